This design comes from an exercise in tuning for small area, a short achievable clock period and few clock cycles on the open sky130 flow, not from production work.
RTL that was checked went through simulation tests only; none was proved equivalent to the original.
Runs are listed by start time; runs that overlapped did not see each other's results, and the first one shown may already differ from the original design.
The series may have gaps, and a smaller design here may also do less where the tests do not look.
Function not checked in runs 2 to 12, 16 to 23, 29, 31, 34 to 37, 39, 41, 43 to 47, 49 and 51: the RTL went through the layout flow alone.

--- flow/config.mk ---
export PLATFORM = sky130hd
export DESIGN_NAME = sha256_v2
export DESIGN_NICKNAME = sha256_v2
export VERILOG_FILES = /design/flow/design.v
export SDC_FILE = /design/flow/constraint.sdc
export NUM_CORES = 8
export LEC_CHECK = 0
export CAP_MARGIN = 20
export CORE_MARGIN = 2
export CORE_UTILIZATION = 40
export SLEW_MARGIN = 20
--- flow/constraint.sdc ---
create_clock -name core_clock -period 20.0 [get_ports {i_clk}]
set_input_delay 4.0000 -clock core_clock [delete_from_list [all_inputs] [get_ports {i_clk}]]
set_output_delay 4.0000 -clock core_clock [all_outputs]
set_load 0.01 [all_outputs]
--- flow/design.v ---
module sha256_counter_data_v2 (
    input wire        i_clk,
    input wire        i_rst,
    input wire        clr_data,
    input wire        cnt_data_en,
    output reg [4:0]  counter_data
);
    always @(posedge i_clk or negedge i_rst) begin
        if (!i_rst) begin
            counter_data <= 0;
        end else begin
            if (clr_data) counter_data <= 0;
            else if (cnt_data_en) counter_data <= counter_data + 5'd1;
            else counter_data <= counter_data;
        end
    end
endmodule
module sha256_counter_i_v2 (
    input wire        i_clk,
    input wire        i_rst,
    input wire        clr_i,
    input wire        cnt_i_en,
    output reg [7:0]  i
);
    always @(posedge i_clk or negedge i_rst) begin
        if (!i_rst) begin
            i <= 0;
        end else begin
            if (clr_i) i <= 0;
            else if (cnt_i_en) i <= i + 8'd1;
            else i <= i;
        end
    end
endmodule
module sha256_counter_j_v2 (
    input wire        i_clk,
    input wire        i_rst,
    input wire        clr_j,
    input wire        cnt_j_en,
    output reg [6:0]  j
);
    always @(posedge i_clk or negedge i_rst) begin
        if (!i_rst) begin
            j <= 0;
        end else begin
            if (clr_j) j <= 0;
            else if (cnt_j_en) j <= j + 7'd1;
            else j <= j;
        end
    end
endmodule
module sha256_functions_v2 (
    input  wire [6:0]  j,
    output wire [31:0] k_j
);
    assign k_j   = func_k(j);
    function [31:0] func_k;
        input [6:0] j;
        begin
            case (j)
                7'd0 :  func_k = 32'h428a2f98;
                7'd1 :  func_k = 32'h71374491;
                7'd2 :  func_k = 32'hb5c0fbcf;
                7'd3 :  func_k = 32'he9b5dba5;
                7'd4 :  func_k = 32'h3956c25b;
                7'd5 :  func_k = 32'h59f111f1;
                7'd6 :  func_k = 32'h923f82a4;
                7'd7 :  func_k = 32'hab1c5ed5;
                7'd8 :  func_k = 32'hd807aa98;
                7'd9 :  func_k = 32'h12835b01;
                7'd10:  func_k = 32'h243185be;
                7'd11:  func_k = 32'h550c7dc3;
                7'd12:  func_k = 32'h72be5d74;
                7'd13:  func_k = 32'h80deb1fe;
                7'd14:  func_k = 32'h9bdc06a7;
                7'd15:  func_k = 32'hc19bf174;
                7'd16:  func_k = 32'he49b69c1;
                7'd17:  func_k = 32'hefbe4786;
                7'd18:  func_k = 32'h0fc19dc6;
                7'd19:  func_k = 32'h240ca1cc;
                7'd20:  func_k = 32'h2de92c6f;
                7'd21:  func_k = 32'h4a7484aa;
                7'd22:  func_k = 32'h5cb0a9dc;
                7'd23:  func_k = 32'h76f988da;
                7'd24:  func_k = 32'h983e5152;
                7'd25:  func_k = 32'ha831c66d;
                7'd26:  func_k = 32'hb00327c8;
                7'd27:  func_k = 32'hbf597fc7;
                7'd28:  func_k = 32'hc6e00bf3;
                7'd29:  func_k = 32'hd5a79147;
                7'd30:  func_k = 32'h06ca6351;
                7'd31:  func_k = 32'h14292967;
                7'd32:  func_k = 32'h27b70a85;
                7'd33:  func_k = 32'h2e1b2138;
                7'd34:  func_k = 32'h4d2c6dfc;
                7'd35:  func_k = 32'h53380d13;
                7'd36:  func_k = 32'h650a7354;
                7'd37:  func_k = 32'h766a0abb;
                7'd38:  func_k = 32'h81c2c92e;
                7'd39:  func_k = 32'h92722c85;
                7'd40:  func_k = 32'ha2bfe8a1;
                7'd41:  func_k = 32'ha81a664b;
                7'd42:  func_k = 32'hc24b8b70;
                7'd43:  func_k = 32'hc76c51a3;
                7'd44:  func_k = 32'hd192e819;
                7'd45:  func_k = 32'hd6990624;
                7'd46:  func_k = 32'hf40e3585;
                7'd47:  func_k = 32'h106aa070;
                7'd48:  func_k = 32'h19a4c116;
                7'd49:  func_k = 32'h1e376c08;
                7'd50:  func_k = 32'h2748774c;
                7'd51:  func_k = 32'h34b0bcb5;
                7'd52:  func_k = 32'h391c0cb3;
                7'd53:  func_k = 32'h4ed8aa4a;
                7'd54:  func_k = 32'h5b9cca4f;
                7'd55:  func_k = 32'h682e6ff3;
                7'd56:  func_k = 32'h748f82ee;
                7'd57:  func_k = 32'h78a5636f;
                7'd58:  func_k = 32'h84c87814;
                7'd59:  func_k = 32'h8cc70208;
                7'd60:  func_k = 32'h90befffa;
                7'd61:  func_k = 32'ha4506ceb;
                7'd62:  func_k = 32'hbef9a3f7;
                default:func_k = 32'hc67178f2;
            endcase
        end
    endfunction
endmodule
module sha256_padding_v2_top (
    input  wire [511:0] i_data,
    input  wire         output_block_pad2,
    input  wire [7:0]   i_N,
    input  wire [8:0]   i_bit_miss,
    output reg  [511:0] o_data_padding
);
    wire [9:0] valid_bits = 10'd512 - i_bit_miss;
    wire [63:0] length_data = ((i_N - 1) * 64'd512 + valid_bits);
    always @(*) begin
        o_data_padding = i_data & ({512{1'b1}} << i_bit_miss);
        if (valid_bits < 10'd448) begin
            o_data_padding[63:0] = length_data;
            o_data_padding[512'd511 - valid_bits] = 1'b1;
        end else if (valid_bits < 10'd512) begin
            o_data_padding[512'd511 - valid_bits] = 1'b1;
            if (output_block_pad2) begin
                o_data_padding = {448'd0, length_data};
            end
        end else begin
            if (output_block_pad2) begin
                o_data_padding = {1'b1, 447'd0, length_data};
            end
        end
    end
endmodule
module sha256_scheduler_v2 (
    input wire clk,
    input wire rst,
    input wire [511:0] i_block,
    input wire i_enable,
    output reg [31:0] W_out
);
    parameter  IDLE = 2'd0,
               LOAD = 2'd1,
               GEN  = 2'd2; 
    reg[1:0] state;
    reg [31:0] w_mem [0:15];
    wire [31:0] w_new;
    reg [5:0] j;
    assign w_new = sigma1(w_mem[14]) + w_mem[9] + sigma0(w_mem[1]) + w_mem[0];
    function [31:0] sigma0(input [31:0] x);
        sigma0 = {x[6:0], x[31:7]} ^ {x[17:0], x[31:18]} ^ (x >> 3);
    endfunction
    function [31:0] sigma1(input [31:0] x);
        sigma1 = {x[16:0], x[31:17]} ^ {x[18:0], x[31:19]} ^ (x >> 10);
    endfunction
    always @(posedge clk or negedge rst) begin
        if (!rst) begin
            state <= IDLE;
            j <= 0;
            W_out <= 0;
            w_mem[1] <= 0;
            w_mem[2] <= 0;
            w_mem[3] <= 0;
            w_mem[4] <= 0;
            w_mem[5] <= 0;
            w_mem[6] <= 0;
            w_mem[7] <= 0;
            w_mem[8] <= 0;
            w_mem[9] <= 0;
            w_mem[10] <= 0;
            w_mem[11] <= 0;
            w_mem[12] <= 0;
            w_mem[13] <= 0;
            w_mem[14] <= 0;
            w_mem[15] <= 0;
        end else begin
            case (state)
                IDLE: begin
                    j <= 0;
                    W_out <= 0;
                    if (i_enable) begin
                        state <= LOAD;
                        w_mem[j] <= i_block[512'd511 - j*512'd32 -: 512'd32];
                        W_out <= i_block[512'd511 - j*512'd32 -: 512'd32];
                        j <= j + 1;
                    end
                end
                LOAD: begin
                    w_mem[j] <= i_block[512'd511 - j*512'd32 -: 512'd32];
                    W_out <= i_block[512'd511 - j*512'd32 -: 512'd32];
                    if (j == 6'd15) begin
                        state <= GEN;
                    end
                    j <= j + 1;
                end
                GEN: begin
                    W_out <= w_new;
                    w_mem[0] <= w_mem[1];
                    w_mem[1] <= w_mem[2];
                    w_mem[2] <= w_mem[3];
                    w_mem[3] <= w_mem[4];
                    w_mem[4] <= w_mem[5];
                    w_mem[5] <= w_mem[6];
                    w_mem[6] <= w_mem[7];
                    w_mem[7] <= w_mem[8];
                    w_mem[8] <= w_mem[9];
                    w_mem[9] <= w_mem[10];
                    w_mem[10] <= w_mem[11];
                    w_mem[11] <= w_mem[12];
                    w_mem[12] <= w_mem[13];
                    w_mem[13] <= w_mem[14];
                    w_mem[14] <= w_mem[15];
                    w_mem[15] <= w_new;
                    if (j == 6'd63) begin
                        state <= IDLE;
                    end else begin
                        j <= j + 1;
                    end
                end
                default: state <= IDLE;
            endcase
        end
    end
endmodule
module sha256_v2(
    input wire i_clk,
    input wire i_rst,
    input wire i_write,
    input wire [7:0] i_N,  
    input wire [8:0] i_bit_miss,  
    input wire i_read, 
    input wire [31:0] i_data,
    output reg [31:0] o_data,
    output reg o_done
);
    parameter IDLE = 3'd0,
            GETDATA = 3'd1,
            PADDING = 3'd2, 
            INITIAL = 3'd3,
            COMPRESS = 3'd4,
            FINISH = 3'd5,  
            READ = 3'd6;
    reg i_write_reg;
    reg [31:0] i_data_reg;
    reg [8:0] i_bit_miss_reg;
    reg i_read_reg;
    reg [2:0] state, next_state;
    reg [31:0] data_use_reg [0:15];
    reg [31:0] a,b,c,d,e,f,g,h;
    reg [31:0] H [0:7];
    reg pad;
    reg output_pad2;
    reg cnt_j_en;
    reg cnt_i_en;
    reg clr_j;
    reg clr_i;
    reg clr_data;
    reg calc_w;
    reg [3:0] cnt_read;
    reg [511:0] data_use;
    wire [511:0] padded_block;
    wire [31:0] k_j;
    wire [31:0] w_out;
    wire [7:0] counter_i;
    wire [6:0] counter_j;
    wire [4:0] counter_data;
    wire output_block_pad2 = output_pad2;
    wire w_enable = calc_w;
    sha256_counter_j_v2 u_counter_j_v2(
        .i_clk(i_clk),
        .i_rst(i_rst),
        .clr_j(clr_j),
        .cnt_j_en(cnt_j_en),
        .j(counter_j)
    );
    sha256_counter_i_v2 u_counter_i_v2(
        .i_clk(i_clk),
        .i_rst(i_rst),
        .clr_i(clr_i),
        .cnt_i_en(cnt_i_en),
        .i(counter_i)
    );
    sha256_counter_data_v2 u_counter_data_v2(
        .i_clk(i_clk),
        .i_rst(i_rst),
        .clr_data(clr_data),
        .cnt_data_en(i_write_reg),  
        .counter_data(counter_data)
    );
    sha256_padding_v2_top u_padding_v2_top(
        .i_data(data_use),
        .i_N(i_N),
        .output_block_pad2(output_block_pad2),
        .i_bit_miss(i_bit_miss_reg),
        .o_data_padding(padded_block)
    );
    sha256_scheduler_v2 u_scheduler_v2(
        .clk(i_clk),
        .rst(i_rst),
        .i_block(data_use),
        .i_enable(w_enable),
        .W_out(w_out)
    );
    sha256_functions_v2 u_functions_v2 (    
        .j(counter_j),
        .k_j(k_j)
    );
    always @(*) begin
        clr_i    = 0;
        clr_j    = 0;
        clr_data = 0;
        cnt_i_en = 0;
        cnt_j_en = 0;
        next_state = state;
        case (next_state) 
            IDLE: begin
                clr_j = 1;
                clr_i = 1;
                if (i_write_reg) begin             
                    next_state = GETDATA;
                end
            end
            GETDATA: begin
                if (counter_data == 5'd16 ) begin
                    clr_data = 1;
                    if (counter_i == i_N-1) begin
                        next_state = PADDING;
                    end else next_state = INITIAL;
                end 
            end
            PADDING: begin
                next_state = INITIAL;
            end
            INITIAL: begin
                next_state = COMPRESS;
            end
            COMPRESS: begin
                cnt_j_en = 1;
                if (counter_j == 7'd64) begin
                    clr_j = 1;
                    cnt_j_en = 0;
                    cnt_i_en = 1;
                    next_state = FINISH; 
                end
            end
            FINISH: begin
                if (i_write_reg) begin           
                    next_state = GETDATA;
                end else begin
                    if (!pad && counter_i >= i_N) begin
                        next_state = READ;
                    end else if(pad) next_state = PADDING;
                end
            end
            READ: begin
                if (cnt_read == 4'd7) begin
                    next_state = IDLE;
                end
            end
            default: next_state = state;
        endcase
    end
    always@(posedge i_clk or negedge i_rst) begin
        if(!i_rst) begin
            i_write_reg <= 1'b0;
            i_data_reg  <= 32'b0;
            i_bit_miss_reg <= 9'd0;
            i_read_reg <= 1'b0;
            state <= IDLE;
            o_done <= 0;
            o_data <= 0;
            cnt_read <= 0; 
            pad <= 0;
            output_pad2 <= 0;
            calc_w <= 0;
            data_use_reg [0]  <=  32'b0;
            data_use_reg [1]  <=  32'b0;
            data_use_reg [2]  <=  32'b0;
            data_use_reg [3]  <=  32'b0;
            data_use_reg [4]  <=  32'b0;
            data_use_reg [5]  <=  32'b0;
            data_use_reg [6]  <=  32'b0;
            data_use_reg [7]  <=  32'b0;
            data_use_reg [8]  <=  32'b0;
            data_use_reg [9]  <=  32'b0;
            data_use_reg [10] <=  32'b0;
            data_use_reg [11] <=  32'b0;
            data_use_reg [12] <=  32'b0;
            data_use_reg [13] <=  32'b0;
            data_use_reg [14] <=  32'b0;
            data_use_reg [15] <=  32'b0;
            H[0] <= 32'h6a09e667;
            H[1] <= 32'hbb67ae85;
            H[2] <= 32'h3c6ef372;
            H[3] <= 32'ha54ff53a;
            H[4] <= 32'h510e527f;
            H[5] <= 32'h9b05688c;
            H[6] <= 32'h1f83d9ab;
            H[7] <= 32'h5be0cd19;
        end else begin
            i_write_reg <= i_write;
            i_data_reg  <= i_data;
            i_bit_miss_reg <= i_bit_miss;
            i_read_reg <= i_read;
            state <= next_state;
            case(state)
                IDLE: begin
                    o_done <= 1;
                    cnt_read <= 0;
                    output_pad2 <= 0;
                    H[0] <= 32'h6a09e667;
                    H[1] <= 32'hbb67ae85;
                    H[2] <= 32'h3c6ef372;
                    H[3] <= 32'ha54ff53a;
                    H[4] <= 32'h510e527f;
                    H[5] <= 32'h9b05688c;
                    H[6] <= 32'h1f83d9ab;
                    H[7] <= 32'h5be0cd19;
                    a <= H[0]; b <= H[1];
                    c <= H[2]; d <= H[3];
                    e <= H[4]; f <= H[5];
                    g <= H[6]; h <= H[7];
                    if (i_write_reg) begin
                        data_use[512'd511 - counter_data*512'd32 -: 512'd32] <= i_data_reg;
                    end
                end
                GETDATA: begin
                    o_done <= 0;
                    if (i_write_reg) begin
                        data_use[512'd511 - counter_data*512'd32 -: 512'd32] <= i_data_reg;
                    end 
                    if (counter_data == 5'd16) begin
                        if (counter_i == i_N - 1) begin
                            pad <= (i_bit_miss_reg <= 9'd64);
                        end else begin
                            calc_w <= 1;
                        end
                    end
                end
                PADDING: begin
                    data_use <= padded_block;
                    calc_w <= 1;
                    if (pad && output_pad2) begin
                        pad <= 0;
                    end
                end
                INITIAL: begin
                    a <= H[0]; b <= H[1];
                    c <= H[2]; d <= H[3];
                    e <= H[4]; f <= H[5];
                    g <= H[6]; h <= H[7];
                    o_done <= 0;
                end
                COMPRESS: begin 
                    calc_w <= 0;
                    if (counter_j < 7'd64) begin
                        a <= t1 + t2;
                        b <= a;
                        c <= b;
                        d <= c;
                        e <= d + t1;
                        f <= e;
                        g <= f;
                        h <= g;
                    end
                    else begin
                        if (counter_i == i_N-1 && i_bit_miss_reg <= 9'd64) begin
                            o_done <= 0;
                        end else o_done <= 1;
                        H[0] <= a + H[0];
                        H[1] <= b + H[1];
                        H[2] <= c + H[2];
                        H[3] <= d + H[3];
                        H[4] <= e + H[4];
                        H[5] <= f + H[5];
                        H[6] <= g + H[6];
                        H[7] <= h + H[7];
                        data_use_reg [0]  <=  32'b0;
                        data_use_reg [1]  <=  32'b0;
                        data_use_reg [2]  <=  32'b0;
                        data_use_reg [3]  <=  32'b0;
                        data_use_reg [4]  <=  32'b0;
                        data_use_reg [5]  <=  32'b0;
                        data_use_reg [6]  <=  32'b0;
                        data_use_reg [7]  <=  32'b0;
                        data_use_reg [8]  <=  32'b0;
                        data_use_reg [9]  <=  32'b0;
                        data_use_reg [10] <=  32'b0;
                        data_use_reg [11] <=  32'b0;
                        data_use_reg [12] <=  32'b0;
                        data_use_reg [13] <=  32'b0;
                        data_use_reg [14] <=  32'b0;
                        data_use_reg [15] <=  32'b0;
                    end 
                end
                FINISH: begin
                    if (i_write_reg ) begin
                        data_use[512'd511 - counter_data*512'd32 -: 512'd32] <= i_data_reg;
                    end else begin
                        if (pad) begin
                            output_pad2 <= 1;
                        end
                    end
                end
                READ: begin
                    if (i_read_reg) begin
                        if (cnt_read < 4'd8) begin
                            cnt_read <= cnt_read + 1;
                        end
                    end
                    case(cnt_read)
                        4'd0: o_data <= H[0];
                        4'd1: o_data <= H[1];
                        4'd2: o_data <= H[2];
                        4'd3: o_data <= H[3];
                        4'd4: o_data <= H[4];
                        4'd5: o_data <= H[5];
                        4'd6: o_data <= H[6];
                        4'd7: o_data <= H[7];
                        default: o_data <= 0;
                    endcase
                end
                default: state <= IDLE;
            endcase
        end
    end
    function [31:0] func_ch;
        input [31:0] x, y, z;
        begin
            func_ch = (x & y) ^ (~x & z);
    end
    endfunction
    function [31:0] func_maj;
        input [31:0] x, y, z;
        begin
            func_maj = (x & y) ^ (x & z) ^ (y & z);
        end
    endfunction
    function [31:0] func_sigma0;
        input [31:0] x;
        begin
            func_sigma0 = {x[1:0], x[31:2]} ^ {x[12:0], x[31:13]} ^ {x[21:0], x[31:22]};
        end
    endfunction
    function [31:0] func_sigma1;
        input [31:0] x;
        begin
            func_sigma1 = {x[5:0], x[31:6]} ^ {x[10:0], x[31:11]} ^ {x[24:0], x[31:25]};
        end
    endfunction
    wire [31:0] ch   = func_ch(e, f, g);
    wire [31:0] maj  = func_maj(a, b, c);
    wire [31:0] sig0 = func_sigma0(a);
    wire [31:0] sig1 = func_sigma1(e);
    wire [31:0] t1 = h + sig1 + ch + k_j + w_out;
    wire [31:0] t2 = sig0 + maj;
endmodule
--- flow/run.sh ---
#!/bin/bash
# synth_recipe.tcl (not shown) runs the flow's synth.tcl, then flattens the netlist and writes it again
# the make line also repeats each setting of config.mk as NAME=value (left out here)
make -C /OpenROAD-flow-scripts/flow DESIGN_CONFIG=/design/flow/config.mk WORK_HOME=/design/flow/orfs CLKGATE_MAP_FILE= SYNTH_SCRIPT=/design/flow/synth_recipe.tcl finish
==> summary.txt, run 1 <==
Run status
  – Status: finished clean

Worst setup path
  – Reg2reg path depth: 36
  – Worst setup SP type: flop
  – Setup crit start: u_counter_j_v2.j[1]$_DFFE_PN0P_
  – Slowest CP cell: fa_1
  – Critical path fanouts, max: 21
  – WP data arrival: 11210 ps
  – Endpoint type of the worst setup path: flop
  – CP peak stage delay: 610 ps
  – Cell mode on critical path: o21ai_0
  – Worst setup path class: flop to flop
  – Reg-to-reg startpoint: u_counter_j_v2.j[1]$_DFFE_PN0P_
  – Critical path data required time: 20640 ps

Global routing
  – Total track usage: 0.337
  – Initial antenna violation count: 32
  – First-pass GRT wire length: 748000 µm
  – GRT overflow: 0
  – Largest net degree at the start of global routing: 233
  – Vias in the first global route: 103000

Clock network
  – TritonCTS clock tree: built
  – Num CTS Buffers: 205
  – Setup bufs post-CTS: 0
  – Clk sinks: 1682
  – CTS root buf: clkbuf_16
  – Hold_buf cts: 0
  – Worst-path clk slew: 60 ps
  – Worst-Skew Late Latency: 970 ps
  – CTS resizes: 0
  – H-tree levels: 4
  – Clk buf depth: 4

Floorplan
  – Core Area: 293000 µm²
  – Die height: 546 µm
  – Die W: 546 µm
  – IO Count: 86
  – Row Count: 199
  – Full die area: 298000 µm²
  – Initial core utilization: 0.401

Min path
  – Hold path cells: 2
  – Min-delay src: u_scheduler_v2.w_mem[15][21]$_DFFE_PN0P_
  – Hold crit path type: flop to flop

Logic synthesis
  – Async SR Flop Fraction: 0.524
  – Synth Warn #: 10
  – Register area share after synthesis: 0.393
  – Synthesis-stage register bit count: 1682
  – Syn Nets: 14100
  – Synth top area cells: edfxtp_1, dfrtp_1, a21oi_1, nand2_1, ha_1
  – Count of different cell masters after synthesis: 98
  – Area leader, netlist: edfxtp_1
  – Synth top area share: 0.204
  – Post-synth EDFFs: 800
  – Syn avg cell area: 8.76 µm²
  – Mapped Cells: 13400
  – Synth Flop Type: edfxtp_1
  – Post-Syn Area: 118000 µm²

STA
  – TNS Setup: 0 ps
  – Max Slew Vio Count: 0
  – Period utilisation layout: 0.528
  – Worst-margin pin slew: 1360 ps
  – RSZ-0062 raised after global routing: no
  – Clock Skews: 127 ps
  – Minimum clock period: 10570 ps
  – Setup-failing EPs final: 0
  – Achievable frequency: 94.6 MHz
  – Final hold vios: 0
  – Worst relative slew slack: 0.0946

Detailed routing
  – Vias per cell: 6.59
  – Residual DRC count: 0
  – First-pass DRT Iterations: 12
  – Iteration-0 DRC Markers: 17700
  – Antenna viol nets, final: 0
  – Drt wl/cell: 30.9 µm
  – Drt total wl: 522000 µm
  – Vias: 111000

Cells and area
  – Area of all placed cells without fillers: 128000 µm²
  – Most common cell after layout, fill and taps aside: nand2_1
  – Nets: 13500
  – Fraction of layout cells with a size suffix above 1: 0.0816
  – Final Core Density: 0.438
  – Most frequent cells in the layout: nand2_1, a21oi_1, nor2_1, o21ai_0, edfxtp_1
  – Syn-to-layout area delta: 9.08%

Flow run
  – Max Cap Violations: 0

Placement
  – Port bufs: 85
  – Placed instance area: 121000 µm²
  – Gpl congestion: 1.01
  – Dpl hpwl: 343000 µm
## through the flow
step | worst slack, ps | hold slack, ps | cells
final | 9430 | 476 | 16900
after global routing | 8830 | 500 | 16900
after CTS | 9620 | 476 | 16900
after detailed placement | 9620 | 460 | 16500
after global placement | 9560 | 464 | 16500
after floorplan | 2370 | 439 | 13400
## final cells by class
class | instances | area [µm²]
clock buffer | 278 | 5760
clock inverter | 98 | 1010
multi-input combinational | 10200 | 65800
sequential | 1682 | 46300
tap | 3919 | 4900
fill | 28900 | 165000
timing repair buffer | 327 | 2880
antenna | 23 | 57.6
inverter | 424 | 1590
## per-layer routing
layer	track usage	vias to the layer above	wire length, µm
met4	0.190	18	36600
met2	0.495	7788	221000
met5	0.00657	-	177
li1	-	47600	-
met1	0.439	54100	198000
met3	0.103	1970	66300
## worst max-delay path: cells and delay by family (launching register included)
| family | cells | cell delay, ps |
|---|---|---|
| AND/OR/NAND/NOR | 5 | 1170 |
| XOR/XNOR | 2 | 390 |
| AO/OA/AOI/OAI | 14 | 3700 |
| adder cells (fa/ha/maj) | 8 | 3740 |
| flip-flops | 1 | 360 |
| buffers and inverters | 7 | 930 |
## final timing paths
check	end	slack [ps]
min in group asynchronous	u_scheduler_v2.w_mem[15][11]$_DFFE_PN0P_	3340
hold reg to reg	u_scheduler_v2.w_mem[15][21]$_DFFE_PN0P_	480
setup reg to reg	a[28]$_DFFE_PP_	9430
max in group asynchronous	u_scheduler_v2.w_mem[4][17]$_DFFE_PN0P_	14370
hold / removal	u_scheduler_v2.w_mem[15][21]$_DFFE_PN0P_	480
setup / recovery	a[28]$_DFFE_PP_	9430
## synth_stat cells (250+ instances only)
master	number
o21ai_0	880
a21o_1	250
edfxtp_1	800
ha_1	463
nand3_1	268
clkbuf_1	966
a221oi_1	264
inv_1	421
a21oi_1	1701
dfrtp_1	746
a31oi_1	445
nand2_1	1814
xnor2_1	371
nor2_1	1217
## kinds of logic (layout without fill, tap and decap cells)
family,count (synthesis),in the layout,share of synthesized area
xor+xnor,610,610,0.0454
simple gates,4044,4044,0.147
compound gates,4557,4557,0.237
buf+inv,1583,1127,0.0518
other cells,0,23,0
fa+ha+maj,662,662,0.0829
flops,1682,1682,0.393
mux,286,286,0.0422
Testbench counts, summed over its fixed seeds: cycles 16,472.
Power of run 1 is not shown: default switching activity piles up to over one toggle a cycle in this logic, so the estimate is an artifact.
## Run 2: large edit since run 1, in outline
flow/design.v: 577 -> 311 lines; modules unchanged: 3
  sha256_functions_v2: edited, 77 -> 77 lines, not shown
  sha256_padding_v2_top: edited, 26 -> 34 lines, not shown
  sha256_scheduler_v2: edited, 90 -> 11 lines
  sha256_v2: edited, 333 -> 138 lines, shown in part
==> module sha256_scheduler_v2 as of run 2 <==
module sha256_scheduler_v2 (
    input  wire [31:0] w0,
    input  wire [31:0] w1,
    input  wire [31:0] w9,
    input  wire [31:0] w14,
    output wire [31:0] w_new
);
    wire [31:0] sg0 = {w1[6:0], w1[31:7]} ^ {w1[17:0], w1[31:18]} ^ (w1 >> 3);
    wire [31:0] sg1 = {w14[16:0], w14[31:17]} ^ {w14[18:0], w14[31:19]} ^ (w14 >> 10);
    assign w_new = sg1 + w9 + sg0 + w0;
endmodule
==> module sha256_v2 as of run 2, first 48 of 138 lines <==
module sha256_v2(
    input wire i_clk,
    input wire i_rst,
    input wire i_write,
    input wire [7:0] i_N,
    input wire [8:0] i_bit_miss,
    input wire i_read,
    input wire [31:0] i_data,
    output reg [31:0] o_data,
    output reg o_done
);
    localparam [255:0] IV = {32'h6a09e667, 32'hbb67ae85, 32'h3c6ef372, 32'ha54ff53a,
                             32'h510e527f, 32'h9b05688c, 32'h1f83d9ab, 32'h5be0cd19};
    reg        wr_r;         
    reg        rd_r, rd_d2;  
    reg [7:0]  n_r;          
    reg [8:0]  bm_r;         
    reg [6:0]  t;            
    reg        padblk;       
    reg [7:0]  blk;          
    reg        ro_d, ro_en;  
    reg [2:0]  rc;           
    wire first    = (blk == 8'd0) & ~padblk;
    wire last     = (blk == n_r - 8'd1) & ~padblk;
    wire need_pad = (bm_r <= 9'd64);
    wire t_lo     = ~t[6] & ~t[5] & ~t[4];           
    wire rnd_en   = t_lo ? (wr_r | padblk) : ~t[6];   
    wire t64      = t[6];
    wire fin      = t64 & (padblk | (last & ~need_pad));
    wire ring_add = t64 | (t[5] & t[4] & t[3] & t[2] & (t[1] | t[0]));  
    wire iv_ld    = (t == 7'd0) & first & ~wr_r;
    wire rot      = ro_en & rd_d2 & (rc != 3'd7);
    always @(posedge i_clk or negedge i_rst) begin
        if (!i_rst) begin
            wr_r   <= 1'b0;
            t      <= 7'd0;
            padblk <= 1'b0;
            blk    <= 8'd0;
            ro_d   <= 1'b0;
            ro_en  <= 1'b0;
            rc     <= 3'd0;
            o_done <= 1'b0;
        end else begin
            wr_r  <= i_write;
            ro_d  <= fin;
            ro_en <= ro_d | (ro_en & (t == 7'd0));
            o_done <= (t == 7'd63) & ~(last & need_pad);
            if (rot) rc <= rc + 3'd1;
==> run 2 against run 1 <==
  * Still clean
  * Utilization grew 0.96 points
  * Non-clock buffer count shrank 165
  * Global-route usage shrank 8.1 points
  * Critical path type unchanged
  * Critical endpoint is now a[30]$_SDFFE_PP1P_
==> summary.txt, run 2 <==
Placement
  – Placed instance area: 61500 µm² (-49%)
  – Dpl hpwl: 142000 µm (-59%)
  – Gpl congestion: 0.969 (-4.4%)
  – Post-place setup slack: 9610 ps (-14.2 ps)
  – Port bufs: 85 (unchanged)

Worst setup path
  – Endpoint type of the worst setup path: flop
  – Crit-path leading delay family: adder cells
  – WP data arrival: 11270 ps (+60 ps)
  – Worst setup SP type: flop
  – CP peak stage delay: 630 ps (+20 ps)
  – R2R Setup Slk: 9380 ps (-50 ps)
  – Worst setup path class: flop to flop
  – Cell mode on critical path: fa_1
  – Reg-to-reg startpoint: t[0]$_DFFE_PN0P_
  – Worst path bufs/invs: 5 (-2)
  – FF-to-FF End: a[30]$_SDFFE_PP1P_
  – Critical path data required time: 20650 ps (about the same)
  – Slowest CP cell: ha_1
  – Reg2reg path depth: 34 (-5.6%)
  – Critical path fanouts, max: 23 (+9.5%)

Global routing
  – Initial antenna violation count: 4 (-88%)
  – Vias in the first global route: 41800 (-59%)
  – GRT overflow: 0 (unchanged)
  – Total track usage: 0.256 (-0.0807)
  – Largest net degree at the start of global routing: 215 (-7.7%)
  – First-pass GRT wire length: 287000 µm (-62%)

Clock network
  – CTS root buf: clkbuf_16
  – Hold_buf cts: 0 (unchanged)
  – Worst-Skew Late Latency: 780 ps (-190 ps)
  – Clk sinks: 1066 (-37%)
  – Setup bufs post-CTS: 0 (unchanged)
  – Worst-path clk slew: 70 ps (about the same)
  – CTS resizes: 0 (unchanged)
  – Num CTS Buffers: 115 (-44%)
  – H-tree levels: 3 (-1)
  – TritonCTS clock tree: built
  – Clk buf depth: 3 (-1)

Logic synthesis
  – Synth top area cells: edfxtp_1, dfxtp_1, nand2_1, fa_1, ha_1
  – Post-synth EDFFs: 736 (-8.0%)
  – Register area share after synthesis: 0.490 (+0.0967)
  – Count of different cell masters after synthesis: 91 (-7.1%)
  – Top post-synthesis cells by count: nand2_1, edfxtp_1, inv_1
  – Synthesis-stage register bit count: 1066 (-37%)
  – Async SR Flop Fraction: 0.0216 (-0.503)
  – Synth Warn #: 4 (-6)
  – Syn Nets: 6237 (-56%)
  – Mapped Cells: 5773 (-57%)
  – Area leader, netlist: edfxtp_1
  – Synth top area share: 0.376 (+0.171)
  – Post-Syn Area: 58800 µm² (-50%)
  – Synth Flop Type: edfxtp_1
  – Syn avg cell area: 10.2 µm² (+16%)
  – Count leader, synth: nand2_1

STA
  – Worst-margin pin slew: 1390 ps (+33.3 ps)
  – Final hold vios: 0 (unchanged)
  – Minimum clock period: 10620 ps (+54.7 ps)
  – TNS Setup: 0 ps (unchanged)
  – Setup-failing EPs final: 0 (unchanged)
  – RSZ-0062 raised after global routing: no
  – Clock Skews: 71.9 ps (-55.3 ps)
  – Max Slew Vio Count: 0 (unchanged)
  – Worst relative slew slack: 0.0723 (-0.0222)
  – Worst setup margin: 9380 ps (-54.7 ps)
  – Achievable frequency: 94.1 MHz (-0.51%)
  – Period utilisation layout: 0.531 (+0.00273)

Min path
  – Hold crit path type: flop to flop
  – Hold Path Sink: rd_d2$_DFF_P_
  – Hold path cells: 0 (-2)
  – Min-delay src: rd_r$_DFF_P_

Flow run
  – Max Cap Violations: 0 (unchanged)

Cells and area
  – Most frequent cells in the layout: nand2_1, edfxtp_1, inv_1, a21oi_1, dfxtp_1
  – Fraction of layout cells with a size suffix above 1: 0.0571 (-0.0245)
  – Syn-to-layout area delta: 10.9%
  – Largest register FFs: 512
  – Area of all placed cells without fillers: 65200 µm² (-49%)
  – Most common cell after layout, fill and taps aside: nand2_1
  – Most flops, register: W
  – Nets: 6182 (-54%)

Floorplan
  – Row Count: 140 (-30%)
  – Initial core utilization: 0.403 (+0.00207)
  – Full die area: 150000 µm² (-50%)
  – Core Area: 146000 µm² (-50%)
  – IO Count: 86 (unchanged)
  – Die W: 388 µm (-29%)
  – Die height: 388 µm (-29%)

Detailed routing
  – Vias per cell: 5.79 (-12%)
  – Vias: 44800 (-60%)
  – First-pass DRT Iterations: 8 (-4)
  – Antenna viol nets, final: 0 (unchanged)
  – Iteration-0 DRC Markers: 4975 (-72%)
  – Drt total wl: 197000 µm (-62%)
  – Residual DRC count: 0 (unchanged)
  – Drt wl/cell: 25.5 µm (-17%)

Run status
  – Status: finished clean
## run 2: cell count changes after synthesis, moves of 407 or more
cell      change
a21oi_1    -1371
a31oi_1     -407
clkbuf_1    -676
dfrtp_1     -723
nand2_1     -693
nor2_1      -988
o21ai_0     -603
## run 2: layer usage
metal,track usage,vias to the layer above,routed length (µm)
met5,0,-,13
met4,0.0731,2,5860
met3,0.0435,295,15200
met2,0.389,1958,87600
met1,0.375,22400,88800
li1,-,20200,-
## run 2: how the worst max path moves through the flow
stage | slack (ps) | cells after the start | startpoint | endpoint
after floorplan | 4160 | 9 | t[5]$_DFFE_PN0P_ | W[0][0]$_DFFE_PN_
after global placement | 9860 | 33 | n_r[0]$_DFF_P_ | a[30]$_SDFFE_PP1P_
after detailed placement | 9610 | 33 | n_r[0]$_DFF_P_ | a[30]$_SDFFE_PP1P_
after CTS | 9530 | 33 | n_r[0]$_DFF_P_ | a[30]$_SDFFE_PP1P_
after global routing | 8930 | 35 | t[0]$_DFFE_PN0P_ | a[30]$_SDFFE_PP1P_
final | 9380 | 34 | t[0]$_DFFE_PN0P_ | a[30]$_SDFFE_PP1P_
## run 2: kinds of logic (layout without fill, tap and decap cells)
group           count (synthesis)  in the layout  share of synthesized area
other cells                     0              1                          0
flops                        1066           1066                      0.490
xor+xnor                      445            445                     0.0667
compound gates               1347           1347                      0.149
mux                            56             56                     0.0111
buf+inv                       674            720                     0.0433
simple gates                 1772           1772                      0.128
fa+ha+maj                     413            413                      0.112
## run 2: cell type report
cell class	count	area [µm²]
Fill cell	13700	80700
Sequential cell	1066	28800
Multi-Input combinational cell	4033	27500
Clock buffer	146	3050
Tap cell	1917	2400
Timing Repair Buffer	162	1480
Inverter	340	1290
Clock inverter	72	663
Antenna cell	1	2.50
## run 2: metrics by stage
step                std cells  hold slack (ps)  utilization
finish                   7737              338        0.447
global route             7736              355        0.447
CTS                      7732              337        0.447
detailed placement       7514              315        0.421
global placement         7514              317        0.421
floorplan                5773              310            -
Power of run 2 is left out for the same reason.
==> inputs of run 3 (changes only) <==
--- a/flow/design.v
+++ b/flow/design.v
@@ -194,7 +194,8 @@
     reg        ro_d, ro_en;  
     reg [2:0]  rc;           
     wire first    = (blk == 8'd0) & ~padblk;
-    wire last     = (blk == n_r - 8'd1) & ~padblk;
+    reg        last_r;       
+    wire last     = last_r & ~padblk;
     wire need_pad = (bm_r <= 9'd64);
     wire t_lo     = ~t[6] & ~t[5] & ~t[4];           
     wire rnd_en   = t_lo ? (wr_r | padblk) : ~t[6];   
@@ -203,6 +204,7 @@
     wire ring_add = t64 | (t[5] & t[4] & t[3] & t[2] & (t[1] | t[0]));  
     wire iv_ld    = (t == 7'd0) & first & ~wr_r;
     wire rot      = ro_en & rd_d2 & (rc != 3'd7);
+    wire [7:0] blk_nx = ~t64 ? blk : (fin ? 8'd0 : (last ? blk : blk + 8'd1));
     always @(posedge i_clk or negedge i_rst) begin
         if (!i_rst) begin
             wr_r   <= 1'b0;
@@ -213,8 +215,10 @@
             ro_en  <= 1'b0;
             rc     <= 3'd0;
             o_done <= 1'b0;
+            last_r <= 1'b0;
         end else begin
             wr_r  <= i_write;
+            last_r <= (i_N == blk_nx + 8'd1);
             ro_d  <= fin;
             ro_en <= ro_d | (ro_en & (t == 7'd0));
             o_done <= (t == 7'd63) & ~(last & need_pad);
--- a/flow/config.mk
+++ b/flow/config.mk
@@ -5,6 +5,7 @@
 export SDC_FILE = /design/flow/constraint.sdc
 export NUM_CORES = 8
 export LEC_CHECK = 0
+export ABC_CLOCK_PERIOD_IN_PS = 4000
 export CAP_MARGIN = 20
 export CORE_MARGIN = 2
 export CORE_UTILIZATION = 40
==> run 3 against run 2 <==
  * Wire length decreased by 2.6%
  * First-iteration DRC count fell by 4.1%
  * Area after synthesis rose by 0.89%
  * Utilization about the same
  * Critical path depth fell by 1
  * Sequential share of layout area down 0.40 points
  * Clock skew grew 0.71 ps
  * Register-to-register slack gained 550 ps
  * Via count decreased by 1.8%
  * Worst hold slack got worse by 6.9 ps
==> summary.txt, run 3 <==
Run status
  – Status: finished clean

Logic synthesis
  – Post-synthesis mux area share: 0.0136 (+0.00250)
  – Syn avg cell area: 10.2 µm² (-0.35%)
  – Post-Synth XOR/XNOR Area: 0.0686 (+0.00188)
  – Synth Flop Type: edfxtp_1
  – Synth Warn #: 4 (unchanged)
  – Post-synth EDFFs: 736 (unchanged)
  – Area leader, netlist: edfxtp_1
  – Main combinational cell family by area after synthesis: compound AO/OA/AOI/OAI gates
  – Count of different cell masters after synthesis: 100 (+9.9%)
  – Synthesis-stage register bit count: 1067 (+0.094%)
  – Post-Synth Simple-Gate Area: 0.127 (-0.000705)
  – Register area share after synthesis: 0.486 (-0.00390)
  – Mapped Cells: 5845 (+1.2%)
  – Post-Syn Area: 59400 µm² (+0.89%)
  – Adder-Cell Fraction of Synth Area: 0.111 (-0.000775)
  – Compound-Gate Fraction of Synth Area: 0.147 (-0.00220)
  – Top post-synthesis cells by count: nand2_1, edfxtp_1, inv_1
  – Count leader, synth: nand2_1
  – Synth top area share: 0.372 (-0.00331)
  – Async SR Flop Fraction: 0.0225 (+0.000917)
  – Syn Nets: 6310 (+1.2%)
  – Synth top area cells: edfxtp_1, dfxtp_1, nand2_1, fa_1, ha_1

Floorplan
  – Full die area: 151000 µm² (+0.88%)
  – Core Area: 147000 µm² (+1.1%)
  – Die height: 389 µm (+0.44%)
  – Die W: 389 µm (+0.44%)
  – Initial core utilization: 0.402 (-0.000750)
  – IO Count: 86 (unchanged)
  – Row Count: 141 (+0.71%)

Detailed routing
  – Drt total wl: 192000 µm (-2.6%)
  – First-pass DRT Iterations: 6 (-2)
  – Vias: 44000 (-1.8%)
  – Iteration-0 DRC Markers: 4773 (-4.1%)
  – Drt wl/cell: 24.6 µm (-3.5%)
  – Antenna viol nets, final: 0 (unchanged)
  – Residual DRC count: 0 (unchanged)
  – Vias per cell: 5.64 (-2.7%)

Cells and area
  – Register area: 28900 µm² (about the same)
  – Most flops, register: W
  – Syn-to-layout area delta: 11.0%
  – Most common cell after layout, fill and taps aside: nand2_1
  – Area of the multi-input gates: 27800 µm² (+1.1%)
  – Most frequent cells in the layout: nand2_1, edfxtp_1, inv_1, a21oi_1, dfxtp_1
  – Fraction of layout cells with a size suffix above 1: 0.0619 (+0.00481)
  – Nets: 6247 (+1.1%)
  – Fill count: 14000 (+1.6%)
  – Non-Filler Instances: 7814 (+1.0%)
  – N_diodes: 0 (-1)
  – Largest register FFs: 512 (unchanged)

Worst setup path
  – Crit-path leading delay family: adder cells
  – CP peak stage delay: 870 ps (+240 ps)
  – Worst path bufs/invs: 4 (-1)
  – Critical path fanouts, max: 25 (+8.7%)
  – Cell mode on critical path: fa_1
  – Critical path data required time: 20610 ps (-40 ps)
  – Worst setup path class: flop to flop
  – Endpoint type of the worst setup path: flop
  – Worst setup SP type: flop
  – Slowest CP cell: ha_1
  – WP data arrival: 10680 ps (-590 ps)
  – R2R Setup Slk: 9930 ps (+550 ps)

STA
  – Setup-failing EPs final: 0 (unchanged)
  – Max Slew Vio Count: 0 (unchanged)
  – RSZ-0062 raised after global routing: no
  – Worst-margin pin slew: 1140 ps (-254 ps)
  – Final hold vios: 0 (unchanged)
  – Period utilisation layout: 0.503 (-0.0277)
  – Minimum clock period: 10070 ps (-554 ps)
  – Worst relative slew slack: 0.233 (+0.161)
  – Achievable frequency: 99.3 MHz (+5.5%)
  – Clock Skews: 72.6 ps (+0.708 ps)
  – TNS Setup: 0 ps (unchanged)
  – WHS: 331 ps (-6.95 ps)

Clock network
  – Worst-Skew Late Latency: 770 ps (about the same)
  – Hold_buf cts: 0 (unchanged)
  – Clk sinks: 1067 (+0.094%)
  – Num CTS Buffers: 116 (+0.87%)
  – CTS root buf: clkbuf_16
  – TritonCTS clock tree: built
  – Clk buf depth: 3 (unchanged)
  – CTS resizes: 0 (unchanged)
  – H-tree levels: 3 (unchanged)
  – Worst-path clk slew: 60 ps (about the same)
  – Setup bufs post-CTS: 0 (unchanged)

Placement
  – Dpl cells: 7594 (+1.1%)
  – Port bufs: 85 (unchanged)
  – Gpl congestion: 0.953 (-1.7%)
  – Dpl hpwl: 138000 µm (-2.8%)

Flow run
  – Max Cap Violations: 0 (unchanged)

Global routing
  – Total track usage: 0.250 (-0.00652)
  – Initial antenna violation count: 1 (-3)
  – Vias in the first global route: 42200 (+0.88%)
  – Largest net degree at the start of global routing: 168 (-22%)
  – GRT overflow: 0 (unchanged)
  – First-pass GRT wire length: 283000 µm (-1.6%)

Min path
  – Hold crit path type: flop to flop
run 3: final timing paths:
path,startpoint,cells past startpoint,end
worst min-delay path,rd_r$_DFF_P_,0,rd_d2$_DFF_P_
worst min register to register,rd_r$_DFF_P_,0,rd_d2$_DFF_P_
max in group asynchronous,i_rst,2,t[6]$_DFF_PN0_
worst max register to register,t[0]$_DFFE_PN0P_,33,a[31]$_SDFFE_PP0P_
min in group asynchronous,i_rst,2,wr_r$_DFF_PN0_
worst max-delay path,t[0]$_DFFE_PN0P_,33,a[31]$_SDFFE_PP0P_
run 3: cells by family after synthesis:
family	Yosys count
compound gates	1342
xor+xnor	462
fa+ha+maj	414
buf+inv	727
flops	1067
mux	67
simple gates	1766
run 3: routing by layer:
| metal | global-route usage | vias up | part of all wire |
|---|---|---|---|
| li1 | - | 20300 | - |
| met1 | 0.346 | 21600 | 0.43 |
| met2 | 0.395 | 1743 | 0.45 |
| met3 | 0.0333 | 347 | 0.066 |
| met4 | 0.102 | 0 | 0.045 |
| met5 | 0 | - | 0 |
run 3: metrics by stage:
| step | setup WS [ps] | cell area (µm²) | util |
|---|---|---|---|
| global placement | 10290 | 61900 | 0.420 |
| global route | 9280 | 65900 | 0.447 |
| detailed placement | 10150 | 61900 | 0.420 |
| finish | 9930 | 65900 | 0.447 |
| floorplan | 4430 | 59400 | - |
| CTS | 9990 | 65900 | 0.447 |
run 3: area by class of cell:
type                       instances  area share
clock buffer                     147      0.0481
clock inverter                    73      0.0116
tap                             1930      0.0366
multi-input combinational       4051       0.422
inverter                         393      0.0226
timing repair buffer             153      0.0211
sequential                      1067       0.438
Power of run 3 is left out for the same reason.
## Run 4: large edit since run 3, in outline
flow/design.v: 315 -> 331 lines; modules unchanged: 4
  sha256_padding_v2_top: edited, 34 -> 18 lines
  sha256_scheduler_v2: edited, 11 -> 15 lines, not shown
  sha256_v2: edited, 142 -> 170 lines, shown in part
==> module sha256_padding_v2_top as of run 4 <==
module sha256_padding_v2_top (
    input  wire [31:0] i_word,
    input  wire [4:0]  i_bit_miss,    
    input  wire [16:0] i_len,
    input  wire        i_full,
    input  wire        i_bnd,
    input  wire        i_p31,
    input  wire        i_len_here,
    output wire [31:0] o_word
);
    wire [31:0] mask_b = {32{1'b1}} << i_bit_miss;
    wire [31:0] pad_b  = (mask_b >> 1) & ~mask_b;         
    wire [31:0] keep   = {32{i_full}} | ({32{i_bnd}} & mask_b);
    assign o_word = (i_word & keep)
                  | ({32{i_bnd}} & pad_b)
                  | {i_p31, 31'd0}
                  | ({32{i_len_here}} & {15'd0, i_len});
endmodule
==> module sha256_v2, changes in run 4, first 33 of 150 lines <==
@@ -15,13 +15,18 @@
     reg        rd_r, rd_d2;  
     reg [7:0]  n_r;          
     reg [8:0]  bm_r;         
+    reg [16:0] len_r;        
     reg [6:0]  t;            
     reg        padblk;       
     reg [7:0]  blk;          
+    reg        last_r;       
     reg        ro_d, ro_en;  
     reg [2:0]  rc;           
+    reg        c_full;       
+    reg        c_bnd;        
+    reg        c_p31;        
+    reg        c_len;        
     wire first    = (blk == 8'd0) & ~padblk;
-    reg        last_r;       
     wire last     = last_r & ~padblk;
     wire need_pad = (bm_r <= 9'd64);
     wire t_lo     = ~t[6] & ~t[5] & ~t[4];           
@@ -31,38 +36,48 @@
     wire ring_add = t64 | (t[5] & t[4] & t[3] & t[2] & (t[1] | t[0]));  
     wire iv_ld    = (t == 7'd0) & first & ~wr_r;
     wire rot      = ro_en & rd_d2 & (rc != 3'd7);
-    wire [7:0] blk_nx = ~t64 ? blk : (fin ? 8'd0 : (last ? blk : blk + 8'd1));
+    wire [6:0] t_nx      = rnd_en ? t + 7'd1 : (t64 ? 7'd0 : t);
+    wire       padblk_nx = t64 ? (~fin & (last | padblk)) : padblk;
+    wire [7:0] blk_nx    = ~t64 ? blk : (fin ? 8'd0 : (last ? blk : blk + 8'd1));
+    wire       last_nx   = (i_N == blk_nx + 8'd1);
+    wire [3:0] k_nx   = t_nx[3:0];
+    wire       lo_nx  = ~t_nx[6] & ~t_nx[5] & ~t_nx[4];
+    wire       actl_nx = lo_nx & last_nx & ~padblk_nx;
+    wire       actp_nx = lo_nx & padblk_nx;
--- a/flow/config.mk
+++ b/flow/config.mk
@@ -5,7 +5,6 @@
 export SDC_FILE = /design/flow/constraint.sdc
 export NUM_CORES = 8
 export LEC_CHECK = 0
-export ABC_CLOCK_PERIOD_IN_PS = 4000
 export CAP_MARGIN = 20
 export CORE_MARGIN = 2
 export CORE_UTILIZATION = 40
==> run 4 against run 3 <==
  * Still clean on timing, DRC and antenna
  * First-iteration DRC count is 5.3% lower
  * Via count down 1.6%
  * Worst setup slack better by 1000 ps
  * Maximum frequency grew 11%
  * Clock skew increased by 13 ps
  * Sequential share of layout area grew 0.81 points
  * Count of clock-buffer cells in the layout rose by 3
  * Critical endpoint is now a[30]$_SDFFE_PP1P_
==> summary.txt, run 4 <==
Worst setup path
  – CP peak stage delay: 920 ps (+50 ps)
  – Critical path data required time: 20640 ps (+30 ps)
  – Worst setup path class: flop to flop
  – Reg-to-reg startpoint: t[1]$_DFF_PN0_
  – R2R Setup Slk: 10950 ps (+1020 ps)
  – Cell mode on critical path: fa_1
  – FF-to-FF End: a[30]$_SDFFE_PP1P_
  – Reg2reg path depth: 24 (-27%)
  – WP data arrival: 9690 ps (-990 ps)
  – Worst setup SP type: flop
  – Cell chain of the critical path: buf_4 -> inv_1 -> ha_1 -> and2_1 -> a21oi_1 -> a211oi_1 -> a21oi_1 -> o21ai_0 -> fa_1 -> inv_1 -> fa_1 -> inv_1 -> fa_1 -> fa_1 -> ha_1 -> a211oi_1 -> nor2_1 -> a211oi_1 -> a21oi_1 -> o41ai_1 -> o21ai_0 -> a31oi_1 -> mux2i_1 -> a221o_1
  – Endpoint type of the worst setup path: flop
  – Crit-path leading delay family: compound AO/OA/AOI/OAI gates
  – Critical path fanouts, max: 27 (+8.0%)
  – Worst path bufs/invs: 4 (unchanged)
  – Slowest CP cell: o21ai_0

Cells and area
  – Syn-to-layout area delta: 11.4%
  – Area of all placed cells without fillers: 65700 µm² (-0.33%)
  – Most flops, register: W
  – Register area: 29300 µm² (+1.5%)
  – Fill count: 13800 (-1.2%)
  – Fraction of layout cells with a size suffix above 1: 0.0607 (-0.00118)
  – Area of the multi-input gates: 27400 µm² (-1.3%)
  – Largest register FFs: 512 (unchanged)
  – Nets: 6076 (-2.7%)
  – Most frequent cells in the layout: nand2_1, edfxtp_1, a21oi_1, dfxtp_1, xnor2_1
  – Final Core Density: 0.450 (+0.00277)
  – Most common cell after layout, fill and taps aside: nand2_1

Clock network
  – CTS resizes: 0 (unchanged)
  – Worst-path clk slew: 70 ps (about the same)
  – Clk buf depth: 3 (unchanged)
  – Setup bufs post-CTS: 0 (unchanged)
  – H-tree levels: 3 (unchanged)
  – Hold_buf cts: 0 (unchanged)
  – Worst-Skew Late Latency: 790 ps (+20 ps)
  – CTS root buf: clkbuf_16
  – Clk sinks: 1088 (+2.0%)
  – TritonCTS clock tree: built
  – Num CTS Buffers: 117 (+0.86%)

STA
  – Clock Skews: 85.3 ps (+12.6 ps)
  – Final hold vios: 0 (unchanged)
  – Achievable frequency: 111 MHz (+11%)
  – Setup-failing EPs final: 0 (unchanged)
  – Max Slew Vio Count: 0 (unchanged)
  – Worst-margin pin slew: 1260 ps (+125 ps)
  – Minimum clock period: 9050 ps (-1020 ps)
  – Period utilisation layout: 0.452 (-0.0511)
  – RSZ-0062 raised after global routing: no
  – Worst relative slew slack: 0.158 (-0.0751)
  – TNS Setup: 0 ps (unchanged)

Logic synthesis
  – Count leader, synth: nand2_1
  – Synth Warn #: 4 (unchanged)
  – Area leader, netlist: edfxtp_1
  – Syn avg cell area: 10.5 µm² (+3.2%)
  – Synthesis-stage register bit count: 1088 (+2.0%)
  – Async SR Flop Fraction: 0.0257 (+0.00324)
  – Register area share after synthesis: 0.497 (+0.0106)
  – Post-synth EDFFs: 736 (unchanged)
  – Post-Syn Area: 59000 µm² (-0.63%)
  – Synth Flop Type: edfxtp_1
  – Synth top area share: 0.375 (+0.00235)
  – Count of different cell masters after synthesis: 86 (-14%)
  – Top post-synthesis cells by count: nand2_1, edfxtp_1, a21oi_1
  – Synth top area cells: edfxtp_1, dfxtp_1, fa_1, nand2_1, xnor2_1
  – Syn Nets: 6124 (-2.9%)
  – Mapped Cells: 5630 (-3.7%)

Floorplan
  – IO Count: 86 (unchanged)
  – Core Area: 146000 µm² (-0.95%)
  – Initial core utilization: 0.404 (+0.00129)
  – Die height: 388 µm (-0.31%)
  – Die W: 388 µm (-0.31%)
  – Full die area: 151000 µm² (-0.62%)
  – Row Count: 140 (-0.71%)

Detailed routing
  – Antenna viol nets, final: 0 (unchanged)
  – Met2 WL: 87500 µm (+0.22%)
  – Drt total wl: 192000 µm (-0.31%)
  – Top sig layer: met5
  – Vias: 43300 (-1.6%)
  – Iteration-0 DRC Markers: 4520 (-5.3%)
  – Drt wl/cell: 25.2 µm (+2.4%)
  – Residual DRC count: 0 (unchanged)
  – First-pass DRT Iterations: 6 (unchanged)
  – WL met3: 14100 µm (+11%)
  – Vias per cell: 5.70 (+1.1%)
  – WL met1: 79900 µm (-4.5%)

Min path
  – Min-delay src: rd_r$_DFF_P_
  – Hold Path Sink: rd_d2$_DFF_P_
  – Hold crit path type: flop to flop
  – Hold path cells: 0 (unchanged)

Global routing
  – Initial antenna violation count: 4 (+3)
  – Largest net degree at the start of global routing: 204 (+21%)
  – GRT overflow: 0 (unchanged)
  – Vias in the first global route: 42000 (-0.63%)
  – Total track usage: 0.252 (+0.00186)
  – First-pass GRT wire length: 283000 µm (about the same)

Placement
  – Gpl congestion: 0.971 (+1.9%)
  – Placed instance area: 61600 µm² (-0.48%)
  – Dpl hpwl: 139000 µm (+1.0%)
  – Port bufs: 85 (unchanged)

Flow run
  – Max Cap Violations: 0 (unchanged)

Run status
  – Status: finished clean
## run 4: how the worst max path moves through the flow
stage / from / endpoint / slack (ps) / cells past startpoint
global placement: t[2]$_DFF_PN0_ / a[30]$_SDFFE_PP1P_ / 11500 / 22
CTS: t[2]$_DFF_PN0_ / a[30]$_SDFFE_PP1P_ / 11270 / 22
detailed placement: t[2]$_DFF_PN0_ / a[30]$_SDFFE_PP1P_ / 11340 / 22
finish: t[1]$_DFF_PN0_ / a[30]$_SDFFE_PP1P_ / 10950 / 24
floorplan: t[4]$_DFF_PN0_ / W[0][0]$_DFFE_PN_ / 4380 / 8
global route: t[2]$_DFF_PN0_ / a[30]$_SDFFE_PP1P_ / 10820 / 23
## run 4: area by class of cell
class	instances	share of cell area
inverter	284	0.0165
tap	1917	0.0365
clock buffer	150	0.0478
antenna	3	0.000114
timing repair buffer	158	0.0219
sequential	1088	0.446
multi-input combinational	3933	0.418
clock inverter	72	0.0132
## run 4: logic make-up after synthesis
logic type               share of synthesized area
buffers and inverters                       0.0389
AND/OR/NAND/NOR                              0.129
flip-flops                                   0.497
AO/OA/AOI/OAI                                0.131
XOR/XNOR                                    0.0629
adder cells (fa/ha/maj)                      0.130
multiplexers                                0.0118
## run 4: metrics by stage
| stage | hold WS [ps] | setup slack [ps] | cells |
|---|---|---|---|
| 2_1_floorplan | 310 | 4380 | 5630 |
| 3_3_place_gp | 318 | 11500 | 7379 |
| 3_5_place_dp | 318 | 11340 | 7379 |
| 4_1_cts | 339 | 11270 | 7601 |
| 5_1_grt | 348 | 10820 | 7602 |
| 6_report | 336 | 10950 | 7605 |
## run 4: routing by layer
metal  vias up  track usage
li1      19700            -
met1     21500        0.338
met2      1786        0.394
met3       379       0.0449
met4         6        0.120
met5         -            0
Power of run 4 is left out for the same reason.
==> inputs of run 5 (changes only) <==
==> flow/flow/run.sh (new file) <==
#!/bin/bash
# Layout flow: the standard synthesis, then the standard layout with
# the timing repair told to keep a setup margin, so that it closes the design
# at a shorter period than the 20 ns constraint. Each step's full output goes
# to a log file of its own here.
set -euo pipefail
MARGIN=14.8
bash standard.sh synth > synth.log 2>&1
bash standard.sh SETUP_SLACK_MARGIN=$MARGIN finish > layout.log 2>&1
==> flow/standard.sh (new file) <==
#!/bin/bash
# synth_recipe.tcl (not shown) runs the flow's synth.tcl, then flattens the netlist and writes it again
# the make line also repeats each setting of config.mk as NAME=value (left out here)
make -C /OpenROAD-flow-scripts/flow DESIGN_CONFIG=/design/flow/config.mk WORK_HOME=/design/flow/orfs CLKGATE_MAP_FILE= SYNTH_SCRIPT=/design/flow/synth_recipe.tcl "${@:-finish}"
removed: flow/run.sh
==> run 5 against run 4 <==
  * Highest routed layer unchanged
  * Still clean
  * Final cell count rose by 1.9%
  * Worst setup slack improved by 2500 ps
  * Wire length is 2.0% higher
  * Sequential cell count stayed put
  * Synthesized cell count is the same
  * Critical path depth stayed put
  * Largest cell class is now multi-input gates
  * First-iteration DRC count shrank 5.9%
  * Global-route usage grew 0.22 points
  * Critical path type unchanged
  * Count of clock-buffer cells in the layout rose by 9
  * Non-clock buffer count is 154 higher
  * Worst hold slack worse by 6.4 ps
==> summary.txt, run 5 <==
Logic synthesis
  – Syn avg cell area: 10.5 µm² (unchanged)
  – Top post-synthesis cells by count: nand2_1, edfxtp_1, a21oi_1
  – Synthesis-stage register bit count: 1088 (unchanged)
  – Syn Nets: 6124 (unchanged)
  – Post-synth EDFFs: 736 (unchanged)
  – Synth Flop Type: edfxtp_1
  – Area leader, netlist: edfxtp_1
  – Synth top area cells: edfxtp_1, dfxtp_1, fa_1, nand2_1, xnor2_1
  – Mapped Cells: 5630 (unchanged)
  – Register area share after synthesis: 0.497 (unchanged)
  – Synth top area share: 0.375 (unchanged)
  – Synth Warn #: 4 (unchanged)
  – Post-Syn Area: 59000 µm² (unchanged)
  – Count leader, synth: nand2_1
  – Count of different cell masters after synthesis: 86 (unchanged)
  – Async SR Flop Fraction: 0.0257 (unchanged)

Clock network
  – Worst-Skew Late Latency: 790 ps (about the same)
  – Num CTS Buffers: 117 (unchanged)
  – Hold_buf cts: 0 (unchanged)
  – TritonCTS clock tree: built
  – Clk buf depth: 3 (unchanged)
  – H-tree levels: 3 (unchanged)
  – Clk sinks: 1088 (unchanged)
  – Worst-path clk slew: 60 ps (about the same)
  – CTS root buf: clkbuf_16

STA
  – Clock Skews: 81.8 ps (-3.51 ps)
  – Worst-margin pin slew: 1380 ps (+119 ps)
  – Worst setup margin: 13440 ps (+2490 ps)
  – RSZ-0062 raised after global routing: yes
  – Achievable frequency: 153 MHz (+38%)
  – Final hold vios: 0 (unchanged)
  – Worst relative slew slack: 0.0790 (-0.0793)
  – Max Slew Vio Count: 0 (unchanged)
  – Period utilisation layout: 0.328 (-0.125)
  – Minimum clock period: 6560 ps (-2490 ps)
  – Setup-failing EPs final: 0 (unchanged)
  – TNS Setup: 0 ps (unchanged)
  – WHS: 330 ps (-6.42 ps)

Global routing
  – GRT overflow: 0 (unchanged)
  – First-pass GRT wire length: 287000 µm (+1.4%)
  – Vias in the first global route: 43000 (+2.4%)
  – Total track usage: 0.254 (+0.00215)
  – Largest net degree at the start of global routing: 165 (-19%)
  – Initial antenna violation count: 5 (+1)

Detailed routing
  – Iteration-0 DRC Markers: 4253 (-5.9%)
  – Drt total wl: 196000 µm (+2.0%)
  – Vias per cell: 5.73 (+0.58%)
  – Drt wl/cell: 25.2 µm (about the same)
  – Antenna viol nets, final: 0 (unchanged)
  – First-pass DRT Iterations: 6 (unchanged)
  – Residual DRC count: 0 (unchanged)
  – Vias: 44400 (+2.5%)

Cells and area
  – Non-Filler Instances: 7753 (+1.9%)
  – Most flops, register: W
  – Final Core Density: 0.475 (+0.0251)
  – Most frequent cells in the layout: nand2_1, edfxtp_1, dfxtp_1, xnor2_1, a21oi_1
  – Fraction of layout cells with a size suffix above 1: 0.149 (+0.0884)
  – Largest register FFs: 512 (unchanged)
  – Syn-to-layout area delta: 17.6%
  – Nets: 6230 (+2.5%)
  – Most common cell after layout, fill and taps aside: nand2_1
  – Fill count: 13500 (-2.4%)
  – Area of all placed cells without fillers: 69300 µm² (+5.6%)

Floorplan
  – Die W: 388 µm (unchanged)
  – Row Count: 140 (unchanged)
  – Die height: 388 µm (unchanged)
  – IO Count: 86 (unchanged)
  – Core Area: 146000 µm² (unchanged)
  – Initial core utilization: 0.404 (unchanged)
  – Full die area: 151000 µm² (unchanged)

Flow run
  – Max Cap Violations: 0 (unchanged)

Placement
  – Post-place setup slack: 12070 ps (+731 ps)
  – Dpl hpwl: 136000 µm (-2.0%)
  – Gpl congestion: 0.949 (-2.3%)
  – Dpl cells: 7367 (-0.16%)
  – Port bufs: 85 (unchanged)
  – Placed instance area: 61900 µm² (+0.49%)

Worst setup path
  – Worst setup SP type: flop
  – Critical path data required time: 20650 ps (about the same)
  – WP data arrival: 7210 ps (-2480 ps)
  – Worst setup path class: flop to flop
  – Critical path fanouts, max: 6 (-78%)
  – Endpoint type of the worst setup path: flop

Run status
  – Status: finished clean

Min path
  – Hold crit path type: flop to flop
run 5: cell counts after synthesis:
No cell type changed its count.
run 5: routing by layer:
layer | GRT usage | up-vias | wire length (µm)
li1 | - | 20000 | -
met1 | 0.344 | 22300 | 81700
met2 | 0.403 | 1751 | 90600
met3 | 0.0367 | 396 | 13400
met4 | 0.115 | 2 | 9710
met5 | 0 | - | 17
run 5: repair_timing:
item,in CTS,in global routing
cloned,4,2
setup endpoints to repair,226,113
gates resized for setup,394,221
pin swaps,75,127
buffers inserted,92,69
run 5: critical path, cell delays in order, from the launching register on:
cell        delay, ps
dfrtp_4           500
clkinvlp_4        200
ha_4              290
buf_8             140
buf_4             140
nand2b_4          170
nand3_4           100
o21ai_1            70
mux4_2            540
fa_2              590
fa_2              480
fa_1              500
inv_1              50
fa_1              480
ha_4              190
a211oi_2          230
nor2_2             80
buf_4             140
nor3_2            220
a21oi_4            80
o41ai_4           420
o21ai_2           140
a31oi_2           250
mux2i_1           100
a221o_1           290
run 5: area by class of cell:
cell class                      count  area (µm²)  area share
Multi-Input combinational cell   3933       29500       0.426
Sequential cell                  1088       29300       0.423
Clock buffer                      159        3320      0.0478
Timing Repair Buffer              312        2950      0.0425
Tap cell                         1917        2400      0.0346
Inverter                          284        1110      0.0161
Clock inverter                     58         713      0.0103
Antenna cell                        2        5.00   0.0000722
run 5: cells by family (layout without fill, tap and decap cells):
family                     after synthesis  after routing  share of synthesized area
AOI/OAI and AO/OA                     1203           1203                      0.131
muxes                                   58             58                     0.0118
buffers and inverters                  609            813                     0.0389
and+or+nand+nor                       1780           1780                      0.129
adders and majority gates              470            470                      0.130
other                                    0              2                          0
DFF                                   1088           1088                      0.497
xor gates and xnor gates               422            422                     0.0629
run 5: path summary, 6_finish.rpt:
check                               startpoint  slack, ps  depth (start not counted)                 end
min in group asynchronous                i_rst       3250                          1     c_bnd$_DFF_PN0_
worst min register to register    rd_r$_DFF_P_        330                          0       rd_d2$_DFF_P_
worst min-delay path              rd_r$_DFF_P_        330                          0       rd_d2$_DFF_P_
worst max register to register  t[1]$_DFF_PN0_      13440                         24  a[30]$_SDFFE_PP1P_
max in group asynchronous                i_rst      16150                          1    blk[0]$_DFF_PN0_
worst max-delay path            t[1]$_DFF_PN0_      13440                         24  a[30]$_SDFFE_PP1P_
Power of run 5 is left out for the same reason.
==> inputs of run 6 (changes only) <==
--- a/flow/design.v
+++ b/flow/design.v
@@ -167,13 +167,13 @@
     input wire [8:0] i_bit_miss,
     input wire i_read,
     input wire [31:0] i_data,
-    output reg [31:0] o_data,
+    output reg [31:0] o_data,    
     output reg o_done
 );
     localparam [255:0] IV = {32'h6a09e667, 32'hbb67ae85, 32'h3c6ef372, 32'ha54ff53a,
                              32'h510e527f, 32'h9b05688c, 32'h1f83d9ab, 32'h5be0cd19};
     reg        wr_r;         
-    reg        rd_r, rd_d2;  
+    reg        rd_r;         
     reg [7:0]  n_r;          
     reg [8:0]  bm_r;         
     reg [16:0] len_r;        
@@ -181,7 +181,7 @@
     reg        padblk;       
     reg [7:0]  blk;          
     reg        last_r;       
-    reg        ro_d, ro_en;  
+    reg        ro_en;        
     reg [2:0]  rc;           
     reg        c_full;       
     reg        c_bnd;        
@@ -196,7 +196,7 @@
     wire fin      = t64 & (padblk | (last & ~need_pad));
     wire ring_add = t64 | (t[5] & t[4] & t[3] & t[2] & (t[1] | t[0]));  
     wire iv_ld    = (t == 7'd0) & first & ~wr_r;
-    wire rot      = ro_en & rd_d2 & (rc != 3'd7);
+    wire rot      = ro_en & rd_r & (rc != 3'd7);
     wire [6:0] t_nx      = rnd_en ? t + 7'd1 : (t64 ? 7'd0 : t);
     wire       padblk_nx = t64 ? (~fin & (last | padblk)) : padblk;
     wire [7:0] blk_nx    = ~t64 ? blk : (fin ? 8'd0 : (last ? blk : blk + 8'd1));
@@ -215,7 +215,6 @@
             padblk <= 1'b0;
             blk    <= 8'd0;
             last_r <= 1'b0;
-            ro_d   <= 1'b0;
             ro_en  <= 1'b0;
             rc     <= 3'd0;
             o_done <= 1'b0;
@@ -229,8 +228,7 @@
             padblk <= padblk_nx;
             blk    <= blk_nx;
             last_r <= last_nx;
-            ro_d   <= fin;
-            ro_en  <= ro_d | (ro_en & (t == 7'd0));
+            ro_en  <= fin | (ro_en & (t == 7'd0));
             o_done <= (t == 7'd63) & ~(last & need_pad);
             if (fin) rc <= 3'd0;
             else if (rot) rc <= rc + 3'd1;
@@ -243,7 +241,6 @@
     end
     always @(posedge i_clk) begin
         rd_r  <= i_read;
-        rd_d2 <= rd_r;
         n_r   <= i_N;
         bm_r  <= i_bit_miss;
         len_r <= {n_r, 9'd0} - {8'd0, bm_r};
@@ -274,28 +271,28 @@
         end
         W[15] <= w15_sched ? w_new : i_data;
     end
-    reg [31:0] a, b, c, d, e, f, g, h;
-    reg [31:0] HA1, HA2, HA3, HE0, HE1, HE2, HE3;
-    wire [31:0] k_t;
-    sha256_functions_v2 u_k (.j(t[5:0]), .k_j(k_t));
+    reg [31:0] a, b, c, d, e, f, g, hk;
+    reg [31:0] HA0, HA1, HA2, HA3, HE0, HE1, HE2, HE3;
+    wire [31:0] kc_nx;
+    sha256_functions_v2 u_k (.j(t_nx[5:0]), .k_j(kc_nx));
     wire [31:0] s0  = {a[1:0], a[31:2]} ^ {a[12:0], a[31:13]} ^ {a[21:0], a[31:22]};
     wire [31:0] s1  = {e[5:0], e[31:6]} ^ {e[10:0], e[31:11]} ^ {e[24:0], e[31:25]};
     wire [31:0] ch  = (e & f) ^ (~e & g);
     wire [31:0] maj = (a & b) | (a & c) | (b & c);
-    wire [31:0] x1s = h ^ ch ^ wt;
-    wire [31:0] x1c = {(h[30:0] & ch[30:0]) | (h[30:0] & wt[30:0]) | (ch[30:0] & wt[30:0]), 1'b0};
-    wire [31:0] x2s = x1s ^ x1c ^ k_t;
-    wire [31:0] x2c = {(x1s[30:0] & x1c[30:0]) | (x1s[30:0] & k_t[30:0]) | (x1c[30:0] & k_t[30:0]), 1'b0};
-    wire [31:0] x3s = x2s ^ x2c ^ s1;
-    wire [31:0] x3c = {(x2s[30:0] & x2c[30:0]) | (x2s[30:0] & s1[30:0]) | (x2c[30:0] & s1[30:0]), 1'b0};
-    wire [31:0] xes = x3s ^ x3c ^ d;
-    wire [31:0] xec = {(x3s[30:0] & x3c[30:0]) | (x3s[30:0] & d[30:0]) | (x3c[30:0] & d[30:0]), 1'b0};
-    wire [31:0] x4s = x3s ^ x3c ^ s0;
-    wire [31:0] x4c = {(x3s[30:0] & x3c[30:0]) | (x3s[30:0] & s0[30:0]) | (x3c[30:0] & s0[30:0]), 1'b0};
-    wire [31:0] x5s = x4s ^ x4c ^ maj;
-    wire [31:0] x5c = {(x4s[30:0] & x4c[30:0]) | (x4s[30:0] & maj[30:0]) | (x4c[30:0] & maj[30:0]), 1'b0};
-    wire [31:0] a_new = x5s + x5c;
-    wire [31:0] e_new = xes + xec;
+    wire [31:0] p_s = hk ^ wt ^ ch;
+    wire [31:0] p_c = {(hk[30:0] & wt[30:0]) | (hk[30:0] & ch[30:0]) | (wt[30:0] & ch[30:0]), 1'b0};
+    wire [31:0] m_s = s1 ^ s0 ^ maj;
+    wire [31:0] m_c = {(s1[30:0] & s0[30:0]) | (s1[30:0] & maj[30:0]) | (s0[30:0] & maj[30:0]), 1'b0};
+    wire [31:0] ea_s = p_s ^ p_c ^ d;
+    wire [31:0] ea_c = {(p_s[30:0] & p_c[30:0]) | (p_s[30:0] & d[30:0]) | (p_c[30:0] & d[30:0]), 1'b0};
+    wire [31:0] eb_s = ea_s ^ ea_c ^ s1;
+    wire [31:0] eb_c = {(ea_s[30:0] & ea_c[30:0]) | (ea_s[30:0] & s1[30:0]) | (ea_c[30:0] & s1[30:0]), 1'b0};
+    wire [31:0] aa_s = p_s ^ p_c ^ m_s;
+    wire [31:0] aa_c = {(p_s[30:0] & p_c[30:0]) | (p_s[30:0] & m_s[30:0]) | (p_c[30:0] & m_s[30:0]), 1'b0};
+    wire [31:0] ab_s = aa_s ^ aa_c ^ m_c;
+    wire [31:0] ab_c = {(aa_s[30:0] & aa_c[30:0]) | (aa_s[30:0] & m_c[30:0]) | (aa_c[30:0] & m_c[30:0]), 1'b0};
+    wire [31:0] a_new = ab_s + ab_c;
+    wire [31:0] e_new = eb_s + eb_c;
     reg [31:0] iva, ive;
     always @(*) begin
         case (t[1:0])
@@ -307,25 +304,27 @@
     end
     wire [31:0] add_a = (first ? iva : HA3) + a;
     wire [31:0] add_e = (first ? ive : HE3) + e;
+    wire [31:0] hk_nx = (t64 ? HE2 : g) + kc_nx;
     always @(posedge i_clk) begin
         if (iv_ld) begin
             a <= IV[255:224]; b <= IV[223:192]; c <= IV[191:160]; d <= IV[159:128];
-            e <= IV[127:96];  f <= IV[95:64];   g <= IV[63:32];   h <= IV[31:0];
+            e <= IV[127:96];  f <= IV[95:64];   g <= IV[63:32];   hk <= IV[31:0] + 32'h428a2f98;
         end else if (t64) begin
-            a <= add_a; b <= o_data; c <= HA1; d <= HA2;
-            e <= add_e; f <= HE0; g <= HE1; h <= HE2;
+            a <= add_a; b <= HA0; c <= HA1; d <= HA2;
+            e <= add_e; f <= HE0; g <= HE1; hk <= hk_nx;
         end else if (rnd_en) begin
             a <= a_new; b <= a; c <= b; d <= c;
-            e <= e_new; f <= e; g <= f; h <= g;
+            e <= e_new; f <= e; g <= f; hk <= hk_nx;
         end
     end
     always @(posedge i_clk) begin
         if (ring_add) begin
-            o_data <= add_a; HA1 <= o_data; HA2 <= HA1; HA3 <= HA2;
+            HA0 <= add_a; HA1 <= HA0; HA2 <= HA1; HA3 <= HA2;
             HE0 <= add_e; HE1 <= HE0; HE2 <= HE1; HE3 <= HE2;
         end else if (rot) begin
-            o_data <= HA1; HA1 <= HA2; HA2 <= HA3; HA3 <= HE0;
+            HA0 <= HA1; HA1 <= HA2; HA2 <= HA3; HA3 <= HE0;
             HE0 <= HE1; HE1 <= HE2; HE2 <= HE3;
         end
     end
+    always @(posedge i_clk) o_data <= HA0;
 endmodule
==> run 6 against run 5 <==
  * Worst hold slack better by 47 ps
  * Worst setup slack better by 700 ps
  * Maximum frequency is 12% higher
  * Via count is 4.9% higher
  * First-iteration DRC count is 13% higher
  * Clock skew is 11 ps lower
  * Non-clock buffer count is 77 higher
  * Utilization is 0.71 points higher
  * Synthesized cell count is 4.8% higher
  * Sequential cell count is 30 higher
==> summary.txt, run 6 <==
Global routing
  – Initial antenna violation count: 9 (+4)
  – GRT overflow: 0 (unchanged)
  – Vias in the first global route: 44700 (+3.9%)
  – First-pass GRT wire length: 301000 µm (+5.1%)
  – Largest net degree at the start of global routing: 199 (+21%)
  – Total track usage: 0.258 (+0.00428)

Detailed routing
  – Vias per cell: 5.68 (-0.96%)
  – Residual DRC count: 0 (unchanged)
  – Antenna viol nets, final: 0 (unchanged)
  – First-pass DRT Iterations: 6 (unchanged)
  – Drt total wl: 210000 µm (+7.3%)
  – Iteration-0 DRC Markers: 4801 (+13%)
  – Drt wl/cell: 25.6 µm (+1.4%)
  – Vias: 46600 (+4.9%)

Logic synthesis
  – Syn Nets: 6437 (+5.1%)
  – Count leader, synth: nand2_1
  – Post-synth EDFFs: 736 (unchanged)
  – Area leader, netlist: edfxtp_1
  – Synth Warn #: 4 (unchanged)
  – Synthesis-stage register bit count: 1118 (+2.8%)
  – Synth top area cells: edfxtp_1, dfxtp_1, fa_1, nand2_1, ha_1
  – Register area share after synthesis: 0.487 (-0.0100)
  – Async SR Flop Fraction: 0.0242 (-0.00159)
  – Mapped Cells: 5901 (+4.8%)
  – Post-Syn Area: 61400 µm² (+4.1%)
  – Top post-synthesis cells by count: nand2_1, edfxtp_1, dfxtp_1
  – Syn avg cell area: 10.4 µm² (-0.64%)
  – Count of different cell masters after synthesis: 102 (+19%)
  – Synth top area share: 0.360 (-0.0149)
  – Synth Flop Type: edfxtp_1

STA
  – Clock Skews: 70.7 ps (-11.0 ps)
  – Max Slew Vio Count: 0 (unchanged)
  – Setup-failing EPs final: 0 (unchanged)
  – RSZ-0062 raised after global routing: yes
  – Period utilisation layout: 0.293 (-0.0351)
  – Worst relative slew slack: 0.224 (+0.145)
  – Minimum clock period: 5850 ps (-702 ps)
  – Worst-margin pin slew: 1160 ps (-221 ps)
  – Final hold vios: 0 (unchanged)
  – Achievable frequency: 171 MHz (+12%)
  – TNS Setup: 0 ps (unchanged)
  – WHS: 377 ps (+47.2 ps)
  – Worst setup margin: 14150 ps (+702 ps)

Min path
  – Hold crit path type: flop to flop

Floorplan
  – IO Count: 86 (unchanged)
  – Full die area: 157000 µm² (+4.1%)
  – Die height: 396 µm (+2.0%)
  – Initial core utilization: 0.403 (about the same)
  – Row Count: 143 (+2.1%)
  – Die W: 396 µm (+2.0%)
  – Core Area: 152000 µm² (+4.2%)

Clock network
  – Hold_buf cts: 0 (unchanged)
  – Worst-path clk slew: 70 ps (about the same)
  – TritonCTS clock tree: built
  – CTS root buf: clkbuf_16
  – Clk buf depth: 3 (unchanged)
  – H-tree levels: 3 (unchanged)
  – Num CTS Buffers: 117 (unchanged)
  – Worst-Skew Late Latency: 790 ps (about the same)
  – Clk sinks: 1118 (+2.8%)

Placement
  – Dpl cells: 7740 (+5.1%)
  – Gpl congestion: 0.980 (+3.3%)
  – Placed instance area: 64100 µm² (+3.5%)
  – Port bufs: 85 (unchanged)
  – Dpl hpwl: 145000 µm (+6.5%)
  – Post-place setup slack: 11650 ps (-424 ps)

Worst setup path
  – Critical path fanouts, max: 4 (-2)
  – WP data arrival: 6550 ps (-660 ps)
  – Worst setup SP type: flop
  – Cell chain of the critical path: nor2b_4 -> nand2_4 -> nor2_4 -> o21ai_2 -> nand3_4 -> fa_2 -> inv_2 -> fa_1 -> fa_1 -> inv_1 -> ha_2 -> inv_2 -> fa_2 -> nor2b_4 -> o31a_1 -> o21ai_4 -> nand4_1 -> a221oi_2 -> buf_4 -> o21bai_4 -> o311ai_4 -> a21oi_2 -> mux2_4 -> a221oi_2
  – Endpoint type of the worst setup path: flop
  – Crit-path leading delay family: adder cells
  – Worst setup path class: flop to flop
  – Slowest CP cell: fa_2
  – Worst path bufs/invs: 4 (-1)
  – CP peak stage delay: 640 ps (+50 ps)
  – Critical path data required time: 20700 ps (+50 ps)

Cells and area
  – Final Core Density: 0.482 (+0.00712)
  – Most frequent cells in the layout: nand2_1, edfxtp_1, dfxtp_1, inv_1, a21oi_1
  – Syn-to-layout area delta: 19.4%
  – Fraction of layout cells with a size suffix above 1: 0.169 (+0.0196)
  – Non-Filler Instances: 8208 (+5.9%)
  – Most flops, register: W
  – Area of all placed cells without fillers: 73400 µm² (+5.8%)
  – Most common cell after layout, fill and taps aside: nand2_1
  – Fill count: 13800 (+2.6%)
  – Register area: 29900 µm² (+2.1%)
  – Largest register FFs: 512 (unchanged)
  – Nets: 6607 (+6.1%)
  – Area of the multi-input gates: 31600 µm² (+7.0%)

Flow run
  – Max Cap Violations: 0 (unchanged)

Run status
  – Status: finished clean
[run 6: cell count changes after synthesis, sizes merged, moves of 16 or more]
| cell | previous run | this run |
|---|---|---|
| nor3 | 51 | 81 |
| maj3 | 29 | 1 |
| buf | 32 | 48 |
| mux2 | 42 | 66 |
| dfxtp | 324 | 355 |
| inv | 281 | 332 |
| a22oi | 207 | 90 |
| a221oi | 24 | 118 |
| o21ai | 251 | 310 |
| nand2 | 1113 | 1179 |
| ha | 194 | 234 |
| a21o | 68 | 125 |
| nand3 | 175 | 60 |
| xor2 | 126 | 154 |
[run 6: area by class of cell]
cell class,instances,share of cell area
antenna,4,0.000136
clock buffer,150,0.0435
clock inverter,72,0.0123
inverter,333,0.0186
multi-input combinational,4110,0.431
sequential,1118,0.408
tap,2030,0.0346
timing repair buffer,389,0.0519
timing repair inverter,2,0.000273
[run 6: worst paths after layout]
path / slack (ps) / startpoint / depth (start not counted) / endpoint
worst max-delay path: 14150 / c_bnd$_DFF_PN0_ / 24 / e[31]$_SDFFE_PP0P_
worst min-delay path: 380 / W[13][14]$_DFFE_PN_ / 0 / W[12][14]$_DFFE_PN_
worst max register to register: 14150 / c_bnd$_DFF_PN0_ / 24 / e[31]$_SDFFE_PP0P_
worst min register to register: 380 / W[13][14]$_DFFE_PN_ / 0 / W[12][14]$_DFFE_PN_
max in group asynchronous: 16020 / i_rst / 2 / c_full$_DFF_PN1_
min in group asynchronous: 3630 / i_rst / 2 / blk[1]$_DFF_PN0_
[run 6: metal layers]
metal  wire, µm  global-route usage
met3      15300              0.0425
met1      87900               0.351
met4       8630              0.0976
met2      98000               0.413
met5        100                   0
[run 6: repair_timing]
item,in CTS,in global routing
setup buffers,126,100
pin swaps,125,178
gates resized for setup,560,298
gates cloned,8,8
setup endpoints to repair,472,166
[run 6: cell families (layout without fill, tap and decap cells)]
family | after synthesis | after routing | synth area share
buf+inv | 673 | 946 | 0.0418
xor+xnor | 447 | 447 | 0.0637
other cells | 0 | 4 | 0
compound gates | 1333 | 1333 | 0.143
simple gates | 1759 | 1759 | 0.120
fa+ha+maj | 484 | 484 | 0.129
flops | 1118 | 1118 | 0.487
mux | 87 | 87 | 0.0155
Power of run 6 is left out for the same reason.
==> inputs of run 7 (changes only) <==
--- a/flow/config.mk
+++ b/flow/config.mk
@@ -7,5 +7,5 @@
 export LEC_CHECK = 0
 export CAP_MARGIN = 20
 export CORE_MARGIN = 2
-export CORE_UTILIZATION = 40
+export CORE_UTILIZATION = 60
 export SLEW_MARGIN = 20
==> run 7 against run 6 <==
  * Synthesized cell count unchanged
  * Non-clock buffer count down 45
  * Area after synthesis unchanged
  * Final cell count down 8.7%
  * Wire length down 4.6%
  * Count of clock-buffer cells in the layout up 9
  * Largest cell class unchanged
  * Sequential cell count unchanged
  * Worst setup slack worse by 130 ps
  * Design area down 3.2%
  * Die area down 33%
  * First-iteration DRC count up 16%
  * Critical path depth down 2
==> summary.txt, run 7 <==
Global routing
  – Largest net degree at the start of global routing: 217 (+9.0%)
  – GRT overflow: 0 (unchanged)
  – Initial antenna violation count: 10 (+1)
  – First-pass GRT wire length: 289000 µm (-4.0%)
  – Total track usage: 0.375 (+0.117)

STA
  – Setup-failing EPs final: 0 (unchanged)
  – WHS: 404 ps (+27.0 ps)
  – Achievable frequency: 167 MHz (-2.2%)
  – TNS Setup: 0 ps (unchanged)
  – Minimum clock period: 5990 ps (+132 ps)
  – Period utilisation layout: 0.299 (+0.00659)
  – Max Slew Vio Count: 0 (unchanged)
  – RSZ-0062 raised after global routing: yes
  – Final hold vios: 0 (unchanged)
  – Worst relative slew slack: 0.260 (+0.0363)
  – Worst-margin pin slew: 1110 ps (-50.1 ps)

Cells and area
  – Area of the multi-input gates: 31000 µm² (-1.7%)
  – Most common cell after layout, fill and taps aside: nand2_1
  – Largest register FFs: 512 (unchanged)
  – Fill count: 7576 (-45%)
  – Fraction of layout cells with a size suffix above 1: 0.150 (-0.0189)
  – Non-Filler Instances: 7491 (-8.7%)
  – Syn-to-layout area delta: 15.6%

Logic synthesis
  – Register area share after synthesis: 0.487 (unchanged)
  – Area leader, netlist: edfxtp_1
  – Post-Synth XOR/XNOR Area: 0.0637 (unchanged)
  – Compound-Gate Fraction of Synth Area: 0.143 (unchanged)
  – Count leader, synth: nand2_1
  – Synth top area cells: edfxtp_1, dfxtp_1, fa_1, nand2_1, ha_1
  – Synth Warn #: 4 (unchanged)
  – Count of different cell masters after synthesis: 102 (unchanged)
  – Synth top area share: 0.360 (unchanged)
  – Synth Flop Type: edfxtp_1
  – Post-synth EDFFs: 736 (unchanged)
  – Post-synthesis mux area share: 0.0155 (unchanged)
  – Main combinational cell family by area after synthesis: compound AO/OA/AOI/OAI gates
  – Async SR Flop Fraction: 0.0242 (unchanged)
  – Synthesis-stage register bit count: 1118 (unchanged)
  – Adder-Cell Fraction of Synth Area: 0.129 (unchanged)

Clock network
  – TritonCTS clock tree: built
  – CTS root buf: clkbuf_16
  – Clk sinks: 1118 (unchanged)
  – Worst-path clk slew: 60 ps (about the same)
  – Worst-Skew Late Latency: 760 ps (-30 ps)
  – Hold_buf cts: 0 (unchanged)
  – H-tree levels: 3 (unchanged)

Floorplan
  – Core Area: 102000 µm² (-33%)
  – Die height: 324 µm (-18%)
  – Full die area: 105000 µm² (-33%)

Worst setup path
  – WP data arrival: 6620 ps (+70 ps)
  – FF-to-FF End: e[31]$_SDFFE_PP0P_
  – Critical path data required time: 20630 ps (-70 ps)
  – Endpoint type of the worst setup path: flop
  – Reg2reg path depth: 22 (-8.3%)
  – Worst setup path class: flop to flop
  – Worst setup SP type: flop
  – Critical path fanouts, max: 5 (+1)
  – Reg-to-reg startpoint: c_bnd$_DFF_PN0_

Detailed routing
  – Vias per cell: 6.31 (+11%)
  – Drt total wl: 200000 µm (-4.6%)
  – Vias: 47300 (+1.4%)
  – Antenna viol nets, final: 0 (unchanged)
  – Iteration-0 DRC Markers: 5566 (+16%)

Placement
  – Gpl congestion: 0.996 (+1.6%)
  – Port bufs: 85 (unchanged)
  – Dpl cells: 7069 (-8.7%)
  – Dpl hpwl: 137000 µm (-6.0%)

Min path
  – Hold Path Sink: o_data[0]$_DFF_P_
  – Hold path cells: 0 (unchanged)

Flow run
  – Max Cap Violations: 0 (unchanged)

Run status
  – Status: finished clean
-- run 7: cell counts after synthesis --
Identical to the previous run, type by type.
-- run 7: critical path, stage by stage (launching register included) --
cell	delay [ps]
dfrtp_4	480
nor2b_4	170
nand2b_4	120
buf_4	130
nor2_1	40
o22ai_1	180
nand2_2	220
fa_2	660
inv_2	70
fa_2	530
fa_1	410
inv_1	70
ha_2	290
o211ai_1	330
a2111oi_4	150
o21ai_4	130
nand4_1	270
a221oi_2	390
o21bai_2	160
o311ai_4	390
a21oi_2	120
mux2_4	320
a221oi_2	220
-- run 7: through the flow --
stage | worst slack [ps] | area, µm²
2_1_floorplan | 14640 | 61500
3_3_place_gp | 12210 | 63200
3_5_place_dp | 12050 | 63200
4_1_cts | 14090 | 69500
5_1_grt | 13940 | 71000
6_report | 14010 | 71000
-- run 7: layout make-up --
class                           instances  share of cell area
Clock buffer                          159              0.0440
Tap cell                             1368              0.0241
Timing Repair Buffer                  344              0.0454
Sequential cell                      1118               0.421
Inverter                              333              0.0188
Antenna cell                            3            0.000106
Multi-Input combinational cell       4112               0.437
Clock inverter                         54             0.00876
-- run 7: cell families after synthesis --
kind of cell    count (synthesis)
simple gates                 1759
compound gates               1333
flops                        1118
buf+inv                       673
fa+ha+maj                     484
xor+xnor                      447
mux                            87
-- run 7: timing repair --
item | 4_1_cts | 5_1_grt
cloned | 10 | 2
endpoints found under the setup margin | 309 | 80
pin swaps | 126 | 178
resized for setup | 492 | 222
buffers inserted | 118 | 75
-- run 7: worst max-delay path by stage --
stage	from	to	cells past startpoint
2_1_floorplan	bm_r[1]$_DFF_P_	e[31]$_SDFFE_PP0P_	25
3_3_place_gp	t[6]$_DFF_PN0_	hk[31]$_SDFFE_PP1P_	24
3_5_place_dp	t[6]$_DFF_PN0_	hk[31]$_SDFFE_PP1P_	26
4_1_cts	bm_r[0]$_DFF_P_	e[31]$_SDFFE_PP0P_	23
5_1_grt	bm_r[0]$_DFF_P_	e[31]$_SDFFE_PP0P_	23
6_report	c_bnd$_DFF_PN0_	e[31]$_SDFFE_PP0P_	22
-- run 7: per-layer routing --
layer / part of all wire / track usage / routed length [µm] / up-vias
met5: 0.00047 / 0 / 95 / -
met4: 0.056 / 0.183 / 11200 / 14
met3: 0.10 / 0.0753 / 20200 / 530
met2: 0.45 / 0.579 / 90800 / 2561
met1: 0.39 / 0.510 / 78000 / 23200
li1: - / - / - / 21000
Power of run 7 is left out for the same reason.
==> run 8: too many edits to list; what changed since run 7 <==
flow/design.v: 330 -> 335 lines; modules unchanged: 5
  sha256_padding_v2_top: edited, 18 -> 22 lines
  sha256_v2: edited, 169 -> 170 lines, shown in part
==> module sha256_padding_v2_top as of run 8 <==
module sha256_padding_v2_top (
    input  wire [3:0]  i_k,
    input  wire        i_last,       
    input  wire        i_padblk,     
    input  wire [8:0]  i_bit_miss,
    input  wire [16:0] i_len,        
    output wire [31:0] o_keep,
    output wire [31:0] o_set
);
    wire [3:0] q  = i_bit_miss[8:5];
    wire [4:0] s  = i_bit_miss[4:0];
    wire [3:0] kb = ~q;                           
    wire full = ~i_padblk & (~i_last | (i_k < kb));
    wire bnd  = i_last & (i_k == kb);
    wire p31  = (i_last & (i_k == kb + 4'd1) & (q != 4'd0) & (s == 5'd0)) |
                (i_padblk & (i_k == 4'd0) & (i_bit_miss == 9'd0));
    wire lenw = (i_k == 4'd15) & (i_padblk | (i_last & (i_bit_miss > 9'd64)));
    wire [31:0] mask_b = {32{1'b1}} << s;
    wire [31:0] pad_b  = (mask_b >> 1) & ~mask_b;    
    assign o_keep = {32{full}} | ({32{bnd}} & mask_b);
    assign o_set  = ({32{bnd}} & pad_b) | {p31, 31'd0} | ({32{lenw}} & {15'd0, i_len});
endmodule
==> module sha256_v2, changes in run 8, first 30 of 168 lines <==
@@ -6,7 +6,7 @@
     input wire [8:0] i_bit_miss,
     input wire i_read,
     input wire [31:0] i_data,
-    output reg [31:0] o_data,    
+    output reg [31:0] o_data,
     output reg o_done
 );
     localparam [255:0] IV = {32'h6a09e667, 32'hbb67ae85, 32'h3c6ef372, 32'ha54ff53a,
@@ -22,10 +22,8 @@
     reg        last_r;       
     reg        ro_en;        
     reg [2:0]  rc;           
-    reg        c_full;       
-    reg        c_bnd;        
-    reg        c_p31;        
-    reg        c_len;        
+    reg [31:0] keep_r;       
+    reg [31:0] set_r;        
     wire first    = (blk == 8'd0) & ~padblk;
     wire last     = last_r & ~padblk;
     wire need_pad = (bm_r <= 9'd64);
@@ -35,68 +33,53 @@
     wire fin      = t64 & (padblk | (last & ~need_pad));
     wire ring_add = t64 | (t[5] & t[4] & t[3] & t[2] & (t[1] | t[0]));  
     wire iv_ld    = (t == 7'd0) & first & ~wr_r;
-    wire rot      = ro_en & rd_r & (rc != 3'd7);
     wire [6:0] t_nx      = rnd_en ? t + 7'd1 : (t64 ? 7'd0 : t);
     wire       padblk_nx = t64 ? (~fin & (last | padblk)) : padblk;
     wire [7:0] blk_nx    = ~t64 ? blk : (fin ? 8'd0 : (last ? blk : blk + 8'd1));
--- a/flow/config.mk
+++ b/flow/config.mk
@@ -7,5 +7,5 @@
 export LEC_CHECK = 0
 export CAP_MARGIN = 20
 export CORE_MARGIN = 2
-export CORE_UTILIZATION = 60
+export CORE_UTILIZATION = 40
 export SLEW_MARGIN = 20
==> run 8 against run 7 <==
  * Area after synthesis is 2.4% higher
  * Highest routed layer unchanged
  * Sequential share of layout area is 2.9 points higher
  * Register-to-register slack better by 540 ps
  * Critical path type unchanged
  * Design area is 5.1% higher
  * Worst hold slack worse by 29 ps
  * Final cell count is 4.1% higher
  * Synthesized cell count is 8.8% lower
  * Utilization is 22 points lower
  * Global-route usage is 12 points lower
==> summary.txt, run 8 <==
Placement
  – Gpl congestion: 0.963 (-3.3%)
  – Dpl hpwl: 143000 µm (+4.3%)
  – Port bufs: 85 (unchanged)
  – Dpl cells: 7297 (+3.2%)
  – Placed instance area: 65900 µm² (+4.2%)

Floorplan
  – Die W: 400 µm
  – Core Area: 156000 µm² (+54%)
  – IO Count: 86
  – Initial core utilization: 0.403
  – Row Count: 145
  – Full die area: 160000 µm² (+53%)
  – Die height: 400 µm (+24%)

Clock network
  – Hold_buf cts: 0 (unchanged)
  – CTS root buf: clkbuf_16
  – Worst-Skew Late Latency: 790 ps (+30 ps)
  – Num CTS Buffers: 133
  – TritonCTS clock tree: built
  – Clk buf depth: 3
  – Clk sinks: 1178 (+5.4%)
  – Worst-path clk slew: 70 ps (about the same)
  – H-tree levels: 4 (+1)

Min path
  – Hold crit path type: flop to flop
  – Min-delay src: bm_r[0]$_DFF_P_

Logic synthesis
  – Async SR Flop Fraction: 0.0161 (-0.00802)
  – Post-synth EDFFs: 992 (+35%)
  – Mapped Cells: 5381
  – Synth top area cells: edfxtp_1, fa_1, dfxtp_1, ha_1, xnor2_1
  – Synth top area share: 0.474 (+0.114)
  – Synth Flop Type: edfxtp_1
  – Top post-synthesis cells by count: edfxtp_1, nand2_1, nor2_1
  – Count of different cell masters after synthesis: 92 (-9.8%)
  – Syn Nets: 5910
  – Register area share after synthesis: 0.534 (+0.0479)
  – Synth Warn #: 4 (unchanged)
  – Synthesis-stage register bit count: 1178 (+5.4%)
  – Count leader, synth: edfxtp_1
  – Syn avg cell area: 11.7 µm²
  – Post-Syn Area: 62900 µm²
  – Area leader, netlist: edfxtp_1

Worst setup path
  – Worst path bufs/invs: 2 (-1)
  – Setup crit start: e[26]$_DFFE_PP_
  – Critical path data required time: 20520 ps (-110 ps)
  – CP peak stage delay: 560 ps (-100 ps)
  – Worst setup path class: flop to flop
  – Reg-to-reg startpoint: e[26]$_DFFE_PP_
  – Critical path fanouts, max: 3 (-2)
  – Cell chain of the critical path: xnor2_2 -> xnor2_2 -> inv_2 -> fa_1 -> inv_1 -> fa_2 -> fa_1 -> ha_2 -> fa_2 -> a211oi_4 -> o211ai_1 -> a31oi_2 -> a21oi_4 -> a221o_1 -> a41oi_2 -> mux2i_1 -> o2111ai_1 -> o21a_1
  – Crit-path leading delay family: adder cells
  – Worst setup SP type: flop
  – Endpoint type of the worst setup path: flop
  – WP data arrival: 5960 ps (-660 ps)
  – Slowest CP cell: fa_1

Detailed routing
  – Antenna viol nets, final: 0 (unchanged)
  – Drt wl/cell: 26.7 µm
  – Vias per cell: 5.81 (-8.0%)
  – First-pass DRT Iterations: 7
  – Drt total wl: 208000 µm (+4.0%)
  – Iteration-0 DRC Markers: 5745 (+3.2%)
  – Vias: 45300 (-4.2%)
  – Residual DRC count: 0

Global routing
  – Largest net degree at the start of global routing: 209 (-3.7%)
  – First-pass GRT wire length: 297000 µm (+2.6%)
  – Total track usage: 0.251 (-0.124)
  – Vias in the first global route: 43400
  – GRT overflow: 0 (unchanged)
  – Initial antenna violation count: 7 (-3)

Run status
  – Status: finished clean

STA
  – Achievable frequency: 184 MHz (+9.9%)
  – TNS Setup: 0 ps (unchanged)
  – Setup-failing EPs final: 0 (unchanged)
  – Period utilisation layout: 0.272 (-0.0270)
  – Max Slew Vio Count: 0 (unchanged)
  – Minimum clock period: 5440 ps (-541 ps)
  – Worst relative slew slack: 0.184 (-0.0762)
  – Worst-margin pin slew: 1220 ps (+111 ps)
  – RSZ-0062 raised after global routing: yes
  – Final hold vios: 0 (unchanged)
  – Clock Skews: 44.3 ps

Cells and area
  – Most flops, register: W
  – Most common cell after layout, fill and taps aside: edfxtp_1
  – Nets: 6160
  – Area of all placed cells without fillers: 74600 µm² (+5.1%)
  – Most frequent cells in the layout: edfxtp_1, nand2_1, nor2_1, a21oi_1, inv_1
  – Syn-to-layout area delta: 18.7%
  – Non-Filler Instances: 7799 (+4.1%)
  – Fraction of layout cells with a size suffix above 1: 0.169 (+0.0195)
  – Largest register FFs: 512 (unchanged)
  – Fill count: 13900 (+83%)

Flow run
  – Max Cap Violations: 0 (unchanged)
run 8: worst reg2reg max path: cells and delay by family, from the launching register on:
kind | cells | cell delay [ps]
mux | 1 | 210
compound gates | 8 | 1830
xor+xnor | 2 | 550
buf+inv | 2 | 150
flops | 1 | 530
fa+ha+maj | 5 | 1940
run 8: stage by stage:
stage | hold slack (ps) | setup slack (ps) | util
6_report | 375 | 14560 | 0.478
5_1_grt | 379 | 14380 | 0.478
4_1_cts | 374 | 14620 | 0.465
3_5_place_dp | 363 | 12590 | 0.422
3_3_place_gp | 365 | 12260 | 0.422
2_1_floorplan | 351 | 12510 | -
run 8: layer usage:
layer | share of wire | vias to the layer above | GRT usage | wire (µm)
met1 | 0.41 | 22700 | 0.344 | 84900
li1 | - | 19900 | - | -
met2 | 0.46 | 2225 | 0.393 | 95600
met5 | 0.000062 | - | 0 | 13
met3 | 0.082 | 478 | 0.0386 | 17100
met4 | 0.052 | 2 | 0.116 | 10800
run 8: layout make-up:
cell class                      instances  area (µm²)  area share
Timing Repair Buffer                  400        3770      0.0505
Inverter                              347        1400      0.0187
Antenna cell                            7        17.5    0.000235
Clock buffer                          178        3550      0.0475
Sequential cell                      1178       33600       0.451
Timing Repair inverter                  5        47.5    0.000637
Clock inverter                         60         709     0.00950
Multi-Input combinational cell       3566       28900       0.388
Tap cell                             2058        2570      0.0345
run 8: kinds of logic (layout without fill, tap and decap cells):
family          Yosys count  count (layout)  synth area share
compound gates         1326            1326             0.135
mux                     111             111            0.0189
fa+ha+maj               477             477             0.125
flops                  1178            1178             0.534
xor+xnor                452             452            0.0630
simple gates           1193            1200            0.0847
other cells               0               7                 0
buf+inv                 644             990            0.0391
run 8: final timing paths:
path / endpoint / slack (ps) / depth (start not counted)
worst max-delay path: a[30]$_DFFE_PP_ / 14560 / 18
worst min-delay path: len_r[0]$_DFF_P_ / 370 / 0
worst max register to register: a[30]$_DFFE_PP_ / 14560 / 18
worst min register to register: len_r[0]$_DFF_P_ / 370 / 0
max in group asynchronous: t[1]$_DFF_PN0_ / 16380 / 1
min in group asynchronous: blk[3]$_DFF_PN0_ / 3180 / 1
run 8: timing repair:
action / CTS / global route
cloned: 12 / 10
endpoints found under the setup margin: 325 / 155
pin swaps: 108 / 99
setup buffers: 142 / 92
gates resized for setup: 473 / 213
Power of run 8 is left out for the same reason.
==> inputs of run 9 (changes only) <==
--- a/flow/config.mk
+++ b/flow/config.mk
@@ -5,6 +5,7 @@
 export SDC_FILE = /design/flow/constraint.sdc
 export NUM_CORES = 8
 export LEC_CHECK = 0
+export ABC_CLOCK_PERIOD_IN_PS = 4000
 export CAP_MARGIN = 20
 export CORE_MARGIN = 2
 export CORE_UTILIZATION = 40
==> run 9 against run 8 <==
  * Clock skew did not move
  * Wire length stayed put
  * Worst setup slack did not move
  * Design area unchanged
  * First-iteration DRC count did not move
  * Critical endpoint unchanged
  * Largest cell class unchanged
  * Highest routed layer unchanged
==> summary.txt, run 9 <==
Floorplan
  – Die W: 400 µm (unchanged)
  – Full die area: 160000 µm² (unchanged)
  – Die height: 400 µm (unchanged)
  – Initial core utilization: 0.403 (unchanged)
  – IO Count: 86 (unchanged)
  – Core Area: 156000 µm² (unchanged)
  – Row Count: 145 (unchanged)

Logic synthesis
  – Area leader, netlist: edfxtp_1
  – Syn Nets: 5910 (unchanged)
  – Synth top area share: 0.474 (unchanged)
  – Synth Warn #: 4 (unchanged)
  – Async SR Flop Fraction: 0.0161 (unchanged)
  – Count of different cell masters after synthesis: 92 (unchanged)
  – Top post-synthesis cells by count: edfxtp_1, nand2_1, nor2_1
  – Mapped Cells: 5381 (unchanged)
  – Post-Syn Area: 62900 µm² (unchanged)
  – Synthesis-stage register bit count: 1178 (unchanged)
  – Synth top area cells: edfxtp_1, fa_1, dfxtp_1, ha_1, xnor2_1
  – Post-synth EDFFs: 992 (unchanged)
  – Register area share after synthesis: 0.534 (unchanged)
  – Count leader, synth: edfxtp_1
  – Syn avg cell area: 11.7 µm² (unchanged)
  – Synth Flop Type: edfxtp_1

Clock network
  – CTS root buf: clkbuf_16
  – TritonCTS clock tree: built
  – Clk buf depth: 3 (unchanged)
  – Worst-Skew Late Latency: 790 ps (about the same)
  – Worst-path clk slew: 70 ps (about the same)
  – H-tree levels: 4 (unchanged)
  – Num CTS Buffers: 133 (unchanged)
  – Clk sinks: 1178 (unchanged)

STA
  – Achievable frequency: 184 MHz (unchanged)
  – Final hold vios: 0 (unchanged)
  – Period utilisation layout: 0.272 (unchanged)
  – Worst-margin pin slew: 1220 ps (unchanged)
  – Clock Skews: 44.3 ps (unchanged)
  – Setup-failing EPs final: 0 (unchanged)
  – Worst relative slew slack: 0.184 (unchanged)
  – RSZ-0062 raised after global routing: yes
  – TNS Setup: 0 ps (unchanged)
  – Max Slew Vio Count: 0 (unchanged)
  – Minimum clock period: 5440 ps (unchanged)

Global routing
  – Vias in the first global route: 43400 (unchanged)
  – GRT overflow: 0 (unchanged)
  – Initial antenna violation count: 7 (unchanged)
  – Total track usage: 0.251 (unchanged)
  – First-pass GRT wire length: 297000 µm (unchanged)
  – Largest net degree at the start of global routing: 209 (unchanged)

Worst setup path
  – Reg-to-reg startpoint: e[26]$_DFFE_PP_
  – Setup crit start: e[26]$_DFFE_PP_
  – Endpoint type of the worst setup path: flop
  – Crit-path leading delay family: adder cells
  – Worst setup path class: flop to flop
  – Critical path data required time: 20520 ps (about the same)
  – Critical path fanouts, max: 3 (unchanged)
  – Slowest CP cell: fa_1
  – Cell chain of the critical path: xnor2_2 -> xnor2_2 -> inv_2 -> fa_1 -> inv_1 -> fa_2 -> fa_1 -> ha_2 -> fa_2 -> a211oi_4 -> o211ai_1 -> a31oi_2 -> a21oi_4 -> a221o_1 -> a41oi_2 -> mux2i_1 -> o2111ai_1 -> o21a_1
  – CP peak stage delay: 560 ps (about the same)
  – WP data arrival: 5960 ps (about the same)
  – Worst setup SP type: flop
  – Worst path bufs/invs: 2 (unchanged)

Cells and area
  – Fill count: 13900 (unchanged)
  – Syn-to-layout area delta: 18.7% (unchanged)
  – Most frequent cells in the layout: edfxtp_1, nand2_1, nor2_1, a21oi_1, inv_1
  – Final Core Density: 0.478 (unchanged)
  – Most common cell after layout, fill and taps aside: edfxtp_1
  – Fraction of layout cells with a size suffix above 1: 0.169 (unchanged)
  – Most flops, register: W
  – Largest register FFs: 512 (unchanged)
  – Nets: 6160 (unchanged)

Placement
  – Dpl hpwl: 143000 µm (unchanged)
  – Port bufs: 85 (unchanged)
  – Gpl congestion: 0.963 (unchanged)

Detailed routing
  – Drt wl/cell: 26.7 µm (unchanged)
  – Drt total wl: 208000 µm (unchanged)
  – Vias per cell: 5.81 (unchanged)
  – Residual DRC count: 0 (unchanged)
  – Vias: 45300 (unchanged)
  – First-pass DRT Iterations: 7 (unchanged)
  – Iteration-0 DRC Markers: 5745 (unchanged)
  – Antenna viol nets, final: 0 (unchanged)

Run status
  – Status: finished clean

Flow run
  – Max Cap Violations: 0 (unchanged)

Min path
  – Min-delay src: bm_r[0]$_DFF_P_
  – Hold crit path type: flop to flop
==> run 9: cell counts after synthesis <==
Identical to the previous run, type by type.
==> run 9: path summary, 6_finish.rpt <==
check,cells after the start,end,slack [ps]
worst max-delay path,18,a[30]$_DFFE_PP_,14560
worst min-delay path,0,len_r[0]$_DFF_P_,370
worst max register to register,18,a[30]$_DFFE_PP_,14560
worst min register to register,0,len_r[0]$_DFF_P_,370
max in group asynchronous,1,t[1]$_DFF_PN0_,16380
min in group asynchronous,1,blk[3]$_DFF_PN0_,3180
==> run 9: final cells by class <==
class | instances | area [µm²] | share of cell area
repair buffers | 400 | 3770 | 0.0505
flip-flops and latches | 1178 | 33600 | 0.451
clock buffers | 178 | 3550 | 0.0475
clock inverters | 60 | 709 | 0.00950
multi-input cells | 3566 | 28900 | 0.388
well taps | 2058 | 2570 | 0.0345
repair inverters | 5 | 47.5 | 0.000637
diodes | 7 | 17.5 | 0.000235
inverters | 347 | 1400 | 0.0187
==> run 9: per-stage QoR <==
| stage | std cells | area (µm²) | worst slack [ps] | hold slack [ps] |
|---|---|---|---|---|
| finish | 7799 | 74600 | 14560 | 375 |
| global route | 7792 | 74600 | 14380 | 379 |
| CTS | 7689 | 72700 | 14620 | 374 |
| detailed placement | 7297 | 65900 | 12590 | 363 |
| global placement | 7296 | 65900 | 12260 | 365 |
| floorplan | 5381 | 63100 | 12510 | 351 |
==> run 9: logic make-up (layout without fill, tap and decap cells) <==
| family | Yosys count | in the layout | synth area share |
|---|---|---|---|
| other cells | 0 | 7 | 0 |
| fa+ha+maj | 477 | 477 | 0.125 |
| compound gates | 1326 | 1326 | 0.135 |
| flops | 1178 | 1178 | 0.534 |
| mux | 111 | 111 | 0.0189 |
| xor+xnor | 452 | 452 | 0.0630 |
| simple gates | 1193 | 1200 | 0.0847 |
| buf+inv | 644 | 990 | 0.0391 |
==> run 9: timing repair <==
action                                  CTS  global route
buffers inserted                        142            92
hold buffers                              0             0
pin swaps                               108            99
hold endpoints to repair                  0             0
endpoints found under the setup margin  325           155
cloned                                   12            10
gates resized for setup                 473           213
==> run 9: metal layers <==
| metal | share of wire | wire, µm | track usage |
|---|---|---|---|
| met1 | 0.41 | 84900 | 0.344 |
| met2 | 0.46 | 95600 | 0.393 |
| met3 | 0.082 | 17100 | 0.0386 |
| met4 | 0.052 | 10800 | 0.116 |
| met5 | 0.000062 | 13 | 0 |
Power of run 9 is left out for the same reason.
==> inputs of run 10 (changes only) <==
--- a/flow/design.v
+++ b/flow/design.v
@@ -292,26 +292,16 @@
     wire [31:0] add_a = (first ? iva : HA3) + a;
     wire [31:0] add_e = (first ? ive : HE3) + e;
     wire [31:0] hk_nx = (t64 ? HE2 : g) + kc_nx;
-    reg [31:0] a_o, b_o, c_o, d_o, e_o, f_o, g_o, hk_o;
-    always @(*) begin
+    always @(posedge i_clk) begin
         if (iv_ld) begin
-            a_o = IV[255:224]; b_o = IV[223:192]; c_o = IV[191:160]; d_o = IV[159:128];
-            e_o = IV[127:96];  f_o = IV[95:64];   g_o = IV[63:32];   hk_o = IV[31:0] + 32'h428a2f98;
+            a <= IV[255:224]; b <= IV[223:192]; c <= IV[191:160]; d <= IV[159:128];
+            e <= IV[127:96];  f <= IV[95:64];   g <= IV[63:32];   hk <= IV[31:0] + 32'h428a2f98;
         end else if (t64) begin
-            a_o = add_a; b_o = HA0; c_o = HA1; d_o = HA2;
-            e_o = add_e; f_o = HE0; g_o = HE1; hk_o = hk_nx;
-        end else begin
-            a_o = a; b_o = b; c_o = c; d_o = d;
-            e_o = e; f_o = f; g_o = g; hk_o = hk;
-        end
-    end
-    always @(posedge i_clk) begin
-        if (rnd_en) begin
+            a <= add_a; b <= HA0; c <= HA1; d <= HA2;
+            e <= add_e; f <= HE0; g <= HE1; hk <= hk_nx;
+        end else if (rnd_en) begin
             a <= a_new; b <= a; c <= b; d <= c;
             e <= e_new; f <= e; g <= f; hk <= hk_nx;
-        end else begin
-            a <= a_o; b <= b_o; c <= c_o; d <= d_o;
-            e <= e_o; f <= f_o; g <= g_o; hk <= hk_o;
         end
     end
     always @(posedge i_clk) begin
--- a/flow/config.mk
+++ b/flow/config.mk
@@ -5,7 +5,6 @@
 export SDC_FILE = /design/flow/constraint.sdc
 export NUM_CORES = 8
 export LEC_CHECK = 0
-export ABC_CLOCK_PERIOD_IN_PS = 4000
 export CAP_MARGIN = 20
 export CORE_MARGIN = 2
 export CORE_UTILIZATION = 40
==> run 10 against run 9 <==
  * Worst setup slack better by 5.8 ps
  * Global-route usage is 2.3 points higher
  * Register-to-register slack hardly changed
  * Area after synthesis is 0.14% lower
  * Largest cell class is now multi-input gates
  * Still clean on timing, DRC and antenna
  * Final cell count is 4.8% higher
  * Critical path depth is 7 higher
  * Via count is 5.7% higher
  * First-iteration DRC count is 2.5% lower
  * Clock skew is 17 ps higher
  * Maximum frequency is 0.11% higher
  * Design area is 0.73% lower
==> summary.txt, run 10 <==
Detailed routing
  – First-pass DRT Iterations: 10 (+3)
  – Drt total wl: 225000 µm (+8.0%)
  – Iteration-0 DRC Markers: 5604 (-2.5%)
  – Antenna viol nets, final: 0 (unchanged)
  – Drt wl/cell: 27.5 µm (+3.0%)
  – Vias: 47900 (+5.7%)
  – Residual DRC count: 0 (unchanged)
  – Vias per cell: 5.86 (+0.81%)

Floorplan
  – Initial core utilization: 0.402 (about the same)
  – Core Area: 156000 µm² (-0.12%)
  – Full die area: 160000 µm² (-0.14%)
  – Die height: 400 µm (about the same)
  – Row Count: 145 (unchanged)
  – IO Count: 86 (unchanged)
  – Die W: 400 µm (about the same)

STA
  – Minimum clock period: 5440 ps (-5.80 ps)
  – Max Slew Vio Count: 0 (unchanged)
  – Achievable frequency: 184 MHz (+0.11%)
  – Clock Skews: 61.4 ps (+17.2 ps)
  – Worst-margin pin slew: 1300 ps (+75.0 ps)
  – Final hold vios: 0 (unchanged)
  – RSZ-0062 raised after global routing: yes
  – Period utilisation layout: 0.272 (-0.000290)
  – Worst relative slew slack: 0.136 (-0.0480)
  – TNS Setup: 0 ps (unchanged)
  – Setup-failing EPs final: 0 (unchanged)

Min path
  – Hold path cells: 0 (unchanged)
  – Hold Path Sink: len_r[0]$_DFF_P_
  – Min-delay src: bm_r[0]$_DFF_P_
  – Hold crit path type: flop to flop

Global routing
  – Largest net degree at the start of global routing: 188 (-10%)
  – GRT overflow: 0 (unchanged)
  – Vias in the first global route: 45800 (+5.6%)
  – First-pass GRT wire length: 321000 µm (+8.3%)
  – Initial antenna violation count: 14 (+7)
  – Total track usage: 0.274 (+0.0229)

Logic synthesis
  – Count leader, synth: edfxtp_1
  – Synthesis-stage register bit count: 1178 (unchanged)
  – Post-synth EDFFs: 736 (-26%)
  – Top post-synthesis cells by count: edfxtp_1, nand2_1, a21oi_1
  – Syn Nets: 6424 (+8.7%)
  – Synth top area cells: edfxtp_1, dfxtp_1, fa_1, ha_1, nand2_1
  – Synth Warn #: 4 (unchanged)
  – Post-Syn Area: 62800 µm² (-0.14%)
  – Synth top area share: 0.352 (-0.122)
  – Count of different cell masters after synthesis: 98 (+6.5%)
  – Async SR Flop Fraction: 0.0161 (unchanged)
  – Syn avg cell area: 10.7 µm² (-8.7%)
  – Synth Flop Type: edfxtp_1
  – Area leader, netlist: edfxtp_1
  – Mapped Cells: 5885 (+9.4%)
  – Register area share after synthesis: 0.494 (-0.0401)

Clock network
  – Worst-Skew Late Latency: 800 ps (about the same)
  – Setup bufs post-CTS: 119 (-16%)
  – Clk sinks: 1178 (unchanged)
  – Hold_buf cts: 0 (unchanged)
  – Num CTS Buffers: 131 (-1.5%)
  – CTS resizes: 529 (+12%)
  – Clk buf depth: 3 (unchanged)
  – H-tree levels: 4 (unchanged)
  – Worst-path clk slew: 60 ps (about the same)
  – TritonCTS clock tree: built
  – CTS root buf: clkbuf_16

Worst setup path
  – FF-to-FF End: hk[30]$_SDFFE_PP0P_
  – Worst setup path class: flop to flop
  – Worst setup SP type: flop
  – R2R Setup Slk: 14560 ps (about the same)
  – Worst path bufs/invs: 4 (+2)
  – Crit-path leading delay family: compound AO/OA/AOI/OAI gates
  – Critical path fanouts, max: 8 (+5)
  – Critical path data required time: 20610 ps (+90 ps)
  – Slowest CP cell: or4_4
  – WP data arrival: 6050 ps (+90 ps)
  – Endpoint type of the worst setup path: flop
  – Reg2reg path depth: 25 (+7)
  – Reg-to-reg startpoint: t[5]$_DFF_PN0_
  – CP peak stage delay: 590 ps (+30 ps)

Placement
  – Port bufs: 85 (unchanged)
  – Gpl congestion: 0.992 (+3.0%)
  – Dpl hpwl: 156000 µm (+9.6%)

Run status
  – Status: finished clean

Cells and area
  – Syn-to-layout area delta: 18.0%
  – Largest register FFs: 512 (unchanged)
  – Most flops, register: W
  – Most frequent cells in the layout: edfxtp_1, nand2_1, a21oi_1, dfxtp_1, nor2_1
  – Most common cell after layout, fill and taps aside: edfxtp_1
  – Fraction of layout cells with a size suffix above 1: 0.158 (-0.0109)
  – Nets: 6549 (+6.3%)

Flow run
  – Max Cap Violations: 0 (unchanged)
-- run 10: cell types whose count changed after synthesis, moves of 12 or more --
cell,change
a21oi_1,+49
nand2_1,+274
nand2b_1,+12
o211ai_1,+34
o21ai_0,+54
o21a_1,+12
dfxtp_1,+256
clkbuf_1,+59
nand3_1,+79
a211oi_1,+18
nor3_1,-15
nor2_1,-70
edfxtp_1,-256
-- run 10: how the worst max path moves through the flow --
| stage | start | depth (start not counted) | endpoint | slack [ps] |
|---|---|---|---|---|
| after floorplan | t[4]$_DFF_PN0_ | 7 | W[15][15]$_DFF_P_ | 9500 |
| after global placement | t[4]$_DFF_PN0_ | 22 | hk[30]$_SDFFE_PP0P_ | 12850 |
| after detailed placement | padblk$_DFF_PN0_ | 22 | hk[30]$_SDFFE_PP0P_ | 12870 |
| after CTS | o_done$_DFF_PN0_ | 1 | o_done | 14660 |
| after global routing | t[5]$_DFF_PN0_ | 24 | hk[30]$_SDFFE_PP0P_ | 14360 |
| final | t[5]$_DFF_PN0_ | 25 | hk[30]$_SDFFE_PP0P_ | 14560 |
-- run 10: routing by layer --
| layer | global-route usage | vias up | wire length [µm] |
|---|---|---|---|
| li1 | - | 21100 | - |
| met1 | 0.361 | 23700 | 89300 |
| met2 | 0.416 | 2453 | 99400 |
| met3 | 0.0637 | 591 | 21400 |
| met4 | 0.151 | 16 | 14700 |
| met5 | 0 | - | 198 |
-- run 10: cells by family after synthesis --
logic type,share of synthesized area
AOI/OAI and AO/OA,0.154
xor gates and xnor gates,0.0626
adders and majority gates,0.127
buffers and inverters,0.0414
DFF,0.494
muxes,0.0175
and+or+nand+nor,0.103
-- run 10: per-stage QoR --
stage	utilization	cell area (µm²)	cells	hold slack, ps	setup WS (ps)
floorplan	-	63300	5885	360	9500
global placement	0.422	65900	7754	376	12850
detailed placement	0.422	65900	7754	377	12870
CTS	0.466	72800	8125	386	14660
global route	0.475	74100	8173	400	14360
finish	0.475	74100	8177	387	14560
-- run 10: final cells by class --
type | instances | area (µm²)
Tap cell | 2058 | 2570
Multi-Input combinational cell | 4025 | 31300
Sequential cell | 1178 | 31200
Inverter | 337 | 1340
Antenna cell | 4 | 10.0
Timing Repair Buffer | 335 | 3250
Timing Repair inverter | 2 | 17.5
Fill cell | 14200 | 81900
Clock inverter | 66 | 818
Clock buffer | 172 | 3580
Power of run 10 is left out for the same reason.
==> inputs of run 11 (changes only) <==
--- a/flow/design.v
+++ b/flow/design.v
@@ -187,6 +187,7 @@
     reg        last_r;       
     reg        ro_en;        
     reg [2:0]  rc;           
+    reg [5:0]  kj;           
     reg [31:0] keep_r;       
     reg [31:0] set_r;        
     wire first    = (blk == 8'd0) & ~padblk;
@@ -238,6 +239,7 @@
         last_r <= last_nx;
         keep_r <= keep_nx;
         set_r  <= set_nx;
+        kj     <= t_nx[6] ? 6'd0 : t_nx[5:0] + 6'd1;
         if (fin) rc <= 3'd0;
         else if (ro_en & rd_r & (rc != 3'd7)) rc <= rc + 3'd1;
     end
@@ -261,7 +263,7 @@
     reg [31:0] a, b, c, d, e, f, g, hk;
     reg [31:0] HA0, HA1, HA2, HA3, HE0, HE1, HE2, HE3;
     wire [31:0] kc_nx;
-    sha256_functions_v2 u_k (.j(t_nx[5:0]), .k_j(kc_nx));
+    sha256_functions_v2 u_k (.j(kj), .k_j(kc_nx));
     wire [31:0] s0  = {a[1:0], a[31:2]} ^ {a[12:0], a[31:13]} ^ {a[21:0], a[31:22]};
     wire [31:0] s1  = {e[5:0], e[31:6]} ^ {e[10:0], e[31:11]} ^ {e[24:0], e[31:25]};
     wire [31:0] ch  = (e & f) ^ (~e & g);
==> run 11 against run 10 <==
  * Design area down 1.5%
  * Utilization decreased by 0.82 points
  * Clock skew is 1.5 ps higher
  * Via count decreased by 3.9%
  * Non-clock buffer count down 100
  * Maximum frequency is 1.7% higher
  * Worst hold slack worse by 26 ps
  * Synthesized cell count shrank 3.6%
  * Worst setup slack better by 91 ps
  * Global-route usage fell by 2.1 points
  * First-iteration DRC count decreased by 8.2%
  * Highest routed layer unchanged
==> summary.txt, run 11 <==
Clock network
  – Worst-path clk slew: 60 ps (about the same)
  – Worst-Skew Late Latency: 820 ps (+20 ps)
  – CTS root buf: clkbuf_16
  – Clk buf depth: 3 (unchanged)
  – H-tree levels: 4 (unchanged)
  – Hold_buf cts: 0 (unchanged)
  – Num CTS Buffers: 135 (+3.1%)
  – TritonCTS clock tree: built
  – Clk sinks: 1210 (+2.7%)

Flow run
  – Max Cap Violations: 0 (unchanged)

STA
  – Setup-failing EPs final: 0 (unchanged)
  – TNS Setup: 0 ps (unchanged)
  – Clock Skews: 62.9 ps (+1.47 ps)
  – Final hold vios: 0 (unchanged)
  – Worst relative slew slack: 0.114 (-0.0221)
  – Minimum clock period: 5350 ps (-91.0 ps)
  – Period utilisation layout: 0.267 (-0.00455)
  – Worst-margin pin slew: 1330 ps (+33.1 ps)
  – RSZ-0062 raised after global routing: yes
  – WHS: 361 ps (-25.7 ps)
  – Achievable frequency: 187 MHz (+1.7%)
  – Max Slew Vio Count: 0 (unchanged)

Detailed routing
  – Drt wl/cell: 26.5 µm (-3.7%)
  – Drt total wl: 209000 µm (-7.2%)
  – Vias: 46000 (-3.9%)
  – Vias per cell: 5.84 (-0.33%)
  – Residual DRC count: 0 (unchanged)
  – Antenna viol nets, final: 0 (unchanged)
  – First-pass DRT Iterations: 9 (-1)
  – Iteration-0 DRC Markers: 5146 (-8.2%)

Cells and area
  – Syn-to-layout area delta: 15.9%
  – Most frequent cells in the layout: edfxtp_1, nand2_1, dfxtp_1, a21oi_1, inv_1
  – Largest register FFs: 512 (unchanged)
  – Most common cell after layout, fill and taps aside: edfxtp_1
  – Nets: 6242 (-4.7%)
  – Fraction of layout cells with a size suffix above 1: 0.137 (-0.0211)
  – Final Core Density: 0.467 (-0.00822)
  – Most flops, register: W

Placement
  – Port bufs: 85 (unchanged)
  – Dpl hpwl: 146000 µm (-6.4%)
  – Gpl congestion: 0.963 (-2.9%)

Worst setup path
  – Cell mode on critical path: buf_6
  – Reg-to-reg startpoint: t[1]$_DFF_PN0_
  – Endpoint type of the worst setup path: flop
  – Critical path fanouts, max: 4 (-4)
  – CP peak stage delay: 320 ps (-270 ps)
  – Reg2reg path depth: 11 (-56%)
  – Cell chain of the critical path: buf_8 -> xnor2_4 -> nor2b_4 -> nand2_1 -> o21ai_1 -> nand4_1 -> buf_6 -> buf_6 -> nor4_4 -> buf_4 -> nand3b_1 -> buf_4 -> buf_6 -> a21o_1 -> nand2_1
  – R2R Setup Slk: 14880 ps (+320 ps)
  – Worst path bufs/invs: 6 (+2)
  – Crit-path leading delay family: buffers and inverters
  – Worst setup path class: input pin to flop
  – Slowest CP cell: nor4_4
  – Worst setup SP type: input pin
  – WP data arrival: 6080 ps (+30 ps)
  – FF-to-FF End: kc_nx[27]$_DFF_P_
  – Critical path data required time: 20730 ps (+120 ps)

Logic synthesis
  – Syn Nets: 6202 (-3.5%)
  – Count leader, synth: edfxtp_1
  – Post-Syn Area: 63000 µm² (+0.33%)
  – Synthesis-stage register bit count: 1210 (+2.7%)
  – Area leader, netlist: edfxtp_1
  – Syn avg cell area: 11.1 µm² (+4.1%)
  – Register area share after synthesis: 0.503 (+0.00853)
  – Synth Flop Type: edfxtp_1
  – Synth top area share: 0.351 (-0.00117)
  – Post-synth EDFFs: 736 (unchanged)
  – Mapped Cells: 5674 (-3.6%)
  – Synth Warn #: 4 (unchanged)
  – Count of different cell masters after synthesis: 94 (-4.1%)
  – Async SR Flop Fraction: 0.0157 (-0.000427)
  – Synth top area cells: edfxtp_1, dfxtp_1, fa_1, ha_1, xnor2_1
  – Top post-synthesis cells by count: edfxtp_1, nand2_1, dfxtp_1

Floorplan
  – Initial core utilization: 0.403 (about the same)
  – IO Count: 86 (unchanged)
  – Core Area: 156000 µm² (+0.23%)
  – Die W: 401 µm (+0.16%)
  – Die height: 401 µm (+0.16%)
  – Row Count: 145 (unchanged)
  – Full die area: 161000 µm² (+0.33%)

Global routing
  – GRT overflow: 0 (unchanged)
  – Vias in the first global route: 44500 (-2.9%)
  – Initial antenna violation count: 13 (-1)
  – First-pass GRT wire length: 301000 µm (-6.4%)
  – Largest net degree at the start of global routing: 192 (+2.1%)
  – Total track usage: 0.253 (-0.0213)

Min path
  – Hold crit path type: flop to flop
  – Hold path cells: 0 (unchanged)
  – Hold Path Sink: len_r[0]$_DFF_P_
  – Min-delay src: bm_r[0]$_DFF_P_

Run status
  – Status: finished clean
[run 11: how the worst max path moves through the flow]
stage                     cells after the start                  to          start
after detailed placement                      9    set_r[5]$_DFF_P_  i_bit_miss[5]
after global routing                         15   keep_r[8]$_DFF_P_         i_N[1]
final                                        15   keep_r[8]$_DFF_P_         i_N[2]
after global placement                        9    set_r[1]$_DFF_P_  i_bit_miss[5]
after floorplan                               9   set_r[11]$_DFF_P_  i_bit_miss[2]
after CTS                                    12  keep_r[12]$_DFF_P_  i_bit_miss[5]
[run 11: repair_timing]
item,CTS,global route
buffers inserted,51,33
cloned,8,2
endpoints found under the setup margin,261,179
gates resized for setup,465,165
pin swaps,63,59
[run 11: final cells by class]
type | instances | area (µm²)
flip-flops and latches | 1210 | 31900
clock inverters | 82 | 1020
diodes | 3 | 7.51
multi-input cells | 3800 | 30200
inverters | 332 | 1270
fillers | 14200 | 83400
clock buffers | 163 | 3610
repair buffers | 235 | 2480
well taps | 2058 | 2570
[run 11: metal layers]
metal	vias up	wire length, µm	global-route usage
met5	-	27	0
met4	4	11200	0.121
met3	450	16800	0.0510
met2	2108	95500	0.399
met1	22900	85400	0.332
li1	20600	-	-
[run 11: kinds of logic after synthesis]
| kind of cell | synth area share |
|---|---|
| flip-flops | 0.503 |
| AND/OR/NAND/NOR | 0.0909 |
| adder cells (fa/ha/maj) | 0.124 |
| buffers and inverters | 0.0407 |
| multiplexers | 0.0198 |
| XOR/XNOR | 0.0624 |
| AO/OA/AOI/OAI | 0.159 |
[run 11: through the flow]
step | setup WS [ps] | area [µm²] | instances
detailed placement | 12530 | 65800 | 7540
CTS | 14650 | 71900 | 7844
floorplan | 14290 | 63200 | 5674
finish | 14650 | 73000 | 7883
global route | 14570 | 73000 | 7880
global placement | 12590 | 65800 | 7540
Power of run 11 is left out for the same reason.
==> inputs of run 12 (changes only) <==
--- a/flow/design.v
+++ b/flow/design.v
@@ -294,17 +294,18 @@
     wire [31:0] add_a = (first ? iva : HA3) + a;
     wire [31:0] add_e = (first ? ive : HE3) + e;
     wire [31:0] hk_nx = (t64 ? HE2 : g) + kc_nx;
+    wire s_rnd = rnd_en, s_ld = t64, s_iv = iv_ld;
+    wire s_hold = ~(s_rnd | s_ld | s_iv);
+    wire [31:0] m_rnd = {32{s_rnd}}, m_ld = {32{s_ld}}, m_iv = {32{s_iv}}, m_hold = {32{s_hold}};
     always @(posedge i_clk) begin
-        if (iv_ld) begin
-            a <= IV[255:224]; b <= IV[223:192]; c <= IV[191:160]; d <= IV[159:128];
-            e <= IV[127:96];  f <= IV[95:64];   g <= IV[63:32];   hk <= IV[31:0] + 32'h428a2f98;
-        end else if (t64) begin
-            a <= add_a; b <= HA0; c <= HA1; d <= HA2;
-            e <= add_e; f <= HE0; g <= HE1; hk <= hk_nx;
-        end else if (rnd_en) begin
-            a <= a_new; b <= a; c <= b; d <= c;
-            e <= e_new; f <= e; g <= f; hk <= hk_nx;
-        end
+        a  <= (m_rnd & a_new) | (m_ld & add_a) | (m_iv & IV[255:224]) | (m_hold & a);
+        b  <= (m_rnd & a)     | (m_ld & HA0)   | (m_iv & IV[223:192]) | (m_hold & b);
+        c  <= (m_rnd & b)     | (m_ld & HA1)   | (m_iv & IV[191:160]) | (m_hold & c);
+        d  <= (m_rnd & c)     | (m_ld & HA2)   | (m_iv & IV[159:128]) | (m_hold & d);
+        e  <= (m_rnd & e_new) | (m_ld & add_e) | (m_iv & IV[127:96])  | (m_hold & e);
+        f  <= (m_rnd & e)     | (m_ld & HE0)   | (m_iv & IV[95:64])   | (m_hold & f);
+        g  <= (m_rnd & f)     | (m_ld & HE1)   | (m_iv & IV[63:32])   | (m_hold & g);
+        hk <= ((m_rnd | m_ld) & hk_nx) | (m_iv & (IV[31:0] + 32'h428a2f98)) | (m_hold & hk);
     end
     always @(posedge i_clk) begin
         if (ring_add) begin
==> run 12 against run 11 <==
  * Still clean on timing, DRC and antenna
  * Sequential share of layout area up 0.60 points
  * Area after synthesis decreased by 0.65%
  * Global-route usage rose by 0.42 points
  * Count of clock-buffer cells in the layout rose by 32
  * Utilization down 0.59 points
  * Largest cell class unchanged
==> summary.txt, run 12 <==
Run status
  – Status: finished clean

Logic synthesis
  – Mapped Cells: 5571 (-1.8%)
  – Synth Flop Type: edfxtp_1
  – Syn avg cell area: 11.2 µm² (+1.2%)
  – Post-synth EDFFs: 736 (unchanged)
  – Synth top area share: 0.353 (+0.00229)
  – Async SR Flop Fraction: 0.0157 (unchanged)
  – Post-Syn Area: 62600 µm² (-0.65%)
  – Synth top area cells: edfxtp_1, dfxtp_1, fa_1, xnor2_1, ha_1
  – Register area share after synthesis: 0.506 (+0.00329)
  – Synthesis-stage register bit count: 1210 (unchanged)

Cells and area
  – Fraction of layout cells with a size suffix above 1: 0.118 (-0.0199)
  – Nets: 6106 (-2.2%)
  – Fill count: 14100 (-0.69%)
  – Most frequent cells in the layout: edfxtp_1, nand2_1, dfxtp_1, inv_1, xnor2_1
  – Syn-to-layout area delta: 14.7%
  – Area of all placed cells without fillers: 71800 µm² (-1.6%)

STA
  – Worst-margin pin slew: 1240 ps (-91.4 ps)
  – Final hold vios: 0 (unchanged)
  – RSZ-0062 raised after global routing: yes
  – WHS: 384 ps (+22.6 ps)
  – Clock Skews: 39.3 ps (-23.5 ps)
  – TNS Setup: 0 ps (unchanged)
  – Period utilisation layout: 0.271 (+0.00316)
  – Achievable frequency: 185 MHz (-1.2%)
  – Max Slew Vio Count: 0 (unchanged)
  – Worst relative slew slack: 0.175 (+0.0609)

Global routing
  – Vias in the first global route: 44200 (-0.52%)
  – GRT overflow: 0 (unchanged)
  – Initial antenna violation count: 8 (-5)
  – GR peak layer: met2
  – Total track usage: 0.257 (+0.00416)
  – Met1 Usage GRT: 0.339 (+0.00634)
  – GR Layer Usage met2: 0.397 (-0.00260)

Placement
  – Placed instance area: 65500 µm² (-0.50%)
  – Port bufs: 85 (unchanged)
  – Post-place setup slack: 13230 ps (+701 ps)

Min path
  – Hold path cells: 0 (unchanged)
  – Hold Path Sink: len_r[0]$_DFF_P_
  – Min-delay src: bm_r[0]$_DFF_P_

Worst setup path
  – Reg2reg path depth: 16 (+5)
  – Cell mode on critical path: buf_12
  – Reg-to-reg startpoint: a[8]$_DFF_P_
  – Crit-path leading delay family: simple AND/OR/NAND/NOR gates
  – WP data arrival: 6120 ps (+40 ps)
  – Worst setup path class: input pin to flop
  – Endpoint type of the worst setup path: flop
  – Slowest CP cell: a2111oi_4
  – R2R Setup Slk: 14880 ps (about the same)
  – Worst setup SP type: input pin
  – Critical path fanouts, max: 6 (+2)
  – Cell chain of the critical path: buf_6 -> or3_4 -> a21o_1 -> a2111oi_4 -> nand4_4 -> buf_12 -> buf_12 -> buf_4 -> nand2b_4 -> nor4b_2

Detailed routing
  – Iteration-0 DRC Markers: 5931 (+15%)
  – Antenna viol nets, final: 0 (unchanged)
  – First-pass DRT Iterations: 9 (unchanged)
  – Drt wl/cell: 26.8 µm (+0.93%)
  – Drt total wl: 208000 µm (-0.41%)
  – Residual DRC count: 0 (unchanged)

Clock network
  – Worst-path clk slew: 70 ps (about the same)
  – Worst-Skew Late Latency: 800 ps (-20 ps)
  – TritonCTS clock tree: built
  – H-tree levels: 4 (unchanged)
  – Num CTS Buffers: 139 (+3.0%)
  – Clk sinks: 1210 (unchanged)
  – Clk buf depth: 3 (unchanged)
  – CTS root buf: clkbuf_16

Floorplan
  – Initial core utilization: 0.402 (-0.00122)
  – Die height: 400 µm (-0.32%)
  – Core Area: 156000 µm² (-0.35%)
  – Row Count: 145 (unchanged)
  – IO Count: 86 (unchanged)
## run 12: changes by cell type after synthesis, sizes merged, moves of 17 or more
cell	change
xnor2	+65
a22oi	-56
nand2b	+23
fa	-36
a221o	+18
a21oi	-90
nand2	-126
a222oi	+82
inv	+59
a211oi	-17
mux2	-29
a21o	+19
xor2	-18
## run 12: area by class of cell
type / instances / area, µm² / share of cell area
multi-input combinational: 3665 / 29400 / 0.409
inverter: 390 / 1480 / 0.0207
tap: 2058 / 2570 / 0.0359
clock inverter: 62 / 761 / 0.0106
sequential: 1210 / 31800 / 0.442
antenna: 2 / 5.00 / 0.0000697
timing repair buffer: 196 / 1970 / 0.0275
clock buffer: 195 / 3860 / 0.0538
## run 12: metrics by stage
step,utilization,cells
after floorplan,-,5571
after global placement,0.420,7465
after detailed placement,0.420,7466
after CTS,0.456,7761
after global routing,0.461,7777
final,0.461,7778
## run 12: kinds of logic (layout without fill, tap and decap cells)
| group | count (synthesis) | in the layout | share of synthesized area |
|---|---|---|---|
| AO/OA/AOI/OAI | 1441 | 1442 | 0.163 |
| XOR/XNOR | 496 | 496 | 0.0694 |
| adder cells (fa/ha/maj) | 455 | 455 | 0.116 |
| buffers and inverters | 704 | 843 | 0.0427 |
| flip-flops | 1210 | 1210 | 0.506 |
| multiplexers | 100 | 100 | 0.0173 |
| other | 0 | 2 | 0 |
| AND/OR/NAND/NOR | 1165 | 1172 | 0.0853 |
## run 12: how the worst max path moves through the flow
| stage | startpoint | endpoint | cells after the start |
|---|---|---|---|
| 2_1_floorplan | i_N[7] | keep_r[6]$_DFF_P_ | 8 |
| 3_3_place_gp | i_N[7] | keep_r[10]$_DFF_P_ | 7 |
| 3_5_place_dp | i_N[7] | keep_r[4]$_DFF_P_ | 7 |
| 4_1_cts | i_N[7] | set_r[10]$_DFF_P_ | 10 |
| 5_1_grt | i_N[7] | set_r[13]$_DFF_P_ | 11 |
| 6_report | i_N[7] | set_r[17]$_DFF_P_ | 10 |
## run 12: routing by layer
metal / share of wire / up-vias
met5: 0.00021 / -
met4: 0.067 / 6
met3: 0.083 / 523
met2: 0.45 / 2240
met1: 0.40 / 22800
li1: - / 20300
## run 12: what timing repair did
item	CTS	global route
cloned	10	2
pin swaps	33	37
resized for setup	300	178
endpoints found under the setup margin	240	260
setup buffers	28	13
Power of run 12 is left out for the same reason.
==> inputs of run 13 (changes only) <==
--- a/flow/design.v
+++ b/flow/design.v
@@ -132,6 +132,9 @@
     input  wire        i_padblk,     
     input  wire [8:0]  i_bit_miss,
     input  wire [16:0] i_len,        
+    input  wire        i_first,      
+    input  wire [7:0]  i_N_in,
+    input  wire [8:0]  i_bm_in,
     output wire [31:0] o_keep,
     output wire [31:0] o_set
 );
@@ -145,8 +148,13 @@
     wire lenw = (i_k == 4'd15) & (i_padblk | (i_last & (i_bit_miss > 9'd64)));
     wire [31:0] mask_b = {32{1'b1}} << s;
     wire [31:0] pad_b  = (mask_b >> 1) & ~mask_b;    
-    assign o_keep = {32{full}} | ({32{bnd}} & mask_b);
-    assign o_set  = ({32{bnd}} & pad_b) | {p31, 31'd0} | ({32{lenw}} & {15'd0, i_len});
+    wire        cut0    = (i_N_in == 8'd1) & (i_bm_in[8:5] == 4'd15);
+    wire [31:0] mask_0  = {32{1'b1}} << i_bm_in[4:0];
+    wire [31:0] pad_0   = (mask_0 >> 1) & ~mask_0;
+    assign o_keep = i_first ? (mask_0 | {32{~cut0}})
+                            : ({32{full}} | ({32{bnd}} & mask_b));
+    assign o_set  = i_first ? (pad_0 & {32{cut0}})
+                            : (({32{bnd}} & pad_b) | {p31, 31'd0} | ({32{lenw}} & {15'd0, i_len}));
 endmodule
 module sha256_scheduler_v2 (
     input  wire [31:0] w0,
@@ -202,15 +210,18 @@
     wire [6:0] t_nx      = rnd_en ? t + 7'd1 : (t64 ? 7'd0 : t);
     wire       padblk_nx = t64 ? (~fin & (last | padblk)) : padblk;
     wire [7:0] blk_nx    = ~t64 ? blk : (fin ? 8'd0 : (last ? blk : blk + 8'd1));
-    wire       last_nx   = (i_N == blk_nx + 8'd1);
+    wire       last_nx   = (n_r == blk_nx + 8'd1);
     wire       lo_nx     = ~t_nx[6] & ~t_nx[5] & ~t_nx[4];
     wire [31:0] keep_nx, set_nx;
     sha256_padding_v2_top u_pad (
         .i_k(t_nx[3:0]),
         .i_last(lo_nx & last_nx & ~padblk_nx),
         .i_padblk(lo_nx & padblk_nx),
-        .i_bit_miss(i_bit_miss),
+        .i_bit_miss(bm_r),
         .i_len(len_r),
+        .i_first((t_nx == 7'd0) & (blk_nx == 8'd0) & ~padblk_nx),
+        .i_N_in(i_N),
+        .i_bm_in(i_bit_miss),
         .o_keep(keep_nx),
         .o_set(set_nx)
     );
==> run 13 against run 12 <==
  * Via count increased by 6.2%
  * Wire length increased by 9.0%
  * Count of clock-buffer cells in the layout decreased by 21
  * Die area increased by 3.2%
  * Non-clock buffer count decreased by 16
  * Maximum frequency increased by 1.4%
  * Utilization decreased by 0.59 points
  * Critical path depth decreased by 9
  * Largest cell class unchanged
==> summary.txt, run 13 <==
Run status
  – Status: finished clean

STA
  – RSZ-0062 raised after global routing: yes
  – Clock Skews: 35.9 ps (-3.43 ps)
  – Worst-margin pin slew: 1190 ps (-51.8 ps)
  – Period utilisation layout: 0.267 (-0.00378)
  – Worst relative slew slack: 0.201 (+0.0262)
  – Setup-failing EPs final: 0
  – Final hold vios: 0 (unchanged)
  – Minimum clock period: 5340 ps
  – WHS: 406 ps (+22.5 ps)
  – Max Slew Vio Count: 0 (unchanged)
  – TNS Setup: 0 ps (unchanged)
  – Achievable frequency: 187 MHz (+1.4%)

Logic synthesis
  – Syn avg cell area: 10.5 µm² (-6.4%)
  – Top post-synthesis cells by count: edfxtp_1, nand2_1, dfxtp_1
  – Syn Nets: 6659
  – Async SR Flop Fraction: 0.0157 (unchanged)
  – Compound-Gate Fraction of Synth Area: 0.160 (-0.00260)
  – Synthesis-stage register bit count: 1210 (unchanged)
  – Post-synth EDFFs: 736 (unchanged)
  – Mapped Cells: 6147 (+10%)
  – Post-Synth Simple-Gate Area: 0.113 (+0.0274)
  – Count of different cell masters after synthesis: 106
  – Count leader, synth: edfxtp_1
  – Post-synthesis mux area share: 0.0153 (-0.00193)
  – Adder-Cell Fraction of Synth Area: 0.114 (-0.00208)
  – Main combinational cell family by area after synthesis: compound AO/OA/AOI/OAI gates
  – Post-Syn Area: 64600 µm² (+3.2%)
  – Area leader, netlist: edfxtp_1
  – Synth Warn #: 4
  – Synth top area share: 0.342 (-0.0110)
  – Synth top area cells: edfxtp_1, dfxtp_1, fa_1, ha_1, xnor2_1
  – Synth Flop Type: edfxtp_1
  – Post-Synth XOR/XNOR Area: 0.0650 (-0.00440)
  – Register area share after synthesis: 0.490 (-0.0158)

Worst setup path
  – Worst setup path class: flop to output port
  – Endpoint type of the worst setup path: output port
  – WP data arrival: 1340 ps (-4780 ps)
  – Cell chain of the critical path: buf_6
  – Critical path fanouts, max: 1 (-5)
  – Worst setup SP type: flop
  – Worst path bufs/invs: 1
  – Crit-path leading delay family: flip-flops
  – Slowest CP cell: dfxtp_4
  – CP peak stage delay: 410 ps
  – Critical path data required time: 16000 ps

Placement
  – Gpl congestion: 0.985
  – Port bufs: 85 (unchanged)
  – Dpl hpwl: 164000 µm

Cells and area
  – Nets: 6612 (+8.3%)
  – Syn-to-layout area delta: 13.1%
  – Most frequent cells in the layout: edfxtp_1, nand2_1, o21ai_0, dfxtp_1, a21oi_1
  – Most flops, register: W
  – Most common cell after layout, fill and taps aside: edfxtp_1
  – Largest register FFs: 512
  – Fill count: 14900 (+5.5%)
  – Fraction of layout cells with a size suffix above 1: 0.0995 (-0.0180)

Floorplan
  – Initial core utilization: 0.402 (+0.000752)
  – Core Area: 161000 µm² (+3.0%)
  – Die W: 406 µm
  – Die height: 406 µm (+1.6%)
  – IO Count: 86 (unchanged)
  – Row Count: 147 (+1.4%)
  – Full die area: 165000 µm²

Clock network
  – Clk buf depth: 3 (unchanged)
  – Num CTS Buffers: 136 (-2.2%)
  – Clk sinks: 1210 (unchanged)
  – Worst-path clk slew: 60 ps (about the same)
  – Worst-Skew Late Latency: 810 ps (about the same)
  – Hold_buf cts: 0
  – CTS root buf: clkbuf_16
  – H-tree levels: 4 (unchanged)
  – TritonCTS clock tree: built

Flow run
  – Max Cap Violations: 0

Detailed routing
  – Drt wl/cell: 27.1 µm (+1.2%)
  – Residual DRC count: 0 (unchanged)
  – Antenna viol nets, final: 0 (unchanged)
  – First-pass DRT Iterations: 6 (-3)
  – Iteration-0 DRC Markers: 6197 (+4.5%)
  – Drt total wl: 227000 µm (+9.0%)
  – Vias per cell: 5.82
  – Vias: 48800

Global routing
  – Initial antenna violation count: 8 (unchanged)
  – Total track usage: 0.272 (+0.0149)
  – First-pass GRT wire length: 325000 µm
  – Largest net degree at the start of global routing: 203
  – GRT overflow: 0 (unchanged)
  – Vias in the first global route: 46400 (+4.9%)

Min path
  – Hold crit path type: flop to flop
run 13: cell types whose count changed after synthesis, sizes merged, moves of 21 or more:
cell and change:
clkbuf +32, inv -50, and3 +63, a21oi +139, a222oi -86, nand3 +107
o211ai +24, o21ai +152, nor2 +59, a31oi +27, nand2b -21, nand2 +192
a221oi -109
run 13: cell type report:
class / count / area (µm²) / share of cell area
antenna: 3 / 7.51 / 0.000103
clock buffer: 174 / 3700 / 0.0506
clock inverter: 74 / 896 / 0.0123
inverter: 337 / 1280 / 0.0176
multi-input combinational: 4235 / 31000 / 0.424
sequential: 1210 / 31800 / 0.435
tap: 2160 / 2700 / 0.0370
timing repair buffer: 180 / 1680 / 0.0230
run 13: timing repair:
action / CTS / global route
pin swaps: 7 / 20
resized for setup: 276 / 110
endpoints found under the setup margin: 212 / 101
cloned: 3 / 0
setup buffers: 5 / 11
run 13: final timing paths:
| kind | from | end | slack (ps) | cells past startpoint |
|---|---|---|---|---|
| max | o_data[3]$_DFF_P_ | o_data[3] | 14660 | 1 |
| min | W[10][17]$_DFFE_PN_ | W[9][17]$_DFFE_PN_ | 410 | 0 |
| max reg2reg | keep_r[1]$_DFF_P_ | e[31]$_DFF_P_ | 14790 | 19 |
| min reg2reg | W[10][17]$_DFFE_PN_ | W[9][17]$_DFFE_PN_ | 410 | 0 |
| max in group asynchronous | i_rst | t[6]$_DFF_PN0_ | 15610 | 1 |
| min in group asynchronous | i_rst | padblk$_DFF_PN0_ | 3710 | 1 |
run 13: cells by family after synthesis:
family                   count (synthesis)
flip-flops                            1210
XOR/XNOR                               477
AND/OR/NAND/NOR                       1589
buffers and inverters                  702
adder cells (fa/ha/maj)                463
AO/OA/AOI/OAI                         1612
multiplexers                            94
run 13: stage by stage:
step                      instances  setup slack, ps  area (µm²)   util
after detailed placement       8103            13190       67500  0.420
after floorplan                6147            14650       64700      -
final                          8373            14660       73000  0.455
after global placement         8099            13280       67500  0.420
after CTS                      8359            14620       72500  0.452
after global routing           8370            14610       73000  0.455
run 13: routing by layer:
metal	GRT usage	wire length, µm
met1	0.360	93200
met2	0.432	104000
met3	0.0432	17400
met4	0.134	12300
met5	0	26
Testbench counts for the RTL of run 13, summed over its fixed seeds: cycles 12,948.
Power of run 13 is left out for the same reason.
==> inputs of run 14 (changes only) <==
--- a/flow/config.mk
+++ b/flow/config.mk
@@ -8,4 +8,5 @@
 export CAP_MARGIN = 20
 export CORE_MARGIN = 2
 export CORE_UTILIZATION = 40
+export CTS_BUF_LIST = sky130_fd_sc_hd__clkbuf_8
 export SLEW_MARGIN = 20
==> run 14 against run 13 <==
  * Still clean
  * Utilization shrank 0.23 points
  * Sequential cell count is the same
  * Die area is the same
  * Worst hold slack lost 8.0 ps
  * Register-to-register slack lost 80 ps
  * Sequential share of layout area grew 0.21 points
  * First-iteration DRC count shrank 1.8%
  * Non-clock buffer count shrank 2
  * Synthesized cell count is the same
  * Wire length grew 0.35%
  * Critical endpoint is now o_data[5]
  * Largest cell class unchanged
  * Highest routed layer unchanged
==> summary.txt, run 14 <==
Logic synthesis
  – Post-Syn Area: 64600 µm² (unchanged)
  – Mapped Cells: 6147 (unchanged)
  – Synth top area cells: edfxtp_1, dfxtp_1, fa_1, ha_1, xnor2_1
  – Post-synth EDFFs: 736 (unchanged)
  – Syn Nets: 6659 (unchanged)
  – Area leader, netlist: edfxtp_1
  – Async SR Flop Fraction: 0.0157 (unchanged)
  – Synthesis-stage register bit count: 1210 (unchanged)
  – Synth Warn #: 4 (unchanged)
  – Register area share after synthesis: 0.490 (unchanged)
  – Syn avg cell area: 10.5 µm² (unchanged)
  – Count leader, synth: edfxtp_1
  – Synth Flop Type: edfxtp_1
  – Count of different cell masters after synthesis: 106 (unchanged)
  – Synth top area share: 0.342 (unchanged)
  – Top post-synthesis cells by count: edfxtp_1, nand2_1, dfxtp_1

STA
  – Achievable frequency: 182 MHz (-2.9%)
  – Worst-margin pin slew: 1210 ps (+27.4 ps)
  – WHS: 398 ps (-7.98 ps)
  – Final hold vios: 0 (unchanged)
  – Worst relative slew slack: 0.187 (-0.0137)
  – RSZ-0062 raised after global routing: yes
  – Period utilisation layout: 0.275 (+0.00804)
  – Clock Skews: 74.6 ps (+38.7 ps)
  – Setup-failing EPs final: 0 (unchanged)
  – Max Slew Vio Count: 0 (unchanged)
  – Minimum clock period: 5500 ps (+161 ps)
  – TNS Setup: 0 ps (unchanged)

Detailed routing
  – Iteration-0 DRC Markers: 6084 (-1.8%)
  – Antenna viol nets, final: 0 (unchanged)
  – Vias per cell: 5.77 (-0.92%)
  – Residual DRC count: 0 (unchanged)
  – First-pass DRT Iterations: 7 (+1)
  – Vias: 49200 (+0.84%)
  – Drt total wl: 228000 µm (+0.35%)
  – Drt wl/cell: 26.7 µm (-1.4%)

Clock network
  – Clk sinks: 1210 (unchanged)
  – Worst-Skew Late Latency: 1000 ps (+190 ps)
  – Worst-path clk slew: 60 ps (about the same)
  – Num CTS Buffers: 206 (+51%)
  – Clk buf depth: 3 (unchanged)
  – Hold_buf cts: 0 (unchanged)
  – TritonCTS clock tree: built
  – CTS root buf: clkbuf_8
  – H-tree levels: 4 (unchanged)

Placement
  – Dpl cells: 8103 (unchanged)
  – Dpl hpwl: 164000 µm (unchanged)
  – Gpl congestion: 0.985 (unchanged)
  – Port bufs: 85 (unchanged)
  – Placed instance area: 67500 µm² (unchanged)

Cells and area
  – Largest register FFs: 512 (unchanged)
  – Fill count: 15000 (+0.58%)
  – Most common cell after layout, fill and taps aside: edfxtp_1
  – Syn-to-layout area delta: 12.5%
  – Most frequent cells in the layout: edfxtp_1, nand2_1, o21ai_0, inv_1, dfxtp_1
  – Most flops, register: W
  – Non-Filler Instances: 8522 (+1.8%)
  – Nets: 6680 (+1.0%)
  – Area of all placed cells without fillers: 72700 µm² (-0.50%)
  – Fraction of layout cells with a size suffix above 1: 0.110 (+0.0110)

Floorplan
  – Core Area: 161000 µm² (unchanged)
  – Row Count: 147 (unchanged)
  – Full die area: 165000 µm² (unchanged)
  – IO Count: 86 (unchanged)
  – Die height: 406 µm (unchanged)
  – Die W: 406 µm (unchanged)
  – Initial core utilization: 0.402 (unchanged)

Worst setup path
  – Worst setup SP type: flop
  – Slowest CP cell: dfxtp_4
  – Crit-path leading delay family: flip-flops
  – Worst path bufs/invs: 1 (unchanged)
  – Critical path data required time: 16000 ps (about the same)
  – CP peak stage delay: 410 ps (about the same)
  – Worst setup path class: flop to output port
  – R2R Setup Slk: 14710 ps (-80 ps)
  – Cell chain of the critical path: buf_6
  – Endpoint type of the worst setup path: output port
  – WP data arrival: 1500 ps (+160 ps)
  – Critical path fanouts, max: 1 (unchanged)

Global routing
  – Initial antenna violation count: 16 (+8)
  – Largest net degree at the start of global routing: 203 (unchanged)
  – GRT overflow: 0 (unchanged)
  – Vias in the first global route: 47200 (+1.7%)
  – Total track usage: 0.273 (+0.000964)
  – First-pass GRT wire length: 327000 µm (+0.62%)

Flow run
  – Max Cap Violations: 0 (unchanged)

Min path
  – Hold crit path type: flop to flop

Run status
  – Status: finished clean
## run 14: logic make-up after synthesis
kind of cell	synth area share
AOI/OAI and AO/OA	0.160
and+or+nand+nor	0.113
DFF	0.490
buffers and inverters	0.0421
xor gates and xnor gates	0.0650
adders and majority gates	0.114
muxes	0.0153
## run 14: timing repair
| action | CTS | global route |
|---|---|---|
| cloned | 1 | 0 |
| endpoints found under the setup margin | 185 | 114 |
| setup buffers | 5 | 11 |
| pin swaps | 5 | 17 |
| resized for setup | 264 | 105 |
## run 14: path summary, 6_finish.rpt
check | endpoint | startpoint | cells past startpoint
max | o_data[5] | o_data[5]$_DFF_P_ | 1
min | W[4][24]$_DFFE_PN_ | W[5][24]$_DFFE_PN_ | 0
max reg2reg | e[31]$_DFF_P_ | blk[0]$_DFF_PN0_ | 19
min reg2reg | W[4][24]$_DFFE_PN_ | W[5][24]$_DFFE_PN_ | 0
max in group asynchronous | t[6]$_DFF_PN0_ | i_rst | 1
min in group asynchronous | padblk$_DFF_PN0_ | i_rst | 1
## run 14: cell type report
type | count | area (µm²) | share of cell area
flip-flops and latches | 1210 | 31800 | 0.437
multi-input cells | 4235 | 31000 | 0.426
clock buffers | 235 | 3230 | 0.0445
well taps | 2160 | 2700 | 0.0372
repair buffers | 178 | 1600 | 0.0220
inverters | 337 | 1280 | 0.0176
clock inverters | 158 | 1080 | 0.0148
diodes | 9 | 22.5 | 0.000310
## run 14: metal layers
metal	track usage	part of all wire
met5	0	0.00023
met4	0.146	0.061
met3	0.0498	0.084
met2	0.430	0.45
met1	0.356	0.40
## run 14: per-stage QoR
stage	utilization	worst slack [ps]
6_report	0.453	14500
5_1_grt	0.453	14420
4_1_cts	0.449	14420
3_5_place_dp	0.420	13190
3_3_place_gp	0.420	13280
2_1_floorplan	-	14650
Power of run 14 is left out for the same reason.
==> inputs of run 15 (changes only) <==
--- a/flow/config.mk
+++ b/flow/config.mk
@@ -8,5 +8,5 @@
 export CAP_MARGIN = 20
 export CORE_MARGIN = 2
 export CORE_UTILIZATION = 40
-export CTS_BUF_LIST = sky130_fd_sc_hd__clkbuf_8
+export CTS_CLUSTER_SIZE = 30
 export SLEW_MARGIN = 20
==> run 15 against run 14 <==
  * Largest cell class unchanged
  * Clock skew fell by 39 ps
  * Area after synthesis did not move
  * Count of clock-buffer cells in the layout fell by 61
  * Sequential share of layout area fell by 0.21 points
  * Non-clock buffer count rose by 2
  * First-iteration DRC count rose by 1.9%
  * Final cell count fell by 1.7%
  * Critical endpoint is now o_data[3]
  * Still clean on timing, DRC and antenna
  * Sequential cell count did not move
  * Worst setup slack improved by 160 ps
  * Highest routed layer unchanged
==> summary.txt, run 15 <==
Run status
  – Status: finished clean

Clock network
  – Num CTS Buffers: 136 (-34%)
  – Worst-Skew Late Latency: 810 ps (-190 ps)
  – Worst-path clk slew: 60 ps (about the same)
  – Clk buf depth: 3 (unchanged)
  – Clk sinks: 1210 (unchanged)
  – H-tree levels: 4 (unchanged)
  – Hold_buf cts: 0 (unchanged)
  – TritonCTS clock tree: built

Logic synthesis
  – Syn avg cell area: 10.5 µm² (unchanged)
  – Count of different cell masters after synthesis: 106 (unchanged)
  – Area leader, netlist: edfxtp_1
  – Synth Warn #: 4 (unchanged)
  – Mapped Cells: 6147 (unchanged)
  – Post-synth EDFFs: 736 (unchanged)
  – Syn Nets: 6659 (unchanged)
  – Count leader, synth: edfxtp_1
  – Synthesis-stage register bit count: 1210 (unchanged)
  – Synth top area cells: edfxtp_1, dfxtp_1, fa_1, ha_1, xnor2_1
  – Synth top area share: 0.342 (unchanged)
  – Async SR Flop Fraction: 0.0157 (unchanged)
  – Register area share after synthesis: 0.490 (unchanged)
  – Top post-synthesis cells by count: edfxtp_1, nand2_1, dfxtp_1

Cells and area
  – Clock buffers: 174 (-26%)
  – Bufs w/o clock: 180 (+1.1%)
  – Most frequent cells in the layout: edfxtp_1, nand2_1, o21ai_0, dfxtp_1, a21oi_1
  – Multi-In Gates: 4235 (unchanged)
  – Layout clock area frac: 0.0629 (+0.00356)
  – FFs & Latches: 1210 (unchanged)
  – N_diodes: 3 (-6)
  – Largest register FFs: 512 (unchanged)
  – Syn-to-layout area delta: 13.1%
  – Fraction of area in registers: 0.435 (-0.00210)
  – Register area: 31800 µm² (about the same)
  – Nets: 6612 (-1.0%)
  – Fill count: 14900 (-0.58%)
  – Data buffer area share: 0.0230 (+0.00102)
  – Area of the multi-input gates: 31000 µm² (about the same)
  – Most flops, register: W
  – Most common cell after layout, fill and taps aside: edfxtp_1
  – Fraction of layout cells with a size suffix above 1: 0.0995 (-0.0110)
  – Inverters: 337 (unchanged)
  – Largest class: sequential cells
  – Fraction of area in multi-input gates: 0.424 (-0.00200)

Global routing
  – Met1 Usage GRT: 0.360 (+0.00404)
  – Initial antenna violation count: 8 (-8)
  – GR Layer Usage met2: 0.432 (+0.00243)
  – Total track usage: 0.272 (-0.000964)
  – GR peak layer: met2
  – First-pass GRT wire length: 325000 µm (-0.62%)
  – GRT overflow: 0 (unchanged)
  – Vias in the first global route: 46400 (-1.7%)
  – Largest net degree at the start of global routing: 203 (unchanged)
  – GR Util met3: 0.0432 (-0.00660)

Detailed routing
  – Vias per cell: 5.82 (+0.93%)
  – Antenna viol nets, final: 0 (unchanged)
  – Residual DRC count: 0 (unchanged)
  – Drt wl/cell: 27.1 µm (+1.4%)
  – Drt total wl: 227000 µm (-0.35%)
  – Vias: 48800 (-0.83%)
  – First-pass DRT Iterations: 6 (-1)
  – Iteration-0 DRC Markers: 6197 (+1.9%)

STA
  – RSZ-0062 raised after global routing: yes
  – Worst setup margin: 14660 ps (+161 ps)
  – TNS Setup: 0 ps (unchanged)
  – Final hold vios: 0 (unchanged)
  – Worst-margin pin slew: 1190 ps (-27.4 ps)
  – Minimum clock period: 5340 ps (-161 ps)
  – Period utilisation layout: 0.267 (-0.00804)
  – Clock Skews: 35.9 ps (-38.7 ps)
  – Max Slew Vio Count: 0 (unchanged)
  – Worst relative slew slack: 0.201 (+0.0137)
  – Setup-failing EPs final: 0 (unchanged)

Worst setup path
  – Critical path fanouts, max: 1 (unchanged)
  – Slowest CP cell: dfxtp_4
  – Crit-path leading delay family: flip-flops
  – Critical path data required time: 16000 ps (about the same)
  – Worst setup path class: flop to output port
  – CP peak stage delay: 410 ps (about the same)
  – FF-to-FF End: e[31]$_DFF_P_
  – Critical Path End: o_data[3]
  – WP depth: 1 (unchanged)
  – Endpoint type of the worst setup path: output port
  – WP data arrival: 1340 ps (-160 ps)
  – Worst path bufs/invs: 1 (unchanged)
  – Cell chain of the critical path: buf_6
  – Worst setup SP type: flop
  – Reg-to-reg startpoint: keep_r[1]$_DFF_P_
  – R2R Setup Slk: 14790 ps (+80 ps)

Placement
  – Post-place setup slack: 13190 ps (unchanged)
  – Dpl hpwl: 164000 µm (unchanged)
  – Gpl congestion: 0.985 (unchanged)
  – Port bufs: 85 (unchanged)

Floorplan
  – N_taps: 2160 (unchanged)
  – IO Count: 86 (unchanged)
  – Die W: 406 µm (unchanged)
  – Full die area: 165000 µm² (unchanged)
  – Core Area: 161000 µm² (unchanged)
  – Initial core utilization: 0.402 (unchanged)
  – Row Count: 147 (unchanged)

Flow run
  – Max Cap Violations: 0 (unchanged)

Min path
  – Hold crit path type: flop to flop
==> run 15: cell counts after synthesis <==
Identical to the previous run, type by type.
==> run 15: per-stage QoR <==
stage | area [µm²] | hold WS (ps) | utilization | instances
floorplan | 64700 | 379 | - | 6147
global placement | 67500 | 400 | 0.420 | 8099
detailed placement | 67500 | 405 | 0.420 | 8103
CTS | 72500 | 396 | 0.452 | 8359
global route | 73000 | 404 | 0.455 | 8370
finish | 73000 | 406 | 0.455 | 8373
==> run 15: cell families (layout without fill, tap and decap cells) <==
| group | count (synthesis) | in the layout | synth area share |
|---|---|---|---|
| AO/OA/AOI/OAI | 1612 | 1612 | 0.160 |
| AND/OR/NAND/NOR | 1589 | 1589 | 0.113 |
| flip-flops | 1210 | 1210 | 0.490 |
| buffers and inverters | 702 | 765 | 0.0421 |
| XOR/XNOR | 477 | 477 | 0.0650 |
| adder cells (fa/ha/maj) | 463 | 463 | 0.114 |
| multiplexers | 94 | 94 | 0.0153 |
| other | 0 | 3 | 0 |
==> run 15: layer usage <==
metal	share of wire	vias to the layer above
met2	0.46	2263
met4	0.054	4
li1	-	21900
met3	0.077	429
met1	0.41	24200
met5	0.00011	-
==> run 15: timing repair <==
action | in CTS | in global routing
gates resized for setup | 276 | 110
setup endpoints to repair | 212 | 101
pin swaps | 7 | 20
cloned | 3 | 0
buffers inserted | 5 | 11
==> run 15: worst min-delay path by stage <==
stage / start / end / slack, ps / cells past startpoint
2_1_floorplan: bm_r[0]$_DFF_P_ / len_r[0]$_DFF_P_ / 380 / 0
4_1_cts: W[8][11]$_DFFE_PN_ / W[7][11]$_DFFE_PN_ / 400 / 0
5_1_grt: W[10][17]$_DFFE_PN_ / W[9][17]$_DFFE_PN_ / 400 / 0
3_3_place_gp: W[7][6]$_DFFE_PN_ / W[6][6]$_DFFE_PN_ / 400 / 0
3_5_place_dp: W[11][12]$_DFFE_PN_ / W[10][12]$_DFFE_PN_ / 400 / 0
6_report: W[10][17]$_DFFE_PN_ / W[9][17]$_DFFE_PN_ / 410 / 0
Power of run 15 is left out for the same reason.
==> inputs of run 16 (changes only) <==
--- a/flow/design.v
+++ b/flow/design.v
@@ -128,33 +128,31 @@
 endmodule
 module sha256_padding_v2_top (
     input  wire [3:0]  i_k,
+    input  wire        i_lo,         
+    input  wire        i_first,      
     input  wire        i_last,       
     input  wire        i_padblk,     
+    input  wire [7:0]  i_N,
     input  wire [8:0]  i_bit_miss,
     input  wire [16:0] i_len,        
-    input  wire        i_first,      
-    input  wire [7:0]  i_N_in,
-    input  wire [8:0]  i_bm_in,
     output wire [31:0] o_keep,
     output wire [31:0] o_set
 );
     wire [3:0] q  = i_bit_miss[8:5];
     wire [4:0] s  = i_bit_miss[4:0];
     wire [3:0] kb = ~q;                           
-    wire full = ~i_padblk & (~i_last | (i_k < kb));
-    wire bnd  = i_last & (i_k == kb);
-    wire p31  = (i_last & (i_k == kb + 4'd1) & (q != 4'd0) & (s == 5'd0)) |
-                (i_padblk & (i_k == 4'd0) & (i_bit_miss == 9'd0));
-    wire lenw = (i_k == 4'd15) & (i_padblk | (i_last & (i_bit_miss > 9'd64)));
+    wire act_p = i_lo & i_padblk;
+    wire act_l = i_lo & i_last & ~i_padblk;
+    wire cut0  = (i_N == 8'd1) & (q == 4'd15);    
+    wire full = i_first ? ~cut0 : (~act_p & (~act_l | (i_k < kb)));
+    wire bnd  = i_first ? cut0  : (act_l & (i_k == kb));
+    wire p31  = ~i_first & ((act_l & (i_k == kb + 4'd1) & (q != 4'd0) & (s == 5'd0)) |
+                            (act_p & (i_k == 4'd0) & (i_bit_miss == 9'd0)));
+    wire lenw = ~i_first & (i_k == 4'd15) & (act_p | (act_l & (i_bit_miss > 9'd64)));
     wire [31:0] mask_b = {32{1'b1}} << s;
     wire [31:0] pad_b  = (mask_b >> 1) & ~mask_b;    
-    wire        cut0    = (i_N_in == 8'd1) & (i_bm_in[8:5] == 4'd15);
-    wire [31:0] mask_0  = {32{1'b1}} << i_bm_in[4:0];
-    wire [31:0] pad_0   = (mask_0 >> 1) & ~mask_0;
-    assign o_keep = i_first ? (mask_0 | {32{~cut0}})
-                            : ({32{full}} | ({32{bnd}} & mask_b));
-    assign o_set  = i_first ? (pad_0 & {32{cut0}})
-                            : (({32{bnd}} & pad_b) | {p31, 31'd0} | ({32{lenw}} & {15'd0, i_len}));
+    assign o_keep = {32{full}} | ({32{bnd}} & mask_b);
+    assign o_set  = ({32{bnd}} & pad_b) | {p31, 31'd0} | ({32{lenw}} & {15'd0, i_len});
 endmodule
 module sha256_scheduler_v2 (
     input  wire [31:0] w0,
@@ -215,13 +213,13 @@
     wire [31:0] keep_nx, set_nx;
     sha256_padding_v2_top u_pad (
         .i_k(t_nx[3:0]),
-        .i_last(lo_nx & last_nx & ~padblk_nx),
-        .i_padblk(lo_nx & padblk_nx),
-        .i_bit_miss(bm_r),
-        .i_len(len_r),
+        .i_lo(lo_nx),
         .i_first((t_nx == 7'd0) & (blk_nx == 8'd0) & ~padblk_nx),
-        .i_N_in(i_N),
-        .i_bm_in(i_bit_miss),
+        .i_last(last_nx),
+        .i_padblk(padblk_nx),
+        .i_N(i_N),
+        .i_bit_miss(i_bit_miss),
+        .i_len(len_r),
         .o_keep(keep_nx),
         .o_set(set_nx)
     );
--- a/flow/config.mk
+++ b/flow/config.mk
@@ -8,5 +8,6 @@
 export CAP_MARGIN = 20
 export CORE_MARGIN = 2
 export CORE_UTILIZATION = 40
-export CTS_CLUSTER_SIZE = 30
+export CTS_CLUSTER_DIAMETER = 100
+export CTS_CLUSTER_SIZE = 20
 export SLEW_MARGIN = 20
==> run 16 against run 15 <==
  * Critical endpoint is now o_data[16]
  * Register-to-register slack about the same
  * Final cell count decreased by 3.2%
  * Via count decreased by 1.9%
==> summary.txt, run 16 <==
Logic synthesis
  – Async SR Flop Fraction: 0.0157 (unchanged)
  – Synth top area cells: edfxtp_1, dfxtp_1, fa_1, xnor2_1, ha_1
  – Area leader, netlist: edfxtp_1
  – Count of different cell masters after synthesis: 109 (+2.8%)
  – Post-Synth Simple-Gate Area: 0.111 (-0.00148)
  – Syn Nets: 6543 (-1.7%)
  – Compound-Gate Fraction of Synth Area: 0.155 (-0.00537)
  – Synth top area share: 0.345 (+0.00254)
  – Count leader, synth: edfxtp_1
  – Synthesis-stage register bit count: 1210 (unchanged)
  – Post-synthesis mux area share: 0.0193 (+0.00394)
  – Mapped Cells: 6037 (-1.8%)
  – Adder-Cell Fraction of Synth Area: 0.114 (-0.000321)
  – Top post-synthesis cells by count: edfxtp_1, nand2_1, o21ai_0
  – Main combinational cell family by area after synthesis: compound AO/OA/AOI/OAI gates
  – Post-Synth XOR/XNOR Area: 0.0656 (+0.000542)
  – Synth Warn #: 4 (unchanged)
  – Syn avg cell area: 10.6 µm² (+1.1%)
  – Post-synth EDFFs: 736 (unchanged)
  – Register area share after synthesis: 0.494 (+0.00365)
  – Post-Syn Area: 64100 µm²
  – Synth Flop Type: edfxtp_1

Cells and area
  – Syn-to-layout area delta: 10.8%
  – Most common cell after layout, fill and taps aside: edfxtp_1
  – Area of all placed cells without fillers: 71000 µm² (-2.7%)
  – Most frequent cells in the layout: edfxtp_1, nand2_1, o21ai_0, dfxtp_1, a21oi_1
  – Nets: 6482 (-2.0%)
  – Most flops, register: W
  – Largest register FFs: 512 (unchanged)
  – Fraction of layout cells with a size suffix above 1: 0.101 (+0.00169)

Floorplan
  – Row Count: 146 (-0.68%)
  – IO Count: 86 (unchanged)
  – Die W: 404 µm (-0.37%)
  – Core Area: 159000 µm² (-1.1%)
  – Full die area: 164000 µm² (-0.73%)
  – Die height: 404 µm
  – Initial core utilization: 0.404 (+0.00162)

Worst setup path
  – Critical path fanouts, max: 1 (unchanged)
  – Worst setup path class: flop to output port
  – Crit-path leading delay family: flip-flops
  – WP data arrival: 1230 ps (-110 ps)
  – Slowest CP cell: dfxtp_4
  – R2R Setup Slk: 14800 ps (about the same)
  – Critical path data required time: 16000 ps (about the same)
  – Endpoint type of the worst setup path: output port
  – Reg2reg path depth: 19
  – Cell chain of the critical path: buf_6
  – Reg-to-reg startpoint: e[5]$_DFF_P_
  – Worst setup SP type: flop
  – CP peak stage delay: 400 ps (about the same)
  – FF-to-FF End: e[29]$_DFF_P_
  – Worst path bufs/invs: 1 (unchanged)

Detailed routing
  – Residual DRC count: 0 (unchanged)
  – Drt wl/cell: 27.6 µm (+1.9%)
  – Iteration-0 DRC Markers: 6330 (+2.1%)
  – First-pass DRT Iterations: 8 (+2)
  – Vias per cell: 5.90 (+1.4%)
  – Antenna viol nets, final: 0 (unchanged)
  – Drt total wl: 224000 µm (-1.4%)
  – Vias: 47800 (-1.9%)

Global routing
  – Vias in the first global route: 44700 (-3.6%)
  – Largest net degree at the start of global routing: 179 (-12%)
  – Initial antenna violation count: 10 (+2)
  – First-pass GRT wire length: 316000 µm (-2.7%)
  – Total track usage: 0.265 (-0.00698)
  – GRT overflow: 0 (unchanged)

STA
  – Achievable frequency: 191 MHz
  – Max Slew Vio Count: 0 (unchanged)
  – Worst relative slew slack: 0.111 (-0.0896)
  – Period utilisation layout: 0.262 (-0.00522)
  – Setup-failing EPs final: 0 (unchanged)
  – Worst-margin pin slew: 1330 ps (+147 ps)
  – TNS Setup: 0 ps (unchanged)
  – Clock Skews: 43.3 ps (+7.37 ps)
  – RSZ-0062 raised after global routing: yes
  – Minimum clock period: 5230 ps (-104 ps)
  – Final hold vios: 0 (unchanged)

Clock network
  – Worst-path clk slew: 100 ps (+40 ps)
  – Clk sinks: 1210 (unchanged)
  – CTS root buf: clkbuf_16
  – Clk buf depth: 3 (unchanged)
  – Hold_buf cts: 0 (unchanged)
  – H-tree levels: 3 (-1)
  – Worst-Skew Late Latency: 720 ps (-90 ps)
  – Num CTS Buffers: 73 (-46%)
  – TritonCTS clock tree: built

Min path
  – Hold crit path type: flop to flop
  – Min-delay src: W[8][11]$_DFFE_PN_
  – Hold Path Sink: W[7][11]$_DFFE_PN_
  – Hold path cells: 0 (unchanged)

Placement
  – Gpl congestion: 0.991 (+0.60%)
  – Dpl hpwl: 158000 µm (-3.5%)
  – Port bufs: 85 (unchanged)
  – Placed instance area: 67000 µm² (-0.69%)

Run status
  – Status: finished clean

Flow run
  – Max Cap Violations: 0 (unchanged)
[run 16: changes by cell type after synthesis, moves of 18 or more]
cell	change
a21oi_1	-31
a222oi_1	+20
a22oi_1	-33
a31oi_1	-22
clkbuf_1	-37
nand2_1	+24
o21ai_0	+22
o221ai_1	-18
[run 16: final cells by class]
class / count / area (µm²)
Multi-Input combinational cell: 4165 / 31100
Tap cell: 2072 / 2590
Clock buffer: 108 / 1970
Timing Repair Buffer: 204 / 2020
Sequential cell: 1210 / 31800
Antenna cell: 6 / 15.0
Fill cell: 14700 / 87700
Inverter: 322 / 1250
Clock inverter: 18 / 259
[run 16: per-stage QoR]
step                hold slack, ps   util  worst slack (ps)  instances
finish                         384  0.447             14770       8105
global route                   403  0.447             14730       8099
CTS                            387  0.441             14720       8064
detailed placement             379  0.422             13290       7917
global placement               384  0.422             13320       7915
floorplan                      360      -             14520       6037
[run 16: routing by layer]
| metal | wire (µm) | track usage | up-vias |
|---|---|---|---|
| met2 | 98800 | 0.406 | 2360 |
| met5 | 41 | 0 | - |
| met1 | 93000 | 0.366 | 23600 |
| li1 | - | - | 21400 |
| met4 | 12600 | 0.126 | 8 |
| met3 | 19100 | 0.0410 | 462 |
[run 16: repair_timing]
item,4_1_cts,5_1_grt
pin swaps,19,48
setup endpoints to repair,198,155
gates cloned,8,4
buffers inserted,13,31
gates resized for setup,364,171
[run 16: how the worst max path moves through the flow]
stage                             startpoint                 to  slack, ps  cells past startpoint
after floorplan                i_bit_miss[7]  set_r[31]$_DFF_P_      14520                      8
after global placement         i_bit_miss[4]   set_r[2]$_DFF_P_      13320                      8
after detailed placement       i_bit_miss[4]  set_r[12]$_DFF_P_      13290                      8
after CTS                   o_done$_DFF_PN0_             o_done      14720                      1
after global routing        o_done$_DFF_PN0_             o_done      14730                      1
final                     o_data[16]$_DFF_P_         o_data[16]      14770                      1
[run 16: kinds of logic (layout without fill, tap and decap cells)]
family | count (synthesis) | after routing
and+or+nand+nor | 1567 | 1572
AOI/OAI and AO/OA | 1542 | 1542
xor gates and xnor gates | 480 | 480
other | 0 | 6
DFF | 1210 | 1210
buffers and inverters | 667 | 652
adders and majority gates | 457 | 457
muxes | 114 | 114
Power of run 16 is left out for the same reason.
==> inputs of run 17 (changes only) <==
--- a/flow/flow/run.sh
+++ b/flow/flow/run.sh
@@ -4,6 +4,6 @@
 # at a shorter period than the 20 ns constraint. Each step's full output goes
 # to a log file of its own here.
 set -euo pipefail
-MARGIN=14.8
+MARGIN=15.0
 bash standard.sh synth > synth.log 2>&1
 bash standard.sh SETUP_SLACK_MARGIN=$MARGIN finish > layout.log 2>&1
--- a/flow/config.mk
+++ b/flow/config.mk
@@ -9,5 +9,5 @@
 export CORE_MARGIN = 2
 export CORE_UTILIZATION = 40
 export CTS_CLUSTER_DIAMETER = 100
-export CTS_CLUSTER_SIZE = 20
+export CTS_CLUSTER_SIZE = 25
 export SLEW_MARGIN = 20
==> run 17 against run 16 <==
  * Via count barely moved
  * Clock skew rose by 33 ps
  * Utilization rose by 0.22 points
  * Maximum frequency rose by 0.16%
  * Sequential cell count did not move
  * Die area did not move
  * Critical endpoint is now o_data[6]
  * Final cell count rose by 0.30%
==> summary.txt, run 17 <==
Worst setup path
  – Worst setup path class: flop to output port
  – WP data arrival: 1220 ps (about the same)
  – Crit-path leading delay family: flip-flops
  – Worst setup SP type: flop
  – CP peak stage delay: 370 ps (-30 ps)
  – Cell chain of the critical path: buf_6
  – Critical path data required time: 16000 ps (about the same)
  – Worst path bufs/invs: 1 (unchanged)
  – R2R Setup Slk: 15020 ps (+220 ps)
  – Slowest CP cell: dfxtp_2
  – Endpoint type of the worst setup path: output port
  – Critical path fanouts, max: 1 (unchanged)

Detailed routing
  – WL met1: 89400 µm (-3.9%)
  – Drt total wl: 220000 µm (-1.8%)
  – Top sig layer: met5
  – Met2 WL: 98000 µm (-0.78%)
  – Vias: 47800 (-0.061%)
  – Antenna viol nets, final: 0 (unchanged)
  – WL met3: 19700 µm (+3.1%)
  – Vias per cell: 5.88 (-0.36%)
  – First-pass DRT Iterations: 6 (-2)
  – Residual DRC count: 0 (unchanged)
  – Drt wl/cell: 27.0 µm (-2.0%)
  – Iteration-0 DRC Markers: 6028 (-4.8%)

Global routing
  – Largest net degree at the start of global routing: 175 (-2.2%)
  – GR Layer Usage met2: 0.406 (about the same)
  – First-pass GRT wire length: 314000 µm (-0.64%)
  – Met1 Usage GRT: 0.357 (-0.00964)
  – Vias in the first global route: 45000 (+0.55%)
  – GRT overflow: 0 (unchanged)
  – GR Util met3: 0.0415 (+0.000474)
  – GR peak layer: met2
  – Total track usage: 0.262 (-0.00276)
  – Initial antenna violation count: 18 (+8)

Logic synthesis
  – Post-Syn Area: 64100 µm² (unchanged)
  – Synth Warn #: 4 (unchanged)
  – Synth Flop Type: edfxtp_1
  – Count of different cell masters after synthesis: 109 (unchanged)
  – Post-synth EDFFs: 736 (unchanged)
  – Synth top area cells: edfxtp_1, dfxtp_1, fa_1, xnor2_1, ha_1
  – Area leader, netlist: edfxtp_1
  – Top post-synthesis cells by count: edfxtp_1, nand2_1, o21ai_0
  – Count leader, synth: edfxtp_1
  – Mapped Cells: 6037 (unchanged)
  – Syn avg cell area: 10.6 µm² (unchanged)
  – Async SR Flop Fraction: 0.0157 (unchanged)
  – Syn Nets: 6543 (unchanged)
  – Synthesis-stage register bit count: 1210 (unchanged)
  – Register area share after synthesis: 0.494 (unchanged)
  – Synth top area share: 0.345 (unchanged)

STA
  – Achievable frequency: 191 MHz (+0.16%)
  – Worst relative slew slack: 0.216 (+0.104)
  – Setup-failing EPs final: 0 (unchanged)
  – Max Slew Vio Count: 0 (unchanged)
  – Worst-margin pin slew: 1170 ps (-162 ps)
  – Clock Skews: 76.1 ps (+32.9 ps)
  – RSZ-0062 raised after global routing: yes
  – Period utilisation layout: 0.261 (-0.000415)
  – TNS Setup: 0 ps (unchanged)
  – Minimum clock period: 5220 ps (-8.30 ps)
  – Final hold vios: 0 (unchanged)

Cells and area
  – Most common cell after layout, fill and taps aside: edfxtp_1
  – Most frequent cells in the layout: edfxtp_1, nand2_1, o21ai_0, dfxtp_1, a21oi_1
  – Largest register FFs: 512 (unchanged)
  – Nets: 6508 (+0.40%)
  – Most flops, register: W
  – Fraction of layout cells with a size suffix above 1: 0.116 (+0.0149)
  – Syn-to-layout area delta: 11.3%

Clock network
  – Clk buf depth: 3 (unchanged)
  – Worst-path clk slew: 100 ps (about the same)
  – Num CTS Buffers: 59 (-19%)
  – Clk sinks: 1210 (unchanged)
  – TritonCTS clock tree: built
  – H-tree levels: 2 (-1)
  – CTS root buf: clkbuf_16
  – Worst-Skew Late Latency: 760 ps (+40 ps)

Floorplan
  – Full die area: 164000 µm² (unchanged)
  – Die W: 404 µm (unchanged)
  – Core Area: 159000 µm² (unchanged)
  – IO Count: 86 (unchanged)
  – Initial core utilization: 0.404 (unchanged)
  – Die height: 404 µm (unchanged)
  – Row Count: 146 (unchanged)

Flow run
  – Max Cap Violations: 0 (unchanged)

Min path
  – Hold crit path type: flop to flop

Placement
  – Dpl hpwl: 157000 µm (-0.84%)
  – Gpl congestion: 0.992 (+0.11%)
  – Port bufs: 85 (unchanged)

Run status
  – Status: finished clean
==> run 17: cell counts after synthesis <==
Identical to the previous run, type by type.
==> run 17: through the flow <==
stage                     hold slack, ps  std cells   util  setup WS [ps]  area [µm²]
after floorplan                      360       6037      -          14520       64300
after detailed placement             377       7920  0.422          13270       67000
after global placement               383       7920  0.422          13270       67000
final                                397       8129  0.450          14780       71400
after CTS                            397       8078  0.442          14720       70200
after global routing                 418       8124  0.450          14730       71400
==> run 17: cells by family (layout without fill, tap and decap cells) <==
family                   count (synthesis)  in the layout  share of synthesized area
XOR/XNOR                               480            480                     0.0656
multiplexers                           114            114                     0.0193
adder cells (fa/ha/maj)                457            457                      0.114
other                                    0              5                          0
AO/OA/AOI/OAI                         1542           1543                      0.155
buffers and inverters                  667            677                     0.0412
AND/OR/NAND/NOR                       1567           1571                      0.111
flip-flops                            1210           1210                      0.494
==> run 17: area by class of cell <==
class                   count  area (µm²)
multi-input cells        4165       31500
inverters                 322        1250
flip-flops and latches   1210       31900
repair buffers            244        2310
fillers                 14600       87400
well taps                2072        2590
clock inverters            17         213
diodes                      5        12.5
clock buffers              94        1630
==> run 17: worst register-to-register path: stages (launching register included) <==
cell and delay, ps:
dfxtp_4 420, xnor2_4 160, xnor2_2 260, inv_1 100
fa_1 580, inv_1 50, maj3_2 310, fa_2 470
ha_4 190, inv_2 50, fa_2 190, nor2b_2 50
o31a_1 310, o211a_4 320, o221ai_4 240, a211oi_4 110
o41ai_4 290, buf_4 210, a31oi_1 80, nor3_1 140
a21oi_1 60, a221o_1 290
==> run 17: final timing paths <==
path | from | depth (start not counted) | end
setup reg to reg | e[12]$_DFF_P_ | 21 | a[30]$_DFF_P_
max in group asynchronous | i_rst | 1 | t[6]$_DFF_PN0_
hold / removal | bm_r[0]$_DFF_P_ | 0 | len_r[0]$_DFF_P_
hold reg to reg | bm_r[0]$_DFF_P_ | 0 | len_r[0]$_DFF_P_
setup / recovery | o_data[6]$_DFF_P_ | 1 | o_data[6]
min in group asynchronous | i_rst | 1 | blk[4]$_DFF_PN0_
==> run 17: timing repair <==
action,in CTS,in global routing
gates resized for setup,456,198
buffers inserted,37,45
hold buffers,0,0
cloned,10,1
pin swaps,52,74
setup endpoints to repair,207,167
Power of run 17 is left out for the same reason.
==> inputs of run 18 (changes only) <==
--- a/flow/design.v
+++ b/flow/design.v
@@ -186,14 +186,12 @@
     reg        rd_r;         
     reg [7:0]  n_r;          
     reg [8:0]  bm_r;         
-    reg [16:0] len_r;        
     reg [6:0]  t;            
     reg        padblk;       
     reg [7:0]  blk;          
     reg        last_r;       
     reg        ro_en;        
     reg [2:0]  rc;           
-    reg [5:0]  kj;           
     reg [31:0] keep_r;       
     reg [31:0] set_r;        
     wire first    = (blk == 8'd0) & ~padblk;
@@ -219,7 +217,7 @@
         .i_padblk(padblk_nx),
         .i_N(i_N),
         .i_bit_miss(i_bit_miss),
-        .i_len(len_r),
+        .i_len({n_r, 9'd0} - {8'd0, bm_r}),
         .o_keep(keep_nx),
         .o_set(set_nx)
     );
@@ -244,11 +242,9 @@
         rd_r   <= i_read;
         n_r    <= i_N;
         bm_r   <= i_bit_miss;
-        len_r  <= {n_r, 9'd0} - {8'd0, bm_r};
         last_r <= last_nx;
         keep_r <= keep_nx;
         set_r  <= set_nx;
-        kj     <= t_nx[6] ? 6'd0 : t_nx[5:0] + 6'd1;
         if (fin) rc <= 3'd0;
         else if (ro_en & rd_r & (rc != 3'd7)) rc <= rc + 3'd1;
     end
@@ -272,7 +268,7 @@
     reg [31:0] a, b, c, d, e, f, g, hk;
     reg [31:0] HA0, HA1, HA2, HA3, HE0, HE1, HE2, HE3;
     wire [31:0] kc_nx;
-    sha256_functions_v2 u_k (.j(kj), .k_j(kc_nx));
+    sha256_functions_v2 u_k (.j(t64 ? 6'd0 : t[5:0] + 6'd1), .k_j(kc_nx));
     wire [31:0] s0  = {a[1:0], a[31:2]} ^ {a[12:0], a[31:13]} ^ {a[21:0], a[31:22]};
     wire [31:0] s1  = {e[5:0], e[31:6]} ^ {e[10:0], e[31:11]} ^ {e[24:0], e[31:25]};
     wire [31:0] ch  = (e & f) ^ (~e & g);
--- a/flow/config.mk
+++ b/flow/config.mk
@@ -9,5 +9,5 @@
 export CORE_MARGIN = 2
 export CORE_UTILIZATION = 40
 export CTS_CLUSTER_DIAMETER = 100
-export CTS_CLUSTER_SIZE = 25
+export CTS_CLUSTER_SIZE = 20
 export SLEW_MARGIN = 20
==> run 18 against run 17 <==
  * Still clean
  * Synthesized cell count fell by 8.5%
  * Non-clock buffer count rose by 99
  * Register-to-register slack lost 60 ps
  * Worst setup slack worse by 19 ps
  * Maximum frequency down 0.36%
  * Global-route usage fell by 0.35 points
  * Utilization increased by 1.7 points
  * Via count fell by 4.6%
  * Wire length is 4.9% lower
==> summary.txt, run 18 <==
Worst setup path
  – Worst setup SP type: flop
  – Cell chain of the critical path: buf_2
  – FF-to-FF End: hk[30]$_DFF_P_
  – Worst setup path class: flop to output port
  – Critical path data required time: 16000 ps (about the same)
  – R2R Setup Slk: 14960 ps (-60 ps)
  – Reg-to-reg startpoint: t[1]$_DFF_PN0_
  – Critical path fanouts, max: 1 (unchanged)
  – Endpoint type of the worst setup path: output port
  – WP data arrival: 1240 ps (+20 ps)
  – Reg2reg path depth: 24 (+14%)
  – WP depth: 1 (unchanged)
  – Slowest CP cell: dfrtp_1
  – CP peak stage delay: 390 ps (+20 ps)
  – Crit-path leading delay family: flip-flops
  – Worst path bufs/invs: 1 (unchanged)

Clock network
  – Clk sinks: 1161 (-4.0%)
  – H-tree levels: 3 (+1)
  – Worst-Skew Late Latency: 750 ps (about the same)
  – Worst-path clk slew: 90 ps (about the same)
  – Num CTS Buffers: 72 (+22%)
  – Hold_buf cts: 0 (unchanged)
  – Clk buf depth: 3 (unchanged)
  – CTS root buf: clkbuf_16
  – TritonCTS clock tree: built

Logic synthesis
  – Post-synth EDFFs: 736 (unchanged)
  – Synthesis-stage register bit count: 1161 (-4.0%)
  – Post-Syn Area: 61400 µm² (-4.3%)
  – Synth Warn #: 4 (unchanged)
  – Synth Flop Type: edfxtp_1
  – Register area share after synthesis: 0.500 (+0.00602)
  – Mapped Cells: 5521 (-8.5%)
  – Synth top area share: 0.360 (+0.0153)
  – Syn Nets: 6021 (-8.0%)
  – Count of different cell masters after synthesis: 94 (-14%)
  – Syn avg cell area: 11.1 µm² (+4.7%)
  – Area leader, netlist: edfxtp_1
  – Async SR Flop Fraction: 0.0164 (+0.000663)
  – Top post-synthesis cells by count: edfxtp_1, nand2_1, dfxtp_1
  – Synth top area cells: edfxtp_1, dfxtp_1, fa_1, xnor2_1, ha_1
  – Count leader, synth: edfxtp_1

STA
  – Worst relative slew slack: 0.166 (-0.0503)
  – Achievable frequency: 191 MHz (-0.36%)
  – Clock Skews: 57.2 ps (-19.0 ps)
  – WHS: 397 ps (+0.0370 ps)
  – RSZ-0062 raised after global routing: yes
  – Worst-margin pin slew: 1250 ps (+80.5 ps)
  – Final hold vios: 0 (unchanged)
  – TNS Setup: 0 ps (unchanged)
  – Max Slew Vio Count: 0 (unchanged)
  – Worst setup margin: 14760 ps (-18.9 ps)
  – Minimum clock period: 5240 ps (+18.9 ps)
  – Period utilisation layout: 0.262 (+0.000945)
  – Setup-failing EPs final: 0 (unchanged)

Detailed routing
  – First-pass DRT Iterations: 8 (+2)
  – Iteration-0 DRC Markers: 5497 (-8.8%)
  – Antenna viol nets, final: 0 (unchanged)
  – WL met1: 85900 µm (-3.9%)
  – Vias per cell: 5.91 (+0.47%)
  – Residual DRC count: 0 (unchanged)
  – Top sig layer: met5
  – Drt wl/cell: 27.1 µm (+0.15%)
  – Drt total wl: 209000 µm (-4.9%)
  – Vias: 45600 (-4.6%)
  – WL met3: 16400 µm (-17%)
  – Met2 WL: 94100 µm (-4.1%)

Global routing
  – Vias in the first global route: 43000 (-4.3%)
  – Initial antenna violation count: 2 (-16)
  – Total track usage: 0.258 (-0.00355)
  – Largest net degree at the start of global routing: 198 (+13%)
  – GRT overflow: 0 (unchanged)
  – First-pass GRT wire length: 299000 µm (-4.9%)

Floorplan
  – Core Area: 152000 µm² (-4.1%)
  – Row Count: 143 (-2.1%)
  – Die W: 396 µm (-2.1%)
  – IO Count: 86 (unchanged)
  – Full die area: 157000 µm² (-4.2%)
  – Initial core utilization: 0.403 (-0.000755)
  – Die height: 396 µm (-2.1%)

Placement
  – Dpl cells: 7391 (-6.7%)
  – Port bufs: 85 (unchanged)
  – Gpl congestion: 0.972 (-2.1%)
  – Placed instance area: 64400 µm² (-3.9%)
  – Post-place setup slack: 13090 ps (-181 ps)
  – Dpl hpwl: 148000 µm (-5.4%)

Min path
  – Hold Path Sink: W[12][17]$_DFFE_PN_
  – Hold crit path type: flop to flop
  – Min-delay src: W[13][17]$_DFFE_PN_
  – Hold path cells: 0 (unchanged)

Cells and area
  – Fraction of layout cells with a size suffix above 1: 0.156 (+0.0402)
  – Nets: 6130 (-5.8%)
  – Final Core Density: 0.467 (+0.0173)
  – Fill count: 13800 (-5.3%)
  – Area of all placed cells without fillers: 71100 µm² (-0.39%)
  – Syn-to-layout area delta: 15.8%
  – Most frequent cells in the layout: edfxtp_1, nand2_1, inv_1, dfxtp_1, xnor2_1
  – Largest register FFs: 512 (unchanged)
  – Non-Filler Instances: 7718 (-5.1%)
  – Most common cell after layout, fill and taps aside: edfxtp_1
  – Most flops, register: W

Run status
  – Status: finished clean

Flow run
  – Max Cap Violations: 0 (unchanged)
## run 18: cell count changes in the layout (fill, tap and decap cells not counted), sizes merged, moves of 78 or more
cell,delta
a21oi,-81
a22oi,+86
buf,+86
inv,+78
nand2,-274
o21ai,-194
## run 18: how the worst max path moves through the flow
stage               slack, ps             start           endpoint
floorplan               14610     i_bit_miss[2]  set_r[10]$_DFF_P_
global placement        13210  blk[0]$_DFF_PN0_      e[26]$_DFF_P_
finish                  14760  o_done$_DFF_PN0_             o_done
CTS                     14700  o_done$_DFF_PN0_             o_done
detailed placement      13090  blk[0]$_DFF_PN0_      e[26]$_DFF_P_
global route            14700  o_done$_DFF_PN0_             o_done
## run 18: logic make-up after synthesis
logic type      Yosys count  synth area share
simple gates           1194            0.0910
flops                  1161             0.500
fa+ha+maj               451             0.118
xor+xnor                503            0.0721
compound gates         1400             0.158
buf+inv                 715            0.0445
mux                      97            0.0166
## run 18: worst register-to-register path, stage by stage, from the launching register on
cell,delay [ps]
dfrtp_2,480
clkinvlp_4,180
ha_4,300
buf_12,110
nand2_8,80
ha_4,250
buf_12,150
nor2_4,140
buf_4,180
nor2_1,90
o211ai_1,340
nand3_1,200
o21ai_2,220
ha_4,270
o21ai_0,80
o21bai_1,140
or3_1,340
a21oi_2,200
a311o_1,240
o211ai_1,100
buf_4,170
a211oi_4,220
o21a_1,160
mux2i_1,180
o211ai_1,90
## run 18: repair_timing
item,CTS,global route
setup buffers,84,95
endpoints found under the setup margin,378,237
pin swaps,67,140
resized for setup,520,302
gates cloned,11,5
## run 18: cell type report
cell class | count | area, µm² | area share
antenna | 2 | 5.00 | 0.0000704
clock buffer | 114 | 1960 | 0.0276
clock inverter | 16 | 322 | 0.00452
inverter | 403 | 1570 | 0.0220
multi-input combinational | 3649 | 30500 | 0.428
sequential | 1161 | 30900 | 0.434
tap | 2030 | 2540 | 0.0357
timing repair buffer | 343 | 3370 | 0.0473
## run 18: metal layers
layer / GRT usage / vias to the layer above
li1: - / 20200
met1: 0.350 / 22900
met2: 0.398 / 2078
met3: 0.0419 / 422
met4: 0.137 / 2
met5: 0 / -
Power of run 18 is left out for the same reason.
==> inputs of run 19 (changes only) <==
--- a/flow/flow/run.sh
+++ b/flow/flow/run.sh
@@ -4,6 +4,6 @@
 # at a shorter period than the 20 ns constraint. Each step's full output goes
 # to a log file of its own here.
 set -euo pipefail
-MARGIN=15.0
+MARGIN=15.2
 bash standard.sh synth > synth.log 2>&1
 bash standard.sh SETUP_SLACK_MARGIN=$MARGIN finish > layout.log 2>&1
==> run 19 against run 18 <==
  * Clock skew is 2.9 ps lower
  * Design area rose by 1.0%
  * Maximum frequency increased by 0.28%
  * Largest cell class is now multi-input gates
==> summary.txt, run 19 <==
Logic synthesis
  – Register area share after synthesis: 0.500 (unchanged)
  – Post-synth EDFFs: 736 (unchanged)
  – Async SR Flop Fraction: 0.0164 (unchanged)
  – Top post-synthesis cells by count: edfxtp_1, nand2_1, dfxtp_1
  – Post-Syn Area: 61400 µm² (unchanged)
  – Syn Nets: 6021 (unchanged)
  – Count of different cell masters after synthesis: 94 (unchanged)
  – Count leader, synth: edfxtp_1
  – Syn avg cell area: 11.1 µm² (unchanged)
  – Synth top area cells: edfxtp_1, dfxtp_1, fa_1, xnor2_1, ha_1
  – Synth Warn #: 4 (unchanged)
  – Mapped Cells: 5521 (unchanged)
  – Synth top area share: 0.360 (unchanged)
  – Synthesis-stage register bit count: 1161 (unchanged)
  – Synth Flop Type: edfxtp_1
  – Area leader, netlist: edfxtp_1

Cells and area
  – Most common cell after layout, fill and taps aside: edfxtp_1
  – Syn-to-layout area delta: 17.0%
  – Largest register FFs: 512 (unchanged)
  – Fill count: 13900 (+0.17%)
  – Most flops, register: W
  – Fraction of layout cells with a size suffix above 1: 0.178 (+0.0221)
  – Nets: 6165 (+0.57%)
  – Area of the multi-input gates: 30900 µm² (+1.5%)
  – Most frequent cells in the layout: edfxtp_1, nand2_1, inv_1, dfxtp_1, xnor2_1
  – Register area: 30900 µm² (about the same)

Floorplan
  – Full die area: 157000 µm² (unchanged)
  – Row Count: 143 (unchanged)
  – Initial core utilization: 0.403 (unchanged)
  – Core Area: 152000 µm² (unchanged)
  – IO Count: 86 (unchanged)
  – Die height: 396 µm (unchanged)
  – Die W: 396 µm (unchanged)

Clock network
  – H-tree levels: 3 (unchanged)
  – Clk buf depth: 3 (unchanged)
  – Worst-path clk slew: 90 ps (about the same)
  – TritonCTS clock tree: built
  – CTS root buf: clkbuf_16
  – Hold_buf cts: 0 (unchanged)
  – Clk sinks: 1161 (unchanged)
  – Num CTS Buffers: 70 (-2.8%)
  – Worst-Skew Late Latency: 730 ps (-20 ps)

Worst setup path
  – Reg-to-reg startpoint: t[1]$_DFF_PN0_
  – Cell chain of the critical path: buf_2
  – CP peak stage delay: 370 ps (-20 ps)
  – Endpoint type of the worst setup path: output port
  – Worst path bufs/invs: 1 (unchanged)
  – WP data arrival: 1230 ps (about the same)
  – Reg2reg path depth: 25 (+4.2%)
  – Critical path fanouts, max: 1 (unchanged)
  – R2R Setup Slk: 14830 ps (-130 ps)
  – Critical path data required time: 16000 ps (about the same)
  – Worst setup SP type: flop
  – Crit-path leading delay family: flip-flops
  – Worst setup path class: flop to output port
  – FF-to-FF End: hk[28]$_DFF_P_
  – Slowest CP cell: dfrtp_1

STA
  – Achievable frequency: 191 MHz (+0.28%)
  – Final hold vios: 0 (unchanged)
  – WHS: 396 ps (-0.709 ps)
  – Period utilisation layout: 0.261 (-0.000720)
  – RSZ-0062 raised after global routing: yes
  – Max Slew Vio Count: 0 (unchanged)
  – Setup-failing EPs final: 0 (unchanged)
  – TNS Setup: 0 ps (unchanged)
  – Minimum clock period: 5230 ps (-14.4 ps)
  – Clock Skews: 54.2 ps (-2.94 ps)
  – Worst relative slew slack: 0.0992 (-0.0663)
  – Worst-margin pin slew: 1350 ps (+99.5 ps)

Detailed routing
  – Residual DRC count: 0 (unchanged)
  – Iteration-0 DRC Markers: 5688 (+3.5%)
  – Vias: 45800 (+0.33%)
  – Top sig layer: met5
  – Antenna viol nets, final: 0 (unchanged)
  – Drt total wl: 211000 µm (+1.0%)
  – WL met1: 84900 µm (-1.3%)
  – Drt wl/cell: 27.3 µm (+0.69%)
  – Vias per cell: 5.91 (about the same)
  – First-pass DRT Iterations: 10 (+2)
  – Met2 WL: 96600 µm (+2.7%)
  – WL met3: 16100 µm (-1.6%)

Global routing
  – Largest net degree at the start of global routing: 152 (-23%)
  – Initial antenna violation count: 2 (unchanged)
  – Total track usage: 0.261 (+0.00293)
  – Vias in the first global route: 43700 (+1.5%)
  – GRT overflow: 0 (unchanged)
  – First-pass GRT wire length: 302000 µm (+1.1%)

Placement
  – Port bufs: 85 (unchanged)
  – Dpl hpwl: 149000 µm (+0.65%)
  – Gpl congestion: 0.971 (about the same)

Min path
  – Hold path cells: 0 (unchanged)
  – Hold crit path type: flop to flop
  – Min-delay src: W[5][8]$_DFFE_PN_
  – Hold Path Sink: W[4][8]$_DFFE_PN_

Run status
  – Status: finished clean

Flow run
  – Max Cap Violations: 0 (unchanged)
run 19: cell counts after synthesis:
No cell type changed its count.
run 19: how the worst max path moves through the flow:
| stage | slack, ps | from | endpoint | cells after the start |
|---|---|---|---|---|
| after detailed placement | 12890 | blk[0]$_DFF_PN0_ | e[26]$_DFF_P_ | 19 |
| final | 14770 | o_done$_DFF_PN0_ | o_done | 1 |
| after CTS | 14700 | o_done$_DFF_PN0_ | o_done | 1 |
| after global routing | 14650 | t[0]$_DFF_PN0_ | hk[30]$_DFF_P_ | 27 |
| after floorplan | 14610 | i_bit_miss[2] | set_r[10]$_DFF_P_ | 8 |
| after global placement | 13070 | blk[0]$_DFF_PN0_ | e[26]$_DFF_P_ | 19 |
run 19: cell families after synthesis:
family / after synthesis / share of synthesized area
fa+ha+maj: 451 / 0.118
flops: 1161 / 0.500
compound gates: 1400 / 0.158
buf+inv: 715 / 0.0445
mux: 97 / 0.0166
xor+xnor: 503 / 0.0721
simple gates: 1194 / 0.0910
run 19: metal layers:
metal  vias up  track usage
li1      20300            -
met1     22900        0.350
met2      2107        0.414
met3       481       0.0347
met4         2        0.136
met5         -            0
run 19: cell type report:
class                   count  share of cell area
well taps                2030              0.0353
clock buffers             106              0.0263
inverters                 403              0.0219
clock inverters            12             0.00345
flip-flops and latches   1161               0.430
repair buffers            379              0.0526
multi-input cells        3650               0.430
diodes                      2           0.0000697
run 19: repair_timing:
action | 4_1_cts | 5_1_grt
pin swaps | 136 | 136
gates cloned | 15 | 1
buffers inserted | 138 | 74
resized for setup | 715 | 278
setup endpoints to repair | 527 | 319
run 19: per-stage QoR:
stage | cells | utilization | setup slack [ps] | cell area (µm²)
2_1_floorplan | 5521 | - | 14610 | 61700
3_3_place_gp | 7395 | 0.423 | 13070 | 64400
3_5_place_dp | 7395 | 0.423 | 12890 | 64400
4_1_cts | 7666 | 0.460 | 14700 | 70000
5_1_grt | 7741 | 0.472 | 14650 | 71800
6_report | 7743 | 0.472 | 14770 | 71900
Power of run 19 is left out for the same reason.
==> inputs of run 20 (changes only) <==
--- a/flow/flow/run.sh
+++ b/flow/flow/run.sh
@@ -4,6 +4,6 @@
 # at a shorter period than the 20 ns constraint. Each step's full output goes
 # to a log file of its own here.
 set -euo pipefail
-MARGIN=15.2
+MARGIN=14.9
 bash standard.sh synth > synth.log 2>&1
 bash standard.sh SETUP_SLACK_MARGIN=$MARGIN finish > layout.log 2>&1
--- a/flow/config.mk
+++ b/flow/config.mk
@@ -7,7 +7,7 @@
 export LEC_CHECK = 0
 export CAP_MARGIN = 20
 export CORE_MARGIN = 2
-export CORE_UTILIZATION = 40
+export CORE_UTILIZATION = 55
 export CTS_CLUSTER_DIAMETER = 100
 export CTS_CLUSTER_SIZE = 20
 export SLEW_MARGIN = 20
==> run 20 against run 19 <==
  * Critical path depth unchanged
  * Via count down 0.28%
  * Non-clock buffer count decreased by 50
  * Final cell count fell by 7.6%
  * Synthesized cell count is the same
  * Utilization grew 16 points
  * Critical path type unchanged
==> summary.txt, run 20 <==
Run status
  – Status: finished clean

Worst setup path
  – Worst path bufs/invs: 1 (unchanged)
  – Crit-path leading delay family: flip-flops
  – Slowest CP cell: dfrtp_1
  – Reg2reg path depth: 23 (-8.0%)
  – Worst setup SP type: flop
  – R2R Setup Slk: 14890 ps (+60 ps)
  – WP data arrival: 1200 ps (-30 ps)
  – Worst setup path class: flop to output port
  – Endpoint type of the worst setup path: output port
  – CP peak stage delay: 380 ps (about the same)
  – Reg-to-reg startpoint: blk[0]$_DFF_PN0_
  – Critical path fanouts, max: 1 (unchanged)
  – Cell chain of the critical path: buf_2
  – Critical path data required time: 16000 ps (about the same)
  – FF-to-FF End: e[30]$_DFF_P_

Floorplan
  – Core Area: 111000 µm² (-27%)
  – Die height: 338 µm (-15%)
  – Die W: 338 µm (-15%)
  – Initial core utilization: 0.555 (+0.152)
  – Full die area: 114000 µm² (-27%)
  – Row Count: 122 (-15%)
  – IO Count: 86 (unchanged)

Global routing
  – GR Util met3: 0.0520 (+0.0173)
  – First-pass GRT wire length: 298000 µm (-1.5%)
  – GR peak layer: met2
  – Total track usage: 0.356 (+0.0944)
  – GRT overflow: 0 (unchanged)
  – Vias in the first global route: 42700 (-2.3%)
  – Largest net degree at the start of global routing: 178 (+17%)
  – Initial antenna violation count: 7 (+5)
  – Met1 Usage GRT: 0.489 (+0.138)
  – GR Layer Usage met2: 0.554 (+0.140)

Placement
  – Post-place setup slack: 12860 ps (-34.4 ps)
  – Dpl cells: 6861 (-7.2%)
  – Port bufs: 85 (unchanged)
  – Dpl hpwl: 150000 µm (+0.38%)
  – Gpl congestion: 0.988 (+1.7%)

Cells and area
  – Syn-to-layout area delta: 13.6%
  – Largest register FFs: 512 (unchanged)
  – Nets: 6112 (-0.86%)
  – Most common cell after layout, fill and taps aside: edfxtp_1
  – Most flops, register: W
  – Most frequent cells in the layout: edfxtp_1, nand2_1, inv_1, dfxtp_1, xnor2_1
  – Fraction of layout cells with a size suffix above 1: 0.147 (-0.0318)
  – Non-Filler Instances: 7156 (-7.6%)
  – Fill count: 8853 (-36%)

Logic synthesis
  – Mapped Cells: 5521 (unchanged)
  – Syn Nets: 6021 (unchanged)
  – Synth top area share: 0.360 (unchanged)
  – Synthesis-stage register bit count: 1161 (unchanged)
  – Post-Syn Area: 61400 µm² (unchanged)
  – Synth Warn #: 4 (unchanged)
  – Count of different cell masters after synthesis: 94 (unchanged)
  – Synth Flop Type: edfxtp_1
  – Register area share after synthesis: 0.500 (unchanged)
  – Synth top area cells: edfxtp_1, dfxtp_1, fa_1, xnor2_1, ha_1
  – Post-synth EDFFs: 736 (unchanged)
  – Area leader, netlist: edfxtp_1
  – Count leader, synth: edfxtp_1
  – Async SR Flop Fraction: 0.0164 (unchanged)
  – Syn avg cell area: 11.1 µm² (unchanged)
  – Top post-synthesis cells by count: edfxtp_1, nand2_1, dfxtp_1

Min path
  – Min-delay src: W[13][16]$_DFFE_PN_
  – Hold Path Sink: W[12][16]$_DFFE_PN_
  – Hold crit path type: flop to flop
  – Hold path cells: 0 (unchanged)

STA
  – WHS: 413 ps (+17.5 ps)
  – Worst-margin pin slew: 1170 ps (-186 ps)
  – Setup-failing EPs final: 0 (unchanged)
  – Worst setup margin: 14800 ps (+31.7 ps)
  – Achievable frequency: 192 MHz (+0.61%)
  – RSZ-0062 raised after global routing: yes
  – TNS Setup: 0 ps (unchanged)
  – Max Slew Vio Count: 0 (unchanged)
  – Clock Skews: 63.3 ps (+9.08 ps)
  – Minimum clock period: 5200 ps (-31.7 ps)
  – Final hold vios: 0 (unchanged)
  – Worst relative slew slack: 0.223 (+0.124)
  – Period utilisation layout: 0.260 (-0.00159)

Clock network
  – TritonCTS clock tree: built
  – Worst-Skew Late Latency: 700 ps (-30 ps)
  – Worst-path clk slew: 90 ps (about the same)
  – Clk sinks: 1161 (unchanged)
  – Hold_buf cts: 0 (unchanged)
  – Clk buf depth: 3 (unchanged)
  – H-tree levels: 3 (unchanged)
  – CTS root buf: clkbuf_16
  – Num CTS Buffers: 69 (-1.4%)

Detailed routing
  – Residual DRC count: 0 (unchanged)
  – First-pass DRT Iterations: 7 (-3)
  – Iteration-0 DRC Markers: 6129 (+7.8%)
  – Vias per cell: 6.38 (+7.9%)
  – Drt wl/cell: 29.3 µm (+7.4%)
  – Vias: 45600 (-0.28%)
  – Antenna viol nets, final: 0 (unchanged)
  – Drt total wl: 209000 µm (-0.78%)

Flow run
  – Max Cap Violations: 0 (unchanged)
==> run 20: final cells by class <==
class	count	area (µm²)	share of cell area
multi-input cells	3648	30200	0.433
flip-flops and latches	1161	30800	0.442
clock buffers	117	1930	0.0276
diodes	1	2.50	0.0000359
repair buffers	329	3180	0.0455
clock inverters	9	141	0.00203
well taps	1488	1860	0.0267
inverters	403	1580	0.0226
==> run 20: timing repair <==
| item | in CTS | in global routing |
|---|---|---|
| gates resized for setup | 480 | 276 |
| gates cloned | 10 | 4 |
| endpoints found under the hold margin | 0 | 0 |
| endpoints found under the setup margin | 535 | 223 |
| buffers inserted | 83 | 71 |
| pin swaps | 53 | 124 |
==> run 20: how the worst max path moves through the flow <==
stage / from / endpoint / cells past startpoint
after floorplan: i_bit_miss[2] / set_r[10]$_DFF_P_ / 8
after global placement: t[0]$_DFF_PN0_ / hk[30]$_DFF_P_ / 21
after detailed placement: t[0]$_DFF_PN0_ / hk[30]$_DFF_P_ / 21
after CTS: o_done$_DFF_PN0_ / o_done / 1
after global routing: t[1]$_DFF_PN0_ / hk[30]$_DFF_P_ / 27
final: o_done$_DFF_PN0_ / o_done / 1
==> run 20: routing by layer <==
metal | share of wire | up-vias
li1 | - | 20200
met1 | 0.39 | 22700
met2 | 0.45 | 2324
met3 | 0.090 | 443
met4 | 0.061 | 6
met5 | 0.00019 | -
==> run 20: cell families (layout without fill, tap and decap cells) <==
group           Yosys count  in the layout  synth area share
xor+xnor                503            503            0.0721
fa+ha+maj               451            451             0.118
compound gates         1400           1402             0.158
flops                  1161           1161             0.500
buf+inv                 715            858            0.0445
other cells               0              1                 0
mux                      97             97            0.0166
simple gates           1194           1195            0.0910
==> run 20: per-stage QoR <==
step	util	area [µm²]
2_1_floorplan	-	61600
3_3_place_gp	0.576	63800
3_5_place_dp	0.576	63800
4_1_cts	0.613	67800
5_1_grt	0.630	69800
6_report	0.630	69800
Power of run 20 is left out for the same reason.
==> inputs of run 21 (changes only) <==
--- a/flow/design.v
+++ b/flow/design.v
@@ -33,21 +33,29 @@
     end
 endmodule
 module sha256_counter_j_v2 (
-    input wire        i_clk,
-    input wire        i_rst,
-    input wire        clr_j,
-    input wire        cnt_j_en,
-    output reg [6:0]  j
+    input  wire [31:0] a,
+    input  wire [31:0] b,
+    output wire [31:0] s
 );
-    always @(posedge i_clk or negedge i_rst) begin
-        if (!i_rst) begin
-            j <= 0;
-        end else begin
-            if (clr_j) j <= 0;
-            else if (cnt_j_en) j <= j + 7'd1;
-            else j <= j;
-        end
+    wire [31:0] p0 = a ^ b;
+    wire [31:0] g0 = a & b;
+    reg  [31:0] G, P;
+    integer d, i;
+    always @(*) begin
+        G = g0;
+        P = p0;
+        for (d = 0; d < 5; d = d + 1)
+            for (i = 31; i >= 0; i = i - 1)
+                if (((i + 1) % (2 << d)) == 0) begin
+                    G[i] = G[i] | (P[i] & G[i - (1 << d)]);
+                    P[i] = P[i] & P[i - (1 << d)];
+                end
+        for (d = 3; d >= 0; d = d - 1)
+            for (i = 0; i < 32; i = i + 1)
+                if ((((i + 1) % (2 << d)) == (1 << d)) && (i >= (2 << d)))
+                    G[i] = G[i] | (P[i] & G[i - (1 << d)]);
     end
+    assign s = p0 ^ {G[30:0], 1'b0};
 endmodule
 module sha256_functions_v2 (
     input  wire [5:0]  j,
@@ -167,7 +175,7 @@
     wire [31:0] y1c = {(w0[30:0] & w9[30:0]) | (w0[30:0] & sg0[30:0]) | (w9[30:0] & sg0[30:0]), 1'b0};
     wire [31:0] y2s = y1s ^ y1c ^ sg1;
     wire [31:0] y2c = {(y1s[30:0] & y1c[30:0]) | (y1s[30:0] & sg1[30:0]) | (y1c[30:0] & sg1[30:0]), 1'b0};
-    assign w_new = y2s + y2c;
+    sha256_counter_j_v2 u_add (.a(y2s), .b(y2c), .s(w_new));
 endmodule
 module sha256_v2(
     input wire i_clk,
@@ -228,18 +236,17 @@
             padblk <= 1'b0;
             blk    <= 8'd0;
             ro_en  <= 1'b0;
-            o_done <= 1'b0;
         end else begin
             wr_r   <= i_write;
             t      <= t_nx;
             padblk <= padblk_nx;
             blk    <= blk_nx;
             ro_en  <= fin | (ro_en & (t == 7'd0));
-            o_done <= (t == 7'd63) & ~(last & need_pad);
         end
     end
     always @(posedge i_clk) begin
         rd_r   <= i_read;
+        o_done <= (t == 7'd63) & ~(last & need_pad);
         n_r    <= i_N;
         bm_r   <= i_bit_miss;
         last_r <= last_nx;
@@ -296,9 +303,10 @@
             default: begin iva = IV[223:192]; ive = IV[95:64]; end
         endcase
     end
-    wire [31:0] add_a = (first ? iva : HA3) + a;
-    wire [31:0] add_e = (first ? ive : HE3) + e;
-    wire [31:0] hk_nx = (t64 ? HE2 : g) + kc_nx;
+    wire [31:0] add_a, add_e, hk_nx;
+    sha256_counter_j_v2 u_add_a (.a(first ? iva : HA3), .b(a), .s(add_a));
+    sha256_counter_j_v2 u_add_e (.a(first ? ive : HE3), .b(e), .s(add_e));
+    sha256_counter_j_v2 u_add_k (.a(t64 ? HE2 : g), .b(kc_nx), .s(hk_nx));
     wire s_rnd = rnd_en, s_ld = t64, s_iv = iv_ld;
     wire s_hold = ~(s_rnd | s_ld | s_iv);
     wire [31:0] m_rnd = {32{s_rnd}}, m_ld = {32{s_ld}}, m_iv = {32{s_iv}}, m_hold = {32{s_hold}};
--- a/flow/flow/run.sh
+++ b/flow/flow/run.sh
@@ -4,6 +4,6 @@
 # at a shorter period than the 20 ns constraint. Each step's full output goes
 # to a log file of its own here.
 set -euo pipefail
-MARGIN=14.9
+MARGIN=15.0
 bash standard.sh synth > synth.log 2>&1
 bash standard.sh SETUP_SLACK_MARGIN=$MARGIN finish > layout.log 2>&1
--- a/flow/config.mk
+++ b/flow/config.mk
@@ -7,7 +7,7 @@
 export LEC_CHECK = 0
 export CAP_MARGIN = 20
 export CORE_MARGIN = 2
-export CORE_UTILIZATION = 55
+export CORE_UTILIZATION = 40
 export CTS_CLUSTER_DIAMETER = 100
 export CTS_CLUSTER_SIZE = 20
 export SLEW_MARGIN = 20
==> run 21 against run 20 <==
  * Area after synthesis is essentially flat
  * Highest routed layer unchanged
  * Non-clock buffer count grew 83
  * First-iteration DRC count shrank 15%
  * Critical path depth grew 24
  * Synthesized cell count shrank 3.1%
  * Largest cell class unchanged
  * Sequential cell count is the same
==> summary.txt, run 21 <==
Run status
  – Status: finished clean

STA
  – Worst-margin pin slew: 1300 ps (+130 ps)
  – Minimum clock period: 5590 ps (+397 ps)
  – Clock Skews: 56.1 ps (-7.20 ps)
  – TNS Setup: 0 ps (unchanged)
  – Period utilisation layout: 0.280 (+0.0199)
  – Achievable frequency: 179 MHz (-7.1%)
  – RSZ-0062 raised after global routing: yes
  – Worst relative slew slack: 0.136 (-0.0869)
  – Setup-failing EPs final: 0 (unchanged)
  – Final hold vios: 0 (unchanged)
  – Max Slew Vio Count: 0 (unchanged)

Worst setup path
  – Critical path data required time: 20540 ps (+4540 ps)
  – Endpoint type of the worst setup path: flop
  – Worst setup path class: flop to flop
  – Critical path fanouts, max: 14 (+13)
  – WP data arrival: 6140 ps (+4940 ps)
  – Worst setup SP type: flop
  – Cell mode on critical path: buf_6
  – Worst path bufs/invs: 5 (+4)
  – Crit-path leading delay family: compound AO/OA/AOI/OAI gates
  – Slowest CP cell: dfrtp_4
  – CP peak stage delay: 570 ps (+190 ps)

Placement
  – Dpl hpwl: 143000 µm (-4.4%)
  – Gpl congestion: 0.984 (-0.37%)
  – Port bufs: 85 (unchanged)

Clock network
  – Worst-path clk slew: 80 ps (about the same)
  – Clk buf depth: 3 (unchanged)
  – Worst-Skew Late Latency: 710 ps (about the same)
  – CTS root buf: clkbuf_16
  – Num CTS Buffers: 69 (unchanged)
  – Hold_buf cts: 0 (unchanged)
  – Clk sinks: 1161 (unchanged)
  – TritonCTS clock tree: built
  – H-tree levels: 3 (unchanged)

Cells and area
  – Most frequent cells in the layout: edfxtp_1, inv_1, nand2_1, dfxtp_1, fa_1
  – Nets: 6084 (-0.46%)
  – Fill count: 13800 (+56%)
  – Syn-to-layout area delta: 17.3%
  – Area of the multi-input gates: 30000 µm² (-0.82%)
  – Most common cell after layout, fill and taps aside: edfxtp_1
  – Register area: 30900 µm² (+0.12%)
  – Largest register FFs: 512 (unchanged)
  – Fraction of layout cells with a size suffix above 1: 0.179 (+0.0324)
  – Most flops, register: W

Logic synthesis
  – Synth Flop Type: edfxtp_1
  – Synth top area share: 0.360 (about the same)
  – Synthesis-stage register bit count: 1161 (unchanged)
  – Syn Nets: 5932 (-1.5%)
  – Register area share after synthesis: 0.500 (about the same)
  – Area leader, netlist: edfxtp_1
  – Count leader, synth: edfxtp_1
  – Top post-synthesis cells by count: edfxtp_1, inv_1, nand2_1
  – Syn avg cell area: 11.5 µm² (+3.1%)
  – Synth Warn #: 5 (+1)
  – Synth top area cells: edfxtp_1, dfxtp_1, fa_1, ha_1, xnor2_1
  – Post-synth EDFFs: 736 (unchanged)
  – Post-Syn Area: 61300 µm² (about the same)
  – Async SR Flop Fraction: 0.0155 (-0.000861)
  – Count of different cell masters after synthesis: 96 (+2.1%)
  – Mapped Cells: 5351 (-3.1%)

Detailed routing
  – Drt wl/cell: 27.8 µm (-5.0%)
  – Antenna viol nets, final: 0 (unchanged)
  – Iteration-0 DRC Markers: 5185 (-15%)
  – Residual DRC count: 0 (unchanged)
  – Drt total wl: 211000 µm (+0.72%)
  – Vias: 44800 (-1.8%)
  – First-pass DRT Iterations: 6 (-1)
  – Vias per cell: 5.91 (-7.4%)

Global routing
  – Met1 Usage GRT: 0.350 (-0.139)
  – GR Layer Usage met2: 0.409 (-0.145)
  – Total track usage: 0.263 (-0.0926)
  – GR Util met3: 0.0398 (-0.0122)
  – Vias in the first global route: 43600 (+2.2%)
  – First-pass GRT wire length: 303000 µm (+1.8%)
  – GR peak layer: met2
  – GRT overflow: 0 (unchanged)
  – Largest net degree at the start of global routing: 198 (+11%)
  – Initial antenna violation count: 8 (+1)

Floorplan
  – Die W: 396 µm (+17%)
  – IO Count: 86 (unchanged)
  – Die height: 396 µm (+17%)
  – Core Area: 152000 µm² (+37%)
  – Initial core utilization: 0.403 (-0.151)
  – Full die area: 157000 µm² (+37%)
  – Row Count: 143 (+17%)

Flow run
  – Max Cap Violations: 0 (unchanged)

Min path
  – Hold crit path type: flop to flop
[run 21: cell count changes after synthesis, moves of 95 or more]
cell and change:
nand3_1 -111, a222oi_1 -100, and3_1 +143, xnor2_1 -116, inv_1 +109, fa_1 +95
a221oi_1 +101
[run 21: layer usage]
metal / wire (µm) / part of all wire
met1: 83900 / 0.40
met2: 95500 / 0.45
met3: 16400 / 0.078
met4: 15100 / 0.071
met5: 26 / 0.00012
[run 21: worst paths after layout]
| kind | slack [ps] | end | from | cells past startpoint |
|---|---|---|---|---|
| max in group asynchronous | 15480 | t[6]$_DFF_PN0_ | i_rst | 1 |
| hold / removal | 400 | W[4][24]$_DFFE_PN_ | W[5][24]$_DFFE_PN_ | 0 |
| min in group asynchronous | 3810 | padblk$_DFF_PN0_ | i_rst | 1 |
| hold reg to reg | 400 | W[4][24]$_DFFE_PN_ | W[5][24]$_DFFE_PN_ | 0 |
| setup reg to reg | 14410 | hk[31]$_DFF_P_ | t[0]$_DFF_PN0_ | 25 |
| setup / recovery | 14410 | hk[31]$_DFF_P_ | t[0]$_DFF_PN0_ | 25 |
[run 21: cells by family (layout without fill, tap and decap cells)]
logic type,count (synthesis),in the layout,share of synthesized area
other,0,2,0
buffers and inverters,849,1045,0.0526
adder cells (fa/ha/maj),529,529,0.146
multiplexers,87,87,0.0155
XOR/XNOR,403,403,0.0575
flip-flops,1161,1161,0.500
AND/OR/NAND/NOR,1058,1061,0.0828
AO/OA/AOI/OAI,1264,1267,0.146
[run 21: what timing repair did]
action / 4_1_cts / 5_1_grt
pin swaps: 153 / 152
cloned: 23 / 4
resized for setup: 704 / 284
endpoints found under the setup margin: 218 / 168
buffers inserted: 164 / 65
[run 21: cell type report]
cell class	count	area share
clock inverter	10	0.00216
clock buffer	111	0.0269
tap	2030	0.0353
antenna	2	0.0000696
timing repair buffer	412	0.0618
inverter	512	0.0277
sequential	1161	0.429
multi-input combinational	3347	0.417
[run 21: through the flow]
stage	hold slack, ps	instances	setup slack (ps)	utilization	area, µm²
after global placement	400	7206	12270	0.423	64300
after floorplan	400	5351	10070	-	61500
after global routing	405	7583	14250	0.473	71900
after CTS	399	7514	14410	0.461	70100
final	400	7585	14410	0.473	71900
after detailed placement	405	7206	12250	0.423	64300
Power of run 21 is left out for the same reason.
==> inputs of run 22 (changes only) <==
==> flow/design.v: back to that of run 18 <==
--- a/flow/flow/run.sh
+++ b/flow/flow/run.sh
@@ -4,6 +4,6 @@
 # at a shorter period than the 20 ns constraint. Each step's full output goes
 # to a log file of its own here.
 set -euo pipefail
-MARGIN=15.0
+MARGIN=14.9
 bash standard.sh synth > synth.log 2>&1
 bash standard.sh SETUP_SLACK_MARGIN=$MARGIN finish > layout.log 2>&1
--- a/flow/config.mk
+++ b/flow/config.mk
@@ -7,7 +7,7 @@
 export LEC_CHECK = 0
 export CAP_MARGIN = 20
 export CORE_MARGIN = 2
-export CORE_UTILIZATION = 40
+export CORE_UTILIZATION = 68
 export CTS_CLUSTER_DIAMETER = 100
 export CTS_CLUSTER_SIZE = 20
 export SLEW_MARGIN = 20
==> run 22 against run 21 <==
  * Die area is 41% lower
  * Worst hold slack better by 13 ps
  * Register-to-register slack better by 410 ps
  * Global-route usage grew 16 points
  * Worst setup slack improved by 410 ps
==> summary.txt, run 22 <==
Cells and area
  – Most flops, register: W
  – Non-Filler Instances: 6807 (-10%)
  – Fraction of layout cells with a size suffix above 1: 0.134 (-0.0455)
  – Nets: 6071 (-0.21%)
  – Largest register FFs: 512 (unchanged)
  – Most common cell after layout, fill and taps aside: edfxtp_1
  – Most frequent cells in the layout: edfxtp_1, nand2_1, inv_1, dfxtp_1, xnor2_1
  – Syn-to-layout area delta: 11.5%

Detailed routing
  – Residual DRC count: 0 (unchanged)
  – Vias per cell: 6.95 (+18%)
  – First-pass DRT Iterations: 13 (+7)
  – Antenna viol nets, final: 0 (unchanged)
  – Drt wl/cell: 29.9 µm (+7.4%)
  – Iteration-0 DRC Markers: 7830 (+51%)
  – Drt total wl: 203000 µm (-3.6%)
  – Vias: 47300 (+5.6%)

Worst setup path
  – Crit-path leading delay family: compound AO/OA/AOI/OAI gates
  – Critical path data required time: 20570 ps (+30 ps)
  – Reg2reg path depth: 24 (-4.0%)
  – Setup crit start: t[0]$_DFF_PN0_
  – Worst path bufs/invs: 5 (unchanged)
  – Endpoint type of the worst setup path: flop
  – Worst setup path class: flop to flop
  – Slowest CP cell: dfrtp_1
  – CP peak stage delay: 430 ps (-140 ps)
  – R2R Setup Slk: 14810 ps (+410 ps)
  – WP depth: 24 (-4.0%)
  – Reg-to-reg startpoint: t[0]$_DFF_PN0_
  – WP data arrival: 5760 ps (-380 ps)
  – Critical Path End: hk[30]$_DFF_P_
  – Worst setup SP type: flop
  – Cell chain of the critical path: buf_12 -> ha_4 -> xnor2_4 -> buf_6 -> nor2_4 -> buf_12 -> clkinvlp_4 -> buf_6 -> nor2_4 -> o21ai_2 -> a311oi_2 -> a31oi_1 -> ha_2 -> fa_2 -> a211o_1 -> a2111oi_4 -> o21ai_2 -> nand3_1 -> a311o_1 -> o211ai_1 -> a211oi_2 -> o21a_1 -> mux2i_1 -> o211ai_1
  – FF-to-FF End: hk[30]$_DFF_P_
  – Critical path fanouts, max: 6 (-8)

Global routing
  – Initial antenna violation count: 9 (+1)
  – First-pass GRT wire length: 289000 µm (-4.6%)
  – Total track usage: 0.424 (+0.161)
  – GRT overflow: 0 (unchanged)
  – Largest net degree at the start of global routing: 206 (+4.0%)
  – Vias in the first global route: 44200 (+1.5%)

Logic synthesis
  – Register area share after synthesis: 0.500 (about the same)
  – Count of different cell masters after synthesis: 94 (-2.1%)
  – Mapped Cells: 5521 (+3.2%)
  – Syn avg cell area: 11.1 µm² (-3.0%)
  – Area leader, netlist: edfxtp_1
  – Synthesis-stage register bit count: 1161 (unchanged)
  – Synth Warn #: 4 (-1)
  – Count leader, synth: edfxtp_1
  – Synth Flop Type: edfxtp_1
  – Top post-synthesis cells by count: edfxtp_1, nand2_1, dfxtp_1
  – Post-Syn Area: 61400 µm² (about the same)
  – Async SR Flop Fraction: 0.0164 (+0.000861)
  – Synth top area cells: edfxtp_1, dfxtp_1, fa_1, xnor2_1, ha_1
  – Synth top area share: 0.360 (about the same)
  – Syn Nets: 6021 (+1.5%)
  – Post-synth EDFFs: 736 (unchanged)

Clock network
  – Hold_buf cts: 0 (unchanged)
  – H-tree levels: 3 (unchanged)
  – Clk sinks: 1161 (unchanged)
  – TritonCTS clock tree: built
  – Worst-path clk slew: 90 ps (about the same)
  – Worst-Skew Late Latency: 690 ps (-20 ps)
  – CTS root buf: clkbuf_16
  – Num CTS Buffers: 69 (unchanged)
  – Clk buf depth: 3 (unchanged)

Placement
  – Dpl cells: 6536 (-9.3%)
  – Dpl hpwl: 142000 µm (-0.52%)
  – Port bufs: 85 (unchanged)
  – Gpl congestion: 1.04 (+5.4%)

Min path
  – Hold crit path type: flop to flop

STA
  – Achievable frequency: 193 MHz (+7.8%)
  – WHS: 414 ps (+13.5 ps)
  – Minimum clock period: 5190 ps (-406 ps)
  – Max Slew Vio Count: 0 (unchanged)
  – Setup-failing EPs final: 0 (unchanged)
  – Worst relative slew slack: 0.174 (+0.0374)
  – RSZ-0062 raised after global routing: yes
  – Period utilisation layout: 0.259 (-0.0203)
  – TNS Setup: 0 ps (unchanged)
  – Final hold vios: 0 (unchanged)
  – Clock Skews: 27.7 ps (-28.4 ps)
  – Worst-margin pin slew: 1240 ps (-56.1 ps)

Floorplan
  – Row Count: 110 (-23%)
  – Die W: 304 µm (-23%)
  – Core Area: 89700 µm² (-41%)
  – Initial core utilization: 0.684 (+0.281)
  – IO Count: 86 (unchanged)
  – Full die area: 92700 µm² (-41%)
  – Die height: 304 µm (-23%)

Run status
  – Status: finished clean

Flow run
  – Max Cap Violations: 0 (unchanged)
==> run 22: metal layers <==
layer | vias up | GRT usage | wire length (µm)
met3 | 821 | 0.0888 | 25700
met1 | 22800 | 0.560 | 71300
met5 | - | 0 | 53
li1 | 20100 | - | -
met2 | 3555 | 0.639 | 88700
met4 | 8 | 0.281 | 17500
==> run 22: final cells by class <==
class                           count  area, µm²
Timing Repair Buffer              286       2630
Tap cell                         1176       1470
Clock buffer                      114       1920
Sequential cell                  1161      30900
Fill cell                        5834      21300
Clock inverter                     10        149
Multi-Input combinational cell   3650      29900
Inverter                          403       1570
Antenna cell                        7       17.5
==> run 22: what timing repair did <==
item,CTS,global route
resized for setup,437,237
gates cloned,7,3
setup endpoints to repair,351,305
pin swaps,40,101
setup buffers,50,80
==> run 22: metrics by stage <==
stage	setup WS, ps	util	area (µm²)
after floorplan	14610	-	61600
after global placement	13470	0.705	63300
after detailed placement	13340	0.705	63300
after CTS	14780	0.744	66800
after global routing	14570	0.763	68500
final	14810	0.763	68500
==> run 22: how the worst min path moves through the flow <==
stage,from,end,slack (ps),cells after the start
after floorplan,W[11][0]$_DFFE_PN_,W[10][0]$_DFFE_PN_,400,0
after global placement,W[10][10]$_DFFE_PN_,W[9][10]$_DFFE_PN_,400,0
after detailed placement,W[11][16]$_DFFE_PN_,W[10][16]$_DFFE_PN_,400,0
after CTS,W[11][29]$_DFFE_PN_,W[10][29]$_DFFE_PN_,410,0
after global routing,W[12][31]$_DFFE_PN_,W[11][31]$_DFFE_PN_,410,0
final,W[11][29]$_DFFE_PN_,W[10][29]$_DFFE_PN_,410,0
==> run 22: cells by family after synthesis <==
family,count (synthesis),synth area share
buffers and inverters,715,0.0445
xor gates and xnor gates,503,0.0721
AOI/OAI and AO/OA,1400,0.158
and+or+nand+nor,1194,0.0910
adders and majority gates,451,0.118
muxes,97,0.0166
DFF,1161,0.500
Power of run 22 is left out for the same reason.
==> inputs of run 23 (changes only) <==
--- a/flow/design.v
+++ b/flow/design.v
@@ -228,18 +228,17 @@
             padblk <= 1'b0;
             blk    <= 8'd0;
             ro_en  <= 1'b0;
-            o_done <= 1'b0;
         end else begin
             wr_r   <= i_write;
             t      <= t_nx;
             padblk <= padblk_nx;
             blk    <= blk_nx;
             ro_en  <= fin | (ro_en & (t == 7'd0));
-            o_done <= (t == 7'd63) & ~(last & need_pad);
         end
     end
     always @(posedge i_clk) begin
         rd_r   <= i_read;
+        o_done <= (t == 7'd63) & ~(last & need_pad);
         n_r    <= i_N;
         bm_r   <= i_bit_miss;
         last_r <= last_nx;
--- a/flow/config.mk
+++ b/flow/config.mk
@@ -7,7 +7,7 @@
 export LEC_CHECK = 0
 export CAP_MARGIN = 20
 export CORE_MARGIN = 2
-export CORE_UTILIZATION = 68
+export CORE_UTILIZATION = 55
 export CTS_CLUSTER_DIAMETER = 100
 export CTS_CLUSTER_SIZE = 20
 export SLEW_MARGIN = 20
==> run 23 against run 22 <==
  * Still clean on timing, DRC and antenna
  * Worst hold slack worse by 3.3 ps
  * Clock skew rose by 10 ps
  * Die area increased by 23%
  * First-iteration DRC count is 23% lower
  * Wire length is 2.8% higher
  * Highest routed layer unchanged
==> summary.txt, run 23 <==
Run status
  – Status: finished clean

Placement
  – Port bufs: 85 (unchanged)
  – Gpl congestion: 0.990 (-4.6%)
  – Dpl hpwl: 149000 µm (+4.3%)

Detailed routing
  – Antenna viol nets, final: 0 (unchanged)
  – Iteration-0 DRC Markers: 5994 (-23%)
  – Vias per cell: 6.38 (-8.3%)
  – Vias: 45400 (-4.0%)
  – First-pass DRT Iterations: 8 (-5)
  – Residual DRC count: 0 (unchanged)
  – Drt total wl: 209000 µm (+2.8%)
  – Drt wl/cell: 29.3 µm (-1.7%)

Logic synthesis
  – Top post-synthesis cells by count: edfxtp_1, nand2_1, dfxtp_1
  – Synth Warn #: 4 (unchanged)
  – Post-Syn Area: 61400 µm² (about the same)
  – Synthesis-stage register bit count: 1161 (unchanged)
  – Count leader, synth: edfxtp_1
  – Syn avg cell area: 11.1 µm² (about the same)
  – Synth top area cells: edfxtp_1, dfxtp_1, fa_1, xnor2_1, ha_1
  – Mapped Cells: 5521 (unchanged)
  – Area leader, netlist: edfxtp_1
  – Synth Flop Type: edfxtp_1
  – Synth top area share: 0.360 (about the same)
  – Register area share after synthesis: 0.500 (about the same)
  – Post-synth EDFFs: 736 (unchanged)
  – Async SR Flop Fraction: 0.0155 (-0.000861)
  – Count of different cell masters after synthesis: 94 (unchanged)
  – Syn Nets: 6021 (unchanged)

Floorplan
  – Core Area: 111000 µm² (+23%)
  – Full die area: 114000 µm² (+23%)
  – Row Count: 122 (+11%)
  – Initial core utilization: 0.555 (-0.129)
  – IO Count: 86 (unchanged)
  – Die W: 338 µm (+11%)
  – Die height: 338 µm (+11%)

Cells and area
  – Fill count: 8965 (+54%)
  – Nets: 6077 (+0.099%)
  – Area of the multi-input gates: 29900 µm² (+0.16%)
  – Most frequent cells in the layout: edfxtp_1, nand2_1, inv_1, dfxtp_1, xnor2_1
  – Syn-to-layout area delta: 12.7%
  – Fraction of layout cells with a size suffix above 1: 0.134 (about the same)
  – Most common cell after layout, fill and taps aside: edfxtp_1
  – Largest register FFs: 512 (unchanged)
  – Most flops, register: W
  – Register area: 30800 µm² (about the same)

Global routing
  – Vias in the first global route: 42400 (-4.1%)
  – Total track usage: 0.353 (-0.0710)
  – Largest net degree at the start of global routing: 181 (-12%)
  – First-pass GRT wire length: 295000 µm (+2.3%)
  – GRT overflow: 0 (unchanged)
  – Initial antenna violation count: 4 (-5)

STA
  – Achievable frequency: 195 MHz (+0.97%)
  – Setup-failing EPs final: 0 (unchanged)
  – Final hold vios: 0 (unchanged)
  – Clock Skews: 37.7 ps (+10.0 ps)
  – Worst-margin pin slew: 1180 ps (-60.1 ps)
  – Max Slew Vio Count: 0 (unchanged)
  – RSZ-0062 raised after global routing: yes
  – TNS Setup: 0 ps (unchanged)
  – Minimum clock period: 5140 ps (-49.6 ps)
  – Worst relative slew slack: 0.214 (+0.0400)
  – Period utilisation layout: 0.257 (-0.00248)

Worst setup path
  – Endpoint type of the worst setup path: output port
  – Critical path fanouts, max: 1 (-5)
  – Critical path data required time: 16000 ps (-4570 ps)
  – Crit-path leading delay family: flip-flops
  – Worst path bufs/invs: 1 (-4)
  – CP peak stage delay: 330 ps (-100 ps)
  – Slowest CP cell: dfxtp_2
  – Worst setup path class: flop to output port
  – R2R Setup Slk: 14880 ps (+70 ps)
  – Worst setup SP type: flop
  – WP data arrival: 1140 ps (-4620 ps)
  – Cell chain of the critical path: buf_6

Clock network
  – Worst-Skew Late Latency: 700 ps (about the same)
  – Worst-path clk slew: 100 ps (about the same)
  – Clk sinks: 1161 (unchanged)
  – CTS root buf: clkbuf_16
  – H-tree levels: 3 (unchanged)
  – Clk buf depth: 3 (unchanged)
  – Num CTS Buffers: 69 (unchanged)
  – TritonCTS clock tree: built

Flow run
  – Max Cap Violations: 0 (unchanged)

Min path
  – Hold crit path type: flop to flop
==> run 23: cell count changes after synthesis <==
cell,delta
dfrtp_1,-1
dfxtp_1,+1
==> run 23: cell type report <==
| cell class | count | area share |
|---|---|---|
| flip-flops and latches | 1161 | 0.446 |
| clock buffers | 114 | 0.0277 |
| multi-input cells | 3649 | 0.433 |
| inverters | 403 | 0.0226 |
| diodes | 2 | 0.0000724 |
| well taps | 1488 | 0.0269 |
| repair buffers | 293 | 0.0416 |
| clock inverters | 10 | 0.00264 |
==> run 23: logic make-up (layout without fill, tap and decap cells) <==
group                    count (synthesis)  in the layout  share of synthesized area
other                                    0              2                          0
XOR/XNOR                               503            503                     0.0721
AND/OR/NAND/NOR                       1194           1196                     0.0910
adder cells (fa/ha/maj)                451            451                      0.118
multiplexers                            97             97                     0.0166
flip-flops                            1161           1161                      0.500
AO/OA/AOI/OAI                         1400           1402                      0.158
buffers and inverters                  715            820                     0.0445
==> run 23: metal layers <==
layer	global-route usage	wire [µm]	vias up
met5	0	27	-
met4	0.185	13000	4
met3	0.0480	17900	451
met2	0.560	96100	2416
met1	0.475	81900	22400
li1	-	-	20100
==> run 23: repair_timing <==
action,CTS,global route
resized for setup,453,212
pin swaps,50,99
endpoints found under the setup margin,312,125
hold buffers,0,0
buffers inserted,70,58
cloned,11,4
==> run 23: through the flow <==
stage / worst slack, ps / instance area (µm²) / std cells / utilization / hold WS, ps
2_1_floorplan: 14610 / 61600 / 5521 / - / 400
3_3_place_gp: 12900 / 63700 / 6850 / 0.575 / 401
3_5_place_dp: 12800 / 63700 / 6851 / 0.575 / 405
4_1_cts: 14820 / 67700 / 7056 / 0.611 / 402
5_1_grt: 14700 / 69200 / 7118 / 0.625 / 415
6_report: 14860 / 69200 / 7120 / 0.625 / 411
==> run 23: final timing paths <==
check | from | endpoint | depth (start not counted)
worst min-delay path | W[6][8]$_DFFE_PN_ | W[5][8]$_DFFE_PN_ | 0
min in group asynchronous | i_rst | blk[5]$_DFF_PN0_ | 1
worst max register to register | t[0]$_DFF_PN0_ | hk[30]$_DFF_P_ | 22
max in group asynchronous | i_rst | t[6]$_DFF_PN0_ | 1
worst max-delay path | o_data[31]$_DFF_P_ | o_data[31] | 1
worst min register to register | W[6][8]$_DFFE_PN_ | W[5][8]$_DFFE_PN_ | 0
Power of run 23 is left out for the same reason.
==> inputs of run 24 (changes only) <==
--- a/flow/design.v
+++ b/flow/design.v
@@ -50,78 +50,78 @@
     end
 endmodule
 module sha256_functions_v2 (
-    input  wire [5:0]  j,
+    input  wire [6:0]  j,
     output wire [31:0] k_j
 );
     assign k_j   = func_k(j);
     function [31:0] func_k;
-        input [5:0] j;
+        input [6:0] j;
         begin
             case (j)
-                6'd0:  func_k = 32'h428a2f98;
-                6'd1:  func_k = 32'h71374491;
-                6'd2:  func_k = 32'hb5c0fbcf;
-                6'd3:  func_k = 32'he9b5dba5;
-                6'd4:  func_k = 32'h3956c25b;
-                6'd5:  func_k = 32'h59f111f1;
-                6'd6:  func_k = 32'h923f82a4;
-                6'd7:  func_k = 32'hab1c5ed5;
-                6'd8:  func_k = 32'hd807aa98;
-                6'd9:  func_k = 32'h12835b01;
-                6'd10:  func_k = 32'h243185be;
-                6'd11:  func_k = 32'h550c7dc3;
-                6'd12:  func_k = 32'h72be5d74;
-                6'd13:  func_k = 32'h80deb1fe;
-                6'd14:  func_k = 32'h9bdc06a7;
-                6'd15:  func_k = 32'hc19bf174;
-                6'd16:  func_k = 32'he49b69c1;
-                6'd17:  func_k = 32'hefbe4786;
-                6'd18:  func_k = 32'h0fc19dc6;
-                6'd19:  func_k = 32'h240ca1cc;
-                6'd20:  func_k = 32'h2de92c6f;
-                6'd21:  func_k = 32'h4a7484aa;
-                6'd22:  func_k = 32'h5cb0a9dc;
-                6'd23:  func_k = 32'h76f988da;
-                6'd24:  func_k = 32'h983e5152;
-                6'd25:  func_k = 32'ha831c66d;
-                6'd26:  func_k = 32'hb00327c8;
-                6'd27:  func_k = 32'hbf597fc7;
-                6'd28:  func_k = 32'hc6e00bf3;
-                6'd29:  func_k = 32'hd5a79147;
-                6'd30:  func_k = 32'h06ca6351;
-                6'd31:  func_k = 32'h14292967;
-                6'd32:  func_k = 32'h27b70a85;
-                6'd33:  func_k = 32'h2e1b2138;
-                6'd34:  func_k = 32'h4d2c6dfc;
-                6'd35:  func_k = 32'h53380d13;
-                6'd36:  func_k = 32'h650a7354;
-                6'd37:  func_k = 32'h766a0abb;
-                6'd38:  func_k = 32'h81c2c92e;
-                6'd39:  func_k = 32'h92722c85;
-                6'd40:  func_k = 32'ha2bfe8a1;
-                6'd41:  func_k = 32'ha81a664b;
-                6'd42:  func_k = 32'hc24b8b70;
-                6'd43:  func_k = 32'hc76c51a3;
-                6'd44:  func_k = 32'hd192e819;
-                6'd45:  func_k = 32'hd6990624;
-                6'd46:  func_k = 32'hf40e3585;
-                6'd47:  func_k = 32'h106aa070;
-                6'd48:  func_k = 32'h19a4c116;
-                6'd49:  func_k = 32'h1e376c08;
-                6'd50:  func_k = 32'h2748774c;
-                6'd51:  func_k = 32'h34b0bcb5;
-                6'd52:  func_k = 32'h391c0cb3;
-                6'd53:  func_k = 32'h4ed8aa4a;
-                6'd54:  func_k = 32'h5b9cca4f;
-                6'd55:  func_k = 32'h682e6ff3;
-                6'd56:  func_k = 32'h748f82ee;
-                6'd57:  func_k = 32'h78a5636f;
-                6'd58:  func_k = 32'h84c87814;
-                6'd59:  func_k = 32'h8cc70208;
-                6'd60:  func_k = 32'h90befffa;
-                6'd61:  func_k = 32'ha4506ceb;
-                6'd62:  func_k = 32'hbef9a3f7;
-                default:func_k = 32'hc67178f2;
+                7'd0:  func_k = 32'h71374491;
+                7'd1:  func_k = 32'hb5c0fbcf;
+                7'd2:  func_k = 32'he9b5dba5;
+                7'd3:  func_k = 32'h3956c25b;
+                7'd4:  func_k = 32'h59f111f1;
+                7'd5:  func_k = 32'h923f82a4;
+                7'd6:  func_k = 32'hab1c5ed5;
+                7'd7:  func_k = 32'hd807aa98;
+                7'd8:  func_k = 32'h12835b01;
+                7'd9:  func_k = 32'h243185be;
+                7'd10: func_k = 32'h550c7dc3;
+                7'd11: func_k = 32'h72be5d74;
+                7'd12: func_k = 32'h80deb1fe;
+                7'd13: func_k = 32'h9bdc06a7;
+                7'd14: func_k = 32'hc19bf174;
+                7'd15: func_k = 32'he49b69c1;
+                7'd16: func_k = 32'hefbe4786;
+                7'd17: func_k = 32'h0fc19dc6;
+                7'd18: func_k = 32'h240ca1cc;
+                7'd19: func_k = 32'h2de92c6f;
+                7'd20: func_k = 32'h4a7484aa;
+                7'd21: func_k = 32'h5cb0a9dc;
+                7'd22: func_k = 32'h76f988da;
+                7'd23: func_k = 32'h983e5152;
+                7'd24: func_k = 32'ha831c66d;
+                7'd25: func_k = 32'hb00327c8;
+                7'd26: func_k = 32'hbf597fc7;
+                7'd27: func_k = 32'hc6e00bf3;
+                7'd28: func_k = 32'hd5a79147;
+                7'd29: func_k = 32'h06ca6351;
+                7'd30: func_k = 32'h14292967;
+                7'd31: func_k = 32'h27b70a85;
+                7'd32: func_k = 32'h2e1b2138;
+                7'd33: func_k = 32'h4d2c6dfc;
+                7'd34: func_k = 32'h53380d13;
+                7'd35: func_k = 32'h650a7354;
+                7'd36: func_k = 32'h766a0abb;
+                7'd37: func_k = 32'h81c2c92e;
+                7'd38: func_k = 32'h92722c85;
+                7'd39: func_k = 32'ha2bfe8a1;
+                7'd40: func_k = 32'ha81a664b;
+                7'd41: func_k = 32'hc24b8b70;
+                7'd42: func_k = 32'hc76c51a3;
+                7'd43: func_k = 32'hd192e819;
+                7'd44: func_k = 32'hd6990624;
+                7'd45: func_k = 32'hf40e3585;
+                7'd46: func_k = 32'h106aa070;
+                7'd47: func_k = 32'h19a4c116;
+                7'd48: func_k = 32'h1e376c08;
+                7'd49: func_k = 32'h2748774c;
+                7'd50: func_k = 32'h34b0bcb5;
+                7'd51: func_k = 32'h391c0cb3;
+                7'd52: func_k = 32'h4ed8aa4a;
+                7'd53: func_k = 32'h5b9cca4f;
+                7'd54: func_k = 32'h682e6ff3;
+                7'd55: func_k = 32'h748f82ee;
+                7'd56: func_k = 32'h78a5636f;
+                7'd57: func_k = 32'h84c87814;
+                7'd58: func_k = 32'h8cc70208;
+                7'd59: func_k = 32'h90befffa;
+                7'd60: func_k = 32'ha4506ceb;
+                7'd61: func_k = 32'hbef9a3f7;
+                7'd62: func_k = 32'hc67178f2;
+                default: func_k = 32'h428a2f98;
             endcase
         end
     endfunction
@@ -267,7 +267,7 @@
     reg [31:0] a, b, c, d, e, f, g, hk;
     reg [31:0] HA0, HA1, HA2, HA3, HE0, HE1, HE2, HE3;
     wire [31:0] kc_nx;
-    sha256_functions_v2 u_k (.j(t64 ? 6'd0 : t[5:0] + 6'd1), .k_j(kc_nx));
+    sha256_functions_v2 u_k (.j(t), .k_j(kc_nx));
     wire [31:0] s0  = {a[1:0], a[31:2]} ^ {a[12:0], a[31:13]} ^ {a[21:0], a[31:22]};
     wire [31:0] s1  = {e[5:0], e[31:6]} ^ {e[10:0], e[31:11]} ^ {e[24:0], e[31:25]};
     wire [31:0] ch  = (e & f) ^ (~e & g);
==> flow/flow/run.sh (replaced) <==
#!/bin/bash
# Layout flow: the standard synthesis, then the standard layout with
# the timing repair told to keep a setup margin, so that it closes the design
# at a shorter period than the 20 ns constraint, and with the ports buffered
# by plain buffers (which the repair may then resize). Each step's full
# output goes to a log file of its own here.
set -euo pipefail
MARGIN=14.9
bash standard.sh synth > synth.log 2>&1
bash standard.sh SETUP_SLACK_MARGIN=$MARGIN "BUFFER_PORTS_ARGS=-buffer_cell sky130_fd_sc_hd__buf_2" finish > layout.log 2>&1
==> run 24 against run 23 <==
  * Still clean
  * Non-clock buffer count shrank 49
  * Worst setup slack lost 66 ps
  * Final cell count grew 0.70%
  * Die area grew 0.46%
  * Register-to-register slack gained 70 ps
  * Area after synthesis grew 0.46%
  * Wire length grew 1.4%
  * Utilization shrank 0.90 points
  * Critical endpoint is now o_data[5]
  * Largest cell class unchanged
==> summary.txt, run 24 <==
Min path
  – Hold crit path type: flop to flop
  – Hold Path Sink: W[2][15]$_DFFE_PN_

Logic synthesis
  – Synth Flop Type: edfxtp_1
  – Count leader, synth: edfxtp_1
  – Post-Syn Area: 61700 µm² (+0.46%)
  – Post-synth EDFFs: 736 (unchanged)
  – Synth top area cells: edfxtp_1, dfxtp_1, fa_1, xnor2_1, ha_1
  – Syn avg cell area: 11.0 µm² (-0.94%)
  – Synth Warn #: 4 (unchanged)
  – Area leader, netlist: edfxtp_1
  – Syn Nets: 6106 (+1.4%)
  – Synth top area share: 0.358 (-0.00166)

STA
  – WHS: 406 ps (-4.59 ps)
  – Clock Skews: 59.1 ps (+21.3 ps)
  – RSZ-0062 raised after global routing: yes
  – Setup-failing EPs final: 0 (unchanged)
  – TNS Setup: 0 ps (unchanged)
  – Worst-margin pin slew: 1240 ps (+62.5 ps)
  – Minimum clock period: 5200 ps (+65.9 ps)
  – Max Slew Vio Count: 0 (unchanged)
  – Achievable frequency: 192 MHz (-1.3%)

Worst setup path
  – FF-to-FF End: a[26]$_DFF_P_
  – Critical path fanouts, max: 1 (unchanged)
  – Reg2reg path depth: 21 (-4.5%)
  – WP data arrival: 1200 ps (+60 ps)
  – Endpoint type of the worst setup path: output port
  – R2R Setup Slk: 14950 ps (+70 ps)
  – Critical path data required time: 16000 ps (about the same)
  – Worst setup path class: flop to output port
  – CP peak stage delay: 380 ps (+50 ps)
  – Reg-to-reg startpoint: e[12]$_DFF_P_
  – Slowest CP cell: dfxtp_4
  – Worst setup SP type: flop
  – Crit-path leading delay family: flip-flops

Clock network
  – Clk sinks: 1161 (unchanged)
  – Worst-Skew Late Latency: 710 ps (about the same)
  – Worst-path clk slew: 90 ps (about the same)
  – Clk buf depth: 3 (unchanged)
  – Num CTS Buffers: 71 (+2.9%)
  – Hold_buf cts: 0 (unchanged)

Floorplan
  – Die height: 339 µm (+0.23%)
  – Die W: 339 µm (+0.23%)
  – Row Count: 122 (unchanged)
  – Core Area: 111000 µm² (+0.28%)

Detailed routing
  – Vias per cell: 6.38 (about the same)
  – Drt wl/cell: 29.6 µm (+0.74%)
  – WL met1: 84000 µm (+2.6%)
  – WL met3: 18200 µm (+1.8%)
  – First-pass DRT Iterations: 9 (+1)
  – Residual DRC count: 0 (unchanged)
  – Drt total wl: 212000 µm (+1.4%)
  – Iteration-0 DRC Markers: 5480 (-8.6%)

Cells and area
  – Most common cell after layout, fill and taps aside: edfxtp_1
  – Largest register FFs: 512 (unchanged)
  – Syn-to-layout area delta: 10.8%
  – Nets: 6121 (+0.72%)
  – Fill count: 9228 (+2.9%)
  – Fraction of layout cells with a size suffix above 1: 0.131 (-0.00293)
  – Most frequent cells in the layout: edfxtp_1, nand2_1, dfxtp_1, xnor2_1, inv_1

Placement
  – Dpl hpwl: 155000 µm (+4.1%)
  – Gpl congestion: 1.02 (+3.0%)
  – Port bufs: 85 (unchanged)

Global routing
  – Met1 Usage GRT: 0.486 (+0.0111)
  – GR peak layer: met2
  – Vias in the first global route: 43500 (+2.5%)
  – First-pass GRT wire length: 303000 µm (+2.7%)
  – Total track usage: 0.361 (+0.00830)
  – GR Layer Usage met2: 0.573 (+0.0130)
  – GR Util met3: 0.0542 (+0.00627)

Run status
  – Status: finished clean

Flow run
  – Max Cap Violations: 0 (unchanged)
[run 24: cell types whose count changed after synthesis, moves of 21 or more]
| cell | before | now |
|---|---|---|
| o211ai_1 | 54 | 77 |
| inv_1 | 400 | 330 |
| nand2_1 | 412 | 600 |
| a22oi_1 | 109 | 68 |
| and3_1 | 31 | 52 |
| a222oi_1 | 133 | 43 |
| a221o_1 | 23 | 54 |
| nand3_1 | 160 | 45 |
| a221oi_1 | 34 | 120 |
| o21a_1 | 47 | 69 |
| o21ai_0 | 282 | 303 |
[run 24: kinds of logic (layout without fill, tap and decap cells)]
family | count (synthesis) | count (layout) | synth area share
and+or+nand+nor | 1312 | 1313 | 0.0961
adders and majority gates | 458 | 458 | 0.119
DFF | 1161 | 1161 | 0.498
other | 0 | 10 | 0
xor gates and xnor gates | 483 | 483 | 0.0688
buffers and inverters | 637 | 709 | 0.0395
AOI/OAI and AO/OA | 1447 | 1447 | 0.161
muxes | 101 | 101 | 0.0179
[run 24: final cells by class]
class	count	area (µm²)	share of cell area
sequential	1161	30800	0.451
multi-input combinational	3802	30000	0.439
timing repair buffer	244	2090	0.0306
clock buffer	115	1960	0.0287
tap	1488	1860	0.0272
inverter	333	1310	0.0191
clock inverter	16	272	0.00397
antenna	10	25.0	0.000366
timing repair inverter	1	5.00	0.0000732
[run 24: worst max-delay path by stage]
stage	from	endpoint	slack, ps	cells past startpoint
6_report	o_data[5]$_DFF_P_	o_data[5]	14800	1
3_5_place_dp	blk[2]$_DFF_PN0_	e[27]$_DFF_P_	13030	17
5_1_grt	e[12]$_DFF_P_	a[30]$_DFF_P_	14740	22
4_1_cts	o_data[5]$_DFF_P_	o_data[5]	14760	1
3_3_place_gp	blk[2]$_DFF_PN0_	e[27]$_DFF_P_	13140	17
2_1_floorplan	t[0]$_DFF_PN0_	HA0[0]$_DFFE_PP_	12200	5
[run 24: what timing repair did]
action / CTS / global route
hold endpoints to repair: 0 / 0
pin swaps: 26 / 42
resized for setup: 250 / 203
gates cloned: 2 / 2
endpoints found under the setup margin: 297 / 201
buffers inserted: 40 / 45
[run 24: metrics by stage]
step	instances	cell area (µm²)	setup slack (ps)	utilization
4_1_cts	7112	67100	14760	0.605
3_5_place_dp	6939	63600	13030	0.573
6_report	7170	68400	14800	0.616
5_1_grt	7166	68400	14740	0.616
3_3_place_gp	6938	63600	13140	0.573
2_1_floorplan	5599	62000	12200	-
Testbench counts for the RTL of run 24, summed over its fixed seeds: cycles 12,948.
Power of run 24 is left out for the same reason.
==> inputs of run 25 (changes only) <==
--- a/flow/config.mk
+++ b/flow/config.mk
@@ -7,7 +7,7 @@
 export LEC_CHECK = 0
 export CAP_MARGIN = 20
 export CORE_MARGIN = 2
-export CORE_UTILIZATION = 55
+export CORE_UTILIZATION = 60
 export CTS_CLUSTER_DIAMETER = 100
 export CTS_CLUSTER_SIZE = 20
 export SLEW_MARGIN = 20
==> run 25 against run 24 <==
  * Still clean on timing, DRC and antenna
  * Register-to-register slack got worse by 30 ps
  * Via count rose by 0.39%
  * Die area fell by 8.2%
  * Sequential share of layout area rose by 0.48 points
  * First-iteration DRC count rose by 11%
  * Non-clock buffer count fell by 28
  * Synthesized cell count did not move
  * Area after synthesis did not move
  * Sequential cell count did not move
  * Count of clock-buffer cells in the layout fell by 8
  * Critical path depth did not move
  * Critical endpoint is now o_data[3]
  * Highest routed layer unchanged
==> summary.txt, run 25 <==
STA
  – TNS Setup: 0 ps (unchanged)
  – RSZ-0062 raised after global routing: yes
  – Worst-margin pin slew: 1120 ps (-126 ps)
  – Achievable frequency: 193 MHz (+0.44%)
  – Worst relative slew slack: 0.256
  – Worst setup margin: 14820 ps (+22.9 ps)
  – Final hold vios: 0
  – Minimum clock period: 5180 ps (-22.9 ps)
  – Max Slew Vio Count: 0 (unchanged)
  – WHS: 414 ps (+8.45 ps)
  – Setup-failing EPs final: 0 (unchanged)
  – Period utilisation layout: 0.259
  – Clock Skews: 50.7 ps (-8.40 ps)

Logic synthesis
  – Synth top area share: 0.358 (unchanged)
  – Mapped Cells: 5599
  – Post-synth EDFFs: 736 (unchanged)
  – Register area share after synthesis: 0.498
  – Synth Flop Type: edfxtp_1
  – Async SR Flop Fraction: 0.0155
  – Syn avg cell area: 11.0 µm² (unchanged)
  – Syn Nets: 6106 (unchanged)
  – Synthesis-stage register bit count: 1161
  – Area leader, netlist: edfxtp_1
  – Synth Warn #: 4 (unchanged)
  – Count leader, synth: edfxtp_1
  – Top post-synthesis cells by count: edfxtp_1, nand2_1, dfxtp_1
  – Post-Syn Area: 61700 µm² (unchanged)
  – Synth top area cells: edfxtp_1, dfxtp_1, fa_1, xnor2_1, ha_1
  – Count of different cell masters after synthesis: 98

Worst setup path
  – Worst setup path class: flop to output port
  – Worst setup SP type: flop
  – Critical path fanouts, max: 1 (unchanged)
  – Cell chain of the critical path: buf_6
  – Endpoint type of the worst setup path: output port
  – WP data arrival: 1180 ps (-20 ps)
  – WP depth: 1 (unchanged)
  – Reg2reg path depth: 19 (-9.5%)
  – Critical path data required time: 16000 ps (about the same)
  – Slowest CP cell: dfxtp_4
  – Worst path bufs/invs: 1
  – CP peak stage delay: 390 ps (about the same)
  – Crit-path leading delay family: flip-flops
  – Reg-to-reg startpoint: e[12]$_DFF_P_
  – Setup crit start: o_data[3]$_DFF_P_

Floorplan
  – Full die area: 105000 µm²
  – IO Count: 86
  – Core Area: 102000 µm² (-8.2%)
  – Row Count: 117 (-4.1%)
  – Initial core utilization: 0.605
  – Die height: 325 µm (-4.2%)
  – Die W: 325 µm (-4.2%)

Detailed routing
  – Residual DRC count: 0 (unchanged)
  – Vias: 45900
  – Iteration-0 DRC Markers: 6104 (+11%)
  – First-pass DRT Iterations: 10 (+1)
  – Drt wl/cell: 29.6 µm (about the same)
  – Drt total wl: 207000 µm (-2.2%)
  – Antenna viol nets, final: 0
  – Vias per cell: 6.55 (+2.7%)

Min path
  – Hold path cells: 0
  – Min-delay src: W[13][15]$_DFFE_PN_
  – Hold crit path type: flop to flop

Cells and area
  – Most flops, register: W
  – Most frequent cells in the layout: edfxtp_1, nand2_1, dfxtp_1, inv_1, xnor2_1
  – Fraction of layout cells with a size suffix above 1: 0.120 (-0.0111)
  – Area of all placed cells without fillers: 67600 µm² (-1.1%)
  – Non-Filler Instances: 7006 (-2.3%)
  – Syn-to-layout area delta: 9.65%
  – Fill count: 7944 (-14%)
  – Most common cell after layout, fill and taps aside: edfxtp_1
  – Nets: 6091 (-0.49%)
  – Largest register FFs: 512 (unchanged)
  – Final Core Density: 0.664 (+0.0478)

Placement
  – Dpl hpwl: 150000 µm (-3.2%)
  – Post-place setup slack: 13520 ps (+492 ps)
  – Gpl congestion: 1.05 (+3.3%)
  – Dpl cells: 6814 (-1.8%)
  – Port bufs: 85 (unchanged)
  – Placed instance area: 63400 µm² (-0.29%)

Clock network
  – Num CTS Buffers: 70 (-1.4%)
  – H-tree levels: 3
  – Clk buf depth: 3 (unchanged)
  – CTS root buf: clkbuf_16
  – Worst-path clk slew: 90 ps (about the same)
  – Clk sinks: 1161 (unchanged)
  – TritonCTS clock tree: built
  – Worst-Skew Late Latency: 700 ps (about the same)

Global routing
  – GRT overflow: 0
  – Initial antenna violation count: 7
  – Vias in the first global route: 43600 (+0.31%)
  – First-pass GRT wire length: 297000 µm (-2.2%)
  – Total track usage: 0.385 (+0.0233)
  – Largest net degree at the start of global routing: 164

Flow run
  – Max Cap Violations: 0 (unchanged)

Run status
  – Status: finished clean
## run 25: timing repair
item                                    CTS  global route
endpoints found under the setup margin  298           228
cloned                                    0             1
buffers inserted                         31            32
pin swaps                                15            35
resized for setup                       209           195
hold buffers                              0             0
## run 25: area by class of cell
cell class | instances | area (µm²) | area share
Sequential cell | 1161 | 30800 | 0.456
Antenna cell | 8 | 20.0 | 0.000296
Multi-Input combinational cell | 3802 | 29900 | 0.442
Timing Repair Buffer | 216 | 1810 | 0.0268
Clock buffer | 107 | 1920 | 0.0284
Tap cell | 1368 | 1710 | 0.0253
Inverter | 333 | 1300 | 0.0192
Clock inverter | 11 | 160 | 0.00237
## run 25: kinds of logic (layout without fill, tap and decap cells)
family          count (synthesis)  in the layout  synth area share
compound gates               1447           1447             0.161
xor+xnor                      483            483            0.0688
fa+ha+maj                     458            458             0.119
buf+inv                       637            667            0.0395
flops                        1161           1161             0.498
mux                           101            101            0.0179
other cells                     0              8                 0
simple gates                 1312           1313            0.0961
## run 25: per-layer routing
| metal | share of wire | GRT usage |
|---|---|---|
| met1 | 0.39 | 0.510 |
| met2 | 0.45 | 0.601 |
| met3 | 0.093 | 0.0712 |
| met4 | 0.071 | 0.212 |
| met5 | 0.000068 | 0 |
## run 25: final timing paths
| path | end | slack [ps] |
|---|---|---|
| max | o_data[3] | 14820 |
| min | W[12][15]$_DFFE_PN_ | 410 |
| max reg2reg | a[20]$_DFF_P_ | 14920 |
| min reg2reg | W[12][15]$_DFFE_PN_ | 410 |
| max in group asynchronous | t[1]$_DFF_PN0_ | 16310 |
| min in group asynchronous | t[0]$_DFF_PN0_ | 3290 |
## run 25: worst reg2reg max path, stage by stage (launching register included)
cell and delay (ps):
dfxtp_4 390, buf_12 140, xnor2_2 190, xnor2_2 130, buf_4 170, inv_1 60
fa_1 470, inv_1 50, fa_1 500, fa_1 440, ha_1 250, or3_1 410
o221a_4 280, o21bai_4 210, a21oi_2 80, or2_4 250, a311o_1 430, xnor2_1 170
nor2_1 60, a221o_1 280
Power of run 25 is left out for the same reason.
==> inputs of run 26 (changes only) <==
--- a/flow/flow/run.sh
+++ b/flow/flow/run.sh
@@ -7,4 +7,4 @@
 set -euo pipefail
 MARGIN=14.9
 bash standard.sh synth > synth.log 2>&1
-bash standard.sh SETUP_SLACK_MARGIN=$MARGIN "BUFFER_PORTS_ARGS=-buffer_cell sky130_fd_sc_hd__buf_2" finish > layout.log 2>&1
+bash standard.sh SETUP_SLACK_MARGIN=$MARGIN "BUFFER_PORTS_ARGS=-buffer_cell sky130_fd_sc_hd__buf_2" "CTS_ARGS=-sink_clustering_enable -repair_clock_nets -sink_clustering_size 20 -sink_clustering_max_diameter 100 -dont_use_dummy_load" finish > layout.log 2>&1
--- a/flow/config.mk
+++ b/flow/config.mk
@@ -7,7 +7,7 @@
 export LEC_CHECK = 0
 export CAP_MARGIN = 20
 export CORE_MARGIN = 2
-export CORE_UTILIZATION = 60
+export CORE_UTILIZATION = 55
 export CTS_CLUSTER_DIAMETER = 100
 export CTS_CLUSTER_SIZE = 20
 export SLEW_MARGIN = 20
==> run 26 against run 25 <==
  * Count of clock-buffer cells in the layout fell by 36
  * Sequential share of layout area fell by 0.25 points
  * Maximum frequency rose by 0.12%
  * First-iteration DRC count fell by 9.0%
  * Clock skew rose by 55 ps
  * Wire length rose by 2.3%
  * Critical path depth did not move
  * Area after synthesis did not move
  * Register-to-register slack improved by 70 ps
  * Still clean
  * Worst hold slack got worse by 6.6 ps
==> summary.txt, run 26 <==
Logic synthesis
  – Synth top area share: 0.358 (unchanged)
  – Area leader, netlist: edfxtp_1
  – Register area share after synthesis: 0.498 (unchanged)
  – Post-synth EDFFs: 736 (unchanged)
  – Synth top area cells: edfxtp_1, dfxtp_1, fa_1, xnor2_1, ha_1
  – Mapped Cells: 5599 (unchanged)
  – Synth Warn #: 4 (unchanged)
  – Synth Flop Type: edfxtp_1
  – Synthesis-stage register bit count: 1161 (unchanged)
  – Post-Syn Area: 61700 µm² (unchanged)
  – Count of different cell masters after synthesis: 98 (unchanged)
  – Async SR Flop Fraction: 0.0155 (unchanged)
  – Count leader, synth: edfxtp_1
  – Syn avg cell area: 11.0 µm² (unchanged)
  – Syn Nets: 6106 (unchanged)
  – Top post-synthesis cells by count: edfxtp_1, nand2_1, dfxtp_1

Worst setup path
  – WP data arrival: 1170 ps (about the same)
  – Worst setup SP type: flop
  – Setup crit start: o_data[5]$_DFF_P_
  – Critical path data required time: 16000 ps (about the same)
  – CP peak stage delay: 380 ps (about the same)
  – Reg-to-reg startpoint: e[2]$_DFF_P_
  – Worst path bufs/invs: 1 (unchanged)
  – Crit-path leading delay family: flip-flops
  – Endpoint type of the worst setup path: output port
  – Slowest CP cell: dfxtp_4
  – Cell chain of the critical path: buf_6
  – Worst setup path class: flop to output port
  – Critical path fanouts, max: 1 (unchanged)

Global routing
  – Largest net degree at the start of global routing: 150 (-8.5%)
  – Total track usage: 0.362 (-0.0228)
  – GR peak layer: met2
  – Initial antenna violation count: 11 (+4)
  – GR Util met3: 0.0561 (-0.0151)
  – Met1 Usage GRT: 0.486 (-0.0242)
  – GRT overflow: 0 (unchanged)
  – GR Layer Usage met2: 0.579 (-0.0217)
  – Vias in the first global route: 43500 (-0.34%)
  – First-pass GRT wire length: 304000 µm (+2.3%)

STA
  – Worst setup margin: 14830 ps (+6.30 ps)
  – Period utilisation layout: 0.259 (-0.000315)
  – Achievable frequency: 193 MHz (+0.12%)
  – Setup-failing EPs final: 0 (unchanged)
  – Minimum clock period: 5170 ps (-6.30 ps)
  – Worst-margin pin slew: 1190 ps (+74.5 ps)
  – Max Slew Vio Count: 0 (unchanged)
  – TNS Setup: 0 ps (unchanged)
  – Final hold vios: 0 (unchanged)
  – Clock Skews: 106 ps (+54.9 ps)
  – RSZ-0062 raised after global routing: yes
  – Worst relative slew slack: 0.207 (-0.0497)

Clock network
  – Worst-path clk slew: 90 ps (about the same)
  – Clk buf depth: 3 (unchanged)
  – Num CTS Buffers: 71 (+1.4%)
  – TritonCTS clock tree: built
  – CTS root buf: clkbuf_16
  – H-tree levels: 3 (unchanged)
  – Clk sinks: 1161 (unchanged)
  – Worst-Skew Late Latency: 680 ps (-20 ps)
  – Hold_buf cts: 0 (unchanged)

Cells and area
  – Most flops, register: W
  – Most frequent cells in the layout: edfxtp_1, nand2_1, dfxtp_1, inv_1, xnor2_1
  – Largest register FFs: 512 (unchanged)
  – Nets: 6129 (+0.62%)
  – Register area: 30900 µm² (about the same)
  – Area of the multi-input gates: 30000 µm² (+0.48%)
  – Syn-to-layout area delta: 10.3%
  – Most common cell after layout, fill and taps aside: edfxtp_1
  – Final Core Density: 0.613 (-0.0508)
  – Fill count: 9232 (+16%)
  – Fraction of layout cells with a size suffix above 1: 0.131 (+0.0112)

Detailed routing
  – Iteration-0 DRC Markers: 5554 (-9.0%)
  – Antenna viol nets, final: 0 (unchanged)
  – Vias per cell: 6.39 (-2.6%)
  – Drt total wl: 212000 µm (+2.3%)
  – Residual DRC count: 0 (unchanged)
  – Drt wl/cell: 29.8 µm (+0.72%)
  – First-pass DRT Iterations: 7 (-3)
  – Vias: 45400 (-1.0%)

Placement
  – Post-place setup slack: 13030 ps (-492 ps)
  – Gpl congestion: 1.02 (-3.2%)
  – Dpl hpwl: 155000 µm (+3.3%)
  – Port bufs: 85 (unchanged)

Floorplan
  – Initial core utilization: 0.556 (-0.0496)
  – Core Area: 111000 µm² (+8.9%)
  – Die W: 339 µm (+4.4%)
  – Die height: 339 µm (+4.4%)
  – IO Count: 86 (unchanged)
  – Full die area: 115000 µm² (+9.0%)
  – Row Count: 122 (+4.3%)

Run status
  – Status: finished clean

Min path
  – Min-delay src: W[3][15]$_DFFE_PN_
  – Hold crit path type: flop to flop

Flow run
  – Max Cap Violations: 0 (unchanged)
-- run 26: cell counts after synthesis --
Identical to the previous run, type by type.
-- run 26: area by class of cell --
class,count,area share
Multi-Input combinational cell,3801,0.441
Tap cell,1488,0.0274
Timing Repair Buffer,253,0.0322
Clock buffer,71,0.0261
Antenna cell,9,0.000331
Inverter,333,0.0192
Timing Repair inverter,1,0.0000736
Sequential cell,1161,0.454
-- run 26: layer usage --
| layer | up-vias | part of all wire | routed length [µm] |
|---|---|---|---|
| met5 | - | 0.00026 | 55 |
| met4 | 8 | 0.056 | 11900 |
| met3 | 500 | 0.088 | 18700 |
| met2 | 2367 | 0.46 | 97800 |
| met1 | 22400 | 0.39 | 83600 |
| li1 | 20200 | - | - |
-- run 26: kinds of logic (layout without fill, tap and decap cells) --
group,after synthesis,in the layout,share of synthesized area
buf+inv,637,658,0.0395
flops,1161,1161,0.498
other cells,0,9,0
mux,101,101,0.0179
compound gates,1447,1447,0.161
fa+ha+maj,458,458,0.119
simple gates,1312,1312,0.0961
xor+xnor,483,483,0.0688
-- run 26: worst paths after layout --
| kind | to | slack (ps) | depth (start not counted) |
|---|---|---|---|
| setup reg to reg | e[23]$_DFF_P_ | 14990 | 20 |
| min in group asynchronous | ro_en$_DFF_PN0_ | 3340 | 1 |
| setup / recovery | o_data[5] | 14830 | 1 |
| max in group asynchronous | t[3]$_DFF_PN0_ | 16190 | 1 |
| hold / removal | W[2][15]$_DFFE_PN_ | 410 | 0 |
| hold reg to reg | W[2][15]$_DFFE_PN_ | 410 | 0 |
-- run 26: per-stage QoR --
| step | cells | hold slack [ps] | cell area [µm²] |
|---|---|---|---|
| CTS | 7055 | 409 | 66700 |
| finish | 7117 | 408 | 68000 |
| global route | 7115 | 414 | 68000 |
| global placement | 6938 | 400 | 63600 |
| floorplan | 5599 | 400 | 62000 |
| detailed placement | 6939 | 405 | 63600 |
-- run 26: what timing repair did --
| action | 4_1_cts | 5_1_grt |
|---|---|---|
| pin swaps | 25 | 50 |
| buffers inserted | 44 | 50 |
| gates cloned | 1 | 2 |
| gates resized for setup | 249 | 197 |
| setup endpoints to repair | 230 | 261 |
Power of run 26 is left out for the same reason.
==> inputs of run 27 (changes only) <==
--- a/flow/flow/run.sh
+++ b/flow/flow/run.sh
@@ -7,4 +7,4 @@
 set -euo pipefail
 MARGIN=14.9
 bash standard.sh synth > synth.log 2>&1
-bash standard.sh SETUP_SLACK_MARGIN=$MARGIN "BUFFER_PORTS_ARGS=-buffer_cell sky130_fd_sc_hd__buf_2" "CTS_ARGS=-sink_clustering_enable -repair_clock_nets -sink_clustering_size 20 -sink_clustering_max_diameter 100 -dont_use_dummy_load" finish > layout.log 2>&1
+bash standard.sh SETUP_SLACK_MARGIN=$MARGIN "BUFFER_PORTS_ARGS=-buffer_cell sky130_fd_sc_hd__buf_2" finish > layout.log 2>&1
--- a/flow/config.mk
+++ b/flow/config.mk
@@ -5,9 +5,10 @@
 export SDC_FILE = /design/flow/constraint.sdc
 export NUM_CORES = 8
 export LEC_CHECK = 0
+export ABC_AREA = 1
 export CAP_MARGIN = 20
 export CORE_MARGIN = 2
-export CORE_UTILIZATION = 55
+export CORE_UTILIZATION = 60
 export CTS_CLUSTER_DIAMETER = 100
 export CTS_CLUSTER_SIZE = 20
 export SLEW_MARGIN = 20
==> run 27 against run 26 <==
  * Utilization up 3.9 points
  * Design area down 2.0%
  * Clock skew down 54 ps
  * Sequential share of layout area grew 0.84 points
  * Final cell count is 9.5% higher
  * Maximum frequency shrank 0.75%
  * First-iteration DRC count grew 22%
  * Worst setup slack lost 39 ps
  * Global-route usage up 3.4 points
  * Non-clock buffer count is 95 lower
  * Via count up 6.9%
==> summary.txt, run 27 <==
Cells and area
  – Area of the multi-input gates: 27500 µm² (-8.3%)
  – Largest register FFs: 512 (unchanged)
  – Most common cell after layout, fill and taps aside: nand2_1
  – Fraction of layout cells with a size suffix above 1: 0.0700 (-0.0607)
  – Nets: 6874 (+12%)
  – Fill count: 8348 (-9.6%)
  – Most frequent cells in the layout: nand2_1, inv_1, edfxtp_1, o21ai_0, a21oi_1
  – Most flops, register: W
  – Syn-to-layout area delta: 7.34%
  – Area of all placed cells without fillers: 66600 µm² (-2.0%)
  – Register area: 30800 µm² (-0.21%)

Logic synthesis
  – Syn avg cell area: 9.73 µm² (-12%)
  – Synth top area cells: edfxtp_1, dfxtp_1, fa_1, nand2_1, inv_1
  – Async SR Flop Fraction: 0.0155 (unchanged)
  – Syn Nets: 6887 (+13%)
  – Post-Syn Area: 62100 µm² (+0.66%)
  – Count leader, synth: nand2_1
  – Mapped Cells: 6380 (+14%)
  – Register area share after synthesis: 0.494 (-0.00326)
  – Synth top area share: 0.356 (-0.00235)
  – Synthesis-stage register bit count: 1161 (unchanged)
  – Post-synth EDFFs: 736 (unchanged)
  – Area leader, netlist: edfxtp_1
  – Synth Flop Type: edfxtp_1
  – Synth Warn #: 4 (unchanged)
  – Top post-synthesis cells by count: nand2_1, inv_1, edfxtp_1
  – Count of different cell masters after synthesis: 67 (-32%)

Clock network
  – CTS root buf: clkbuf_16
  – TritonCTS clock tree: built
  – Clk buf depth: 3 (unchanged)
  – Clk sinks: 1161 (unchanged)
  – Worst-path clk slew: 90 ps (about the same)
  – Hold_buf cts: 0 (unchanged)
  – Num CTS Buffers: 69 (-2.8%)
  – Worst-Skew Late Latency: 730 ps (+50 ps)
  – H-tree levels: 3 (unchanged)

Worst setup path
  – WP data arrival: 1210 ps (+40 ps)
  – Worst setup path class: flop to output port
  – Crit-path leading delay family: flip-flops
  – Worst setup SP type: flop
  – CP peak stage delay: 370 ps (about the same)
  – Critical path data required time: 16000 ps (about the same)
  – Critical path fanouts, max: 1 (unchanged)
  – Cell chain of the critical path: buf_6
  – Worst path bufs/invs: 1 (unchanged)
  – Endpoint type of the worst setup path: output port
  – R2R Setup Slk: 14990 ps (about the same)
  – Slowest CP cell: dfxtp_4
  – Reg2reg path depth: 15 (-25%)
  – WP depth: 1 (unchanged)

Run status
  – Status: finished clean

Min path
  – Hold path cells: 0 (unchanged)
  – Hold crit path type: flop to flop

Detailed routing
  – Residual DRC count: 0 (unchanged)
  – Drt wl/cell: 27.2 µm (-8.8%)
  – Vias per cell: 6.23 (-2.4%)
  – First-pass DRT Iterations: 6 (-1)
  – Iteration-0 DRC Markers: 6771 (+22%)
  – Antenna viol nets, final: 0 (unchanged)
  – Vias: 48600 (+6.9%)
  – Drt total wl: 212000 µm (about the same)

Placement
  – Gpl congestion: 1.02 (-0.19%)
  – Port bufs: 85 (unchanged)
  – Post-place setup slack: 13760 ps (+726 ps)
  – Placed instance area: 63900 µm² (+0.40%)
  – Dpl hpwl: 158000 µm (+1.9%)

STA
  – Clock Skews: 51.3 ps (-54.3 ps)
  – RSZ-0062 raised after global routing: yes
  – Achievable frequency: 192 MHz (-0.75%)
  – Max Slew Vio Count: 0 (unchanged)
  – Setup-failing EPs final: 0 (unchanged)
  – Period utilisation layout: 0.261 (+0.00196)
  – Minimum clock period: 5210 ps (+39.2 ps)
  – Final hold vios: 0 (unchanged)
  – Worst relative slew slack: 0.197 (-0.00929)
  – Worst-margin pin slew: 1200 ps (+13.9 ps)
  – TNS Setup: 0 ps (unchanged)
  – Worst setup margin: 14790 ps (-39.2 ps)

Global routing
  – Vias in the first global route: 46000 (+5.7%)
  – Largest net degree at the start of global routing: 212 (+41%)
  – Total track usage: 0.396 (+0.0338)
  – First-pass GRT wire length: 306000 µm (+0.89%)
  – GRT overflow: 0 (unchanged)
  – Initial antenna violation count: 6 (-5)

Floorplan
  – Core Area: 102000 µm² (-7.9%)
  – IO Count: 86 (unchanged)
  – Initial core utilization: 0.608 (+0.0518)
  – Die height: 326 µm (-3.9%)
  – Full die area: 106000 µm² (-7.6%)
  – Die W: 326 µm (-3.9%)
  – Row Count: 117 (-4.1%)

Flow run
  – Max Cap Violations: 0 (unchanged)
==> run 27: changes by cell type in the layout (fill, tap and decap cells not counted), moves of 77 or more <==
cell     before   now
inv_1       319   860
nand2_1     580  1029
nand3_1      41   290
o21ai_0     269   463
xnor2_1     318   154
a21o_1      166    35
xor2_1      118   242
a21oi_1     261   363
buf_4       139    62
==> run 27: cells by family after synthesis <==
logic type,count (synthesis),share of synthesized area
AOI/OAI and AO/OA,1401,0.138
DFF,1161,0.494
xor gates and xnor gates,414,0.0585
adders and majority gates,454,0.117
buffers and inverters,1124,0.0686
and+or+nand+nor,1826,0.123
==> run 27: through the flow <==
| step | std cells | hold WS [ps] | util |
|---|---|---|---|
| after global placement | 7648 | 400 | 0.625 |
| after global routing | 7792 | 419 | 0.652 |
| after detailed placement | 7649 | 405 | 0.625 |
| after CTS | 7782 | 415 | 0.648 |
| after floorplan | 6380 | 400 | - |
| final | 7794 | 414 | 0.652 |
==> run 27: final timing paths <==
check                                          from                  to
min in group asynchronous                     i_rst      wr_r$_DFF_PN0_
max in group asynchronous                     i_rst      t[6]$_DFF_PN0_
worst max register to register    W[15][22]$_DFF_P_       e[29]$_DFF_P_
worst min register to register  W[10][22]$_DFFE_PN_  W[9][22]$_DFFE_PN_
worst min-delay path            W[10][22]$_DFFE_PN_  W[9][22]$_DFFE_PN_
worst max-delay path             o_data[20]$_DFF_P_          o_data[20]
==> run 27: layer usage <==
metal / part of all wire / vias to the layer above / GRT usage
met5: 0.000061 / - / 0
met4: 0.090 / 2 / 0.290
met3: 0.11 / 697 / 0.0817
met2: 0.43 / 3107 / 0.594
met1: 0.37 / 23200 / 0.511
li1: - / 21600 / -
==> run 27: final cells by class <==
type                    count  area share
well taps                1368      0.0257
clock inverters            12     0.00289
repair buffers            158      0.0179
diodes                      2   0.0000751
inverters                 882      0.0501
multi-input cells        4095       0.413
clock buffers             116      0.0286
flip-flops and latches   1161       0.462
==> run 27: repair_timing <==
item                       4_1_cts  5_1_grt
pin swaps                        0        3
setup buffers                    5        9
resized for setup               67      113
setup endpoints to repair      139      157
Power of run 27 is left out for the same reason.
==> inputs of run 28 (changes only) <==
==> flow/flow/run.sh (replaced) <==
#!/bin/bash
# Layout flow: the standard synthesis, then the standard layout with
# the timing repair told to keep a setup margin, so that it closes the design
# at a shorter period than the 20 ns constraint, and with the ports buffered
# by plain buffers (which the repair may then resize); the flip-flops that
# drive output ports are placed next to the ports' buffers. Each step's full
# output goes to a log file of its own here.
set -euo pipefail
MARGIN=14.9
bash standard.sh synth > synth.log 2>&1
bash standard.sh SETUP_SLACK_MARGIN=$MARGIN "BUFFER_PORTS_ARGS=-buffer_cell sky130_fd_sc_hd__buf_2" "POST_GLOBAL_PLACE_TCL=$PWD/flow/place_io_flops.tcl" "CTS_ARGS=-sink_clustering_enable -repair_clock_nets -sink_clustering_size 20 -sink_clustering_max_diameter 100 -dont_use_dummy_load" finish > layout.log 2>&1
==> flow/flow/place_io_flops.tcl (new file) <==
# After global placement: put each flip-flop that drives an output port's
# buffer next to that buffer, so the flop-to-port path has a short wire.
# Detailed placement legalizes the moved cells afterwards.
set block [ord::get_db_block]
set moved 0
foreach bterm [$block getBTerms] {
  if {[$bterm getIoType] ne "OUTPUT"} { continue }
  set net [$bterm getNet]
  if {$net eq "NULL"} { continue }
  set buf ""
  foreach it [$net getITerms] {
    if {[$it isOutputSignal]} { set buf [$it getInst] }
  }
  if {$buf eq ""} { continue }
  set ff ""
  foreach it [$buf getITerms] {
    if {![$it isInputSignal]} { continue }
    set n2 [$it getNet]
    if {$n2 eq "NULL"} { continue }
    foreach jt [$n2 getITerms] {
      if {[$jt isOutputSignal] && [[[$jt getInst] getMaster] isSequential]} { set ff [$jt getInst] }
    }
  }
  if {$ff eq ""} { continue }
  set loc [$buf getLocation]
  $ff setLocation [lindex $loc 0] [lindex $loc 1]
  incr moved
}
puts "place_io_flops: moved $moved flip-flops next to their output buffers"
==> run 28 against run 27 <==
  * Area after synthesis unchanged
  * Sequential share of layout area is 0.22 points higher
  * Clock skew grew 20 ps
  * Still clean
  * First-iteration DRC count fell by 0.80%
  * Critical endpoint is now o_data[5]
  * Non-clock buffer count up 4
  * Design area down 0.51%
  * Wire length increased by 0.23%
  * Die area did not move
  * Highest routed layer unchanged
  * Global-route usage rose by 0.058 points
  * Register-to-register slack about the same
  * Via count about the same
==> summary.txt, run 28 <==
Worst setup path
  – Worst path bufs/invs: 1 (unchanged)
  – Critical path data required time: 16000 ps (about the same)
  – Slowest CP cell: dfxtp_2
  – WP data arrival: 1130 ps (-80 ps)
  – Cell chain of the critical path: buf_6
  – Crit-path leading delay family: flip-flops
  – Worst setup SP type: flop
  – Worst setup path class: flop to output port
  – Endpoint type of the worst setup path: output port
  – CP peak stage delay: 330 ps (-40 ps)
  – R2R Setup Slk: 14980 ps (about the same)
  – Critical path fanouts, max: 1 (unchanged)

Detailed routing
  – Antenna viol nets, final: 0 (unchanged)
  – Drt wl/cell: 27.4 µm (+0.89%)
  – Vias: 48600 (+0.016%)
  – First-pass DRT Iterations: 9 (+3)
  – Drt total wl: 212000 µm (+0.23%)
  – Iteration-0 DRC Markers: 6717 (-0.80%)
  – Residual DRC count: 0 (unchanged)
  – Vias per cell: 6.28 (+0.68%)

STA
  – Period utilisation layout: 0.257 (-0.00411)
  – Clock Skews: 71.5 ps (+20.3 ps)
  – Final hold vios: 0 (unchanged)
  – Achievable frequency: 195 MHz (+1.6%)
  – RSZ-0062 raised after global routing: yes
  – TNS Setup: 0 ps (unchanged)
  – Max Slew Vio Count: 0 (unchanged)
  – Minimum clock period: 5130 ps (-82.3 ps)
  – Worst-margin pin slew: 1270 ps (+68.1 ps)
  – Worst relative slew slack: 0.152 (-0.0454)
  – Setup-failing EPs final: 0 (unchanged)

Logic synthesis
  – Mapped Cells: 6380 (unchanged)
  – Syn avg cell area: 9.73 µm² (unchanged)
  – Syn Nets: 6887 (unchanged)
  – Synth top area cells: edfxtp_1, dfxtp_1, fa_1, nand2_1, inv_1
  – Count leader, synth: nand2_1
  – Synthesis-stage register bit count: 1161 (unchanged)
  – Count of different cell masters after synthesis: 67 (unchanged)
  – Async SR Flop Fraction: 0.0155 (unchanged)
  – Synth Flop Type: edfxtp_1
  – Post-Syn Area: 62100 µm² (unchanged)
  – Register area share after synthesis: 0.494 (unchanged)
  – Synth Warn #: 4 (unchanged)
  – Post-synth EDFFs: 736 (unchanged)
  – Synth top area share: 0.356 (unchanged)
  – Area leader, netlist: edfxtp_1
  – Top post-synthesis cells by count: nand2_1, inv_1, edfxtp_1

Cells and area
  – Nets: 6878 (+0.058%)
  – Non-Filler Instances: 7743 (-0.65%)
  – Most common cell after layout, fill and taps aside: nand2_1
  – Fraction of layout cells with a size suffix above 1: 0.0692 (-0.000808)
  – Most flops, register: W
  – Largest register FFs: 512 (unchanged)
  – Syn-to-layout area delta: 6.80%
  – Most frequent cells in the layout: nand2_1, inv_1, edfxtp_1, o21ai_0, a21oi_1

Placement
  – Dpl cells: 7649 (unchanged)
  – Dpl hpwl: 157000 µm (-0.13%)
  – Port bufs: 85 (unchanged)

Clock network
  – TritonCTS clock tree: built
  – Hold_buf cts: 0 (unchanged)
  – Worst-path clk slew: 80 ps (about the same)
  – Clk buf depth: 3 (unchanged)
  – Num CTS Buffers: 69 (unchanged)
  – CTS root buf: clkbuf_16
  – H-tree levels: 3 (unchanged)
  – Worst-Skew Late Latency: 690 ps (-40 ps)
  – Clk sinks: 1161 (unchanged)

Floorplan
  – Initial core utilization: 0.608 (unchanged)
  – Core Area: 102000 µm² (unchanged)
  – Full die area: 106000 µm² (unchanged)
  – Die W: 326 µm (unchanged)
  – IO Count: 86 (unchanged)
  – Die height: 326 µm (unchanged)
  – Row Count: 117 (unchanged)

Global routing
  – GRT overflow: 0 (unchanged)
  – First-pass GRT wire length: 307000 µm (about the same)
  – Total track usage: 0.396 (+0.000578)
  – Vias in the first global route: 46000 (+0.10%)
  – Initial antenna violation count: 9 (+3)
  – Largest net degree at the start of global routing: 212 (unchanged)

Min path
  – Hold crit path type: flop to flop

Run status
  – Status: finished clean

Flow run
  – Max Cap Violations: 0 (unchanged)
run 28: cell count changes in the layout (fill, tap and decap cells not counted), sizes merged:
cell | before | now
buf | 157 | 162
clkbuf | 117 | 69
clkinvlp | 3 | 4
inv | 882 | 873
clkinv | 9 | 5
diode | 2 | 6
run 28: stage by stage:
stage	instance area [µm²]	hold slack [ps]	worst slack, ps	util
2_1_floorplan	62200	400	12190	-
3_3_place_gp	63800	400	13730	0.625
3_5_place_dp	63900	405	13770	0.625
4_1_cts	65800	398	14840	0.644
5_1_grt	66300	396	14790	0.649
6_report	66300	403	14870	0.649
run 28: path summary, 6_finish.rpt:
kind,startpoint,to,cells past startpoint
setup reg to reg,t[0]$_DFF_PN0_,hk[27]$_DFF_P_,20
hold / removal,W[6][7]$_DFFE_PN_,W[5][7]$_DFFE_PN_,0
max in group asynchronous,i_rst,t[6]$_DFF_PN0_,1
hold reg to reg,W[6][7]$_DFFE_PN_,W[5][7]$_DFFE_PN_,0
setup / recovery,o_data[5]$_DFF_P_,o_data[5],1
min in group asynchronous,i_rst,blk[4]$_DFF_PN0_,1
run 28: cells by family (layout without fill, tap and decap cells):
group                      count (synthesis)  after routing  synth area share
buffers and inverters                   1124           1113            0.0686
other                                      0              6                 0
and+or+nand+nor                         1826           1826             0.123
adders and majority gates                454            454             0.117
AOI/OAI and AO/OA                       1401           1401             0.138
DFF                                     1161           1161             0.494
xor gates and xnor gates                 414            414            0.0585
run 28: per-layer routing:
metal  global-route usage  wire length (µm)  vias up
met5                    0                49        -
met4                0.282             18900        8
met3               0.0720             22100      741
met2                0.605             92600     3065
met1                0.513             78800    23200
li1                     -                 -    21600
run 28: cell type report:
class | instances | area (µm²)
Fill cell | 8323 | 35900
Sequential cell | 1161 | 30800
Multi-Input combinational cell | 4095 | 27500
Inverter | 882 | 3340
Clock buffer | 69 | 1730
Tap cell | 1368 | 1710
Timing Repair Buffer | 162 | 1210
Antenna cell | 6 | 15.0
run 28: what timing repair did:
item,4_1_cts,5_1_grt
gates cloned,0,0
hold endpoints to repair,0,0
gates resized for setup,62,114
pin swaps,0,5
setup buffers,8,11
endpoints found under the setup margin,143,147
Power of run 28 is left out for the same reason.
==> inputs of run 29 (changes only) <==
--- a/flow/design.v
+++ b/flow/design.v
@@ -194,7 +194,7 @@
     reg [2:0]  rc;           
     reg [31:0] keep_r;       
     reg [31:0] set_r;        
-    wire first    = (blk == 8'd0) & ~padblk;
+    reg        first;        
     wire last     = last_r & ~padblk;
     wire need_pad = (bm_r <= 9'd64);
     wire t_lo     = ~t[6] & ~t[5] & ~t[4];           
@@ -228,12 +228,14 @@
             padblk <= 1'b0;
             blk    <= 8'd0;
             ro_en  <= 1'b0;
+            first  <= 1'b1;
         end else begin
             wr_r   <= i_write;
             t      <= t_nx;
             padblk <= padblk_nx;
             blk    <= blk_nx;
             ro_en  <= fin | (ro_en & (t == 7'd0));
+            first  <= (blk_nx == 8'd0) & ~padblk_nx;
         end
     end
     always @(posedge i_clk) begin
==> run 29 against run 28 <==
  * Critical endpoint is now o_data[14]
  * Design area grew 0.34%
  * Utilization is 0.22 points higher
  * Sequential share of layout area fell by 0.11 points
  * Synthesized cell count decreased by 1.3%
  * Worst hold slack better by 9.6 ps
==> summary.txt, run 29 <==
Run status
  – Status: finished clean

Floorplan
  – Die W: 326 µm (about the same)
  – Initial core utilization: 0.607 (about the same)
  – Die height: 326 µm (about the same)
  – Core Area: 102000 µm² (unchanged)
  – Row Count: 117 (unchanged)
  – Full die area: 106000 µm² (about the same)
  – IO Count: 86 (unchanged)

Logic synthesis
  – Post-synth EDFFs: 736 (unchanged)
  – Register area share after synthesis: 0.495 (+0.000773)
  – Synth top area share: 0.356 (about the same)
  – Area leader, netlist: edfxtp_1
  – Syn Nets: 6803 (-1.2%)
  – Syn avg cell area: 9.86 µm² (+1.3%)
  – Post-Syn Area: 62000 µm² (about the same)
  – Top post-synthesis cells by count: nand2_1, inv_1, edfxtp_1
  – Synthesis-stage register bit count: 1162 (+0.086%)
  – Mapped Cells: 6295 (-1.3%)
  – Count of different cell masters after synthesis: 70 (+4.5%)
  – Synth Flop Type: edfxtp_1
  – Count leader, synth: nand2_1
  – Synth Warn #: 4 (unchanged)
  – Synth top area cells: edfxtp_1, dfxtp_1, fa_1, nand2_1, inv_1
  – Async SR Flop Fraction: 0.0164 (+0.000847)

Placement
  – Post-place setup slack: 13570 ps (-198 ps)
  – Dpl hpwl: 160000 µm (+1.9%)
  – Port bufs: 85 (unchanged)
  – Dpl cells: 7571 (-1.0%)
  – Placed instance area: 63800 µm² (about the same)

Cells and area
  – Largest register FFs: 512 (unchanged)
  – Nets: 6819 (-0.86%)
  – Most frequent cells in the layout: nand2_1, inv_1, edfxtp_1, o21ai_0, a21oi_1
  – Fill count: 8224 (-1.2%)
  – Most flops, register: W
  – Non-Filler Instances: 7678 (-0.84%)
  – Syn-to-layout area delta: 7.24%
  – Most common cell after layout, fill and taps aside: nand2_1
  – Fraction of layout cells with a size suffix above 1: 0.0780 (+0.00874)
  – Area of all placed cells without fillers: 66500 µm² (+0.34%)

Clock network
  – Clk buf depth: 3 (unchanged)
  – H-tree levels: 3 (unchanged)
  – Num CTS Buffers: 70 (+1.4%)
  – Clk sinks: 1162 (+0.086%)
  – Hold_buf cts: 0 (unchanged)
  – Worst-Skew Late Latency: 680 ps (about the same)
  – Worst-path clk slew: 90 ps (about the same)
  – TritonCTS clock tree: built
  – CTS root buf: clkbuf_16

Detailed routing
  – Drt wl/cell: 28.1 µm (+2.3%)
  – First-pass DRT Iterations: 8 (-1)
  – Drt total wl: 215000 µm (+1.5%)
  – Vias per cell: 6.28 (+0.11%)
  – Antenna viol nets, final: 0 (unchanged)
  – Iteration-0 DRC Markers: 6729 (+0.18%)
  – Vias: 48200 (-0.73%)
  – Residual DRC count: 0 (unchanged)

Global routing
  – Total track usage: 0.400 (+0.00370)
  – Initial antenna violation count: 6 (-3)
  – Largest net degree at the start of global routing: 147 (-31%)
  – Vias in the first global route: 45700 (-0.70%)
  – GRT overflow: 0 (unchanged)
  – First-pass GRT wire length: 309000 µm (+0.65%)

STA
  – RSZ-0062 raised after global routing: yes
  – Max Slew Vio Count: 0 (unchanged)
  – Worst relative slew slack: 0.172 (+0.0198)
  – Final hold vios: 0 (unchanged)
  – Worst setup margin: 14880 ps (+10.3 ps)
  – Achievable frequency: 195 MHz (+0.20%)
  – Clock Skews: 82.4 ps (+10.9 ps)
  – Period utilisation layout: 0.256 (-0.000515)
  – Setup-failing EPs final: 0 (unchanged)
  – TNS Setup: 0 ps (unchanged)
  – Worst-margin pin slew: 1240 ps (-35.1 ps)
  – Minimum clock period: 5120 ps (-10.3 ps)

Worst setup path
  – Worst setup SP type: flop
  – Worst path bufs/invs: 1 (unchanged)
  – CP peak stage delay: 330 ps (about the same)
  – Slowest CP cell: dfxtp_2
  – Cell chain of the critical path: buf_6
  – Worst setup path class: flop to output port
  – WP data arrival: 1120 ps (about the same)
  – Critical path data required time: 16000 ps (about the same)
  – Endpoint type of the worst setup path: output port
  – Critical path fanouts, max: 1 (unchanged)
  – Crit-path leading delay family: flip-flops

Flow run
  – Max Cap Violations: 0 (unchanged)

Min path
  – Hold crit path type: flop to flop
run 29: worst paths after layout:
check	cells past startpoint	start	slack, ps	endpoint
min in group asynchronous	1	i_rst	3280	blk[7]$_DFF_PN0_
worst max register to register	15	W[15][22]$_DFF_P_	14900	e[29]$_DFF_P_
max in group asynchronous	1	i_rst	16290	t[1]$_DFF_PN0_
worst min register to register	0	W[12][23]$_DFFE_PN_	410	W[11][23]$_DFFE_PN_
worst max-delay path	1	o_data[14]$_DFF_P_	14880	o_data[14]
worst min-delay path	0	W[12][23]$_DFFE_PN_	410	W[11][23]$_DFFE_PN_
run 29: stage by stage:
stage                util  hold WS, ps
finish              0.651          412
global route        0.651          419
CTS                 0.646          410
detailed placement  0.625          405
global placement    0.625          400
floorplan               -          400
run 29: what timing repair did:
action | CTS | global route
gates cloned | 1 | 0
endpoints found under the setup margin | 402 | 291
setup buffers | 16 | 18
pin swaps | 2 | 5
hold endpoints to repair | 0 | 0
resized for setup | 89 | 110
run 29: cell type report:
cell class | count | area (µm²) | area share
Sequential cell | 1162 | 30800 | 0.463
Multi-Input combinational cell | 4000 | 27500 | 0.413
Inverter | 894 | 3400 | 0.0511
Clock buffer | 70 | 1750 | 0.0263
Tap cell | 1368 | 1710 | 0.0257
Timing Repair Buffer | 183 | 1390 | 0.0208
Antenna cell | 1 | 2.50 | 0.0000376
run 29: per-layer routing:
metal	share of wire	global-route usage	up-vias
li1	-	-	21400
met1	0.38	0.532	23200
met2	0.44	0.612	2914
met3	0.10	0.0660	672
met4	0.083	0.260	6
met5	0.00015	0	-
run 29: logic make-up (layout without fill, tap and decap cells):
group | Yosys count | count (layout) | synth area share
AOI/OAI and AO/OA | 1460 | 1461 | 0.145
xor gates and xnor gates | 412 | 412 | 0.0582
adders and majority gates | 455 | 455 | 0.118
buffers and inverters | 1134 | 1147 | 0.0700
DFF | 1162 | 1162 | 0.495
other | 0 | 1 | 0
and+or+nand+nor | 1672 | 1672 | 0.115
Power of run 29 is left out for the same reason.
==> inputs of run 30 (changes only) <==
--- a/flow/design.v
+++ b/flow/design.v
@@ -194,7 +194,7 @@
     reg [2:0]  rc;           
     reg [31:0] keep_r;       
     reg [31:0] set_r;        
-    reg        first;        
+    wire first    = (blk == 8'd0) & ~padblk;
     wire last     = last_r & ~padblk;
     wire need_pad = (bm_r <= 9'd64);
     wire t_lo     = ~t[6] & ~t[5] & ~t[4];           
@@ -228,14 +228,12 @@
             padblk <= 1'b0;
             blk    <= 8'd0;
             ro_en  <= 1'b0;
-            first  <= 1'b1;
         end else begin
             wr_r   <= i_write;
             t      <= t_nx;
             padblk <= padblk_nx;
             blk    <= blk_nx;
             ro_en  <= fin | (ro_en & (t == 7'd0));
-            first  <= (blk_nx == 8'd0) & ~padblk_nx;
         end
     end
     always @(posedge i_clk) begin
==> flow/flow/run.sh (replaced) <==
#!/bin/bash
# Layout flow: the standard synthesis, then the standard layout with
# the timing repair told to keep a setup margin, so that it closes the design
# at a shorter period than the 20 ns constraint, and with the ports buffered
# by plain buffers (which the repair may then resize). Each step's full
# output goes to a log file of its own here.
set -euo pipefail
MARGIN=14.9
bash standard.sh synth > synth.log 2>&1
bash standard.sh SETUP_SLACK_MARGIN=$MARGIN "BUFFER_PORTS_ARGS=-buffer_cell sky130_fd_sc_hd__buf_2" "CTS_ARGS=-sink_clustering_enable -repair_clock_nets -sink_clustering_size 20 -sink_clustering_max_diameter 100 -dont_use_dummy_load" finish > layout.log 2>&1
removed: flow/flow/place_io_flops.tcl
==> run 30 against run 29 <==
  * Design area shrank 0.31%
  * Sequential cell count down 1
  * Final cell count up 0.78%
  * First-iteration DRC count decreased by 0.98%
  * Highest routed layer unchanged
  * Register-to-register slack gained 70 ps
==> summary.txt, run 30 <==
Run status
  – Status: finished clean

Global routing
  – First-pass GRT wire length: 307000 µm (-0.60%)
  – Vias in the first global route: 45800 (+0.26%)
  – Total track usage: 0.396 (-0.00385)
  – Largest net degree at the start of global routing: 212 (+44%)
  – GRT overflow: 0 (unchanged)
  – Initial antenna violation count: 12 (+6)

Logic synthesis
  – Post-Syn Area: 62100 µm² (about the same)
  – Synth Flop Type: edfxtp_1
  – Post-synth EDFFs: 736 (unchanged)
  – Synth top area cells: edfxtp_1, dfxtp_1, fa_1, nand2_1, inv_1
  – Syn avg cell area: 9.73 µm² (-1.3%)
  – Async SR Flop Fraction: 0.0155 (-0.000847)
  – Top post-synthesis cells by count: nand2_1, inv_1, edfxtp_1
  – Syn Nets: 6887 (+1.2%)
  – Register area share after synthesis: 0.494 (-0.000773)
  – Count leader, synth: nand2_1
  – Area leader, netlist: edfxtp_1
  – Mapped Cells: 6380 (+1.4%)
  – Count of different cell masters after synthesis: 67 (-4.3%)
  – Synth Warn #: 4 (unchanged)
  – Synth top area share: 0.356 (about the same)
  – Synthesis-stage register bit count: 1161 (-0.086%)

Worst setup path
  – WP data arrival: 1150 ps (+30 ps)
  – Critical path data required time: 16000 ps (about the same)
  – Worst path bufs/invs: 1 (unchanged)
  – Slowest CP cell: dfxtp_4
  – Worst setup SP type: flop
  – Reg2reg path depth: 21 (+6)
  – Critical path fanouts, max: 1 (unchanged)
  – Worst setup path class: flop to output port
  – Cell chain of the critical path: buf_6
  – Reg-to-reg startpoint: t[0]$_DFF_PN0_
  – R2R Setup Slk: 14970 ps (+70 ps)
  – Crit-path leading delay family: flip-flops
  – FF-to-FF End: e[24]$_DFF_P_
  – Endpoint type of the worst setup path: output port
  – CP peak stage delay: 370 ps (+40 ps)

STA
  – Worst-margin pin slew: 1200 ps (-39.7 ps)
  – Minimum clock period: 5150 ps (+25.2 ps)
  – Worst relative slew slack: 0.202 (+0.0301)
  – Max Slew Vio Count: 0 (unchanged)
  – Setup-failing EPs final: 0 (unchanged)
  – Final hold vios: 0 (unchanged)
  – Period utilisation layout: 0.257 (+0.00126)
  – Clock Skews: 65.3 ps (-17.2 ps)
  – RSZ-0062 raised after global routing: yes
  – WHS: 401 ps (-11.5 ps)
  – Achievable frequency: 194 MHz (-0.49%)
  – TNS Setup: 0 ps (unchanged)

Clock network
  – Num CTS Buffers: 69 (-1.4%)
  – Worst-Skew Late Latency: 690 ps (about the same)
  – Clk buf depth: 3 (unchanged)
  – H-tree levels: 3 (unchanged)
  – CTS root buf: clkbuf_16
  – TritonCTS clock tree: built
  – Clk sinks: 1161 (-0.086%)
  – Worst-path clk slew: 90 ps (about the same)

Min path
  – Min-delay src: W[8][20]$_DFFE_PN_
  – Hold Path Sink: W[7][20]$_DFFE_PN_
  – Hold path cells: 0 (unchanged)
  – Hold crit path type: flop to flop

Detailed routing
  – Antenna viol nets, final: 0 (unchanged)
  – First-pass DRT Iterations: 8 (unchanged)
  – Drt total wl: 212000 µm (-1.6%)
  – Drt wl/cell: 27.4 µm (-2.4%)
  – Vias per cell: 6.27 (-0.25%)
  – Residual DRC count: 0 (unchanged)
  – Vias: 48500 (+0.53%)
  – Iteration-0 DRC Markers: 6663 (-0.98%)

Floorplan
  – Full die area: 106000 µm² (about the same)
  – IO Count: 86 (unchanged)
  – Row Count: 117 (unchanged)
  – Initial core utilization: 0.608 (about the same)
  – Core Area: 102000 µm² (unchanged)
  – Die W: 326 µm (about the same)
  – Die height: 326 µm (about the same)

Cells and area
  – Fraction of layout cells with a size suffix above 1: 0.0688 (-0.00917)
  – Most flops, register: W
  – Syn-to-layout area delta: 6.83%
  – Most frequent cells in the layout: nand2_1, inv_1, edfxtp_1, o21ai_0, a21oi_1
  – Most common cell after layout, fill and taps aside: nand2_1
  – Largest register FFs: 512 (unchanged)
  – Area of all placed cells without fillers: 66300 µm² (-0.31%)
  – Fill count: 8365 (+1.7%)
  – Nets: 6874 (+0.81%)

Placement
  – Port bufs: 85 (unchanged)
  – Gpl congestion: 1.02
  – Dpl hpwl: 158000 µm (-1.7%)
  – Placed instance area: 63900 µm² (about the same)

Flow run
  – Max Cap Violations: 0 (unchanged)
run 30: cell count changes after synthesis, sizes merged, moves of 9 or more:
| cell | previous run | this run |
|---|---|---|
| nand2 | 954 | 1039 |
| nand3 | 216 | 294 |
| a21oi | 410 | 374 |
| o211ai | 105 | 87 |
| nand4 | 53 | 41 |
| inv | 888 | 877 |
| o21bai | 9 | 19 |
| a31oi | 51 | 42 |
| buf | 28 | 37 |
| o2111ai | 55 | 46 |
run 30: layout make-up:
class                           count  area (µm²)  area share
Sequential cell                  1161       30800       0.464
Antenna cell                        5        12.5    0.000189
Inverter                          882        3340      0.0503
Clock buffer                       69        1730      0.0260
Multi-Input combinational cell   4095       27500       0.415
Timing Repair Buffer              158        1220      0.0183
Tap cell                         1368        1710      0.0258
run 30: cells by family after synthesis:
family / count (synthesis) / synth area share
and+or+nand+nor: 1826 / 0.123
AOI/OAI and AO/OA: 1401 / 0.138
DFF: 1161 / 0.494
buffers and inverters: 1124 / 0.0686
adders and majority gates: 454 / 0.117
xor gates and xnor gates: 414 / 0.0585
run 30: worst max path at each step:
stage,startpoint,to,slack (ps),cells after the start
finish,o_data[20]$_DFF_P_,o_data[20],14850,1
global route,e[5]$_DFF_P_,e[26]$_DFF_P_,14820,21
CTS,o_data[20]$_DFF_P_,o_data[20],14840,1
detailed placement,i_bit_miss[6],keep_r[20]$_DFF_P_,13760,9
global placement,i_bit_miss[6],keep_r[18]$_DFF_P_,13730,9
floorplan,t[0]$_DFF_PN0_,HA0[0]$_DFFE_PP_,12190,4
run 30: layer usage:
metal | track usage | up-vias | wire length [µm]
met2 | 0.592 | 2987 | 91400
met5 | 0 | - | 54
met3 | 0.0812 | 679 | 22300
met4 | 0.293 | 8 | 19100
met1 | 0.513 | 23300 | 79200
li1 | - | 21600 | -
run 30: per-stage QoR:
stage	cells	setup WS [ps]	util
6_report	7738	14850	0.649
5_1_grt	7734	14820	0.649
4_1_cts	7723	14840	0.644
3_5_place_dp	7649	13760	0.625
3_3_place_gp	7648	13730	0.625
2_1_floorplan	6380	12190	-
run 30: what timing repair did:
action / CTS / global route
endpoints found under the hold margin: 0 / 0
pin swaps: 0 / 3
hold buffers: 0 / 0
setup buffers: 5 / 8
endpoints found under the setup margin: 132 / 143
resized for setup: 63 / 119
Testbench counts for the RTL of run 30, summed over its fixed seeds: cycles 12,948.
Power of run 30 is left out for the same reason.
==> inputs of run 31 (changes only) <==
--- a/flow/design.v
+++ b/flow/design.v
@@ -194,13 +194,15 @@
     reg [2:0]  rc;           
     reg [31:0] keep_r;       
     reg [31:0] set_r;        
-    wire first    = (blk == 8'd0) & ~padblk;
+    reg        first;        
     wire last     = last_r & ~padblk;
     wire need_pad = (bm_r <= 9'd64);
     wire t_lo     = ~t[6] & ~t[5] & ~t[4];           
     wire rnd_en   = t_lo ? (wr_r | padblk) : ~t[6];   
     wire t64      = t[6];
-    wire fin      = t64 & (padblk | (last & ~need_pad));
+    wire msg_end  = padblk | (last & ~need_pad);     
+    wire fin      = t64 & msg_end;
+    wire fin63    = (t == 7'd63) & msg_end;          
     wire ring_add = t64 | (t[5] & t[4] & t[3] & t[2] & (t[1] | t[0]));  
     wire iv_ld    = (t == 7'd0) & first & ~wr_r;
     wire [6:0] t_nx      = rnd_en ? t + 7'd1 : (t64 ? 7'd0 : t);
@@ -228,23 +230,25 @@
             padblk <= 1'b0;
             blk    <= 8'd0;
             ro_en  <= 1'b0;
+            first  <= 1'b1;
         end else begin
             wr_r   <= i_write;
             t      <= t_nx;
             padblk <= padblk_nx;
             blk    <= blk_nx;
-            ro_en  <= fin | (ro_en & (t == 7'd0));
+            ro_en  <= fin63 | (ro_en & ((t == 7'd0) | t64));
+            first  <= (blk_nx == 8'd0) & ~padblk_nx;
         end
     end
     always @(posedge i_clk) begin
         rd_r   <= i_read;
-        o_done <= (t == 7'd63) & ~(last & need_pad);
+        o_done <= ((t == 7'd63) & ~last & ~padblk) | ((t == 7'd62) & msg_end);
         n_r    <= i_N;
         bm_r   <= i_bit_miss;
         last_r <= last_nx;
         keep_r <= keep_nx;
         set_r  <= set_nx;
-        if (fin) rc <= 3'd0;
+        if (fin63) rc <= 3'd0;
         else if (ro_en & rd_r & (rc != 3'd7)) rc <= rc + 3'd1;
     end
     reg [31:0] W [0:15];
@@ -318,15 +322,18 @@
         end
     end
     always @(posedge i_clk) begin
-        case (rc)
-            3'd0: o_data <= HA0;
-            3'd1: o_data <= HA1;
-            3'd2: o_data <= HA2;
-            3'd3: o_data <= HA3;
-            3'd4: o_data <= HE0;
-            3'd5: o_data <= HE1;
-            3'd6: o_data <= HE2;
-            default: o_data <= HE3;
-        endcase
+        if (t64) o_data <= add_a;
+        else begin
+            case (rc)
+                3'd0: o_data <= HA0;
+                3'd1: o_data <= HA1;
+                3'd2: o_data <= HA2;
+                3'd3: o_data <= HA3;
+                3'd4: o_data <= HE0;
+                3'd5: o_data <= HE1;
+                3'd6: o_data <= HE2;
+                default: o_data <= HE3;
+            endcase
+        end
     end
 endmodule
==> flow/flow/run.sh (replaced) <==
#!/bin/bash
# Layout flow: the standard synthesis, then the standard layout with
# the timing repair told to keep a setup margin, so that it closes the design
# at a shorter period than the 20 ns constraint, and with the ports buffered
# by plain buffers (which the repair may then resize); the flip-flops that
# drive output ports are placed next to the ports' buffers. Each step's full
# output goes to a log file of its own here.
set -euo pipefail
MARGIN=14.9
bash standard.sh synth > synth.log 2>&1
bash standard.sh SETUP_SLACK_MARGIN=$MARGIN "BUFFER_PORTS_ARGS=-buffer_cell sky130_fd_sc_hd__buf_2" "POST_GLOBAL_PLACE_TCL=$PWD/flow/place_io_flops.tcl" "CTS_ARGS=-sink_clustering_enable -repair_clock_nets -sink_clustering_size 20 -sink_clustering_max_diameter 100 -dont_use_dummy_load" finish > layout.log 2>&1
==> flow/flow/place_io_flops.tcl (new file) <==
# After global placement: put each flip-flop that drives an output port's
# buffer next to that buffer, so the flop-to-port path has a short wire.
# Detailed placement legalizes the moved cells afterwards.
set block [ord::get_db_block]
set moved 0
foreach bterm [$block getBTerms] {
  if {[$bterm getIoType] ne "OUTPUT"} { continue }
  set net [$bterm getNet]
  if {$net eq "NULL"} { continue }
  set buf ""
  foreach it [$net getITerms] {
    if {[$it isOutputSignal]} { set buf [$it getInst] }
  }
  if {$buf eq ""} { continue }
  set ff ""
  foreach it [$buf getITerms] {
    if {![$it isInputSignal]} { continue }
    set n2 [$it getNet]
    if {$n2 eq "NULL"} { continue }
    foreach jt [$n2 getITerms] {
      if {[$jt isOutputSignal] && [[[$jt getInst] getMaster] isSequential]} { set ff [$jt getInst] }
    }
  }
  if {$ff eq ""} { continue }
  set loc [$buf getLocation]
  $ff setLocation [lindex $loc 0] [lindex $loc 1]
  incr moved
}
puts "place_io_flops: moved $moved flip-flops next to their output buffers"
==> run 31 against run 30 <==
  * Design area grew 0.18%
  * Wire length rose by 7.9%
  * Worst setup slack got worse by 70 ps
  * Maximum frequency shrank 1.4%
  * Final cell count barely moved
  * First-iteration DRC count increased by 15%
  * Still clean on timing, DRC and antenna
  * Sequential share of layout area shrank 0.071 points
  * Highest routed layer unchanged
  * Critical path type is now flop to flop
  * Global-route usage is 2.9 points higher
  * Utilization down 0.43 points
==> summary.txt, run 31 <==
Run status
  – Status: finished clean

Logic synthesis
  – Syn Nets: 6866 (-0.30%)
  – Post-Synth XOR/XNOR Area: 0.0582 (-0.000290)
  – Area leader, netlist: edfxtp_1
  – Syn avg cell area: 9.77 µm² (+0.36%)
  – Top post-synthesis cells by count: nand2_1, inv_1, edfxtp_1
  – Synth Warn #: 4 (unchanged)
  – Post-Synth Simple-Gate Area: 0.123 (about the same)
  – Compound-Gate Fraction of Synth Area: 0.140 (+0.00246)
  – Post-Syn Area: 62100 µm² (about the same)
  – Post-synth EDFFs: 736 (unchanged)
  – Mapped Cells: 6358 (-0.34%)
  – Synth top area share: 0.356 (about the same)
  – Synth top area cells: edfxtp_1, dfxtp_1, fa_1, nand2_1, inv_1
  – Async SR Flop Fraction: 0.0164 (+0.000847)
  – Register area share after synthesis: 0.495 (about the same)
  – Count of different cell masters after synthesis: 71 (+6.0%)
  – Post-synthesis mux area share: 0 (unchanged)
  – Count leader, synth: nand2_1
  – Synth Flop Type: edfxtp_1
  – Adder-Cell Fraction of Synth Area: 0.117 (+0.000185)
  – Synthesis-stage register bit count: 1162 (+0.086%)
  – Main combinational cell family by area after synthesis: compound AO/OA/AOI/OAI gates

Global routing
  – First-pass GRT wire length: 326000 µm (+6.2%)
  – Vias in the first global route: 46900 (+2.4%)
  – Largest net degree at the start of global routing: 183 (-14%)
  – GRT overflow: 0 (unchanged)
  – Initial antenna violation count: 14 (+2)
  – Total track usage: 0.425 (+0.0294)

Placement
  – Dpl hpwl: 170000 µm (+8.0%)
  – Port bufs: 85 (unchanged)
  – Placed instance area: 63900 µm² (about the same)

Detailed routing
  – WL met3: 27200 µm (+22%)
  – Antenna viol nets, final: 0 (unchanged)
  – Residual DRC count: 0 (unchanged)
  – Vias: 49500 (+2.1%)
  – Top sig layer: met5
  – Vias per cell: 6.40 (+2.1%)
  – Drt wl/cell: 29.6 µm (+8.0%)
  – Iteration-0 DRC Markers: 7645 (+15%)
  – First-pass DRT Iterations: 8 (unchanged)
  – WL met1: 84500 µm (+6.8%)
  – Drt total wl: 229000 µm (+7.9%)
  – Met2 WL: 98600 µm (+7.9%)

Clock network
  – Clk buf depth: 3 (unchanged)
  – Clk sinks: 1162 (+0.086%)
  – Hold_buf cts: 0 (unchanged)
  – Num CTS Buffers: 70 (+1.4%)
  – TritonCTS clock tree: built
  – Worst-Skew Late Latency: 690 ps (about the same)
  – H-tree levels: 3 (unchanged)
  – Worst-path clk slew: 90 ps (about the same)
  – CTS root buf: clkbuf_16

Floorplan
  – Row Count: 118 (+0.85%)
  – Full die area: 106000 µm² (about the same)
  – Initial core utilization: 0.603 (-0.00506)
  – Die height: 326 µm (about the same)
  – Core Area: 103000 µm² (+0.86%)
  – Die W: 326 µm (about the same)
  – IO Count: 86 (unchanged)

Cells and area
  – Syn-to-layout area delta: 7.01%
  – Register area: 30800 µm² (about the same)
  – Most common cell after layout, fill and taps aside: nand2_1
  – Area of the multi-input gates: 27800 µm² (+0.87%)
  – Largest register FFs: 512 (unchanged)
  – Most flops, register: W
  – Most frequent cells in the layout: nand2_1, inv_1, edfxtp_1, o21ai_0, a21oi_1
  – Fraction of layout cells with a size suffix above 1: 0.0759 (+0.00708)
  – Fill count: 8331 (-0.41%)
  – Nets: 6861 (-0.19%)
  – Area of all placed cells without fillers: 66400 µm² (+0.18%)

STA
  – Worst relative slew slack: 0.227 (+0.0254)
  – RSZ-0062 raised after global routing: yes
  – Achievable frequency: 192 MHz (-1.4%)
  – TNS Setup: 0 ps (unchanged)
  – Setup-failing EPs final: 0 (unchanged)
  – Period utilisation layout: 0.261 (+0.00352)
  – Max Slew Vio Count: 0 (unchanged)
  – Worst-margin pin slew: 1150 ps (-50.3 ps)
  – Clock Skews: 84.1 ps (+18.9 ps)
  – Final hold vios: 0 (unchanged)
  – Minimum clock period: 5220 ps (+70.4 ps)

Min path
  – Hold crit path type: flop to flop

Worst setup path
  – Endpoint type of the worst setup path: flop
  – WP data arrival: 5720 ps (+4570 ps)
  – Critical path data required time: 20510 ps (+4510 ps)
  – Critical path fanouts, max: 6 (+5)
  – Worst setup SP type: flop
  – Worst setup path class: flop to flop

Flow run
  – Max Cap Violations: 0 (unchanged)
run 31: cell types whose count changed in the layout (fill, tap and decap cells not counted), moves of 31 or more:
cell	previous run	this run
a21oi_1	360	413
nand3_1	290	177
a22oi_1	127	71
a221oi_1	43	101
o21ai_1	11	50
o2111ai_1	46	15
inv_1	860	801
nor2_1	316	348
run 31: layout make-up:
| type | instances | share of cell area |
|---|---|---|
| sequential | 1162 | 0.464 |
| multi-input combinational | 4123 | 0.418 |
| inverter | 832 | 0.0475 |
| clock buffer | 70 | 0.0264 |
| tap | 1380 | 0.0260 |
| timing repair buffer | 164 | 0.0185 |
| antenna | 5 | 0.000188 |
run 31: repair_timing:
action	4_1_cts	5_1_grt
gates cloned	1	0
gates resized for setup	55	117
pin swaps	2	8
setup endpoints to repair	170	357
buffers inserted	6	16
run 31: worst paths after layout:
check,slack (ps),from,depth (start not counted),to
min reg2reg,410,W[13][21]$_DFFE_PN_,0,W[12][21]$_DFFE_PN_
max in group asynchronous,16250,i_rst,1,t[3]$_DFF_PN0_
max reg2reg,14780,e[26]$_DFF_P_,14,a[31]$_DFF_P_
min,410,W[13][21]$_DFFE_PN_,0,W[12][21]$_DFFE_PN_
max,14780,e[26]$_DFF_P_,14,a[31]$_DFF_P_
min in group asynchronous,3290,i_rst,1,blk[6]$_DFF_PN0_
run 31: through the flow:
step,hold WS (ps),instances,util,worst slack (ps)
after floorplan,400,6358,-,14360
after global placement,400,7637,0.620,13530
after detailed placement,405,7638,0.620,13470
after CTS,399,7715,0.640,14870
after global routing,405,7731,0.645,14840
final,406,7736,0.645,14780
run 31: metal layers:
metal	up-vias	GRT usage
met4	6	0.283
met5	-	0
li1	21600	-
met1	23700	0.559
met2	3476	0.631
met3	784	0.101
run 31: logic make-up (layout without fill, tap and decap cells):
family	after synthesis	after routing
buf+inv	1074	1066
other cells	0	5
fa+ha+maj	455	455
xor+xnor	412	412
simple gates	1810	1810
flops	1162	1162
compound gates	1445	1446
run 31: worst max-delay path, cell delays in order (launching register included):
cell and delay (ps):
dfxtp_1 680, inv_1 270, xor2_1 410, fa_1 480, inv_1 90, fa_1 410, fa_1 510, ha_1 420
nand2_1 150, nor4_2 430, nand3_1 170, nand3_1 280, a31oi_1 220, xnor2_1 370, o211ai_1 150
Power of run 31 is left out for the same reason.
==> inputs of run 32 (changes only) <==
==> flow/design.v: back to that of run 24 <==
==> flow/flow/run.sh (replaced) <==
#!/bin/bash
# Layout flow: the standard synthesis, then the standard layout with
# the timing repair told to keep a setup margin, so that it closes the design
# at a shorter period than the 20 ns constraint, and with the ports buffered
# by plain buffers (which the repair may then resize). Each step's full
# output goes to a log file of its own here. The repair after global routing
# keeps a larger margin, for what detailed routing adds.
set -euo pipefail
MARGIN=14.9
GRT_MARGIN=15.05
bash standard.sh synth > synth.log 2>&1
ARGS=("BUFFER_PORTS_ARGS=-buffer_cell sky130_fd_sc_hd__buf_2" "CTS_ARGS=-sink_clustering_enable -repair_clock_nets -sink_clustering_size 20 -sink_clustering_max_diameter 100 -dont_use_dummy_load")
bash standard.sh SETUP_SLACK_MARGIN=$MARGIN "${ARGS[@]}" cts > layout.log 2>&1
bash standard.sh SETUP_SLACK_MARGIN=$GRT_MARGIN "${ARGS[@]}" finish > layout2.log 2>&1
removed: flow/flow/place_io_flops.tcl
==> run 32 against run 31 <==
  * Design area is 0.40% higher
  * Count of clock-buffer cells in the layout decreased by 1
  * Sequential share of layout area fell by 0.17 points
  * Critical path type is now flop to output port
  * Sequential cell count down 1
  * Via count decreased by 1.4%
  * Die area hardly changed
  * Highest routed layer unchanged
==> summary.txt, run 32 <==
Clock network
  – Clk buf depth: 3 (unchanged)
  – H-tree levels: 3 (unchanged)
  – Worst-path clk slew: 90 ps (about the same)
  – Hold_buf cts: 0 (unchanged)
  – Clk sinks: 1161 (-0.086%)
  – TritonCTS clock tree: built
  – Num CTS Buffers: 69 (-1.4%)
  – CTS root buf: clkbuf_16
  – Worst-Skew Late Latency: 690 ps (about the same)

Flow run
  – Max Cap Violations: 0 (unchanged)

Logic synthesis
  – Syn avg cell area: 9.73 µm² (-0.36%)
  – Synthesis-stage register bit count: 1161 (-0.086%)
  – Async SR Flop Fraction: 0.0155 (-0.000847)
  – Register area share after synthesis: 0.494 (about the same)
  – Area leader, netlist: edfxtp_1
  – Synth Warn #: 4 (unchanged)
  – Synth Flop Type: edfxtp_1
  – Mapped Cells: 6380 (+0.35%)
  – Syn Nets: 6887 (+0.31%)
  – Top post-synthesis cells by count: nand2_1, inv_1, edfxtp_1
  – Count leader, synth: nand2_1
  – Synth top area cells: edfxtp_1, dfxtp_1, fa_1, nand2_1, inv_1
  – Count of different cell masters after synthesis: 67 (-5.6%)
  – Post-Syn Area: 62100 µm² (about the same)
  – Post-synth EDFFs: 736 (unchanged)
  – Synth top area share: 0.356 (about the same)

Worst setup path
  – Crit-path leading delay family: flip-flops
  – Worst setup path class: flop to output port
  – Worst path bufs/invs: 1 (-1)
  – WP depth: 1 (-13)
  – Slowest CP cell: dfxtp_4
  – Reg2reg path depth: 22 (+8)
  – WP data arrival: 1150 ps (-4570 ps)
  – FF-to-FF End: e[26]$_DFF_P_
  – Critical Path End: o_data[20]
  – Setup crit start: o_data[20]$_DFF_P_
  – Worst setup SP type: flop
  – Cell chain of the critical path: buf_6
  – R2R Setup Slk: 15120 ps (+340 ps)
  – CP peak stage delay: 370 ps (-310 ps)
  – Critical path fanouts, max: 1 (-5)
  – Endpoint type of the worst setup path: output port
  – Critical path data required time: 16000 ps (-4510 ps)
  – Reg-to-reg startpoint: W[15][5]$_DFF_P_

STA
  – Setup-failing EPs final: 0 (unchanged)
  – TNS Setup: 0 ps (unchanged)
  – Minimum clock period: 5150 ps (-65.0 ps)
  – Achievable frequency: 194 MHz (+1.3%)
  – Clock Skews: 64.3 ps (-19.9 ps)
  – Max Slew Vio Count: 0 (unchanged)
  – Worst relative slew slack: 0.175 (-0.0520)
  – Worst-margin pin slew: 1240 ps (+90.1 ps)
  – WHS: 399 ps (-7.09 ps)
  – Final hold vios: 0 (unchanged)
  – RSZ-0062 raised after global routing: yes
  – Worst setup margin: 14850 ps (+65.0 ps)
  – Period utilisation layout: 0.258 (-0.00325)

Detailed routing
  – Vias: 48800 (-1.4%)
  – Drt wl/cell: 27.6 µm (-6.7%)
  – Iteration-0 DRC Markers: 6613 (-13%)
  – Antenna viol nets, final: 0 (unchanged)
  – Drt total wl: 214000 µm (-6.5%)
  – First-pass DRT Iterations: 9 (+1)
  – Vias per cell: 6.30 (-1.6%)
  – Residual DRC count: 0 (unchanged)

Placement
  – Port bufs: 85 (unchanged)
  – Dpl hpwl: 158000 µm (-7.4%)
  – Placed instance area: 63900 µm² (about the same)
  – Gpl congestion: 1.02
  – Post-place setup slack: 13760 ps (+281 ps)
  – Dpl cells: 7649 (+0.14%)

Floorplan
  – Row Count: 117 (-0.85%)
  – IO Count: 86 (unchanged)
  – Core Area: 102000 µm² (-0.85%)
  – Die height: 326 µm (about the same)
  – Initial core utilization: 0.608 (+0.00506)
  – Full die area: 106000 µm² (about the same)
  – Die W: 326 µm (about the same)

Cells and area
  – Final Core Density: 0.653 (+0.00811)
  – Area of all placed cells without fillers: 66700 µm² (+0.40%)
  – Fill count: 8336 (+0.060%)
  – Non-Filler Instances: 7751 (+0.19%)
  – Largest register FFs: 512 (unchanged)
  – Most flops, register: W
  – Syn-to-layout area delta: 7.45%
  – Nets: 6889 (+0.41%)
  – Fraction of layout cells with a size suffix above 1: 0.0785 (+0.00263)
  – Most frequent cells in the layout: nand2_1, inv_1, edfxtp_1, o21ai_0, a21oi_1
  – Most common cell after layout, fill and taps aside: nand2_1

Global routing
  – GRT overflow: 0 (unchanged)
  – Largest net degree at the start of global routing: 212 (+16%)
  – Initial antenna violation count: 12 (-2)
  – Vias in the first global route: 45800 (-2.4%)
  – First-pass GRT wire length: 307000 µm (-5.8%)
  – Total track usage: 0.396 (-0.0294)

Min path
  – Hold crit path type: flop to flop

Run status
  – Status: finished clean
## run 32: cell types whose count changed after synthesis, moves of 14 or more
cell,previous run,this run
a22oi_1,71,127
o21ai_1,30,0
inv_1,814,868
o2111ai_1,15,46
o211ai_1,64,87
nand3_1,190,293
nor2_1,364,324
nand4_1,57,41
o221ai_1,36,22
a221oi_1,101,44
a21oi_1,424,374
## run 32: worst min-delay path by stage
stage,startpoint,to,slack (ps),cells past startpoint
floorplan,W[11][0]$_DFFE_PN_,W[10][0]$_DFFE_PN_,400,0
global placement,W[11][7]$_DFFE_PN_,W[10][7]$_DFFE_PN_,400,0
detailed placement,W[11][31]$_DFFE_PN_,W[10][31]$_DFFE_PN_,400,0
CTS,W[8][20]$_DFFE_PN_,W[7][20]$_DFFE_PN_,390,0
global route,W[8][20]$_DFFE_PN_,W[7][20]$_DFFE_PN_,390,0
finish,W[5][28]$_DFFE_PN_,W[4][28]$_DFFE_PN_,400,0
## run 32: kinds of logic (layout without fill, tap and decap cells)
| family | Yosys count | count (layout) | synth area share |
|---|---|---|---|
| flops | 1161 | 1161 | 0.494 |
| compound gates | 1401 | 1401 | 0.138 |
| other cells | 0 | 3 | 0 |
| buf+inv | 1124 | 1121 | 0.0686 |
| simple gates | 1826 | 1829 | 0.123 |
| xor+xnor | 414 | 414 | 0.0585 |
| fa+ha+maj | 454 | 454 | 0.117 |
## run 32: what timing repair did
| action | in CTS | in global routing |
|---|---|---|
| endpoints found under the setup margin | 132 | 181 |
| pin swaps | 0 | 11 |
| cloned | 0 | 4 |
| resized for setup | 63 | 189 |
| setup buffers | 5 | 19 |
## run 32: metal layers
metal  GRT usage  up-vias  routed length, µm
met5           0        -                 54
met4       0.293        8              19700
met3      0.0812      725              23600
met2       0.592     3160              91900
met1       0.513    23300              78600
li1            -    21600                  -
## run 32: cell type report
cell class / count / area, µm² / area share
Multi-Input combinational cell: 4098 / 27800 / 0.416
Inverter: 882 / 3350 / 0.0502
Clock buffer: 69 / 1730 / 0.0259
Timing Repair Buffer: 170 / 1330 / 0.0199
Tap cell: 1368 / 1710 / 0.0257
Antenna cell: 3 / 7.51 / 0.000113
Sequential cell: 1161 / 30800 / 0.462
Testbench counts for the RTL of run 32, summed over its fixed seeds: cycles 12,948.
Power of run 32 is left out for the same reason.
==> inputs of run 33 (changes only) <==
--- a/flow/flow/run.sh
+++ b/flow/flow/run.sh
@@ -7,7 +7,7 @@
 # keeps a larger margin, for what detailed routing adds.
 set -euo pipefail
 MARGIN=14.9
-GRT_MARGIN=15.05
+GRT_MARGIN=15.2
 bash standard.sh synth > synth.log 2>&1
 ARGS=("BUFFER_PORTS_ARGS=-buffer_cell sky130_fd_sc_hd__buf_2" "CTS_ARGS=-sink_clustering_enable -repair_clock_nets -sink_clustering_size 20 -sink_clustering_max_diameter 100 -dont_use_dummy_load")
 bash standard.sh SETUP_SLACK_MARGIN=$MARGIN "${ARGS[@]}" cts > layout.log 2>&1
==> run 33 against run 32 <==
  * Clock skew grew 0.83 ps
  * Sequential cell count is the same
  * Die area is the same
  * Wire length grew 0.63%
  * Sequential share of layout area shrank 0.57 points
  * Worst hold slack gained 1.3 ps
  * First-iteration DRC count grew 4.1%
==> summary.txt, run 33 <==
Run status
  – Status: finished clean

Global routing
  – Vias in the first global route: 45800 (unchanged)
  – GRT overflow: 0 (unchanged)
  – First-pass GRT wire length: 307000 µm (unchanged)
  – Total track usage: 0.396 (unchanged)
  – Initial antenna violation count: 13 (+1)
  – Largest net degree at the start of global routing: 212 (unchanged)

Logic synthesis
  – Top post-synthesis cells by count: nand2_1, inv_1, edfxtp_1
  – Mapped Cells: 6380 (unchanged)
  – Post-Synth XOR/XNOR Area: 0.0585 (unchanged)
  – Post-synth EDFFs: 736 (unchanged)
  – Adder-Cell Fraction of Synth Area: 0.117 (unchanged)
  – Syn Nets: 6887 (unchanged)
  – Register area share after synthesis: 0.494 (unchanged)
  – Synth Flop Type: edfxtp_1
  – Synthesis-stage register bit count: 1161 (unchanged)
  – Count of different cell masters after synthesis: 67 (unchanged)
  – Area leader, netlist: edfxtp_1
  – Synth Warn #: 4 (unchanged)
  – Post-synthesis mux area share: 0 (unchanged)
  – Syn avg cell area: 9.73 µm² (unchanged)
  – Main combinational cell family by area after synthesis: compound AO/OA/AOI/OAI gates
  – Count leader, synth: nand2_1
  – Compound-Gate Fraction of Synth Area: 0.138 (unchanged)
  – Synth top area cells: edfxtp_1, dfxtp_1, fa_1, nand2_1, inv_1
  – Synth top area share: 0.356 (unchanged)
  – Async SR Flop Fraction: 0.0155 (unchanged)
  – Post-Synth Simple-Gate Area: 0.123 (unchanged)
  – Post-Syn Area: 62100 µm² (unchanged)

STA
  – Setup-failing EPs final: 0 (unchanged)
  – Achievable frequency: 194 MHz (+0.12%)
  – Worst-margin pin slew: 1210 ps (-26.9 ps)
  – Max Slew Vio Count: 0 (unchanged)
  – Minimum clock period: 5140 ps (-6.40 ps)
  – Final hold vios: 0 (unchanged)
  – Clock Skews: 65.1 ps (+0.834 ps)
  – Worst relative slew slack: 0.193 (+0.0179)
  – Period utilisation layout: 0.257 (-0.000320)
  – TNS Setup: 0 ps (unchanged)
  – RSZ-0062 raised after global routing: yes

Worst setup path
  – WP data arrival: 1140 ps (about the same)
  – CP peak stage delay: 370 ps (about the same)
  – Reg2reg path depth: 22 (unchanged)
  – Worst path bufs/invs: 1 (unchanged)
  – Worst setup SP type: flop
  – Reg-to-reg startpoint: W[15][5]$_DFF_P_
  – Slowest CP cell: dfxtp_4
  – Cell chain of the critical path: buf_6
  – Endpoint type of the worst setup path: output port
  – R2R Setup Slk: 15200 ps (+80 ps)
  – Worst setup path class: flop to output port
  – Critical path fanouts, max: 1 (unchanged)
  – FF-to-FF End: e[26]$_DFF_P_
  – Crit-path leading delay family: flip-flops
  – Critical path data required time: 16000 ps (about the same)
  – WP depth: 1 (unchanged)

Cells and area
  – Most common cell after layout, fill and taps aside: nand2_1
  – Largest register FFs: 512 (unchanged)
  – Most flops, register: W
  – Fraction of layout cells with a size suffix above 1: 0.0945 (+0.0160)
  – Nets: 6922 (+0.48%)
  – Fill count: 8232 (-1.2%)
  – Syn-to-layout area delta: 8.88%
  – Non-Filler Instances: 7785 (+0.44%)
  – Most frequent cells in the layout: nand2_1, inv_1, edfxtp_1, o21ai_0, a21oi_1

Clock network
  – Clk buf depth: 3 (unchanged)
  – Worst-path clk slew: 90 ps (about the same)
  – CTS root buf: clkbuf_16
  – Clk sinks: 1161 (unchanged)
  – Num CTS Buffers: 69 (unchanged)
  – Worst-Skew Late Latency: 680 ps (about the same)
  – TritonCTS clock tree: built
  – H-tree levels: 3 (unchanged)

Min path
  – Hold path cells: 0 (unchanged)
  – Min-delay src: W[5][28]$_DFFE_PN_
  – Hold Path Sink: W[4][28]$_DFFE_PN_
  – Hold crit path type: flop to flop

Detailed routing
  – Iteration-0 DRC Markers: 6884 (+4.1%)
  – Drt wl/cell: 27.7 µm (+0.19%)
  – First-pass DRT Iterations: 7 (-2)
  – Vias: 48900 (+0.25%)
  – Vias per cell: 6.29 (-0.19%)
  – Antenna viol nets, final: 0 (unchanged)
  – Residual DRC count: 0 (unchanged)
  – Drt total wl: 215000 µm (+0.63%)

Placement
  – Gpl congestion: 1.02 (unchanged)
  – Port bufs: 85 (unchanged)
  – Dpl cells: 7649 (unchanged)
  – Dpl hpwl: 158000 µm (unchanged)

Floorplan
  – Row Count: 117 (unchanged)
  – Die W: 326 µm (unchanged)
  – Core Area: 102000 µm² (unchanged)
  – Initial core utilization: 0.608 (unchanged)
  – IO Count: 86 (unchanged)
  – Die height: 326 µm (unchanged)
  – Full die area: 106000 µm² (unchanged)

Flow run
  – Max Cap Violations: 0 (unchanged)
## run 33: cell types whose count changed in the layout (fill, tap and decap cells not counted), moves of 7 or more
cell / change
a21oi_4: +7
buf_4: +25
dfxtp_4: +8
ha_1: -8
nand2_2: +7
nand3_1: -10
nand3_2: +7
o21ai_0: -11
xor2_1: -9
xor2_2: +8
## run 33: final cells by class
class | count | area, µm² | share of cell area
antenna | 4 | 10.0 | 0.000148
tap | 1368 | 1710 | 0.0253
timing repair buffer | 201 | 1700 | 0.0251
clock buffer | 69 | 1730 | 0.0255
multi-input combinational | 4100 | 28300 | 0.418
inverter | 882 | 3360 | 0.0497
sequential | 1161 | 30800 | 0.456
## run 33: what timing repair did
item                       CTS  global route
pin swaps                    0            39
setup endpoints to repair  132           390
cloned                       0            10
hold endpoints to repair     0             0
hold buffers                 0             0
setup buffers                5            46
resized for setup           63           324
## run 33: worst max path at each step
stage	startpoint	to
3_3_place_gp	i_bit_miss[6]	keep_r[18]$_DFF_P_
4_1_cts	o_data[20]$_DFF_P_	o_data[20]
6_report	o_data[20]$_DFF_P_	o_data[20]
2_1_floorplan	t[0]$_DFF_PN0_	HA0[0]$_DFFE_PP_
5_1_grt	o_data[20]$_DFF_P_	o_data[20]
3_5_place_dp	i_bit_miss[6]	keep_r[20]$_DFF_P_
## run 33: logic make-up after synthesis
group / count (synthesis)
flops: 1161
buf+inv: 1124
compound gates: 1401
simple gates: 1826
xor+xnor: 414
fa+ha+maj: 454
## run 33: layer usage
layer | global-route usage | up-vias | wire [µm]
met5 | 0 | - | 54
met3 | 0.0812 | 727 | 23600
met2 | 0.592 | 3188 | 93100
li1 | - | 21700 | -
met1 | 0.513 | 23400 | 78900
met4 | 0.293 | 8 | 19600
## run 33: stage by stage
stage          utilization  area, µm²  worst slack, ps  hold slack, ps
2_1_floorplan            -      62200            12190             400
3_5_place_dp         0.625      63900            13760             405
6_report             0.662      67600            14860             401
5_1_grt              0.661      67600            14840             393
3_3_place_gp         0.625      63800            13730             400
4_1_cts              0.644      65800            14840             392
Power of run 33 is left out for the same reason.
==> inputs of run 34 (changes only) <==
==> flow/design.v: back to that of run 31 <==
==> flow/flow/run.sh (replaced) <==
#!/bin/bash
# Layout flow: the standard synthesis, then the standard layout with
# the timing repair told to keep a setup margin, so that it closes the design
# at a shorter period than the 20 ns constraint, and with the ports buffered
# by plain buffers (which the repair may then resize); the flip-flops that
# drive output ports are placed next to the ports' buffers. Each step's full
# output goes to a log file of its own here. The repair after global routing
# keeps a larger margin, for what detailed routing adds.
set -euo pipefail
MARGIN=14.9
GRT_MARGIN=15.05
bash standard.sh synth > synth.log 2>&1
ARGS=("BUFFER_PORTS_ARGS=-buffer_cell sky130_fd_sc_hd__buf_2" "POST_GLOBAL_PLACE_TCL=$PWD/flow/place_io_flops.tcl" "CTS_ARGS=-sink_clustering_enable -repair_clock_nets -sink_clustering_size 20 -sink_clustering_max_diameter 100 -dont_use_dummy_load")
bash standard.sh SETUP_SLACK_MARGIN=$MARGIN "${ARGS[@]}" cts > layout.log 2>&1
bash standard.sh SETUP_SLACK_MARGIN=$GRT_MARGIN "${ARGS[@]}" finish > layout2.log 2>&1
==> flow/flow/place_io_flops.tcl (new file) <==
# After global placement: put each flip-flop that drives an output port's
# buffer next to that buffer, so the flop-to-port path has a short wire.
# Detailed placement legalizes the moved cells afterwards.
set block [ord::get_db_block]
set moved 0
foreach bterm [$block getBTerms] {
  if {[$bterm getIoType] ne "OUTPUT"} { continue }
  set net [$bterm getNet]
  if {$net eq "NULL"} { continue }
  set buf ""
  foreach it [$net getITerms] {
    if {[$it isOutputSignal]} { set buf [$it getInst] }
  }
  if {$buf eq ""} { continue }
  set ff ""
  foreach it [$buf getITerms] {
    if {![$it isInputSignal]} { continue }
    set n2 [$it getNet]
    if {$n2 eq "NULL"} { continue }
    foreach jt [$n2 getITerms] {
      if {[$jt isOutputSignal] && [[[$jt getInst] getMaster] isSequential]} { set ff [$jt getInst] }
    }
  }
  if {$ff eq ""} { continue }
  set loc [$buf getLocation]
  $ff setLocation [lindex $loc 0] [lindex $loc 1]
  incr moved
}
puts "place_io_flops: moved $moved flip-flops next to their output buffers"
==> run 34 against run 33 <==
  * Utilization decreased by 1.1 points
  * First-iteration DRC count increased by 11%
  * Worst setup slack improved by 28 ps
  * Die area about the same
  * Still clean on timing, DRC and antenna
  * Worst hold slack improved by 8.4 ps
  * Largest cell class unchanged
  * Sequential cell count increased by 1
  * Synthesized cell count decreased by 0.34%
  * Via count increased by 2.0%
  * Area after synthesis about the same
==> summary.txt, run 34 <==
Logic synthesis
  – Synth top area cells: edfxtp_1, dfxtp_1, fa_1, nand2_1, inv_1
  – Top post-synthesis cells by count: nand2_1, inv_1, edfxtp_1
  – Syn Nets: 6866 (-0.30%)
  – Synth Warn #: 4 (unchanged)
  – Syn avg cell area: 9.77 µm² (+0.36%)
  – Count of different cell masters after synthesis: 71 (+6.0%)
  – Synth top area share: 0.356 (about the same)
  – Synthesis-stage register bit count: 1162 (+0.086%)
  – Mapped Cells: 6358 (-0.34%)
  – Post-synth EDFFs: 736 (unchanged)
  – Register area share after synthesis: 0.495 (about the same)
  – Synth Flop Type: edfxtp_1
  – Count leader, synth: nand2_1
  – Area leader, netlist: edfxtp_1
  – Post-Syn Area: 62100 µm² (about the same)
  – Async SR Flop Fraction: 0.0164 (+0.000847)

Min path
  – Min-delay src: W[4][27]$_DFFE_PN_
  – Hold Path Sink: W[3][27]$_DFFE_PN_
  – Hold path cells: 0 (unchanged)
  – Hold crit path type: flop to flop

Placement
  – Port bufs: 85 (unchanged)
  – Dpl hpwl: 170000 µm (+8.0%)

Detailed routing
  – Iteration-0 DRC Markers: 7621 (+11%)
  – First-pass DRT Iterations: 9 (+2)
  – Residual DRC count: 0 (unchanged)
  – Vias: 49900 (+2.0%)
  – Vias per cell: 6.43 (+2.3%)
  – Antenna viol nets, final: 0 (unchanged)
  – Drt wl/cell: 29.7 µm (+7.3%)
  – Drt total wl: 230000 µm (+6.9%)

Worst setup path
  – Cell chain of the critical path: buf_2
  – Worst setup SP type: flop
  – Worst setup path class: flop to output port
  – Slowest CP cell: dfxtp_1
  – Critical path data required time: 16000 ps (about the same)
  – CP peak stage delay: 320 ps (-50 ps)
  – Critical path fanouts, max: 1 (unchanged)
  – Reg-to-reg startpoint: e[19]$_DFF_P_
  – FF-to-FF End: e[30]$_DFF_P_
  – Worst path bufs/invs: 1 (unchanged)
  – R2R Setup Slk: 14990 ps (-210 ps)
  – Endpoint type of the worst setup path: output port
  – WP data arrival: 1120 ps (-20 ps)
  – Reg2reg path depth: 17 (-23%)
  – Crit-path leading delay family: flip-flops

STA
  – Max Slew Vio Count: 0 (unchanged)
  – Achievable frequency: 195 MHz (+0.56%)
  – Minimum clock period: 5120 ps (-28.4 ps)
  – Final hold vios: 0 (unchanged)
  – RSZ-0062 raised after global routing: yes
  – Period utilisation layout: 0.256 (-0.00142)
  – Setup-failing EPs final: 0 (unchanged)
  – Clock Skews: 83.5 ps (+18.4 ps)
  – Worst-margin pin slew: 1210 ps (+0.173 ps)
  – Worst relative slew slack: 0.193 (about the same)
  – TNS Setup: 0 ps (unchanged)

Floorplan
  – Full die area: 106000 µm² (about the same)
  – IO Count: 86 (unchanged)
  – Die W: 326 µm (about the same)
  – Die height: 326 µm (about the same)
  – Initial core utilization: 0.603 (-0.00506)
  – Core Area: 103000 µm² (+0.86%)
  – Row Count: 118 (+0.85%)

Cells and area
  – Nets: 6882 (-0.58%)
  – Largest register FFs: 512 (unchanged)
  – Most flops, register: W
  – Most frequent cells in the layout: nand2_1, inv_1, edfxtp_1, o21ai_0, a21oi_1
  – Most common cell after layout, fill and taps aside: nand2_1
  – Fraction of layout cells with a size suffix above 1: 0.0873 (-0.00724)
  – Syn-to-layout area delta: 7.94%

Flow run
  – Max Cap Violations: 0 (unchanged)

Global routing
  – Largest net degree at the start of global routing: 183 (-14%)
  – First-pass GRT wire length: 326000 µm (+6.2%)
  – Initial antenna violation count: 14 (+1)
  – GRT overflow: 0 (unchanged)
  – Vias in the first global route: 46900 (+2.4%)
  – Total track usage: 0.425 (+0.0294)

Clock network
  – Num CTS Buffers: 70 (+1.4%)
  – Clk buf depth: 3 (unchanged)
  – H-tree levels: 3 (unchanged)
  – CTS root buf: clkbuf_16
  – Worst-path clk slew: 90 ps (about the same)
  – Clk sinks: 1162 (+0.086%)
  – TritonCTS clock tree: built
  – Worst-Skew Late Latency: 690 ps (about the same)

Run status
  – Status: finished clean
## run 34: logic make-up after synthesis
logic type / after synthesis / synth area share
buffers and inverters: 1074 / 0.0659
and+or+nand+nor: 1810 / 0.123
adders and majority gates: 455 / 0.117
xor gates and xnor gates: 412 / 0.0582
AOI/OAI and AO/OA: 1445 / 0.140
DFF: 1162 / 0.495
## run 34: worst max path at each step
stage / from / to / depth (start not counted)
finish: o_data[16]$_DFF_P_ / o_data[16] / 1
global route: i_N[7] / keep_r[16]$_DFF_P_ / 8
CTS: o_data[16]$_DFF_P_ / o_data[16] / 1
detailed placement: i_N[2] / keep_r[27]$_DFF_P_ / 6
global placement: i_N[2] / keep_r[26]$_DFF_P_ / 6
floorplan: t[0]$_DFF_PN0_ / HA0[0]$_DFFE_PP_ / 6
## run 34: metrics by stage
step                instances   util  cell area (µm²)  setup slack (ps)  hold WS, ps
finish                   7758  0.650            67000             14880          409
CTS                      7715  0.640            65900             14870          399
global placement         7637  0.620            63900             13530          400
global route             7752  0.650            67000             14840          405
detailed placement       7638  0.620            63900             13470          405
floorplan                6358      -            62400             14360          400
## run 34: what timing repair did
item	CTS	global route
hold buffers	0	0
resized for setup	55	209
gates cloned	1	5
pin swaps	2	19
endpoints found under the setup margin	170	463
buffers inserted	6	32
## run 34: layout make-up
cell class | instances | area [µm²]
fillers | 8261 | 36000
flip-flops and latches | 1162 | 30800
multi-input cells | 4126 | 28000
inverters | 832 | 3160
clock buffers | 70 | 1750
well taps | 1380 | 1730
repair buffers | 182 | 1510
diodes | 6 | 15.0
## run 34: layer usage
| layer | up-vias | GRT usage | share of wire |
|---|---|---|---|
| met5 | - | 0 | 0.00023 |
| met4 | 8 | 0.283 | 0.082 |
| met3 | 779 | 0.101 | 0.12 |
| met2 | 3593 | 0.631 | 0.43 |
| met1 | 23900 | 0.559 | 0.37 |
| li1 | 21600 | - | - |
Power of run 34 is left out for the same reason.
==> inputs of run 35 (changes only) <==
--- a/flow/design.v
+++ b/flow/design.v
@@ -132,27 +132,32 @@
     input  wire        i_first,      
     input  wire        i_last,       
     input  wire        i_padblk,     
-    input  wire [7:0]  i_N,
     input  wire [8:0]  i_bit_miss,
     input  wire [16:0] i_len,        
-    output wire [31:0] o_keep,
-    output wire [31:0] o_set
+    input  wire [7:0]  i_N_in,
+    input  wire [8:0]  i_bm_in,
+    input  wire [31:0] i_word,
+    output wire [31:0] o_word
 );
     wire [3:0] q  = i_bit_miss[8:5];
     wire [4:0] s  = i_bit_miss[4:0];
     wire [3:0] kb = ~q;                           
     wire act_p = i_lo & i_padblk;
     wire act_l = i_lo & i_last & ~i_padblk;
-    wire cut0  = (i_N == 8'd1) & (q == 4'd15);    
-    wire full = i_first ? ~cut0 : (~act_p & (~act_l | (i_k < kb)));
-    wire bnd  = i_first ? cut0  : (act_l & (i_k == kb));
-    wire p31  = ~i_first & ((act_l & (i_k == kb + 4'd1) & (q != 4'd0) & (s == 5'd0)) |
-                            (act_p & (i_k == 4'd0) & (i_bit_miss == 9'd0)));
-    wire lenw = ~i_first & (i_k == 4'd15) & (act_p | (act_l & (i_bit_miss > 9'd64)));
+    wire full = ~act_p & (~act_l | (i_k < kb));
+    wire bnd  = act_l & (i_k == kb);
+    wire p31  = (act_l & (i_k == kb + 4'd1) & (q != 4'd0) & (s == 5'd0)) |
+                (act_p & (i_k == 4'd0) & (i_bit_miss == 9'd0));
+    wire lenw = (i_k == 4'd15) & (act_p | (act_l & (i_bit_miss > 9'd64)));
     wire [31:0] mask_b = {32{1'b1}} << s;
     wire [31:0] pad_b  = (mask_b >> 1) & ~mask_b;    
-    assign o_keep = {32{full}} | ({32{bnd}} & mask_b);
-    assign o_set  = ({32{bnd}} & pad_b) | {p31, 31'd0} | ({32{lenw}} & {15'd0, i_len});
+    wire [31:0] keep   = {32{full}} | ({32{bnd}} & mask_b);
+    wire [31:0] set    = ({32{bnd}} & pad_b) | {p31, 31'd0} | ({32{lenw}} & {15'd0, i_len});
+    wire        cut0   = (i_N_in == 8'd1) & (i_bm_in[8:5] == 4'd15);
+    wire [31:0] mask_0 = {32{1'b1}} << i_bm_in[4:0];
+    wire [31:0] pad_0  = (mask_0 >> 1) & ~mask_0;
+    wire [31:0] word_0 = cut0 ? ((i_word & mask_0) | pad_0) : i_word;
+    assign o_word = i_first ? word_0 : ((i_word & keep) | set);
 endmodule
 module sha256_scheduler_v2 (
     input  wire [31:0] w0,
@@ -192,8 +197,6 @@
     reg        last_r;       
     reg        ro_en;        
     reg [2:0]  rc;           
-    reg [31:0] keep_r;       
-    reg [31:0] set_r;        
     reg        first;        
     wire last     = last_r & ~padblk;
     wire need_pad = (bm_r <= 9'd64);
@@ -210,19 +213,6 @@
     wire [7:0] blk_nx    = ~t64 ? blk : (fin ? 8'd0 : (last ? blk : blk + 8'd1));
     wire       last_nx   = (n_r == blk_nx + 8'd1);
     wire       lo_nx     = ~t_nx[6] & ~t_nx[5] & ~t_nx[4];
-    wire [31:0] keep_nx, set_nx;
-    sha256_padding_v2_top u_pad (
-        .i_k(t_nx[3:0]),
-        .i_lo(lo_nx),
-        .i_first((t_nx == 7'd0) & (blk_nx == 8'd0) & ~padblk_nx),
-        .i_last(last_nx),
-        .i_padblk(padblk_nx),
-        .i_N(i_N),
-        .i_bit_miss(i_bit_miss),
-        .i_len({n_r, 9'd0} - {8'd0, bm_r}),
-        .o_keep(keep_nx),
-        .o_set(set_nx)
-    );
     always @(posedge i_clk or negedge i_rst) begin
         if (!i_rst) begin
             wr_r   <= 1'b0;
@@ -246,15 +236,27 @@
         n_r    <= i_N;
         bm_r   <= i_bit_miss;
         last_r <= last_nx;
-        keep_r <= keep_nx;
-        set_r  <= set_nx;
         if (fin63) rc <= 3'd0;
         else if (ro_en & rd_r & (rc != 3'd7)) rc <= rc + 3'd1;
     end
     reg [31:0] W [0:15];
     wire [31:0] wt;       
     wire [31:0] w_new;
-    assign wt = (W[15] & keep_r) | set_r;
+    assign wt = W[15];
+    wire [31:0] w_in;
+    sha256_padding_v2_top u_pad (
+        .i_k(t_nx[3:0]),
+        .i_lo(lo_nx),
+        .i_first((t_nx == 7'd0) & (blk_nx == 8'd0) & ~padblk_nx),
+        .i_last(last_nx),
+        .i_padblk(padblk_nx),
+        .i_bit_miss(bm_r),
+        .i_len({n_r, 9'd0} - {8'd0, bm_r}),
+        .i_N_in(i_N),
+        .i_bm_in(i_bit_miss),
+        .i_word(i_data),
+        .o_word(w_in)
+    );
     sha256_scheduler_v2 u_sched (
         .w0(W[0]), .w1(W[1]), .w9(W[9]), .w14(W[14]),
         .w_new(w_new)
@@ -266,7 +268,7 @@
             for (i = 0; i < 14; i = i + 1) W[i] <= W[i+1];
             W[14] <= wt;
         end
-        W[15] <= w15_sched ? w_new : i_data;
+        W[15] <= w15_sched ? w_new : w_in;
     end
     reg [31:0] a, b, c, d, e, f, g, hk;
     reg [31:0] HA0, HA1, HA2, HA3, HE0, HE1, HE2, HE3;
==> run 35 against run 34 <==
  * Sequential cell count decreased by 64
  * Wire length fell by 2.9%
  * Worst setup slack worse by 31 ps
  * First-iteration DRC count is 13% lower
  * Critical endpoint is now W[15][23]$_DFF_P_
  * Maximum frequency is 0.60% lower
  * Synthesized cell count is 0.41% higher
  * Area after synthesis fell by 1.1%
  * Critical path depth is 9 higher
  * Highest routed layer unchanged
  * Sequential share of layout area is 1.8 points lower
  * Count of clock-buffer cells in the layout shrank 3
  * Via count about the same
==> summary.txt, run 35 <==
Cells and area
  – Syn-to-layout area delta: 9.23%
  – Final Core Density: 0.660 (+0.00976)
  – Fill count: 8073 (-2.3%)
  – Nets: 6990 (+1.6%)
  – Fraction of layout cells with a size suffix above 1: 0.103 (+0.0158)
  – Most flops, register: W
  – Most frequent cells in the layout: nand2_1, inv_1, edfxtp_1, o21ai_0, nor2_1

Flow run
  – Max Cap Violations: 0 (unchanged)

Worst setup path
  – Worst setup path class: input pin to flop
  – Worst setup SP type: input pin
  – FF-to-FF End: W[15][27]$_DFF_P_
  – WP data arrival: 5680 ps (+4560 ps)
  – Critical path fanouts, max: 3 (+2)
  – Reg-to-reg startpoint: W[1][8]$_DFFE_PN_

Min path
  – Hold path cells: 0 (unchanged)
  – Hold crit path type: flop to flop
  – Hold Path Sink: W[12][18]$_DFFE_PN_
  – Min-delay src: W[13][18]$_DFFE_PN_

Global routing
  – First-pass GRT wire length: 317000 µm (-2.8%)
  – Vias in the first global route: 47300 (+0.80%)
  – Total track usage: 0.421 (-0.00475)
  – GRT overflow: 0 (unchanged)
  – Initial antenna violation count: 11 (-3)
  – Met1 Usage GRT: 0.533 (-0.0260)

Detailed routing
  – Vias: 49900 (-0.050%)
  – WL met3: 24700 µm (-9.9%)
  – Residual DRC count: 0 (unchanged)
  – Iteration-0 DRC Markers: 6614 (-13%)
  – Met2 WL: 99900 µm (+0.81%)

Logic synthesis
  – Synth Flop Type: edfxtp_1
  – Synth top area share: 0.360 (+0.00405)
  – Count of different cell masters after synthesis: 74 (+4.2%)
  – Synth top area cells: edfxtp_1, dfxtp_1, fa_1, nand2_1, inv_1
  – Mapped Cells: 6384 (+0.41%)
  – Count leader, synth: nand2_1
  – Post-synth EDFFs: 736 (unchanged)
  – Syn Nets: 6929 (+0.92%)
  – Register area share after synthesis: 0.480 (-0.0152)
  – Top post-synthesis cells by count: nand2_1, inv_1, edfxtp_1

Placement
  – Placed instance area: 63300 µm² (-1.0%)
  – Post-place setup slack: 13460 ps (-12.6 ps)
  – Dpl cells: 7656 (+0.24%)
  – Port bufs: 85 (unchanged)
  – Dpl hpwl: 164000 µm (-3.7%)

STA
  – RSZ-0062 raised after global routing: yes
  – Clock Skews: 94.8 ps (+11.3 ps)
  – Minimum clock period: 5150 ps (+30.7 ps)
  – Worst relative slew slack: 0.227 (+0.0344)
  – Max Slew Vio Count: 0 (unchanged)
  – Achievable frequency: 194 MHz (-0.60%)
  – Period utilisation layout: 0.257 (+0.00153)
  – WHS: 394 ps (-15.4 ps)
  – Final hold vios: 0 (unchanged)
  – Worst-margin pin slew: 1150 ps (-60.4 ps)
  – Worst setup margin: 14850 ps (-30.7 ps)
  – TNS Setup: 0 ps (unchanged)

Floorplan
  – Row Count: 117 (-0.85%)
  – Core Area: 102000 µm² (-1.4%)
  – Die W: 324 µm (-0.56%)
  – IO Count: 86 (unchanged)
  – Die height: 324 µm (-0.56%)

Clock network
  – CTS root buf: clkbuf_16
  – Worst-Skew Late Latency: 700 ps (about the same)
  – TritonCTS clock tree: built
  – Worst-path clk slew: 90 ps (about the same)
  – Hold_buf cts: 0 (unchanged)
  – Clk buf depth: 3 (unchanged)
  – Num CTS Buffers: 67 (-4.3%)
  – H-tree levels: 3 (unchanged)
  – Clk sinks: 1098 (-5.5%)

Run status
  – Status: finished clean
==> run 35: changes by cell type in the layout (fill, tap and decap cells not counted), moves of 24 or more <==
cell / before / now
dfxtp_4: 4 / 28
buf_4: 72 / 120
o21ai_0: 468 / 379
fa_1: 213 / 245
dfxtp_1: 345 / 277
nand3_1: 176 / 213
o2111ai_1: 15 / 56
xnor2_1: 156 / 128
nand2_1: 1021 / 1199
a21oi_1: 406 / 325
a221oi_1: 101 / 53
a22oi_1: 71 / 107
xor2_1: 234 / 201
==> run 35: cell type report <==
cell class                      count  area [µm²]  area share
Multi-Input combinational cell   4196       28900       0.431
Clock buffer                       67        1680      0.0250
Tap cell                         1368        1710      0.0255
Timing Repair Buffer              236        1910      0.0284
Antenna cell                        8        20.0    0.000299
Inverter                          846        3230      0.0482
Sequential cell                  1098       29600       0.441
==> run 35: what timing repair did <==
action | CTS | global route
buffers inserted | 17 | 71
setup endpoints to repair | 460 | 311
pin swaps | 10 | 63
resized for setup | 133 | 264
==> run 35: cell families after synthesis <==
| group | after synthesis | synth area share |
|---|---|---|
| flip-flops | 1098 | 0.480 |
| AO/OA/AOI/OAI | 1285 | 0.128 |
| multiplexers | 2 | 0.000367 |
| buffers and inverters | 1090 | 0.0676 |
| AND/OR/NAND/NOR | 2045 | 0.140 |
| XOR/XNOR | 372 | 0.0535 |
| adder cells (fa/ha/maj) | 492 | 0.131 |
==> run 35: worst max-delay path by stage <==
| stage | endpoint | startpoint | cells after the start | slack, ps |
|---|---|---|---|---|
| after global routing | W[15][30]$_DFF_P_ | i_N[3] | 14 | 14800 |
| after floorplan | HA0[0]$_DFFE_PP_ | t[0]$_DFF_PN0_ | 4 | 12350 |
| after CTS | o_data[29] | o_data[29]$_DFF_P_ | 1 | 14850 |
| after detailed placement | W[11][16]$_DFFE_PN_ | t[6]$_DFF_PN0_ | 12 | 13460 |
| final | W[15][23]$_DFF_P_ | i_N[1] | 10 | 14850 |
| after global placement | W[6][21]$_DFFE_PN_ | t[6]$_DFF_PN0_ | 12 | 13570 |
==> run 35: worst max-delay path: stages <==
cell      delay (ps)
buf_2            130
nor4_2           300
nand3_2          190
nor2_1           210
nand2_1          140
nor2_1           190
a21oi_1           70
o21ai_1          110
o21bai_1         190
o21ai_2          140
Power of run 35 is left out for the same reason.
==> inputs of run 36 (changes only) <==
==> flow/design.v: back to that of run 31 <==
==> flow/flow/run.sh (replaced) <==
#!/bin/bash
# Layout flow: the standard synthesis, then the standard layout with
# the timing repair told to keep a setup margin, so that it closes the design
# at a shorter period than the 20 ns constraint, and with the ports buffered
# by plain buffers (which the repair may then resize). Each step's full
# output goes to a log file of its own here.
set -euo pipefail
MARGIN=14.9
bash standard.sh synth > synth.log 2>&1
bash standard.sh SETUP_SLACK_MARGIN=$MARGIN "BUFFER_PORTS_ARGS=-buffer_cell sky130_fd_sc_hd__buf_2" "CTS_ARGS=-sink_clustering_enable -repair_clock_nets -sink_clustering_size 20 -sink_clustering_max_diameter 100 -dont_use_dummy_load" finish > layout.log 2>&1
removed: flow/flow/place_io_flops.tcl
==> run 36 against run 35 <==
  * Still clean on timing, DRC and antenna
  * Synthesized cell count decreased by 0.41%
  * Sequential share of layout area is 2.2 points higher
  * Sequential cell count increased by 64
  * Clock skew grew 6.9 ps
  * Design area fell by 1.0%
  * Critical path depth fell by 9
  * Area after synthesis rose by 1.1%
  * Maximum frequency is 1.2% lower
  * Via count is 0.52% lower
==> summary.txt, run 36 <==
Logic synthesis
  – Syn avg cell area: 9.77 µm²
  – Synth Flop Type: edfxtp_1
  – Post-Syn Area: 62100 µm²
  – Area leader, netlist: edfxtp_1
  – Post-synth EDFFs: 736 (unchanged)
  – Synth Warn #: 4
  – Async SR Flop Fraction: 0.0164
  – Mapped Cells: 6358 (-0.41%)
  – Count of different cell masters after synthesis: 71 (-4.1%)
  – Synthesis-stage register bit count: 1162
  – Count leader, synth: nand2_1
  – Synth top area cells: edfxtp_1, dfxtp_1, fa_1, nand2_1, inv_1
  – Synth top area share: 0.356 (-0.00405)
  – Top post-synthesis cells by count: nand2_1, inv_1, edfxtp_1
  – Register area share after synthesis: 0.495 (+0.0152)
  – Syn Nets: 6866 (-0.91%)

Cells and area
  – Fraction of layout cells with a size suffix above 1: 0.0752 (-0.0279)
  – Fill count: 8308 (+2.9%)
  – Most frequent cells in the layout: nand2_1, inv_1, edfxtp_1, o21ai_0, a21oi_1
  – Largest register FFs: 512
  – Syn-to-layout area delta: 6.92%
  – Nets: 6857 (-1.9%)
  – Most flops, register: W
  – Most common cell after layout, fill and taps aside: nand2_1

Worst setup path
  – WP depth: 1 (-9)
  – Critical path data required time: 16000 ps
  – Slowest CP cell: dfxtp_4
  – Critical path fanouts, max: 1 (-2)
  – Worst path bufs/invs: 1 (unchanged)
  – Cell chain of the critical path: buf_6
  – Worst setup SP type: flop
  – Worst setup path class: flop to output port
  – Setup crit start: o_data[28]$_DFF_P_
  – WP data arrival: 1210 ps (-4470 ps)
  – Reg-to-reg startpoint: e[0]$_DFF_P_
  – Endpoint type of the worst setup path: output port
  – CP peak stage delay: 390 ps (+90 ps)
  – Crit-path leading delay family: flip-flops
  – Reg2reg path depth: 14

Detailed routing
  – Vias per cell: 6.42
  – Drt wl/cell: 29.6 µm
  – Iteration-0 DRC Markers: 7650 (+16%)
  – Residual DRC count: 0 (unchanged)
  – Vias: 49600 (-0.52%)
  – Drt total wl: 229000 µm
  – First-pass DRT Iterations: 9
  – Antenna viol nets, final: 0

Clock network
  – Clk buf depth: 3 (unchanged)
  – Hold_buf cts: 0 (unchanged)
  – Worst-Skew Late Latency: 710 ps (about the same)
  – CTS root buf: clkbuf_16
  – H-tree levels: 3 (unchanged)
  – Worst-path clk slew: 80 ps (about the same)
  – TritonCTS clock tree: built
  – Clk sinks: 1162 (+5.8%)
  – Num CTS Buffers: 70 (+4.5%)

STA
  – Max Slew Vio Count: 0 (unchanged)
  – Worst relative slew slack: 0.224 (-0.00323)
  – Clock Skews: 102 ps (+6.94 ps)
  – Minimum clock period: 5210 ps (+62.5 ps)
  – TNS Setup: 0 ps (unchanged)
  – Worst setup margin: 14790 ps (-62.5 ps)
  – Period utilisation layout: 0.260 (+0.00312)
  – RSZ-0062 raised after global routing: yes
  – Setup-failing EPs final: 0
  – Achievable frequency: 192 MHz (-1.2%)
  – Final hold vios: 0 (unchanged)
  – WHS: 381 ps (-12.9 ps)
  – Worst-margin pin slew: 1150 ps (+1.52 ps)

Global routing
  – GRT overflow: 0 (unchanged)
  – Total track usage: 0.425 (+0.00395)
  – Vias in the first global route: 46600 (-1.6%)
  – Largest net degree at the start of global routing: 183
  – Initial antenna violation count: 10 (-1)
  – First-pass GRT wire length: 324000 µm (+2.4%)

Min path
  – Hold path cells: 0 (unchanged)
  – Hold crit path type: flop to flop
  – Min-delay src: W[3][29]$_DFFE_PN_

Floorplan
  – Initial core utilization: 0.603
  – Die height: 326 µm (+0.56%)
  – Full die area: 106000 µm²
  – Core Area: 103000 µm² (+1.4%)
  – IO Count: 86 (unchanged)
  – Row Count: 118 (+0.85%)
  – Die W: 326 µm (+0.56%)

Flow run
  – Max Cap Violations: 0 (unchanged)

Placement
  – Dpl hpwl: 171000 µm (+4.0%)
  – Gpl congestion: 1.06
  – Post-place setup slack: 13460 ps (-4.30 ps)
  – Port bufs: 85 (unchanged)

Run status
  – Status: finished clean
## run 36: cell count changes in the layout (fill, tap and decap cells not counted), sizes merged, moves of 35 or more
cell / change
nand2: -188
a21oi: +80
buf: -74
o21ai: +68
dfxtp: +64
a221oi: +48
o2111ai: -43
fa: -36
nand3: -36
a22oi: -35
## run 36: what timing repair did
action | CTS | global route
resized for setup | 60 | 110
gates cloned | 1 | 0
pin swaps | 3 | 5
endpoints found under the setup margin | 173 | 283
buffers inserted | 8 | 10
## run 36: area by class of cell
| type | count | area [µm²] | area share |
|---|---|---|---|
| Antenna cell | 1 | 2.50 | 0.0000377 |
| Clock buffer | 70 | 1750 | 0.0264 |
| Inverter | 832 | 3160 | 0.0476 |
| Multi-Input combinational cell | 4123 | 27800 | 0.418 |
| Sequential cell | 1162 | 30800 | 0.464 |
| Tap cell | 1380 | 1730 | 0.0260 |
| Timing Repair Buffer | 160 | 1180 | 0.0178 |
## run 36: stage by stage
step / area, µm² / std cells / util
3_3_place_gp: 63900 / 7637 / 0.620
4_1_cts: 65900 / 7717 / 0.640
6_report: 66400 / 7728 / 0.644
3_5_place_dp: 63900 / 7638 / 0.620
5_1_grt: 66400 / 7727 / 0.644
2_1_floorplan: 62400 / 6358 / -
## run 36: worst paths after layout
kind                       slack, ps            endpoint
min in group asynchronous       3280    blk[7]$_DFF_PN0_
setup / recovery               14790          o_data[28]
max in group asynchronous      16230      t[3]$_DFF_PN0_
setup reg to reg               14890       a[31]$_DFF_P_
hold / removal                   380  W[2][29]$_DFFE_PN_
hold reg to reg                  380  W[2][29]$_DFFE_PN_
## run 36: cells by family after synthesis
family / Yosys count / share of synthesized area
and+or+nand+nor: 1810 / 0.123
AOI/OAI and AO/OA: 1445 / 0.140
DFF: 1162 / 0.495
buffers and inverters: 1074 / 0.0659
adders and majority gates: 455 / 0.117
xor gates and xnor gates: 412 / 0.0582
## run 36: metal layers
metal	track usage	vias up	share of wire
met5	0	-	0.00011
met4	0.268	4	0.077
met3	0.0908	730	0.12
met2	0.636	3559	0.43
met1	0.566	23700	0.37
li1	-	21600	-
## run 36: worst register-to-register path, cell delays in order (launching register included)
cell and delay, ps:
dfxtp_2 580, xor2_2 330, xor2_1 380, fa_1 480, inv_1 100, fa_1 460, fa_1 480, ha_1 450
nand2_1 180, nor4_2 450, nand3_1 160, nand3_1 280, a31oi_1 220, xnor2_1 320, o211ai_1 130
Power of run 36 is left out for the same reason.
==> inputs of run 37 (changes only) <==
==> flow/flow/run.sh (replaced) <==
#!/bin/bash
# Layout flow: the standard synthesis, then the standard layout with
# the timing repair told to keep a setup margin, so that it closes the design
# at a shorter period than the 20 ns constraint, and with the ports buffered
# by plain buffers (which the repair may then resize). Each step's full
# output goes to a log file of its own here. The repair after global routing
# keeps a larger margin, for what detailed routing adds.
set -euo pipefail
MARGIN=14.9
GRT_MARGIN=15.05
bash standard.sh synth > synth.log 2>&1
ARGS=("BUFFER_PORTS_ARGS=-buffer_cell sky130_fd_sc_hd__buf_2" "CTS_ARGS=-sink_clustering_enable -repair_clock_nets -sink_clustering_size 20 -sink_clustering_max_diameter 100 -dont_use_dummy_load")
bash standard.sh SETUP_SLACK_MARGIN=$MARGIN "${ARGS[@]}" cts > layout.log 2>&1
bash standard.sh SETUP_SLACK_MARGIN=$GRT_MARGIN "${ARGS[@]}" finish > layout2.log 2>&1
==> run 37 against run 36 <==
  * Die area did not move
  * Worst hold slack worse by 1.6 ps
  * Non-clock buffer count rose by 23
  * Synthesized cell count is the same
  * Clock skew is 4.5 ps lower
  * Wire length grew 0.32%
  * Utilization increased by 0.56 points
  * Critical path type unchanged
  * Final cell count up 0.30%
==> summary.txt, run 37 <==
Worst setup path
  – Cell chain of the critical path: buf_6
  – Endpoint type of the worst setup path: output port
  – CP peak stage delay: 400 ps (about the same)
  – Worst setup path class: flop to output port
  – Worst path bufs/invs: 1 (unchanged)
  – Reg2reg path depth: 16 (+2)
  – Critical path data required time: 16000 ps (about the same)
  – WP depth: 1 (unchanged)
  – Crit-path leading delay family: flip-flops
  – Critical path fanouts, max: 1 (unchanged)
  – Slowest CP cell: dfxtp_4
  – Worst setup SP type: flop
  – R2R Setup Slk: 15000 ps (+110 ps)
  – WP data arrival: 1220 ps (about the same)

STA
  – Period utilisation layout: 0.261 (+0.000580)
  – Worst-margin pin slew: 1120 ps (-30.3 ps)
  – Achievable frequency: 192 MHz (-0.22%)
  – Final hold vios: 0 (unchanged)
  – Max Slew Vio Count: 0 (unchanged)
  – Worst relative slew slack: 0.245 (+0.0204)
  – RSZ-0062 raised after global routing: yes
  – Clock Skews: 97.2 ps (-4.55 ps)
  – WHS: 379 ps (-1.58 ps)
  – Setup-failing EPs final: 0 (unchanged)
  – TNS Setup: 0 ps (unchanged)
  – Minimum clock period: 5220 ps (+11.6 ps)

Logic synthesis
  – Synthesis-stage register bit count: 1162 (unchanged)
  – Synth Warn #: 4 (unchanged)
  – Area leader, netlist: edfxtp_1
  – Synth top area share: 0.356 (unchanged)
  – Top post-synthesis cells by count: nand2_1, inv_1, edfxtp_1
  – Async SR Flop Fraction: 0.0164 (unchanged)
  – Syn Nets: 6866 (unchanged)
  – Syn avg cell area: 9.77 µm² (unchanged)
  – Mapped Cells: 6358 (unchanged)
  – Count of different cell masters after synthesis: 71 (unchanged)
  – Synth top area cells: edfxtp_1, dfxtp_1, fa_1, nand2_1, inv_1
  – Count leader, synth: nand2_1
  – Register area share after synthesis: 0.495 (unchanged)
  – Synth Flop Type: edfxtp_1
  – Post-synth EDFFs: 736 (unchanged)
  – Post-Syn Area: 62100 µm² (unchanged)

Floorplan
  – Die height: 326 µm (unchanged)
  – Full die area: 106000 µm² (unchanged)
  – Core Area: 103000 µm² (unchanged)
  – Die W: 326 µm (unchanged)
  – IO Count: 86 (unchanged)
  – Initial core utilization: 0.603 (unchanged)
  – Row Count: 118 (unchanged)

Clock network
  – H-tree levels: 3 (unchanged)
  – Hold_buf cts: 0 (unchanged)
  – TritonCTS clock tree: built
  – CTS root buf: clkbuf_16
  – Clk sinks: 1162 (unchanged)
  – Num CTS Buffers: 70 (unchanged)
  – Worst-path clk slew: 80 ps (about the same)
  – Clk buf depth: 3 (unchanged)
  – Worst-Skew Late Latency: 710 ps (about the same)

Global routing
  – Largest net degree at the start of global routing: 183 (unchanged)
  – Total track usage: 0.425 (unchanged)
  – Vias in the first global route: 46600 (unchanged)
  – First-pass GRT wire length: 324000 µm (unchanged)
  – GRT overflow: 0 (unchanged)
  – Initial antenna violation count: 10 (unchanged)

Detailed routing
  – Vias per cell: 6.42 (about the same)
  – Residual DRC count: 0 (unchanged)
  – First-pass DRT Iterations: 7 (-2)
  – Iteration-0 DRC Markers: 7389 (-3.4%)
  – Drt wl/cell: 29.6 µm (about the same)
  – Antenna viol nets, final: 0 (unchanged)
  – Drt total wl: 230000 µm (+0.32%)
  – Vias: 49800 (+0.28%)

Cells and area
  – Most frequent cells in the layout: nand2_1, inv_1, edfxtp_1, o21ai_0, a21oi_1
  – Largest register FFs: 512 (unchanged)
  – Syn-to-layout area delta: 7.85%
  – Nets: 6880 (+0.34%)
  – Fraction of layout cells with a size suffix above 1: 0.0879 (+0.0128)
  – Most common cell after layout, fill and taps aside: nand2_1
  – Most flops, register: W

Placement
  – Port bufs: 85 (unchanged)
  – Gpl congestion: 1.06 (unchanged)
  – Dpl hpwl: 171000 µm (unchanged)

Min path
  – Hold path cells: 0 (unchanged)
  – Hold crit path type: flop to flop

Flow run
  – Max Cap Violations: 0 (unchanged)

Run status
  – Status: finished clean
run 37: cell counts after synthesis:
No cell type changed its count.
run 37: final cells by class:
type	instances	area, µm²
tap	1380	1730
fill	8231	36100
timing repair buffer	183	1510
antenna	1	2.50
inverter	832	3160
clock buffer	70	1750
multi-input combinational	4123	28000
sequential	1162	30800
run 37: layer usage:
metal,vias to the layer above,GRT usage,share of wire
li1,21600,-,-
met1,23800,0.566,0.37
met2,3544,0.636,0.43
met3,771,0.0908,0.12
met4,4,0.268,0.079
met5,-,0,0.00011
run 37: kinds of logic (layout without fill, tap and decap cells):
kind of cell,count (synthesis),after routing,share of synthesized area
other,0,1,0
AOI/OAI and AO/OA,1445,1446,0.140
and+or+nand+nor,1810,1810,0.123
adders and majority gates,455,455,0.117
xor gates and xnor gates,412,412,0.0582
DFF,1162,1162,0.495
buffers and inverters,1074,1085,0.0659
run 37: worst paths after layout:
path                                    start                  to
setup / recovery           o_data[28]$_DFF_P_          o_data[28]
hold / removal             W[3][29]$_DFFE_PN_  W[2][29]$_DFFE_PN_
setup reg to reg                a[22]$_DFF_P_       a[31]$_DFF_P_
hold reg to reg            W[3][29]$_DFFE_PN_  W[2][29]$_DFFE_PN_
max in group asynchronous               i_rst      t[3]$_DFF_PN0_
min in group asynchronous               i_rst    blk[7]$_DFF_PN0_
run 37: through the flow:
| stage | instance area, µm² | util | instances | setup slack [ps] |
|---|---|---|---|---|
| final | 67000 | 0.650 | 7751 | 14780 |
| after global routing | 67000 | 0.650 | 7750 | 14780 |
| after CTS | 65900 | 0.640 | 7717 | 14790 |
| after detailed placement | 63900 | 0.620 | 7638 | 13460 |
| after global placement | 63900 | 0.620 | 7637 | 13530 |
| after floorplan | 62400 | - | 6358 | 14360 |
run 37: timing repair:
action | 4_1_cts | 5_1_grt
endpoints found under the hold margin | 0 | 0
setup buffers | 8 | 31
endpoints found under the setup margin | 173 | 467
resized for setup | 60 | 211
pin swaps | 3 | 16
cloned | 1 | 2
Power of run 37 is left out for the same reason.
==> inputs of run 38 (changes only) <==
==> flow/design.v: back to that of run 24 <==
==> flow/flow/run.sh (replaced) <==
#!/bin/bash
# Layout flow: the standard synthesis, then the standard layout with
# the timing repair told to keep a setup margin, so that it closes the design
# at a shorter period than the 20 ns constraint, and with the ports buffered
# by plain buffers (which the repair may then resize); the flip-flops that
# drive output ports are placed next to the ports' buffers. Each step's full
# output goes to a log file of its own here. The repair after global routing
# keeps a larger margin, for what detailed routing adds.
set -euo pipefail
MARGIN=14.9
GRT_MARGIN=15.1
bash standard.sh synth > synth.log 2>&1
ARGS=("BUFFER_PORTS_ARGS=-buffer_cell sky130_fd_sc_hd__buf_2" "POST_GLOBAL_PLACE_TCL=$PWD/flow/place_io_flops.tcl" "CTS_ARGS=-sink_clustering_enable -repair_clock_nets -sink_clustering_size 20 -sink_clustering_max_diameter 100 -dont_use_dummy_load")
bash standard.sh SETUP_SLACK_MARGIN=$MARGIN "${ARGS[@]}" cts > layout.log 2>&1
bash standard.sh SETUP_SLACK_MARGIN=$GRT_MARGIN "${ARGS[@]}" finish > layout2.log 2>&1
==> flow/flow/place_io_flops.tcl (new file) <==
# After global placement: put each flip-flop that drives an output port's
# buffer next to that buffer, so the flop-to-port path has a short wire.
# Detailed placement legalizes the moved cells afterwards.
set block [ord::get_db_block]
set moved 0
foreach bterm [$block getBTerms] {
  if {[$bterm getIoType] ne "OUTPUT"} { continue }
  set net [$bterm getNet]
  if {$net eq "NULL"} { continue }
  set buf ""
  foreach it [$net getITerms] {
    if {[$it isOutputSignal]} { set buf [$it getInst] }
  }
  if {$buf eq ""} { continue }
  set ff ""
  foreach it [$buf getITerms] {
    if {![$it isInputSignal]} { continue }
    set n2 [$it getNet]
    if {$n2 eq "NULL"} { continue }
    foreach jt [$n2 getITerms] {
      if {[$jt isOutputSignal] && [[[$jt getInst] getMaster] isSequential]} { set ff [$jt getInst] }
    }
  }
  if {$ff eq ""} { continue }
  set loc [$buf getLocation]
  $ff setLocation [lindex $loc 0] [lindex $loc 1]
  incr moved
}
puts "place_io_flops: moved $moved flip-flops next to their output buffers"
==> run 38 against run 37 <==
  * Utilization rose by 0.40 points
  * Critical path type unchanged
  * Die area barely moved
  * Wire length fell by 6.8%
  * Final cell count barely moved
  * Still clean on timing, DRC and antenna
  * Via count fell by 2.0%
==> summary.txt, run 38 <==
Cells and area
  – Most frequent cells in the layout: nand2_1, inv_1, edfxtp_1, o21ai_0, a21oi_1
  – Syn-to-layout area delta: 7.61%
  – Most common cell after layout, fill and taps aside: nand2_1
  – Largest register FFs: 512 (unchanged)
  – Fill count: 8263 (+0.39%)
  – Area of all placed cells without fillers: 66800 µm² (-0.23%)
  – Nets: 6893 (+0.19%)
  – Fraction of layout cells with a size suffix above 1: 0.0813 (-0.00662)
  – Most flops, register: W
  – Final Core Density: 0.654 (+0.00402)

Worst setup path
  – WP data arrival: 1130 ps (-90 ps)
  – Reg-to-reg startpoint: t[0]$_DFF_PN0_
  – CP peak stage delay: 330 ps (-70 ps)
  – Worst path bufs/invs: 1 (unchanged)
  – Worst setup path class: flop to output port
  – Slowest CP cell: dfxtp_2
  – Endpoint type of the worst setup path: output port
  – Crit-path leading delay family: flip-flops
  – Critical path fanouts, max: 1 (unchanged)
  – FF-to-FF End: a[21]$_DFF_P_
  – Worst setup SP type: flop
  – R2R Setup Slk: 15170 ps (+170 ps)
  – Cell chain of the critical path: buf_6
  – Reg2reg path depth: 22 (+6)
  – Critical path data required time: 16000 ps (about the same)

STA
  – RSZ-0062 raised after global routing: yes
  – Max Slew Vio Count: 0 (unchanged)
  – Setup-failing EPs final: 0 (unchanged)
  – Clock Skews: 76.5 ps (-20.7 ps)
  – Worst-margin pin slew: 1190 ps (+68.1 ps)
  – Worst relative slew slack: 0.207 (-0.0375)
  – Final hold vios: 0 (unchanged)
  – Achievable frequency: 195 MHz (+1.7%)
  – WHS: 401 ps (+22.3 ps)
  – Period utilisation layout: 0.257 (-0.00436)
  – TNS Setup: 0 ps (unchanged)
  – Minimum clock period: 5130 ps (-87.2 ps)

Clock network
  – Clk buf depth: 3 (unchanged)
  – H-tree levels: 3 (unchanged)
  – TritonCTS clock tree: built
  – Clk sinks: 1161 (-0.086%)
  – Worst-Skew Late Latency: 690 ps (-20 ps)
  – Num CTS Buffers: 69 (-1.4%)
  – CTS root buf: clkbuf_16
  – Worst-path clk slew: 80 ps (about the same)

Logic synthesis
  – Post-synth EDFFs: 736 (unchanged)
  – Register area share after synthesis: 0.494 (about the same)
  – Synth Warn #: 4 (unchanged)
  – Async SR Flop Fraction: 0.0155 (-0.000847)
  – Synthesis-stage register bit count: 1161 (-0.086%)
  – Count leader, synth: nand2_1
  – Post-Syn Area: 62100 µm² (about the same)
  – Count of different cell masters after synthesis: 67 (-5.6%)
  – Top post-synthesis cells by count: nand2_1, inv_1, edfxtp_1
  – Synth top area share: 0.356 (about the same)
  – Synth top area cells: edfxtp_1, dfxtp_1, fa_1, nand2_1, inv_1
  – Syn avg cell area: 9.73 µm² (-0.36%)
  – Syn Nets: 6887 (+0.31%)
  – Mapped Cells: 6380 (+0.35%)
  – Area leader, netlist: edfxtp_1
  – Synth Flop Type: edfxtp_1

Global routing
  – Vias in the first global route: 46000 (-1.1%)
  – GRT overflow: 0 (unchanged)
  – Largest net degree at the start of global routing: 212 (+16%)
  – Total track usage: 0.396 (-0.0284)
  – First-pass GRT wire length: 307000 µm (-5.4%)
  – Initial antenna violation count: 8 (-2)

Placement
  – Port bufs: 85 (unchanged)
  – Dpl hpwl: 157000 µm (-7.7%)
  – Placed instance area: 63900 µm² (about the same)

Floorplan
  – Row Count: 117 (-0.85%)
  – Die height: 326 µm (about the same)
  – Full die area: 106000 µm² (about the same)
  – Core Area: 102000 µm² (-0.85%)
  – IO Count: 86 (unchanged)
  – Die W: 326 µm (about the same)
  – Initial core utilization: 0.608 (+0.00506)

Detailed routing
  – Top sig layer: met5
  – Drt wl/cell: 27.6 µm (-6.9%)
  – WL met3: 23100 µm (-15%)
  – Vias per cell: 6.29 (-2.1%)
  – Antenna viol nets, final: 0 (unchanged)
  – WL met1: 78500 µm (-7.3%)
  – First-pass DRT Iterations: 8 (+1)
  – Drt total wl: 214000 µm (-6.8%)
  – Vias: 48700 (-2.0%)
  – Iteration-0 DRC Markers: 6748 (-8.7%)
  – Met2 WL: 93600 µm (-6.0%)
  – Residual DRC count: 0 (unchanged)

Run status
  – Status: finished clean

Min path
  – Hold crit path type: flop to flop
  – Hold path cells: 0 (unchanged)
  – Min-delay src: W[7][28]$_DFFE_PN_
  – Hold Path Sink: W[6][28]$_DFFE_PN_

Flow run
  – Max Cap Violations: 0 (unchanged)
[run 38: cell types whose count changed after synthesis, sizes merged, moves of 17 or more]
cell     before  now
nand3       194  294
a221oi      101   44
a22oi        72  127
a21oi       424  374
inv         830  877
nor2        375  331
o21ai       528  485
o2111ai      15   46
o211ai       64   87
nor3         64   47
[run 38: final cells by class]
cell class                      instances  area [µm²]  area share
Antenna cell                            4        10.0    0.000150
Multi-Input combinational cell       4098       27900       0.417
Sequential cell                      1161       30800       0.461
Inverter                              882        3350      0.0501
Timing Repair Buffer                  174        1340      0.0200
Clock buffer                           69        1730      0.0258
Tap cell                             1368        1710      0.0256
[run 38: logic make-up (layout without fill, tap and decap cells)]
logic type      count (synthesis)  in the layout  share of synthesized area
flops                        1161           1161                      0.494
other cells                     0              4                          0
fa+ha+maj                     454            454                      0.117
xor+xnor                      414            414                     0.0585
compound gates               1401           1401                      0.138
simple gates                 1826           1829                      0.123
buf+inv                      1124           1125                     0.0686
[run 38: how the worst max path moves through the flow]
stage / startpoint / to / slack [ps] / depth (start not counted)
after CTS: o_data[3]$_DFF_P_ / o_data[3] / 14840 / 1
after global routing: o_data[3]$_DFF_P_ / o_data[3] / 14820 / 1
after floorplan: t[0]$_DFF_PN0_ / HA0[0]$_DFFE_PP_ / 12190 / 4
after global placement: i_bit_miss[6] / keep_r[18]$_DFF_P_ / 13730 / 9
after detailed placement: i_bit_miss[6] / keep_r[27]$_DFF_P_ / 13770 / 9
final: o_data[3]$_DFF_P_ / o_data[3] / 14870 / 1
[run 38: worst reg2reg max path, delay by kind of cell (launching register included)]
family | cells | cell delay, ps
buffers and inverters | 7 | 1410
adder cells (fa/ha/maj) | 2 | 720
flip-flops | 1 | 350
AO/OA/AOI/OAI | 5 | 1100
AND/OR/NAND/NOR | 7 | 800
XOR/XNOR | 1 | 390
[run 38: layer usage]
layer  up-vias  track usage
li1      21600            -
met1     23200        0.513
met2      3174        0.605
met3       718       0.0720
met4         4        0.282
met5         -            0
[run 38: what timing repair did]
action                     4_1_cts  5_1_grt
resized for setup               62      217
buffers inserted                 8       22
gates cloned                     0        4
pin swaps                        0       18
setup endpoints to repair      143      190
hold buffers                     0        0
[run 38: stage by stage]
stage,instances,setup WS [ps]
after global placement,7648,13730
after global routing,7752,14820
after floorplan,6380,12190
after detailed placement,7649,13770
after CTS,7726,14840
final,7756,14870
Testbench counts for the RTL of run 38, summed over its fixed seeds: cycles 12,948.
Power of run 38 is left out for the same reason.
==> inputs of run 39 (changes only) <==
--- a/flow/design.v
+++ b/flow/design.v
@@ -132,9 +132,10 @@
     input  wire        i_first,      
     input  wire        i_last,       
     input  wire        i_padblk,     
-    input  wire [7:0]  i_N,
     input  wire [8:0]  i_bit_miss,
     input  wire [16:0] i_len,        
+    input  wire [7:0]  i_N_in,
+    input  wire [8:0]  i_bm_in,
     output wire [31:0] o_keep,
     output wire [31:0] o_set
 );
@@ -143,13 +144,14 @@
     wire [3:0] kb = ~q;                           
     wire act_p = i_lo & i_padblk;
     wire act_l = i_lo & i_last & ~i_padblk;
-    wire cut0  = (i_N == 8'd1) & (q == 4'd15);    
+    wire cut0  = (i_N_in == 8'd1) & (i_bm_in[8:5] == 4'd15);
     wire full = i_first ? ~cut0 : (~act_p & (~act_l | (i_k < kb)));
     wire bnd  = i_first ? cut0  : (act_l & (i_k == kb));
     wire p31  = ~i_first & ((act_l & (i_k == kb + 4'd1) & (q != 4'd0) & (s == 5'd0)) |
                             (act_p & (i_k == 4'd0) & (i_bit_miss == 9'd0)));
     wire lenw = ~i_first & (i_k == 4'd15) & (act_p | (act_l & (i_bit_miss > 9'd64)));
-    wire [31:0] mask_b = {32{1'b1}} << s;
+    wire [4:0]  s_sel  = i_first ? i_bm_in[4:0] : s;
+    wire [31:0] mask_b = {32{1'b1}} << s_sel;
     wire [31:0] pad_b  = (mask_b >> 1) & ~mask_b;    
     assign o_keep = {32{full}} | ({32{bnd}} & mask_b);
     assign o_set  = ({32{bnd}} & pad_b) | {p31, 31'd0} | ({32{lenw}} & {15'd0, i_len});
@@ -215,9 +217,10 @@
         .i_first((t_nx == 7'd0) & (blk_nx == 8'd0) & ~padblk_nx),
         .i_last(last_nx),
         .i_padblk(padblk_nx),
-        .i_N(i_N),
-        .i_bit_miss(i_bit_miss),
+        .i_bit_miss(bm_r),
         .i_len({n_r, 9'd0} - {8'd0, bm_r}),
+        .i_N_in(i_N),
+        .i_bm_in(i_bit_miss),
         .o_keep(keep_nx),
         .o_set(set_nx)
     );
==> run 39 against run 38 <==
  * Still clean
  * Design area increased by 0.69%
  * Count of clock-buffer cells in the layout decreased by 1
  * Via count increased by 5.0%
  * Highest routed layer unchanged
==> summary.txt, run 39 <==
Placement
  – Port bufs: 85 (unchanged)
  – Dpl hpwl: 178000 µm (+13%)
  – Placed instance area: 64200 µm² (+0.51%)

Clock network
  – Hold_buf cts: 0 (unchanged)
  – TritonCTS clock tree: built
  – Worst-Skew Late Latency: 690 ps (about the same)
  – Worst-path clk slew: 100 ps (+20 ps)
  – H-tree levels: 3 (unchanged)
  – Clk sinks: 1161 (unchanged)
  – CTS root buf: clkbuf_16
  – Clk buf depth: 3 (unchanged)
  – Num CTS Buffers: 68 (-1.4%)

Worst setup path
  – R2R Setup Slk: 15020 ps (-150 ps)
  – Critical path fanouts, max: 1 (unchanged)
  – FF-to-FF End: hk[29]$_DFF_P_
  – Worst setup SP type: flop
  – Critical path data required time: 16000 ps (about the same)
  – Endpoint type of the worst setup path: output port
  – Reg-to-reg startpoint: t[0]$_DFF_PN0_
  – Worst path bufs/invs: 1 (unchanged)
  – Cell chain of the critical path: buf_6
  – WP data arrival: 1130 ps (about the same)
  – Reg2reg path depth: 21 (-4.5%)
  – CP peak stage delay: 350 ps (+20 ps)
  – Worst setup path class: flop to output port
  – Slowest CP cell: dfxtp_2
  – Crit-path leading delay family: flip-flops

STA
  – TNS Setup: 0 ps (unchanged)
  – Max Slew Vio Count: 0 (unchanged)
  – Period utilisation layout: 0.257 (about the same)
  – Minimum clock period: 5130 ps (+0.600 ps)
  – Achievable frequency: 195 MHz (about the same)
  – Final hold vios: 0 (unchanged)
  – Clock Skews: 86.2 ps (+9.67 ps)
  – Setup-failing EPs final: 0 (unchanged)
  – RSZ-0062 raised after global routing: yes
  – Worst relative slew slack: 0.246 (+0.0395)
  – Worst-margin pin slew: 1130 ps (-63.0 ps)

Global routing
  – GRT overflow: 0 (unchanged)
  – Largest net degree at the start of global routing: 96 (-55%)
  – Vias in the first global route: 48600 (+5.7%)
  – Total track usage: 0.441 (+0.0445)
  – First-pass GRT wire length: 338000 µm (+10%)
  – Initial antenna violation count: 17 (+9)

Logic synthesis
  – Count leader, synth: nand2_1
  – Synth Flop Type: edfxtp_1
  – Post-Syn Area: 62500 µm² (+0.59%)
  – Top post-synthesis cells by count: nand2_1, inv_1, edfxtp_1
  – Count of different cell masters after synthesis: 66 (-1.5%)
  – Area leader, netlist: edfxtp_1
  – Syn avg cell area: 9.73 µm² (about the same)
  – Mapped Cells: 6420 (+0.63%)
  – Synth top area cells: edfxtp_1, dfxtp_1, fa_1, nand2_1, inv_1
  – Synth Warn #: 4 (unchanged)
  – Register area share after synthesis: 0.492 (-0.00292)
  – Syn Nets: 6929 (+0.61%)
  – Post-synth EDFFs: 736 (unchanged)
  – Synth top area share: 0.354 (-0.00210)
  – Synthesis-stage register bit count: 1161 (unchanged)
  – Async SR Flop Fraction: 0.0155 (unchanged)

Detailed routing
  – Antenna viol nets, final: 0 (unchanged)
  – Drt total wl: 241000 µm (+13%)
  – Vias: 51200 (+5.0%)
  – Drt wl/cell: 30.7 µm (+11%)
  – Vias per cell: 6.53 (+3.9%)
  – Residual DRC count: 0 (unchanged)
  – First-pass DRT Iterations: 9 (+1)
  – Iteration-0 DRC Markers: 7564 (+12%)

Cells and area
  – Fraction of layout cells with a size suffix above 1: 0.0857 (+0.00436)
  – Most common cell after layout, fill and taps aside: nand2_1
  – Most flops, register: W
  – Syn-to-layout area delta: 7.72% (about the same)
  – Area of all placed cells without fillers: 67300 µm² (+0.69%)
  – Nets: 6955 (+0.90%)
  – Final Core Density: 0.651 (-0.00291)
  – Largest register FFs: 512 (unchanged)
  – Most frequent cells in the layout: nand2_1, inv_1, edfxtp_1, o21ai_0, dfxtp_1

Floorplan
  – Initial core utilization: 0.604 (-0.00330)
  – Full die area: 107000 µm² (+0.59%)
  – Die W: 327 µm (+0.29%)
  – Die height: 327 µm (+0.29%)
  – IO Count: 86 (unchanged)
  – Row Count: 118 (+0.85%)
  – Core Area: 103000 µm² (+1.1%)

Flow run
  – Max Cap Violations: 0 (unchanged)

Min path
  – Hold path cells: 0 (unchanged)
  – Min-delay src: W[11][8]$_DFFE_PN_
  – Hold Path Sink: W[10][8]$_DFFE_PN_
  – Hold crit path type: flop to flop

Run status
  – Status: finished clean
## run 39: through the flow
stage	cells	worst slack, ps	hold slack, ps
3_3_place_gp	7709	13210	401
6_report	7835	14870	384
5_1_grt	7824	14860	401
4_1_cts	7786	14840	379
2_1_floorplan	6420	12190	400
3_5_place_dp	7709	13780	405
## run 39: final cells by class
| cell class | count | area (µm²) |
|---|---|---|
| fillers | 8041 | 36100 |
| flip-flops and latches | 1161 | 30800 |
| multi-input cells | 4147 | 28200 |
| inverters | 876 | 3330 |
| well taps | 1380 | 1730 |
| clock buffers | 68 | 1700 |
| repair buffers | 192 | 1490 |
| diodes | 11 | 27.5 |
## run 39: how the worst max path moves through the flow
stage	start	end	slack, ps	cells after the start
detailed placement	blk[1]$_DFF_PN0_	HA0[22]$_DFFE_PP_	13780	21
global route	o_data[2]$_DFF_P_	o_data[2]	14860	1
finish	o_data[2]$_DFF_P_	o_data[2]	14870	1
floorplan	t[1]$_DFF_PN0_	HA0[0]$_DFFE_PP_	12190	6
global placement	blk[1]$_DFF_PN0_	HA0[22]$_DFFE_PP_	13210	21
CTS	o_data[2]$_DFF_P_	o_data[2]	14840	1
## run 39: kinds of logic (layout without fill, tap and decap cells)
family                   after synthesis  after routing  synth area share
AND/OR/NAND/NOR                     1875           1876             0.128
AO/OA/AOI/OAI                       1406           1407             0.138
flip-flops                          1161           1161             0.492
buffers and inverters               1114           1136            0.0684
adder cells (fa/ha/maj)              456            456             0.117
XOR/XNOR                             408            408            0.0572
other                                  0             11                 0
## run 39: metal layers
| metal | GRT usage | vias up | part of all wire |
|---|---|---|---|
| li1 | - | 21900 | - |
| met1 | 0.552 | 24300 | 0.35 |
| met2 | 0.661 | 3934 | 0.43 |
| met3 | 0.106 | 1053 | 0.12 |
| met4 | 0.342 | 16 | 0.098 |
| met5 | 0 | - | 0.00039 |
## run 39: repair_timing
action | 4_1_cts | 5_1_grt
pin swaps | 1 | 9
buffers inserted | 9 | 31
resized for setup | 75 | 183
gates cloned | 0 | 5
endpoints found under the hold margin | 0 | 0
setup endpoints to repair | 283 | 381
Power of run 39 is left out for the same reason.
==> inputs of run 40 (changes only) <==
--- a/flow/design.v
+++ b/flow/design.v
@@ -132,10 +132,9 @@
     input  wire        i_first,      
     input  wire        i_last,       
     input  wire        i_padblk,     
+    input  wire [7:0]  i_N,
     input  wire [8:0]  i_bit_miss,
     input  wire [16:0] i_len,        
-    input  wire [7:0]  i_N_in,
-    input  wire [8:0]  i_bm_in,
     output wire [31:0] o_keep,
     output wire [31:0] o_set
 );
@@ -144,14 +143,13 @@
     wire [3:0] kb = ~q;                           
     wire act_p = i_lo & i_padblk;
     wire act_l = i_lo & i_last & ~i_padblk;
-    wire cut0  = (i_N_in == 8'd1) & (i_bm_in[8:5] == 4'd15);
+    wire cut0  = (i_N == 8'd1) & (q == 4'd15);    
     wire full = i_first ? ~cut0 : (~act_p & (~act_l | (i_k < kb)));
     wire bnd  = i_first ? cut0  : (act_l & (i_k == kb));
     wire p31  = ~i_first & ((act_l & (i_k == kb + 4'd1) & (q != 4'd0) & (s == 5'd0)) |
                             (act_p & (i_k == 4'd0) & (i_bit_miss == 9'd0)));
     wire lenw = ~i_first & (i_k == 4'd15) & (act_p | (act_l & (i_bit_miss > 9'd64)));
-    wire [4:0]  s_sel  = i_first ? i_bm_in[4:0] : s;
-    wire [31:0] mask_b = {32{1'b1}} << s_sel;
+    wire [31:0] mask_b = {32{1'b1}} << s;
     wire [31:0] pad_b  = (mask_b >> 1) & ~mask_b;    
     assign o_keep = {32{full}} | ({32{bnd}} & mask_b);
     assign o_set  = ({32{bnd}} & pad_b) | {p31, 31'd0} | ({32{lenw}} & {15'd0, i_len});
@@ -217,10 +215,9 @@
         .i_first((t_nx == 7'd0) & (blk_nx == 8'd0) & ~padblk_nx),
         .i_last(last_nx),
         .i_padblk(padblk_nx),
-        .i_bit_miss(bm_r),
+        .i_N(i_N),
+        .i_bit_miss(i_bit_miss),
         .i_len({n_r, 9'd0} - {8'd0, bm_r}),
-        .i_N_in(i_N),
-        .i_bm_in(i_bit_miss),
         .o_keep(keep_nx),
         .o_set(set_nx)
     );
--- a/flow/flow/run.sh
+++ b/flow/flow/run.sh
@@ -10,6 +10,6 @@
 MARGIN=14.9
 GRT_MARGIN=15.1
 bash standard.sh synth > synth.log 2>&1
-ARGS=("BUFFER_PORTS_ARGS=-buffer_cell sky130_fd_sc_hd__buf_2" "POST_GLOBAL_PLACE_TCL=$PWD/flow/place_io_flops.tcl" "CTS_ARGS=-sink_clustering_enable -repair_clock_nets -sink_clustering_size 20 -sink_clustering_max_diameter 100 -dont_use_dummy_load")
+ARGS=("MATCH_CELL_FOOTPRINT=0" "BUFFER_PORTS_ARGS=-buffer_cell sky130_fd_sc_hd__buf_2" "POST_GLOBAL_PLACE_TCL=$PWD/flow/place_io_flops.tcl" "CTS_ARGS=-sink_clustering_enable -repair_clock_nets -sink_clustering_size 20 -sink_clustering_max_diameter 100 -dont_use_dummy_load")
 bash standard.sh SETUP_SLACK_MARGIN=$MARGIN "${ARGS[@]}" cts > layout.log 2>&1
 bash standard.sh SETUP_SLACK_MARGIN=$GRT_MARGIN "${ARGS[@]}" finish > layout2.log 2>&1
==> run 40 against run 39 <==
  * Still clean on timing, DRC and antenna
  * Via count down 4.7%
  * Utilization increased by 0.31 points
  * Register-to-register slack better by 140 ps
  * Non-clock buffer count shrank 17
  * Worst setup slack better by 2.8 ps
  * Die area shrank 0.58%
  * Design area down 0.67%
  * Synthesized cell count down 0.62%
  * Count of clock-buffer cells in the layout is 1 higher
==> summary.txt, run 40 <==
Run status
  – Status: finished clean

Cells and area
  – Syn-to-layout area delta: 7.64% (about the same)
  – Most frequent cells in the layout: nand2_1, inv_1, edfxtp_1, o21ai_0, a21oi_1
  – Most common cell after layout, fill and taps aside: nand2_1
  – Most flops, register: W
  – Largest register FFs: 512 (unchanged)
  – Fraction of layout cells with a size suffix above 1: 0.0814 (-0.00422)
  – Nets: 6894 (-0.88%)
  – Area of all placed cells without fillers: 66800 µm² (-0.67%)
  – Fill count: 8257 (+2.7%)

Clock network
  – CTS root buf: clkbuf_16
  – Clk buf depth: 3 (unchanged)
  – Worst-Skew Late Latency: 680 ps (about the same)
  – Hold_buf cts: 0 (unchanged)
  – Worst-path clk slew: 80 ps (-20 ps)
  – Clk sinks: 1161 (unchanged)
  – Num CTS Buffers: 69 (+1.5%)
  – H-tree levels: 3 (unchanged)
  – TritonCTS clock tree: built

Detailed routing
  – Drt wl/cell: 27.6 µm (-10%)
  – Vias per cell: 6.29 (-3.7%)
  – Residual DRC count: 0 (unchanged)
  – First-pass DRT Iterations: 7 (-2)
  – Drt total wl: 214000 µm (-11%)
  – Iteration-0 DRC Markers: 6491 (-14%)
  – Vias: 48800 (-4.7%)
  – Antenna viol nets, final: 0 (unchanged)

Global routing
  – Initial antenna violation count: 8 (-9)
  – Vias in the first global route: 46000 (-5.4%)
  – GRT overflow: 0 (unchanged)
  – Largest net degree at the start of global routing: 212 (+120%)
  – First-pass GRT wire length: 307000 µm (-9.3%)
  – Total track usage: 0.396 (-0.0445)

Min path
  – Hold crit path type: flop to flop

Logic synthesis
  – Post-synth EDFFs: 736 (unchanged)
  – Synth Flop Type: edfxtp_1
  – Async SR Flop Fraction: 0.0155 (unchanged)
  – Register area share after synthesis: 0.494 (+0.00292)
  – Post-Syn Area: 62100 µm² (-0.59%)
  – Syn avg cell area: 9.73 µm² (about the same)
  – Mapped Cells: 6380 (-0.62%)
  – Count of different cell masters after synthesis: 67 (+1.5%)
  – Top post-synthesis cells by count: nand2_1, inv_1, edfxtp_1
  – Synth top area share: 0.356 (+0.00210)
  – Synth Warn #: 4 (unchanged)
  – Synthesis-stage register bit count: 1161 (unchanged)
  – Syn Nets: 6887 (-0.61%)
  – Area leader, netlist: edfxtp_1
  – Synth top area cells: edfxtp_1, dfxtp_1, fa_1, nand2_1, inv_1
  – Count leader, synth: nand2_1

Worst setup path
  – Worst path bufs/invs: 1 (unchanged)
  – Worst setup path class: flop to output port
  – Endpoint type of the worst setup path: output port
  – CP peak stage delay: 330 ps (-20 ps)
  – Slowest CP cell: dfxtp_2
  – Cell chain of the critical path: buf_6
  – Critical path fanouts, max: 1 (unchanged)
  – Worst setup SP type: flop
  – Critical path data required time: 16000 ps (about the same)
  – WP data arrival: 1130 ps (about the same)
  – Crit-path leading delay family: flip-flops

STA
  – Setup-failing EPs final: 0 (unchanged)
  – Clock Skews: 67.3 ps (-18.9 ps)
  – TNS Setup: 0 ps (unchanged)
  – Worst relative slew slack: 0.196 (-0.0505)
  – Final hold vios: 0 (unchanged)
  – Minimum clock period: 5130 ps (-2.80 ps)
  – RSZ-0062 raised after global routing: yes
  – Period utilisation layout: 0.257 (about the same)
  – Worst-margin pin slew: 1210 ps (+79.5 ps)
  – Achievable frequency: 195 MHz (about the same)
  – Max Slew Vio Count: 0 (unchanged)

Flow run
  – Max Cap Violations: 0 (unchanged)

Floorplan
  – IO Count: 86 (unchanged)
  – Die W: 326 µm (-0.29%)
  – Initial core utilization: 0.608 (+0.00330)
  – Row Count: 117 (-0.85%)
  – Core Area: 102000 µm² (-1.1%)
  – Die height: 326 µm (-0.29%)
  – Full die area: 106000 µm² (-0.58%)

Placement
  – Dpl hpwl: 157000 µm (-11%)
  – Port bufs: 85 (unchanged)
  – Placed instance area: 63900 µm² (-0.50%)
run 40: cell types whose count changed after synthesis, sizes merged, moves of 12 or more:
cell     before   now
o211ai      101    87
nand4        56    41
nand3b       21     9
a22oi       111   127
nand2      1054  1039
o2111ai      58    46
run 40: kinds of logic (layout without fill, tap and decap cells):
| kind of cell | after synthesis | in the layout | synth area share |
|---|---|---|---|
| buf+inv | 1124 | 1126 | 0.0686 |
| xor+xnor | 414 | 414 | 0.0585 |
| simple gates | 1826 | 1829 | 0.123 |
| other cells | 0 | 6 | 0 |
| compound gates | 1401 | 1401 | 0.138 |
| flops | 1161 | 1161 | 0.494 |
| fa+ha+maj | 454 | 454 | 0.117 |
run 40: final timing paths:
| path | from | end | slack, ps | cells past startpoint |
|---|---|---|---|---|
| setup / recovery | o_data[3]$_DFF_P_ | o_data[3] | 14870 | 1 |
| hold / removal | W[6][7]$_DFFE_PN_ | W[5][7]$_DFFE_PN_ | 400 | 0 |
| setup reg to reg | t[0]$_DFF_PN0_ | hk[27]$_DFF_P_ | 15160 | 21 |
| hold reg to reg | W[6][7]$_DFFE_PN_ | W[5][7]$_DFFE_PN_ | 400 | 0 |
| max in group asynchronous | i_rst | t[6]$_DFF_PN0_ | 16370 | 1 |
| min in group asynchronous | i_rst | blk[4]$_DFF_PN0_ | 3280 | 1 |
run 40: routing by layer:
metal | global-route usage | vias up | routed length (µm)
li1 | - | 21600 | -
met5 | 0 | - | 35
met4 | 0.282 | 6 | 18700
met2 | 0.605 | 3130 | 93800
met1 | 0.513 | 23300 | 78600
met3 | 0.0720 | 714 | 22900
run 40: repair_timing:
item	4_1_cts	5_1_grt
endpoints found under the setup margin	143	190
buffers inserted	8	23
gates cloned	0	4
pin swaps	0	18
gates resized for setup	63	216
run 40: area by class of cell:
type | instances | area (µm²) | area share
clock buffers | 69 | 1730 | 0.0258
multi-input cells | 4098 | 27900 | 0.417
flip-flops and latches | 1161 | 30800 | 0.461
well taps | 1368 | 1710 | 0.0256
repair buffers | 175 | 1340 | 0.0201
diodes | 6 | 15.0 | 0.000225
inverters | 882 | 3350 | 0.0501
run 40: per-stage QoR:
step	setup slack (ps)	hold slack [ps]	util	instances
floorplan	12190	400	-	6380
global placement	13730	400	0.625	7648
detailed placement	13770	405	0.625	7649
CTS	14840	398	0.644	7726
global route	14820	396	0.654	7753
finish	14870	401	0.654	7759
Testbench counts for the RTL of run 40, summed over its fixed seeds: cycles 12,948.
Power of run 40 is left out for the same reason.
==> inputs of run 41 (changes only) <==
==> flow/design.v: back to that of run 31 <==
==> run 41 against run 40 <==
  * Clock skew up 13 ps
  * Critical endpoint is now o_data[21]
  * Maximum frequency about the same
  * Count of clock-buffer cells in the layout unchanged
  * Non-clock buffer count grew 16
  * Sequential cell count is 1 higher
  * Critical path type unchanged
  * Register-to-register slack worse by 70 ps
  * Global-route usage increased by 3.7 points
  * Utilization fell by 0.16 points
  * Critical path depth unchanged
  * Largest cell class unchanged
  * Worst setup slack better by 0.70 ps
  * Sequential share of layout area is 0.24 points lower
==> summary.txt, run 41 <==
Run status
  – Status: finished clean

Worst setup path
  – CP peak stage delay: 330 ps (about the same)
  – Worst setup SP type: flop
  – Endpoint type of the worst setup path: output port
  – Cell chain of the critical path: buf_6
  – Critical path fanouts, max: 1 (unchanged)
  – Slowest CP cell: dfxtp_2
  – Worst setup path class: flop to output port
  – WP data arrival: 1130 ps (about the same)
  – Worst path bufs/invs: 1 (unchanged)
  – Crit-path leading delay family: flip-flops
  – Critical path data required time: 16000 ps (about the same)

Cells and area
  – Syn-to-layout area delta: 8.28%
  – Fill count: 8262 (+0.061%)
  – Area of the multi-input gates: 28200 µm² (+1.2%)
  – Register area: 30800 µm² (about the same)
  – Most flops, register: W
  – Nets: 6892 (-0.029%)
  – Most common cell after layout, fill and taps aside: nand2_1
  – Fraction of layout cells with a size suffix above 1: 0.0948 (+0.0134)
  – Largest register FFs: 512 (unchanged)
  – Most frequent cells in the layout: nand2_1, inv_1, edfxtp_1, o21ai_0, a21oi_1

STA
  – Clock Skews: 80.7 ps (+13.4 ps)
  – Worst relative slew slack: 0.131 (-0.0647)
  – Worst-margin pin slew: 1300 ps (+97.0 ps)
  – TNS Setup: 0 ps (unchanged)
  – Minimum clock period: 5130 ps (-0.700 ps)
  – Period utilisation layout: 0.257 (about the same)
  – RSZ-0062 raised after global routing: yes
  – Max Slew Vio Count: 0 (unchanged)
  – Achievable frequency: 195 MHz (about the same)
  – Setup-failing EPs final: 0 (unchanged)
  – Final hold vios: 0 (unchanged)

Clock network
  – Hold_buf cts: 0 (unchanged)
  – H-tree levels: 3 (unchanged)
  – Worst-path clk slew: 90 ps (about the same)
  – Clk buf depth: 3 (unchanged)
  – Worst-Skew Late Latency: 680 ps (about the same)
  – Clk sinks: 1162 (+0.086%)
  – Num CTS Buffers: 69 (unchanged)
  – TritonCTS clock tree: built
  – CTS root buf: clkbuf_16

Detailed routing
  – First-pass DRT Iterations: 8 (+1)
  – Antenna viol nets, final: 0 (unchanged)
  – Drt wl/cell: 30.3 µm (+9.7%)
  – Residual DRC count: 0 (unchanged)
  – Drt total wl: 235000 µm (+9.8%)
  – Iteration-0 DRC Markers: 8349 (+29%)
  – Vias: 50500 (+3.4%)
  – Vias per cell: 6.50 (+3.3%)

Logic synthesis
  – Synth Warn #: 4 (unchanged)
  – Synthesis-stage register bit count: 1162 (+0.086%)
  – Synth top area cells: edfxtp_1, dfxtp_1, fa_1, nand2_1, inv_1
  – Count of different cell masters after synthesis: 71 (+6.0%)
  – Synth top area share: 0.356 (about the same)
  – Mapped Cells: 6358 (-0.34%)
  – Post-synth EDFFs: 736 (unchanged)
  – Top post-synthesis cells by count: nand2_1, inv_1, edfxtp_1
  – Async SR Flop Fraction: 0.0164 (+0.000847)
  – Register area share after synthesis: 0.495 (about the same)
  – Count leader, synth: nand2_1
  – Syn Nets: 6866 (-0.30%)
  – Synth Flop Type: edfxtp_1
  – Area leader, netlist: edfxtp_1
  – Post-Syn Area: 62100 µm² (about the same)
  – Syn avg cell area: 9.77 µm² (+0.36%)

Floorplan
  – Row Count: 118 (+0.85%)
  – Die height: 326 µm (about the same)
  – Die W: 326 µm (about the same)
  – Full die area: 106000 µm² (about the same)
  – Initial core utilization: 0.603 (-0.00506)
  – Core Area: 103000 µm² (+0.86%)
  – IO Count: 86 (unchanged)

Placement
  – Dpl hpwl: 174000 µm (+10%)
  – Port bufs: 85 (unchanged)

Global routing
  – Total track usage: 0.433 (+0.0369)
  – First-pass GRT wire length: 331000 µm (+7.9%)
  – Vias in the first global route: 47800 (+3.8%)
  – Largest net degree at the start of global routing: 140 (-34%)
  – GRT overflow: 0 (unchanged)
  – Initial antenna violation count: 15 (+7)

Min path
  – Hold crit path type: flop to flop

Flow run
  – Max Cap Violations: 0 (unchanged)
run 41: cell type report:
class | instances | share of cell area
clock buffers | 69 | 0.0257
inverters | 832 | 0.0469
repair buffers | 191 | 0.0234
multi-input cells | 4128 | 0.419
well taps | 1380 | 0.0257
diodes | 5 | 0.000186
flip-flops and latches | 1162 | 0.459
run 41: logic make-up (layout without fill, tap and decap cells):
family	after synthesis	in the layout	share of synthesized area
other	0	5	0
XOR/XNOR	412	412	0.0582
AO/OA/AOI/OAI	1445	1446	0.140
flip-flops	1162	1162	0.495
adder cells (fa/ha/maj)	455	455	0.117
AND/OR/NAND/NOR	1810	1815	0.123
buffers and inverters	1074	1092	0.0659
run 41: final timing paths:
kind                                       end                start  slack, ps  depth (start not counted)
hold reg to reg            W[12][30]$_DFFE_PN_  W[13][30]$_DFFE_PN_        380                          0
setup / recovery                    o_data[21]   o_data[21]$_DFF_P_      14870                          1
min in group asynchronous     blk[0]$_DFF_PN0_                i_rst       3340                          1
hold / removal             W[12][30]$_DFFE_PN_  W[13][30]$_DFFE_PN_        380                          0
setup reg to reg            o_data[22]$_DFF_P_       t[1]$_DFF_PN0_      15090                         20
max in group asynchronous       t[6]$_DFF_PN0_                i_rst      16190                          1
run 41: stage by stage:
| step | area (µm²) | std cells | util | hold slack, ps | setup slack (ps) |
|---|---|---|---|---|---|
| final | 67200 | 7767 | 0.652 | 381 | 14870 |
| after CTS | 66000 | 7722 | 0.641 | 389 | 14850 |
| after floorplan | 62300 | 6358 | - | 400 | 14380 |
| after global routing | 67200 | 7763 | 0.652 | 391 | 14840 |
| after detailed placement | 63900 | 7640 | 0.620 | 405 | 13450 |
| after global placement | 63900 | 7640 | 0.620 | 400 | 13510 |
run 41: routing by layer:
metal,up-vias,track usage,part of all wire
li1,21700,-,-
met3,878,0.103,0.13
met5,-,0,0.00024
met4,6,0.309,0.087
met1,24100,0.569,0.36
met2,3800,0.634,0.42
run 41: what timing repair did:
| action | in CTS | in global routing |
|---|---|---|
| resized for setup | 70 | 259 |
| pin swaps | 4 | 28 |
| endpoints found under the setup margin | 453 | 357 |
| setup buffers | 11 | 34 |
| gates cloned | 2 | 6 |
Power of run 41 is left out for the same reason.
==> inputs of run 42 (changes only) <==
==> flow/design.v: back to that of run 24 <==
==> flow/flow/run.sh (replaced) <==
#!/bin/bash
# Layout flow: the standard synthesis, then the standard layout with
# the timing repair told to keep a setup margin, so that it closes the design
# at a shorter period than the 20 ns constraint, and with the ports buffered
# by plain buffers (which the repair may then resize). Each step's full
# output goes to a log file of its own here.
set -euo pipefail
MARGIN=14.9
bash standard.sh synth > synth.log 2>&1
bash standard.sh SETUP_SLACK_MARGIN=$MARGIN MATCH_CELL_FOOTPRINT=0 TNS_END_PERCENT=50 "BUFFER_PORTS_ARGS=-buffer_cell sky130_fd_sc_hd__buf_2" "CTS_ARGS=-sink_clustering_enable -repair_clock_nets -sink_clustering_size 20 -sink_clustering_max_diameter 100 -dont_use_dummy_load" finish > layout.log 2>&1
removed: flow/flow/place_io_flops.tcl
==> run 42 against run 41 <==
  * Largest cell class unchanged
  * Global-route usage is 3.1 points lower
  * Die area hardly changed
  * Critical path depth stayed put
  * First-iteration DRC count is 17% lower
  * Sequential share of layout area is 0.52 points higher
  * Clock skew is 7.5 ps lower
  * Still clean on timing, DRC and antenna
  * Maximum frequency is 0.12% lower
  * Worst hold slack better by 18 ps
==> summary.txt, run 42 <==
Logic synthesis
  – Mapped Cells: 6380 (+0.35%)
  – Area leader, netlist: edfxtp_1
  – Count leader, synth: nand2_1
  – Top post-synthesis cells by count: nand2_1, inv_1, edfxtp_1
  – Synthesis-stage register bit count: 1161 (-0.086%)
  – Count of different cell masters after synthesis: 67 (-5.6%)
  – Post-synth EDFFs: 736 (unchanged)
  – Synth top area cells: edfxtp_1, dfxtp_1, fa_1, nand2_1, inv_1
  – Synth Flop Type: edfxtp_1
  – Synth Warn #: 4 (unchanged)
  – Register area share after synthesis: 0.494 (about the same)
  – Syn Nets: 6887 (+0.31%)
  – Synth top area share: 0.356 (about the same)
  – Post-Syn Area: 62100 µm² (about the same)
  – Async SR Flop Fraction: 0.0155 (-0.000847)
  – Syn avg cell area: 9.73 µm² (-0.36%)

Clock network
  – Clk buf depth: 3 (unchanged)
  – CTS root buf: clkbuf_16
  – TritonCTS clock tree: built
  – H-tree levels: 3 (unchanged)
  – Hold_buf cts: 0 (unchanged)
  – Clk sinks: 1161 (-0.086%)
  – Num CTS Buffers: 69 (unchanged)
  – Worst-path clk slew: 80 ps (about the same)
  – Worst-Skew Late Latency: 690 ps (about the same)

Floorplan
  – Die W: 326 µm (about the same)
  – Row Count: 117 (-0.85%)
  – Initial core utilization: 0.608 (+0.00506)
  – Die height: 326 µm (about the same)
  – Full die area: 106000 µm² (about the same)
  – Core Area: 102000 µm² (-0.85%)
  – IO Count: 86 (unchanged)

Global routing
  – Initial antenna violation count: 14 (-1)
  – Largest net degree at the start of global routing: 182 (+30%)
  – GRT overflow: 0 (unchanged)
  – Total track usage: 0.402 (-0.0308)
  – First-pass GRT wire length: 310000 µm (-6.2%)
  – Vias in the first global route: 46000 (-3.6%)

STA
  – Setup-failing EPs final: 0 (unchanged)
  – Clock Skews: 73.1 ps (-7.54 ps)
  – TNS Setup: 0 ps (unchanged)
  – RSZ-0062 raised after global routing: yes
  – Period utilisation layout: 0.257 (+0.000305)
  – Worst-margin pin slew: 1280 ps (-27.5 ps)
  – Worst relative slew slack: 0.150 (+0.0183)
  – Max Slew Vio Count: 0 (unchanged)
  – Final hold vios: 0 (unchanged)
  – Achievable frequency: 195 MHz (-0.12%)
  – Minimum clock period: 5140 ps (+6.10 ps)

Flow run
  – Max Cap Violations: 0 (unchanged)

Worst setup path
  – Slowest CP cell: dfxtp_1
  – Worst setup SP type: flop
  – Endpoint type of the worst setup path: output port
  – Worst setup path class: flop to output port
  – Worst path bufs/invs: 1 (unchanged)
  – CP peak stage delay: 350 ps (+20 ps)
  – Cell chain of the critical path: buf_2
  – WP data arrival: 1140 ps (about the same)
  – Critical path data required time: 16000 ps (about the same)
  – Crit-path leading delay family: flip-flops
  – Critical path fanouts, max: 1 (unchanged)

Detailed routing
  – WL met3: 23800 µm (-20%)
  – Met2 WL: 95300 µm (-4.2%)
  – Drt wl/cell: 28.1 µm (-7.2%)
  – WL met1: 79700 µm (-6.3%)
  – First-pass DRT Iterations: 8 (unchanged)
  – Top sig layer: met5
  – Antenna viol nets, final: 0 (unchanged)
  – Iteration-0 DRC Markers: 6924 (-17%)
  – Vias per cell: 6.33 (-2.5%)
  – Vias: 49100 (-2.8%)
  – Residual DRC count: 0 (unchanged)
  – Drt total wl: 218000 µm (-7.4%)

Cells and area
  – Most frequent cells in the layout: nand2_1, inv_1, edfxtp_1, o21ai_0, dfxtp_1
  – Most flops, register: W
  – Fraction of layout cells with a size suffix above 1: 0.0653 (-0.0295)
  – Nets: 6883 (-0.13%)
  – Syn-to-layout area delta: 6.83%
  – Fill count: 8253 (-0.11%)
  – Most common cell after layout, fill and taps aside: nand2_1
  – Largest register FFs: 512 (unchanged)

Run status
  – Status: finished clean

Min path
  – Hold crit path type: flop to flop

Placement
  – Dpl hpwl: 160000 µm (-7.6%)
  – Gpl congestion: 1.02
  – Port bufs: 85 (unchanged)
run 42: final cells by class:
type / instances / area (µm²) / share of cell area
sequential: 1161 / 30800 / 0.464
multi-input combinational: 4096 / 27600 / 0.415
inverter: 882 / 3350 / 0.0505
clock buffer: 69 / 1730 / 0.0260
tap: 1368 / 1710 / 0.0258
timing repair buffer: 166 / 1200 / 0.0181
antenna: 7 / 17.5 / 0.000264
run 42: stage by stage:
| stage | setup slack [ps] | area (µm²) | hold slack (ps) | instances | utilization |
|---|---|---|---|---|---|
| after floorplan | 12190 | 62100 | 400 | 6380 | - |
| final | 14860 | 66300 | 399 | 7749 | 0.649 |
| after detailed placement | 13510 | 63900 | 405 | 7654 | 0.625 |
| after CTS | 14790 | 65800 | 391 | 7726 | 0.644 |
| after global routing | 14780 | 66300 | 413 | 7743 | 0.649 |
| after global placement | 13590 | 63900 | 400 | 7652 | 0.625 |
run 42: per-layer routing:
| layer | track usage | vias to the layer above |
|---|---|---|
| met5 | 0 | - |
| met4 | 0.283 | 14 |
| met3 | 0.0721 | 786 |
| met2 | 0.612 | 3225 |
| met1 | 0.525 | 23400 |
| li1 | - | 21600 |
run 42: kinds of logic after synthesis:
kind of cell | synth area share
AOI/OAI and AO/OA | 0.138
xor gates and xnor gates | 0.0585
DFF | 0.494
and+or+nand+nor | 0.123
buffers and inverters | 0.0686
adders and majority gates | 0.117
run 42: worst paths after layout:
check	from	to	slack (ps)	cells after the start
setup / recovery	o_data[20]$_DFF_P_	o_data[20]	14860	1
hold / removal	W[7][23]$_DFFE_PN_	W[6][23]$_DFFE_PN_	400	0
setup reg to reg	t[0]$_DFF_PN0_	HA0[30]$_DFFE_PP_	14980	22
hold reg to reg	W[7][23]$_DFFE_PN_	W[6][23]$_DFFE_PN_	400	0
max in group asynchronous	i_rst	t[1]$_DFF_PN0_	16320	1
min in group asynchronous	i_rst	blk[3]$_DFF_PN0_	3280	1
run 42: timing repair:
| action | CTS | global route |
|---|---|---|
| gates cloned | 0 | 2 |
| setup buffers | 3 | 13 |
| pin swaps | 1 | 4 |
| resized for setup | 60 | 94 |
| endpoints found under the hold margin | 0 | 0 |
| setup endpoints to repair | 518 | 290 |
Testbench counts for the RTL of run 42, summed over its fixed seeds: cycles 12,948.
Power of run 42 is left out for the same reason.
==> inputs of run 43 (changes only) <==
==> flow/design.v: back to that of run 31 <==
==> flow/flow/run.sh (replaced) <==
#!/bin/bash
# Layout flow: the standard synthesis, then the standard layout with
# the timing repair told to keep a setup margin, so that it closes the design
# at a shorter period than the 20 ns constraint, and with the ports buffered
# by plain buffers (which the repair may then resize). Each step's full
# output goes to a log file of its own here.
set -euo pipefail
MARGIN=14.9
bash standard.sh synth > synth.log 2>&1
bash standard.sh SETUP_SLACK_MARGIN=$MARGIN MATCH_CELL_FOOTPRINT=0 "BUFFER_PORTS_ARGS=-buffer_cell sky130_fd_sc_hd__buf_2" "CTS_ARGS=-sink_clustering_enable -repair_clock_nets -sink_clustering_size 20 -sink_clustering_max_diameter 100 -dont_use_dummy_load" finish > layout.log 2>&1
==> run 43 against run 42 <==
  * Final cell count down 0.17%
  * Via count grew 2.5%
  * Clock skew rose by 22 ps
  * Sequential cell count grew 1
  * Maximum frequency is 0.96% lower
  * First-iteration DRC count is 18% higher
  * Die area hardly changed
  * Register-to-register slack lost 140 ps
  * Count of clock-buffer cells in the layout is the same
  * Highest routed layer unchanged
==> summary.txt, run 43 <==
Global routing
  – GR Layer Usage met2: 0.636 (+0.0241)
  – GR Util met3: 0.105 (+0.0328)
  – Met1 Usage GRT: 0.571 (+0.0459)
  – Vias in the first global route: 47800 (+3.8%)
  – Total track usage: 0.437 (+0.0346)
  – Initial antenna violation count: 13 (-1)
  – GRT overflow: 0 (unchanged)
  – GR peak layer: met2
  – Largest net degree at the start of global routing: 140 (-23%)
  – First-pass GRT wire length: 333000 µm (+7.4%)

Floorplan
  – Initial core utilization: 0.603 (-0.00506)
  – Full die area: 106000 µm² (about the same)
  – Row Count: 118 (+0.85%)
  – IO Count: 86 (unchanged)
  – Die W: 326 µm (about the same)
  – Die height: 326 µm (about the same)
  – Core Area: 103000 µm² (+0.86%)

Worst setup path
  – CP peak stage delay: 410 ps (+60 ps)
  – Cell chain of the critical path: buf_6
  – Critical path data required time: 16000 ps (about the same)
  – WP data arrival: 1190 ps (+50 ps)
  – Worst setup SP type: flop
  – Worst path bufs/invs: 1 (unchanged)
  – Crit-path leading delay family: flip-flops
  – Worst setup path class: flop to output port
  – Critical path fanouts, max: 1 (unchanged)
  – Endpoint type of the worst setup path: output port
  – Slowest CP cell: dfxtp_4

Logic synthesis
  – Top post-synthesis cells by count: nand2_1, inv_1, edfxtp_1
  – Count of different cell masters after synthesis: 71 (+6.0%)
  – Register area share after synthesis: 0.495 (about the same)
  – Area leader, netlist: edfxtp_1
  – Mapped Cells: 6358 (-0.34%)
  – Post-synth EDFFs: 736 (unchanged)
  – Async SR Flop Fraction: 0.0164 (+0.000847)
  – Synthesis-stage register bit count: 1162 (+0.086%)
  – Synth Warn #: 4 (unchanged)
  – Synth top area share: 0.356 (about the same)
  – Count leader, synth: nand2_1
  – Syn avg cell area: 9.77 µm² (+0.36%)
  – Synth top area cells: edfxtp_1, dfxtp_1, fa_1, nand2_1, inv_1
  – Post-Syn Area: 62100 µm² (about the same)
  – Syn Nets: 6866 (-0.30%)
  – Synth Flop Type: edfxtp_1

STA
  – Final hold vios: 0 (unchanged)
  – Max Slew Vio Count: 0 (unchanged)
  – RSZ-0062 raised after global routing: yes
  – Clock Skews: 95.3 ps (+22.2 ps)
  – Worst-margin pin slew: 1340 ps (+65.8 ps)
  – Achievable frequency: 193 MHz (-0.96%)
  – Minimum clock period: 5190 ps (+50.0 ps)
  – TNS Setup: 0 ps (unchanged)
  – Worst relative slew slack: 0.106 (-0.0439)
  – Setup-failing EPs final: 0 (unchanged)
  – Period utilisation layout: 0.259 (+0.00250)

Detailed routing
  – Drt wl/cell: 30.4 µm (+8.1%)
  – Drt total wl: 235000 µm (+7.9%)
  – Vias per cell: 6.51 (+2.7%)
  – Antenna viol nets, final: 0 (unchanged)
  – Residual DRC count: 0 (unchanged)
  – Iteration-0 DRC Markers: 8136 (+18%)
  – Vias: 50300 (+2.5%)
  – First-pass DRT Iterations: 7 (-1)

Clock network
  – Worst-path clk slew: 90 ps (about the same)
  – Clk sinks: 1162 (+0.086%)
  – CTS root buf: clkbuf_16
  – TritonCTS clock tree: built
  – Num CTS Buffers: 69 (unchanged)
  – Worst-Skew Late Latency: 710 ps (+20 ps)
  – H-tree levels: 3 (unchanged)
  – Hold_buf cts: 0 (unchanged)
  – Clk buf depth: 3 (unchanged)

Flow run
  – Max Cap Violations: 0 (unchanged)

Cells and area
  – Most frequent cells in the layout: nand2_1, inv_1, edfxtp_1, o21ai_0, a21oi_1
  – Nets: 6862 (-0.31%)
  – Most common cell after layout, fill and taps aside: nand2_1
  – Area of the multi-input gates: 27800 µm² (+0.87%)
  – Largest register FFs: 512 (unchanged)
  – Fraction of layout cells with a size suffix above 1: 0.0798 (+0.0146)
  – Most flops, register: W
  – Fill count: 8351 (+1.2%)
  – Syn-to-layout area delta: 7.17%
  – Register area: 30800 µm² (+0.22%)

Placement
  – Port bufs: 85 (unchanged)
  – Gpl congestion: 1.05 (+3.0%)
  – Dpl hpwl: 173000 µm (+8.1%)

Min path
  – Hold crit path type: flop to flop

Run status
  – Status: finished clean
==> run 43: area by class of cell <==
type	instances	area share
flip-flops and latches	1162	0.463
multi-input cells	4123	0.418
inverters	832	0.0473
clock buffers	69	0.0259
well taps	1380	0.0259
repair buffers	166	0.0196
diodes	4	0.000150
==> run 43: layer usage <==
metal | up-vias | share of wire
met2 | 3907 | 0.42
li1 | 21600 | -
met1 | 23900 | 0.36
met4 | 2 | 0.093
met5 | - | 0.000055
met3 | 941 | 0.13
==> run 43: cell families (layout without fill, tap and decap cells) <==
logic type | count (synthesis) | in the layout | synth area share
buffers and inverters | 1074 | 1067 | 0.0659
xor gates and xnor gates | 412 | 412 | 0.0582
DFF | 1162 | 1162 | 0.495
and+or+nand+nor | 1810 | 1810 | 0.123
AOI/OAI and AO/OA | 1445 | 1446 | 0.140
adders and majority gates | 455 | 455 | 0.117
other | 0 | 4 | 0
==> run 43: final timing paths <==
| check | from | endpoint | slack (ps) | cells past startpoint |
|---|---|---|---|---|
| worst max-delay path | o_data[26]$_DFF_P_ | o_data[26] | 14810 | 1 |
| worst min-delay path | W[13][30]$_DFFE_PN_ | W[12][30]$_DFFE_PN_ | 400 | 0 |
| worst max register to register | W[15][15]$_DFF_P_ | a[29]$_DFF_P_ | 14840 | 15 |
| worst min register to register | W[13][30]$_DFFE_PN_ | W[12][30]$_DFFE_PN_ | 400 | 0 |
| max in group asynchronous | i_rst | t[6]$_DFF_PN0_ | 16190 | 1 |
| min in group asynchronous | i_rst | blk[0]$_DFF_PN0_ | 3320 | 1 |
==> run 43: stage by stage <==
step                      std cells  area, µm²  setup slack [ps]  hold slack (ps)   util
after global routing           7733      66500             14810              402  0.646
final                          7736      66500             14810              396  0.646
after CTS                      7725      66100             14800              378  0.642
after detailed placement       7640      63900             13480              405  0.620
after global placement         7640      63900             13510              400  0.620
after floorplan                6358      62300             14380              400      -
==> run 43: repair_timing <==
item | CTS | global route
cloned | 3 | 0
buffers inserted | 13 | 7
pin swaps | 4 | 4
gates resized for setup | 87 | 119
endpoints found under the setup margin | 444 | 249
Power of run 43 is left out for the same reason.
==> inputs of run 44 (changes only) <==
--- a/flow/design.v
+++ b/flow/design.v
@@ -182,7 +182,6 @@
 );
     localparam [255:0] IV = {32'h6a09e667, 32'hbb67ae85, 32'h3c6ef372, 32'ha54ff53a,
                              32'h510e527f, 32'h9b05688c, 32'h1f83d9ab, 32'h5be0cd19};
-    reg        wr_r;         
     reg        rd_r;         
     reg [7:0]  n_r;          
     reg [8:0]  bm_r;         
@@ -195,26 +194,26 @@
     reg [31:0] keep_r;       
     reg [31:0] set_r;        
     reg        first;        
+    reg        rnd_en;       
+    reg        iv_ld;        
+    reg        w15_sched;    
+    reg        ring_add;     
     wire last     = last_r & ~padblk;
     wire need_pad = (bm_r <= 9'd64);
-    wire t_lo     = ~t[6] & ~t[5] & ~t[4];           
-    wire rnd_en   = t_lo ? (wr_r | padblk) : ~t[6];   
     wire t64      = t[6];
-    wire msg_end  = padblk | (last & ~need_pad);     
-    wire fin      = t64 & msg_end;
-    wire fin63    = (t == 7'd63) & msg_end;          
-    wire ring_add = t64 | (t[5] & t[4] & t[3] & t[2] & (t[1] | t[0]));  
-    wire iv_ld    = (t == 7'd0) & first & ~wr_r;
+    wire fin      = t64 & (padblk | (last & ~need_pad));
     wire [6:0] t_nx      = rnd_en ? t + 7'd1 : (t64 ? 7'd0 : t);
     wire       padblk_nx = t64 ? (~fin & (last | padblk)) : padblk;
     wire [7:0] blk_nx    = ~t64 ? blk : (fin ? 8'd0 : (last ? blk : blk + 8'd1));
     wire       last_nx   = (n_r == blk_nx + 8'd1);
     wire       lo_nx     = ~t_nx[6] & ~t_nx[5] & ~t_nx[4];
+    wire       first_nx  = (blk_nx == 8'd0) & ~padblk_nx;
+    wire       rnd_nx    = lo_nx ? (i_write | padblk_nx) : ~t_nx[6];
     wire [31:0] keep_nx, set_nx;
     sha256_padding_v2_top u_pad (
         .i_k(t_nx[3:0]),
         .i_lo(lo_nx),
-        .i_first((t_nx == 7'd0) & (blk_nx == 8'd0) & ~padblk_nx),
+        .i_first((t_nx == 7'd0) & first_nx),
         .i_last(last_nx),
         .i_padblk(padblk_nx),
         .i_N(i_N),
@@ -225,30 +224,36 @@
     );
     always @(posedge i_clk or negedge i_rst) begin
         if (!i_rst) begin
-            wr_r   <= 1'b0;
-            t      <= 7'd0;
-            padblk <= 1'b0;
-            blk    <= 8'd0;
-            ro_en  <= 1'b0;
-            first  <= 1'b1;
+            t         <= 7'd0;
+            padblk    <= 1'b0;
+            blk       <= 8'd0;
+            ro_en     <= 1'b0;
+            first     <= 1'b1;
+            rnd_en    <= 1'b0;
+            iv_ld     <= 1'b1;
+            w15_sched <= 1'b0;
+            ring_add  <= 1'b0;
         end else begin
-            wr_r   <= i_write;
-            t      <= t_nx;
-            padblk <= padblk_nx;
-            blk    <= blk_nx;
-            ro_en  <= fin63 | (ro_en & ((t == 7'd0) | t64));
-            first  <= (blk_nx == 8'd0) & ~padblk_nx;
+            t         <= t_nx;
+            padblk    <= padblk_nx;
+            blk       <= blk_nx;
+            ro_en     <= fin | (ro_en & (t == 7'd0));
+            first     <= first_nx;
+            rnd_en    <= rnd_nx;
+            iv_ld     <= (t_nx == 7'd0) & first_nx & ~i_write;
+            w15_sched <= rnd_nx & (t_nx >= 7'd15) & (t_nx <= 7'd62);
+            ring_add  <= t_nx[6] | (t_nx >= 7'd61);
         end
     end
     always @(posedge i_clk) begin
         rd_r   <= i_read;
-        o_done <= ((t == 7'd63) & ~last & ~padblk) | ((t == 7'd62) & msg_end);
+        o_done <= (t == 7'd63) & ~(last & need_pad);
         n_r    <= i_N;
         bm_r   <= i_bit_miss;
         last_r <= last_nx;
         keep_r <= keep_nx;
         set_r  <= set_nx;
-        if (fin63) rc <= 3'd0;
+        if (fin) rc <= 3'd0;
         else if (ro_en & rd_r & (rc != 3'd7)) rc <= rc + 3'd1;
     end
     reg [31:0] W [0:15];
@@ -259,7 +264,6 @@
         .w0(W[0]), .w1(W[1]), .w9(W[9]), .w14(W[14]),
         .w_new(w_new)
     );
-    wire w15_sched = rnd_en & (t >= 7'd15) & (t <= 7'd62);
     integer i;
     always @(posedge i_clk) begin
         if (rnd_en) begin
@@ -322,18 +326,15 @@
         end
     end
     always @(posedge i_clk) begin
-        if (t64) o_data <= add_a;
-        else begin
-            case (rc)
-                3'd0: o_data <= HA0;
-                3'd1: o_data <= HA1;
-                3'd2: o_data <= HA2;
-                3'd3: o_data <= HA3;
-                3'd4: o_data <= HE0;
-                3'd5: o_data <= HE1;
-                3'd6: o_data <= HE2;
-                default: o_data <= HE3;
-            endcase
-        end
+        case (rc)
+            3'd0: o_data <= HA0;
+            3'd1: o_data <= HA1;
+            3'd2: o_data <= HA2;
+            3'd3: o_data <= HA3;
+            3'd4: o_data <= HE0;
+            3'd5: o_data <= HE1;
+            3'd6: o_data <= HE2;
+            default: o_data <= HE3;
+        endcase
     end
 endmodule
==> run 44 against run 43 <==
  * Wire length decreased by 7.9%
  * Worst hold slack got worse by 19 ps
  * Critical path depth unchanged
  * Design area increased by 0.14%
  * Critical path type unchanged
  * Critical endpoint is now o_data[4]
  * Highest routed layer unchanged
==> summary.txt, run 44 <==
Run status
  – Status: finished clean

Cells and area
  – Most frequent cells in the layout: nand2_1, inv_1, edfxtp_1, a21oi_1, o21ai_0
  – Largest register FFs: 512 (unchanged)
  – Fill count: 8231 (-1.4%)
  – Nets: 6862 (unchanged)
  – Area of all placed cells without fillers: 66600 µm² (+0.14%)
  – Most common cell after layout, fill and taps aside: nand2_1
  – Most flops, register: W
  – Fraction of layout cells with a size suffix above 1: 0.0775 (-0.00236)
  – Syn-to-layout area delta: 7.03%

Min path
  – Hold crit path type: flop to flop

STA
  – Clock Skews: 77.1 ps (-18.2 ps)
  – Achievable frequency: 193 MHz (about the same)
  – Setup-failing EPs final: 0 (unchanged)
  – Max Slew Vio Count: 0 (unchanged)
  – Worst-margin pin slew: 1290 ps (-53.9 ps)
  – Final hold vios: 0 (unchanged)
  – Worst relative slew slack: 0.142 (+0.0360)
  – Minimum clock period: 5190 ps (+2.10 ps)
  – RSZ-0062 raised after global routing: yes
  – TNS Setup: 0 ps (unchanged)
  – Period utilisation layout: 0.259 (about the same)

Detailed routing
  – First-pass DRT Iterations: 7 (unchanged)
  – Drt wl/cell: 28.0 µm (-7.9%)
  – Drt total wl: 216000 µm (-7.9%)
  – Vias: 48500 (-3.7%)
  – Antenna viol nets, final: 0 (unchanged)
  – Iteration-0 DRC Markers: 6281 (-23%)
  – Vias per cell: 6.27 (-3.7%)
  – Residual DRC count: 0 (unchanged)

Worst setup path
  – Crit-path leading delay family: flip-flops
  – Endpoint type of the worst setup path: output port
  – Slowest CP cell: dfxtp_2
  – Critical path fanouts, max: 1 (unchanged)
  – WP data arrival: 1190 ps (about the same)
  – Worst setup SP type: flop
  – Critical path data required time: 16000 ps (about the same)
  – Worst setup path class: flop to output port
  – CP peak stage delay: 380 ps (-30 ps)
  – Worst path bufs/invs: 1 (unchanged)
  – Cell chain of the critical path: buf_6

Clock network
  – Clk buf depth: 3 (unchanged)
  – TritonCTS clock tree: built
  – Clk sinks: 1165 (+0.26%)
  – Num CTS Buffers: 71 (+2.9%)
  – H-tree levels: 3 (unchanged)
  – Worst-Skew Late Latency: 690 ps (-20 ps)
  – CTS root buf: clkbuf_16
  – Worst-path clk slew: 90 ps (about the same)

Flow run
  – Max Cap Violations: 0 (unchanged)

Logic synthesis
  – Syn Nets: 6863 (-0.044%)
  – Post-Syn Area: 62300 µm² (+0.27%)
  – Synth top area share: 0.355 (-0.000973)
  – Syn avg cell area: 9.80 µm² (+0.32%)
  – Async SR Flop Fraction: 0.0189 (+0.00253)
  – Synthesis-stage register bit count: 1165 (+0.26%)
  – Register area share after synthesis: 0.495 (about the same)
  – Count leader, synth: nand2_1
  – Count of different cell masters after synthesis: 70 (-1.4%)
  – Mapped Cells: 6355 (-0.047%)
  – Top post-synthesis cells by count: nand2_1, inv_1, edfxtp_1
  – Synth Warn #: 4 (unchanged)
  – Synth Flop Type: edfxtp_1
  – Post-synth EDFFs: 736 (unchanged)
  – Synth top area cells: edfxtp_1, dfxtp_1, fa_1, nand2_1, inv_1
  – Area leader, netlist: edfxtp_1

Placement
  – Placed instance area: 64000 µm² (about the same)
  – Gpl congestion: 0.984 (-6.3%)
  – Dpl hpwl: 159000 µm (-8.1%)
  – Port bufs: 85 (unchanged)

Global routing
  – First-pass GRT wire length: 310000 µm (-7.0%)
  – Total track usage: 0.402 (-0.0351)
  – GRT overflow: 0 (unchanged)
  – Largest net degree at the start of global routing: 169 (+21%)
  – Vias in the first global route: 46300 (-3.1%)
  – Initial antenna violation count: 10 (-3)

Floorplan
  – Initial core utilization: 0.603 (+0.000787)
  – IO Count: 86 (unchanged)
  – Die W: 326 µm (+0.14%)
  – Die height: 326 µm (+0.14%)
  – Full die area: 106000 µm² (+0.27%)
  – Row Count: 118 (unchanged)
  – Core Area: 103000 µm² (+0.14%)
[run 44: path summary, 6_finish.rpt]
kind,start,end,slack (ps),depth (start not counted)
min,W[10][25]$_DFFE_PP_,W[9][25]$_DFFE_PP_,380,0
max in group asynchronous,i_rst,rnd_en$_DFF_PN0_,16220,1
min in group asynchronous,i_rst,blk[6]$_DFF_PN0_,3330,1
min reg2reg,W[10][25]$_DFFE_PP_,W[9][25]$_DFFE_PP_,380,0
max,o_data[4]$_DFF_P_,o_data[4],14810,1
max reg2reg,W[15][19]$_DFF_P_,e[27]$_DFF_P_,15030,16
[run 44: metal layers]
| metal | wire, µm | GRT usage | up-vias |
|---|---|---|---|
| li1 | - | - | 21500 |
| met1 | 79800 | 0.519 | 23300 |
| met2 | 95600 | 0.612 | 2972 |
| met3 | 22100 | 0.0783 | 678 |
| met4 | 18700 | 0.283 | 4 |
| met5 | 27 | 0 | - |
[run 44: timing repair]
| action | CTS | global route |
|---|---|---|
| gates resized for setup | 93 | 110 |
| cloned | 2 | 0 |
| setup buffers | 10 | 10 |
| endpoints found under the setup margin | 121 | 135 |
| hold buffers | 0 | 0 |
| pin swaps | 0 | 2 |
[run 44: through the flow]
step	util	worst slack [ps]	hold slack [ps]	std cells
final	0.646	14810	377	7735
after detailed placement	0.620	13780	405	7639
after CTS	0.641	14790	371	7722
after global routing	0.646	14790	382	7732
after global placement	0.620	13810	400	7639
after floorplan	-	14250	400	6355
[run 44: cell type report]
class | instances | area, µm² | area share
Timing Repair Buffer | 167 | 1260 | 0.0189
Multi-Input combinational cell | 4024 | 27500 | 0.412
Inverter | 924 | 3500 | 0.0525
Tap cell | 1380 | 1730 | 0.0259
Sequential cell | 1165 | 30900 | 0.464
Timing Repair inverter | 1 | 5.00 | 0.0000751
Clock buffer | 71 | 1780 | 0.0267
Antenna cell | 3 | 7.51 | 0.000113
[run 44: logic make-up after synthesis]
family          count (synthesis)  share of synthesized area
fa+ha+maj                     455                      0.117
compound gates               1440                      0.140
flops                        1165                      0.495
buf+inv                      1167                     0.0719
xor+xnor                      416                     0.0588
simple gates                 1712                      0.118
Power of run 44 is left out for the same reason.
==> inputs of run 45 (changes only) <==
==> flow/flow/run.sh (replaced) <==
#!/bin/bash
# Layout flow: the standard synthesis, then the standard layout with
# the timing repair told to keep a setup margin, so that it closes the design
# at a shorter period than the 20 ns constraint, and with the ports buffered
# by plain buffers (which the repair may then resize); the flip-flops that
# drive output ports are placed next to the ports' buffers. Each step's full
# output goes to a log file of its own here. The repair after global routing
# keeps a larger margin, for what detailed routing adds.
set -euo pipefail
MARGIN=14.9
GRT_MARGIN=15.05
bash standard.sh synth > synth.log 2>&1
ARGS=("MATCH_CELL_FOOTPRINT=0" "BUFFER_PORTS_ARGS=-buffer_cell sky130_fd_sc_hd__buf_2" "POST_GLOBAL_PLACE_TCL=$PWD/flow/place_io_flops.tcl" "CTS_ARGS=-sink_clustering_enable -repair_clock_nets -sink_clustering_size 20 -sink_clustering_max_diameter 100 -dont_use_dummy_load")
bash standard.sh SETUP_SLACK_MARGIN=$MARGIN "${ARGS[@]}" cts > layout.log 2>&1
bash standard.sh SETUP_SLACK_MARGIN=$GRT_MARGIN "${ARGS[@]}" finish > layout2.log 2>&1
==> flow/flow/place_io_flops.tcl (new file) <==
# After global placement: put each flip-flop that drives an output port's
# buffer next to that buffer, so the flop-to-port path has a short wire.
# Detailed placement legalizes the moved cells afterwards.
set block [ord::get_db_block]
set moved 0
foreach bterm [$block getBTerms] {
  if {[$bterm getIoType] ne "OUTPUT"} { continue }
  set net [$bterm getNet]
  if {$net eq "NULL"} { continue }
  set buf ""
  foreach it [$net getITerms] {
    if {[$it isOutputSignal]} { set buf [$it getInst] }
  }
  if {$buf eq ""} { continue }
  set ff ""
  foreach it [$buf getITerms] {
    if {![$it isInputSignal]} { continue }
    set n2 [$it getNet]
    if {$n2 eq "NULL"} { continue }
    foreach jt [$n2 getITerms] {
      if {[$jt isOutputSignal] && [[[$jt getInst] getMaster] isSequential]} { set ff [$jt getInst] }
    }
  }
  if {$ff eq ""} { continue }
  set loc [$buf getLocation]
  $ff setLocation [lindex $loc 0] [lindex $loc 1]
  incr moved
}
puts "place_io_flops: moved $moved flip-flops next to their output buffers"
==> run 45 against run 44 <==
  * Non-clock buffer count rose by 21
  * Count of clock-buffer cells in the layout stayed put
  * Sequential share of layout area decreased by 0.35 points
  * Via count grew 1.1%
  * Still clean
  * Clock skew rose by 7.3 ps
  * Highest routed layer unchanged
  * Die area stayed put
  * Final cell count increased by 0.31%
  * Maximum frequency up 0.29%
==> summary.txt, run 45 <==
Detailed routing
  – Met2 WL: 96400 µm (+0.77%)
  – Vias: 49000 (+1.1%)
  – Drt wl/cell: 28.3 µm (+1.1%)
  – Iteration-0 DRC Markers: 6703 (+6.7%)
  – Antenna viol nets, final: 0 (unchanged)
  – Top sig layer: met5
  – Drt total wl: 219000 µm (+1.4%)
  – WL met1: 81200 µm (+1.7%)
  – Residual DRC count: 0 (unchanged)
  – Vias per cell: 6.31 (+0.76%)
  – First-pass DRT Iterations: 6 (-1)
  – WL met3: 22500 µm (+2.1%)

Floorplan
  – Die height: 326 µm (unchanged)
  – Initial core utilization: 0.603 (unchanged)
  – Row Count: 118 (unchanged)
  – Die W: 326 µm (unchanged)
  – Full die area: 106000 µm² (unchanged)
  – Core Area: 103000 µm² (unchanged)
  – IO Count: 86 (unchanged)

Logic synthesis
  – Async SR Flop Fraction: 0.0189 (unchanged)
  – Synth top area cells: edfxtp_1, dfxtp_1, fa_1, nand2_1, inv_1
  – Syn avg cell area: 9.80 µm² (unchanged)
  – Count leader, synth: nand2_1
  – Area leader, netlist: edfxtp_1
  – Post-synth EDFFs: 736 (unchanged)
  – Synth Warn #: 4 (unchanged)
  – Top post-synthesis cells by count: nand2_1, inv_1, edfxtp_1
  – Syn Nets: 6863 (unchanged)
  – Mapped Cells: 6355 (unchanged)
  – Register area share after synthesis: 0.495 (unchanged)
  – Synth top area share: 0.355 (unchanged)
  – Post-Syn Area: 62300 µm² (unchanged)
  – Synth Flop Type: edfxtp_1
  – Count of different cell masters after synthesis: 70 (unchanged)
  – Synthesis-stage register bit count: 1165 (unchanged)

Cells and area
  – Most flops, register: W
  – Largest register FFs: 512 (unchanged)
  – Syn-to-layout area delta: 7.90%
  – Fraction of layout cells with a size suffix above 1: 0.0888 (+0.0113)
  – Fill count: 8224 (-0.085%)
  – Most common cell after layout, fill and taps aside: nand2_1
  – Nets: 6886 (+0.35%)
  – Most frequent cells in the layout: nand2_1, inv_1, edfxtp_1, a21oi_1, o21ai_0

Worst setup path
  – R2R Setup Slk: 15080 ps (+50 ps)
  – Slowest CP cell: dfxtp_2
  – Critical path fanouts, max: 1 (unchanged)
  – Cell chain of the critical path: buf_6
  – Worst path bufs/invs: 1 (unchanged)
  – Endpoint type of the worst setup path: output port
  – Worst setup SP type: flop
  – Critical path data required time: 16000 ps (about the same)
  – WP data arrival: 1170 ps (-20 ps)
  – Worst setup path class: flop to output port
  – Reg2reg path depth: 16 (unchanged)
  – CP peak stage delay: 350 ps (-30 ps)
  – Crit-path leading delay family: flip-flops
  – FF-to-FF End: e[27]$_DFF_P_
  – Reg-to-reg startpoint: W[15][19]$_DFF_P_

Placement
  – Dpl hpwl: 160000 µm (+0.11%)
  – Post-place setup slack: 13780 ps (+3.90 ps)
  – Port bufs: 85 (unchanged)

STA
  – WHS: 380 ps (+2.59 ps)
  – RSZ-0062 raised after global routing: yes
  – Period utilisation layout: 0.259 (-0.000755)
  – Achievable frequency: 193 MHz (+0.29%)
  – Setup-failing EPs final: 0 (unchanged)
  – Clock Skews: 84.4 ps (+7.31 ps)
  – Max Slew Vio Count: 0 (unchanged)
  – Final hold vios: 0 (unchanged)
  – Worst relative slew slack: 0.126 (-0.0156)
  – TNS Setup: 0 ps (unchanged)
  – Minimum clock period: 5170 ps (-15.1 ps)
  – Worst setup margin: 14830 ps (+15.1 ps)
  – Worst-margin pin slew: 1310 ps (+23.4 ps)

Clock network
  – Clk sinks: 1165 (unchanged)
  – Clk buf depth: 3 (unchanged)
  – Worst-path clk slew: 90 ps (about the same)
  – Worst-Skew Late Latency: 690 ps (about the same)
  – Num CTS Buffers: 71 (unchanged)
  – CTS root buf: clkbuf_16
  – H-tree levels: 3 (unchanged)
  – TritonCTS clock tree: built

Min path
  – Hold Path Sink: W[11][29]$_DFFE_PP_
  – Min-delay src: W[12][29]$_DFFE_PP_
  – Hold crit path type: flop to flop
  – Hold path cells: 0 (unchanged)

Global routing
  – Largest net degree at the start of global routing: 169 (unchanged)
  – Initial antenna violation count: 17 (+7)
  – GRT overflow: 0 (unchanged)
  – Vias in the first global route: 46100 (-0.43%)
  – First-pass GRT wire length: 312000 µm (+0.72%)
  – Total track usage: 0.406 (+0.00372)

Run status
  – Status: finished clean

Flow run
  – Max Cap Violations: 0 (unchanged)
run 45: cell counts after synthesis:
Identical to the previous run, type by type.
run 45: stage by stage:
| stage | utilization | area (µm²) | instances |
|---|---|---|---|
| after detailed placement | 0.620 | 64000 | 7639 |
| after global placement | 0.620 | 64000 | 7639 |
| after global routing | 0.651 | 67200 | 7756 |
| after floorplan | - | 62300 | 6355 |
| after CTS | 0.641 | 66200 | 7726 |
| final | 0.651 | 67200 | 7759 |
run 45: area by class of cell:
type                    instances  area [µm²]  area share
repair inverters                1        5.00   0.0000745
inverters                     924        3500      0.0521
clock buffers                  71        1780      0.0264
diodes                          3        7.51    0.000112
well taps                    1380        1730      0.0257
multi-input cells            4027       27700       0.412
repair buffers                188        1530      0.0227
flip-flops and latches       1165       30900       0.460
run 45: metal layers:
metal	GRT usage	vias up
met4	0.282	4
li1	-	21600
met5	0	-
met3	0.0685	687
met1	0.535	23600
met2	0.614	3063
run 45: worst max path at each step:
stage | start | to | slack [ps] | cells after the start
final | o_data[0]$_DFF_P_ | o_data[0] | 14830 | 1
after global routing | o_data[7]$_DFF_P_ | o_data[7] | 14800 | 1
after CTS | o_data[7]$_DFF_P_ | o_data[7] | 14810 | 1
after detailed placement | i_N[2] | keep_r[9]$_DFF_P_ | 13780 | 7
after global placement | i_N[2] | keep_r[16]$_DFF_P_ | 13810 | 7
after floorplan | rnd_en$_DFF_PN0_ | keep_r[27]$_DFF_P_ | 14250 | 14
run 45: cells by family (layout without fill, tap and decap cells):
| family | after synthesis | in the layout | share of synthesized area |
|---|---|---|---|
| simple gates | 1712 | 1715 | 0.118 |
| compound gates | 1440 | 1441 | 0.140 |
| buf+inv | 1167 | 1184 | 0.0719 |
| flops | 1165 | 1165 | 0.495 |
| fa+ha+maj | 455 | 455 | 0.117 |
| xor+xnor | 416 | 416 | 0.0588 |
| other cells | 0 | 3 | 0 |
run 45: worst register-to-register path: cells and delay by family, from the launching register on:
family,cells,cell delay [ps]
and+or+nand+nor,3,390
buffers and inverters,3,370
AOI/OAI and AO/OA,6,1830
adders and majority gates,4,1850
DFF,1,350
run 45: repair_timing:
action                                  4_1_cts  5_1_grt
setup buffers                                14       26
pin swaps                                     0       14
resized for setup                            78      217
gates cloned                                  2        3
hold buffers                                  0        0
endpoints found under the setup margin      131      175
Power of run 45 is left out for the same reason.
==> inputs of run 46 (changes only) <==
--- a/flow/flow/run.sh
+++ b/flow/flow/run.sh
@@ -8,7 +8,7 @@
 # keeps a larger margin, for what detailed routing adds.
 set -euo pipefail
 MARGIN=14.9
-GRT_MARGIN=15.05
+GRT_MARGIN=15.1
 bash standard.sh synth > synth.log 2>&1
 ARGS=("MATCH_CELL_FOOTPRINT=0" "BUFFER_PORTS_ARGS=-buffer_cell sky130_fd_sc_hd__buf_2" "POST_GLOBAL_PLACE_TCL=$PWD/flow/place_io_flops.tcl" "CTS_ARGS=-sink_clustering_enable -repair_clock_nets -sink_clustering_size 20 -sink_clustering_max_diameter 100 -dont_use_dummy_load")
 bash standard.sh SETUP_SLACK_MARGIN=$MARGIN "${ARGS[@]}" cts > layout.log 2>&1
==> run 46 against run 45 <==
  * Still clean on timing, DRC and antenna
  * Via count down 0.15%
  * Synthesized cell count unchanged
  * Final cell count up 0.17%
  * Clock skew down 2.0 ps
  * Die area unchanged
  * Non-clock buffer count up 12
==> summary.txt, run 46 <==
Worst setup path
  – Critical path data required time: 16000 ps (about the same)
  – Worst setup SP type: flop
  – Reg2reg path depth: 21 (+5)
  – Endpoint type of the worst setup path: output port
  – Cell chain of the critical path: buf_6
  – Crit-path leading delay family: flip-flops
  – Worst path bufs/invs: 1 (unchanged)
  – Worst setup path class: flop to output port
  – Slowest CP cell: dfxtp_2
  – FF-to-FF End: a[29]$_DFF_P_
  – Critical path fanouts, max: 1 (unchanged)
  – WP data arrival: 1170 ps (about the same)
  – Reg-to-reg startpoint: keep_r[10]$_DFF_P_
  – R2R Setup Slk: 15130 ps (+50 ps)
  – CP peak stage delay: 340 ps (about the same)
  – WP depth: 1 (unchanged)

Cells and area
  – Nets: 6899 (+0.19%)
  – Most common cell after layout, fill and taps aside: nand2_1
  – Largest register FFs: 512 (unchanged)
  – Fraction of layout cells with a size suffix above 1: 0.0955 (+0.00671)
  – Most frequent cells in the layout: nand2_1, inv_1, edfxtp_1, a21oi_1, o21ai_0
  – Syn-to-layout area delta: 8.56%
  – Most flops, register: W

STA
  – TNS Setup: 0 ps (unchanged)
  – Period utilisation layout: 0.259 (about the same)
  – Max Slew Vio Count: 0 (unchanged)
  – RSZ-0062 raised after global routing: yes
  – Minimum clock period: 5170 ps (-3.00 ps)
  – Worst-margin pin slew: 1300 ps (-10.9 ps)
  – Clock Skews: 82.4 ps (-1.99 ps)
  – Achievable frequency: 193 MHz (about the same)
  – Final hold vios: 0 (unchanged)
  – Worst setup margin: 14830 ps (+3.00 ps)
  – Setup-failing EPs final: 0 (unchanged)
  – Worst relative slew slack: 0.133 (+0.00727)

Clock network
  – Clk buf depth: 3 (unchanged)
  – Worst-Skew Late Latency: 690 ps (about the same)
  – Hold_buf cts: 0 (unchanged)
  – Clk sinks: 1165 (unchanged)
  – H-tree levels: 3 (unchanged)
  – Worst-path clk slew: 100 ps (about the same)
  – TritonCTS clock tree: built
  – Num CTS Buffers: 71 (unchanged)
  – CTS root buf: clkbuf_16

Logic synthesis
  – Main combinational cell family by area after synthesis: compound AO/OA/AOI/OAI gates
  – Post-Syn Area: 62300 µm² (unchanged)
  – Synth Flop Type: edfxtp_1
  – Adder-Cell Fraction of Synth Area: 0.117 (unchanged)
  – Mapped Cells: 6355 (unchanged)
  – Synthesis-stage register bit count: 1165 (unchanged)
  – Count leader, synth: nand2_1
  – Compound-Gate Fraction of Synth Area: 0.140 (unchanged)
  – Synth Warn #: 4 (unchanged)
  – Count of different cell masters after synthesis: 70 (unchanged)
  – Post-synth EDFFs: 736 (unchanged)
  – Area leader, netlist: edfxtp_1
  – Syn avg cell area: 9.80 µm² (unchanged)
  – Register area share after synthesis: 0.495 (unchanged)
  – Top post-synthesis cells by count: nand2_1, inv_1, edfxtp_1
  – Syn Nets: 6863 (unchanged)
  – Async SR Flop Fraction: 0.0189 (unchanged)
  – Post-Synth XOR/XNOR Area: 0.0588 (unchanged)
  – Post-Synth Simple-Gate Area: 0.118 (unchanged)
  – Post-synthesis mux area share: 0 (unchanged)
  – Synth top area share: 0.355 (unchanged)
  – Synth top area cells: edfxtp_1, dfxtp_1, fa_1, nand2_1, inv_1

Placement
  – Dpl hpwl: 160000 µm (unchanged)
  – Port bufs: 85 (unchanged)
  – Post-place setup slack: 13780 ps (unchanged)

Floorplan
  – Core Area: 103000 µm² (unchanged)
  – Die height: 326 µm (unchanged)
  – Full die area: 106000 µm² (unchanged)
  – IO Count: 86 (unchanged)
  – Die W: 326 µm (unchanged)
  – Initial core utilization: 0.603 (unchanged)
  – Row Count: 118 (unchanged)

Min path
  – Hold crit path type: flop to flop
  – Min-delay src: W[12][29]$_DFFE_PP_
  – Hold Path Sink: W[11][29]$_DFFE_PP_
  – Hold path cells: 0 (unchanged)

Global routing
  – GRT overflow: 0 (unchanged)
  – Met1 Usage GRT: 0.535 (unchanged)
  – GR Layer Usage met2: 0.614 (unchanged)
  – Vias in the first global route: 46100 (unchanged)
  – GR Util met3: 0.0685 (unchanged)
  – First-pass GRT wire length: 312000 µm (unchanged)
  – GR peak layer: met2
  – Total track usage: 0.406 (unchanged)
  – Initial antenna violation count: 17 (unchanged)
  – Largest net degree at the start of global routing: 169 (unchanged)

Detailed routing
  – Drt total wl: 220000 µm (+0.24%)
  – First-pass DRT Iterations: 6 (unchanged)
  – Vias per cell: 6.29 (-0.32%)
  – Residual DRC count: 0 (unchanged)
  – Antenna viol nets, final: 0 (unchanged)
  – Drt wl/cell: 28.3 µm (about the same)
  – Vias: 48900 (-0.15%)
  – Iteration-0 DRC Markers: 6853 (+2.2%)

Flow run
  – Max Cap Violations: 0 (unchanged)

Run status
  – Status: finished clean
[run 46: changes by cell type in the layout (fill, tap and decap cells not counted), sizes merged]
cell    change
nand2       +1
clkbuf      +3
buf         +9
[run 46: how the worst max path moves through the flow]
stage                      startpoint  slack (ps)                  to
floorplan            rnd_en$_DFF_PN0_       14250  keep_r[27]$_DFF_P_
global placement               i_N[2]       13810  keep_r[16]$_DFF_P_
detailed placement             i_N[2]       13780   keep_r[9]$_DFF_P_
CTS                 o_data[7]$_DFF_P_       14810           o_data[7]
global route        o_data[7]$_DFF_P_       14800           o_data[7]
finish              o_data[7]$_DFF_P_       14830           o_data[7]
[run 46: through the flow]
step	util	hold slack (ps)	area [µm²]	std cells
2_1_floorplan	-	400	62300	6355
3_3_place_gp	0.620	400	64000	7639
3_5_place_dp	0.620	405	64000	7639
4_1_cts	0.641	388	66200	7726
5_1_grt	0.655	391	67600	7769
6_report	0.655	386	67600	7772
[run 46: cells by family after synthesis]
logic type | Yosys count
and+or+nand+nor | 1712
AOI/OAI and AO/OA | 1440
buffers and inverters | 1167
DFF | 1165
adders and majority gates | 455
xor gates and xnor gates | 416
[run 46: area by class of cell]
cell class	instances	area, µm²
Timing Repair Buffer	200	1660
Clock buffer	71	1780
Sequential cell	1165	31000
Timing Repair inverter	1	5.00
Multi-Input combinational cell	4028	28000
Antenna cell	3	7.51
Fill cell	8198	35600
Tap cell	1380	1730
Inverter	924	3500
[run 46: metal layers]
| layer | part of all wire | wire [µm] |
|---|---|---|
| met1 | 0.37 | 80400 |
| met2 | 0.44 | 96800 |
| met3 | 0.11 | 23600 |
| met4 | 0.086 | 18900 |
| met5 | 0.00010 | 23 |
[run 46: timing repair]
| item | in CTS | in global routing |
|---|---|---|
| hold endpoints to repair | 0 | 0 |
| buffers inserted | 14 | 36 |
| endpoints found under the setup margin | 131 | 178 |
| gates resized for setup | 78 | 283 |
| cloned | 2 | 6 |
| pin swaps | 0 | 28 |
Power of run 46 is left out for the same reason.
==> inputs of run 47 (changes only) <==
==> flow/flow/run.sh (replaced) <==
#!/bin/bash
# Layout flow: the standard synthesis, then the standard layout with
# the timing repair told to keep a setup margin, so that it closes the design
# at a shorter period than the 20 ns constraint, and with the ports buffered
# by plain buffers (which the repair may then resize); each output port's
# buffer, and the flip-flop driving it, are placed at the port. Each step's full
# output goes to a log file of its own here. The repair after global routing
# keeps a larger margin, for what detailed routing adds.
set -euo pipefail
MARGIN=14.9
GRT_MARGIN=15.05
bash standard.sh synth > synth.log 2>&1
ARGS=("MATCH_CELL_FOOTPRINT=0" "BUFFER_PORTS_ARGS=-buffer_cell sky130_fd_sc_hd__buf_2" "POST_GLOBAL_PLACE_TCL=$PWD/flow/place_io_flops.tcl" "CTS_ARGS=-sink_clustering_enable -repair_clock_nets -sink_clustering_size 20 -sink_clustering_max_diameter 100 -dont_use_dummy_load")
bash standard.sh SETUP_SLACK_MARGIN=$MARGIN "${ARGS[@]}" cts > layout.log 2>&1
bash standard.sh SETUP_SLACK_MARGIN=$GRT_MARGIN "${ARGS[@]}" finish > layout2.log 2>&1
==> flow/flow/place_io_flops.tcl (replaced) <==
# After global placement: put each output port's buffer at the port's pin,
# and the flip-flop that drives it right next to it, so both wires on the
# flop-to-port path are short. Detailed placement legalizes them afterwards.
set block [ord::get_db_block]
set core [$block getCoreArea]
set moved 0
proc clampv {v lo hi} { expr {$v < $lo ? $lo : ($v > $hi ? $hi : $v)} }
foreach bterm [$block getBTerms] {
  if {[$bterm getIoType] ne "OUTPUT"} { continue }
  set net [$bterm getNet]
  if {$net eq "NULL"} { continue }
  set buf ""
  foreach it [$net getITerms] {
    if {[$it isOutputSignal]} { set buf [$it getInst] }
  }
  if {$buf eq ""} { continue }
  set ff ""
  foreach it [$buf getITerms] {
    if {![$it isInputSignal]} { continue }
    set n2 [$it getNet]
    if {$n2 eq "NULL"} { continue }
    foreach jt [$n2 getITerms] {
      if {[$jt isOutputSignal] && [[[$jt getInst] getMaster] isSequential]} { set ff [$jt getInst] }
    }
  }
  set pins [$bterm getBPins]
  if {![llength $pins]} { continue }
  set box [[lindex $pins 0] getBBox]
  set px [expr {([$box xMin] + [$box xMax]) / 2}]
  set py [expr {([$box yMin] + [$box yMax]) / 2}]
  set x [clampv $px [$core xMin] [expr {[$core xMax] - [[$buf getMaster] getWidth]}]]
  set y [clampv $py [$core yMin] [expr {[$core yMax] - [[$buf getMaster] getHeight]}]]
  $buf setLocation $x $y
  if {$ff ne ""} {
    # one cell-width further into the core
    set dx [expr {$px <= [$core xMin] ? 1 : ($px >= [$core xMax] ? -1 : 0)}]
    set dy [expr {$py <= [$core yMin] ? 1 : ($py >= [$core yMax] ? -1 : 0)}]
    set fx [clampv [expr {$x + $dx * [[$buf getMaster] getWidth]}] [$core xMin] [expr {[$core xMax] - [[$ff getMaster] getWidth]}]]
    set fy [clampv [expr {$y + $dy * [[$buf getMaster] getHeight]}] [$core yMin] [expr {[$core yMax] - [[$ff getMaster] getHeight]}]]
    $ff setLocation $fx $fy
    incr moved
  }
}
puts "place_io_flops: moved $moved output flip-flops and their buffers to the ports"
==> run 47 against run 46 <==
  * Sequential share of layout area rose by 0.31 points
  * Utilization fell by 0.48 points
  * Critical path depth did not move
  * First-iteration DRC count fell by 3.8%
  * Synthesized cell count did not move
  * Clock skew rose by 11 ps
  * Largest cell class unchanged
  * Highest routed layer unchanged
==> summary.txt, run 47 <==
Run status
  – Status: finished clean

Floorplan
  – Core Area: 103000 µm² (unchanged)
  – Die W: 326 µm (unchanged)
  – Row Count: 118 (unchanged)
  – Initial core utilization: 0.603 (unchanged)
  – Die height: 326 µm (unchanged)
  – Full die area: 106000 µm² (unchanged)
  – IO Count: 86 (unchanged)

STA
  – Final hold vios: 0 (unchanged)
  – Minimum clock period: 5150 ps (-17.4 ps)
  – Worst relative slew slack: 0.175 (+0.0419)
  – WHS: 405 ps (+18.7 ps)
  – Clock Skews: 93.0 ps (+10.5 ps)
  – RSZ-0062 raised after global routing: yes
  – TNS Setup: 0 ps (unchanged)
  – Period utilisation layout: 0.258 (-0.000870)
  – Setup-failing EPs final: 0 (unchanged)
  – Achievable frequency: 194 MHz (+0.34%)
  – Worst-margin pin slew: 1240 ps (-62.9 ps)
  – Max Slew Vio Count: 0 (unchanged)

Worst setup path
  – Endpoint type of the worst setup path: output port
  – Worst setup SP type: flop
  – Critical path fanouts, max: 1 (unchanged)
  – Critical path data required time: 16000 ps (about the same)
  – Slowest CP cell: dfxtp_2
  – Worst path bufs/invs: 1 (unchanged)
  – CP peak stage delay: 340 ps (about the same)
  – Crit-path leading delay family: flip-flops
  – Reg2reg path depth: 17 (-19%)
  – WP depth: 1 (unchanged)
  – Cell chain of the critical path: buf_6
  – WP data arrival: 1150 ps (-20 ps)
  – Worst setup path class: flop to output port

Logic synthesis
  – Area leader, netlist: edfxtp_1
  – Post-Syn Area: 62300 µm² (unchanged)
  – Syn avg cell area: 9.80 µm² (unchanged)
  – Synthesis-stage register bit count: 1165 (unchanged)
  – Top post-synthesis cells by count: nand2_1, inv_1, edfxtp_1
  – Synth Warn #: 4 (unchanged)
  – Async SR Flop Fraction: 0.0189 (unchanged)
  – Count of different cell masters after synthesis: 70 (unchanged)
  – Syn Nets: 6863 (unchanged)
  – Synth Flop Type: edfxtp_1
  – Synth top area share: 0.355 (unchanged)
  – Register area share after synthesis: 0.495 (unchanged)
  – Post-synth EDFFs: 736 (unchanged)
  – Mapped Cells: 6355 (unchanged)
  – Synth top area cells: edfxtp_1, dfxtp_1, fa_1, nand2_1, inv_1
  – Count leader, synth: nand2_1

Clock network
  – H-tree levels: 3 (unchanged)
  – CTS root buf: clkbuf_16
  – Hold_buf cts: 0 (unchanged)
  – Num CTS Buffers: 69 (-2.8%)
  – Worst-path clk slew: 100 ps (about the same)
  – TritonCTS clock tree: built
  – Worst-Skew Late Latency: 690 ps (about the same)
  – Clk sinks: 1165 (unchanged)
  – Clk buf depth: 3 (unchanged)

Detailed routing
  – First-pass DRT Iterations: 9 (+3)
  – Drt wl/cell: 28.2 µm (-0.19%)
  – Drt total wl: 219000 µm (-0.38%)
  – Antenna viol nets, final: 0 (unchanged)
  – Iteration-0 DRC Markers: 6596 (-3.8%)
  – Vias: 48900 (-0.018%)
  – Residual DRC count: 0 (unchanged)
  – Vias per cell: 6.31 (+0.17%)

Placement
  – Dpl hpwl: 159000 µm (-0.25%)
  – Placed instance area: 64000 µm² (unchanged)
  – Port bufs: 85 (unchanged)

Cells and area
  – Most common cell after layout, fill and taps aside: nand2_1
  – Syn-to-layout area delta: 7.76%
  – Fill count: 8304 (+1.3%)
  – Most flops, register: W
  – Fraction of layout cells with a size suffix above 1: 0.0872 (-0.00825)
  – Area of all placed cells without fillers: 67100 µm² (-0.73%)
  – Largest register FFs: 512 (unchanged)
  – Most frequent cells in the layout: nand2_1, inv_1, edfxtp_1, a21oi_1, o21ai_0
  – Nets: 6884 (-0.22%)
  – Area of the multi-input gates: 27700 µm² (-0.82%)
  – Register area: 30900 µm² (about the same)

Global routing
  – First-pass GRT wire length: 311000 µm (-0.29%)
  – Initial antenna violation count: 9 (-8)
  – Vias in the first global route: 46200 (+0.18%)
  – Total track usage: 0.404 (-0.00117)
  – GRT overflow: 0 (unchanged)
  – Largest net degree at the start of global routing: 169 (unchanged)

Flow run
  – Max Cap Violations: 0 (unchanged)

Min path
  – Hold path cells: 0 (unchanged)
  – Hold crit path type: flop to flop
## run 47: final cells by class
cell class | count | share of cell area
Sequential cell | 1165 | 0.461
Multi-Input combinational cell | 4027 | 0.413
Inverter | 924 | 0.0522
Clock buffer | 69 | 0.0257
Tap cell | 1380 | 0.0257
Timing Repair Buffer | 187 | 0.0218
Timing Repair inverter | 2 | 0.000149
Antenna cell | 3 | 0.000112
## run 47: final timing paths
check                                    start                  end  slack [ps]
setup / recovery             o_data[7]$_DFF_P_            o_data[7]       14850
hold / removal             W[13][29]$_DFFE_PP_  W[12][29]$_DFFE_PP_         400
setup reg to reg                t[0]$_DFF_PN0_       hk[31]$_DFF_P_       15130
hold reg to reg            W[13][29]$_DFFE_PP_  W[12][29]$_DFFE_PP_         400
max in group asynchronous                i_rst       t[0]$_DFF_PN0_       16210
min in group asynchronous                i_rst       t[3]$_DFF_PN0_        3320
## run 47: cell families (layout without fill, tap and decap cells)
group	Yosys count	in the layout	share of synthesized area
and+or+nand+nor	1712	1715	0.118
buffers and inverters	1167	1182	0.0719
other	0	3	0
xor gates and xnor gates	416	416	0.0588
adders and majority gates	455	455	0.117
DFF	1165	1165	0.495
AOI/OAI and AO/OA	1440	1441	0.140
## run 47: layer usage
| metal | track usage | vias to the layer above | wire (µm) |
|---|---|---|---|
| met5 | 0 | - | 53 |
| met4 | 0.279 | 8 | 18800 |
| met3 | 0.0767 | 663 | 21700 |
| met2 | 0.619 | 3038 | 97300 |
| met1 | 0.523 | 23600 | 81100 |
| li1 | - | 21600 | - |
## run 47: stage by stage
stage | setup slack, ps | std cells | util
after global placement | 13810 | 7639 | 0.620
after global routing | 14820 | 7754 | 0.650
final | 14850 | 7757 | 0.650
after detailed placement | 13810 | 7639 | 0.620
after CTS | 14820 | 7722 | 0.640
after floorplan | 14250 | 6355 | -
## run 47: timing repair
| item | in CTS | in global routing |
|---|---|---|
| endpoints found under the setup margin | 118 | 179 |
| cloned | 2 | 4 |
| gates resized for setup | 63 | 215 |
| pin swaps | 0 | 15 |
| setup buffers | 12 | 27 |
Power of run 47 is left out for the same reason.
==> inputs of run 48 (changes only) <==
==> flow/design.v: back to that of run 24 <==
==> flow/flow/run.sh (replaced) <==
#!/bin/bash
# Layout flow: the standard synthesis, then the standard layout with
# the timing repair told to keep a setup margin, so that it closes the design
# at a shorter period than the 20 ns constraint, and with the ports buffered
# by plain buffers (which the repair may then resize). Each step's full
# output goes to a log file of its own here.
set -euo pipefail
MARGIN=14.9
bash standard.sh synth > synth.log 2>&1
bash standard.sh SETUP_SLACK_MARGIN=$MARGIN MATCH_CELL_FOOTPRINT=0 "BUFFER_PORTS_ARGS=-buffer_cell sky130_fd_sc_hd__buf_2" "CTS_ARGS=-sink_clustering_enable -repair_clock_nets -sink_clustering_size 20 -sink_clustering_max_diameter 100 -dont_use_dummy_load" finish > layout.log 2>&1
removed: flow/flow/place_io_flops.tcl
==> run 48 against run 47 <==
  * Clock skew decreased by 27 ps
  * Still clean
  * Maximum frequency about the same
  * Register-to-register slack got worse by 130 ps
  * Via count decreased by 0.65%
  * Synthesized cell count increased by 0.39%
  * Area after synthesis decreased by 0.29%
  * Non-clock buffer count decreased by 29
  * Critical path depth unchanged
  * Utilization decreased by 0.10 points
==> summary.txt, run 48 <==
STA
  – Worst relative slew slack: 0.196 (+0.0207)
  – TNS Setup: 0 ps (unchanged)
  – Worst-margin pin slew: 1210 ps (-31.0 ps)
  – Max Slew Vio Count: 0 (unchanged)
  – Achievable frequency: 194 MHz (about the same)
  – Minimum clock period: 5150 ps (-3.50 ps)
  – RSZ-0062 raised after global routing: yes
  – Clock Skews: 65.8 ps (-27.2 ps)
  – Worst setup margin: 14850 ps (+3.50 ps)
  – Final hold vios: 0 (unchanged)
  – Period utilisation layout: 0.257 (about the same)
  – Setup-failing EPs final: 0 (unchanged)

Worst setup path
  – Crit-path leading delay family: flip-flops
  – Reg-to-reg startpoint: t[0]$_DFF_PN0_
  – Worst path bufs/invs: 1 (unchanged)
  – Worst setup SP type: flop
  – Critical path data required time: 16000 ps (about the same)
  – R2R Setup Slk: 15000 ps (-130 ps)
  – Cell chain of the critical path: buf_6
  – Endpoint type of the worst setup path: output port
  – WP data arrival: 1150 ps (about the same)
  – FF-to-FF End: e[24]$_DFF_P_
  – Slowest CP cell: dfxtp_4
  – Critical path fanouts, max: 1 (unchanged)
  – Worst setup path class: flop to output port
  – Reg2reg path depth: 21 (+4)
  – CP peak stage delay: 370 ps (+30 ps)

Min path
  – Hold path cells: 0 (unchanged)
  – Hold Path Sink: W[7][20]$_DFFE_PN_
  – Min-delay src: W[8][20]$_DFFE_PN_
  – Hold crit path type: flop to flop

Clock network
  – Num CTS Buffers: 69 (unchanged)
  – Worst-path clk slew: 90 ps (about the same)
  – H-tree levels: 3 (unchanged)
  – CTS root buf: clkbuf_16
  – Worst-Skew Late Latency: 690 ps (about the same)
  – Hold_buf cts: 0 (unchanged)
  – TritonCTS clock tree: built
  – Clk sinks: 1161 (-0.34%)
  – Clk buf depth: 3 (unchanged)

Global routing
  – GRT overflow: 0 (unchanged)
  – Largest net degree at the start of global routing: 212 (+25%)
  – First-pass GRT wire length: 307000 µm (-1.4%)
  – Initial antenna violation count: 12 (+3)
  – Vias in the first global route: 45800 (-0.74%)
  – Total track usage: 0.396 (-0.00825)

Logic synthesis
  – Synth top area cells: edfxtp_1, dfxtp_1, fa_1, nand2_1, inv_1
  – Count leader, synth: nand2_1
  – Post-Syn Area: 62100 µm² (-0.29%)
  – Synthesis-stage register bit count: 1161 (-0.34%)
  – Syn Nets: 6887 (+0.35%)
  – Mapped Cells: 6380 (+0.39%)
  – Synth top area share: 0.356 (+0.00102)
  – Async SR Flop Fraction: 0.0155 (-0.00338)
  – Count of different cell masters after synthesis: 67 (-4.3%)
  – Synth Flop Type: edfxtp_1
  – Area leader, netlist: edfxtp_1
  – Top post-synthesis cells by count: nand2_1, inv_1, edfxtp_1
  – Synth Warn #: 4 (unchanged)
  – Syn avg cell area: 9.73 µm² (-0.68%)
  – Post-synth EDFFs: 736 (unchanged)
  – Register area share after synthesis: 0.494 (about the same)

Floorplan
  – IO Count: 86 (unchanged)
  – Full die area: 106000 µm² (-0.28%)
  – Die height: 326 µm (-0.14%)
  – Die W: 326 µm (-0.14%)
  – Row Count: 117 (-0.85%)
  – Core Area: 102000 µm² (-0.99%)
  – Initial core utilization: 0.608 (+0.00428)

Cells and area
  – Largest register FFs: 512 (unchanged)
  – Most frequent cells in the layout: nand2_1, inv_1, edfxtp_1, o21ai_0, a21oi_1
  – Nets: 6874 (-0.15%)
  – Fraction of layout cells with a size suffix above 1: 0.0690 (-0.0183)
  – Most common cell after layout, fill and taps aside: nand2_1
  – Syn-to-layout area delta: 6.83%
  – Most flops, register: W
  – Final Core Density: 0.649 (-0.00105)
  – Non-Filler Instances: 7736 (-0.27%)

Detailed routing
  – WL met3: 22600 µm (+4.2%)
  – Iteration-0 DRC Markers: 6650 (+0.82%)
  – Residual DRC count: 0 (unchanged)
  – Antenna viol nets, final: 0 (unchanged)
  – Drt total wl: 212000 µm (-3.1%)
  – Top sig layer: met5
  – First-pass DRT Iterations: 14 (+5)
  – WL met1: 79000 µm (-2.6%)
  – Vias: 48600 (-0.65%)
  – Vias per cell: 6.28 (-0.38%)
  – Drt wl/cell: 27.4 µm (-2.8%)
  – Met2 WL: 91100 µm (-6.3%)

Placement
  – Dpl cells: 7649 (+0.13%)
  – Port bufs: 85 (unchanged)
  – Dpl hpwl: 158000 µm (-0.95%)
  – Gpl congestion: 1.02
  – Post-place setup slack: 13760 ps (-51.0 ps)

Run status
  – Status: finished clean

Flow run
  – Max Cap Violations: 0 (unchanged)
-- run 48: cell count changes in the layout (fill, tap and decap cells not counted), sizes merged, moves of 14 or more --
cell	change
o221ai	-75
nand2	+94
o21ai	+14
o2111ai	+35
a22oi	+124
buf	-30
a22o	+17
nand3	+16
nand4	+14
a32o	+16
a21oi	-92
o22ai	-20
inv	-34
a221oi	-58
-- run 48: layout make-up --
type | instances | area [µm²]
antenna | 3 | 7.51
timing repair buffer | 158 | 1220
multi-input combinational | 4095 | 27500
inverter | 882 | 3340
clock buffer | 69 | 1730
fill | 8366 | 35900
tap | 1368 | 1710
sequential | 1161 | 30800
-- run 48: cells by family (layout without fill, tap and decap cells) --
kind of cell	count (synthesis)	in the layout	share of synthesized area
fa+ha+maj	454	454	0.117
other cells	0	3	0
simple gates	1826	1826	0.123
compound gates	1401	1401	0.138
buf+inv	1124	1109	0.0686
xor+xnor	414	414	0.0585
flops	1161	1161	0.494
-- run 48: metrics by stage --
| stage | hold slack [ps] | instance area (µm²) |
|---|---|---|
| floorplan | 400 | 62200 |
| global placement | 400 | 63800 |
| detailed placement | 405 | 63900 |
| CTS | 392 | 65800 |
| global route | 393 | 66300 |
| finish | 401 | 66300 |
-- run 48: routing by layer --
layer / track usage / vias up
met3: 0.0812 / 694
met4: 0.293 / 8
li1: - / 21600
met5: 0 / -
met1: 0.513 / 23300
met2: 0.592 / 3065
-- run 48: what timing repair did --
action,4_1_cts,5_1_grt
pin swaps,0,3
resized for setup,64,119
buffers inserted,5,8
endpoints found under the setup margin,132,143
-- run 48: worst max-delay path by stage --
stage / from / endpoint / slack (ps) / depth (start not counted)
2_1_floorplan: t[0]$_DFF_PN0_ / HA0[0]$_DFFE_PP_ / 12190 / 4
3_3_place_gp: i_bit_miss[6] / keep_r[18]$_DFF_P_ / 13730 / 9
3_5_place_dp: i_bit_miss[6] / keep_r[20]$_DFF_P_ / 13760 / 9
4_1_cts: o_data[20]$_DFF_P_ / o_data[20] / 14840 / 1
5_1_grt: e[5]$_DFF_P_ / e[26]$_DFF_P_ / 14820 / 21
6_report: o_data[20]$_DFF_P_ / o_data[20] / 14850 / 1
Testbench counts for the RTL of run 48, summed over its fixed seeds: cycles 12,948.
Power of run 48 is left out for the same reason.
==> inputs of run 49 (changes only) <==
--- a/flow/design.v
+++ b/flow/design.v
@@ -297,7 +297,8 @@
     end
     wire [31:0] add_a = (first ? iva : HA3) + a;
     wire [31:0] add_e = (first ? ive : HE3) + e;
-    wire [31:0] hk_nx = (t64 ? HE2 : g) + kc_nx;
+    wire [31:0] hk_nx = g + kc_nx;
+    wire t63 = (t == 7'd63);
     wire s_rnd = rnd_en, s_ld = t64, s_iv = iv_ld;
     wire s_hold = ~(s_rnd | s_ld | s_iv);
     wire [31:0] m_rnd = {32{s_rnd}}, m_ld = {32{s_ld}}, m_iv = {32{s_iv}}, m_hold = {32{s_hold}};
@@ -308,7 +309,7 @@
         d  <= (m_rnd & c)     | (m_ld & HA2)   | (m_iv & IV[159:128]) | (m_hold & d);
         e  <= (m_rnd & e_new) | (m_ld & add_e) | (m_iv & IV[127:96])  | (m_hold & e);
         f  <= (m_rnd & e)     | (m_ld & HE0)   | (m_iv & IV[95:64])   | (m_hold & f);
-        g  <= (m_rnd & f)     | (m_ld & HE1)   | (m_iv & IV[63:32])   | (m_hold & g);
+        g  <= ({32{s_rnd & ~t63}} & f) | ({32{s_ld | t63}} & HE1) | (m_iv & IV[63:32]) | (m_hold & g);
         hk <= ((m_rnd | m_ld) & hk_nx) | (m_iv & (IV[31:0] + 32'h428a2f98)) | (m_hold & hk);
     end
     always @(posedge i_clk) begin
==> run 49 against run 48 <==
  * Still clean on timing, DRC and antenna
  * Synthesized cell count is 1.1% lower
  * Design area decreased by 0.11%
  * First-iteration DRC count rose by 13%
  * Register-to-register slack worse by 80 ps
  * Utilization barely moved
  * Clock skew rose by 18 ps
==> summary.txt, run 49 <==
Run status
  – Status: finished clean

Detailed routing
  – Vias per cell: 6.38 (+1.5%)
  – Residual DRC count: 0 (unchanged)
  – Drt wl/cell: 29.7 µm (+8.3%)
  – Iteration-0 DRC Markers: 7511 (+13%)
  – First-pass DRT Iterations: 9 (-5)
  – Antenna viol nets, final: 0 (unchanged)
  – Drt total wl: 229000 µm (+7.9%)
  – Vias: 49100 (+1.1%)

Min path
  – Hold path cells: 0 (unchanged)
  – Min-delay src: W[11][31]$_DFFE_PN_
  – Hold crit path type: flop to flop
  – Hold Path Sink: W[10][31]$_DFFE_PN_

STA
  – Setup-failing EPs final: 0 (unchanged)
  – Clock Skews: 83.8 ps (+18.1 ps)
  – TNS Setup: 0 ps (unchanged)
  – Worst relative slew slack: 0.207 (+0.0109)
  – Max Slew Vio Count: 0 (unchanged)
  – Achievable frequency: 192 MHz (-1.0%)
  – Final hold vios: 0 (unchanged)
  – RSZ-0062 raised after global routing: yes
  – Worst-margin pin slew: 1180 ps (-28.7 ps)
  – Minimum clock period: 5200 ps (+52.7 ps)
  – Period utilisation layout: 0.260 (+0.00263)

Logic synthesis
  – Synth Flop Type: edfxtp_1
  – Async SR Flop Fraction: 0.0155 (unchanged)
  – Area leader, netlist: edfxtp_1
  – Synth top area share: 0.358 (+0.00157)
  – Top post-synthesis cells by count: nand2_1, inv_1, edfxtp_1
  – Syn avg cell area: 9.80 µm² (+0.68%)
  – Count leader, synth: nand2_1
  – Syn Nets: 6816 (-1.0%)
  – Count of different cell masters after synthesis: 64 (-4.5%)
  – Synthesis-stage register bit count: 1161 (unchanged)
  – Post-Syn Area: 61800 µm² (-0.44%)
  – Synth Warn #: 4 (unchanged)
  – Synth top area cells: edfxtp_1, dfxtp_1, fa_1, nand2_1, inv_1
  – Post-synth EDFFs: 736 (unchanged)
  – Mapped Cells: 6309 (-1.1%)
  – Register area share after synthesis: 0.497 (+0.00218)

Global routing
  – Vias in the first global route: 46200 (+0.76%)
  – Largest net degree at the start of global routing: 126 (-41%)
  – GRT overflow: 0 (unchanged)
  – First-pass GRT wire length: 322000 µm (+5.1%)
  – Total track usage: 0.423 (+0.0272)
  – Initial antenna violation count: 14 (+2)

Worst setup path
  – Worst setup SP type: flop
  – CP peak stage delay: 410 ps (+40 ps)
  – Cell chain of the critical path: buf_6
  – Endpoint type of the worst setup path: output port
  – Reg-to-reg startpoint: a[6]$_DFF_P_
  – Crit-path leading delay family: flip-flops
  – Critical path fanouts, max: 1 (unchanged)
  – Slowest CP cell: dfxtp_4
  – Setup crit start: o_data[3]$_DFF_P_
  – WP depth: 1 (unchanged)
  – Worst setup path class: flop to output port
  – R2R Setup Slk: 14920 ps (-80 ps)
  – Reg2reg path depth: 17 (-19%)
  – Worst path bufs/invs: 1 (unchanged)
  – Critical path data required time: 16000 ps (about the same)
  – WP data arrival: 1200 ps (+50 ps)
  – FF-to-FF End: a[23]$_DFF_P_
  – Critical Path End: o_data[3]

Clock network
  – TritonCTS clock tree: built
  – Worst-Skew Late Latency: 690 ps (about the same)
  – H-tree levels: 3 (unchanged)
  – Num CTS Buffers: 68 (-1.4%)
  – Worst-path clk slew: 80 ps (about the same)
  – Clk sinks: 1161 (unchanged)
  – Clk buf depth: 3 (unchanged)
  – Hold_buf cts: 0 (unchanged)
  – CTS root buf: clkbuf_16

Floorplan
  – Die W: 325 µm (-0.22%)
  – IO Count: 86 (unchanged)
  – Full die area: 106000 µm² (-0.43%)
  – Row Count: 117 (unchanged)
  – Die height: 325 µm (-0.22%)
  – Core Area: 102000 µm² (-0.14%)
  – Initial core utilization: 0.606 (-0.00180)

Cells and area
  – Most flops, register: W
  – Fill count: 8087 (-3.3%)
  – Most common cell after layout, fill and taps aside: nand2_1
  – Fraction of layout cells with a size suffix above 1: 0.0730 (+0.00403)
  – Nets: 6838 (-0.52%)
  – Largest register FFs: 512 (unchanged)
  – Area of the multi-input gates: 27200 µm² (-1.0%)
  – Register area: 30800 µm² (about the same)
  – Most frequent cells in the layout: nand2_1, inv_1, edfxtp_1, a21oi_1, o21ai_0
  – Final Core Density: 0.649 (about the same)
  – Syn-to-layout area delta: 7.18%

Placement
  – Gpl congestion: 1.04 (+1.9%)
  – Dpl hpwl: 173000 µm (+9.7%)
  – Port bufs: 85 (unchanged)

Flow run
  – Max Cap Violations: 0 (unchanged)
-- run 49: cell count changes after synthesis, sizes merged, moves of 8 or more --
cell / before / now
a21oi: 374 / 455
inv: 877 / 909
nand3: 294 / 277
a22oi: 127 / 58
or2: 44 / 52
o221ai: 22 / 89
clkbuf: 205 / 187
nand2: 1039 / 967
o21ai: 485 / 440
nand4: 41 / 33
o211ai: 87 / 55
-- run 49: cells by family after synthesis --
kind of cell             after synthesis  share of synthesized area
AND/OR/NAND/NOR                     1743                      0.119
AO/OA/AOI/OAI                       1403                      0.138
flip-flops                          1161                      0.497
buffers and inverters               1137                     0.0702
adder cells (fa/ha/maj)              454                      0.118
XOR/XNOR                             411                     0.0584
-- run 49: layout make-up --
class | instances | area share
Clock buffer | 68 | 0.0257
Tap cell | 1368 | 0.0258
Timing Repair Buffer | 176 | 0.0202
Antenna cell | 4 | 0.000151
Multi-Input combinational cell | 4013 | 0.411
Inverter | 911 | 0.0520
Sequential cell | 1161 | 0.465
-- run 49: metal layers --
layer,wire [µm],vias up,share of wire,GRT usage
met1,85100,23500,0.37,0.562
li1,-,21400,-,-
met2,98000,3436,0.43,0.627
met3,28700,675,0.13,0.110
met4,16800,18,0.074,0.252
met5,109,-,0.00048,0
-- run 49: worst register-to-register path, cell delays in order (launching register included) --
cell and delay, ps:
dfxtp_1 510, buf_4 290, nand2_1 80, nand2_1 60
o21ai_0 240, fa_1 620, inv_1 60, fa_1 450
fa_1 420, ha_1 370, a21oi_4 290, nor2_1 70
o21ai_0 190, o211ai_1 230, nand2_1 130, nand3_2 180
o21ai_0 580, o211ai_1 180
-- run 49: per-stage QoR --
step           hold slack (ps)  instance area, µm²  setup WS (ps)  cells
3_5_place_dp               405               63600          13380   7601
3_3_place_gp               401               63600          13060   7601
5_1_grt                    394               66200          14790   7698
4_1_cts                    387               65800          14800   7680
6_report                   392               66300          14800   7701
2_1_floorplan              400               61800          14550   6309
-- run 49: timing repair --
action / CTS / global route
pin swaps: 3 / 8
gates cloned: 2 / 0
resized for setup: 109 / 105
buffers inserted: 9 / 17
setup endpoints to repair: 211 / 258
Power of run 49 is left out for the same reason.
==> inputs of run 50 (changes only) <==
--- a/flow/design.v
+++ b/flow/design.v
@@ -33,21 +33,29 @@
     end
 endmodule
 module sha256_counter_j_v2 (
-    input wire        i_clk,
-    input wire        i_rst,
-    input wire        clr_j,
-    input wire        cnt_j_en,
-    output reg [6:0]  j
+    input  wire [31:0] a,
+    input  wire [31:0] b,
+    output wire [31:0] s
 );
-    always @(posedge i_clk or negedge i_rst) begin
-        if (!i_rst) begin
-            j <= 0;
-        end else begin
-            if (clr_j) j <= 0;
-            else if (cnt_j_en) j <= j + 7'd1;
-            else j <= j;
-        end
+    wire [31:0] p0 = a ^ b;
+    wire [31:0] g0 = a & b;
+    reg  [31:0] G, P;
+    integer d, i;
+    always @(*) begin
+        G = g0;
+        P = p0;
+        for (d = 0; d < 5; d = d + 1)
+            for (i = 31; i >= 0; i = i - 1)
+                if (((i + 1) % (2 << d)) == 0) begin
+                    G[i] = G[i] | (P[i] & G[i - (1 << d)]);
+                    P[i] = P[i] & P[i - (1 << d)];
+                end
+        for (d = 3; d >= 0; d = d - 1)
+            for (i = 0; i < 32; i = i + 1)
+                if ((((i + 1) % (2 << d)) == (1 << d)) && (i >= (2 << d)))
+                    G[i] = G[i] | (P[i] & G[i - (1 << d)]);
     end
+    assign s = p0 ^ {G[30:0], 1'b0};
 endmodule
 module sha256_functions_v2 (
     input  wire [6:0]  j,
@@ -295,8 +303,9 @@
             default: begin iva = IV[223:192]; ive = IV[95:64]; end
         endcase
     end
-    wire [31:0] add_a = (first ? iva : HA3) + a;
-    wire [31:0] add_e = (first ? ive : HE3) + e;
+    wire [31:0] add_a, add_e;
+    sha256_counter_j_v2 u_add_a (.a(first ? iva : HA3), .b(a), .s(add_a));
+    sha256_counter_j_v2 u_add_e (.a(first ? ive : HE3), .b(e), .s(add_e));
     wire [31:0] hk_nx = g + kc_nx;
     wire t63 = (t == 7'd63);
     wire s_rnd = rnd_en, s_ld = t64, s_iv = iv_ld;
==> run 50 against run 49 <==
  * Global-route usage fell by 2.7 points
  * Worst hold slack better by 18 ps
  * Worst setup slack improved by 75 ps
  * Critical endpoint is now o_data[31]
==> summary.txt, run 50 <==
Logic synthesis
  – Area leader, netlist: edfxtp_1
  – Mapped Cells: 5978 (-5.2%)
  – Post-Synth XOR/XNOR Area: 0.0561 (-0.00223)
  – Synth Warn #: 5 (+1)
  – Post-synth EDFFs: 736 (unchanged)
  – Count leader, synth: nand2_1
  – Synthesis-stage register bit count: 1161 (unchanged)
  – Syn Nets: 6511 (-4.5%)
  – Syn avg cell area: 10.2 µm² (+3.9%)
  – Synth top area cells: edfxtp_1, dfxtp_1, fa_1, nand2_1, ha_1
  – Async SR Flop Fraction: 0.0155 (unchanged)
  – Count of different cell masters after synthesis: 73 (+14%)
  – Top post-synthesis cells by count: nand2_1, inv_1, edfxtp_1
  – Post-Syn Area: 60800 µm² (-1.6%)
  – Main combinational cell family by area after synthesis: adder cells
  – Compound-Gate Fraction of Synth Area: 0.127 (-0.0115)
  – Synth Flop Type: edfxtp_1
  – Post-Synth Simple-Gate Area: 0.118 (-0.000780)
  – Register area share after synthesis: 0.505 (+0.00802)
  – Synth top area share: 0.363 (+0.00577)
  – Adder-Cell Fraction of Synth Area: 0.129 (+0.0110)
  – Post-synthesis mux area share: 0.000535 (+0.000535)

Floorplan
  – Die height: 322 µm (-0.79%)
  – Die W: 322 µm (-0.79%)
  – Full die area: 104000 µm² (-1.6%)
  – Core Area: 100000 µm² (-1.7%)
  – IO Count: 86 (unchanged)
  – Initial core utilization: 0.607 (+0.000734)
  – Row Count: 116 (-0.85%)

STA
  – Worst-margin pin slew: 1260 ps (+79.7 ps)
  – Setup-failing EPs final: 0 (unchanged)
  – Worst relative slew slack: 0.162 (-0.0449)
  – Clock Skews: 70.7 ps (-13.1 ps)
  – Period utilisation layout: 0.256 (-0.00377)
  – RSZ-0062 raised after global routing: yes
  – Minimum clock period: 5130 ps (-75.4 ps)
  – Worst setup margin: 14870 ps (+75.4 ps)
  – Max Slew Vio Count: 0 (unchanged)
  – TNS Setup: 0 ps (unchanged)
  – Achievable frequency: 195 MHz (+1.5%)
  – Final hold vios: 0 (unchanged)

Global routing
  – Vias in the first global route: 44100 (-4.4%)
  – Initial antenna violation count: 12 (-2)
  – Largest net degree at the start of global routing: 196 (+56%)
  – GRT overflow: 0 (unchanged)
  – Total track usage: 0.396 (-0.0275)
  – First-pass GRT wire length: 296000 µm (-8.2%)

Worst setup path
  – Reg2reg path depth: 16 (-1)
  – Critical path data required time: 16000 ps (about the same)
  – Reg-to-reg startpoint: t[6]$_DFF_PN0_
  – Worst setup SP type: flop
  – FF-to-FF End: hk[31]$_DFF_P_
  – Worst path bufs/invs: 1 (unchanged)
  – R2R Setup Slk: 15020 ps (+100 ps)
  – Endpoint type of the worst setup path: output port
  – Critical path fanouts, max: 1 (unchanged)
  – Slowest CP cell: dfxtp_2
  – Worst setup path class: flop to output port
  – Cell chain of the critical path: buf_6
  – WP data arrival: 1130 ps (-70 ps)
  – CP peak stage delay: 330 ps (-80 ps)
  – Crit-path leading delay family: flip-flops

Min path
  – Min-delay src: W[5][30]$_DFFE_PN_
  – Hold Path Sink: W[4][30]$_DFFE_PN_
  – Hold path cells: 0 (unchanged)
  – Hold crit path type: flop to flop

Detailed routing
  – Antenna viol nets, final: 0 (unchanged)
  – Drt total wl: 206000 µm (-10%)
  – Iteration-0 DRC Markers: 5740 (-24%)
  – Vias: 45900 (-6.6%)
  – Residual DRC count: 0 (unchanged)
  – Vias per cell: 6.24 (-2.1%)
  – First-pass DRT Iterations: 6 (-3)
  – Drt wl/cell: 28.0 µm (-5.8%)

Clock network
  – TritonCTS clock tree: built
  – Worst-path clk slew: 90 ps (about the same)
  – Clk buf depth: 3 (unchanged)
  – CTS root buf: clkbuf_16
  – Num CTS Buffers: 68 (unchanged)
  – Clk sinks: 1161 (unchanged)
  – Worst-Skew Late Latency: 690 ps (about the same)
  – H-tree levels: 3 (unchanged)

Run status
  – Status: finished clean

Flow run
  – Max Cap Violations: 0 (unchanged)

Cells and area
  – Nets: 6525 (-4.6%)
  – Most flops, register: W
  – Most common cell after layout, fill and taps aside: nand2_1
  – Syn-to-layout area delta: 7.61%
  – Most frequent cells in the layout: nand2_1, inv_1, edfxtp_1, o21ai_0, dfxtp_1
  – Largest register FFs: 512 (unchanged)
  – Final Core Density: 0.653 (+0.00340)
  – Area of all placed cells without fillers: 65500 µm² (-1.2%)
  – Fraction of layout cells with a size suffix above 1: 0.0876 (+0.0146)

Placement
  – Gpl congestion: 1.03 (-0.96%)
  – Dpl hpwl: 151000 µm (-12%)
  – Placed instance area: 62600 µm² (-1.6%)
  – Post-place setup slack: 13830 ps (+452 ps)
  – Port bufs: 85 (unchanged)
-- run 50: changes by cell type after synthesis, sizes merged, moves of 21 or more --
| cell | change |
|---|---|
| nand4 | +34 |
| a22o | -23 |
| a21oi | -130 |
| o221ai | -56 |
| a22oi | +35 |
| nor2 | -47 |
| o211ai | +40 |
| o21ai | -21 |
| inv | -116 |
| fa | +30 |
-- run 50: cell families (layout without fill, tap and decap cells) --
kind of cell    after synthesis  count (layout)
xor+xnor                    389             389
other cells                   0               4
mux                           3               3
simple gates               1663            1663
buf+inv                    1032            1043
fa+ha+maj                   480             480
flops                      1161            1161
compound gates             1250            1251
-- run 50: metrics by stage --
stage	instances	hold WS, ps
6_report	7351	409
5_1_grt	7347	415
2_1_floorplan	5978	400
4_1_cts	7322	409
3_3_place_gp	7238	401
3_5_place_dp	7238	405
-- run 50: area by class of cell --
type	count	area, µm²
timing repair inverter	1	5.00
sequential	1161	30800
timing repair buffer	179	1410
inverter	795	3030
multi-input combinational	3786	26800
tap	1357	1700
antenna	4	10.0
fill	7976	34800
clock buffer	68	1700
-- run 50: how the worst max path moves through the flow --
stage,startpoint,end,slack [ps],depth (start not counted)
6_report,o_data[31]$_DFF_P_,o_data[31],14870,1
5_1_grt,o_data[11]$_DFF_P_,o_data[11],14840,1
4_1_cts,o_data[16]$_DFF_P_,o_data[16],14840,1
3_5_place_dp,t[0]$_DFF_PN0_,a[31]$_DFF_P_,13830,28
3_3_place_gp,t[0]$_DFF_PN0_,a[31]$_DFF_P_,13970,28
2_1_floorplan,i_bit_miss[1],set_r[11]$_DFF_P_,14700,14
-- run 50: per-layer routing --
metal  routed length [µm]  part of all wire  vias up  global-route usage
met2                92200              0.45     2651               0.615
met5                   42           0.00020        -                   0
met4                18300             0.089        6               0.296
li1                     -                 -    20400                   -
met3                19200             0.094      674              0.0733
met1                75900              0.37    22200               0.496
-- run 50: repair_timing --
item,CTS,global route
gates cloned,3,0
endpoints found under the setup margin,141,244
endpoints found under the hold margin,0,0
hold buffers,0,0
gates resized for setup,102,125
setup buffers,13,25
pin swaps,2,12
Testbench counts for the RTL of run 50, summed over its fixed seeds: cycles 12,948.
Power of run 50 is left out for the same reason.
==> inputs of run 51 (changes only) <==
--- a/flow/design.v
+++ b/flow/design.v
@@ -175,7 +175,7 @@
     wire [31:0] y1c = {(w0[30:0] & w9[30:0]) | (w0[30:0] & sg0[30:0]) | (w9[30:0] & sg0[30:0]), 1'b0};
     wire [31:0] y2s = y1s ^ y1c ^ sg1;
     wire [31:0] y2c = {(y1s[30:0] & y1c[30:0]) | (y1s[30:0] & sg1[30:0]) | (y1c[30:0] & sg1[30:0]), 1'b0};
-    assign w_new = y2s + y2c;
+    sha256_counter_j_v2 u_add (.a(y2s), .b(y2c), .s(w_new));
 endmodule
 module sha256_v2(
     input wire i_clk,
==> run 51 against run 50 <==
  * Still clean
  * Global-route usage is 0.56 points lower
  * Design area about the same
  * Final cell count down 2.3%
  * Sequential cell count did not move
  * Clock skew down 4.7 ps
  * Sequential share of layout area barely moved
  * Worst hold slack got worse by 14 ps
  * Register-to-register slack about the same
  * Area after synthesis fell by 1.1%
  * Utilization is 0.45 points higher
==> summary.txt, run 51 <==
Clock network
  – H-tree levels: 3 (unchanged)
  – Num CTS Buffers: 70 (+2.9%)
  – TritonCTS clock tree: built
  – CTS root buf: clkbuf_16
  – Worst-Skew Late Latency: 670 ps (-20 ps)
  – Hold_buf cts: 0 (unchanged)
  – Clk buf depth: 3 (unchanged)
  – Clk sinks: 1161 (unchanged)
  – Worst-path clk slew: 80 ps (about the same)

Detailed routing
  – Residual DRC count: 0 (unchanged)
  – Iteration-0 DRC Markers: 5905 (+2.9%)
  – Vias per cell: 6.28 (+0.65%)
  – First-pass DRT Iterations: 9 (+3)
  – Drt total wl: 203000 µm (-1.6%)
  – Antenna viol nets, final: 0 (unchanged)
  – Vias: 45100 (-1.7%)
  – Drt wl/cell: 28.2 µm (+0.78%)

Logic synthesis
  – Syn avg cell area: 10.4 µm² (+1.9%)
  – Synth top area cells: edfxtp_1, dfxtp_1, fa_1, inv_1, ha_1
  – Count of different cell masters after synthesis: 66 (-9.6%)
  – Post-synth EDFFs: 736 (unchanged)
  – Synth Flop Type: edfxtp_1
  – Top post-synthesis cells by count: inv_1, nand2_1, edfxtp_1
  – Synthesis-stage register bit count: 1161 (unchanged)
  – Mapped Cells: 5801 (-3.0%)
  – Syn Nets: 6347 (-2.5%)
  – Register area share after synthesis: 0.511 (+0.00585)
  – Async SR Flop Fraction: 0.0155 (unchanged)
  – Synth top area share: 0.368 (+0.00421)
  – Post-Syn Area: 60100 µm² (-1.1%)
  – Count leader, synth: inv_1
  – Area leader, netlist: edfxtp_1
  – Synth Warn #: 5 (unchanged)

Placement
  – Placed instance area: 62000 µm² (-0.97%)
  – Dpl hpwl: 149000 µm (-1.6%)
  – Port bufs: 85 (unchanged)
  – Gpl congestion: 1.03 (-0.19%)

Cells and area
  – Area of all placed cells without fillers: 65500 µm² (about the same)
  – Fraction of layout cells with a size suffix above 1: 0.102 (+0.0141)
  – Nets: 6425 (-1.5%)
  – Largest register FFs: 512 (unchanged)
  – Most frequent cells in the layout: inv_1, edfxtp_1, nand2_1, o21ai_0, dfxtp_1
  – Most flops, register: W
  – Final Core Density: 0.657 (+0.00445)
  – Syn-to-layout area delta: 8.97%
  – Most common cell after layout, fill and taps aside: inv_1
  – Fill count: 7864 (-1.4%)

Floorplan
  – Initial core utilization: 0.603 (-0.00346)
  – Full die area: 103000 µm² (-1.1%)
  – Die W: 321 µm (-0.57%)
  – Row Count: 116 (unchanged)
  – IO Count: 86 (unchanged)
  – Die height: 321 µm (-0.57%)
  – Core Area: 99700 µm² (-0.58%)

Worst setup path
  – Worst path bufs/invs: 1 (unchanged)
  – WP data arrival: 1160 ps (+30 ps)
  – Reg-to-reg startpoint: t[1]$_DFF_PN0_
  – Endpoint type of the worst setup path: output port
  – Slowest CP cell: dfxtp_2
  – Setup crit start: o_data[5]$_DFF_P_
  – CP peak stage delay: 380 ps (+50 ps)
  – Worst setup SP type: flop
  – Worst setup path class: flop to output port
  – Cell chain of the critical path: buf_6
  – Critical path fanouts, max: 1 (unchanged)
  – Crit-path leading delay family: flip-flops
  – Critical path data required time: 16000 ps (about the same)

Min path
  – Min-delay src: W[7][21]$_DFFE_PN_
  – Hold crit path type: flop to flop

STA
  – TNS Setup: 0 ps (unchanged)
  – Final hold vios: 0 (unchanged)
  – Clock Skews: 66.0 ps (-4.65 ps)
  – Worst-margin pin slew: 1310 ps (+52.9 ps)
  – Max Slew Vio Count: 0 (unchanged)
  – Minimum clock period: 5160 ps (+33.5 ps)
  – RSZ-0062 raised after global routing: yes
  – Achievable frequency: 194 MHz (-0.65%)
  – Worst relative slew slack: 0.127 (-0.0353)
  – Setup-failing EPs final: 0 (unchanged)
  – Period utilisation layout: 0.258 (+0.00168)

Global routing
  – GRT overflow: 0 (unchanged)
  – First-pass GRT wire length: 289000 µm (-2.2%)
  – Total track usage: 0.390 (-0.00555)
  – Vias in the first global route: 43100 (-2.5%)
  – Largest net degree at the start of global routing: 199 (+1.5%)
  – Initial antenna violation count: 15 (+3)

Run status
  – Status: finished clean

Flow run
  – Max Cap Violations: 0 (unchanged)
==> run 51: cell types whose count changed after synthesis, moves of 38 or more <==
cell / change
nand2_1: -179
a221oi_1: +84
o21ai_0: +82
inv_1: +74
nand3_1: -48
o2111ai_1: -38
==> run 51: kinds of logic after synthesis <==
family,Yosys count,share of synthesized area
simple gates,1354,0.0947
compound gates,1327,0.136
flops,1161,0.511
buf+inv,1084,0.0680
fa+ha+maj,493,0.135
xor+xnor,380,0.0555
mux,2,0.000375
==> run 51: layer usage <==
layer	vias to the layer above	share of wire	GRT usage	wire [µm]
li1	19900	-	-	-
met1	21900	0.37	0.507	75600
met2	2711	0.44	0.595	88900
met3	649	0.10	0.0713	20200
met4	6	0.088	0.275	17800
met5	-	0.00017	0	34
==> run 51: repair_timing <==
item / CTS / global route
setup endpoints to repair: 264 / 214
resized for setup: 109 / 179
cloned: 4 / 3
setup buffers: 30 / 47
pin swaps: 16 / 31
==> run 51: path summary, 6_finish.rpt <==
path	endpoint	slack (ps)	cells after the start
worst max-delay path	o_data[5]	14840	1
min in group asynchronous	blk[5]$_DFF_PN0_	3270	1
max in group asynchronous	t[0]$_DFF_PN0_	16340	1
worst min-delay path	W[6][21]$_DFFE_PN_	400	0
worst min register to register	W[6][21]$_DFFE_PN_	400	0
worst max register to register	hk[30]$_DFF_P_	15010	18
==> run 51: per-stage QoR <==
stage,worst slack (ps),std cells,hold slack [ps]
final,14840,7180,395
after global routing,14790,7175,407
after CTS,14820,7125,394
after detailed placement,13770,7021,405
after global placement,13760,7021,400
after floorplan,14620,5801,400
==> run 51: area by class of cell <==
type,count,area [µm²],share of cell area
antenna,5,12.5,0.000191
tap,1298,1620,0.0248
clock buffer,70,1750,0.0267
timing repair buffer,224,1830,0.0280
sequential,1161,30800,0.470
multi-input combinational,3558,26200,0.400
inverter,864,3280,0.0500
Power of run 51 is left out for the same reason.
==> inputs of run 52 (changes only) <==
--- a/flow/design.v
+++ b/flow/design.v
@@ -175,7 +175,7 @@
     wire [31:0] y1c = {(w0[30:0] & w9[30:0]) | (w0[30:0] & sg0[30:0]) | (w9[30:0] & sg0[30:0]), 1'b0};
     wire [31:0] y2s = y1s ^ y1c ^ sg1;
     wire [31:0] y2c = {(y1s[30:0] & y1c[30:0]) | (y1s[30:0] & sg1[30:0]) | (y1c[30:0] & sg1[30:0]), 1'b0};
-    sha256_counter_j_v2 u_add (.a(y2s), .b(y2c), .s(w_new));
+    assign w_new = y2s + y2c;
 endmodule
 module sha256_v2(
     input wire i_clk,
==> flow/flow/run.sh (replaced) <==
#!/bin/bash
# Layout flow: the standard synthesis, then the standard layout with
# the timing repair told to keep a setup margin, so that it closes the design
# at a shorter period than the 20 ns constraint, and with the ports buffered
# by plain buffers (which the repair may then resize); each output port's
# buffer, and the flip-flop driving it, are placed at the port. Each step's full
# output goes to a log file of its own here. The repair after global routing
# keeps a larger margin, for what detailed routing adds.
set -euo pipefail
MARGIN=14.9
GRT_MARGIN=15.0
bash standard.sh synth > synth.log 2>&1
ARGS=("MATCH_CELL_FOOTPRINT=0" "BUFFER_PORTS_ARGS=-buffer_cell sky130_fd_sc_hd__buf_2" "POST_GLOBAL_PLACE_TCL=$PWD/flow/place_io_flops.tcl" "CTS_ARGS=-sink_clustering_enable -repair_clock_nets -sink_clustering_size 20 -sink_clustering_max_diameter 100 -dont_use_dummy_load")
bash standard.sh SETUP_SLACK_MARGIN=$MARGIN "${ARGS[@]}" cts > layout.log 2>&1
bash standard.sh SETUP_SLACK_MARGIN=$GRT_MARGIN "${ARGS[@]}" finish > layout2.log 2>&1
==> flow/flow/place_io_flops.tcl (new file) <==
# After global placement: put each output port's buffer at the port's pin,
# and the flip-flop that drives it right next to it, so both wires on the
# flop-to-port path are short. Detailed placement legalizes them afterwards.
set block [ord::get_db_block]
set core [$block getCoreArea]
set moved 0
proc clampv {v lo hi} { expr {$v < $lo ? $lo : ($v > $hi ? $hi : $v)} }
foreach bterm [$block getBTerms] {
  if {[$bterm getIoType] ne "OUTPUT"} { continue }
  set net [$bterm getNet]
  if {$net eq "NULL"} { continue }
  set buf ""
  foreach it [$net getITerms] {
    if {[$it isOutputSignal]} { set buf [$it getInst] }
  }
  if {$buf eq ""} { continue }
  set ff ""
  foreach it [$buf getITerms] {
    if {![$it isInputSignal]} { continue }
    set n2 [$it getNet]
    if {$n2 eq "NULL"} { continue }
    foreach jt [$n2 getITerms] {
      if {[$jt isOutputSignal] && [[[$jt getInst] getMaster] isSequential]} { set ff [$jt getInst] }
    }
  }
  set pins [$bterm getBPins]
  if {![llength $pins]} { continue }
  set box [[lindex $pins 0] getBBox]
  set px [expr {([$box xMin] + [$box xMax]) / 2}]
  set py [expr {([$box yMin] + [$box yMax]) / 2}]
  set x [clampv $px [$core xMin] [expr {[$core xMax] - [[$buf getMaster] getWidth]}]]
  set y [clampv $py [$core yMin] [expr {[$core yMax] - [[$buf getMaster] getHeight]}]]
  $buf setLocation $x $y
  if {$ff ne ""} {
    # one cell-width further into the core
    set dx [expr {$px <= [$core xMin] ? 1 : ($px >= [$core xMax] ? -1 : 0)}]
    set dy [expr {$py <= [$core yMin] ? 1 : ($py >= [$core yMax] ? -1 : 0)}]
    set fx [clampv [expr {$x + $dx * [[$buf getMaster] getWidth]}] [$core xMin] [expr {[$core xMax] - [[$ff getMaster] getWidth]}]]
    set fy [clampv [expr {$y + $dy * [[$buf getMaster] getHeight]}] [$core yMin] [expr {[$core yMax] - [[$ff getMaster] getHeight]}]]
    $ff setLocation $fx $fy
    incr moved
  }
}
puts "place_io_flops: moved $moved output flip-flops and their buffers to the ports"
==> run 52 against run 51 <==
  * Still clean
  * Area after synthesis up 1.2%
  * Worst setup slack better by 50 ps
  * Register-to-register slack better by 20 ps
  * Count of clock-buffer cells in the layout down 2
  * Maximum frequency up 0.98%
==> summary.txt, run 52 <==
Worst setup path
  – Critical path fanouts, max: 1 (unchanged)
  – Critical path data required time: 16000 ps (about the same)
  – Slowest CP cell: dfxtp_2
  – CP peak stage delay: 320 ps (-60 ps)
  – Cell chain of the critical path: buf_6
  – Worst path bufs/invs: 1 (unchanged)
  – Worst setup path class: flop to output port
  – WP data arrival: 1110 ps (-50 ps)
  – Endpoint type of the worst setup path: output port
  – Worst setup SP type: flop
  – Crit-path leading delay family: flip-flops

Floorplan
  – Initial core utilization: 0.607 (+0.00346)
  – IO Count: 86 (unchanged)
  – Die height: 322 µm (+0.57%)
  – Die W: 322 µm (+0.57%)
  – Row Count: 116 (unchanged)
  – Full die area: 104000 µm² (+1.1%)
  – Core Area: 100000 µm² (+0.58%)

Logic synthesis
  – Synth Warn #: 5 (unchanged)
  – Synth top area cells: edfxtp_1, dfxtp_1, fa_1, nand2_1, ha_1
  – Synthesis-stage register bit count: 1161 (unchanged)
  – Syn avg cell area: 10.2 µm² (-1.8%)
  – Synth Flop Type: edfxtp_1
  – Synth top area share: 0.363 (-0.00421)
  – Register area share after synthesis: 0.505 (-0.00585)
  – Area leader, netlist: edfxtp_1
  – Syn Nets: 6511 (+2.6%)
  – Post-Syn Area: 60800 µm² (+1.2%)
  – Count leader, synth: nand2_1
  – Count of different cell masters after synthesis: 73 (+11%)
  – Mapped Cells: 5978 (+3.1%)
  – Post-synth EDFFs: 736 (unchanged)
  – Async SR Flop Fraction: 0.0155 (unchanged)
  – Top post-synthesis cells by count: nand2_1, inv_1, edfxtp_1

Detailed routing
  – Residual DRC count: 0 (unchanged)
  – Iteration-0 DRC Markers: 6517 (+10%)
  – Vias: 46200 (+2.4%)
  – Drt wl/cell: 28.0 µm (-0.59%)
  – First-pass DRT Iterations: 8 (-1)
  – Vias per cell: 6.26 (-0.28%)
  – Antenna viol nets, final: 0 (unchanged)
  – Drt total wl: 207000 µm (+2.1%)

STA
  – Period utilisation layout: 0.256 (-0.00250)
  – Final hold vios: 0 (unchanged)
  – Max Slew Vio Count: 0 (unchanged)
  – Achievable frequency: 196 MHz (+0.98%)
  – RSZ-0062 raised after global routing: yes
  – Worst relative slew slack: 0.125 (-0.00166)
  – Minimum clock period: 5110 ps (-50.1 ps)
  – Clock Skews: 73.4 ps (+7.37 ps)
  – Setup-failing EPs final: 0 (unchanged)
  – TNS Setup: 0 ps (unchanged)
  – Worst-margin pin slew: 1310 ps (+2.49 ps)

Clock network
  – Worst-Skew Late Latency: 680 ps (about the same)
  – Clk sinks: 1161 (unchanged)
  – Worst-path clk slew: 80 ps (about the same)
  – Num CTS Buffers: 68 (-2.9%)
  – CTS root buf: clkbuf_16
  – Clk buf depth: 3 (unchanged)
  – H-tree levels: 3 (unchanged)
  – TritonCTS clock tree: built

Cells and area
  – Most common cell after layout, fill and taps aside: nand2_1
  – Fill count: 7943 (+1.0%)
  – Nets: 6541 (+1.8%)
  – Most flops, register: W
  – Register area: 30800 µm² (about the same)
  – Largest register FFs: 512 (unchanged)
  – Syn-to-layout area delta: 8.20%
  – Area of the multi-input gates: 27100 µm² (+3.2%)
  – Fraction of layout cells with a size suffix above 1: 0.0959 (-0.00585)
  – Most frequent cells in the layout: nand2_1, inv_1, edfxtp_1, o21ai_0, dfxtp_1

Placement
  – Port bufs: 85 (unchanged)
  – Dpl hpwl: 152000 µm (+1.8%)

Global routing
  – First-pass GRT wire length: 295000 µm (+2.1%)
  – Largest net degree at the start of global routing: 196 (-1.5%)
  – Initial antenna violation count: 12 (-3)
  – Vias in the first global route: 44000 (+2.3%)
  – GRT overflow: 0 (unchanged)
  – Total track usage: 0.395 (+0.00483)

Min path
  – Hold crit path type: flop to flop

Flow run
  – Max Cap Violations: 0 (unchanged)

Run status
  – Status: finished clean
-- run 52: final timing paths --
| kind | from | endpoint | slack, ps | cells after the start |
|---|---|---|---|---|
| worst max register to register | t[0]$_DFF_PN0_ | hk[30]$_DFF_P_ | 15030 | 19 |
| max in group asynchronous | i_rst | t[6]$_DFF_PN0_ | 16410 | 1 |
| worst min-delay path | W[3][4]$_DFFE_PN_ | W[2][4]$_DFFE_PN_ | 390 | 0 |
| worst min register to register | W[3][4]$_DFFE_PN_ | W[2][4]$_DFFE_PN_ | 390 | 0 |
| worst max-delay path | o_data[13]$_DFF_P_ | o_data[13] | 14890 | 1 |
| min in group asynchronous | i_rst | t[3]$_DFF_PN0_ | 3270 | 1 |
-- run 52: cell families (layout without fill, tap and decap cells) --
kind of cell | count (synthesis) | after routing | share of synthesized area
AO/OA/AOI/OAI | 1250 | 1251 | 0.127
XOR/XNOR | 389 | 389 | 0.0561
adder cells (fa/ha/maj) | 480 | 480 | 0.129
buffers and inverters | 1032 | 1058 | 0.0652
flip-flops | 1161 | 1161 | 0.505
multiplexers | 3 | 3 | 0.000535
other | 0 | 9 | 0
AND/OR/NAND/NOR | 1663 | 1664 | 0.118
-- run 52: per-stage QoR --
step	instance area [µm²]	util	worst slack (ps)	hold WS [ps]	cells
after floorplan	60900	-	14700	400	5978
after global placement	62600	0.624	13970	401	7238
after detailed placement	62600	0.624	13830	405	7238
after CTS	64700	0.645	14860	400	7324
after global routing	65800	0.656	14850	404	7363
final	65800	0.656	14890	394	7372
-- run 52: what timing repair did --
item,in CTS,in global routing
setup endpoints to repair,135,299
hold buffers,0,0
pin swaps,3,28
gates cloned,3,1
endpoints found under the hold margin,0,0
setup buffers,15,38
resized for setup,93,187
-- run 52: routing by layer --
metal | wire length [µm] | global-route usage | vias up
met5 | 46 | 0 | -
met4 | 17700 | 0.277 | 8
met3 | 19500 | 0.0715 | 675
met2 | 93200 | 0.621 | 2815
met1 | 76100 | 0.497 | 22300
li1 | - | - | 20400
-- run 52: layout make-up --
| class | instances | area share |
|---|---|---|
| tap | 1357 | 0.0258 |
| antenna | 9 | 0.000342 |
| inverter | 795 | 0.0461 |
| multi-input combinational | 3787 | 0.411 |
| sequential | 1161 | 0.468 |
| timing repair inverter | 1 | 0.0000760 |
| clock buffer | 68 | 0.0259 |
| timing repair buffer | 194 | 0.0224 |
Testbench counts for the RTL of run 52, summed over its fixed seeds: cycles 12,948.
Power of run 52 is left out for the same reason.
==> inputs of run 53 (changes only) <==
==> flow/flow/run.sh (replaced) <==
#!/bin/bash
# Layout flow: the standard synthesis, then the standard layout with
# the timing repair told to keep a setup margin, so that it closes the design
# at a shorter period than the 20 ns constraint, and with the ports buffered
# by plain buffers (which the repair may then resize). Each step's full
# output goes to a log file of its own here.
set -euo pipefail
MARGIN=14.9
bash standard.sh synth > synth.log 2>&1
bash standard.sh SETUP_SLACK_MARGIN=$MARGIN MATCH_CELL_FOOTPRINT=0 "BUFFER_PORTS_ARGS=-buffer_cell sky130_fd_sc_hd__buf_2" "CTS_ARGS=-sink_clustering_enable -repair_clock_nets -sink_clustering_size 20 -sink_clustering_max_diameter 100 -dont_use_dummy_load" finish > layout.log 2>&1
--- a/flow/config.mk
+++ b/flow/config.mk
@@ -8,7 +8,7 @@
 export ABC_AREA = 1
 export CAP_MARGIN = 20
 export CORE_MARGIN = 2
-export CORE_UTILIZATION = 60
+export CORE_UTILIZATION = 65
 export CTS_CLUSTER_DIAMETER = 100
 export CTS_CLUSTER_SIZE = 20
 export SLEW_MARGIN = 20
removed: flow/flow/place_io_flops.tcl
==> run 53 against run 52 <==
  * Worst setup slack got worse by 17 ps
  * Clock skew rose by 5.6 ps
  * Non-clock buffer count fell by 14
  * Global-route usage rose by 5.9 points
  * Still clean
  * First-iteration DRC count rose by 16%
  * Final cell count fell by 1.5%
  * Utilization rose by 4.7 points
  * Maximum frequency fell by 0.32%
==> summary.txt, run 53 <==
STA
  – Worst-margin pin slew: 1290 ps (-22.6 ps)
  – TNS Setup: 0 ps (unchanged)
  – Worst setup margin: 14870 ps (-16.6 ps)
  – RSZ-0062 raised after global routing: yes
  – Minimum clock period: 5130 ps (+16.6 ps)
  – Final hold vios: 0 (unchanged)
  – Max Slew Vio Count: 0 (unchanged)
  – Clock Skews: 79.0 ps (+5.62 ps)
  – Period utilisation layout: 0.256 (+0.000830)
  – Achievable frequency: 195 MHz (-0.32%)
  – Setup-failing EPs final: 0 (unchanged)
  – Worst relative slew slack: 0.140 (+0.0151)

Worst setup path
  – Slowest CP cell: dfxtp_1
  – Cell chain of the critical path: buf_2
  – Critical path data required time: 16000 ps (about the same)
  – Endpoint type of the worst setup path: output port
  – WP data arrival: 1130 ps (+20 ps)
  – R2R Setup Slk: 14900 ps (-130 ps)
  – Critical path fanouts, max: 1 (unchanged)
  – Worst path bufs/invs: 1 (unchanged)
  – CP peak stage delay: 320 ps (about the same)
  – Crit-path leading delay family: flip-flops
  – Worst setup path class: flop to output port
  – Worst setup SP type: flop
  – Reg-to-reg startpoint: W[1][8]$_DFFE_PN_
  – FF-to-FF End: W[15][23]$_DFF_P_
  – Reg2reg path depth: 21 (+2)

Flow run
  – Max Cap Violations: 0 (unchanged)

Placement
  – Dpl hpwl: 153000 µm (+1.1%)
  – Gpl congestion: 1.04
  – Placed instance area: 62400 µm² (-0.28%)
  – Port bufs: 85 (unchanged)
  – Post-place setup slack: 13930 ps (+96.1 ps)

Logic synthesis
  – Count leader, synth: nand2_1
  – Synthesis-stage register bit count: 1161 (unchanged)
  – Synth top area share: 0.363 (unchanged)
  – Post-synth EDFFs: 736 (unchanged)
  – Mapped Cells: 5978 (unchanged)
  – Post-Synth XOR/XNOR Area: 0.0561 (unchanged)
  – Synth Warn #: 5 (unchanged)
  – Syn avg cell area: 10.2 µm² (unchanged)
  – Post-Synth Simple-Gate Area: 0.118 (unchanged)
  – Compound-Gate Fraction of Synth Area: 0.127 (unchanged)
  – Count of different cell masters after synthesis: 73 (unchanged)
  – Post-Syn Area: 60800 µm² (unchanged)
  – Synth Flop Type: edfxtp_1
  – Adder-Cell Fraction of Synth Area: 0.129 (unchanged)
  – Area leader, netlist: edfxtp_1
  – Main combinational cell family by area after synthesis: adder cells
  – Synth top area cells: edfxtp_1, dfxtp_1, fa_1, nand2_1, ha_1
  – Post-synthesis mux area share: 0.000535 (unchanged)
  – Syn Nets: 6511 (unchanged)
  – Async SR Flop Fraction: 0.0155 (unchanged)
  – Register area share after synthesis: 0.505 (unchanged)
  – Top post-synthesis cells by count: nand2_1, inv_1, edfxtp_1

Clock network
  – Worst-Skew Late Latency: 700 ps (+20 ps)
  – Num CTS Buffers: 70 (+2.9%)
  – H-tree levels: 3 (unchanged)
  – CTS root buf: clkbuf_16
  – Clk sinks: 1161 (unchanged)
  – Clk buf depth: 3 (unchanged)
  – Worst-path clk slew: 100 ps (+20 ps)
  – Hold_buf cts: 0 (unchanged)
  – TritonCTS clock tree: built

Detailed routing
  – Residual DRC count: 0 (unchanged)
  – Iteration-0 DRC Markers: 7551 (+16%)
  – Antenna viol nets, final: 0 (unchanged)
  – Vias per cell: 6.66 (+6.4%)
  – Vias: 48400 (+4.7%)
  – Drt total wl: 218000 µm (+5.6%)
  – First-pass DRT Iterations: 21 (+13)
  – Drt wl/cell: 30.1 µm (+7.2%)

Floorplan
  – Initial core utilization: 0.654 (+0.0472)
  – Row Count: 112 (-3.4%)
  – Full die area: 96000 µm² (-7.6%)
  – IO Count: 86 (unchanged)
  – Die height: 310 µm (-3.9%)
  – Die W: 310 µm (-3.9%)
  – Core Area: 93000 µm² (-7.2%)

Global routing
  – Total track usage: 0.455 (+0.0594)
  – Largest net degree at the start of global routing: 163 (-17%)
  – First-pass GRT wire length: 312000 µm (+5.7%)
  – Vias in the first global route: 46400 (+5.3%)
  – GRT overflow: 0 (unchanged)
  – Initial antenna violation count: 15 (+3)

Cells and area
  – Fraction of layout cells with a size suffix above 1: 0.0884 (-0.00747)
  – Most frequent cells in the layout: nand2_1, inv_1, edfxtp_1, o21ai_0, dfxtp_1
  – Area of all placed cells without fillers: 65500 µm² (-0.53%)
  – Fill count: 6737 (-15%)
  – Most common cell after layout, fill and taps aside: nand2_1
  – Most flops, register: W
  – Syn-to-layout area delta: 7.63%
  – Nets: 6528 (-0.20%)
  – Largest register FFs: 512 (unchanged)

Min path
  – Hold crit path type: flop to flop
  – Hold Path Sink: W[6][22]$_DFFE_PN_
  – Min-delay src: W[7][22]$_DFFE_PN_
  – Hold path cells: 0 (unchanged)

Run status
  – Status: finished clean
run 53: what timing repair did:
action | in CTS | in global routing
resized for setup | 116 | 119
setup buffers | 19 | 21
setup endpoints to repair | 238 | 192
gates cloned | 5 | 0
pin swaps | 2 | 7
run 53: metal layers:
| layer | vias up | track usage | routed length (µm) |
|---|---|---|---|
| met5 | - | 0 | 29 |
| met4 | 4 | 0.379 | 23400 |
| met3 | 1106 | 0.107 | 26500 |
| met2 | 4008 | 0.683 | 95100 |
| met1 | 22900 | 0.559 | 73300 |
| li1 | 20400 | - | - |
run 53: cell type report:
cell class	count	area, µm²	share of cell area
multi-input cells	3786	26800	0.410
repair inverters	1	7.51	0.000115
clock buffers	70	1750	0.0268
flip-flops and latches	1161	30800	0.470
well taps	1254	1570	0.0240
inverters	795	3030	0.0463
repair buffers	180	1450	0.0221
diodes	12	30.0	0.000459
run 53: worst max-delay path by stage:
stage | start | to | slack [ps] | cells after the start
after floorplan | i_bit_miss[1] | set_r[11]$_DFF_P_ | 14700 | 14
after global placement | t[6]$_DFF_PN0_ | hk[23]$_DFF_P_ | 13820 | 21
after detailed placement | blk[0]$_DFF_PN0_ | e[31]$_DFF_P_ | 13930 | 32
after CTS | o_data[2]$_DFF_P_ | o_data[2] | 14860 | 1
after global routing | blk[1]$_DFF_PN0_ | e[31]$_DFF_P_ | 14750 | 32
final | o_data[31]$_DFF_P_ | o_data[31] | 14870 | 1
run 53: kinds of logic (layout without fill, tap and decap cells):
kind of cell    after synthesis  after routing
compound gates             1250           1251
simple gates               1663           1663
buf+inv                    1032           1046
fa+ha+maj                   480            480
flops                      1161           1161
other cells                   0             12
xor+xnor                    389            389
mux                           3              3
run 53: per-stage QoR:
| step | cells | utilization | hold slack [ps] |
|---|---|---|---|
| 2_1_floorplan | 5978 | - | 400 |
| 3_3_place_gp | 7132 | 0.671 | 400 |
| 3_5_place_dp | 7132 | 0.671 | 405 |
| 4_1_cts | 7226 | 0.696 | 423 |
| 5_1_grt | 7247 | 0.703 | 426 |
| 6_report | 7259 | 0.704 | 410 |
Power of run 53 is left out for the same reason.

separate check: timing with driven ports:
How much do the figures lean on ideal ports? The routed layouts below were timed once more, with nothing changed but the port constraints. Step 1 (the two cells are an assumption about what drives the block):
set clk [get_ports {i_clk}]
set_driving_cell -lib_cell sky130_fd_sc_hd__clkbuf_16 $clk
set_driving_cell -lib_cell sky130_fd_sc_hd__buf_2 [delete_from_list [all_inputs] $clk]
Step 2 times the ports against the registers' clock, not the clock port: input delays grow and output delays shrink by t, the midpoint of the rising clock arrivals with the driver on. Slacks: ideal ports / drivers / drivers and shift; pairs: ideal ports / drivers.
run | t, ns | setup slack, ns | hold WS [ns] | slew at the worst register clock pin (ns)
run 1 | 1.015 | 9.433 / 9.433 / 9.433 | 0.476 / 0.476 / 0.476 | 0.08 / 0.08
run 2 | 0.825 | 9.378 / 9.378 / 9.378 | 0.338 / 0.338 / 0.338 | 0.07 / 0.07
run 3 | 0.816 | 9.932 / 9.932 / 9.932 | 0.331 / 0.331 / 0.331 | 0.07 / 0.07
run 4 | 0.832 | 10.954 / 10.954 / 10.954 | 0.336 / 0.336 / 0.336 | 0.07 / 0.07
run 5 | 0.834 | 13.444 / 13.444 / 13.444 | 0.330 / 0.330 / 0.330 | 0.07 / 0.07
run 6 | 0.828 | 14.146 / 14.146 / 14.070 | 0.377 / 0.377 / 0.377 | 0.07 / 0.07
run 7 | 0.789 | 14.015 / 14.015 / 14.015 | 0.404 / 0.404 / 0.404 | 0.07 / 0.07
run 8 | 0.847 | 14.555 / 14.555 / 13.873 | 0.375 / 0.375 / 0.375 | 0.07 / 0.07
run 9 | 0.847 | 14.555 / 14.555 / 13.873 | 0.375 / 0.375 / 0.375 | 0.07 / 0.07
run 10 | 0.858 | 14.561 / 14.561 / 13.955 | 0.387 / 0.387 / 0.387 | 0.07 / 0.07
run 11 | 0.869 | 14.652 / 14.651 / 13.829 | 0.361 / 0.361 / 0.361 | 0.07 / 0.07
run 12 | 0.870 | 14.589 / 14.641 / 13.771 | 0.384 / 0.384 / 0.384 | 0.07 / 0.07
run 13 | 0.883 | 14.665 / 14.577 / 14.003 | 0.406 / 0.406 / 0.406 | 0.07 / 0.07
run 14 | 1.042 | 14.504 / 14.421 / 13.846 | 0.398 / 0.398 / 0.398 | 0.08 / 0.08
run 15 | 0.883 | 14.665 / 14.577 / 14.003 | 0.406 / 0.406 / 0.406 | 0.07 / 0.07
run 16 | 0.797 | 14.769 / 14.685 / 14.136 | 0.384 / 0.384 / 0.384 | 0.11 / 0.11
run 17 | 0.807 | 14.778 / 14.696 / 14.223 | 0.397 / 0.397 / 0.397 | 0.12 / 0.12
run 18 | 0.797 | 14.759 / 14.678 / 14.287 | 0.397 / 0.397 / 0.397 | 0.10 / 0.10
run 19 | 0.780 | 14.773 / 14.695 / 14.358 | 0.396 / 0.396 / 0.396 | 0.10 / 0.10
run 20 | 0.742 | 14.805 / 14.734 / 14.227 | 0.413 / 0.413 / 0.413 | 0.10 / 0.10
run 21 | 0.774 | 14.408 / 14.408 / 13.993 | 0.400 / 0.400 / 0.400 | 0.10 / 0.10
run 22 | 0.752 | 14.814 / 14.741 / 14.230 | 0.414 / 0.414 / 0.414 | 0.09 / 0.09
run 23 | 0.751 | 14.863 / 14.790 / 14.249 | 0.411 / 0.411 / 0.411 | 0.10 / 0.10
run 24 | 0.758 | 14.798 / 14.716 / 14.118 | 0.406 / 0.406 / 0.406 | 0.09 / 0.09
run 25 | 0.756 | 14.820 / 14.741 / 14.220 | 0.414 / 0.414 / 0.414 | 0.10 / 0.10
run 26 | 0.713 | 14.827 / 14.746 / 14.176 | 0.408 / 0.408 / 0.408 | 0.09 / 0.09
run 27 | 0.779 | 14.787 / 14.710 / 14.353 | 0.414 / 0.414 / 0.414 | 0.10 / 0.10
run 28 | 0.733 | 14.870 / 14.788 / 14.352 | 0.403 / 0.403 / 0.403 | 0.10 / 0.10
run 29 | 0.718 | 14.880 / 14.804 / 14.302 | 0.412 / 0.412 / 0.412 | 0.10 / 0.10
run 30 | 0.732 | 14.855 / 14.776 / 14.337 | 0.401 / 0.401 / 0.401 | 0.10 / 0.10
run 31 | 0.728 | 14.784 / 14.784 / 14.302 | 0.406 / 0.406 / 0.406 | 0.10 / 0.10
run 32 | 0.732 | 14.849 / 14.771 / 14.465 | 0.399 / 0.399 / 0.399 | 0.10 / 0.10
run 33 | 0.730 | 14.856 / 14.777 / 14.527 | 0.401 / 0.401 / 0.401 | 0.10 / 0.10
run 34 | 0.728 | 14.884 / 14.806 / 14.192 | 0.409 / 0.409 / 0.409 | 0.10 / 0.10
run 35 | 0.742 | 14.854 / 14.787 / 14.157 | 0.394 / 0.394 / 0.394 | 0.10 / 0.10
run 36 | 0.738 | 14.791 / 14.712 / 14.373 | 0.381 / 0.381 / 0.381 | 0.09 / 0.09
run 37 | 0.740 | 14.780 / 14.701 / 14.327 | 0.379 / 0.379 / 0.379 | 0.10 / 0.10
run 38 | 0.732 | 14.867 / 14.785 / 14.488 | 0.401 / 0.401 / 0.401 | 0.10 / 0.10
run 39 | 0.729 | 14.866 / 14.781 / 14.572 | 0.384 / 0.384 / 0.384 | 0.10 / 0.10
run 40 | 0.732 | 14.869 / 14.788 / 14.481 | 0.401 / 0.401 / 0.401 | 0.10 / 0.10
run 41 | 0.727 | 14.870 / 14.788 / 14.323 | 0.381 / 0.381 / 0.381 | 0.09 / 0.09
run 42 | 0.731 | 14.864 / 14.783 / 14.245 | 0.399 / 0.399 / 0.399 | 0.10 / 0.10
run 43 | 0.744 | 14.813 / 14.730 / 14.292 | 0.396 / 0.396 / 0.396 | 0.10 / 0.10
run 44 | 0.735 | 14.811 / 14.732 / 14.318 | 0.377 / 0.377 / 0.377 | 0.10 / 0.10
run 45 | 0.741 | 14.827 / 14.746 / 14.357 | 0.380 / 0.380 / 0.380 | 0.10 / 0.10
run 46 | 0.739 | 14.830 / 14.750 / 14.368 | 0.386 / 0.386 / 0.386 | 0.10 / 0.10
run 47 | 0.728 | 14.847 / 14.766 / 14.393 | 0.405 / 0.405 / 0.405 | 0.10 / 0.10
run 48 | 0.732 | 14.850 / 14.772 / 14.342 | 0.401 / 0.401 / 0.401 | 0.10 / 0.10
run 49 | 0.729 | 14.798 / 14.715 / 14.259 | 0.392 / 0.392 / 0.392 | 0.10 / 0.10
run 50 | 0.730 | 14.873 / 14.798 / 14.314 | 0.409 / 0.409 / 0.409 | 0.10 / 0.10
run 51 | 0.715 | 14.840 / 14.762 / 14.363 | 0.395 / 0.395 / 0.395 | 0.09 / 0.09
run 52 | 0.725 | 14.890 / 14.812 / 14.420 | 0.394 / 0.394 / 0.394 | 0.10 / 0.10
run 53 | 0.734 | 14.873 / 14.792 / 14.333 | 0.410 / 0.410 / 0.410 | 0.10 / 0.10
After both steps setup and hold are still met in every run listed. The setup slack of run 11, which loses most, moves by -0.001 ns with the drivers and by -0.823 ns with both steps.
